Background: an optimization exercise with open tools, aiming at small area. Do not read the settings as production practice.
RTL that was checked went through simulation tests only; none was proved equivalent to the original.
The runs stand in the order in which they began. Some may have run side by side, so a run need not build on the results above it, and the first need not be the original design.
Some runs may be left out. An edit can pass the tests and still lose a function that they never use.
Only the layout flow was run in runs 3 to 5, 13, 14, 16, 18 and 22; the RTL was not checked for function there.
Power and IR drop assume default switching activity.

--- flow/design.v ---
`timescale 1ns / 1ps
module apb_bus(
	input i_clk,
	input i_rst_n,
	input i_psel,
	input i_pwrite,
	input i_penable,
	input [31:0] i_paddr,
	input [31:0] i_pwdata,
	output[31:0] o_prdata,
	output o_pready, 
	output o_pslverr,
	input i_error,
	input [31:0] i_rdata,
	output [11:0] o_addr,
	output o_wr_en, 
	output o_rd_en,
	output [31:0] o_wdata
);
assign o_wr_en = i_psel & i_pwrite & i_penable & o_pready & (i_paddr[31:12] == 20'h40002);
assign o_addr =  (i_paddr[31:12] == 20'h40002)?i_paddr[11:0]:0;
assign o_wdata = i_pwdata;
assign o_rd_en = i_psel & !i_pwrite & i_penable & o_pready & (i_paddr[31:12] == 20'h40002);
assign o_prdata = o_pready? i_rdata: 32'b0;
assign o_pready = 1'b1;
	assign o_pslverr = o_pready & (i_error | (i_psel & i_penable & (i_paddr[31:0] >= 32'h40002018 & i_paddr[31:0] <= 32'h40002FFF )));  
endmodule
`timescale 1ns / 1ps
module fifo (
    input              i_clk,
    input              i_rst_n,
    input              i_wr_en,
    input              i_rd_en,
    input  [15:0]      i_data_in,
    output [15:0]      o_data_out,
    output             o_fifo_full,
    output             o_fifo_empty
);    
    reg  [4:0]  r_wptr, r_rptr;         
    reg  [15:0] r_mem[15:0];            
    wire w_fifo_wr, w_fifo_rd, w_fbit_comp, w_pointer_equal;
    assign w_fifo_wr = (~o_fifo_full)  & i_wr_en;
    assign w_fifo_rd = (~o_fifo_empty) & i_rd_en;
    assign w_fbit_comp     = r_wptr[4] ^ r_rptr[4];
    assign w_pointer_equal = (r_wptr[3:0] == r_rptr[3:0]);
    assign o_fifo_full  = w_fbit_comp    & w_pointer_equal;
    assign o_fifo_empty = (~w_fbit_comp) & w_pointer_equal;
    always @(posedge i_clk or negedge i_rst_n) begin
        if(!i_rst_n)
            r_wptr <= 5'b00000;
        else if(w_fifo_wr)
            r_wptr <= r_wptr + 1'b1;
        else 
            r_wptr <= r_wptr;
    end
    always @(posedge i_clk or negedge i_rst_n) begin
        if(!i_rst_n)
            r_rptr <= 5'b00000;
        else if(w_fifo_rd)
            r_rptr <= r_rptr + 1'b1;
        else 
            r_rptr <= r_rptr;
    end
    always @(posedge i_clk) begin
        if(w_fifo_wr) 
            r_mem[r_wptr[3:0]] <= i_data_in;
    end
    assign o_data_out = r_mem[r_rptr[3:0]];
endmodule
`timescale 1ns / 1ps
module interrupt(
	output o_int,
	input tx_empty,
	input tx_full,
	input rx_empty,
	input rx_full,
	input en_tx_empty,
	input en_tx_full,
	input en_rx_empty,
	input en_rx_full
    );
    wire int_tx_empty;    
    wire int_tx_full;     
    wire int_rx_empty;    
    wire int_rx_full;     
    assign int_tx_empty = tx_empty & en_tx_empty;
    assign int_tx_full = tx_full & en_tx_full;
    assign int_rx_empty = rx_empty & en_rx_empty;
    assign int_rx_full = rx_full & en_rx_full;
    assign o_int = int_tx_empty | int_tx_full | int_rx_empty | int_rx_full;
endmodule
`timescale 1ns / 1ps
module register(
    input i_clk,
    input i_rst_n,
    input i_rd_en,
    input i_wr_en,
    input [11:0] i_addr,
    input [31:0] i_wdata,
    output o_error,
    output reg [31:0] o_rdata,
    input i_busy,
    output [7:0] o_div_val,
    output o_cpol,
    output o_cpha,
    output o_wls,
    output o_cdte,
    output [1:0] o_ss,
    input i_tx_empty,
    input i_tx_full,
    output reg o_tx_wr_en,
    output [15:0] o_tx_data,
    input i_rx_empty,
    input i_rx_full,
    input [15:0] i_rx_data,
    output reg o_rx_rd_en,
    output o_en_tx_empty,
    output o_en_tx_full,
    output o_en_rx_empty,
    output o_en_rx_full
    );
    parameter DEFAULT_LCR   = 32'h0000_0000;
    parameter DEFAULT_DLR   = 32'h0000_0000;
    parameter DEFAULT_IER   = 32'h0000_0000;
    parameter DEFAULT_FSR   = 32'h0000_000A;
    parameter DEFAULT_TBR   = 32'h0000_0000;
    parameter DEFAULT_RBR   = 32'h0000_0000;
    reg [31:0] r_LCR;
    reg [31:0] r_DLR;
    reg [31:0] r_IER;
    reg [31:0] r_FSR;
    reg [31:0] r_TBR;
    reg [31:0] r_RBR;
    reg [6:0] r_sel;
    reg r_LCR_change, r_div_val_change, r_div_val_limit;
    always@(i_addr) begin
        case(i_addr)
            12'h000: r_sel = 6'b00_0001;      
            12'h004: r_sel = 6'b00_0010;      
            12'h008: r_sel = 6'b00_0100;      
            12'h00C: r_sel = 6'b00_1000;      
            12'h010: r_sel = 6'b01_0000;      
            12'h014: r_sel = 6'b10_0000;      
            default: r_sel = 6'b00_0000;
        endcase
     end
     always@(*) begin
        if(!i_rst_n) begin
            r_LCR_change = 0;
            r_div_val_change = 0;
            r_div_val_limit = 0;
        end
        else if (i_wr_en) begin
            r_div_val_change = r_sel[1] && i_busy && i_wdata[7:0]!=r_DLR[7:0];
            r_LCR_change = r_sel[0] && i_busy && i_wdata[5:0]!=r_LCR[5:0];
            r_div_val_limit = r_sel[1] && (i_wdata[7:0] == 8'd0);
        end
        else begin
            r_LCR_change = 0;
            r_div_val_change = 0;
            r_div_val_limit = 0;
        end 
     end 
     assign o_error = r_LCR_change | r_div_val_change;
     always@(posedge i_clk, negedge i_rst_n) begin
        if (!i_rst_n)
            r_LCR <= DEFAULT_LCR;
        else if(i_wr_en && r_sel[0] && !i_rd_en && ~o_error)
            r_LCR[5:0] <= i_wdata[5:0];
        else
            r_LCR <= r_LCR;
     end
     assign o_wls    	= r_LCR[0];
     assign o_cpol    	= r_LCR[1];
     assign o_cpha    	= r_LCR[2];
     assign o_cdte    	= r_LCR[3];
     assign o_ss      	= r_LCR[5:4];
     always@(posedge i_clk, negedge i_rst_n) begin
        if (!i_rst_n)
            r_DLR <= DEFAULT_DLR;
        else if (i_wr_en && r_sel[1] && !i_rd_en && ~o_error)
            r_DLR <= i_wdata[7:0];
        else
            r_DLR <= r_DLR;
     end
     assign o_div_val = r_DLR[7:0];
     always@(posedge i_clk, negedge i_rst_n) begin
        if (!i_rst_n)  
            r_IER <= DEFAULT_IER;
        else if (i_wr_en && r_sel[2] && !i_rd_en && ~o_error)
            r_IER <= i_wdata[3:0];
        else
            r_IER <= r_IER;
     end
     assign o_en_tx_empty = r_IER[0];
     assign o_en_tx_full = r_IER[1]; 
     assign o_en_rx_empty = r_IER[2];
     assign o_en_rx_full = r_IER[3];
     always@(posedge i_clk, negedge i_rst_n) begin
     	if (!i_rst_n)
     		r_FSR <= DEFAULT_FSR;
     	else
     		r_FSR <= r_FSR;
     end
     always@(posedge i_clk, negedge i_rst_n) begin
     	if (!i_rst_n)
     		r_TBR <= DEFAULT_TBR;
     	else if (i_wr_en && r_sel[4] && !i_rd_en && ~o_error)
     		r_TBR <= i_wdata[15:0];
     	else
     		r_TBR <= r_TBR;
     end
     assign o_tx_data = r_TBR;
     always@(posedge i_clk, negedge i_rst_n) begin
     	if(!i_rst_n)
     		r_RBR <= DEFAULT_RBR;
     	else
     		r_RBR <= r_RBR;
     end
     always@(*) begin
     	if (i_rd_en)
     		case(r_sel) 
     			6'b00_0001: o_rdata = r_LCR;												 
     			6'b00_0010: o_rdata = r_DLR;												 
     			6'b00_0100: o_rdata = r_IER;												 
     			6'b00_1000: o_rdata = {28'h0, i_rx_full, i_rx_empty, i_tx_full, i_tx_empty}; 
     			6'b01_0000: o_rdata = 32'h0000_0000;										 
     			6'b10_0000: o_rdata = {16'h0000, i_rx_data};											 
     			default:	o_rdata = 32'hFFFF_FFFF;										 
     		endcase
     	else
     		o_rdata = 0;
     end
     always@(posedge i_clk or negedge i_rst_n) begin
     	if(!i_rst_n) 
     		o_tx_wr_en <= 1'b0;
     	else if (~i_tx_full & i_wr_en & r_sel[4])
     		o_tx_wr_en <= 1'b1;
     	else
     		o_tx_wr_en <= 1'b0;
     end
     always@(posedge i_clk or negedge i_rst_n) begin
     	if (!i_rst_n)
     		o_rx_rd_en <= 1'b0;
     	else if (~i_rx_empty & i_rd_en & r_sel[5])
     		o_rx_rd_en <= 1'b1;
     	else 
     		o_rx_rd_en <= 1'b0;
     end     
endmodule
`timescale 1ns / 1ps
module spi_cs_gen(
    input  wire [1:0] i_ss,
    input  wire [1:0] i_state,
    output wire [3:0] o_SS
);
    wire [3:0] w_sel =
        (i_ss == 2'd0) ? 4'b0001 :
        (i_ss == 2'd1) ? 4'b0010 :
        (i_ss == 2'd2) ? 4'b0100 :
                         4'b1000;
    assign o_SS =
        (i_state == 2'b01 ||  
         i_state == 2'b10 )   
         ? ~w_sel             
         : 4'b1111;
endmodule
`timescale 1ns / 1ps
module spi_fsm_ctrl(
    input  wire       i_clk,
    input  wire       i_rst_n,
    input  wire       i_tx_empty,
    input  wire       i_rx_full,
    input  wire       i_cdte,
    input  wire       i_frame_done,
    output reg        o_tx_load,
    output reg        o_tx_rd,
    output reg        o_frame_init,
    output reg        o_in_transfer,
    output reg        o_shift_en,
    output reg        o_sample_en,
    output reg [1:0]  o_state,
    output wire       o_busy
);
    localparam [1:0]
        ST_IDLE     = 2'b00,
        ST_LOAD     = 2'b01,
        ST_TRANSFER = 2'b10,
        ST_DONE     = 2'b11;
    reg [1:0] next_state;
    reg [2:0] gap_cnt;
    assign o_busy = (o_state != ST_IDLE);
    always @(*) begin
        next_state     = o_state;
        o_tx_load      = 1'b0;
        o_tx_rd        = 1'b0;
        o_frame_init   = 1'b0;
        o_in_transfer  = 1'b0;
        o_shift_en     = 1'b0;
        o_sample_en    = 1'b0;
        case (o_state)
            ST_IDLE: begin
                if (!i_tx_empty && !i_rx_full)
                    next_state = ST_LOAD;
            end
            ST_LOAD: begin
                o_tx_rd      = 1'b1;
                o_tx_load    = 1'b1;
                o_frame_init = 1'b1;
                next_state   = ST_TRANSFER;
            end
            ST_TRANSFER: begin
                o_in_transfer = 1'b1;
                o_shift_en    = 1'b1;
                o_sample_en   = 1'b1;
                if (i_frame_done) begin
                    if (!i_cdte)
                        next_state = ST_DONE;
                    else begin
                        if (!i_tx_empty && !i_rx_full)
                            next_state = ST_LOAD;
                        else
                            next_state = ST_IDLE;
                    end
                end
            end
            ST_DONE: begin
                if (gap_cnt == 3)
                    next_state = ST_IDLE;
            end
        endcase
    end
    always @(posedge i_clk or negedge i_rst_n) begin
        if (!i_rst_n) begin
            o_state <= ST_IDLE;
            gap_cnt <= 3'd0;
        end else begin
            o_state <= next_state;
            if (o_state == ST_DONE) begin
                if (gap_cnt != 3'd3)
                    gap_cnt <= gap_cnt + 1'b1;
            end else begin
                gap_cnt <= 3'd0;
            end
        end
    end
endmodule
`timescale 1ns / 1ps
module spi_shift_datapath(
    input  wire        i_clk,
    input  wire        i_rst_n,
    input  wire        i_cpha,
    input  wire        i_wls,
    input  wire [15:0] i_tx_data,
    input  wire [4:0]  i_bit_cnt,
    input  wire        i_tx_load,
    input  wire        i_shift_en,
    input  wire        i_sample_en,
    input  wire        i_frame_done,
    input  wire        i_frame_active,
    input  wire        i_leading_edge,
    input  wire        i_trailing_edge,
    input  wire        i_MISO,
    output reg         o_MOSI,
    output reg         o_rx_wr,
    output reg [15:0]  o_rx_data
);
    reg [15:0] tx_shift;
    reg [15:0] rx_shift;
    reg [4:0]  tx_idx;
    reg [3:0]  rx_idx;
    wire w_shift_edge  = i_cpha ? i_leading_edge  : i_trailing_edge;
    wire w_sample_edge = i_cpha ? i_trailing_edge : i_leading_edge;
    always @(posedge i_clk or negedge i_rst_n) begin
        if (!i_rst_n) begin
            tx_shift <= 16'h0000;
            rx_shift <= 16'h0000;
            tx_idx   <= 0;
            rx_idx   <= 0;
            o_MOSI   <= 1'b0;
            o_rx_wr  <= 1'b0;
            o_rx_data<= 16'h0000;
        end else begin
            o_rx_wr <= 1'b0;
            if (i_tx_load) begin
                tx_shift <= i_wls ? i_tx_data
                                  : {8'h00, i_tx_data[7:0]};
                rx_shift <= 16'h0000;
                rx_idx   <= 0;
                if (!i_cpha) begin
                    tx_idx  <= i_bit_cnt - 1;
                    o_MOSI  <= i_tx_data[i_bit_cnt-1];
                end
                else begin
                    tx_idx <= i_bit_cnt;
                end
            end
            if (i_shift_en && w_shift_edge && i_frame_active) begin
                if (tx_idx != 0) begin
                    tx_idx <= tx_idx - 1;
                    o_MOSI <= tx_shift[tx_idx-1];
                end
            end
            if (i_sample_en && w_sample_edge && i_frame_active) begin
                rx_shift <= {rx_shift[14:0], i_MISO};
                if (rx_idx != (i_bit_cnt - 1))
                    rx_idx <= rx_idx + 1'b1;
            end
            if (i_frame_done) begin
                o_rx_data <= i_wls ? rx_shift
                                   : {8'h00, rx_shift[7:0]};
                o_rx_wr   <= 1'b1;
            end
        end
    end
endmodule
`timescale 1ns / 1ps
module spi_sclk_gen(
    input  wire       i_clk,
    input  wire       i_rst_n,
    input  wire       i_cpol,
    input  wire [7:0] i_div_val,
    input  wire [5:0] i_edge_total,
    input  wire       i_frame_init,
    input  wire       i_in_transfer,
    output reg        o_sclk,
    output reg        o_frame_done,
    output reg        o_frame_active,
    output wire       o_leading_edge,
    output wire       o_trailing_edge
);
    reg [8:0] div_cnt;
    reg [5:0] edge_rem;
    wire toggle = o_frame_active && (div_cnt == i_div_val);
    assign o_leading_edge  = toggle && (o_sclk == i_cpol);
    assign o_trailing_edge = toggle && (o_sclk != i_cpol);
    always @(posedge i_clk or negedge i_rst_n) begin
        if (!i_rst_n) begin
            o_sclk       <= 1'b0;
            div_cnt      <= 9'd0;
            edge_rem     <= 6'd0;
            o_frame_active <= 1'b0;
            o_frame_done <= 1'b0;
        end else begin
            o_frame_done <= 1'b0;
            if (i_frame_init) begin
                o_sclk       <= i_cpol;
                div_cnt      <= 9'd0;
                edge_rem     <= i_edge_total;
                o_frame_active <= 1'b1;
            end
            else if (!i_in_transfer) begin
                o_sclk       <= i_cpol;
                div_cnt      <= 9'd0;
                edge_rem     <= 6'd0;
                o_frame_active <= 1'b0;
            end
            else if (o_frame_active) begin
                if (toggle) begin
                    div_cnt <= 0;
                    o_sclk  <= ~o_sclk;
                    if (edge_rem != 0) begin
                        edge_rem <= edge_rem - 1'b1;
                        if (edge_rem == 6'd1) begin
                            o_frame_active <= 1'b0;
                            o_frame_done <= 1'b1;
                            o_sclk       <= i_cpol;
                        end
                    end
                end
                else begin
                    div_cnt <= div_cnt + 1'b1;
                end
            end
        end
    end
endmodule
`timescale 1ns / 1ps
module spi_master(
    input  wire        i_clk,
    input  wire        i_rst_n,
    input  wire [7:0]  i_div_val,
    input  wire        i_cpol,
    input  wire        i_cpha,
    input  wire        i_wls,
    input  wire        i_cdte,
    input  wire [1:0]  i_ss,
    output wire        o_busy,
    input  wire [15:0] i_tx_data,
    input  wire        i_tx_empty,
    input  wire        i_tx_full,
    output wire [15:0] o_rx_data,
    input  wire        i_rx_empty,
    input  wire        i_rx_full,
    output wire        o_tx_rd,
    output wire        o_rx_wr,
    input  wire        i_MISO,
    output wire        o_MOSI,
    output wire        o_SCLK,
    output wire [3:0]  o_SS
);
    wire [1:0] w_state;
    wire       w_tx_load, w_tx_rd, w_frame_init, w_in_transfer;
    wire       w_shift_en, w_sample_en;
    wire       w_leading_edge, w_trailing_edge, w_frame_done, w_frame_active;
    wire [4:0] bit_cnt  = i_wls ? 5'd16 : 5'd8;
    wire [5:0] edge_cnt = {bit_cnt,1'b0};
    spi_fsm_ctrl FSM(
        .i_clk(i_clk),
        .i_rst_n(i_rst_n),
        .i_tx_empty(i_tx_empty),
        .i_rx_full(i_rx_full),
        .i_cdte(i_cdte),
        .i_frame_done(w_frame_done),
        .o_tx_load(w_tx_load),
        .o_tx_rd(o_tx_rd),
        .o_frame_init(w_frame_init),
        .o_in_transfer(w_in_transfer),
        .o_shift_en(w_shift_en),
        .o_sample_en(w_sample_en),
        .o_state(w_state),
        .o_busy(o_busy)
    );
    spi_sclk_gen SCLK_GEN(
        .i_clk(i_clk),
        .i_rst_n(i_rst_n),
        .i_cpol(i_cpol),
        .i_div_val(i_div_val),
        .i_edge_total(edge_cnt),
        .i_frame_init(w_frame_init),
        .i_in_transfer(w_in_transfer),
        .o_sclk(o_SCLK),
        .o_frame_done(w_frame_done),
        .o_frame_active(w_frame_active),
        .o_leading_edge(w_leading_edge),
        .o_trailing_edge(w_trailing_edge)
    );
    spi_shift_datapath SHIFT(
        .i_clk(i_clk),
        .i_rst_n(i_rst_n),
        .i_cpha(i_cpha),
        .i_wls(i_wls),
        .i_tx_data(i_tx_data),
        .i_bit_cnt(bit_cnt),
        .i_tx_load(w_tx_load),
        .i_shift_en(w_shift_en),
        .i_sample_en(w_sample_en),
        .i_frame_done(w_frame_done),
        .i_frame_active(w_frame_active),
        .i_leading_edge(w_leading_edge),
        .i_trailing_edge(w_trailing_edge),
        .i_MISO(i_MISO),
        .o_MOSI(o_MOSI),
        .o_rx_wr(o_rx_wr),
        .o_rx_data(o_rx_data)
    );
    spi_cs_gen CS(
        .i_ss(i_ss),
        .i_state(w_state),
        .o_SS(o_SS)
    );
endmodule
`timescale 1ns / 1ps
module apb_spi_top(
    input  wire        i_clk,
    input  wire        i_rst_n,
    input  wire        i_psel,
    input  wire        i_pwrite,
    input  wire        i_penable,
    input  wire [31:0] i_paddr,
    input  wire [31:0] i_pwdata,
    output wire [31:0] o_prdata,
    output wire        o_pready,
    output wire        o_pslverr,
    input  wire        i_MISO,
    output wire        o_MOSI,
    output wire        o_SCLK,
    output wire        o_SS0,
    output wire        o_SS1,
    output wire        o_SS2,
    output wire        o_SS3,
    output wire        o_int
);
    wire [11:0] w_addr;
    wire        w_wr_en;
    wire        w_rd_en;
    wire [31:0] w_wdata;
    wire        w_error;
    wire [31:0] w_rdata;
    wire [7:0]  w_div_val;
    wire        w_cpol;
    wire        w_cpha;
    wire        w_wls;
    wire        w_cdte;
    wire [1:0]  w_ss;           
    wire        w_busy;
    wire        w_tx_empty;
    wire        w_tx_full;
    wire        w_tx_wr_en;
    wire [15:0] w_tx_data;
    wire        w_rx_empty;
    wire        w_rx_full;
    wire        w_rx_rd_en;
    wire [15:0] w_rx_fifo_dout;
    wire        w_tx_rd;
    wire        w_rx_wr;
    wire [15:0] w_tx_fifo_dout;
    wire [15:0] w_rx_spi_data;
    wire        w_en_tx_empty;
    wire        w_en_tx_full;
    wire        w_en_rx_empty;
    wire        w_en_rx_full;
    wire [3:0] w_SS_bus;
    apb_bus u_apb_bus (
        .i_clk     (i_clk),
        .i_rst_n   (i_rst_n),
        .i_psel    (i_psel),
        .i_pwrite  (i_pwrite),
        .i_penable (i_penable),
        .i_paddr   (i_paddr),
        .i_pwdata  (i_pwdata),
        .o_prdata  (o_prdata),
        .o_pready  (o_pready),
        .o_pslverr (o_pslverr),
        .i_error   (w_error),
        .i_rdata   (w_rdata),
        .o_addr    (w_addr),
        .o_wr_en   (w_wr_en),
        .o_rd_en   (w_rd_en),
        .o_wdata   (w_wdata)
    );
    register u_register (
        .i_clk      (i_clk),
        .i_rst_n    (i_rst_n),
        .i_rd_en    (w_rd_en),
        .i_wr_en    (w_wr_en),
        .i_addr     (w_addr),
        .i_wdata    (w_wdata),
        .o_error    (w_error),
        .o_rdata    (w_rdata),
        .i_busy     (w_busy),
        .o_div_val  (w_div_val),
        .o_cpol     (w_cpol),
        .o_cpha     (w_cpha),
        .o_wls      (w_wls),
        .o_cdte     (w_cdte),
        .o_ss       (w_ss),
        .i_tx_empty (w_tx_empty),
        .i_tx_full  (w_tx_full),
        .o_tx_wr_en (w_tx_wr_en),
        .o_tx_data  (w_tx_data),
        .i_rx_empty (w_rx_empty),
        .i_rx_full  (w_rx_full),
        .i_rx_data  (w_rx_fifo_dout),
        .o_rx_rd_en (w_rx_rd_en),
        .o_en_tx_empty (w_en_tx_empty),
        .o_en_tx_full  (w_en_tx_full),
        .o_en_rx_empty (w_en_rx_empty),
        .o_en_rx_full  (w_en_rx_full)
    );
    fifo u_tx_fifo (
        .i_clk       (i_clk),
        .i_rst_n     (i_rst_n),
        .i_wr_en     (w_tx_wr_en),
        .i_rd_en     (w_tx_rd),
        .i_data_in   (w_tx_data),
        .o_data_out  (w_tx_fifo_dout),
        .o_fifo_full (w_tx_full),
        .o_fifo_empty(w_tx_empty)
    );
    fifo u_rx_fifo (
        .i_clk       (i_clk),
        .i_rst_n     (i_rst_n),
        .i_wr_en     (w_rx_wr),
        .i_rd_en     (w_rx_rd_en),
        .i_data_in   (w_rx_spi_data),
        .o_data_out  (w_rx_fifo_dout),
        .o_fifo_full (w_rx_full),
        .o_fifo_empty(w_rx_empty)
    );
    spi_master u_spi_master (
        .i_clk      (i_clk),
        .i_rst_n    (i_rst_n),
        .i_div_val  (w_div_val),
        .i_cpol     (w_cpol),
        .i_cpha     (w_cpha),
        .i_wls      (w_wls),
        .i_cdte     (w_cdte),
        .i_ss       (w_ss),
        .o_busy     (w_busy),
        .i_tx_data  (w_tx_fifo_dout),
        .i_tx_empty (w_tx_empty),
        .i_tx_full  (w_tx_full),
        .o_rx_data  (w_rx_spi_data),
        .i_rx_empty (w_rx_empty),
        .i_rx_full  (w_rx_full),
        .o_tx_rd    (w_tx_rd),
        .o_rx_wr    (w_rx_wr),
        .i_MISO     (i_MISO),
        .o_MOSI     (o_MOSI),
        .o_SCLK     (o_SCLK),
        .o_SS       (w_SS_bus)       
    );
    assign o_SS0 = w_SS_bus[0];
    assign o_SS1 = w_SS_bus[1];
    assign o_SS2 = w_SS_bus[2];
    assign o_SS3 = w_SS_bus[3];
    interrupt u_interrupt (
        .o_int        (o_int),
        .tx_empty     (w_tx_empty),
        .tx_full      (w_tx_full),
        .rx_empty     (w_rx_empty),
        .rx_full      (w_rx_full),
        .en_tx_empty  (w_en_tx_empty),
        .en_tx_full   (w_en_tx_full),
        .en_rx_empty  (w_en_rx_empty),
        .en_rx_full   (w_en_rx_full)
    );
endmodule
--- flow/config.mk ---
export PLATFORM = sky130hd
export DESIGN_NAME = apb_spi_top
export DESIGN_NICKNAME = apb_spi_top
export VERILOG_FILES = /design/flow/design.v
export SDC_FILE = /design/flow/constraint.sdc
export NUM_CORES = 4
export LEC_CHECK = 0
export CAP_MARGIN = 20
export CORE_MARGIN = 2
export CORE_UTILIZATION = 40
export PLACE_DENSITY = 0.6
export SLEW_MARGIN = 20
--- flow/constraint.sdc ---
create_clock -name core_clock -period 10.0 [get_ports {i_clk}]
set_input_delay 2.0000 -clock core_clock [delete_from_list [all_inputs] [get_ports {i_clk}]]
set_output_delay 2.0000 -clock core_clock [all_outputs]
set_load 0.01 [all_outputs]
--- flow/run.sh ---
#!/bin/bash
# synth_recipe.tcl (not shown) runs the flow's synth.tcl, then flattens the netlist and writes it again
# the make line also repeats each setting of config.mk as NAME=value (left out here)
make -C /OpenROAD-flow-scripts/flow DESIGN_CONFIG=/design/flow/config.mk WORK_HOME=/design/flow/orfs CLKGATE_MAP_FILE= SYNTH_SCRIPT=/design/flow/synth_recipe.tcl finish
==> notes.md, run 1 <==
- TritonCTS clock tree: built
- Area contributors post-synth: edfxtp_1 (57%), dfrtp_1 (13%), mux4_2 (12%)
- GR peak layer: met2
- Cts bufs inserted: 70
- Latest clock arrival within the worst-skew pair: about 0.6 ns
- Synth Warn #: 5
- DRT Pass-1 Iters: 5
- Flip-flop and latch count after synthesis: between 600 and 700
- Layout cells sized above 1: a little under a quarter
- Yosys top cell area share: a little under three fifths
- Detail-routed net length per standard cell: 23.3 um
- Starting Density: between 40% and 50%
- Fin. max-slew vios: 0
- Max Cap Viol: 0
- Vias per cell: 5.43
- Status: complete, no violations
- First-pass GRT wire length: about 90000 um
- Post-synth top flop: edfxtp_1
- DIE HEIGHT: 263 um
- Syn_area_per_cell: 17.6 sq um
- Row Count: between 90 and 100
- Gr usage total: 17.4%
- Met2 Track Usage GR: between 30 and 40%
- CP Class: input port to primary output
- Core box area: between 60000 and 70000 sq um
- Met1 GRT Util: around 22%
- Sequential element share of the synthesized area: between 70% and 80%
- Worst-margin pin slew: ~1.1 ns
- Htree depth: 3
- Post-layout min period: approximately 7 ns
- Final Hold Viols: 0
- Syn Nets: around 1600
- Final WL: about 60000 um
- Initial antenna violation count: 2
- Max clock buf depth: 3
- Max FO, Critical Path: 13
- Largest net degree at the start of global routing: between 60 and 70
- Critical path data required time: 8.00 ns
- # Post-CTS Setup Buffers: 0
- Total grt overflow: 0
- Cell Area, Synth: about 27000 sq um
- Slew HR: roughly 28%
- Signal arrival time at the worst endpoint: 5.18 ns
- Post-DRT Antenna Nets: 0
- Root Buffer: clkbuf_16
- 1st-iter DRT viols: around 1100
- Synth cell types: 66
- Post-synth EDFFs: 512
- Nets: roughly 1700
- Routed vias: approximately 14000
- Post-CTS Resized: 0
- Post-DP HPWL: between 30000 and 40000 um
- Met3 Use GR: 3.10%
- Cells after Synth: approximately 1500
- Final setup fails: 0
- Ports: about 110
- Die area: a little under 70000 sq um
- RSZ-0062 raised after global routing: false
- Synth area leader: edfxtp_1
- Clk slew on worst S/H paths: about 0.060 ns
- # port buffers: 93
- Inserted Diodes: 0
- Layout overhead on the synthesized area: 15.9%
- Setup TNS: 0 ns
- Drc violations: 0
- Fin crit share: 71.8%
- Fill cells: between 5000 and 6000
- Fmax: 0.139 GHz
- Hold Path Class: flip-flop to flip-flop
- Sink Count: roughly 650
- Hold buffer count at CTS: 0
- CP endpoint kind: primary output
- Crit start category: input port
- Die Wd: ~260 um
- GP Congestion: between 0.7 and 0.8
- Number of global-route vias before repair: 14321
- Worst Skew: between 0.02 and 0.03 ns
- Post-synth ARST share: 20.7%
-- routing by layer --
metal  wire, um  part of all wire (%)  vias to the layer above
met3       3080                   5.2                       97
met1      24700                    41                     7253
met4       1480                   2.5                        0
met2      30300                    51                      333
met5          0                     0                        -
li1           -                     -                     6168
-- cell families after synthesis --
kind of cell	Yosys count	share of synthesized area, %
mux	243	16.1
flops	646	70.0
xor+xnor	65	2.13
buf+inv	125	2.17
fa+ha+maj	23	1.08
other cells	1	0.0140
compound gates	117	2.73
simple gates	300	5.73
-- layout make-up --
| cell class | instances | area, sq um | share of cell area (%) |
|---|---|---|---|
| multi-input cells | 749 | 7510 | 24.2 |
| inverters | 35 | 131 | 0.424 |
| clock inverters | 36 | 345 | 1.11 |
| repair buffers | 127 | 1200 | 3.87 |
| clock buffers | 94 | 2000 | 6.44 |
| well taps | 864 | 1080 | 3.49 |
| flip-flops and latches | 646 | 18700 | 60.4 |
-- flip-flops by register name (all words and copies together) (netlist names), 4 cells and up --
register / cells
u_register.r_DLR: 8
u_register.r_IER: 4
u_register.r_LCR: 6
u_register.r_TBR: 16
u_rx_fifo.r_mem: 256
u_rx_fifo.r_rptr: 5
u_rx_fifo.r_wptr: 5
u_spi_master.SCLK_GEN.div_cnt: 9
u_spi_master.SCLK_GEN.edge_rem: 6
u_spi_master.SHIFT.o_rx_data: 16
u_spi_master.SHIFT.rx_shift: 16
u_spi_master.SHIFT.tx_idx: 5
u_spi_master.SHIFT.tx_shift: 16
u_tx_fifo.r_mem: 256
u_tx_fifo.r_rptr: 5
u_tx_fifo.r_wptr: 5
-- per-stage QoR --
stage | util, % | setup WS [ns] | std cells | instance area [sq um] | hold slack [ns]
4_1_cts | 47.0 | 2.82 | 2550 | 31000 | 0.479
2_1_floorplan | - | 4.29 | 1520 | 26700 | 0.352
6_report | 47.0 | 2.82 | 2551 | 31000 | 0.474
5_1_grt | 47.0 | 2.65 | 2551 | 31000 | 0.511
3_3_place_gp | 43.4 | 2.88 | 2420 | 28600 | 0.466
3_5_place_dp | 43.4 | 2.82 | 2420 | 28600 | 0.466
-- critical path, stage by stage --
cell	delay, ns
clkdlybuf4s50_1	0.45
nor4b_2	0.31
nand4_2	0.22
nor2_4	0.22
nand3_2	0.13
or4_1	0.79
o22ai_1	0.41
clkdlybuf4s50_1	0.63
-- synthesized netlist by cell type, types with 12 or more instances --
master    number
nand4_1       23
xor2_1        15
edfxtp_1     512
ha_1          23
mux2i_1       34
clkbuf_1      43
buf_2         21
xnor2_1       50
inv_1         35
nand2_1       75
a21oi_1       35
buf_4         16
nor2_1        76
dfrtp_1      134
mux2_2        59
nor3_1        12
nand3_1       44
mux4_2       141
o21ai_0       35
-- path summary, 6_finish.rpt --
path | from | endpoint | slack, ns | depth (start not counted)
setup reg to reg | u_tx_fifo.r_rptr[0] | u_tx_fifo.r_mem[1][0] | 6.18 | 7
max in group asynchronous | i_rst_n | u_rx_fifo.r_rptr[0] | 6.77 | 3
setup / recovery | i_paddr[23] | o_prdata[4] | 2.82 | 8
hold / removal | u_spi_master.SHIFT.tx_shift[7] | u_spi_master.SHIFT.tx_shift[7] | 0.47 | 1
hold reg to reg | u_spi_master.SHIFT.tx_shift[7] | u_spi_master.SHIFT.tx_shift[7] | 0.47 | 1
min in group asynchronous | i_rst_n | u_register.r_TBR[6] | 1.26 | 1
-- cells in the final DEF, fill, tap and decap left out, types with 11 or more instances in the layout --
cell type and instances:
a21oi_1 35, clkbuf_16 74, dfrtp_1 128, buf_4 33
nand4_1 23, mux2i_1 34, o21ai_0 35, nand3_1 44
clkinv_1 11, ha_1 23, nor2b_1 11, mux4_2 141
nand2_1 75, clkdlybuf4s50_1 92, nor2_2 12, inv_1 34
nor2_1 65, edfxtp_1 512, clkbuf_1 13, xor2_1 15
mux2_2 59, clkinv_2 13, xnor2_1 50
Power of run 1 is not shown: the default activity estimate is doubtful for this run.
==> run 2, diff against run 1 <==
==> flow/design.v (replaced) <==
`timescale 1ns / 1ps
module apb_spi_top(
    input  wire        i_clk,
    input  wire        i_rst_n,
    input  wire        i_psel,
    input  wire        i_pwrite,
    input  wire        i_penable,
    input  wire [31:0] i_paddr,
    input  wire [31:0] i_pwdata,
    output wire [31:0] o_prdata,
    output wire        o_pready,
    output wire        o_pslverr,
    input  wire        i_MISO,
    output reg         o_MOSI,
    output reg         o_SCLK,
    output wire        o_SS0,
    output wire        o_SS1,
    output wire        o_SS2,
    output wire        o_SS3,
    output wire        o_int
);
    localparam [1:0] ST_IDLE = 2'd0, ST_LOAD = 2'd1, ST_XFER = 2'd2, ST_DONE = 2'd3;
    wire        page = (i_paddr[31:12] == 20'h40002);
    wire [11:0] off  = i_paddr[11:0];
    wire        acc  = i_psel & i_penable & page;
    wire        wr   = acc & i_pwrite;
    wire        rd   = acc & ~i_pwrite;
    wire s_lcr = (off == 12'h000);
    wire s_dlr = (off == 12'h004);
    wire s_ier = (off == 12'h008);
    wire s_tbr = (off == 12'h010);
    wire s_rbr = (off == 12'h014);
    reg  [1:0] state;
    reg  [1:0] gap;
    wire busy = (state != ST_IDLE);
    wire st_load = (state == ST_LOAD);
    wire st_xfer = (state == ST_XFER);
    reg  [5:0] lcr;
    reg  [7:0] dlr;
    reg  [3:0] ier;
    wire wls  = lcr[0];
    wire cpol = lcr[1];
    wire cpha = lcr[2];
    wire cdte = lcr[3];
    reg  [15:0] tmem [0:15];
    reg  [15:0] rmem [0:15];
    reg  [4:0]  twp, trp, rwp, rrp;
    wire t_eq    = (twp[3:0] == trp[3:0]);
    wire t_empty = t_eq & (twp[4] == trp[4]);
    wire t_full  = t_eq & (twp[4] != trp[4]);
    wire r_eq    = (rwp[3:0] == rrp[3:0]);
    wire r_empty = r_eq & (rwp[4] == rrp[4]);
    wire r_full  = r_eq & (rwp[4] != rrp[4]);
    wire [15:0] thead = tmem[trp[3:0]];
    wire [15:0] rhead = rmem[rrp[3:0]];
    wire tbr_w = wr & s_tbr & ~t_full;
    reg  tx_push, rx_pop, rx_wr;
    reg  [15:0] rx_sh;
    wire rx_w = rx_wr & ~r_full;
    always @(posedge i_clk) begin
        if (tbr_w) tmem[twp[3:0]] <= i_pwdata[15:0];
        if (rx_w)  rmem[rwp[3:0]] <= rx_sh;
    end
    always @(posedge i_clk or negedge i_rst_n) begin
        if (!i_rst_n) begin
            twp <= 5'd0; trp <= 5'd0; rwp <= 5'd0; rrp <= 5'd0;
            tx_push <= 1'b0; rx_pop <= 1'b0;
        end else begin
            tx_push <= tbr_w;
            rx_pop  <= rd & s_rbr & ~r_empty;
            if (tx_push) twp <= twp + 1'b1;
            if (st_load) trp <= trp + 1'b1;
            if (rx_w)    rwp <= rwp + 1'b1;
            if (rx_pop)  rrp <= rrp + 1'b1;
        end
    end
    always @(posedge i_clk or negedge i_rst_n) begin
        if (!i_rst_n) begin
            lcr <= 6'd0; dlr <= 8'd0; ier <= 4'd0;
        end else begin
            if (wr & s_lcr & ~busy) lcr <= i_pwdata[5:0];
            if (wr & s_dlr & ~busy) dlr <= i_pwdata[7:0];
            if (wr & s_ier)         ier <= i_pwdata[3:0];
        end
    end
    assign o_pready  = 1'b1;
    assign o_pslverr = (wr & busy & ((s_lcr & (i_pwdata[5:0] != lcr)) |
                                     (s_dlr & (i_pwdata[7:0] != dlr))))
                     | (acc & (off >= 12'h018));
    reg [31:0] rdata;
    always @(*) begin
        case (off)
            12'h000: rdata = {26'd0, lcr};
            12'h004: rdata = {24'd0, dlr};
            12'h008: rdata = {28'd0, ier};
            12'h00C: rdata = {28'd0, r_full, r_empty, t_full, t_empty};
            12'h010: rdata = 32'd0;
            12'h014: rdata = {16'd0, rhead};
            default: rdata = 32'hFFFF_FFFF;
        endcase
    end
    assign o_prdata = page ? rdata : 32'd0;
    assign o_int = (t_empty & ier[0]) | (t_full & ier[1]) | (r_empty & ier[2]) | (r_full & ier[3]);
    reg  [7:0] cnt;       
    reg  [5:0] m;         
    reg        done;
    reg [15:0] tx_sh;
    wire z      = (cnt == 8'd0);
    wire toggle = st_xfer & ~done & z;
    wire shedge = m[0] ^ cpha;
    wire can_go = ~t_empty & ~r_full;
    always @(posedge i_clk or negedge i_rst_n) begin
        if (!i_rst_n) begin
            state <= ST_IDLE;
            gap   <= 2'd0;
        end else begin
            if (state == ST_DONE) gap <= gap + 1'b1;
            case (state)
                ST_IDLE: if (can_go) state <= ST_LOAD;
                ST_LOAD: state <= ST_XFER;
                ST_XFER: if (done) state <= ~cdte ? ST_DONE : (can_go ? ST_LOAD : ST_IDLE);
                ST_DONE: if (gap == 2'd3) state <= ST_IDLE;
            endcase
        end
    end
    always @(posedge i_clk) begin
        cnt <= (z | st_load) ? dlr : cnt - 1'b1;
        if (st_load)     m <= wls ? 6'd30 : 6'd14;
        else if (toggle) m <= m - 1'b1;
        if (st_load) tx_sh <= thead;
        if (toggle & ~shedge)
            rx_sh <= {rx_sh[14:8], rx_sh[7] & wls, rx_sh[6:0], i_MISO};
    end
    always @(posedge i_clk or negedge i_rst_n) begin
        if (!i_rst_n) begin
            o_SCLK <= 1'b0;
            o_MOSI <= 1'b0;
            done   <= 1'b0;
            rx_wr  <= 1'b0;
        end else begin
            done  <= toggle & m[5];
            rx_wr <= done;
            if (!st_xfer)    o_SCLK <= cpol;
            else if (toggle) o_SCLK <= ~o_SCLK;
            if (st_load & ~cpha)                o_MOSI <= wls ? thead[15] : thead[7];
            else if (toggle & shedge & ~m[5])   o_MOSI <= tx_sh[m[4:1]];
        end
    end
    wire ss_act = st_load | st_xfer;
    assign o_SS0 = ~(ss_act & (lcr[5:4] == 2'd0));
    assign o_SS1 = ~(ss_act & (lcr[5:4] == 2'd1));
    assign o_SS2 = ~(ss_act & (lcr[5:4] == 2'd2));
    assign o_SS3 = ~(ss_act & (lcr[5:4] == 2'd3));
endmodule
==> run 2 against run 1 <==
Synthesized area is 8.5% lower. Die area shrank 8.4%. Cell area fell by 8.1%. Still clean on timing, DRC and antenna. Highest routed layer unchanged.
==> notes.md, run 2 <==
- Status: complete, no violations
- Layout cells sized above 1: 25.0% (+1.9 points)
- Inst Count DP: 2041 (-16%)
- Syn Nets: 1276 (-21%)
- Largest net degree at the start of global routing: 69 (+11%)
- Sequential element share of the synthesized area: 73.1% (+3.1 points)
- Vias per cell: 5.39 (-0.72%)
- Clk slew on worst S/H paths: 0.06 ns (about the same)
- Fin crit share: 72.6% (+0.76 points)
- Synth area leader: edfxtp_1
- Internal: 0.00434 W
- Cells after Synth: 1188 (-22%)
- Yosys top cell area share: 67.5% (+10 points)
- Hold Path Class: flip-flop to flip-flop
- Sw Share: 21.2%
- Setup TNS: 0 ns (unchanged)
- Peak VDD IR: between 0.15 and 0.2 mV
- # Post-CTS Setup Buffers: 0 (unchanged)
- Syn_area_per_cell: 20.6 sq um (+17%)
- Die area: 63100 sq um (-8.4%)
- Hold buffer count at CTS: 0 (unchanged)
- DIE HEIGHT: 251 um (-4.3%)
- Commonest cells after routing, fill and taps aside: edfxtp_1 (550), mux4_2 (158), clkdlybuf4s50_1 (92), clkbuf_16 (67), buf_4 (45)
- Total power divided by cell area: slightly below 200 nW/um^2
- Initial antenna violation count: 0 (-2)
- Post-synth ARST share: 7.92% (-13 points)
- Post-DP HPWL: 31000 um (-15%)
- CP endpoint kind: primary output
- First-pass GRT wire length: 78800 um (-12%)
- Fin. max-slew vios: 0 (unchanged)
- Post-CTS Resized: 0 (unchanged)
- Layout overhead on the synthesized area: 16.5%
- RSZ-0062 raised after global routing: false
- Commonest cells post-synth: edfxtp_1 (550), mux4_2 (158), dfrtp_1 (48), inv_1 (42), xnor2_1 (34)
- Clock power share: 42.8%
- 1st-iter DRT viols: 1130 (+3.9%)
- Htree depth: 3 (unchanged)
- Max FO, Critical Path: 13 (unchanged)
- Gr usage total: 17.2% (-0.27 points)
- Crit start category: input port
- Fin cells: 2156 (-15%)
- Drc violations: 0 (unchanged)
- Slew HR: 23.5% (-4.5 points)
- Final Hold Viols: 0 (unchanged)
- Post-layout min period: 7.26 ns (+0.0756 ns)
- DRT Pass-1 Iters: 5 (unchanged)
- Ports: 111 (unchanged)
- Final setup fails: 0 (unchanged)
- Pleak: about 9.1 nW
- Synth cell types: 66 (unchanged)
- Die Wd: 251 um (-4.3%)
- TritonCTS clock tree: built
- # port buffers: 93 (unchanged)
- Post-synth top flop: edfxtp_1
- WHS Path Cells: 0 (-1)
- Post-DRT Antenna Nets: 0 (unchanged)
- Gate power share: around 6%
- Max clock buf depth: 3 (unchanged)
- Most common cell in the netlist: edfxtp_1
- Root Buffer: clkbuf_16
- Reg2Reg Depth: 6 (-1)
- Most common cell after layout, fill and taps aside: edfxtp_1
- Sequential share of power: roughly half
- Sw power: between 0.001 and 0.0015 W
- Critical path data required time: 8.00 ns (about the same)
- Synth Warn #: 1 (-4)
- Hold slack: 0.448 ns (-0.0258 ns)
- Signal arrival time at the worst endpoint: 5.26 ns (+0.08 ns)
- Inserted Diodes: 0 (unchanged)
- Row Count: 90 (-4.3%)
- Flip-flop and latch count after synthesis: 606 (-6.2%)
- Final Util: 47.2% (+0.21 points)
- Final WL: 53600 um (-9.9%)
- Cts bufs inserted: 66 (-5.7%)
- Routed vias: 11622 (-16%)
- Starting Density: 40.5% (about the same)
- Cell Area, Synth: 24500 sq um (-8.5%)
- CP Class: input port to primary output
- Max Cap Viol: 0 (unchanged)
- Worst-margin pin slew: 1.15 ns (+0.0669 ns)
- Latest clock arrival within the worst-skew pair: 0.60 ns (about the same)
- Area contributors post-synth: edfxtp_1 (68%), mux4_2 (15%), dfrtp_1 (4.9%)
- Fmax: 0.138 GHz (-1.0%)
- Total grt overflow: 0 (unchanged)
- Detail-routed net length per standard cell: 24.9 um (+6.6%)
- Nets: 1415 (-18%)
- Core box area: 60400 sq um (-8.5%)
- Setup ws final: 2.74 ns (-0.0756 ns)
- Worst Skew: 0.0188 ns (-0.00802 ns)
- Post-synth EDFFs: 550 (+7.4%)
- Sink Count: 606 (-6.2%)
- GP Congestion: 0.750 (-4.9%)
- Post-place setup slack: 2.72 ns (-0.0973 ns)
- Number of global-route vias before repair: 12127 (-15%)
## run 2: final cells by class
| type | count | area, sq um |
|---|---|---|
| timing repair buffer | 139 | 1270 |
| clock buffer | 80 | 1730 |
| clock inverter | 35 | 380 |
| tap | 782 | 978 |
| inverter | 43 | 161 |
| sequential | 606 | 17900 |
| fill | 4987 | 31900 |
| multi-input combinational | 471 | 6080 |
## run 2: kinds of logic after synthesis
kind of cell    Yosys count  share of synthesized area (%)
flops                   606                           73.1
mux                     194                           16.5
simple gates            146                           3.75
buf+inv                 111                           2.14
compound gates           57                           1.64
other cells               1                         0.0153
fa+ha+maj                18                          0.921
xor+xnor                 55                           1.97
## run 2: per-layer routing
| layer | vias to the layer above | share of wire (%) | track usage (%) |
|---|---|---|---|
| met4 | 0 | 2.9 | 5.99 |
| met2 | 279 | 51 | 29.0 |
| met5 | - | 0 | 0 |
| met1 | 6122 | 42 | 22.6 |
| li1 | 5119 | - | - |
| met3 | 102 | 4.3 | 2.90 |
## run 2: worst paths after layout
kind | startpoint | end | slack (ns)
worst max-delay path | i_paddr[7] | o_prdata[7] | 2.74
worst min-delay path | done | rx_wr | 0.45
worst max register to register | rrp[1] | rmem[10][11] | 6.51
worst min register to register | done | rx_wr | 0.45
max in group asynchronous | i_rst_n | rrp[0] | 8.01
min in group asynchronous | i_rst_n | o_SCLK | 1.49
## run 2: worst max-delay path, cell delays in order
cell and delay (ns):
clkdlybuf4s50_1 0.43, or4_4 0.57, nor4_2 0.32, or4b_1 0.70
or2_4 0.41, o221ai_1 0.22, clkdlybuf4s50_1 0.60
## run 2: metrics by stage
| stage | power, W | instance area (sq um) |
|---|---|---|
| 3_5_place_dp | 0.00321 | 26400 |
| 4_1_cts | 0.00557 | 28500 |
| 6_report | 0.00551 | 28500 |
| 2_1_floorplan | 0.00310 | 24500 |
| 3_3_place_gp | 0.00320 | 26400 |
| 5_1_grt | 0.00569 | 28500 |
## run 2: power groups by stage
stage               sequential (W)  clock (W)  combinational [W]
floorplan                  0.00283          0           0.000274
global placement           0.00287          0           0.000330
detailed placement         0.00287          0           0.000336
CTS                        0.00282    0.00241           0.000339
global route               0.00282    0.00251           0.000358
finish                     0.00282    0.00236           0.000333
==> run 3, diff against run 2 <==
--- a/flow/design.v
+++ b/flow/design.v
@@ -51,8 +51,14 @@
     wire r_eq    = (rwp[3:0] == rrp[3:0]);
     wire r_empty = r_eq & (rwp[4] == rrp[4]);
     wire r_full  = r_eq & (rwp[4] != rrp[4]);
-    wire [15:0] thead = tmem[trp[3:0]];
-    wire [15:0] rhead = rmem[rrp[3:0]];
+    wire [15:0] tsel, rsel;
+    wire [15:0] thead, rhead;
+    spi_dec16 u_tdec (.i_a(trp[3:0]), .o_y(tsel));
+    spi_dec16 u_rdec (.i_a(rrp[3:0]), .o_y(rsel));
+    spi_ohmux16 u_tmux (.i_sel(tsel), .i_d({tmem[15], tmem[14], tmem[13], tmem[12], tmem[11], tmem[10], tmem[9], tmem[8],
+                                             tmem[7], tmem[6], tmem[5], tmem[4], tmem[3], tmem[2], tmem[1], tmem[0]}), .o_q(thead));
+    spi_ohmux16 u_rmux (.i_sel(rsel), .i_d({rmem[15], rmem[14], rmem[13], rmem[12], rmem[11], rmem[10], rmem[9], rmem[8],
+                                             rmem[7], rmem[6], rmem[5], rmem[4], rmem[3], rmem[2], rmem[1], rmem[0]}), .o_q(rhead));
     wire tbr_w = wr & s_tbr & ~t_full;
     reg  tx_push, rx_pop, rx_wr;
     reg  [15:0] rx_sh;
@@ -152,3 +158,25 @@
     assign o_SS2 = ~(ss_act & (lcr[5:4] == 2'd2));
     assign o_SS3 = ~(ss_act & (lcr[5:4] == 2'd3));
 endmodule
+module spi_dec16(input wire [3:0] i_a, output wire [15:0] o_y);
+    assign o_y = 16'd1 << i_a;
+endmodule
+module spi_ohmux16(input wire [15:0] i_sel, input wire [255:0] i_d, output wire [15:0] o_q);
+    genvar b;
+    generate for (b = 0; b < 16; b = b + 1) begin : g_bit
+        wire [5:0] g;
+        spi_aoi222 u_g0 (.i_a({i_d[16*2+b],  i_d[16*1+b],  i_d[16*0+b]}),  .i_s(i_sel[2:0]),   .o_y(g[0]));
+        spi_aoi222 u_g1 (.i_a({i_d[16*5+b],  i_d[16*4+b],  i_d[16*3+b]}),  .i_s(i_sel[5:3]),   .o_y(g[1]));
+        spi_aoi222 u_g2 (.i_a({i_d[16*8+b],  i_d[16*7+b],  i_d[16*6+b]}),  .i_s(i_sel[8:6]),   .o_y(g[2]));
+        spi_aoi222 u_g3 (.i_a({i_d[16*11+b], i_d[16*10+b], i_d[16*9+b]}),  .i_s(i_sel[11:9]),  .o_y(g[3]));
+        spi_aoi222 u_g4 (.i_a({i_d[16*14+b], i_d[16*13+b], i_d[16*12+b]}), .i_s(i_sel[14:12]), .o_y(g[4]));
+        assign g[5] = ~(i_d[16*15+b] & i_sel[15]);
+        spi_nand6 u_n (.i_a(g), .o_y(o_q[b]));
+    end endgenerate
+endmodule
+module spi_aoi222(input wire [2:0] i_a, input wire [2:0] i_s, output wire o_y);
+    assign o_y = ~((i_a[0] & i_s[0]) | (i_a[1] & i_s[1]) | (i_a[2] & i_s[2]));
+endmodule
+module spi_nand6(input wire [5:0] i_a, output wire o_y);
+    assign o_y = ~&i_a;
+endmodule
==> flow/config.mk (replaced) <==
export PLATFORM = sky130hd
export DESIGN_NAME = apb_spi_top
export DESIGN_NICKNAME = apb_spi_top
export VERILOG_FILES = /design/flow/design.v
export SDC_FILE = /design/flow/constraint.sdc
export NUM_CORES = 4
export LEC_CHECK = 0
export CAP_MARGIN = 0
export CORE_MARGIN = 2
export CORE_UTILIZATION = 70
export CTS_BUF_LIST = sky130_fd_sc_hd__clkbuf_8
export CTS_CLUSTER_DIAMETER = 50
export CTS_CLUSTER_SIZE = 20
export PLACE_DENSITY = 0.85
export SLEW_MARGIN = 0
export SYNTH_HIERARCHICAL = 1
export SYNTH_MINIMUM_KEEP_SIZE = 0
==> run 3 against run 2 <==
Still clean. Setup slack worse by 0.047 ns. Clock power shrank about 40%. Global-route usage rose by 13 points. Wire length grew 0.23%. Synthesized area fell by 4.9%. Cell area is 9.9% lower. First-iteration DRC count up 140%. Critical endpoint is now o_prdata[11].
==> notes.md, run 3 <==
- Critical R2R Capture: rmem[1][8]
- Die area: 34700 sq um (-45%)
- Syn Nets: 1377 (+7.9%)
- Final Util: 78.7% (+32 points)
- CP peak stage delay: 0.84 ns (+0.14 ns)
- Reg2reg start: rrp[2]
- Total Power: 0.00446 W (-19%)
- CP Class: input port to primary output
- DIE HEIGHT: 186 um (-26%)
- Hold EP: gap[0]
- Post-synth ARST share: 7.92% (unchanged)
- Syn_area_per_cell: 18.1 sq um (-12%)
- Initial antenna violation count: 3 (+3)
- Layout overhead on the synthesized area: 10.3%
- Most common cell in the netlist: edfxtp_1
- CP endpoint kind: primary output
- Total power divided by cell area: 174 nW/um^2 (-10%)
- Sequential element share of the synthesized area: 76.8% (+3.7 points)
- Fill cells: 1681 (-66%)
- WHS Path Cells: 1 (+1)
- Pleak: 8.35 nW (-8.3%)
- Synth Warn #: 7 (+6)
- Worst path cell trace: clkdlybuf4s50_1 > or4_1 > or4_1 > nor4_2 > a21o_1 > clkdlybuf4s50_1
- Worst Skew: 0.0522 ns (+0.0334 ns)
- RSZ-0062 raised after global routing: false
- Cts bufs inserted: 44 (-33%)
- Clk slew on worst S/H paths: 0.09 ns (+0.03 ns)
- Yosys top cell area share: 71.0% (+3.4 points)
- Hold slack: 0.497 ns (+0.0497 ns)
- Max Cap Viol: 0 (unchanged)
- Hold buffer count at CTS: 0 (unchanged)
- Ports: 111 (unchanged)
- Post-synth EDFFs: 550 (unchanged)
- Top delay family on crit path: simple AND/OR/NAND/NOR gates
- Flip-flop and latch count after synthesis: 606 (unchanged)
- Critical path data required time: 8.00 ns (about the same)
- Worst-margin pin slew: 1.11 ns (-0.0367 ns)
- Final WL: 53800 um (+0.23%)
- Starting Density: 71.3% (+31 points)
- Max FO, Critical Path: 10 (-3)
- Slew HR: 25.7% (+2.2 points)
- Crit start category: input port
- Total grt overflow: 0 (unchanged)
- Setup ws final: 2.70 ns (-0.0471 ns)
- Cell Area, Synth: 23300 sq um (-4.9%)
- Htree depth: 2 (-1)
- Die Wd: 186 um (-26%)
- Sink Count: 606 (unchanged)
- Hold Path Class: flip-flop to flip-flop
- Post-synth top flop: edfxtp_1
- Synth cell types: 65 (-1.5%)
- # port buffers: 93 (unchanged)
- Post-CTS Resized: 0 (unchanged)
- Root Buffer: clkbuf_8
- Cells after Synth: 1289 (+8.5%)
- Largest net degree at the start of global routing: 49 (-29%)
- Latest clock arrival within the worst-skew pair: 0.62 ns (+0.02 ns)
- Commonest cells post-synth: edfxtp_1 (550), a222oi_1 (160), nand2_1 (52), dfrtp_1 (48), nand3_1 (42)
- Signal arrival time at the worst endpoint: 5.30 ns (+0.04 ns)
- Setup TNS: 0 ns (unchanged)
- Fmax: 0.137 GHz (-0.65%)
- TritonCTS clock tree: built
- Fin. max-slew vios: 0 (unchanged)
- Post-place setup slack: 2.76 ns (+0.0333 ns)
- Synth area leader: edfxtp_1
- Final Hold Viols: 0 (unchanged)
- Post-DRT Antenna Nets: 0 (unchanged)
- Post-DP HPWL: 31300 um (+0.94%)
- Hold Crit Start: gap[0]
- Gr usage total: 30.7% (+13 points)
- Vias per cell: 7.22 (+34%)
- Row Count: 66 (-27%)
- DRT Pass-1 Iters: 8 (+3)
- Slowest CP cell: nor4_2
- Layout cells sized above 1: 11.5% (-13 points)
- Final setup fails: 0 (unchanged)
- Multi-input logic area: 5030 sq um (-17%)
- Peak VDD IR: 0.149 mV (-22%)
- Buffers plus inverters on the worst setup path: 2 (unchanged)
- Fin crit share: 73.0% (+0.47 points)
- Area contributors post-synth: edfxtp_1 (71%), a222oi_1 (6.9%), dfrtp_1 (5.2%)
- Detail-routed net length per standard cell: 28.6 um (+15%)
- Routed vias: 13578 (+17%)
- Commonest cells after routing, fill and taps aside: edfxtp_1 (550), a222oi_1 (160), clkdlybuf4s50_1 (92), nand2_1 (52), dfrtp_1 (48)
- # Post-CTS Setup Buffers: 0 (unchanged)
- Number of global-route vias before repair: 13383 (+10%)
- GP Congestion: 0.843 (+12%)
- Drc violations: 0 (unchanged)
- Nets: 1498 (+5.9%)
- Most common cell after layout, fill and taps aside: edfxtp_1
- Post-layout min period: 7.30 ns (+0.0471 ns)
- Reg2Reg Depth: 6 (unchanged)
- Register Area: 17900 sq um (about the same)
- R2r setup slk: 6.68 ns (+0.17 ns)
- 1st-iter DRT viols: 2670 (+140%)
- Status: complete, no violations
- First-pass GRT wire length: 80400 um (+2.0%)
- Inserted Diodes: 0 (unchanged)
- Core box area: 32600 sq um (-46%)
- Max clock buf depth: 3 (unchanged)
## run 3: worst max-delay path by stage
stage | from | end | slack [ns] | depth (start not counted)
floorplan | i_paddr[18] | o_prdata[17] | 3.77 | 6
global placement | i_paddr[9] | o_prdata[11] | 2.82 | 6
detailed placement | i_paddr[9] | o_prdata[15] | 2.76 | 6
CTS | i_paddr[9] | o_prdata[11] | 2.69 | 6
global route | i_paddr[9] | o_prdata[11] | 2.60 | 6
finish | i_paddr[9] | o_prdata[11] | 2.70 | 6
## run 3: cell families (layout without fill, tap and decap cells)
kind of cell	count (synthesis)	count (layout)	synth area share (%)
buffers and inverters	63	213	1.65
AO/OA/AOI/OAI	222	222	8.72
adder cells (fa/ha/maj)	18	18	0.968
AND/OR/NAND/NOR	288	288	7.97
other	1	1	0.0161
flip-flops	606	606	76.8
XOR/XNOR	54	54	2.03
multiplexers	37	37	1.83
## run 3: final cells by class
cell class | instances | share of cell area [%]
Timing Repair Buffer | 123 | 4.48
Inverter | 15 | 0.219
Clock buffer | 44 | 2.36
Sequential cell | 606 | 69.6
Multi-Input combinational cell | 620 | 19.6
Clock inverter | 31 | 1.56
Tap cell | 442 | 2.15
## run 3: metal layers
| metal | global-route usage [%] | up-vias | wire [um] |
|---|---|---|---|
| li1 | - | 5700 | - |
| met1 | 44.6 | 6696 | 19800 |
| met2 | 47.9 | 1054 | 25400 |
| met3 | 6.53 | 122 | 7370 |
| met4 | 9.02 | 6 | 1180 |
| met5 | 0 | - | 40 |
## run 3: where the power goes
group | leakage, nW | total, W | switching (W) | internal (W)
Combinational | 2.20 | 0.000227 | 0.000123 | 0.000104
Sequential | 5.67 | 0.00281 | 0.0000349 | 0.00278
Clock | 0.482 | 0.00142 | 0.000819 | 0.000602
## run 3: stage by stage
stage	std cells	area (sq um)
after floorplan	1289	23300
after global placement	1806	24700
after CTS	1881	25700
final	1881	25700
after global routing	1881	25700
after detailed placement	1806	24700
## run 3: per-module statistics from Yosys, one instance, submodules excluded
module / flops+latches / area, sq um
spi_aoi222: 0 / 10.0
spi_ohmux16: 0 / 98.8
spi_dec16: 0 / 226
spi_nand6: 0 / 13.8
apb_spi_top: 606 / 20600
## run 3: worst register-to-register path, stage by stage, from the launching register on
cell and delay (ns):
dfrtp_1 0.83, xor2_1 0.21, nor4_1 0.12, a21boi_1 0.59, nand2_1 0.37, nor3_2 0.58, buf_4 0.33
==> run 4, diff against run 3 <==
--- a/flow/config.mk
+++ b/flow/config.mk
@@ -8,9 +8,9 @@
 export CAP_MARGIN = 0
 export CORE_MARGIN = 2
 export CORE_UTILIZATION = 70
-export CTS_BUF_LIST = sky130_fd_sc_hd__clkbuf_8
-export CTS_CLUSTER_DIAMETER = 50
-export CTS_CLUSTER_SIZE = 20
+export CTS_BUF_LIST = sky130_fd_sc_hd__clkbuf_4
+export CTS_CLUSTER_DIAMETER = 40
+export CTS_CLUSTER_SIZE = 10
 export PLACE_DENSITY = 0.85
 export SLEW_MARGIN = 0
 export SYNTH_HIERARCHICAL = 1
==> run 4 against run 3 <==
Global-route usage down 0.34 points. Critical endpoint unchanged. Still clean on timing, DRC and antenna. Non-clock buffer count is the same. Die area is the same. Combinational power is 2% lower. Clock power is 13% lower.
==> notes.md, run 4 <==
- Status: complete, no violations
- Gr usage total: 30.3% (-0.34 points)
- Post-place instance area: 24700 sq um (unchanged)
- Max Cap Viol: 0 (unchanged)
- Reg2reg start: trp[0]
- Max FO, Critical Path: 10 (unchanged)
- Pleak: 8.33 nW (-0.22%)
- Post-CTS Resized: 0 (unchanged)
- Number of global-route vias before repair: 13530 (+1.1%)
- Post-synth ARST share: 7.92% (unchanged)
- Crit start category: input port
- Commonest cells after routing, fill and taps aside: edfxtp_1 (550), a222oi_1 (160), clkdlybuf4s50_1 (92), clkbuf_4 (86), nand2_1 (52)
- Cell Area, Synth: 23300 sq um (unchanged)
- Hold EP: gap[0]
- Multi-input logic area: 5030 sq um (unchanged)
- Row Count: 66 (unchanged)
- Die area: 34700 sq um (unchanged)
- Register Area: 17900 sq um (unchanged)
- Most common cell after layout, fill and taps aside: edfxtp_1
- Post-synth EDFFs: 550 (unchanged)
- TritonCTS clock tree: built
- Synth area leader: edfxtp_1
- # port buffers: 93 (unchanged)
- Post-layout min period: 7.27 ns (-0.0303 ns)
- Die Wd: 186 um (unchanged)
- Sink Count: 606 (unchanged)
- Drc violations: 0 (unchanged)
- # Post-CTS Setup Buffers: 0 (unchanged)
- CP endpoint kind: primary output
- Signal arrival time at the worst endpoint: 5.27 ns (-0.03 ns)
- Final Hold Viols: 0 (unchanged)
- GP Congestion: 0.843 (unchanged)
- Post-synth top flop: edfxtp_1
- Cts bufs inserted: 73 (+66%)
- Synth cell types: 65 (unchanged)
- Fmax: 0.137 GHz (+0.42%)
- Fin crit share: 72.7% (-0.30 points)
- Hold Path Class: flip-flop to flip-flop
- WHS Path Cells: 1 (unchanged)
- Detail-routed net length per standard cell: 27.6 um (-3.6%)
- Initial antenna violation count: 2 (-1)
- Synth Warn #: 7 (unchanged)
- Fin cells: 1904 (+1.2%)
- DIE HEIGHT: 186 um (unchanged)
- Layout overhead on the synthesized area: 9.37%
- Post-DP HPWL: 31300 um (unchanged)
- Htree depth: 3 (+1)
- Fill cells: 1735 (+3.2%)
- Critical R2R Capture: o_MOSI
- Largest net degree at the start of global routing: 49 (unchanged)
- Layout cells sized above 1: 13.1% (+1.5 points)
- Hold Crit Start: gap[0]
- Total power divided by cell area: 168 nW/um^2 (-3.5%)
- Post-route cell area: 25500 sq um (-0.88%)
- Worst Skew: 0.0423 ns (-0.00989 ns)
- CP Class: input port to primary output
- Cells after Synth: 1289 (unchanged)
- Critical path data required time: 8.00 ns (about the same)
- Final setup fails: 0 (unchanged)
- Nets: 1527 (+1.9%)
- Commonest cells post-synth: edfxtp_1 (550), a222oi_1 (160), nand2_1 (52), dfrtp_1 (48), nand3_1 (42)
- First-pass GRT wire length: 79300 um (-1.3%)
- Max clock buf depth: 3 (unchanged)
- Setup TNS: 0 ns (unchanged)
- Clk slew on worst S/H paths: 0.10 ns (about the same)
- 1st-iter DRT viols: 2661 (-0.34%)
- Worst-margin pin slew: 1.12 ns (+0.00887 ns)
- DRT Pass-1 Iters: 12 (+4)
- Starting Density: 71.3% (unchanged)
- Fin. max-slew vios: 0 (unchanged)
- Inst Count DP: 1806 (unchanged)
- Final Util: 78.0% (-0.69 points)
- Post-DRT Antenna Nets: 0 (unchanged)
- RSZ-0062 raised after global routing: false
- Yosys top cell area share: 71.0% (unchanged)
- Total grt overflow: 0 (unchanged)
- Most common cell in the netlist: edfxtp_1
- Reg2Reg Depth: 9 (+3)
- Vias per cell: 7.14 (-1.1%)
- Root Buffer: clkbuf_4
- Slew HR: 25.1% (-0.59 points)
- Latest clock arrival within the worst-skew pair: 0.75 ns (+0.13 ns)
- Routed vias: 13588 (+0.074%)
- Ports: 111 (unchanged)
- Core box area: 32600 sq um (unchanged)
- Sequential element share of the synthesized area: 76.8% (unchanged)
- Final WL: 52500 um (-2.4%)
- Area contributors post-synth: edfxtp_1 (71%), a222oi_1 (6.9%), dfrtp_1 (5.2%)
- R2r setup slk: 6.76 ns (+0.08 ns)
- Flip-flop and latch count after synthesis: 606 (unchanged)
- Hold buffer count at CTS: 0 (unchanged)
- Syn_area_per_cell: 18.1 sq um (unchanged)
- Peak VDD IR: 0.124 mV (-17%)
- Syn Nets: 1377 (unchanged)
## run 4: cell counts after synthesis
Identical to the previous run, type by type.
## run 4: layout make-up
cell class	instances	area share, %
clock buffer	86	2.54
tap	442	2.17
multi-input combinational	620	19.8
clock inverter	11	0.521
inverter	15	0.221
antenna	1	0.00983
timing repair buffer	123	4.52
sequential	606	70.2
## run 4: critical path: stages
cell             delay, ns
clkdlybuf4s50_1       0.39
or4_1                 0.54
or4_1                 0.73
nor4_2                0.82
a21o_1                0.23
clkdlybuf4s50_1       0.56
## run 4: report_power, final
part	leakage [nW]	internal [W]	switching [W]
clock network	0.463	0.000480	0.000751
logic	2.20	0.000104	0.000119
registers	5.67	0.00278	0.0000349
total	8.33	0.00336	0.000905
## run 4: stage by stage
step	power (W)	hold WS, ns	setup WS [ns]
floorplan	0.00299	0.367	3.77
global placement	0.00308	0.463	2.82
detailed placement	0.00309	0.477	2.76
CTS	0.00428	0.497	2.75
global route	0.00440	0.507	2.62
finish	0.00427	0.496	2.73
## run 4: kinds of logic after synthesis
| group | share of synthesized area, % |
|---|---|
| XOR/XNOR | 2.03 |
| AO/OA/AOI/OAI | 8.72 |
| adder cells (fa/ha/maj) | 0.968 |
| other | 0.0161 |
| AND/OR/NAND/NOR | 7.97 |
| multiplexers | 1.83 |
| flip-flops | 76.8 |
| buffers and inverters | 1.65 |
## run 4: worst max-delay path by stage
stage                           start      endpoint  cells past startpoint  slack, ns
after detailed placement   i_paddr[9]  o_prdata[15]                      6       2.76
after CTS                  i_paddr[9]  o_prdata[15]                      6       2.75
after global routing       i_paddr[9]  o_prdata[15]                      6       2.62
after global placement     i_paddr[9]  o_prdata[11]                      6       2.82
final                      i_paddr[9]  o_prdata[11]                      6       2.73
after floorplan           i_paddr[18]  o_prdata[17]                      6       3.77
## run 4: modules after synthesis, one instance, submodules excluded
module | copies in the design | area (sq um) | cells
apb_spi_top | 1 | 20600 | 989
spi_ohmux16 | 2 | 98.8 | 18
spi_dec16 | 2 | 226 | 20
spi_nand6 | 32 | 13.8 | 2
spi_aoi222 | 160 | 10.0 | 1
## run 4: layer usage
| layer | up-vias | GRT usage, % | part of all wire (%) |
|---|---|---|---|
| met5 | - | 0 | 0.025 |
| li1 | 5802 | - | - |
| met1 | 6645 | 43.7 | 37 |
| met4 | 2 | 9.85 | 2.2 |
| met3 | 121 | 7.56 | 14 |
| met2 | 1018 | 46.5 | 47 |
==> run 5, diff against run 4 <==
--- a/flow/design.v
+++ b/flow/design.v
@@ -44,40 +44,45 @@
     wire cdte = lcr[3];
     reg  [15:0] tmem [0:15];
     reg  [15:0] rmem [0:15];
-    reg  [4:0]  twp, trp, rwp, rrp;
-    wire t_eq    = (twp[3:0] == trp[3:0]);
-    wire t_empty = t_eq & (twp[4] == trp[4]);
-    wire t_full  = t_eq & (twp[4] != trp[4]);
-    wire r_eq    = (rwp[3:0] == rrp[3:0]);
-    wire r_empty = r_eq & (rwp[4] == rrp[4]);
-    wire r_full  = r_eq & (rwp[4] != rrp[4]);
+    reg  [4:0]  th, rh;
+    reg  tx_push, rx_pop, rx_wr;
+    reg  [15:0] rx_sh;
+    wire t_empty = tx_push ? (th == 5'd0) : (th == 5'd31);
+    wire t_full  = ~tx_push & (th == 5'd15);
+    wire r_empty = (rh == 5'd31);
+    wire r_full  = (rh == 5'd15);
+    wire tbr_w   = wr & s_tbr & ~t_full;
+    wire rx_w    = rx_wr & ~r_full;
     wire [15:0] tsel, rsel;
     wire [15:0] thead, rhead;
-    spi_dec16 u_tdec (.i_a(trp[3:0]), .o_y(tsel));
-    spi_dec16 u_rdec (.i_a(rrp[3:0]), .o_y(rsel));
+    spi_dec16 u_tdec (.i_a(th[3:0]), .o_y(tsel));
+    spi_dec16 u_rdec (.i_a(rh[3:0]), .o_y(rsel));
     spi_ohmux16 u_tmux (.i_sel(tsel), .i_d({tmem[15], tmem[14], tmem[13], tmem[12], tmem[11], tmem[10], tmem[9], tmem[8],
                                              tmem[7], tmem[6], tmem[5], tmem[4], tmem[3], tmem[2], tmem[1], tmem[0]}), .o_q(thead));
     spi_ohmux16 u_rmux (.i_sel(rsel), .i_d({rmem[15], rmem[14], rmem[13], rmem[12], rmem[11], rmem[10], rmem[9], rmem[8],
                                              rmem[7], rmem[6], rmem[5], rmem[4], rmem[3], rmem[2], rmem[1], rmem[0]}), .o_q(rhead));
-    wire tbr_w = wr & s_tbr & ~t_full;
-    reg  tx_push, rx_pop, rx_wr;
-    reg  [15:0] rx_sh;
-    wire rx_w = rx_wr & ~r_full;
+    integer k;
     always @(posedge i_clk) begin
-        if (tbr_w) tmem[twp[3:0]] <= i_pwdata[15:0];
-        if (rx_w)  rmem[rwp[3:0]] <= rx_sh;
+        if (tbr_w) begin
+            tmem[0] <= i_pwdata[15:0];
+            for (k = 1; k < 16; k = k + 1) tmem[k] <= tmem[k-1];
+        end
+        if (rx_w) begin
+            rmem[0] <= rx_sh;
+            for (k = 1; k < 16; k = k + 1) rmem[k] <= rmem[k-1];
+        end
     end
     always @(posedge i_clk or negedge i_rst_n) begin
         if (!i_rst_n) begin
-            twp <= 5'd0; trp <= 5'd0; rwp <= 5'd0; rrp <= 5'd0;
+            th <= 5'd31; rh <= 5'd31;
             tx_push <= 1'b0; rx_pop <= 1'b0;
         end else begin
             tx_push <= tbr_w;
             rx_pop  <= rd & s_rbr & ~r_empty;
-            if (tx_push) twp <= twp + 1'b1;
-            if (st_load) trp <= trp + 1'b1;
-            if (rx_w)    rwp <= rwp + 1'b1;
-            if (rx_pop)  rrp <= rrp + 1'b1;
+            if (tbr_w & ~st_load)      th <= th + 1'b1;
+            else if (~tbr_w & st_load) th <= th - 1'b1;
+            if (rx_w & ~rx_pop)        rh <= rh + 1'b1;
+            else if (~rx_w & rx_pop)   rh <= rh - 1'b1;
         end
     end
     always @(posedge i_clk or negedge i_rst_n) begin
==> run 5 against run 4 <==
Still clean on timing, DRC and antenna. First-iteration DRC count down 8.5%. Maximum frequency up 5.3%. Flip-flop and latch count down 10. Synthesized cell count down 3.5%. Critical endpoint is now o_prdata[0]. Largest cell class unchanged.
==> notes.md, run 5 <==
- Largest net degree at the start of global routing: 209 (+330%)
- Layout overhead on the synthesized area: 9.85%
- Latest clock arrival within the worst-skew pair: 0.78 ns (+0.03 ns)
- Pleak: 8.33 nW (about the same)
- Setup ws final: 3.09 ns (+0.364 ns)
- Ports: 111 (unchanged)
- Fin crit share: 69.1% (-3.6 points)
- Max FO, Critical Path: 15 (+5)
- # port buffers: 93 (unchanged)
- Fin. max-slew vios: 0 (unchanged)
- Vias per cell: 7.15 (+0.25%)
- Crit start category: input port
- Starting Density: 70.7% (-0.60 points)
- Most common cell in the netlist: edfxtp_1
- Cts bufs inserted: 76 (+4.1%)
- Hold slack: 0.418 ns (-0.0772 ns)
- Post-CTS Resized: 0 (unchanged)
- Post-synth ARST share: 6.38% (-1.5 points)
- Post-DP HPWL: 29000 um (-7.3%)
- Sink Count: 596 (-1.7%)
- Die Wd: 185 um (-0.66%)
- Post-DRT Antenna Nets: 0 (unchanged)
- Syn Nets: 1332 (-3.3%)
- CP Class: input port to primary output
- Post-place instance area: 24200 sq um (-1.8%)
- Signal arrival time at the worst endpoint: 4.91 ns (-0.36 ns)
- Routed vias: 13293 (-2.2%)
- GP Congestion: 0.901 (+7.0%)
- Final WL: 46700 um (-11%)
- 1st-iter DRT viols: 2436 (-8.5%)
- Synth area leader: edfxtp_1
- Status: complete, no violations
- CP endpoint kind: primary output
- Reg2Reg Depth: 12 (+3)
- Area contributors post-synth: edfxtp_1 (72%), a222oi_1 (7.0%), dfrtp_1 (3.1%)
- Number of global-route vias before repair: 12776 (-5.6%)
- Root Buffer: clkbuf_4
- First-pass GRT wire length: 71800 um (-9.4%)
- Yosys top cell area share: 71.9% (+0.97 points)
- Slew HR: 27.8% (+2.7 points)
- DRT Pass-1 Iters: 11 (-1)
- WHS Path Cells: 0 (-1)
- Final Hold Viols: 0 (unchanged)
- Sequential element share of the synthesized area: 76.8% (about the same)
- Total power divided by cell area: 179 nW/um^2 (+6.8%)
- Critical path data required time: 8.00 ns (about the same)
- Synth cell types: 67 (+3.1%)
- Post-synth top flop: edfxtp_1
- Post-route cell area: 25200 sq um (-0.91%)
- DIE HEIGHT: 185 um (-0.66%)
- Clk slew on worst S/H paths: 0.10 ns (about the same)
- # Post-CTS Setup Buffers: 0 (unchanged)
- Post-synth EDFFs: 550 (unchanged)
- Max Cap Viol: 0 (unchanged)
- Max clock buf depth: 3 (unchanged)
- Fmax: 0.145 GHz (+5.3%)
- Core box area: 32500 sq um (-0.51%)
- Total grt overflow: 0 (unchanged)
- Gr usage total: 27.8% (-2.5 points)
- Post-place setup slack: 3.13 ns (+0.379 ns)
- RSZ-0062 raised after global routing: false
- Worst-margin pin slew: 1.08 ns (-0.0426 ns)
- Flip-flop and latch count after synthesis: 596 (-1.7%)
- Hold Path Class: flip-flop to flip-flop
- Final Util: 77.7% (-0.32 points)
- TritonCTS clock tree: built
- Final setup fails: 0 (unchanged)
- Cells after Synth: 1244 (-3.5%)
- Most common cell after layout, fill and taps aside: edfxtp_1
- Commonest cells post-synth: edfxtp_1 (550), a222oi_1 (160), nand2_1 (52), nand3_1 (40), nor2_1 (38)
- Row Count: 66 (unchanged)
- Syn_area_per_cell: 18.5 sq um (+2.2%)
- Commonest cells after routing, fill and taps aside: edfxtp_1 (550), a222oi_1 (160), clkbuf_4 (92), clkdlybuf4s50_1 (92), nand2_1 (52)
- Layout cells sized above 1: 13.7% (+0.64 points)
- Htree depth: 3 (unchanged)
- Nets: 1469 (-3.8%)
- Initial antenna violation count: 2 (unchanged)
- Synth Warn #: 9 (+2)
- Worst Skew: 0.0545 ns (+0.0123 ns)
- Drc violations: 0 (unchanged)
- Detail-routed net length per standard cell: 25.2 um (-8.7%)
- Peak VDD IR: 0.127 mV (+2.9%)
- Post-layout min period: 6.91 ns (-0.364 ns)
- Die area: 34300 sq um (-1.3%)
- Cell Area, Synth: 23000 sq um (-1.3%)
- Hold buffer count at CTS: 0 (unchanged)
-- run 5: cell types whose count changed after synthesis, sizes merged, moves of 5 or more --
cell,change
clkbuf,-7
and3,-16
nor2,+5
xor2,-17
dfstp,+10
dfrtp,-20
nor2b,-7
a21oi,+19
a21o,-6
-- run 5: path summary, 6_finish.rpt --
path	start	end	slack, ns
setup / recovery	i_paddr[9]	o_prdata[0]	3.09
hold / removal	rmem[13][7]	rmem[14][7]	0.42
setup reg to reg	th[0]	th[4]	6.14
hold reg to reg	rmem[13][7]	rmem[14][7]	0.42
max in group asynchronous	i_rst_n	o_MOSI	8.09
min in group asynchronous	i_rst_n	lcr[1]	1.35
-- run 5: cells by family after synthesis --
group                    Yosys count  synth area share, %
AO/OA/AOI/OAI                    225                 8.74
AND/OR/NAND/NOR                  277                 8.49
other                              1               0.0163
flip-flops                       596                 76.8
multiplexers                      35                 1.86
adder cells (fa/ha/maj)           18                 1.05
buffers and inverters             57                 1.68
XOR/XNOR                          35                 1.34
-- run 5: final cells by class --
| cell class | count | area, sq um |
|---|---|---|
| Sequential cell | 596 | 17600 |
| Fill cell | 1679 | 7230 |
| Multi-Input combinational cell | 591 | 4980 |
| Timing Repair Buffer | 100 | 1000 |
| Clock buffer | 92 | 691 |
| Tap cell | 442 | 553 |
| Clock inverter | 20 | 289 |
| Inverter | 16 | 60.1 |
| Antenna cell | 1 | 2.50 |
-- run 5: power by group --
group | internal [W] | leakage, nW | switching, W
Combinational | 0.000137 | 1.97 | 0.000228
Clock | 0.000620 | 0.565 | 0.000783
Sequential | 0.00271 | 5.79 | 0.0000379
Total | 0.00347 | 8.33 | 0.00105
-- run 5: worst max-delay path: stages --
cell,delay (ns)
clkdlybuf4s50_1,0.46
or4_1,0.63
nor4_4,0.81
nand2_1,0.16
a31oi_1,0.26
clkdlybuf4s50_1,0.59
-- run 5: modules after synthesis (local to each module, per instance) --
module	cells inside	times used
spi_dec16	20	2
spi_nand6	2	32
apb_spi_top	944	1
spi_ohmux16	18	2
spi_aoi222	1	160
-- run 5: stage by stage --
step | TNS (ns) | power [W] | cells
after global routing | 0 | 0.00466 | 1858
after global placement | 0 | 0.00314 | 1745
final | 0 | 0.00451 | 1858
after floorplan | -375.85 | 0.00303 | 1244
after CTS | 0 | 0.00454 | 1857
after detailed placement | 0 | 0.00316 | 1745
-- run 5: per-layer routing --
metal / GRT usage [%] / share of wire, %
met1: 40.9 / 40
met5: 0 / 0
met2: 43.0 / 48
met3: 5.86 / 11
met4: 8.57 / 2.1
==> run 6, diff against run 5 <==
--- a/flow/design.v
+++ b/flow/design.v
@@ -42,47 +42,56 @@
     wire cpol = lcr[1];
     wire cpha = lcr[2];
     wire cdte = lcr[3];
-    reg  [15:0] tmem [0:15];
-    reg  [15:0] rmem [0:15];
-    reg  [4:0]  th, rh;
-    reg  tx_push, rx_pop, rx_wr;
+    reg  [15:0] tring [0:15];
+    reg  [15:0] rring [0:15];
+    reg  [3:0]  xh, rh;
+    reg  [4:0]  xc, rc;
+    reg  [15:0] tbr;
     reg  [15:0] rx_sh;
-    wire t_empty = tx_push ? (th == 5'd0) : (th == 5'd31);
-    wire t_full  = ~tx_push & (th == 5'd15);
-    wire r_empty = (rh == 5'd31);
-    wire r_full  = (rh == 5'd15);
+    reg         tx_push, tx_pend, rx_pop, rx_wr, done;
+    wire t_empty = (xc == 5'd0);
+    wire t_full  = xc[4];
+    wire r_empty = (rc == 5'd0);
+    wire r_full  = rc[4];
     wire tbr_w   = wr & s_tbr & ~t_full;
-    wire rx_w    = rx_wr & ~r_full;
+    wire [3:0] xtail = xh + xc[3:0];
+    wire [3:0] rtail = rh + rc[3:0];
+    wire t_ins = (tx_push & ~xtail[0]) | tx_pend;
+    wire r_ins = ((done & (~r_full | rx_pop)) | (rx_wr & ~r_full)) & ~rtail[0];
     wire [15:0] tsel, rsel;
     wire [15:0] thead, rhead;
-    spi_dec16 u_tdec (.i_a(th[3:0]), .o_y(tsel));
-    spi_dec16 u_rdec (.i_a(rh[3:0]), .o_y(rsel));
-    spi_ohmux16 u_tmux (.i_sel(tsel), .i_d({tmem[15], tmem[14], tmem[13], tmem[12], tmem[11], tmem[10], tmem[9], tmem[8],
-                                             tmem[7], tmem[6], tmem[5], tmem[4], tmem[3], tmem[2], tmem[1], tmem[0]}), .o_q(thead));
-    spi_ohmux16 u_rmux (.i_sel(rsel), .i_d({rmem[15], rmem[14], rmem[13], rmem[12], rmem[11], rmem[10], rmem[9], rmem[8],
-                                             rmem[7], rmem[6], rmem[5], rmem[4], rmem[3], rmem[2], rmem[1], rmem[0]}), .o_q(rhead));
+    spi_dec16 u_tdec (.i_a(xh), .o_y(tsel));
+    spi_dec16 u_rdec (.i_a(rh), .o_y(rsel));
+    spi_ohmux16 u_tmux (.i_sel(tsel), .i_d({tring[15], tring[14], tring[13], tring[12], tring[11], tring[10], tring[9], tring[8],
+                                             tring[7], tring[6], tring[5], tring[4], tring[3], tring[2], tring[1], tring[0]}), .o_q(thead));
+    spi_ohmux16 u_rmux (.i_sel(rsel), .i_d({rring[15], rring[14], rring[13], rring[12], rring[11], rring[10], rring[9], rring[8],
+                                             rring[7], rring[6], rring[5], rring[4], rring[3], rring[2], rring[1], rring[0]}), .o_q(rhead));
     integer k;
     always @(posedge i_clk) begin
-        if (tbr_w) begin
-            tmem[0] <= i_pwdata[15:0];
-            for (k = 1; k < 16; k = k + 1) tmem[k] <= tmem[k-1];
-        end
-        if (rx_w) begin
-            rmem[0] <= rx_sh;
-            for (k = 1; k < 16; k = k + 1) rmem[k] <= rmem[k-1];
+        if (tbr_w) tbr <= i_pwdata[15:0];
+        tring[0] <= tring[15];
+        rring[0] <= rring[15];
+        for (k = 1; k < 16; k = k + 1) begin
+            if ((k & 1) && t_ins && (xtail[3:1] == (k >> 1))) tring[k] <= tbr;
+            else                                          tring[k] <= tring[k-1];
+            if ((k & 1) && r_ins && (rtail[3:1] == (k >> 1))) rring[k] <= rx_sh;
+            else                                              rring[k] <= rring[k-1];
         end
     end
     always @(posedge i_clk or negedge i_rst_n) begin
         if (!i_rst_n) begin
-            th <= 5'd31; rh <= 5'd31;
-            tx_push <= 1'b0; rx_pop <= 1'b0;
+            xh <= 4'd0; rh <= 4'd0; xc <= 5'd0; rc <= 5'd0;
+            tx_push <= 1'b0; tx_pend <= 1'b0; rx_pop <= 1'b0;
         end else begin
             tx_push <= tbr_w;
+            tx_pend <= tx_push & xtail[0];
             rx_pop  <= rd & s_rbr & ~r_empty;
-            if (tbr_w & ~st_load)      th <= th + 1'b1;
-            else if (~tbr_w & st_load) th <= th - 1'b1;
-            if (rx_w & ~rx_pop)        rh <= rh + 1'b1;
-            else if (~rx_w & rx_pop)   rh <= rh - 1'b1;
+            xh <= xh + 1'b1 + st_load;
+            rh <= rh + 1'b1 + rx_pop;
+            if (tx_push & ~st_load)      xc <= xc + 1'b1;
+            else if (~tx_push & st_load) xc <= xc - 1'b1;
+            if (rx_wr & ~r_full & ~rx_pop)    rc <= rc + 1'b1;
+            else if (~(rx_wr & ~r_full) & rx_pop) rc <= rc - 1'b1;
         end
     end
     always @(posedge i_clk or negedge i_rst_n) begin
@@ -114,7 +123,6 @@
     assign o_int = (t_empty & ier[0]) | (t_full & ier[1]) | (r_empty & ier[2]) | (r_full & ier[3]);
     reg  [7:0] cnt;       
     reg  [5:0] m;         
-    reg        done;
     reg [15:0] tx_sh;
     wire z      = (cnt == 8'd0);
     wire toggle = st_xfer & ~done & z;
==> run 6 against run 5 <==
Setup slack got worse by 0.23 ns. Synthesized cell count grew 28%. Core utilization grew 0.67 points. Critical path depth down 1. Global-route usage is 3.9 points higher. Clock power barely moved. Sequential share of layout area shrank 15 points. Wire length rose by 13%. Clock-buffer cell count rose by 20. Flip-flop and latch count grew 25. Critical endpoint is now o_prdata[23]. Clock skew hardly changed. Total power decreased by 7.6%.
==> notes.md, run 6 <==
- Status: complete, no violations
- DIE HEIGHT: 180 um (-2.6%)
- Largest net degree at the start of global routing: 48 (-77%)
- Latest clock arrival within the worst-skew pair: 0.76 ns (-0.02 ns)
- 1st-iter DRT viols: 2087 (-14%)
- Drc violations: 0 (unchanged)
- Gr usage total: 31.8% (+3.9 points)
- Synth cell types: 60 (-10%)
- Vias per cell: 6.67 (-6.8%)
- Slowest CP cell: nor2b_1
- Slew HR: 15.6% (-12 points)
- Clk slew on worst S/H paths: 0.11 ns (about the same)
- Sequential share of power: 61.0% (+0.2 points)
- Post-CTS Resized: 0 (unchanged)
- Nets: 1821 (+24%)
- Cell Area, Synth: 21800 sq um (-5.3%)
- Total grt overflow: 0 (unchanged)
- Total power divided by cell area: 174 nW/um^2 (-2.8%)
- Pleak: 9.65 nW (+16%)
- Synth area leader: dfxtp_1
- Starting Density: 71.1% (+0.37 points)
- Post-route cell area: 24000 sq um (-4.9%)
- CP endpoint kind: primary output
- Fmax: 0.140 GHz (-3.2%)
- Max Cap Viol: 0 (unchanged)
- Most common cell after layout, fill and taps aside: dfxtp_1
- Max clock buf depth: 3 (unchanged)
- CP peak stage delay: 0.77 ns (-0.04 ns)
- Hold slack: 0.306 ns (-0.112 ns)
- RSZ-0062 raised after global routing: false
- Initial antenna violation count: 1 (-1)
- Final Hold Viols: 0 (unchanged)
- Post-layout min period: 7.14 ns (+0.229 ns)
- Fin crit share: 71.4% (+2.3 points)
- Synth Warn #: 9 (unchanged)
- Hold Path Class: flip-flop to flip-flop
- Final setup fails: 0 (unchanged)
- Cell mode on critical path: clkdlybuf4s50_1
- Commonest cells after routing, fill and taps aside: dfxtp_1 (520), mux2_2 (277), a222oi_1 (162), clkbuf_4 (112), clkdlybuf4s50_1 (92)
- Hold buffer count at CTS: 0 (unchanged)
- Core box area: 30600 sq um (-5.7%)
- Internal: 0.00320 W (-7.7%)
- Commonest cells post-synth: dfxtp_1 (520), mux2_2 (277), a222oi_1 (162), nand2_1 (71), edfxtp_1 (54)
- Worst path cell trace: clkdlybuf4s50_1 > or4b_4 > or3_2 > nor2b_1 > clkdlybuf4s50_1
- Most common cell in the netlist: dfxtp_1
- Cells after Synth: 1592 (+28%)
- Die area: 32500 sq um (-5.1%)
- Worst Skew: 0.0544 ns (-0.000108 ns)
- Max FO, Critical Path: 17 (+2)
- # port buffers: 93 (unchanged)
- Post-DRT Antenna Nets: 0 (unchanged)
- Crit start category: input port
- Sink Count: 621 (+4.2%)
- Post-DP HPWL: 31700 um (+9.2%)
- Cts bufs inserted: 76 (unchanged)
- Syn Nets: 1692 (+27%)
- Post-synth ARST share: 7.57% (+1.2 points)
- # Post-CTS Setup Buffers: 0 (unchanged)
- Final WL: 52700 um (+13%)
- Gate power share: 4.7% (-3.4 points)
- Peak VDD IR: 0.119 mV (-6.3%)
- Buffers plus inverters on the worst setup path: 2 (unchanged)
- Area contributors post-synth: dfxtp_1 (48%), mux2_2 (14%), a222oi_1 (7.5%)
- CP Class: input port to primary output
- Syn_area_per_cell: 13.7 sq um (-26%)
- Sw power: 0.000975 W (-7.1%)
- Die Wd: 180 um (-2.6%)
- TritonCTS clock tree: built
- Row Count: 64 (-3.0%)
- Detail-routed net length per standard cell: 24.3 um (-3.5%)
- Number of global-route vias before repair: 14491 (+13%)
- Fin. max-slew vios: 0 (unchanged)
- Sequential element share of the synthesized area: 60.7% (-16 points)
- Yosys top cell area share: 47.9% (-24 points)
- First-pass GRT wire length: 81100 um (+13%)
- Post-place instance area: 22900 sq um (-5.3%)
- Layout cells sized above 1: 26.4% (+13 points)
- Post-synth EDFFs: 54 (-90%)
- DRT Pass-1 Iters: 10 (-1)
- GP Congestion: 0.895 (-0.71%)
- Htree depth: 3 (unchanged)
- Total Power: 0.00417 W (-7.6%)
- Critical path data required time: 8.00 ns (about the same)
- Top delay family on crit path: simple AND/OR/NAND/NOR gates
- Sw Share: 23.4% (+0.12 points)
- Routed vias: 14467 (+8.8%)
- Signal arrival time at the worst endpoint: 5.14 ns (+0.23 ns)
- Setup TNS: 0 ns (unchanged)
- Clock power share: 34.3% (+3.2 points)
- Root Buffer: clkbuf_4
- Post-synth top flop: dfxtp_1
- Ports: 111 (unchanged)
- Layout overhead on the synthesized area: 10.2%
- Worst-margin pin slew: 1.26 ns (+0.187 ns)
- Flip-flop and latch count after synthesis: 621 (+4.2%)
## run 6: cells by family (layout without fill, tap and decap cells)
logic type,count (synthesis),count (layout),share of synthesized area [%]
mux,287,287,15.1
flops,621,621,60.7
buf+inv,85,265,2.32
simple gates,288,288,8.59
xor+xnor,50,50,2.05
compound gates,230,230,9.32
other cells,1,3,0.0172
fa+ha+maj,30,30,1.86
## run 6: layer usage
metal  up-vias  part of all wire, %  global-route usage [%]
met5         -                    0                       0
met1      7124                   41                    43.6
li1       6447                    -                       -
met2       778                   47                    50.3
met3       118                  9.7                    6.53
met4         0                  2.8                    11.8
## run 6: power by group through the flow
stage	clock network (W)	logic, W	registers, W
detailed placement	0	0.000192	0.00260
CTS	0.00145	0.000193	0.00254
floorplan	0	0.000127	0.00258
global route	0.00156	0.000214	0.00255
global placement	0	0.000186	0.00260
finish	0.00143	0.000196	0.00254
## run 6: worst paths after layout
check / cells past startpoint / slack [ns] / end / start
setup reg to reg: 6 / 6.57 / tring[7][10] / xh[1]
hold / removal: 0 / 0.31 / tring[8][7] / tring[7][7]
min in group asynchronous: 1 / 1.42 / gap[0] / i_rst_n
setup / recovery: 5 / 2.86 / o_prdata[23] / i_paddr[12]
hold reg to reg: 0 / 0.31 / tring[8][7] / tring[7][7]
max in group asynchronous: 1 / 7.88 / ier[0] / i_rst_n
## run 6: layout make-up
type | instances | area (sq um)
Fill cell | 1864 | 6610
Tap cell | 396 | 495
Inverter | 21 | 78.8
Clock inverter | 17 | 185
Multi-Input combinational cell | 886 | 8070
Clock buffer | 112 | 841
Timing Repair Buffer | 115 | 1090
Antenna cell | 2 | 5.00
Sequential cell | 621 | 13200
## run 6: through the flow
stage,setup WS (ns),util (%),std cells
2_1_floorplan,3.96,-,1592
3_3_place_gp,2.94,75.0,2039
3_5_place_dp,2.82,75.0,2039
4_1_cts,2.82,78.4,2168
5_1_grt,2.69,78.4,2169
6_report,2.86,78.4,2170
## run 6: worst reg2reg max path, cell delays in order, from the launching register on
cell and delay, ns:
dfrtp_1 0.86, ha_1 0.35, a21o_1 0.18, a21oi_1 0.23
xnor2_2 0.24, nor2b_2 1.02, mux2_2 0.43
## run 6: modules after synthesis, one instance, submodules excluded
module,cells,copies in the design,flops+latches
spi_ohmux16,18,2,0
spi_nand6,2,32,0
apb_spi_top,1292,1,621
spi_dec16,20,2,0
spi_aoi222,1,160,0
==> run 7, diff against run 6 <==
==> flow/flow/run.sh (new file) <==
#!/bin/bash
# Standard ORFS layout (standard.sh) with two changes:
#  - port buffers use the smallest buffer cell instead of the resizer's pick
#  - clock tree synthesis without dummy loads
set -euo pipefail
export BUFFER_PORTS_ARGS="-buffer_cell sky130_fd_sc_hd__buf_1"
export CTS_ARGS="-sink_clustering_enable -repair_clock_nets -dont_use_dummy_load -buf_list sky130_fd_sc_hd__clkbuf_4 -sink_clustering_size 10 -sink_clustering_max_diameter 40"
bash standard.sh > standard.log 2>&1
==> flow/standard.sh (new file) <==
#!/bin/bash
# synth_recipe.tcl (not shown) runs the flow's synth.tcl, then flattens the netlist and writes it again
# the make line also repeats each setting of config.mk as NAME=value (left out here)
make -C /OpenROAD-flow-scripts/flow DESIGN_CONFIG=/design/flow/config.mk WORK_HOME=/design/flow/orfs CLKGATE_MAP_FILE= SYNTH_SCRIPT=/design/flow/synth_recipe.tcl "${@:-finish}"
removed: flow/run.sh
==> run 7 against run 6 <==
Still clean on timing, DRC and antenna. Setup slack improved by 0.90 ns. Synthesized area did not move. Die area did not move. Highest routed layer unchanged.
==> notes.md, run 7 <==
- CP peak stage delay: 0.71 ns (-0.06 ns)
- Commonest cells after routing, fill and taps aside: dfxtp_1 (520), mux2_2 (277), a222oi_1 (162), buf_1 (92), clkbuf_4 (76)
- First-pass GRT wire length: 79700 um (-1.7%)
- Synth Warn #: 9 (unchanged)
- Post-DP HPWL: 31300 um (-1.3%)
- Sink Count: 621 (unchanged)
- DIE HEIGHT: 180 um (unchanged)
- Core box area: 30600 sq um (unchanged)
- Die Wd: 180 um (unchanged)
- Gate power share: 4.8% (about the same)
- Clock power share: 28.7% (-5.6 points)
- Hold Path Class: flip-flop to flip-flop
- Htree depth: 3 (unchanged)
- Cell Area, Synth: 21800 sq um (unchanged)
- Worst path cell trace: buf_1 > or4b_4 > or3_2 > nor2b_1 > buf_1
- Commonest cells post-synth: dfxtp_1 (520), mux2_2 (277), a222oi_1 (162), nand2_1 (71), edfxtp_1 (54)
- Cell mode on critical path: buf_1
- Peak VDD IR: 0.140 mV (+18%)
- Cells after Synth: 1592 (unchanged)
- Initial antenna violation count: 1 (unchanged)
- Post-layout min period: 6.24 ns (-0.896 ns)
- DRT Pass-1 Iters: 10 (unchanged)
- Number of global-route vias before repair: 14627 (+0.94%)
- Largest net degree at the start of global routing: 48 (unchanged)
- Syn Nets: 1692 (unchanged)
- Sequential share of power: 66.5% (+5.5 points)
- Hold buffer count at CTS: 0 (unchanged)
- Internal: 0.00294 W (-8.2%)
- 1st-iter DRT viols: 2068 (-0.91%)
- Signal arrival time at the worst endpoint: 4.24 ns (-0.90 ns)
- Worst-margin pin slew: 1.26 ns (-0.00110 ns)
- Total Power: 0.00383 W (-8.3%)
- Synth area leader: dfxtp_1
- Fill cells: 1965 (+5.4%)
- CP endpoint kind: primary output
- # port buffers: 93 (unchanged)
- Fin crit share: 62.4% (-9.0 points)
- Slowest CP cell: nor2b_1
- Flip-flop and latch count after synthesis: 621 (unchanged)
- Detail-routed net length per standard cell: 24.4 um (+0.68%)
- Pleak: 9.17 nW (-5.0%)
- Gr usage total: 31.3% (-0.50 points)
- Fmax: 0.160 GHz (+14%)
- Syn_area_per_cell: 13.7 sq um (unchanged)
- Fin. max-slew vios: 0 (unchanged)
- Post-DRT Antenna Nets: 0 (unchanged)
- Crit start category: input port
- Final WL: 51700 um (-1.8%)
- Synth cell types: 60 (unchanged)
- Post-route cell area: 22900 sq um (-4.3%)
- Max FO, Critical Path: 17 (unchanged)
- Area contributors post-synth: dfxtp_1 (48%), mux2_2 (14%), a222oi_1 (7.5%)
- Slew HR: 15.7% (+0.073 points)
- Ports: 111 (unchanged)
- Latest clock arrival within the worst-skew pair: 0.75 ns (about the same)
- Post-CTS Resized: 0 (unchanged)
- Die area: 32500 sq um (unchanged)
- Post-synth EDFFs: 54 (unchanged)
- Setup TNS: 0 ns (unchanged)
- Post-place setup slack: 3.72 ns (+0.898 ns)
- RSZ-0062 raised after global routing: false
- Setup ws final: 3.76 ns (+0.896 ns)
- Root Buffer: clkbuf_4
- Most common cell in the netlist: dfxtp_1
- TritonCTS clock tree: built
- Sw power: 0.000891 W (-8.6%)
- Starting Density: 71.1% (unchanged)
- # Post-CTS Setup Buffers: 0 (unchanged)
- Vias per cell: 6.81 (+2.1%)
- Worst Skew: 0.0804 ns (+0.0259 ns)
- Total grt overflow: 0 (unchanged)
- Yosys top cell area share: 47.9% (unchanged)
- Cts bufs inserted: 76 (unchanged)
- Max Cap Viol: 0 (unchanged)
- Critical path data required time: 8.00 ns (about the same)
- Routed vias: 14409 (-0.40%)
- Layout overhead on the synthesized area: 5.48%
- Layout cells sized above 1: 24.3% (-2.1 points)
- Post-place instance area: 22400 sq um (-2.5%)
- Status: complete, no violations
- Post-synth top flop: dfxtp_1
- Max clock buf depth: 3 (unchanged)
- Sequential element share of the synthesized area: 60.7% (unchanged)
- CP Class: input port to primary output
- GP Congestion: 0.918 (+2.6%)
- Post-synth ARST share: 7.57% (unchanged)
- Row Count: 64 (unchanged)
- Nets: 1821 (unchanged)
- Sw Share: 23.3% (-0.074 points)
- Top delay family on crit path: simple AND/OR/NAND/NOR gates
- Final setup fails: 0 (unchanged)
- Clk slew on worst S/H paths: 0.10 ns (about the same)
- Most common cell after layout, fill and taps aside: dfxtp_1
- Buffers plus inverters on the worst setup path: 2 (unchanged)
- Total power divided by cell area: 167 nW/um^2 (-4.2%)
- Final Hold Viols: 0 (unchanged)
- Drc violations: 0 (unchanged)
[run 7: final timing paths]
| kind | from | to | slack [ns] | depth (start not counted) |
|---|---|---|---|---|
| setup / recovery | i_paddr[12] | o_prdata[23] | 3.76 | 5 |
| hold / removal | tring[13][5] | tring[14][5] | 0.31 | 0 |
| setup reg to reg | state[1] | xc[4] | 6.55 | 11 |
| hold reg to reg | tring[13][5] | tring[14][5] | 0.31 | 0 |
| max in group asynchronous | i_rst_n | lcr[5] | 8.18 | 2 |
| min in group asynchronous | i_rst_n | rh[1] | 1.36 | 2 |
[run 7: cell families after synthesis]
family / count (synthesis) / share of synthesized area, %
flops: 621 / 60.7
simple gates: 288 / 8.59
mux: 287 / 15.1
compound gates: 230 / 9.32
buf+inv: 85 / 2.32
xor+xnor: 50 / 2.05
fa+ha+maj: 30 / 1.86
other cells: 1 / 0.0172
[run 7: layout make-up]
cell class              instances  area [sq um]  share of cell area (%)
diodes                          2          5.00                  0.0218
inverters                      21          78.8                   0.344
flip-flops and latches        621         13200                    57.6
repair buffers                115           515                    2.25
clock buffers                  76           571                    2.49
multi-input cells             886          8070                    35.2
well taps                     396           495                    2.16
[run 7: stage by stage]
| stage | hold slack (ns) | utilization [%] | instances |
|---|---|---|---|
| after floorplan | 0.330 | - | 1592 |
| after global placement | 0.332 | 73.1 | 2039 |
| after detailed placement | 0.334 | 73.1 | 2039 |
| after CTS | 0.306 | 75.0 | 2115 |
| after global routing | 0.308 | 75.0 | 2117 |
| final | 0.305 | 75.0 | 2117 |
[run 7: layer usage]
metal	vias up	part of all wire (%)	track usage, %
met2	826	46	49.3
met5	-	0	0
met4	0	3.4	14.0
met3	144	11	7.07
li1	6390	-	-
met1	7049	40	41.7
[run 7: worst reg2reg max path: cells and delay by family (launching register included)]
family                   cells  cell delay [ns]
adder cells (fa/ha/maj)      3             1.49
buffers and inverters        3             0.64
flip-flops                   1             0.43
AO/OA/AOI/OAI                2             0.37
XOR/XNOR                     2             0.30
AND/OR/NAND/NOR              1             0.07
[run 7: per-module statistics from Yosys (local to each module, per instance)]
module / flip-flops and latches / times used
spi_ohmux16: 0 / 2
spi_nand6: 0 / 32
spi_dec16: 0 / 2
spi_aoi222: 0 / 160
apb_spi_top: 621 / 1
[run 7: power groups by stage]
stage                     sequential (W)  combinational, W  clock [W]
after floorplan                  0.00258          0.000127          0
after global placement           0.00260          0.000171          0
after detailed placement         0.00260          0.000180          0
after CTS                        0.00254          0.000181    0.00111
after global routing             0.00255          0.000198    0.00121
final                            0.00254          0.000184    0.00110
==> run 8, diff against run 7 <==
--- a/flow/design.v
+++ b/flow/design.v
@@ -58,17 +58,20 @@
     wire [3:0] rtail = rh + rc[3:0];
     wire t_ins = (tx_push & ~xtail[0]) | tx_pend;
     wire r_ins = ((done & (~r_full | rx_pop)) | (rx_wr & ~r_full)) & ~rtail[0];
-    wire [15:0] tsel, rsel;
-    wire [15:0] thead, rhead;
-    spi_dec16 u_tdec (.i_a(xh), .o_y(tsel));
+    reg  [15:0] thead;
+    reg         thv;
+    wire th_tbr  = tx_push & (xc == {4'd0, st_load});
+    wire th_ring = ~thv & (xh == 4'd0) & ~t_empty;
+    wire [15:0] rsel;
+    wire [15:0] rhead;
     spi_dec16 u_rdec (.i_a(rh), .o_y(rsel));
-    spi_ohmux16 u_tmux (.i_sel(tsel), .i_d({tring[15], tring[14], tring[13], tring[12], tring[11], tring[10], tring[9], tring[8],
-                                             tring[7], tring[6], tring[5], tring[4], tring[3], tring[2], tring[1], tring[0]}), .o_q(thead));
     spi_ohmux16 u_rmux (.i_sel(rsel), .i_d({rring[15], rring[14], rring[13], rring[12], rring[11], rring[10], rring[9], rring[8],
                                              rring[7], rring[6], rring[5], rring[4], rring[3], rring[2], rring[1], rring[0]}), .o_q(rhead));
     integer k;
     always @(posedge i_clk) begin
         if (tbr_w) tbr <= i_pwdata[15:0];
+        if (th_tbr)       thead <= tbr;
+        else if (th_ring) thead <= tring[0];
         tring[0] <= tring[15];
         rring[0] <= rring[15];
         for (k = 1; k < 16; k = k + 1) begin
@@ -82,7 +85,10 @@
         if (!i_rst_n) begin
             xh <= 4'd0; rh <= 4'd0; xc <= 5'd0; rc <= 5'd0;
             tx_push <= 1'b0; tx_pend <= 1'b0; rx_pop <= 1'b0;
-        end else begin
+            thv <= 1'b0;
+        end else begin
+            if (th_tbr | th_ring) thv <= 1'b1;
+            else if (st_load)     thv <= 1'b0;
             tx_push <= tbr_w;
             tx_pend <= tx_push & xtail[0];
             rx_pop  <= rd & s_rbr & ~r_empty;
==> run 8 against run 7 <==
Still clean on timing, DRC and antenna. Combinational power down 33%. Cell count down 5.6%. Non-clock buffer count decreased by 9. Cell area shrank 2.7%. Critical endpoint is now o_prdata[6].
==> notes.md, run 8 <==
- Post-DRT Antenna Nets: 0 (unchanged)
- Synth Warn #: 9 (unchanged)
- Peak VDD IR: 0.132 mV (-6.1%)
- Final WL: 43500 um (-16%)
- Cells after Synth: 1487 (-6.6%)
- Post-synth top flop: dfxtp_1
- Fill cells: 1894 (-3.6%)
- 1st-iter DRT viols: 1200 (-42%)
- Hold buffer count at CTS: 0 (unchanged)
- Drc violations: 0 (unchanged)
- Syn Nets: 1587 (-6.2%)
- Detail-routed net length per standard cell: 21.8 um (-11%)
- Cell Area, Synth: 21200 sq um (-2.6%)
- Met2 Track Usage GR: 47.0% (-2.3 points)
- Final setup fails: 0 (unchanged)
- Initial antenna violation count: 3 (+2)
- CP Class: input port to primary output
- Hold Crit Start: rring[11][0]
- Reg2Reg Depth: 11 (unchanged)
- DRT Pass-1 Iters: 10 (unchanged)
- Routed vias: 12340 (-14%)
- Post-route cell area: 22300 sq um (-2.7%)
- Post-CTS Resized: 0 (unchanged)
- Root Buffer: clkbuf_4
- Crit start category: input port
- Fin. max-slew vios: 0 (unchanged)
- Critical path data required time: 8.00 ns (about the same)
- Gr usage total: 28.0% (-3.3 points)
- Post-DP HPWL: 26400 um (-15%)
- Multi-input logic area: 7020 sq um (-13%)
- Status: complete, no violations
- Syn_area_per_cell: 14.2 sq um (+4.3%)
- Clk slew on worst S/H paths: 0.11 ns (about the same)
- Hold Path Class: flip-flop to flip-flop
- Sink Count: 638 (+2.7%)
- R2r setup slk: 6.35 ns (-0.20 ns)
- # port buffers: 93 (unchanged)
- GR peak layer: met2
- Row Count: 63 (-1.6%)
- Cts bufs inserted: 76 (unchanged)
- Total power divided by cell area: 171 nW/um^2 (+2.8%)
- Worst-margin pin slew: 1.13 ns (-0.139 ns)
- Max Cap Viol: 0 (unchanged)
- Yosys top cell area share: 49.1% (+1.3 points)
- Post-layout min period: 6.59 ns (+0.352 ns)
- Worst Skew: 0.0963 ns (+0.0159 ns)
- Vias per cell: 6.17 (-9.3%)
- Number of global-route vias before repair: 12584 (-14%)
- Nets: 1709 (-6.2%)
- Hold slack: 0.289 ns (-0.0163 ns)
- Die Wd: 178 um (-1.3%)
- Layout overhead on the synthesized area: 5.33%
- Max clock buf depth: 3 (unchanged)
- Die area: 31700 sq um (-2.6%)
- Area contributors post-synth: dfxtp_1 (49%), mux2_2 (15%), edfxtp_1 (9.9%)
- Setup TNS: 0 ns (unchanged)
- Total grt overflow: 0 (unchanged)
- Pleak: 9.18 nW (about the same)
- Critical R2R Capture: xc[4]
- Met3 Use GR: 5.12% (-2.0 points)
- Htree depth: 3 (unchanged)
- Reg2reg start: state[1]
- Largest net degree at the start of global routing: 49 (+2.1%)
- Synth cell types: 65 (+8.3%)
- Slew HR: 24.7% (+9.0 points)
- Hold EP: rring[12][0]
- Layout cells sized above 1: 25.3% (+1.0 points)
- GP Congestion: 0.841 (-8.4%)
- WHS Path Cells: 0 (unchanged)
- Ports: 111 (unchanged)
- Worst setup path start: i_paddr[9]
- RSZ-0062 raised after global routing: false
- Final Hold Viols: 0 (unchanged)
- DIE HEIGHT: 178 um (-1.3%)
- Post-synth ARST share: 7.52% (-0.045 points)
- Total Power: 0.00383 W (about the same)
- CP endpoint kind: primary output
- Commonest cells after routing, fill and taps aside: dfxtp_1 (520), mux2_2 (285), buf_1 (92), a222oi_1 (81), clkbuf_4 (76)
- Flip-flop and latch count after synthesis: 638 (+2.7%)
- Most common cell in the netlist: dfxtp_1
- Fmax: 0.152 GHz (-5.3%)
- Max FO, Critical Path: 17 (unchanged)
- Post-place instance area: 21700 sq um (-2.8%)
- Sequential element share of the synthesized area: 64.7% (+4.0 points)
- First-pass GRT wire length: 67600 um (-15%)
- Register Area: 13700 sq um (+3.8%)
- Post-synth EDFFs: 70 (+30%)
- Signal arrival time at the worst endpoint: 4.59 ns (+0.35 ns)
- TritonCTS clock tree: built
- # Post-CTS Setup Buffers: 0 (unchanged)
- Starting Density: 71.3% (+0.18 points)
- Core box area: 29700 sq um (-2.9%)
- Synth area leader: dfxtp_1
- Most common cell after layout, fill and taps aside: dfxtp_1
- Commonest cells post-synth: dfxtp_1 (520), mux2_2 (285), a222oi_1 (81), edfxtp_1 (70), nand2_1 (52)
- Latest clock arrival within the worst-skew pair: 0.75 ns (about the same)
- Met1 GRT Util: 35.9% (-5.8 points)
- Fin crit share: 65.9% (+3.5 points)
## run 8: cell count changes in the layout (fill, tap and decap cells not counted), sizes merged, moves of 9 or more
cell / change
mux2: +18
xnor2: -10
a222oi: -81
edfxtp: +16
and4: -17
xor2: +11
nand2: -18
buf: -9
nand3: -22
## run 8: worst max-delay path by stage
stage / endpoint / slack, ns / cells after the start
detailed placement: o_prdata[6] / 3.47 / 7
CTS: o_prdata[6] / 3.46 / 7
global route: o_prdata[6] / 3.37 / 7
floorplan: o_prdata[17] / 4.24 / 6
global placement: o_prdata[6] / 3.49 / 7
finish: o_prdata[6] / 3.41 / 7
## run 8: through the flow
step           setup WS [ns]  utilization [%]  std cells
2_1_floorplan           4.24                -       1487
3_3_place_gp            3.49             73.2       1921
3_5_place_dp            3.47             73.2       1921
4_1_cts                 3.46             75.1       1997
5_1_grt                 3.37             75.1       1999
6_report                3.41             75.1       1999
## run 8: where the power goes
part | internal, W | switching, W
clock network | 0.000351 | 0.000746
registers | 0.00259 | 0.0000138
logic | 0.0000537 | 0.0000703
total | 0.00300 | 0.000831
## run 8: layer usage
metal,part of all wire (%),up-vias,wire [um]
met5,0,-,0
met1,41,6114,18000
li1,-,5715,-
met2,49,403,21200
met4,3.1,0,1360
met3,6.7,108,2920
## run 8: kinds of logic after synthesis
kind of cell               count (synthesis)  synth area share, %
AOI/OAI and AO/OA                        151                 5.93
xor gates and xnor gates                  51                 2.14
adders and majority gates                 30                 1.91
buffers and inverters                     80                 2.18
DFF                                      638                 64.7
muxes                                    307                 16.3
other                                      1               0.0177
and+or+nand+nor                          229                 6.82
## run 8: worst max-delay path: stages
cell and delay (ns):
buf_1 0.07, or4_1 0.70, nor4_2 0.28, and4b_1 0.86, a221oi_1 0.23, nor2_1 0.25
buf_1 0.19
## run 8: layout make-up
cell class / instances / area share (%)
multi-input cells: 769 / 31.5
well taps: 390 / 2.19
inverters: 18 / 0.303
diodes: 2 / 0.0224
flip-flops and latches: 638 / 61.5
repair buffers: 106 / 2.01
clock buffers: 76 / 2.56
## run 8: modules after synthesis, one instance, submodules excluded
module       cell area [sq um]  flip-flops and latches  cells inside  copies in the design
apb_spi_top              19800                     638          1337                     1
spi_dec16                  277                       0            20                     1
spi_ohmux16               98.8                       0            18                     1
spi_nand6                 13.8                       0             2                    16
spi_aoi222                10.0                       0             1                    80
==> run 9, diff against run 8 <==
==> flow/flow/run.sh (replaced) <==
#!/bin/bash
# Standard ORFS layout (standard.sh) with two changes:
#  - port buffers use the smallest buffer cell instead of the resizer's pick
#  - clock tree synthesis without dummy loads
set -euo pipefail
export BUFFER_PORTS_ARGS="-buffer_cell sky130_fd_sc_hd__buf_1"
export CTS_ARGS="-sink_clustering_enable -repair_clock_nets -dont_use_dummy_load -buf_list sky130_fd_sc_hd__clkbuf_16 -sink_clustering_size 32 -sink_clustering_max_diameter 50"
bash standard.sh > standard.log 2>&1
==> run 9 against run 8 <==
Still clean. Combinational power about the same. Sequential share of layout area decreased by 1.1 points. Wire length grew 1.7%. Clock power grew 32%. Flip-flop and latch count stayed put. Via count hardly changed. Synthesized cell count did not move. Cell count is 2.0% lower. Clock skew shrank 0.021 ns. Cell area up 1.8%. Setup slack got worse by 0.043 ns. Largest power group unchanged.
==> notes.md, run 9 <==
- Status: complete, no violations
- Latest clock arrival within the worst-skew pair: 0.56 ns (-0.19 ns)
- Register Area: 13700 sq um (unchanged)
- Root Buffer: clkbuf_16
- Signal arrival time at the worst endpoint: 4.64 ns (+0.05 ns)
- Final setup fails: 0 (unchanged)
- Multi-input logic area: 7020 sq um (unchanged)
- Flip-flop and latch count after synthesis: 638 (unchanged)
- Htree depth: 2 (-1)
- Slowest CP cell: and4b_1
- Synth area leader: dfxtp_1
- Setup TNS: 0 ns (unchanged)
- Syn Nets: 1587 (unchanged)
- Reg2Reg Depth: 11 (unchanged)
- Top delay family on crit path: simple AND/OR/NAND/NOR gates
- Crit. path cell count: 7 (unchanged)
- Peak VDD IR: 0.164 mV (+24%)
- Slew HR: 24.5% (-0.14 points)
- Worst-margin pin slew: 1.13 ns (+0.00714 ns)
- Worst Skew: 0.0754 ns (-0.0209 ns)
- CP endpoint kind: primary output
- Vias per cell: 6.29 (+1.9%)
- TritonCTS clock tree: built
- Total grt overflow: 0 (unchanged)
- Largest net degree at the start of global routing: 49 (unchanged)
- Area contributors post-synth: dfxtp_1 (49%), mux2_2 (15%), edfxtp_1 (9.9%)
- Total power divided by cell area: 184 nW/um^2 (+7.4%)
- Buffers plus inverters on the worst setup path: 2 (unchanged)
- Post-DP HPWL: 26400 um (unchanged)
- Row Count: 63 (unchanged)
- Post-synth ARST share: 7.52% (unchanged)
- Post-DRT Antenna Nets: 0 (unchanged)
- Critical path data required time: 8.00 ns (about the same)
- Syn_area_per_cell: 14.2 sq um (unchanged)
- First-pass GRT wire length: 68200 um (+0.91%)
- Final Hold Viols: 0 (unchanged)
- Fill cells: 1807 (-4.6%)
- Most common cell in the netlist: dfxtp_1
- Core box area: 29700 sq um (unchanged)
- Commonest cells post-synth: dfxtp_1 (520), mux2_2 (285), a222oi_1 (81), edfxtp_1 (70), nand2_1 (52)
- 1st-iter DRT viols: 1097 (-8.6%)
- DIE HEIGHT: 178 um (unchanged)
- WHS Path Cells: 0 (unchanged)
- Sequential element share of the synthesized area: 64.7% (unchanged)
- Post-layout min period: 6.64 ns (+0.0426 ns)
- Post-place instance area: 21700 sq um (unchanged)
- Detail-routed net length per standard cell: 22.5 um (+3.7%)
- Max FO, Critical Path: 17 (unchanged)
- Crit start category: input port
- Number of global-route vias before repair: 12481 (-0.82%)
- Fin cells: 1960 (-2.0%)
- Hold slack: 0.292 ns (+0.00299 ns)
- Most common cell after layout, fill and taps aside: dfxtp_1
- Hold Path Class: flip-flop to flip-flop
- Clk slew on worst S/H paths: 0.10 ns (about the same)
- Fin. max-slew vios: 0 (unchanged)
- Worst path cell trace: buf_1 > or4_1 > nor4_2 > and4b_1 > a221oi_1 > nor2_1 > buf_1
- DRT Pass-1 Iters: 9 (-1)
- Max Cap Viol: 0 (unchanged)
- Die area: 31700 sq um (unchanged)
- Cells after Synth: 1487 (unchanged)
- Ports: 111 (unchanged)
- Cell mode on critical path: buf_1
- Routed vias: 12335 (-0.041%)
- RSZ-0062 raised after global routing: false
- GP Congestion: 0.841 (unchanged)
- Final WL: 44200 um (+1.7%)
- Starting Density: 71.3% (unchanged)
- Commonest cells after routing, fill and taps aside: dfxtp_1 (520), mux2_2 (285), buf_1 (92), a222oi_1 (81), edfxtp_1 (70)
- Sink Count: 638 (unchanged)
- Yosys top cell area share: 49.1% (unchanged)
- Post-route cell area: 22700 sq um (+1.8%)
- Post-synth EDFFs: 70 (unchanged)
- Cell Area, Synth: 21200 sq um (unchanged)
- Cts bufs inserted: 39 (-49%)
- CP Class: input port to primary output
- CP peak stage delay: 0.87 ns (about the same)
- Layout cells sized above 1: 23.6% (-1.8 points)
- Inst Count DP: 1921 (unchanged)
- Gr usage total: 28.1% (+0.098 points)
- Post-CTS Resized: 0 (unchanged)
- Synth cell types: 65 (unchanged)
- Die Wd: 178 um (unchanged)
- Fmax: 0.151 GHz (-0.64%)
- Layout overhead on the synthesized area: 7.22%
- Nets: 1672 (-2.2%)
- Pleak: 9.31 nW (+1.4%)
- Post-synth top flop: dfxtp_1
- Synth Warn #: 9 (unchanged)
- Initial antenna violation count: 0 (-3)
- Hold buffer count at CTS: 0 (unchanged)
- Drc violations: 0 (unchanged)
- # Post-CTS Setup Buffers: 0 (unchanged)
- Max clock buf depth: 3 (unchanged)
- Final Util: 76.4% (+1.3 points)
- Inserted Diodes: 0 (-2)
- # port buffers: 93 (unchanged)
- Fin crit share: 66.4% (+0.43 points)
[run 9: layer usage]
layer	part of all wire (%)	vias up	global-route usage (%)
li1	-	5600	-
met1	41	6148	36.2
met3	6.7	110	4.11
met2	49	477	48.4
met5	0	-	0
met4	3.1	0	9.87
[run 9: final cells by class]
cell class	instances	area share, %
timing repair buffer	106	1.97
inverter	18	0.297
clock buffer	39	4.30
tap	390	2.15
multi-input combinational	769	30.9
sequential	638	60.4
[run 9: final timing paths]
path / startpoint / end / slack (ns)
max in group asynchronous: i_rst_n / xc[2] / 7.96
worst min-delay path: tring[3][0] / tring[4][0] / 0.29
min in group asynchronous: i_rst_n / xh[3] / 1.58
worst max-delay path: i_paddr[9] / o_prdata[6] / 3.36
worst max register to register: state[1] / xc[4] / 6.34
worst min register to register: tring[3][0] / tring[4][0] / 0.29
[run 9: kinds of logic after synthesis]
kind of cell | share of synthesized area [%]
fa+ha+maj | 1.91
buf+inv | 2.18
compound gates | 5.93
simple gates | 6.82
flops | 64.7
other cells | 0.0177
mux | 16.3
xor+xnor | 2.14
[run 9: per-stage QoR]
stage,setup slack (ns),total power (W)
floorplan,4.24,0.00275
global placement,3.49,0.00278
detailed placement,3.47,0.00279
CTS,3.46,0.00420
global route,3.37,0.00430
finish,3.36,0.00418
[run 9: where the power goes]
| group | internal [W] | switching, W |
|---|---|---|
| Clock | 0.000693 | 0.000760 |
| Combinational | 0.0000537 | 0.0000710 |
| Sequential | 0.00259 | 0.0000138 |
| Total | 0.00334 | 0.000845 |
[run 9: modules after synthesis, one instance, submodules excluded]
| module | cells | times used |
|---|---|---|
| apb_spi_top | 1337 | 1 |
| spi_nand6 | 2 | 16 |
| spi_aoi222 | 1 | 80 |
| spi_ohmux16 | 18 | 1 |
| spi_dec16 | 20 | 1 |
==> run 10, diff against run 9 <==
==> flow/flow/run.sh (replaced) <==
#!/bin/bash
# Standard ORFS layout (standard.sh) with two changes:
#  - port buffers use the smallest buffer cell instead of the resizer's pick
#  - clock tree synthesis without dummy loads
set -euo pipefail
export BUFFER_PORTS_ARGS="-buffer_cell sky130_fd_sc_hd__buf_1"
export CTS_ARGS="-sink_clustering_enable -repair_clock_nets -dont_use_dummy_load -buf_list sky130_fd_sc_hd__clkbuf_4 -sink_clustering_size 12 -sink_clustering_max_diameter 30"
bash standard.sh > standard.log 2>&1
==> run 10 against run 9 <==
Register-to-register slack barely moved. Still clean on timing, DRC and antenna. Non-clock buffer count did not move. Via count grew 1.3%. Largest cell class unchanged. Critical endpoint unchanged. Sequential power about the same. Critical path type unchanged. Largest power group unchanged.
==> notes.md, run 10 <==
- Hold Path Class: flip-flop to flip-flop
- Reg2Reg Depth: 11 (unchanged)
- Post-Synth Simple-Gate Area: 6.82% (unchanged)
- WHS Path Cells: 0 (unchanged)
- Post-synth ARST share: 7.52% (unchanged)
- Critical path data required time: 8.00 ns (about the same)
- Total grt overflow: 0 (unchanged)
- Cell Area, Synth: 21200 sq um (unchanged)
- Sink Count: 638 (unchanged)
- Latest clock arrival within the worst-skew pair: 0.79 ns (+0.23 ns)
- Setup TNS: 0 ns (unchanged)
- Gr usage total: 28.0% (-0.028 points)
- Post-DP HPWL: 26400 um (unchanged)
- Reg2reg start: state[1]
- First-pass GRT wire length: 68000 um (-0.38%)
- Max Cap Viol: 0 (unchanged)
- R2r setup slk: 6.34 ns (about the same)
- Critical R2R Capture: xc[4]
- Row Count: 63 (unchanged)
- Worst-margin pin slew: 1.13 ns (-0.00345 ns)
- Syn Nets: 1587 (unchanged)
- Total power divided by cell area: 176 nW/um^2 (-4.7%)
- Cell mode on critical path: buf_1
- Most common cell after layout, fill and taps aside: dfxtp_1
- Commonest cells post-synth: dfxtp_1 (520), mux2_2 (285), a222oi_1 (81), edfxtp_1 (70), nand2_1 (52)
- Root Buffer: clkbuf_4
- Hold slack: 0.271 ns (-0.0214 ns)
- Multiplexer share of the synthesized area: 16.3% (unchanged)
- Drc violations: 0 (unchanged)
- Post-place setup slack: 3.47 ns (unchanged)
- Hold buffer count at CTS: 0 (unchanged)
- Slew HR: 24.4% (-0.11 points)
- Ports: 111 (unchanged)
- Post-synth top flop: dfxtp_1
- Htree depth: 3 (+1)
- CP peak stage delay: 0.86 ns (about the same)
- Fill cells: 1869 (+3.4%)
- Die Wd: 178 um (unchanged)
- Cts bufs inserted: 99 (+150%)
- Peak VDD IR: 0.148 mV (-9.7%)
- Post-CTS Resized: 0 (unchanged)
- Post-layout min period: 6.57 ns (-0.0625 ns)
- Setup ws final: 3.43 ns (+0.0625 ns)
- Fmax: 0.152 GHz (+0.95%)
- Synth Area in Compound Gates: 5.93% (unchanged)
- Largest family of logic cells by synthesized area: multiplexers
- Hold EP: tring[6][7]
- XOR/XNOR share of the synthesized area: 2.14% (unchanged)
- Clk slew on worst S/H paths: 0.11 ns (about the same)
- Initial antenna violation count: 1 (+1)
- Syn_area_per_cell: 14.2 sq um (unchanged)
- CP Class: input port to primary output
- Synth Warn #: 9 (unchanged)
- Max clock buf depth: 3 (unchanged)
- Cells after Synth: 1487 (unchanged)
- Crit start category: input port
- Nets: 1732 (+3.6%)
- 1st-iter DRT viols: 1198 (+9.2%)
- GP Congestion: 0.841 (unchanged)
- Post-DRT Antenna Nets: 0 (unchanged)
- Fin. max-slew vios: 0 (unchanged)
- Largest net degree at the start of global routing: 49 (unchanged)
- RSZ-0062 raised after global routing: false
- Die area: 31700 sq um (unchanged)
- # port buffers: 93 (unchanged)
- Hold Crit Start: tring[5][7]
- Vias per cell: 6.19 (-1.7%)
- Most common cell in the netlist: dfxtp_1
- Final WL: 43500 um (-1.5%)
- Top delay family on crit path: simple AND/OR/NAND/NOR gates
- Layout cells sized above 1: 26.4% (+2.8 points)
- Number of global-route vias before repair: 12841 (+2.9%)
- Post-synth EDFFs: 70 (unchanged)
- DIE HEIGHT: 178 um (unchanged)
- CP endpoint kind: primary output
- Pleak: 9.28 nW (-0.27%)
- Buffers plus inverters on the worst setup path: 2 (unchanged)
- Fin crit share: 65.7% (-0.62 points)
- Status: complete, no violations
- Sequential element share of the synthesized area: 64.7% (unchanged)
- Area contributors post-synth: dfxtp_1 (49%), mux2_2 (15%), edfxtp_1 (9.9%)
- Worst path cell trace: buf_1 > or4_1 > nor4_2 > and4b_1 > a221oi_1 > nor2_1 > buf_1
- Final setup fails: 0 (unchanged)
- Commonest cells after routing, fill and taps aside: dfxtp_1 (520), mux2_2 (285), clkbuf_4 (99), buf_1 (92), a222oi_1 (81)
- DRT Pass-1 Iters: 6 (-3)
- Flip-flop and latch count after synthesis: 638 (unchanged)
- Max FO, Critical Path: 17 (unchanged)
- Starting Density: 71.3% (unchanged)
- TritonCTS clock tree: built
- Adder-cell share of the synthesized area: 1.91% (unchanged)
- Fin cells: 2021 (+3.1%)
- Slowest CP cell: and4b_1
- Final Util: 75.7% (-0.77 points)
- Inst Count DP: 1921 (unchanged)
- Yosys top cell area share: 49.1% (unchanged)
- # Post-CTS Setup Buffers: 0 (unchanged)
- Layout overhead on the synthesized area: 6.14%
- Final Hold Viols: 0 (unchanged)
- Core box area: 29700 sq um (unchanged)
- Worst Skew: 0.104 ns (+0.0282 ns)
- Signal arrival time at the worst endpoint: 4.57 ns (-0.07 ns)
- Detail-routed net length per standard cell: 21.5 um (-4.5%)
- Synth cell types: 65 (unchanged)
- Synth area leader: dfxtp_1
- Routed vias: 12501 (+1.3%)
==> run 10: cell counts after synthesis <==
No cell type changed its count.
==> run 10: how the worst max path moves through the flow <==
| stage | from | end | slack (ns) | cells past startpoint |
|---|---|---|---|---|
| detailed placement | i_paddr[9] | o_prdata[6] | 3.47 | 7 |
| global placement | i_paddr[9] | o_prdata[6] | 3.49 | 7 |
| CTS | i_paddr[9] | o_prdata[6] | 3.45 | 7 |
| finish | i_paddr[9] | o_prdata[6] | 3.43 | 7 |
| floorplan | i_paddr[5] | o_prdata[17] | 4.24 | 6 |
| global route | i_paddr[9] | o_prdata[6] | 3.36 | 7 |
==> run 10: layer usage <==
layer  global-route usage, %  up-vias  part of all wire [%]
li1                        -     5756                     -
met1                    35.6     6149                    41
met2                    47.5      479                    49
met3                    5.29      117                   6.8
met4                    11.1        0                   2.9
met5                       0        -                     0
==> run 10: cell type report <==
cell class              instances  area [sq um]  share of cell area (%)
diodes                          1          2.50                  0.0111
clock buffers                  99           743                    3.31
inverters                      18          67.6                   0.300
multi-input cells             769          7020                    31.2
flip-flops and latches        638         13700                    61.0
well taps                     390           488                    2.17
repair buffers                106           448                    1.99
==> run 10: modules after synthesis (local to each module, per instance) <==
module | cell area [sq um] | cells | flops+latches
apb_spi_top | 19800 | 1337 | 638
spi_dec16 | 277 | 20 | 0
spi_ohmux16 | 98.8 | 18 | 0
spi_nand6 | 13.8 | 2 | 0
spi_aoi222 | 10.0 | 1 | 0
==> run 10: cells by family (layout without fill, tap and decap cells) <==
kind of cell | Yosys count | in the layout
AOI/OAI and AO/OA | 151 | 151
xor gates and xnor gates | 51 | 51
adders and majority gates | 30 | 30
buffers and inverters | 80 | 223
DFF | 638 | 638
muxes | 307 | 307
other | 1 | 2
and+or+nand+nor | 229 | 229
==> run 10: metrics by stage <==
step,instance area [sq um],total power (W)
floorplan,21200,0.00275
global placement,21700,0.00278
detailed placement,21700,0.00279
CTS,22500,0.00398
global route,22500,0.00410
finish,22500,0.00395
==> run 10: power breakdown <==
| part | leakage, nW | internal (W) | switching (W) |
|---|---|---|---|
| sequential | 5.50 | 0.00259 | 0.0000138 |
| clock | 0.455 | 0.000453 | 0.000765 |
| combinational | 3.33 | 0.0000536 | 0.0000702 |
| total | 9.28 | 0.00310 | 0.000849 |
==> run 11, diff against run 10 <==
--- a/flow/design.v
+++ b/flow/design.v
@@ -70,20 +70,23 @@
     integer k;
     always @(posedge i_clk) begin
         if (tbr_w) tbr <= i_pwdata[15:0];
+        xh <= xh + 1'b1 + st_load;
+        rh <= rh + 1'b1 + rx_pop;
         if (th_tbr)       thead <= tbr;
         else if (th_ring) thead <= tring[0];
         tring[0] <= tring[15];
         rring[0] <= rring[15];
         for (k = 1; k < 16; k = k + 1) begin
-            if ((k & 1) && t_ins && (xtail[3:1] == (k >> 1))) tring[k] <= tbr;
-            else                                          tring[k] <= tring[k-1];
+            if (k & 1) tring[k] <= ~((t_ins && (xtail[3:1] == (k >> 1))) ? (((k >> 1) & 1) ? ~tbr : tbr)
+                                                                           : tring[k-1]);
+            else       tring[k] <= tring[k-1];
             if ((k & 1) && r_ins && (rtail[3:1] == (k >> 1))) rring[k] <= rx_sh;
             else                                              rring[k] <= rring[k-1];
         end
     end
     always @(posedge i_clk or negedge i_rst_n) begin
         if (!i_rst_n) begin
-            xh <= 4'd0; rh <= 4'd0; xc <= 5'd0; rc <= 5'd0;
+            xc <= 5'd0; rc <= 5'd0;
             tx_push <= 1'b0; tx_pend <= 1'b0; rx_pop <= 1'b0;
             thv <= 1'b0;
         end else begin
@@ -92,8 +95,6 @@
             tx_push <= tbr_w;
             tx_pend <= tx_push & xtail[0];
             rx_pop  <= rd & s_rbr & ~r_empty;
-            xh <= xh + 1'b1 + st_load;
-            rh <= rh + 1'b1 + rx_pop;
             if (tx_push & ~st_load)      xc <= xc + 1'b1;
             else if (~tx_push & st_load) xc <= xc - 1'b1;
             if (rx_wr & ~r_full & ~rx_pop)    rc <= rc + 1'b1;
@@ -178,7 +179,19 @@
     assign o_SS3 = ~(ss_act & (lcr[5:4] == 2'd3));
 endmodule
 module spi_dec16(input wire [3:0] i_a, output wire [15:0] o_y);
-    assign o_y = 16'd1 << i_a;
+    wire [3:0] lo, hi;
+    spi_dec4 u_lo (.i_a(i_a[1:0]), .o_y(lo));
+    spi_dec4 u_hi (.i_a(i_a[3:2]), .o_y(hi));
+    spi_and4x4 u_and (.i_lo(lo), .i_hi(hi), .o_y(o_y));
+endmodule
+module spi_dec4(input wire [1:0] i_a, output wire [3:0] o_y);
+    assign o_y = 4'd1 << i_a;
+endmodule
+module spi_and4x4(input wire [3:0] i_lo, input wire [3:0] i_hi, output wire [15:0] o_y);
+    genvar i;
+    generate for (i = 0; i < 16; i = i + 1) begin : g_and
+        assign o_y[i] = i_lo[i % 4] & i_hi[i / 4];
+    end endgenerate
 endmodule
 module spi_ohmux16(input wire [15:0] i_sel, input wire [255:0] i_d, output wire [15:0] o_q);
     genvar b;
==> flow/flow/run.sh (replaced) <==
#!/bin/bash
# Standard ORFS layout (standard.sh) with two changes:
#  - port buffers use the smallest buffer cell instead of the resizer's pick
#  - clock tree synthesis without dummy loads
set -euo pipefail
export BUFFER_PORTS_ARGS="-buffer_cell sky130_fd_sc_hd__buf_1"
export RECOVER_POWER=100
export CTS_ARGS="-sink_clustering_enable -repair_clock_nets -dont_use_dummy_load -buf_list sky130_fd_sc_hd__clkbuf_4 -sink_clustering_size 10 -sink_clustering_max_diameter 40"
bash standard.sh > standard.log 2>&1
==> run 11 against run 10 <==
Now fails the layout checks on max-capacitance violations, max-slew violations. Clock-buffer cell count is 23 lower. Cell area shrank 2.6%. Sequential power hardly changed. Critical path depth is 1 lower. Cell count increased by 0.59%. Total power shrank 2.4%. Largest power group unchanged.
==> notes.md, run 11 <==
- Status: failed layout checks
- Violated checks: max-capacitance violations, max-slew violations
- Fmax: 0.153 GHz (+0.31%)
- Largest family of logic cells by synthesized area: multiplexers
- First-pass GRT wire length: 68200 um (+0.34%)
- Die Wd: 177 um (-0.70%)
- Total power divided by cell area: 176 nW/um^2 (+0.19%)
- Initial antenna violation count: 2 (+1)
- CP endpoint: o_prdata[23]
- Critical path data required time: 8.00 ns (about the same)
- Final WL: 43700 um (+0.46%)
- Detail-routed net length per standard cell: 21.5 um (-0.13%)
- Syn_area_per_cell: 13.8 sq um (-3.4%)
- Fin cells: 2033 (+0.59%)
- Crit. path cell count: 6 (-1)
- 1st-iter DRT viols: 1254 (+4.7%)
- Gr usage total: 28.5% (+0.48 points)
- Post-DRT Antenna Nets: 0 (unchanged)
- Setup TNS: 0 ns (unchanged)
- Hold Path Class: flip-flop to flip-flop
- Post-Synth Simple-Gate Area: 6.69% (-0.12 points)
- Flip-flop and latch count after synthesis: 638 (unchanged)
- Sequential element share of the synthesized area: 65.5% (+0.74 points)
- DIE HEIGHT: 177 um (-0.70%)
- Cells after Synth: 1518 (+2.1%)
- Fin. max-slew vios: 163 (+163)
- Critical R2R Capture: thead[3]
- Hold buffer count at CTS: 0 (unchanged)
- Top delay family on crit path: simple AND/OR/NAND/NOR gates
- R2r setup slk: 5.47 ns (-0.87 ns)
- Multiplexer share of the synthesized area: 15.0% (-1.3 points)
- Adder-cell share of the synthesized area: 1.94% (+0.028 points)
- Max FO, Critical Path: 17 (unchanged)
- Layout overhead on the synthesized area: 4.89%
- Commonest cells after routing, fill and taps aside: dfxtp_1 (528), mux2_2 (152), mux2i_1 (132), buf_1 (85), a222oi_1 (81)
- Post-synth top flop: dfxtp_1
- Ports: 111 (unchanged)
- Worst setup path start: i_paddr[18]
- XOR/XNOR share of the synthesized area: 2.17% (+0.031 points)
- Synth cell types: 58 (-11%)
- Worst path cell trace: buf_1 > nor4b_1 > nand3_1 > nand2b_1 > nor2_1 > buf_1
- Fill cells: 1945 (+4.1%)
- Row Count: 63 (unchanged)
- Register Area: 13700 sq um (-0.29%)
- Final Hold Viols: 0 (unchanged)
- Commonest cells post-synth: dfxtp_1 (528), mux2_2 (153), mux2i_1 (132), a222oi_1 (81), edfxtp_1 (70)
- CP peak stage delay: 0.99 ns (+0.13 ns)
- Multi-input logic area: 6640 sq um (-5.4%)
- Buffers plus inverters on the worst setup path: 2 (unchanged)
- # port buffers: 93 (unchanged)
- Die area: 31200 sq um (-1.4%)
- Synth Area in Compound Gates: 6.24% (+0.31 points)
- Routed vias: 12438 (-0.50%)
- Slowest CP cell: nor2_1
- Crit start category: input port
- Total grt overflow: 0 (unchanged)
- # Post-CTS Setup Buffers: 0 (unchanged)
- Number of global-route vias before repair: 12651 (-1.5%)
- Post-DP HPWL: 27100 um (+2.5%)
- Setup ws final: 3.45 ns (+0.0206 ns)
- Cell Area, Synth: 20900 sq um (-1.4%)
- Area contributors post-synth: dfxtp_1 (51%), edfxtp_1 (10%), mux2_2 (8.2%)
- Post-place setup slack: 3.45 ns (-0.0182 ns)
- TritonCTS clock tree: built
- Worst-margin pin slew: 2.21 ns (+1.08 ns)
- Max clock buf depth: 3 (unchanged)
- Reg2Reg Depth: 8 (-3)
- Worst Skew: 0.0848 ns (-0.0188 ns)
- Core box area: 29500 sq um (-0.80%)
- Layout cells sized above 1: 14.9% (-12 points)
- Signal arrival time at the worst endpoint: 4.55 ns (-0.02 ns)
- GP Congestion: 0.841 (about the same)
- Sink Count: 638 (unchanged)
- Synth Warn #: 9 (unchanged)
- Peak VDD IR: 0.151 mV (+1.8%)
- Post-route cell area: 21900 sq um (-2.6%)
- Post-synth ARST share: 6.27% (-1.3 points)
- Nets: 1743 (+0.64%)
- Root Buffer: clkbuf_4
- Post-CTS Resized: 0 (unchanged)
- Synth area leader: dfxtp_1
- Starting Density: 70.8% (-0.45 points)
- DRT Pass-1 Iters: 10 (+4)
- Slew HR: -47.5% (-72 points)
- Pleak: 8.66 nW (-6.7%)
- Fin crit share: 65.5% (-0.21 points)
- Max Cap Viol: 8 (+8)
- Post-layout min period: 6.55 ns (-0.0206 ns)
- Htree depth: 3 (unchanged)
- Total Power: 0.00385 W (-2.4%)
- Most common cell in the netlist: dfxtp_1
- Latest clock arrival within the worst-skew pair: 0.73 ns (-0.06 ns)
- CP Class: input port to primary output
- Vias per cell: 6.12 (-1.1%)
- Post-synth EDFFs: 70 (unchanged)
- Cell mode on critical path: buf_1
- Syn Nets: 1618 (+2.0%)
- Largest net degree at the start of global routing: 41 (-16%)
- CP endpoint kind: primary output
- Drc violations: 0 (unchanged)
- Inst Count DP: 1955 (+1.8%)
- Reg2reg start: state[1]
- Cts bufs inserted: 76 (-23%)
- Clk slew on worst S/H paths: 0.09 ns (-0.02 ns)
- WHS Path Cells: 0 (unchanged)
- Final setup fails: 0 (unchanged)
- Most common cell after layout, fill and taps aside: dfxtp_1
- Post-place instance area: 21400 sq um (-1.4%)
- Yosys top cell area share: 50.6% (+1.5 points)
- RSZ-0062 raised after global routing: false
-- run 11: worst min-delay path by stage --
stage | endpoint | startpoint | slack (ns)
floorplan | tring[0][0] | tring[15][0] | 0.31
global placement | tring[10][11] | tring[9][11] | 0.31
detailed placement | tring[12][4] | tring[11][4] | 0.31
CTS | tring[12][6] | tring[11][6] | 0.27
global route | tring[10][3] | tring[9][3] | 0.28
finish | tring[10][3] | tring[9][3] | 0.28
-- run 11: power by group --
group,switching (W),internal (W)
Sequential,0.0000203,0.00260
Combinational,0.0000829,0.0000600
Clock,0.000739,0.000351
-- run 11: layout make-up --
class                      instances  share of cell area (%)
sequential                       638                    62.4
inverter                          37                   0.634
antenna                            2                  0.0228
multi-input combinational        787                    30.3
tap                              390                    2.23
timing repair buffer             103                    1.77
clock buffer                      76                    2.60
-- run 11: modules after synthesis (local to each module, per instance), a selection --
module,area [sq um],flip-flops and latches,times used,cells inside
apb_spi_top,19600,638,1,1364
spi_dec4,26.3,0,2,4
spi_and4x4,100,0,1,16
spi_nand6,13.8,0,16,2
spi_ohmux16,98.8,0,1,18
spi_aoi222,10.0,0,80,1
-- run 11: metal layers --
metal | GRT usage, % | vias to the layer above | wire (um)
met4 | 13.3 | 0 | 1540
li1 | - | 5744 | -
met2 | 48.2 | 443 | 21600
met1 | 35.7 | 6129 | 17800
met3 | 5.28 | 122 | 2730
met5 | 0 | - | 0
-- run 11: logic make-up (layout without fill, tap and decap cells) --
group,Yosys count,after routing
flip-flops,638,638
AND/OR/NAND/NOR,249,249
other,1,3
multiplexers,289,289
adder cells (fa/ha/maj),30,30
XOR/XNOR,51,51
buffers and inverters,93,216
AO/OA/AOI/OAI,167,167
-- run 11: stage by stage --
stage	hold WS (ns)	utilization, %
floorplan	0.310	-
global placement	0.310	72.7
detailed placement	0.312	72.7
CTS	0.274	74.6
global route	0.277	74.3
finish	0.277	74.3
==> run 12, diff against run 11 <==
==> flow/design.v: back to that of run 8 <==
==> flow/flow/run.sh (replaced) <==
#!/bin/bash
# Standard ORFS layout (standard.sh) with two changes:
#  - port buffers use the smallest buffer cell instead of the resizer's pick
#  - clock tree synthesis without dummy loads
set -euo pipefail
export BUFFER_PORTS_ARGS="-buffer_cell sky130_fd_sc_hd__buf_1"
export CTS_ARGS="-sink_clustering_enable -repair_clock_nets -dont_use_dummy_load -buf_list sky130_fd_sc_hd__clkbuf_8 -sink_clustering_size 20 -sink_clustering_max_diameter 40"
bash standard.sh > standard.log 2>&1
==> run 12 against run 11 <==
Now clean on timing, DRC and antenna. Cell count fell by 2.9%. Clock skew rose by 0.0078 ns. Critical path depth rose by 1. Synthesized area rose by 1.4%. Combinational power fell by 13%. Worst hold slack improved by 0.014 ns. Clock power rose by 12%. Sequential share of layout area fell by 1.4 points. Core utilization rose by 1.4 points. Setup slack got worse by 0.048 ns.
==> notes.md, run 12 <==
- Status: complete, no violations
- TritonCTS clock tree: built
- Yosys top cell area share: 49.1% (-1.5 points)
- DIE HEIGHT: 178 um (+0.70%)
- Cell Area, Synth: 21200 sq um (+1.4%)
- Most common cell in the netlist: dfxtp_1
- Cts bufs inserted: 54 (-29%)
- Crit start category: input port
- Post-synth top flop: dfxtp_1
- Worst Skew: 0.0925 ns (+0.00777 ns)
- Final Util: 75.7% (+1.4 points)
- Detail-routed net length per standard cell: 22.2 um (+3.1%)
- Fin crit share: 66.0% (+0.48 points)
- Row Count: 63 (unchanged)
- Syn_area_per_cell: 14.2 sq um (+3.6%)
- GP Congestion: 0.841 (about the same)
- Pleak: 9.22 nW (+6.4%)
- Post-DRT Antenna Nets: 0 (unchanged)
- Setup ws final: 3.40 ns (-0.0483 ns)
- Max Cap Viol: 0 (-8)
- Starting Density: 71.3% (+0.45 points)
- Total grt overflow: 0 (unchanged)
- Setup TNS: 0 ns (unchanged)
- Layout cells sized above 1: 24.3% (+9.4 points)
- Area contributors post-synth: dfxtp_1 (49%), mux2_2 (15%), edfxtp_1 (9.9%)
- Core box area: 29700 sq um (+0.80%)
- Cells after Synth: 1487 (-2.0%)
- Die Wd: 178 um (+0.70%)
- Cell mode on critical path: buf_1
- Commonest cells post-synth: dfxtp_1 (520), mux2_2 (285), a222oi_1 (81), edfxtp_1 (70), nand2_1 (52)
- Layout overhead on the synthesized area: 6.12%
- Max FO, Critical Path: 17 (unchanged)
- Ports: 111 (unchanged)
- Adder-cell share of the synthesized area: 1.91% (-0.028 points)
- Commonest cells after routing, fill and taps aside: dfxtp_1 (520), mux2_2 (285), buf_1 (92), a222oi_1 (81), edfxtp_1 (70)
- CP peak stage delay: 0.87 ns (-0.12 ns)
- Gr usage total: 28.0% (-0.54 points)
- Htree depth: 2 (-1)
- Latest clock arrival within the worst-skew pair: 0.62 ns (-0.11 ns)
- Clk slew on worst S/H paths: 0.11 ns (+0.02 ns)
- Synth Area in Compound Gates: 5.93% (-0.31 points)
- # Post-CTS Setup Buffers: 0 (unchanged)
- Slowest CP cell: and4b_1
- Fill cells: 1864 (-4.2%)
- Post-place setup slack: 3.47 ns (+0.0182 ns)
- Synth Warn #: 9 (unchanged)
- DRT Pass-1 Iters: 10 (unchanged)
- Worst-margin pin slew: 1.14 ns (-1.08 ns)
- Multiplexer share of the synthesized area: 16.3% (+1.3 points)
- Critical path data required time: 8.00 ns (about the same)
- Die area: 31700 sq um (+1.4%)
- Total Power: 0.00395 W (+2.6%)
- Vias per cell: 6.21 (+1.4%)
- Peak VDD IR: 0.168 mV (+12%)
- RSZ-0062 raised after global routing: false
- CP Class: input port to primary output
- Largest family of logic cells by synthesized area: multiplexers
- CP endpoint kind: primary output
- Total power divided by cell area: 176 nW/um^2 (about the same)
- Hold Path Class: flip-flop to flip-flop
- Inserted Diodes: 0 (-2)
- Post-CTS Resized: 0 (unchanged)
- Largest net degree at the start of global routing: 49 (+20%)
- Max clock buf depth: 3 (unchanged)
- Multi-input logic area: 7020 sq um (+5.7%)
- Slew HR: 24.0% (+71 points)
- Fin. max-slew vios: 0 (-100%)
- Post-DP HPWL: 26400 um (-2.5%)
- Nets: 1687 (-3.2%)
- Fmax: 0.151 GHz (-0.73%)
- Root Buffer: clkbuf_8
- Post-layout min period: 6.60 ns (+0.0483 ns)
- Post-synth ARST share: 7.52% (+1.3 points)
- Worst path cell trace: buf_1 > or4_1 > nor4_2 > and4b_1 > a221oi_1 > nor2_1 > buf_1
- Synth cell types: 65 (+12%)
- Register Area: 13700 sq um (+0.29%)
- Post-synth EDFFs: 70 (unchanged)
- Initial antenna violation count: 0 (-2)
- Final WL: 43800 um (+0.16%)
- Drc violations: 0 (unchanged)
- Final Hold Viols: 0 (unchanged)
- Sink Count: 638 (unchanged)
- Syn Nets: 1587 (-1.9%)
- # port buffers: 93 (unchanged)
- Hold buffer count at CTS: 0 (unchanged)
- Flip-flop and latch count after synthesis: 638 (unchanged)
- Number of global-route vias before repair: 12503 (-1.2%)
- Synth area leader: dfxtp_1
- Signal arrival time at the worst endpoint: 4.60 ns (+0.05 ns)
- Post-Synth Simple-Gate Area: 6.82% (+0.12 points)
- Final setup fails: 0 (unchanged)
- First-pass GRT wire length: 68100 um (about the same)
- Sequential element share of the synthesized area: 64.7% (-0.74 points)
- Most common cell after layout, fill and taps aside: dfxtp_1
- XOR/XNOR share of the synthesized area: 2.14% (-0.031 points)
- 1st-iter DRT viols: 1076 (-14%)
- Routed vias: 12257 (-1.5%)
## run 12: cell families (layout without fill, tap and decap cells)
family                   count (synthesis)  count (layout)
AO/OA/AOI/OAI                          151             151
other                                    1               1
adder cells (fa/ha/maj)                 30              30
flip-flops                             638             638
AND/OR/NAND/NOR                        229             229
XOR/XNOR                                51              51
buffers and inverters                   80             178
multiplexers                           307             307
## run 12: worst max-delay path: cells and delay by family
| family | cells | cell delay (ns) |
|---|---|---|
| buffers and inverters | 2 | 0.26 |
| AND/OR/NAND/NOR | 4 | 2.09 |
| AO/OA/AOI/OAI | 1 | 0.24 |
## run 12: worst paths after layout
kind,start,endpoint,slack [ns],cells after the start
max,i_paddr[9],o_prdata[6],3.40,7
min,tring[7][7],tring[8][7],0.29,0
max reg2reg,state[1],xc[4],6.39,11
min reg2reg,tring[7][7],tring[8][7],0.29,0
max in group asynchronous,i_rst_n,o_SCLK,8.01,2
min in group asynchronous,i_rst_n,rc[2],1.49,2
## run 12: routing by layer
layer / global-route usage, % / share of wire, %
met4: 9.08 / 2.5
met1: 36.5 / 41
met2: 48.0 / 49
met3: 4.37 / 7.0
met5: 0 / 0
## run 12: modules after synthesis (local to each module, per instance)
module,area [sq um],flops+latches
spi_nand6,13.8,0
spi_aoi222,10.0,0
spi_dec16,277,0
spi_ohmux16,98.8,0
apb_spi_top,19800,638
## run 12: final cells by class
cell class / instances / area share (%)
clock buffers: 54 / 3.31
inverters: 18 / 0.301
multi-input cells: 769 / 31.2
flip-flops and latches: 638 / 61.0
well taps: 390 / 2.17
repair buffers: 106 / 1.99
## run 12: report_power, final
part	internal, W	switching, W
combinational	0.0000537	0.0000711
sequential	0.00259	0.0000139
clock	0.000480	0.000742
## run 12: per-stage QoR
| step | instance area (sq um) | hold slack (ns) | cells |
|---|---|---|---|
| 3_5_place_dp | 21700 | 0.312 | 1921 |
| 2_1_floorplan | 21200 | 0.310 | 1487 |
| 6_report | 22500 | 0.290 | 1975 |
| 5_1_grt | 22500 | 0.281 | 1975 |
| 3_3_place_gp | 21700 | 0.310 | 1921 |
| 4_1_cts | 22500 | 0.286 | 1975 |
==> run 13, diff against run 12 <==
--- a/flow/design.v
+++ b/flow/design.v
@@ -64,26 +64,30 @@
     wire th_ring = ~thv & (xh == 4'd0) & ~t_empty;
     wire [15:0] rsel;
     wire [15:0] rhead;
-    spi_dec16 u_rdec (.i_a(rh), .o_y(rsel));
-    spi_ohmux16 u_rmux (.i_sel(rsel), .i_d({rring[15], rring[14], rring[13], rring[12], rring[11], rring[10], rring[9], rring[8],
+    spi_dec16p u_rdec (.i_a(rh), .o_y(rsel));
+    spi_ohmux16p u_rmux (.i_sel(rsel), .i_d({rring[15], rring[14], rring[13], rring[12], rring[11], rring[10], rring[9], rring[8],
                                              rring[7], rring[6], rring[5], rring[4], rring[3], rring[2], rring[1], rring[0]}), .o_q(rhead));
     integer k;
     always @(posedge i_clk) begin
         if (tbr_w) tbr <= i_pwdata[15:0];
+        xh <= xh + 1'b1 + st_load;
+        rh <= rh + 1'b1 + rx_pop;
         if (th_tbr)       thead <= tbr;
         else if (th_ring) thead <= tring[0];
         tring[0] <= tring[15];
         rring[0] <= rring[15];
         for (k = 1; k < 16; k = k + 1) begin
-            if ((k & 1) && t_ins && (xtail[3:1] == (k >> 1))) tring[k] <= tbr;
-            else                                          tring[k] <= tring[k-1];
-            if ((k & 1) && r_ins && (rtail[3:1] == (k >> 1))) rring[k] <= rx_sh;
-            else                                              rring[k] <= rring[k-1];
-        end
-    end
-    always @(posedge i_clk or negedge i_rst_n) begin
-        if (!i_rst_n) begin
-            xh <= 4'd0; rh <= 4'd0; xc <= 5'd0; rc <= 5'd0;
+            if (k & 1) tring[k] <= ~((t_ins && (xtail[3:1] == (k >> 1))) ? (((k >> 1) & 1) ? ~tbr : tbr)
+                                                                           : tring[k-1]);
+            else       tring[k] <= tring[k-1];
+            if (k & 1) rring[k] <= ~((r_ins && (rtail[3:1] == (k >> 1))) ? (((k >> 1) & 1) ? ~rx_sh : rx_sh)
+                                                                           : rring[k-1]);
+            else       rring[k] <= rring[k-1];
+        end
+    end
+    always @(posedge i_clk or negedge i_rst_n) begin
+        if (!i_rst_n) begin
+            xc <= 5'd0; rc <= 5'd0;
             tx_push <= 1'b0; tx_pend <= 1'b0; rx_pop <= 1'b0;
             thv <= 1'b0;
         end else begin
@@ -92,8 +96,6 @@
             tx_push <= tbr_w;
             tx_pend <= tx_push & xtail[0];
             rx_pop  <= rd & s_rbr & ~r_empty;
-            xh <= xh + 1'b1 + st_load;
-            rh <= rh + 1'b1 + rx_pop;
             if (tx_push & ~st_load)      xc <= xc + 1'b1;
             else if (~tx_push & st_load) xc <= xc - 1'b1;
             if (rx_wr & ~r_full & ~rx_pop)    rc <= rc + 1'b1;
@@ -177,25 +179,49 @@
     assign o_SS2 = ~(ss_act & (lcr[5:4] == 2'd2));
     assign o_SS3 = ~(ss_act & (lcr[5:4] == 2'd3));
 endmodule
-module spi_dec16(input wire [3:0] i_a, output wire [15:0] o_y);
-    assign o_y = 16'd1 << i_a;
-endmodule
-module spi_ohmux16(input wire [15:0] i_sel, input wire [255:0] i_d, output wire [15:0] o_q);
+module spi_dec16p(input wire [3:0] i_a, output wire [15:0] o_y);
+    wire [3:0] lo, hi;
+    spi_dec4 u_lo (.i_a(i_a[1:0]), .o_y(lo));
+    spi_dec4 u_hi (.i_a(i_a[3:2]), .o_y(hi));
+    spi_and4x4p u_and (.i_lo(lo), .i_hi(hi), .o_y(o_y));
+endmodule
+module spi_dec4(input wire [1:0] i_a, output wire [3:0] o_y);
+    assign o_y = 4'd1 << i_a;
+endmodule
+module spi_and4x4p(input wire [3:0] i_lo, input wire [3:0] i_hi, output wire [15:0] o_y);
+    genvar i;
+    generate for (i = 0; i < 16; i = i + 1) begin : g_and
+        if (((i + 1) >> 1) & 1) begin : g_n
+            assign o_y[i] = ~(i_lo[i % 4] & i_hi[i / 4]);
+        end else begin : g_p
+            assign o_y[i] = i_lo[i % 4] & i_hi[i / 4];
+        end
+    end endgenerate
+endmodule
+module spi_ohmux16p(input wire [15:0] i_sel, input wire [255:0] i_d, output wire [15:0] o_q);
     genvar b;
     generate for (b = 0; b < 16; b = b + 1) begin : g_bit
-        wire [5:0] g;
-        spi_aoi222 u_g0 (.i_a({i_d[16*2+b],  i_d[16*1+b],  i_d[16*0+b]}),  .i_s(i_sel[2:0]),   .o_y(g[0]));
-        spi_aoi222 u_g1 (.i_a({i_d[16*5+b],  i_d[16*4+b],  i_d[16*3+b]}),  .i_s(i_sel[5:3]),   .o_y(g[1]));
-        spi_aoi222 u_g2 (.i_a({i_d[16*8+b],  i_d[16*7+b],  i_d[16*6+b]}),  .i_s(i_sel[8:6]),   .o_y(g[2]));
-        spi_aoi222 u_g3 (.i_a({i_d[16*11+b], i_d[16*10+b], i_d[16*9+b]}),  .i_s(i_sel[11:9]),  .o_y(g[3]));
-        spi_aoi222 u_g4 (.i_a({i_d[16*14+b], i_d[16*13+b], i_d[16*12+b]}), .i_s(i_sel[14:12]), .o_y(g[4]));
-        assign g[5] = ~(i_d[16*15+b] & i_sel[15]);
-        spi_nand6 u_n (.i_a(g), .o_y(o_q[b]));
+        wire [2:0] g;
+        wire [3:0] h;
+        spi_aoi222 u_g0 (.i_a({i_d[16*4+b],  i_d[16*3+b],  i_d[16*0+b]}),  .i_s({i_sel[4],  i_sel[3],  i_sel[0]}),  .o_y(g[0]));
+        spi_aoi222 u_g1 (.i_a({i_d[16*11+b], i_d[16*8+b],  i_d[16*7+b]}),  .i_s({i_sel[11], i_sel[8],  i_sel[7]}),  .o_y(g[1]));
+        spi_aoi22  u_g2 (.i_a({i_d[16*15+b], i_d[16*12+b]}),               .i_s({i_sel[15], i_sel[12]}),            .o_y(g[2]));
+        spi_oai22  u_h0 (.i_a({i_d[16*2+b],  i_d[16*1+b]}),  .i_s({i_sel[2],  i_sel[1]}),  .o_y(h[0]));
+        spi_oai22  u_h1 (.i_a({i_d[16*6+b],  i_d[16*5+b]}),  .i_s({i_sel[6],  i_sel[5]}),  .o_y(h[1]));
+        spi_oai22  u_h2 (.i_a({i_d[16*10+b], i_d[16*9+b]}),  .i_s({i_sel[10], i_sel[9]}),  .o_y(h[2]));
+        spi_oai22  u_h3 (.i_a({i_d[16*14+b], i_d[16*13+b]}), .i_s({i_sel[14], i_sel[13]}), .o_y(h[3]));
+        spi_or_mix u_o (.i_g(g), .i_h(h), .o_y(o_q[b]));
     end endgenerate
 endmodule
 module spi_aoi222(input wire [2:0] i_a, input wire [2:0] i_s, output wire o_y);
     assign o_y = ~((i_a[0] & i_s[0]) | (i_a[1] & i_s[1]) | (i_a[2] & i_s[2]));
 endmodule
-module spi_nand6(input wire [5:0] i_a, output wire o_y);
-    assign o_y = ~&i_a;
-endmodule
+module spi_aoi22(input wire [1:0] i_a, input wire [1:0] i_s, output wire o_y);
+    assign o_y = ~((i_a[0] & i_s[0]) | (i_a[1] & i_s[1]));
+endmodule
+module spi_oai22(input wire [1:0] i_a, input wire [1:0] i_s, output wire o_y);
+    assign o_y = ~((i_a[0] | i_s[0]) & (i_a[1] | i_s[1]));
+endmodule
+module spi_or_mix(input wire [2:0] i_g, input wire [3:0] i_h, output wire o_y);
+    assign o_y = ~&i_g | (|i_h);
+endmodule
==> flow/flow/run.sh (replaced) <==
#!/bin/bash
# Standard ORFS layout (standard.sh) with three changes:
#  - port buffers use the smallest buffer cell instead of the resizer's pick
#  - after global placement, gates with timing slack are downsized
#    (flow/pre_resize.tcl) before the usual repair_design
#  - clock tree synthesis without dummy loads
set -euo pipefail
export BUFFER_PORTS_ARGS="-buffer_cell sky130_fd_sc_hd__buf_1"
export PRE_RESIZE_TCL="$PWD/flow/pre_resize.tcl"
export CTS_ARGS="-sink_clustering_enable -repair_clock_nets -dont_use_dummy_load -buf_list sky130_fd_sc_hd__clkbuf_4 -sink_clustering_size 10 -sink_clustering_max_diameter 40"
bash standard.sh > standard.log 2>&1
==> flow/flow/pre_resize.tcl (new file) <==
# Downsize gates off the critical paths before repair_design runs (resize.tcl
# calls repair_design right after this hook, fixing any slew or cap left over).
estimate_parasitics -placement
set_dont_use $::env(DONT_USE_CELLS)
repair_timing -recover_power 100 -verbose
==> run 13 against run 12 <==
Still clean. Flip-flop and latch count unchanged. Worst hold slack better by 0.014 ns. Combinational power rose by 18%. First-iteration DRC count is 1.1% lower. Via count grew 3.1%. Die area fell by 0.91%. Cell area shrank 1.4%. Core utilization decreased by 0.63 points. Synthesized cell count increased by 4.3%. Maximum frequency shrank 4.5%. Critical path type unchanged. Critical endpoint is now o_prdata[7]. Largest power group unchanged. Highest routed layer unchanged.
==> notes.md, run 13 <==
- Max clock buf depth: 3 (unchanged)
- Status: complete, no violations
- Total power divided by cell area: 175 nW/um^2 (-0.33%)
- Drc violations: 0 (unchanged)
- Final WL: 45400 um (+3.7%)
- Layout overhead on the synthesized area: 5.68%
- 1st-iter DRT viols: 1064 (-1.1%)
- Final setup fails: 0 (unchanged)
- Htree depth: 3 (+1)
- Fill cells: 1856 (-0.43%)
- Largest net degree at the start of global routing: 35 (-29%)
- Cell mode on critical path: buf_1
- CP peak stage delay: 0.91 ns (+0.04 ns)
- Critical path data required time: 8.00 ns (about the same)
- Clk slew on worst S/H paths: 0.10 ns (about the same)
- DIE HEIGHT: 177 um (-0.46%)
- Final Hold Viols: 0 (unchanged)
- Peak VDD IR: 0.154 mV (-8.0%)
- Post-DP HPWL: 28600 um (+8.3%)
- Worst-margin pin slew: 1.41 ns (+0.279 ns)
- Multi-input logic area: 6710 sq um (-4.5%)
- Max Cap Viol: 0 (unchanged)
- Multiplexer share of the synthesized area: 14.1% (-2.2 points)
- # Post-CTS Setup Buffers: 0 (unchanged)
- Post-DRT Antenna Nets: 0 (unchanged)
- Post-synth ARST share: 6.27% (-1.3 points)
- Vias per cell: 6.07 (-2.2%)
- Syn_area_per_cell: 13.5 sq um (-5.0%)
- Starting Density: 71.0% (-0.29 points)
- Nets: 1792 (+6.2%)
- Max FO, Critical Path: 10 (-7)
- Synth Warn #: 9 (unchanged)
- # port buffers: 93 (unchanged)
- Slowest CP cell: nor4_1
- Gr usage total: 29.6% (+1.7 points)
- Root Buffer: clkbuf_4
- Slew HR: 5.45% (-19 points)
- Synth area leader: dfxtp_1
- Routed vias: 12637 (+3.1%)
- Post-Synth Simple-Gate Area: 7.11% (+0.29 points)
- Signal arrival time at the worst endpoint: 4.91 ns (+0.31 ns)
- Latest clock arrival within the worst-skew pair: 0.77 ns (+0.15 ns)
- GP Congestion: 0.899 (+6.9%)
- Die area: 31400 sq um (-0.91%)
- Syn Nets: 1651 (+4.0%)
- Top delay family on crit path: simple AND/OR/NAND/NOR gates
- Cells after Synth: 1551 (+4.3%)
- Synth cell types: 61 (-6.2%)
- Worst path cell trace: buf_1 > nor4_1 > nand4_1 > a221oi_1 > nor2_1 > buf_1
- Hold buffer count at CTS: 0 (unchanged)
- Yosys top cell area share: 50.4% (+1.2 points)
- TritonCTS clock tree: built
- Die Wd: 177 um (-0.46%)
- Commonest cells post-synth: dfxtp_1 (528), mux2i_1 (261), edfxtp_1 (70), o22ai_1 (64), inv_1 (57)
- Fin. max-slew vios: 0 (unchanged)
- Synth Area in Compound Gates: 6.98% (+1.1 points)
- Post-synth top flop: dfxtp_1
- Fmax: 0.145 GHz (-4.5%)
- Row Count: 63 (unchanged)
- Cts bufs inserted: 79 (+46%)
- Setup TNS: 0 ns (unchanged)
- Most common cell after layout, fill and taps aside: dfxtp_1
- Detail-routed net length per standard cell: 21.8 um (-1.6%)
- Total grt overflow: 0 (unchanged)
- Most common cell in the netlist: dfxtp_1
- First-pass GRT wire length: 71100 um (+4.3%)
- Crit start category: input port
- CP endpoint kind: primary output
- Number of global-route vias before repair: 13100 (+4.8%)
- Fin crit share: 69.1% (+3.1 points)
- Post-synth EDFFs: 70 (unchanged)
- CP Class: input port to primary output
- XOR/XNOR share of the synthesized area: 2.17% (+0.026 points)
- RSZ-0062 raised after global routing: false
- Flip-flop and latch count after synthesis: 638 (unchanged)
- Commonest cells after routing, fill and taps aside: dfxtp_1 (528), mux2i_1 (261), buf_1 (85), clkbuf_4 (79), edfxtp_1 (70)
- Adder-cell share of the synthesized area: 1.93% (+0.018 points)
- Cell Area, Synth: 21000 sq um (-0.94%)
- Worst Skew: 0.111 ns (+0.0187 ns)
- Hold Path Class: flip-flop to flip-flop
- Sink Count: 638 (unchanged)
- Post-CTS Resized: 0 (unchanged)
- Area contributors post-synth: dfxtp_1 (50%), mux2i_1 (12%), edfxtp_1 (10%)
- Ports: 111 (unchanged)
- Pleak: 9.46 nW (+2.7%)
- Register Area: 13700 sq um (-0.29%)
- Layout cells sized above 1: 10.1% (-14 points)
- Total Power: 0.00389 W (-1.7%)
- Core box area: 29600 sq um (-0.53%)
- Buffers plus inverters on the worst setup path: 2 (unchanged)
- Sequential element share of the synthesized area: 65.2% (+0.42 points)
- Largest family of logic cells by synthesized area: multiplexers
- Initial antenna violation count: 1 (+1)
- DRT Pass-1 Iters: 9 (-1)
- Post-layout min period: 6.91 ns (+0.314 ns)
[run 13: path summary, 6_finish.rpt]
kind	slack, ns	endpoint	from	cells after the start
worst max register to register	6.26	tring[7][7]	xc[1]	7
max in group asynchronous	8.36	rx_wr	i_rst_n	2
min in group asynchronous	1.17	xc[2]	i_rst_n	1
worst min register to register	0.30	tring[4][7]	tring[3][7]	0
worst max-delay path	3.09	o_prdata[7]	i_paddr[9]	6
worst min-delay path	0.30	tring[4][7]	tring[3][7]	0
[run 13: layer usage]
layer  vias to the layer above  wire, um  track usage, %
met3                       127      3070            5.97
met1                      6157     18400            36.9
li1                       5860         -               -
met4                         0      1460            12.5
met5                         -         0               0
met2                       493     22500            50.4
[run 13: per-module statistics from Yosys, one instance, submodules excluded, excerpt]
module / times used / area (sq um)
apb_spi_top: 1 / 19600
spi_and4x4p: 1 / 80.1
spi_dec4: 2 / 26.3
spi_or_mix: 16 / 23.8
spi_aoi22: 16 / 12.5
spi_aoi222: 32 / 10.0
spi_oai22: 64 / 6.26
[run 13: where the power goes]
group	internal [W]	switching, W
registers	0.00260	0.0000190
logic	0.0000618	0.0000851
clock network	0.000364	0.000758
total	0.00302	0.000862
[run 13: cell families after synthesis]
kind of cell / count (synthesis)
other cells: 1
xor+xnor: 49
flops: 638
compound gates: 204
mux: 289
fa+ha+maj: 30
simple gates: 231
buf+inv: 109
[run 13: through the flow]
step | cell area, sq um | worst slack, ns | instances | hold WS (ns) | utilization [%]
finish | 22200 | 3.09 | 2082 | 0.305 | 75.0
global route | 22200 | 2.87 | 2081 | 0.301 | 75.0
CTS | 22200 | 3.19 | 2080 | 0.291 | 75.0
detailed placement | 21600 | 3.16 | 2001 | 0.312 | 73.0
global placement | 21600 | 3.81 | 1998 | 0.310 | 73.2
floorplan | 21000 | 4.33 | 1551 | 0.310 | -
[run 13: area by class of cell]
type,instances,area share (%)
diodes,2,0.0226
clock buffers,79,2.67
inverters,57,0.965
multi-input cells,804,30.3
flip-flops and latches,638,61.7
well taps,390,2.20
repair buffers,112,2.23
==> run 14, diff against run 13 <==
--- a/flow/design.v
+++ b/flow/design.v
@@ -31,7 +31,7 @@
     wire s_tbr = (off == 12'h010);
     wire s_rbr = (off == 12'h014);
     reg  [1:0] state;
-    reg  [1:0] gap;
+    reg  [5:0] m;         
     wire busy = (state != ST_IDLE);
     wire st_load = (state == ST_LOAD);
     wire st_xfer = (state == ST_XFER);
@@ -48,7 +48,8 @@
     reg  [4:0]  xc, rc;
     reg  [15:0] tbr;
     reg  [15:0] rx_sh;
-    reg         tx_push, tx_pend, rx_pop, rx_wr, done;
+    reg         tx_push, tx_pend, rx_pop, rx_wr;
+    wire        done = st_xfer & m[5] & ~m[0];
     wire t_empty = (xc == 5'd0);
     wire t_full  = xc[4];
     wire r_empty = (rc == 5'd0);
@@ -64,8 +65,8 @@
     wire th_ring = ~thv & (xh == 4'd0) & ~t_empty;
     wire [15:0] rsel;
     wire [15:0] rhead;
-    spi_dec16p u_rdec (.i_a(rh), .o_y(rsel));
-    spi_ohmux16p u_rmux (.i_sel(rsel), .i_d({rring[15], rring[14], rring[13], rring[12], rring[11], rring[10], rring[9], rring[8],
+    spi_dec16 u_rdec (.i_a(rh), .o_y(rsel));
+    spi_ohmux16 u_rmux (.i_sel(rsel), .i_d({rring[15], rring[14], rring[13], rring[12], rring[11], rring[10], rring[9], rring[8],
                                              rring[7], rring[6], rring[5], rring[4], rring[3], rring[2], rring[1], rring[0]}), .o_q(rhead));
     integer k;
     always @(posedge i_clk) begin
@@ -80,9 +81,8 @@
             if (k & 1) tring[k] <= ~((t_ins && (xtail[3:1] == (k >> 1))) ? (((k >> 1) & 1) ? ~tbr : tbr)
                                                                            : tring[k-1]);
             else       tring[k] <= tring[k-1];
-            if (k & 1) rring[k] <= ~((r_ins && (rtail[3:1] == (k >> 1))) ? (((k >> 1) & 1) ? ~rx_sh : rx_sh)
-                                                                           : rring[k-1]);
-            else       rring[k] <= rring[k-1];
+            if ((k & 1) && r_ins && (rtail[3:1] == (k >> 1))) rring[k] <= rx_sh;
+            else                                              rring[k] <= rring[k-1];
         end
     end
     always @(posedge i_clk or negedge i_rst_n) begin
@@ -130,7 +130,6 @@
     assign o_prdata = page ? rdata : 32'd0;
     assign o_int = (t_empty & ier[0]) | (t_full & ier[1]) | (r_empty & ier[2]) | (r_full & ier[3]);
     reg  [7:0] cnt;       
-    reg  [5:0] m;         
     reg [15:0] tx_sh;
     wire z      = (cnt == 8'd0);
     wire toggle = st_xfer & ~done & z;
@@ -139,21 +138,19 @@
     always @(posedge i_clk or negedge i_rst_n) begin
         if (!i_rst_n) begin
             state <= ST_IDLE;
-            gap   <= 2'd0;
-        end else begin
-            if (state == ST_DONE) gap <= gap + 1'b1;
+        end else begin
             case (state)
                 ST_IDLE: if (can_go) state <= ST_LOAD;
                 ST_LOAD: state <= ST_XFER;
                 ST_XFER: if (done) state <= ~cdte ? ST_DONE : (can_go ? ST_LOAD : ST_IDLE);
-                ST_DONE: if (gap == 2'd3) state <= ST_IDLE;
+                ST_DONE: if (m == 6'd59) state <= ST_IDLE;
             endcase
         end
     end
     always @(posedge i_clk) begin
         cnt <= (z | st_load) ? dlr : cnt - 1'b1;
         if (st_load)     m <= wls ? 6'd30 : 6'd14;
-        else if (toggle) m <= m - 1'b1;
+        else if (toggle | (state == ST_DONE)) m <= m - 1'b1;
         if (st_load) tx_sh <= thead;
         if (toggle & ~shedge)
             rx_sh <= {rx_sh[14:8], rx_sh[7] & wls, rx_sh[6:0], i_MISO};
@@ -162,10 +159,8 @@
         if (!i_rst_n) begin
             o_SCLK <= 1'b0;
             o_MOSI <= 1'b0;
-            done   <= 1'b0;
             rx_wr  <= 1'b0;
         end else begin
-            done  <= toggle & m[5];
             rx_wr <= done;
             if (!st_xfer)    o_SCLK <= cpol;
             else if (toggle) o_SCLK <= ~o_SCLK;
@@ -179,49 +174,37 @@
     assign o_SS2 = ~(ss_act & (lcr[5:4] == 2'd2));
     assign o_SS3 = ~(ss_act & (lcr[5:4] == 2'd3));
 endmodule
-module spi_dec16p(input wire [3:0] i_a, output wire [15:0] o_y);
+module spi_dec16(input wire [3:0] i_a, output wire [15:0] o_y);
     wire [3:0] lo, hi;
     spi_dec4 u_lo (.i_a(i_a[1:0]), .o_y(lo));
     spi_dec4 u_hi (.i_a(i_a[3:2]), .o_y(hi));
-    spi_and4x4p u_and (.i_lo(lo), .i_hi(hi), .o_y(o_y));
+    spi_and4x4 u_and (.i_lo(lo), .i_hi(hi), .o_y(o_y));
 endmodule
 module spi_dec4(input wire [1:0] i_a, output wire [3:0] o_y);
     assign o_y = 4'd1 << i_a;
 endmodule
-module spi_and4x4p(input wire [3:0] i_lo, input wire [3:0] i_hi, output wire [15:0] o_y);
+module spi_and4x4(input wire [3:0] i_lo, input wire [3:0] i_hi, output wire [15:0] o_y);
     genvar i;
     generate for (i = 0; i < 16; i = i + 1) begin : g_and
-        if (((i + 1) >> 1) & 1) begin : g_n
-            assign o_y[i] = ~(i_lo[i % 4] & i_hi[i / 4]);
-        end else begin : g_p
-            assign o_y[i] = i_lo[i % 4] & i_hi[i / 4];
-        end
+        assign o_y[i] = i_lo[i % 4] & i_hi[i / 4];
     end endgenerate
 endmodule
-module spi_ohmux16p(input wire [15:0] i_sel, input wire [255:0] i_d, output wire [15:0] o_q);
+module spi_ohmux16(input wire [15:0] i_sel, input wire [255:0] i_d, output wire [15:0] o_q);
     genvar b;
     generate for (b = 0; b < 16; b = b + 1) begin : g_bit
-        wire [2:0] g;
-        wire [3:0] h;
-        spi_aoi222 u_g0 (.i_a({i_d[16*4+b],  i_d[16*3+b],  i_d[16*0+b]}),  .i_s({i_sel[4],  i_sel[3],  i_sel[0]}),  .o_y(g[0]));
-        spi_aoi222 u_g1 (.i_a({i_d[16*11+b], i_d[16*8+b],  i_d[16*7+b]}),  .i_s({i_sel[11], i_sel[8],  i_sel[7]}),  .o_y(g[1]));
-        spi_aoi22  u_g2 (.i_a({i_d[16*15+b], i_d[16*12+b]}),               .i_s({i_sel[15], i_sel[12]}),            .o_y(g[2]));
-        spi_oai22  u_h0 (.i_a({i_d[16*2+b],  i_d[16*1+b]}),  .i_s({i_sel[2],  i_sel[1]}),  .o_y(h[0]));
-        spi_oai22  u_h1 (.i_a({i_d[16*6+b],  i_d[16*5+b]}),  .i_s({i_sel[6],  i_sel[5]}),  .o_y(h[1]));
-        spi_oai22  u_h2 (.i_a({i_d[16*10+b], i_d[16*9+b]}),  .i_s({i_sel[10], i_sel[9]}),  .o_y(h[2]));
-        spi_oai22  u_h3 (.i_a({i_d[16*14+b], i_d[16*13+b]}), .i_s({i_sel[14], i_sel[13]}), .o_y(h[3]));
-        spi_or_mix u_o (.i_g(g), .i_h(h), .o_y(o_q[b]));
+        wire [5:0] g;
+        spi_aoi222 u_g0 (.i_a({i_d[16*2+b],  i_d[16*1+b],  i_d[16*0+b]}),  .i_s(i_sel[2:0]),   .o_y(g[0]));
+        spi_aoi222 u_g1 (.i_a({i_d[16*5+b],  i_d[16*4+b],  i_d[16*3+b]}),  .i_s(i_sel[5:3]),   .o_y(g[1]));
+        spi_aoi222 u_g2 (.i_a({i_d[16*8+b],  i_d[16*7+b],  i_d[16*6+b]}),  .i_s(i_sel[8:6]),   .o_y(g[2]));
+        spi_aoi222 u_g3 (.i_a({i_d[16*11+b], i_d[16*10+b], i_d[16*9+b]}),  .i_s(i_sel[11:9]),  .o_y(g[3]));
+        spi_aoi222 u_g4 (.i_a({i_d[16*14+b], i_d[16*13+b], i_d[16*12+b]}), .i_s(i_sel[14:12]), .o_y(g[4]));
+        assign g[5] = ~(i_d[16*15+b] & i_sel[15]);
+        spi_nand6 u_n (.i_a(g), .o_y(o_q[b]));
     end endgenerate
 endmodule
 module spi_aoi222(input wire [2:0] i_a, input wire [2:0] i_s, output wire o_y);
     assign o_y = ~((i_a[0] & i_s[0]) | (i_a[1] & i_s[1]) | (i_a[2] & i_s[2]));
 endmodule
-module spi_aoi22(input wire [1:0] i_a, input wire [1:0] i_s, output wire o_y);
-    assign o_y = ~((i_a[0] & i_s[0]) | (i_a[1] & i_s[1]));
-endmodule
-module spi_oai22(input wire [1:0] i_a, input wire [1:0] i_s, output wire o_y);
-    assign o_y = ~((i_a[0] | i_s[0]) & (i_a[1] | i_s[1]));
-endmodule
-module spi_or_mix(input wire [2:0] i_g, input wire [3:0] i_h, output wire o_y);
-    assign o_y = ~&i_g | (|i_h);
-endmodule
+module spi_nand6(input wire [5:0] i_a, output wire o_y);
+    assign o_y = ~&i_a;
+endmodule
==> run 14 against run 13 <==
Total power grew 0.23%. Maximum frequency grew 0.51%. Die area shrank 1.5%. Global-route usage shrank 0.51 points. Cell count shrank 3.5%. Non-clock buffer count grew 4. Critical path type unchanged. Critical endpoint is now o_prdata[4]. Largest cell class unchanged. Highest routed layer unchanged.
==> notes.md, run 14 <==
- Syn_area_per_cell: 13.9 sq um (+2.5%)
- Post-synth EDFFs: 70 (unchanged)
- Die area: 30900 sq um (-1.5%)
- Fill cells: 1848 (-0.43%)
- Post-DP HPWL: 28100 um (-1.8%)
- Fin crit share: 68.8% (-0.35 points)
- R2r setup slk: 6.10 ns (-0.16 ns)
- Peak VDD IR: 0.121 mV (-21%)
- Syn Nets: 1590 (-3.7%)
- GP Congestion: 0.843 (-6.3%)
- Drc violations: 0 (unchanged)
- Layout cells sized above 1: 15.9% (+5.8 points)
- Starting Density: 71.6% (+0.62 points)
- Latest clock arrival within the worst-skew pair: 0.74 ns (-0.03 ns)
- Hold buffer count at CTS: 0 (unchanged)
- CP endpoint kind: primary output
- Most common cell after layout, fill and taps aside: dfxtp_1
- Sequential share of power: 67.2% (about the same)
- Htree depth: 3 (unchanged)
- Total power divided by cell area: 178 nW/um^2 (+1.4%)
- Crit start category: input port
- Ports: 111 (unchanged)
- Cells after Synth: 1490 (-3.9%)
- First-pass GRT wire length: 69500 um (-2.3%)
- Worst path cell trace: buf_1 > or4_1 > or4_1 > nor3_2 > clkbuf_1 > a22oi_1 > a31oi_1 > buf_1
- Synth cell types: 66 (+8.2%)
- Internal: 0.00302 W (-0.18%)
- CP peak stage delay: 0.83 ns (-0.08 ns)
- Synth Warn #: 9 (unchanged)
- DIE HEIGHT: 176 um (-0.75%)
- # port buffers: 93 (unchanged)
- Worst-margin pin slew: 1.42 ns (+0.00532 ns)
- Largest net degree at the start of global routing: 35 (unchanged)
- Post-place setup slack: 3.20 ns (+0.0385 ns)
- Gate power share: 5.0% (+1.2 points)
- Post-DRT Antenna Nets: 0 (unchanged)
- Sink Count: 635 (-0.47%)
- Max clock buf depth: 3 (unchanged)
- CP Class: input port to primary output
- Hold Path Class: flip-flop to flip-flop
- Final setup fails: 0 (unchanged)
- Post-synth top flop: dfxtp_1
- Post-layout min period: 6.88 ns (-0.0352 ns)
- Pleak: 8.66 nW (-8.5%)
- Number of global-route vias before repair: 12797 (-2.3%)
- Nets: 1725 (-3.7%)
- Critical path data required time: 8.00 ns (about the same)
- Max Cap Viol: 0 (unchanged)
- Core box area: 28900 sq um (-2.4%)
- Slowest CP cell: clkbuf_1
- Post-CTS Resized: 0 (unchanged)
- Setup TNS: 0 ns (unchanged)
- Cts bufs inserted: 75 (-5.1%)
- Total grt overflow: 0 (unchanged)
- Post-synth ARST share: 5.83% (-0.44 points)
- TritonCTS clock tree: built
- Commonest cells after routing, fill and taps aside: dfxtp_1 (528), mux2_2 (146), mux2i_1 (133), buf_1 (85), a222oi_1 (82)
- Area contributors post-synth: dfxtp_1 (51%), edfxtp_1 (10%), mux2_2 (8.0%)
- Total Power: 0.00390 W (+0.23%)
- Slew HR: 5.36% (-0.090 points)
- Setup ws final: 3.12 ns (+0.0352 ns)
- Layout overhead on the synthesized area: 6.04%
- Clk slew on worst S/H paths: 0.10 ns (about the same)
- Fmax: 0.145 GHz (+0.51%)
- Sw power: 0.000876 W (+1.7%)
- Clock power share: 27.8% (-1.1 points)
- Fin. max-slew vios: 0 (unchanged)
- Max FO, Critical Path: 17 (+7)
- Commonest cells post-synth: dfxtp_1 (528), mux2_2 (146), mux2i_1 (133), a222oi_1 (82), edfxtp_1 (70)
- Yosys top cell area share: 51.1% (+0.78 points)
- Routed vias: 12361 (-2.2%)
- RSZ-0062 raised after global routing: false
- Worst Skew: 0.104 ns (-0.00775 ns)
- Vias per cell: 6.15 (+1.3%)
- Synth area leader: dfxtp_1
- Cell Area, Synth: 20700 sq um (-1.5%)
- Final WL: 44700 um (-1.5%)
- DRT Pass-1 Iters: 9 (unchanged)
- 1st-iter DRT viols: 1221 (+15%)
- Signal arrival time at the worst endpoint: 4.88 ns (-0.03 ns)
- Detail-routed net length per standard cell: 22.3 um (+2.0%)
- Die Wd: 176 um (-0.75%)
- # Post-CTS Setup Buffers: 0 (unchanged)
- Status: complete, no violations
- Gr usage total: 29.1% (-0.51 points)
- Most common cell in the netlist: dfxtp_1
- Final Hold Viols: 0 (unchanged)
- Row Count: 62 (-1.6%)
- Initial antenna violation count: 1 (unchanged)
- Sw Share: 22.5% (+0.32 points)
- Flip-flop and latch count after synthesis: 635 (-0.47%)
- Root Buffer: clkbuf_4
- Sequential element share of the synthesized area: 65.8% (+0.65 points)
- Final Util: 75.9% (+0.91 points)
==> run 14: layout make-up <==
class,count,area [sq um],area share (%)
Sequential cell,635,13600,62.1
Multi-Input combinational cell,763,6620,30.2
Clock buffer,75,563,2.57
Timing Repair Buffer,116,520,2.38
Tap cell,384,480,2.19
Inverter,34,128,0.582
Antenna cell,3,7.51,0.0343
==> run 14: cells by family (layout without fill, tap and decap cells) <==
logic type,after synthesis,count (layout),share of synthesized area [%]
AOI/OAI and AO/OA,171,171,6.57
xor gates and xnor gates,49,49,2.08
adders and majority gates,30,30,1.96
buffers and inverters,92,225,2.16
DFF,635,635,65.8
muxes,287,287,15.1
other,1,4,0.0181
and+or+nand+nor,225,225,6.30
==> run 14: path summary, 6_finish.rpt <==
check | start | cells after the start | end
min in group asynchronous | i_rst_n | 1 | rc[1]
hold / removal | tring[9][1] | 0 | tring[10][1]
max in group asynchronous | i_rst_n | 2 | lcr[1]
hold reg to reg | tring[9][1] | 0 | tring[10][1]
setup reg to reg | xc[0] | 7 | tring[3][5]
setup / recovery | i_paddr[9] | 8 | o_prdata[4]
==> run 14: layer usage <==
metal | share of wire (%) | vias up | GRT usage, %
li1 | - | 5679 | -
met4 | 3.4 | 0 | 11.6
met3 | 6.0 | 120 | 4.29
met5 | 0 | - | 0
met1 | 40 | 6121 | 36.9
met2 | 50 | 441 | 50.6
==> run 14: per-stage QoR <==
step                hold slack, ns  instances  cell area [sq um]
CTS                          0.254       2005              21900
global placement             0.310       1927              21400
floorplan                    0.310       1490              20700
global route                 0.259       2010              21900
finish                       0.281       2010              21900
detailed placement           0.312       1930              21300
==> run 14: per-module statistics from Yosys, one instance, submodules excluded, excerpt <==
module       copies in the design  flip-flops and latches  cell area [sq um]
spi_nand6                      16                       0               13.8
spi_dec4                        2                       0               26.3
apb_spi_top                     1                     635              19400
spi_and4x4                      1                       0                100
spi_ohmux16                     1                       0               98.8
spi_aoi222                     80                       0               10.0
==> run 14: critical path: cells and delay by family <==
| family | cells | cell delay, ns |
|---|---|---|
| AO/OA/AOI/OAI | 2 | 0.51 |
| buffers and inverters | 3 | 1.09 |
| AND/OR/NAND/NOR | 3 | 1.28 |
==> run 14: power by group through the flow <==
stage	clock, W	combinational [W]	sequential (W)
6_report	0.00108	0.000194	0.00262
5_1_grt	0.00121	0.000221	0.00262
4_1_cts	0.00110	0.000196	0.00262
3_5_place_dp	0	0.000194	0.00268
3_3_place_gp	0	0.000185	0.00267
2_1_floorplan	0	0.000137	0.00267
==> run 15, diff against run 14 <==
--- a/flow/design.v
+++ b/flow/design.v
@@ -31,7 +31,7 @@
     wire s_tbr = (off == 12'h010);
     wire s_rbr = (off == 12'h014);
     reg  [1:0] state;
-    reg  [5:0] m;         
+    reg  [1:0] gap;
     wire busy = (state != ST_IDLE);
     wire st_load = (state == ST_LOAD);
     wire st_xfer = (state == ST_XFER);
@@ -48,8 +48,7 @@
     reg  [4:0]  xc, rc;
     reg  [15:0] tbr;
     reg  [15:0] rx_sh;
-    reg         tx_push, tx_pend, rx_pop, rx_wr;
-    wire        done = st_xfer & m[5] & ~m[0];
+    reg         tx_push, tx_pend, rx_pop, rx_wr, done;
     wire t_empty = (xc == 5'd0);
     wire t_full  = xc[4];
     wire r_empty = (rc == 5'd0);
@@ -130,6 +129,7 @@
     assign o_prdata = page ? rdata : 32'd0;
     assign o_int = (t_empty & ier[0]) | (t_full & ier[1]) | (r_empty & ier[2]) | (r_full & ier[3]);
     reg  [7:0] cnt;       
+    reg  [5:0] m;         
     reg [15:0] tx_sh;
     wire z      = (cnt == 8'd0);
     wire toggle = st_xfer & ~done & z;
@@ -138,19 +138,21 @@
     always @(posedge i_clk or negedge i_rst_n) begin
         if (!i_rst_n) begin
             state <= ST_IDLE;
-        end else begin
+            gap   <= 2'd0;
+        end else begin
+            if (state == ST_DONE) gap <= gap + 1'b1;
             case (state)
                 ST_IDLE: if (can_go) state <= ST_LOAD;
                 ST_LOAD: state <= ST_XFER;
                 ST_XFER: if (done) state <= ~cdte ? ST_DONE : (can_go ? ST_LOAD : ST_IDLE);
-                ST_DONE: if (m == 6'd59) state <= ST_IDLE;
+                ST_DONE: if (gap == 2'd3) state <= ST_IDLE;
             endcase
         end
     end
     always @(posedge i_clk) begin
         cnt <= (z | st_load) ? dlr : cnt - 1'b1;
         if (st_load)     m <= wls ? 6'd30 : 6'd14;
-        else if (toggle | (state == ST_DONE)) m <= m - 1'b1;
+        else if (toggle) m <= m - 1'b1;
         if (st_load) tx_sh <= thead;
         if (toggle & ~shedge)
             rx_sh <= {rx_sh[14:8], rx_sh[7] & wls, rx_sh[6:0], i_MISO};
@@ -159,8 +161,10 @@
         if (!i_rst_n) begin
             o_SCLK <= 1'b0;
             o_MOSI <= 1'b0;
+            done   <= 1'b0;
             rx_wr  <= 1'b0;
         end else begin
+            done  <= toggle & m[5];
             rx_wr <= done;
             if (!st_xfer)    o_SCLK <= cpol;
             else if (toggle) o_SCLK <= ~o_SCLK;
==> run 15 against run 14 <==
Synthesized area is 1.1% higher. Synthesized cell count is 1.9% higher. Sequential share of layout area is 0.21 points higher. Cell count is 1.2% higher. Combinational power is 26% lower. Total power is 0.80% lower. Cell area is 0.22% higher. Clock power hardly changed. Clock skew is 0.0033 ns lower. Core utilization is 1.4 points lower. Clock-buffer cell count is 1 higher. Worst hold slack better by 0.0013 ns.
==> notes.md, run 15 <==
- Sw Share: 22.1% (-0.42 points)
- Syn Nets: 1618 (+1.8%)
- # Post-CTS Setup Buffers: 0 (unchanged)
- Die area: 31200 sq um (+1.0%)
- 1st-iter DRT viols: 1305 (+6.9%)
- RSZ-0062 raised after global routing: false
- Most common cell in the netlist: dfxtp_1
- Clock power share: 28.5% (+0.7 points)
- Sink Count: 638 (+0.47%)
- CP Class: input port to primary output
- Hold Path Class: flip-flop to flip-flop
- Peak VDD IR: 0.145 mV (+20%)
- Setup ws final: 3.43 ns (+0.310 ns)
- Internal: 0.00301 W (-0.26%)
- Layout overhead on the synthesized area: 5.16%
- Final setup fails: 0 (unchanged)
- Final Hold Viols: 0 (unchanged)
- Die Wd: 177 um (+0.51%)
- Latest clock arrival within the worst-skew pair: 0.73 ns (about the same)
- Nets: 1745 (+1.2%)
- Inst Count DP: 1957 (+1.4%)
- Most common cell after layout, fill and taps aside: dfxtp_1
- CP endpoint kind: primary output
- Starting Density: 70.8% (-0.78 points)
- Synth Warn #: 9 (unchanged)
- Worst Skew: 0.100 ns (-0.00332 ns)
- Drc violations: 0 (unchanged)
- Initial antenna violation count: 2 (+1)
- Fin crit share: 65.7% (-3.1 points)
- Post-layout min period: 6.57 ns (-0.310 ns)
- Crit start category: input port
- Sequential share of power: 67.8% (+0.6 points)
- Commonest cells after routing, fill and taps aside: dfxtp_1 (528), mux2_2 (153), mux2i_1 (132), buf_1 (85), a222oi_1 (81)
- Layout cells sized above 1: 15.7% (-0.19 points)
- Register Area: 13700 sq um (+0.55%)
- Vias per cell: 6.09 (-0.97%)
- Commonest cells post-synth: dfxtp_1 (528), mux2_2 (153), mux2i_1 (132), a222oi_1 (81), edfxtp_1 (70)
- Fin cells: 2035 (+1.2%)
- Ports: 111 (unchanged)
- Post-synth ARST share: 6.27% (+0.44 points)
- Number of global-route vias before repair: 12775 (-0.17%)
- Flip-flop and latch count after synthesis: 638 (+0.47%)
- First-pass GRT wire length: 68900 um (-0.78%)
- Post-route cell area: 22000 sq um (+0.22%)
- Area contributors post-synth: dfxtp_1 (51%), edfxtp_1 (10%), mux2_2 (8.2%)
- Routed vias: 12393 (+0.26%)
- DRT Pass-1 Iters: 9 (unchanged)
- Signal arrival time at the worst endpoint: 4.57 ns (-0.31 ns)
- Post-synth EDFFs: 70 (unchanged)
- Status: complete, no violations
- Total grt overflow: 0 (unchanged)
- Gate power share: 3.7% (-1.3 points)
- Post-DP HPWL: 27200 um (-3.1%)
- Multi-input logic area: 6660 sq um (+0.59%)
- Post-place setup slack: 3.48 ns (+0.276 ns)
- Post-DRT Antenna Nets: 0 (unchanged)
- Pleak: 8.70 nW (+0.44%)
- Sequential element share of the synthesized area: 65.5% (-0.33 points)
- Max FO, Critical Path: 17 (unchanged)
- Syn_area_per_cell: 13.8 sq um (-0.81%)
- Post-place instance area: 21400 sq um (+0.40%)
- Core box area: 29500 sq um (+2.2%)
- Total Power: 0.00386 W (-0.80%)
- GP Congestion: 0.841 (-0.27%)
- Gr usage total: 28.7% (-0.42 points)
- DIE HEIGHT: 177 um (+0.51%)
- Fmax: 0.152 GHz (+4.7%)
- Yosys top cell area share: 50.6% (-0.53 points)
- TritonCTS clock tree: built
- Post-CTS Resized: 0 (unchanged)
- Row Count: 63 (+1.6%)
- Cts bufs inserted: 76 (+1.3%)
- Max Cap Viol: 0 (unchanged)
- Detail-routed net length per standard cell: 21.6 um (-2.8%)
- Fill cells: 1924 (+4.1%)
- Largest net degree at the start of global routing: 35 (unchanged)
- Post-synth top flop: dfxtp_1
- Root Buffer: clkbuf_4
- # port buffers: 93 (unchanged)
- Cell Area, Synth: 20900 sq um (+1.1%)
- Cells after Synth: 1518 (+1.9%)
- Max clock buf depth: 3 (unchanged)
- Critical path data required time: 8.00 ns (about the same)
- Slew HR: 4.84% (-0.52 points)
- Sw power: 0.000853 W (-2.6%)
- Clk slew on worst S/H paths: 0.09 ns (about the same)
- Setup TNS: 0 ns (unchanged)
- Synth cell types: 58 (-12%)
- Total power divided by cell area: 176 nW/um^2 (-1.0%)
- Fin. max-slew vios: 0 (unchanged)
- Worst-margin pin slew: 1.43 ns (+0.00776 ns)
- Htree depth: 3 (unchanged)
- Hold buffer count at CTS: 0 (unchanged)
- Synth area leader: dfxtp_1
- Final WL: 44000 um (-1.6%)
-- run 15: critical path: stages --
cell,delay (ns)
buf_1,0.08
nor4b_1,0.45
nand3_1,0.17
nand2b_1,0.61
nor2_1,1.00
buf_1,0.23
-- run 15: final timing paths --
check	endpoint	startpoint	depth (start not counted)	slack (ns)
worst max-delay path	o_prdata[23]	i_paddr[21]	6	3.43
min in group asynchronous	tx_pend	i_rst_n	1	1.11
worst min-delay path	tring[10][3]	tring[9][3]	0	0.28
worst max register to register	xc[4]	state[1]	12	6.22
max in group asynchronous	rc[3]	i_rst_n	2	8.32
worst min register to register	tring[10][3]	tring[9][3]	0	0.28
-- run 15: modules after synthesis, one instance, submodules excluded, a selection --
module | cells | flip-flops and latches | cell area (sq um) | times used
spi_aoi222 | 1 | 0 | 10.0 | 80
spi_dec4 | 4 | 0 | 26.3 | 2
apb_spi_top | 1364 | 638 | 19600 | 1
spi_nand6 | 2 | 0 | 13.8 | 16
spi_ohmux16 | 18 | 0 | 98.8 | 1
spi_and4x4 | 16 | 0 | 100 | 1
-- run 15: layer usage --
| layer | share of wire [%] | up-vias | global-route usage [%] | routed length [um] |
|---|---|---|---|---|
| met5 | 0 | - | 0 | 0 |
| met4 | 3.1 | 0 | 11.9 | 1350 |
| met3 | 6.8 | 118 | 5.69 | 2990 |
| met2 | 50 | 484 | 49.2 | 21900 |
| met1 | 40 | 6053 | 35.7 | 17800 |
| li1 | - | 5738 | - | - |
-- run 15: power groups by stage --
stage | clock network [W] | logic (W) | registers [W]
final | 0.00110 | 0.000144 | 0.00262
after global routing | 0.00122 | 0.000164 | 0.00262
after CTS | 0.00112 | 0.000144 | 0.00262
after detailed placement | 0 | 0.000143 | 0.00268
after global placement | 0 | 0.000137 | 0.00268
after floorplan | 0 | 0.000110 | 0.00267
-- run 15: logic make-up (layout without fill, tap and decap cells) --
| group | after synthesis | count (layout) | share of synthesized area, % |
|---|---|---|---|
| AND/OR/NAND/NOR | 249 | 249 | 6.69 |
| other | 1 | 3 | 0.0180 |
| buffers and inverters | 93 | 218 | 2.46 |
| AO/OA/AOI/OAI | 167 | 167 | 6.24 |
| flip-flops | 638 | 638 | 65.5 |
| multiplexers | 289 | 289 | 15.0 |
| XOR/XNOR | 51 | 51 | 2.17 |
| adder cells (fa/ha/maj) | 30 | 30 | 1.94 |
-- run 15: through the flow --
stage	utilization, %	hold slack, ns
2_1_floorplan	-	0.310
3_3_place_gp	72.7	0.310
3_5_place_dp	72.5	0.312
4_1_cts	74.5	0.287
5_1_grt	74.5	0.277
6_report	74.5	0.282
-- run 15: cell type report --
cell class                 instances  share of cell area (%)
sequential                       638                    62.3
antenna                            2                  0.0228
multi-input combinational        787                    30.3
clock buffer                      76                    2.60
inverter                          37                   0.632
tap                              390                    2.22
timing repair buffer             105                    1.96
==> run 16, diff against run 15 <==
--- a/flow/design.v
+++ b/flow/design.v
@@ -31,7 +31,7 @@
     wire s_tbr = (off == 12'h010);
     wire s_rbr = (off == 12'h014);
     reg  [1:0] state;
-    reg  [1:0] gap;
+    reg  [5:0] m;         
     wire busy = (state != ST_IDLE);
     wire st_load = (state == ST_LOAD);
     wire st_xfer = (state == ST_XFER);
@@ -48,7 +48,8 @@
     reg  [4:0]  xc, rc;
     reg  [15:0] tbr;
     reg  [15:0] rx_sh;
-    reg         tx_push, tx_pend, rx_pop, rx_wr, done;
+    reg         tx_push, tx_pend, rx_pop, rx_wr;
+    wire        done = st_xfer & m[5] & ~m[0];
     wire t_empty = (xc == 5'd0);
     wire t_full  = xc[4];
     wire r_empty = (rc == 5'd0);
@@ -56,12 +57,13 @@
     wire tbr_w   = wr & s_tbr & ~t_full;
     wire [3:0] xtail = xh + xc[3:0];
     wire [3:0] rtail = rh + rc[3:0];
-    wire t_ins = (tx_push & ~xtail[0]) | tx_pend;
+    wire t0    = (xc == {4'd0, st_load});
+    wire t_ins = (tx_push & ~t0 & ~xtail[0]) | tx_pend;
+    wire t_now = tx_push & t0;
     wire r_ins = ((done & (~r_full | rx_pop)) | (rx_wr & ~r_full)) & ~rtail[0];
     reg  [15:0] thead;
     reg         thv;
-    wire th_tbr  = tx_push & (xc == {4'd0, st_load});
-    wire th_ring = ~thv & (xh == 4'd0) & ~t_empty;
+    wire th_ring = ~thv & (xh == 4'd15) & ~t_empty;
     wire [15:0] rsel;
     wire [15:0] rhead;
     spi_dec16 u_rdec (.i_a(rh), .o_y(rsel));
@@ -70,14 +72,13 @@
     integer k;
     always @(posedge i_clk) begin
         if (tbr_w) tbr <= i_pwdata[15:0];
-        xh <= xh + 1'b1 + st_load;
+        xh <= t_now ? 4'd15 : xh + 1'b1 + st_load;
         rh <= rh + 1'b1 + rx_pop;
-        if (th_tbr)       thead <= tbr;
-        else if (th_ring) thead <= tring[0];
+        if (th_ring) thead <= tring[15];
         tring[0] <= tring[15];
         rring[0] <= rring[15];
         for (k = 1; k < 16; k = k + 1) begin
-            if (k & 1) tring[k] <= ~((t_ins && (xtail[3:1] == (k >> 1))) ? (((k >> 1) & 1) ? ~tbr : tbr)
+            if (k & 1) tring[k] <= ~(((t_ins && (xtail[3:1] == (k >> 1))) || (t_now && k == 15)) ? (((k >> 1) & 1) ? ~tbr : tbr)
                                                                            : tring[k-1]);
             else       tring[k] <= tring[k-1];
             if ((k & 1) && r_ins && (rtail[3:1] == (k >> 1))) rring[k] <= rx_sh;
@@ -90,10 +91,10 @@
             tx_push <= 1'b0; tx_pend <= 1'b0; rx_pop <= 1'b0;
             thv <= 1'b0;
         end else begin
-            if (th_tbr | th_ring) thv <= 1'b1;
+            if (th_ring)          thv <= 1'b1;
             else if (st_load)     thv <= 1'b0;
             tx_push <= tbr_w;
-            tx_pend <= tx_push & xtail[0];
+            tx_pend <= tx_push & ~t0 & xtail[0];
             rx_pop  <= rd & s_rbr & ~r_empty;
             if (tx_push & ~st_load)      xc <= xc + 1'b1;
             else if (~tx_push & st_load) xc <= xc - 1'b1;
@@ -129,7 +130,6 @@
     assign o_prdata = page ? rdata : 32'd0;
     assign o_int = (t_empty & ier[0]) | (t_full & ier[1]) | (r_empty & ier[2]) | (r_full & ier[3]);
     reg  [7:0] cnt;       
-    reg  [5:0] m;         
     reg [15:0] tx_sh;
     wire z      = (cnt == 8'd0);
     wire toggle = st_xfer & ~done & z;
@@ -138,21 +138,19 @@
     always @(posedge i_clk or negedge i_rst_n) begin
         if (!i_rst_n) begin
             state <= ST_IDLE;
-            gap   <= 2'd0;
-        end else begin
-            if (state == ST_DONE) gap <= gap + 1'b1;
+        end else begin
             case (state)
                 ST_IDLE: if (can_go) state <= ST_LOAD;
                 ST_LOAD: state <= ST_XFER;
                 ST_XFER: if (done) state <= ~cdte ? ST_DONE : (can_go ? ST_LOAD : ST_IDLE);
-                ST_DONE: if (gap == 2'd3) state <= ST_IDLE;
+                ST_DONE: if (m == 6'd59) state <= ST_IDLE;
             endcase
         end
     end
     always @(posedge i_clk) begin
         cnt <= (z | st_load) ? dlr : cnt - 1'b1;
         if (st_load)     m <= wls ? 6'd30 : 6'd14;
-        else if (toggle) m <= m - 1'b1;
+        else if (toggle | (state == ST_DONE)) m <= m - 1'b1;
         if (st_load) tx_sh <= thead;
         if (toggle & ~shedge)
             rx_sh <= {rx_sh[14:8], rx_sh[7] & wls, rx_sh[6:0], i_MISO};
@@ -161,10 +159,8 @@
         if (!i_rst_n) begin
             o_SCLK <= 1'b0;
             o_MOSI <= 1'b0;
-            done   <= 1'b0;
             rx_wr  <= 1'b0;
         end else begin
-            done  <= toggle & m[5];
             rx_wr <= done;
             if (!st_xfer)    o_SCLK <= cpol;
             else if (toggle) o_SCLK <= ~o_SCLK;
==> run 16 against run 15 <==
Critical endpoint is now o_prdata[31]. Non-clock buffer count increased by 9. Critical path type unchanged. Highest routed layer unchanged. Wire length decreased by 0.19%. Synthesized area decreased by 0.34%. Cell count decreased by 1.3%.
==> notes.md, run 16 <==
- Post-layout min period: 6.56 ns (-0.00575 ns)
- Worst setup path start: i_paddr[12]
- Sink Count: 635 (-0.47%)
- CP Class: input port to primary output
- WHS Path Cells: 0 (unchanged)
- Detail-routed net length per standard cell: 21.9 um (+1.1%)
- Latest clock arrival within the worst-skew pair: 0.75 ns (+0.02 ns)
- Layout overhead on the synthesized area: 5.25% (about the same)
- 1st-iter DRT viols: 1410 (+8.0%)
- Number of global-route vias before repair: 12448 (-2.6%)
- Status: complete, no violations
- GP Congestion: 0.806 (-4.1%)
- Fin. max-slew vios: 0 (unchanged)
- Cells after Synth: 1486 (-2.1%)
- Syn Nets: 1586 (-2.0%)
- Clk slew on worst S/H paths: 0.11 ns (+0.02 ns)
- Setup ws final: 3.44 ns (+0.00575 ns)
- Post-CTS Resized: 0 (unchanged)
- Max clock buf depth: 3 (unchanged)
- Reg2reg start: state[1]
- Hold Path Class: flip-flop to flip-flop
- Multi-input logic area: 6640 sq um (-0.23%)
- Cell Area, Synth: 20800 sq um (-0.34%)
- Crit start category: input port
- Die area: 31100 sq um (-0.33%)
- Final Hold Viols: 0 (unchanged)
- Signal arrival time at the worst endpoint: 4.56 ns (about the same)
- Post-synth EDFFs: 70 (unchanged)
- # Post-CTS Setup Buffers: 0 (unchanged)
- Vias per cell: 6.12 (+0.51%)
- Pleak: 8.36 nW (-3.9%)
- Routed vias: 12297 (-0.77%)
- Yosys top cell area share: 50.8% (+0.17 points)
- Starting Density: 70.6% (-0.24 points)
- First-pass GRT wire length: 67900 um (-1.5%)
- Fin crit share: 65.6% (about the same)
- Hold Crit Start: rring[11][13]
- Root Buffer: clkbuf_4
- Syn_area_per_cell: 14.0 sq um (+1.8%)
- Final WL: 44000 um (-0.19%)
- Post-place setup slack: 3.49 ns (+0.0157 ns)
- Max FO, Critical Path: 19 (+2)
- Post-DRT Antenna Nets: 0 (unchanged)
- # port buffers: 93 (unchanged)
- Largest net degree at the start of global routing: 36 (+2.9%)
- Total power divided by cell area: 176 nW/um^2 (+0.24%)
- Most common cell after layout, fill and taps aside: dfxtp_1
- Cts bufs inserted: 77 (+1.3%)
- Initial antenna violation count: 1 (-1)
- Flip-flop and latch count after synthesis: 635 (-0.47%)
- Row Count: 63 (unchanged)
- Critical R2R Capture: tring[1][3]
- Hold slack: 0.248 ns (-0.0339 ns)
- Setup TNS: 0 ns (unchanged)
- Post-synth ARST share: 5.83% (-0.44 points)
- Slew HR: 4.44% (-0.40 points)
- Post-DP HPWL: 27100 um (-0.63%)
- Commonest cells after routing, fill and taps aside: dfxtp_1 (528), mux2_2 (148), mux2i_1 (133), buf_1 (86), a222oi_1 (81)
- Fmax: 0.152 GHz (about the same)
- Core box area: 29500 sq um (unchanged)
- CP endpoint kind: primary output
- Hold buffer count at CTS: 0 (unchanged)
- Most common cell in the netlist: dfxtp_1
- Peak VDD IR: 0.179 mV (+23%)
- Ports: 111 (unchanged)
- Htree depth: 3 (unchanged)
- Register Area: 13600 sq um (-0.55%)
- Critical path data required time: 8.00 ns (about the same)
- Final setup fails: 0 (unchanged)
- Worst-margin pin slew: 1.43 ns (+0.00600 ns)
- Post-synth top flop: dfxtp_1
- Hold EP: rring[12][13]
- Sequential element share of the synthesized area: 65.3% (-0.14 points)
- Die Wd: 176 um (-0.17%)
- Total grt overflow: 0 (unchanged)
- DIE HEIGHT: 176 um (-0.17%)
- Max Cap Viol: 0 (unchanged)
- Reg2Reg Depth: 8 (-4)
- Area contributors post-synth: dfxtp_1 (51%), edfxtp_1 (10%), mux2_2 (8.0%)
- TritonCTS clock tree: built
- Fill cells: 1871 (-2.8%)
- Commonest cells post-synth: dfxtp_1 (528), mux2_2 (148), mux2i_1 (133), a222oi_1 (81), edfxtp_1 (70)
- Nets: 1720 (-1.4%)
- Synth Warn #: 9 (unchanged)
- Drc violations: 0 (unchanged)
- Synth area leader: dfxtp_1
- Layout cells sized above 1: 16.4% (+0.68 points)
- Worst Skew: 0.113 ns (+0.0124 ns)
- Synth cell types: 71 (+22%)
- R2r setup slk: 6.42 ns (+0.20 ns)
- RSZ-0062 raised after global routing: false
- DRT Pass-1 Iters: 6 (-3)
- Gr usage total: 28.4% (-0.34 points)
-- run 16: cell families (layout without fill, tap and decap cells) --
logic type               Yosys count  in the layout  share of synthesized area (%)
flip-flops                       635            635                           65.3
multiplexers                     291            291                           15.3
AND/OR/NAND/NOR                  232            232                           6.69
AO/OA/AOI/OAI                    154            154                           6.18
buffers and inverters             93            225                           2.45
XOR/XNOR                          50             50                           2.10
adder cells (fa/ha/maj)           30             30                           1.95
other                              1              2                         0.0180
-- run 16: how the worst max path moves through the flow --
stage,end,slack [ns]
detailed placement,o_prdata[31],3.49
finish,o_prdata[31],3.44
CTS,o_prdata[31],3.49
global placement,o_prdata[31],3.88
global route,o_prdata[17],3.12
floorplan,o_prdata[17],4.27
-- run 16: final cells by class --
type                       instances  share of cell area [%]
tap                              390                    2.23
timing repair buffer             114                    2.15
antenna                            1                  0.0114
clock buffer                      77                    2.64
inverter                          34                   0.583
sequential                       635                    62.1
multi-input combinational        758                    30.3
-- run 16: worst max-delay path, stage by stage --
cell and delay (ns):
buf_1 0.09, nor4b_1 0.37, and3_1 0.20, nand3_1 0.61
a21oi_1 1.07, buf_1 0.22
-- run 16: per-module statistics from Yosys, one instance, submodules excluded, a selection --
module,times used,cell area [sq um]
spi_and4x4,1,100
spi_nand6,16,13.8
spi_ohmux16,1,98.8
spi_aoi222,80,10.0
spi_dec4,2,26.3
apb_spi_top,1,19500
-- run 16: where the power goes --
part	switching, W	internal (W)
Sequential	0.0000134	0.00258
Combinational	0.000108	0.0000641
Clock	0.000744	0.000356
Total	0.000865	0.00300
-- run 16: stage by stage --
step	utilization [%]	total power [W]	std cells	cell area, sq um
6_report	74.3	0.00386	2009	21900
5_1_grt	74.3	0.00400	2009	21900
4_1_cts	74.3	0.00388	2008	21900
3_5_place_dp	72.3	0.00282	1931	21300
3_3_place_gp	72.7	0.00282	1929	21400
2_1_floorplan	-	0.00278	1486	20800
-- run 16: routing by layer --
layer	track usage [%]	wire length, um	vias up
met2	48.2	21400	511
met5	0	0	-
met3	4.67	3020	117
met4	10.3	1390	0
li1	-	-	5646
met1	37.0	18100	6023
==> run 17, diff against run 16 <==
--- a/flow/design.v
+++ b/flow/design.v
@@ -47,7 +47,7 @@
     reg  [3:0]  xh, rh;
     reg  [4:0]  xc, rc;
     reg  [15:0] tbr;
-    reg  [15:0] rx_sh;
+    reg  [15:0] rx_sh;    
     reg         tx_push, tx_pend, rx_pop, rx_wr;
     wire        done = st_xfer & m[5] & ~m[0];
     wire t_empty = (xc == 5'd0);
@@ -130,7 +130,6 @@
     assign o_prdata = page ? rdata : 32'd0;
     assign o_int = (t_empty & ier[0]) | (t_full & ier[1]) | (r_empty & ier[2]) | (r_full & ier[3]);
     reg  [7:0] cnt;       
-    reg [15:0] tx_sh;
     wire z      = (cnt == 8'd0);
     wire toggle = st_xfer & ~done & z;
     wire shedge = m[0] ^ cpha;
@@ -151,8 +150,8 @@
         cnt <= (z | st_load) ? dlr : cnt - 1'b1;
         if (st_load)     m <= wls ? 6'd30 : 6'd14;
         else if (toggle | (state == ST_DONE)) m <= m - 1'b1;
-        if (st_load) tx_sh <= thead;
-        if (toggle & ~shedge)
+        if (st_load) rx_sh <= thead;
+        else if (toggle & ~shedge)
             rx_sh <= {rx_sh[14:8], rx_sh[7] & wls, rx_sh[6:0], i_MISO};
     end
     always @(posedge i_clk or negedge i_rst_n) begin
@@ -165,7 +164,7 @@
             if (!st_xfer)    o_SCLK <= cpol;
             else if (toggle) o_SCLK <= ~o_SCLK;
             if (st_load & ~cpha)                o_MOSI <= wls ? thead[15] : thead[7];
-            else if (toggle & shedge & ~m[5])   o_MOSI <= tx_sh[m[4:1]];
+            else if (toggle & shedge & ~m[5])   o_MOSI <= wls ? rx_sh[15] : rx_sh[7];
         end
     end
     wire ss_act = st_load | st_xfer;
==> run 17 against run 16 <==
Via count rose by 1.4%. Setup slack got worse by 0.20 ns. Combinational power fell by 12%. Cell area fell by 2.8%. Clock power barely moved. Critical endpoint is now o_prdata[30]. Largest cell class unchanged. Largest power group unchanged.
==> notes.md, run 17 <==
- Status: complete, no violations
- Signal arrival time at the worst endpoint: 4.76 ns (+0.20 ns)
- Max FO, Critical Path: 19 (unchanged)
- Flip-flop and latch count after synthesis: 619 (-2.5%)
- Ports: 111 (unchanged)
- Cells after Synth: 1499 (+0.87%)
- Slowest CP cell: a21oi_1
- Slew HR: 13.7% (+9.3 points)
- Synth Area in Compound Gates: 6.60% (+0.42 points)
- Final Hold Viols: 0 (unchanged)
- Sw Share: 22.4% (+0.035 points)
- Worst path cell trace: buf_1 > or4_2 > nand3b_1 > or3b_1 > a21oi_1 > buf_1
- First-pass GRT wire length: 68900 um (+1.4%)
- Die Wd: 174 um (-1.5%)
- Fin. max-slew vios: 0 (unchanged)
- Gate power share: 4.1% (-0.4 points)
- Post-synth top flop: dfxtp_1
- Post-DP HPWL: 28000 um (+3.6%)
- Most common cell in the netlist: dfxtp_1
- Starting Density: 70.7% (+0.14 points)
- Sink Count: 619 (-2.5%)
- Hold Path Class: flip-flop to flip-flop
- Fmax: 0.148 GHz (-3.0%)
- Post-layout min period: 6.76 ns (+0.200 ns)
- Largest net degree at the start of global routing: 35 (-2.8%)
- Fin cells: 1999 (-0.50%)
- # port buffers: 93 (unchanged)
- Adder-cell share of the synthesized area: 2.01% (+0.060 points)
- Post-Synth Simple-Gate Area: 6.72% (+0.026 points)
- Synth cell types: 60 (-15%)
- Commonest cells post-synth: dfxtp_1 (528), mux2_2 (163), mux2i_1 (112), a222oi_1 (82)
- GP Congestion: 0.857 (+6.3%)
- Detail-routed net length per standard cell: 22.2 um (+1.5%)
- Syn Nets: 1599 (+0.82%)
- Clock power share: 28.6% (about the same)
- Pleak: 8.95 nW (+7.1%)
- Worst Skew: 0.0972 ns (-0.0154 ns)
- Crit start category: input port
- Most common cell after layout, fill and taps aside: dfxtp_1
- Sequential share of power: 67.4% (+0.3 points)
- Final WL: 44400 um (+1.0%)
- # Post-CTS Setup Buffers: 0 (unchanged)
- Sequential element share of the synthesized area: 65.0% (-0.38 points)
- Total power divided by cell area: 176 nW/um^2 (-0.42%)
- Commonest cells after routing, fill and taps aside: dfxtp_1 (528), mux2_2 (163), mux2i_1 (112), buf_1 (86), a222oi_1 (82)
- Cell mode on critical path: buf_1
- Root Buffer: clkbuf_4
- Fin crit share: 67.6% (+2.0 points)
- Die area: 30200 sq um (-2.9%)
- Peak VDD IR: 0.177 mV (-1.3%)
- Top delay family on crit path: simple AND/OR/NAND/NOR gates
- Nets: 1716 (-0.23%)
- Inst Count DP: 1925 (-0.31%)
- TritonCTS clock tree: built
- DIE HEIGHT: 174 um (-1.5%)
- CP Class: input port to primary output
- Largest family of logic cells by synthesized area: multiplexers
- Total grt overflow: 0 (unchanged)
- Post-synth EDFFs: 54 (-23%)
- Core box area: 28500 sq um (-3.2%)
- Drc violations: 0 (unchanged)
- Hold buffer count at CTS: 0 (unchanged)
- Post-CTS Resized: 0 (unchanged)
- 1st-iter DRT viols: 1290 (-8.5%)
- Gr usage total: 29.4% (+1.0 points)
- RSZ-0062 raised after global routing: false
- Post-DRT Antenna Nets: 0 (unchanged)
- Synth Warn #: 9 (unchanged)
- Cts bufs inserted: 73 (-5.2%)
- Yosys top cell area share: 52.3% (+1.6 points)
- Post-synth ARST share: 5.98% (+0.15 points)
- Worst-margin pin slew: 1.29 ns (-0.139 ns)
- Final setup fails: 0 (unchanged)
- Max clock buf depth: 3 (unchanged)
- Internal: 0.00290 W (-3.2%)
- Initial antenna violation count: 1 (unchanged)
- Number of global-route vias before repair: 12594 (+1.2%)
- Sw power: 0.000839 W (-3.0%)
- Latest clock arrival within the worst-skew pair: 0.74 ns (about the same)
- XOR/XNOR share of the synthesized area: 2.21% (+0.11 points)
- DRT Pass-1 Iters: 7 (+1)
- Vias per cell: 6.24 (+1.9%)
- Syn_area_per_cell: 13.5 sq um (-3.8%)
- Setup TNS: 0 ns (unchanged)
- Buffers plus inverters on the worst setup path: 2 (unchanged)
- Synth area leader: dfxtp_1
- CP endpoint kind: primary output
- Routed vias: 12468 (+1.4%)
- Area contributors post-synth: dfxtp_1 (52%), mux2_2 (9.1%), edfxtp_1 (8.0%)
- Multiplexer share of the synthesized area: 15.1% (-0.22 points)
- Htree depth: 3 (unchanged)
- Layout cells sized above 1: 16.1% (-0.27 points)
- Layout overhead on the synthesized area: 5.46%
- Row Count: 62 (-1.6%)
- CP peak stage delay: 0.85 ns (-0.22 ns)
- Cell Area, Synth: 20200 sq um (-3.0%)
- Max Cap Viol: 0 (unchanged)
- Critical path data required time: 8.00 ns (about the same)
- Clk slew on worst S/H paths: 0.10 ns (about the same)
[run 17: metal layers]
metal | track usage, % | part of all wire (%) | wire (um)
met1 | 37.6 | 40 | 17900
met2 | 50.4 | 49 | 22000
met3 | 4.80 | 7.3 | 3250
met4 | 11.2 | 3.0 | 1340
met5 | 0 | 0 | 0
[run 17: worst reg2reg max path, delay by kind of cell, from the launching register on]
| family | cells | cell delay [ns] |
|---|---|---|
| AND/OR/NAND/NOR | 1 | 1.06 |
| adder cells (fa/ha/maj) | 1 | 0.83 |
| AO/OA/AOI/OAI | 3 | 0.71 |
| buffers and inverters | 2 | 0.93 |
| XOR/XNOR | 1 | 0.19 |
| flip-flops | 1 | 0.45 |
[run 17: layout make-up]
type                       instances  area, sq um
clock buffer                      73          548
tap                              384          480
inverter                          34          128
multi-input combinational        781         6590
fill                            1856         7250
timing repair buffer             107          429
antenna                            1         2.50
sequential                       619        13100
[run 17: path summary, 6_finish.rpt]
path                                    from      endpoint  slack, ns  cells past startpoint
worst max-delay path             i_paddr[22]  o_prdata[30]       3.24                      6
worst min-delay path            tring[11][0]  tring[12][0]       0.27                      0
worst max register to register      state[1]   tring[7][7]       5.68                      8
worst min register to register  tring[11][0]  tring[12][0]       0.27                      0
max in group asynchronous            i_rst_n        lcr[0]       8.42                      2
min in group asynchronous            i_rst_n         rc[1]       1.14                      1
[run 17: kinds of logic (layout without fill, tap and decap cells)]
| family | Yosys count | after routing |
|---|---|---|
| adder cells (fa/ha/maj) | 30 | 30 |
| buffers and inverters | 99 | 214 |
| other | 1 | 2 |
| XOR/XNOR | 51 | 51 |
| AND/OR/NAND/NOR | 251 | 251 |
| flip-flops | 619 | 619 |
| AO/OA/AOI/OAI | 168 | 168 |
| multiplexers | 280 | 280 |
[run 17: power groups by stage]
stage / clock network [W] / logic [W] / registers (W)
finish: 0.00107 / 0.000152 / 0.00252
floorplan: 0 / 0.000102 / 0.00257
global placement: 0 / 0.000141 / 0.00257
CTS: 0.00109 / 0.000151 / 0.00252
global route: 0.00118 / 0.000171 / 0.00252
detailed placement: 0 / 0.000150 / 0.00258
[run 17: per-stage QoR]
step | utilization (%) | worst slack (ns) | cell area (sq um) | total power [W] | hold WS (ns)
2_1_floorplan | - | 3.82 | 20200 | 0.00267 | 0.310
3_5_place_dp | 72.7 | 3.28 | 20700 | 0.00273 | 0.312
3_3_place_gp | 72.8 | 3.57 | 20800 | 0.00272 | 0.310
6_report | 74.6 | 3.24 | 21300 | 0.00374 | 0.274
4_1_cts | 74.6 | 3.28 | 21300 | 0.00376 | 0.253
5_1_grt | 74.6 | 3.08 | 21300 | 0.00387 | 0.267
[run 17: per-module statistics from Yosys, one instance, submodules excluded, a selection]
module	times used	flip-flops and latches	cells	cell area (sq um)
apb_spi_top	1	619	1345	18900
spi_and4x4	1	0	16	100
spi_aoi222	80	0	1	10.0
spi_dec4	2	0	4	26.3
spi_nand6	16	0	2	13.8
spi_ohmux16	1	0	18	98.8
==> run 18, diff against run 17 <==
--- a/flow/design.v
+++ b/flow/design.v
@@ -48,8 +48,12 @@
     reg  [4:0]  xc, rc;
     reg  [15:0] tbr;
     reg  [15:0] rx_sh;    
-    reg         tx_push, tx_pend, rx_pop, rx_wr;
+    reg         tx_push, tx_pend, rx_pop, rx_wr, rx_p2;
     wire        done = st_xfer & m[5] & ~m[0];
+    reg  [7:0] cnt;       
+    wire z      = (cnt == 8'd0);
+    wire toggle = st_xfer & ~done & z;
+    wire shedge = m[0] ^ cpha;
     wire t_empty = (xc == 5'd0);
     wire t_full  = xc[4];
     wire r_empty = (rc == 5'd0);
@@ -60,42 +64,68 @@
     wire t0    = (xc == {4'd0, st_load});
     wire t_ins = (tx_push & ~t0 & ~xtail[0]) | tx_pend;
     wire t_now = tx_push & t0;
-    wire r_ins = ((done & (~r_full | rx_pop)) | (rx_wr & ~r_full)) & ~rtail[0];
+    wire [3:0] rt1  = rtail + 1'b1;
+    wire p_t    = (rtail == 4'd0) | (rtail == 4'd3) | (rtail == 4'd6) | (rtail == 4'd9) | (rtail == 4'd12) | (rtail == 4'd15);
+    wire p_t1   = (rt1 == 4'd0) | (rt1 == 4'd3) | (rt1 == 4'd6) | (rt1 == 4'd9) | (rt1 == 4'd12) | (rt1 == 4'd15);
+    wire r_acc1 = rx_wr & ~r_full & ~p_t;         
+    wire r_k0   = (rc == {4'd0, rx_pop});
+    wire r_reph = r_acc1 & ~p_t1 & r_k0;
+    wire r_ins  = (((done & (~r_full | rx_pop)) | r_acc1) & p_t1) | rx_p2;
+    wire [3:0] r_tg = rx_p2 ? rtail : rt1;
     reg  [15:0] thead;
     reg         thv;
-    wire th_ring = ~thv & (xh == 4'd15) & ~t_empty;
+    reg         sl;       
+    wire fs      = toggle & ~shedge & ~sl;
+    wire th_ring = (~thv | fs) & (xh == 4'd15) & ~t_empty;
     wire [15:0] rsel;
     wire [15:0] rhead;
     spi_dec16 u_rdec (.i_a(rh), .o_y(rsel));
     spi_ohmux16 u_rmux (.i_sel(rsel), .i_d({rring[15], rring[14], rring[13], rring[12], rring[11], rring[10], rring[9], rring[8],
                                              rring[7], rring[6], rring[5], rring[4], rring[3], rring[2], rring[1], rring[0]}), .o_q(rhead));
+    wire [15:0] t_sel, r_sel;             
+    wire [15:0] tnext [0:15];
+    wire [15:0] rnext [0:15];
+    wire [15:0] tbr_n = ~tbr;
+    genvar gk;
+    generate for (gk = 0; gk < 16; gk = gk + 1) begin : g_slot
+        if (gk & 1) begin : g_t
+            assign t_sel[gk] = (t_ins && (xtail[3:1] == (gk >> 1))) || (t_now && gk == 15);
+            spi_mux2i_w u_tm (.i_s(t_sel[gk]), .i_a1(((gk >> 1) & 1) ? tbr_n : tbr), .i_a0(tring[gk-1]), .o_y(tnext[gk]));
+        end else begin : g_tc
+            assign t_sel[gk] = 1'b0;
+            assign tnext[gk] = tring[(gk + 15) % 16];
+        end
+        if (gk % 3 == 0) begin : g_r
+            assign r_sel[gk] = (r_ins && r_tg == gk) || (r_reph && gk == 15);
+            spi_mux2_w u_rm (.i_s(r_sel[gk]), .i_a1(rx_sh), .i_a0(rring[(gk + 15) % 16]), .o_y(rnext[gk]));
+        end else begin : g_rc
+            assign r_sel[gk] = 1'b0;
+            assign rnext[gk] = rring[(gk + 15) % 16];
+        end
+    end endgenerate
     integer k;
     always @(posedge i_clk) begin
         if (tbr_w) tbr <= i_pwdata[15:0];
         xh <= t_now ? 4'd15 : xh + 1'b1 + st_load;
-        rh <= rh + 1'b1 + rx_pop;
+        rh <= r_reph ? 4'd15 : rh + 1'b1 + rx_pop;
         if (th_ring) thead <= tring[15];
-        tring[0] <= tring[15];
-        rring[0] <= rring[15];
-        for (k = 1; k < 16; k = k + 1) begin
-            if (k & 1) tring[k] <= ~(((t_ins && (xtail[3:1] == (k >> 1))) || (t_now && k == 15)) ? (((k >> 1) & 1) ? ~tbr : tbr)
-                                                                           : tring[k-1]);
-            else       tring[k] <= tring[k-1];
-            if ((k & 1) && r_ins && (rtail[3:1] == (k >> 1))) rring[k] <= rx_sh;
-            else                                              rring[k] <= rring[k-1];
+        for (k = 0; k < 16; k = k + 1) begin
+            tring[k] <= tnext[k];
+            rring[k] <= rnext[k];
         end
     end
     always @(posedge i_clk or negedge i_rst_n) begin
         if (!i_rst_n) begin
             xc <= 5'd0; rc <= 5'd0;
-            tx_push <= 1'b0; tx_pend <= 1'b0; rx_pop <= 1'b0;
+            tx_push <= 1'b0; tx_pend <= 1'b0; rx_pop <= 1'b0; rx_p2 <= 1'b0;
             thv <= 1'b0;
         end else begin
             if (th_ring)          thv <= 1'b1;
-            else if (st_load)     thv <= 1'b0;
+            else if (fs)          thv <= 1'b0;
             tx_push <= tbr_w;
             tx_pend <= tx_push & ~t0 & xtail[0];
             rx_pop  <= rd & s_rbr & ~r_empty;
+            rx_p2   <= r_acc1 & ~p_t1 & ~r_k0;
             if (tx_push & ~st_load)      xc <= xc + 1'b1;
             else if (~tx_push & st_load) xc <= xc - 1'b1;
             if (rx_wr & ~r_full & ~rx_pop)    rc <= rc + 1'b1;
@@ -129,10 +159,6 @@
     end
     assign o_prdata = page ? rdata : 32'd0;
     assign o_int = (t_empty & ier[0]) | (t_full & ier[1]) | (r_empty & ier[2]) | (r_full & ier[3]);
-    reg  [7:0] cnt;       
-    wire z      = (cnt == 8'd0);
-    wire toggle = st_xfer & ~done & z;
-    wire shedge = m[0] ^ cpha;
     wire can_go = ~t_empty & ~r_full;
     always @(posedge i_clk or negedge i_rst_n) begin
         if (!i_rst_n) begin
@@ -150,9 +176,11 @@
         cnt <= (z | st_load) ? dlr : cnt - 1'b1;
         if (st_load)     m <= wls ? 6'd30 : 6'd14;
         else if (toggle | (state == ST_DONE)) m <= m - 1'b1;
-        if (st_load) rx_sh <= thead;
-        else if (toggle & ~shedge)
-            rx_sh <= {rx_sh[14:8], rx_sh[7] & wls, rx_sh[6:0], i_MISO};
+        if (st_load) sl <= 1'b0;
+        else if (toggle & ~shedge) sl <= 1'b1;
+        if (toggle & ~shedge)
+            rx_sh <= sl ? {rx_sh[14:8], rx_sh[7] & wls, rx_sh[6:0], i_MISO}
+                        : {thead[14:8], thead[7] & wls, thead[6:0], i_MISO};
     end
     always @(posedge i_clk or negedge i_rst_n) begin
         if (!i_rst_n) begin
@@ -164,7 +192,7 @@
             if (!st_xfer)    o_SCLK <= cpol;
             else if (toggle) o_SCLK <= ~o_SCLK;
             if (st_load & ~cpha)                o_MOSI <= wls ? thead[15] : thead[7];
-            else if (toggle & shedge & ~m[5])   o_MOSI <= wls ? rx_sh[15] : rx_sh[7];
+            else if (toggle & shedge & ~m[5])   o_MOSI <= sl ? (wls ? rx_sh[15] : rx_sh[7]) : (wls ? thead[15] : thead[7]);
         end
     end
     wire ss_act = st_load | st_xfer;
@@ -207,3 +235,21 @@
 module spi_nand6(input wire [5:0] i_a, output wire o_y);
     assign o_y = ~&i_a;
 endmodule
+module spi_mux2i_w(input wire i_s, input wire [15:0] i_a1, input wire [15:0] i_a0, output wire [15:0] o_y);
+    genvar b;
+    generate for (b = 0; b < 16; b = b + 1) begin : g_b
+        spi_mux2i u_m (.i_s(i_s), .i_a1(i_a1[b]), .i_a0(i_a0[b]), .o_y(o_y[b]));
+    end endgenerate
+endmodule
+module spi_mux2i(input wire i_s, input wire i_a1, input wire i_a0, output wire o_y);
+    assign o_y = ~(i_s ? i_a1 : i_a0);
+endmodule
+module spi_mux2_w(input wire i_s, input wire [15:0] i_a1, input wire [15:0] i_a0, output wire [15:0] o_y);
+    genvar b;
+    generate for (b = 0; b < 16; b = b + 1) begin : g_b
+        spi_mux2 u_m (.i_s(i_s), .i_a1(i_a1[b]), .i_a0(i_a0[b]), .o_y(o_y[b]));
+    end endgenerate
+endmodule
+module spi_mux2(input wire i_s, input wire i_a1, input wire i_a0, output wire o_y);
+    assign o_y = i_s ? i_a1 : i_a0;
+endmodule
--- a/flow/flow/run.sh
+++ b/flow/flow/run.sh
@@ -7,5 +7,5 @@
 set -euo pipefail
 export BUFFER_PORTS_ARGS="-buffer_cell sky130_fd_sc_hd__buf_1"
 export PRE_RESIZE_TCL="$PWD/flow/pre_resize.tcl"
-export CTS_ARGS="-sink_clustering_enable -repair_clock_nets -dont_use_dummy_load -buf_list sky130_fd_sc_hd__clkbuf_4 -sink_clustering_size 10 -sink_clustering_max_diameter 40"
+export CTS_ARGS="-sink_clustering_enable -repair_clock_nets -dont_use_dummy_load -buf_list sky130_fd_sc_hd__clkbuf_4 -sink_clustering_size 11 -sink_clustering_max_diameter 35"
 bash standard.sh > standard.log 2>&1
==> run 18 against run 17 <==
Setup slack better by 0.33 ns. Sequential power hardly changed. First-iteration DRC count is 13% lower. Die area is 0.94% higher.
==> notes.md, run 18 <==
- Status: complete, no violations
- Worst Skew: 0.101 ns (+0.00418 ns)
- Final setup fails: 0 (unchanged)
- Pleak: 8.31 nW (-7.2%)
- Cell Area, Synth: 20400 sq um (+0.96%)
- Sequential element share of the synthesized area: 64.6% (-0.40 points)
- Yosys top cell area share: 51.9% (-0.40 points)
- Post-layout min period: 6.43 ns (-0.333 ns)
- Hold buffer count at CTS: 0 (unchanged)
- Slew HR: 4.49% (-9.3 points)
- Routed vias: 11995 (-3.8%)
- Commonest cells after routing, fill and taps aside: dfxtp_1 (529), mux2i_1 (135), mux2_2 (90), buf_1 (85), a222oi_1 (81)
- Fin crit share: 64.3% (-3.3 points)
- Flip-flop and latch count after synthesis: 621 (+0.32%)
- CP Class: input port to primary output
- Core box area: 28700 sq um (+0.54%)
- Post-CTS Resized: 0 (unchanged)
- Most common cell after layout, fill and taps aside: dfxtp_1
- Number of global-route vias before repair: 12245 (-2.8%)
- Syn Nets: 1556 (-2.7%)
- Max Cap Viol: 0 (unchanged)
- Total Power: 0.00376 W (+0.57%)
- Cell mode on critical path: buf_1
- Fin cells: 1995 (-0.20%)
- DRT Pass-1 Iters: 8 (+1)
- Synth area leader: dfxtp_1
- Final Hold Viols: 0 (unchanged)
- Peak VDD IR: 0.149 mV (-16%)
- Worst path cell trace: buf_1 > nor4b_1 > and3_1 > nand3_1 > or2_2 > nor2_1 > a21o_1 > buf_1
- Post-DRT Antenna Nets: 0 (unchanged)
- Post-synth EDFFs: 54 (unchanged)
- Ports: 111 (unchanged)
- Detail-routed net length per standard cell: 21.3 um (-4.2%)
- CP endpoint kind: primary output
- Sink Count: 621 (+0.32%)
- # Post-CTS Setup Buffers: 0 (unchanged)
- TritonCTS clock tree: built
- Cts bufs inserted: 73 (unchanged)
- Max clock buf depth: 3 (unchanged)
- Most common cell in the netlist: dfxtp_1
- # port buffers: 93 (unchanged)
- Final Util: 74.6% (about the same)
- Commonest cells post-synth: dfxtp_1 (529), mux2i_1 (135), mux2_4 (104), a222oi_1 (81), edfxtp_1 (54)
- Post-DP HPWL: 26900 um (-4.1%)
- Final WL: 42500 um (-4.4%)
- Total power divided by cell area: 176 nW/um^2 (about the same)
- Critical path data required time: 8.00 ns (about the same)
- Die area: 30500 sq um (+0.94%)
- Total grt overflow: 0 (unchanged)
- Layout cells sized above 1: 13.2% (-2.9 points)
- First-pass GRT wire length: 65800 um (-4.4%)
- Max FO, Critical Path: 11 (-8)
- Fin. max-slew vios: 0 (unchanged)
- Hold Path Class: flip-flop to flip-flop
- Htree depth: 3 (unchanged)
- Area contributors post-synth: dfxtp_1 (52%), edfxtp_1 (8.0%), mux2_4 (7.7%)
- Post-synth top flop: dfxtp_1
- Drc violations: 0 (unchanged)
- Synth Warn #: 11 (+2)
- Cells after Synth: 1452 (-3.1%)
- Die Wd: 175 um (+0.47%)
- Slowest CP cell: nor2_1
- Starting Density: 71.0% (+0.29 points)
- Crit start category: input port
- Largest net degree at the start of global routing: 25 (-29%)
- Top delay family on crit path: simple AND/OR/NAND/NOR gates
- Root Buffer: clkbuf_4
- CP peak stage delay: 0.76 ns (-0.09 ns)
- Gr usage total: 27.9% (-1.5 points)
- Signal arrival time at the worst endpoint: 4.43 ns (-0.33 ns)
- Initial antenna violation count: 3 (+2)
- 1st-iter DRT viols: 1123 (-13%)
- Nets: 1716 (unchanged)
- Vias per cell: 6.01 (-3.6%)
- Layout overhead on the synthesized area: 5.01%
- RSZ-0062 raised after global routing: false
- Synth cell types: 60 (unchanged)
- Syn_area_per_cell: 14.0 sq um (+4.2%)
- Setup TNS: 0 ns (unchanged)
- Row Count: 62 (unchanged)
- Clk slew on worst S/H paths: 0.10 ns (about the same)
- Buffers plus inverters on the worst setup path: 2 (unchanged)
- Worst-margin pin slew: 1.43 ns (+0.139 ns)
- DIE HEIGHT: 175 um (+0.47%)
- Fmax: 0.156 GHz (+5.2%)
- GP Congestion: 0.883 (+3.1%)
- Fill cells: 1877 (+1.1%)
- Latest clock arrival within the worst-skew pair: 0.75 ns (about the same)
- Inst Count DP: 1921 (-0.21%)
- Post-synth ARST share: 6.12% (+0.14 points)
[run 18: through the flow]
stage / hold WS (ns) / instance area (sq um) / setup slack [ns]
final: 0.256 / 21400 / 3.57
after global routing: 0.234 / 21400 / 3.44
after CTS: 0.227 / 21400 / 3.65
after detailed placement: 0.312 / 20900 / 3.65
after global placement: 0.311 / 21200 / 3.69
after floorplan: 0.310 / 20400 / 4.37
[run 18: metal layers]
metal | track usage (%) | part of all wire (%)
met2 | 47.5 | 49
met1 | 35.4 | 41
met5 | 0 | 0
met4 | 10.3 | 2.6
met3 | 5.50 | 6.4
[run 18: area by class of cell]
class / count / area [sq um] / area share (%)
Antenna cell: 1 / 2.50 / 0.0117
Clock buffer: 73 / 548 / 2.56
Inverter: 40 / 150 / 0.701
Multi-Input combinational cell: 757 / 6530 / 30.5
Sequential cell: 621 / 13200 / 61.5
Tap cell: 384 / 480 / 2.24
Timing Repair Buffer: 119 / 539 / 2.52
[run 18: cell families after synthesis]
family,after synthesis,synth area share [%]
flops,621,64.6
mux,271,16.1
simple gates,237,6.40
compound gates,160,6.44
buf+inv,74,1.81
xor+xnor,54,2.42
fa+ha+maj,34,2.23
other cells,1,0.0184
[run 18: final timing paths]
path	slack [ns]	from	end	cells past startpoint
max in group asynchronous	8.19	i_rst_n	lcr[3]	2
min in group asynchronous	1.20	i_rst_n	dlr[1]	1
hold / removal	0.26	tring[1][7]	tring[2][7]	0
setup / recovery	3.57	i_paddr[18]	o_prdata[13]	8
hold reg to reg	0.26	tring[1][7]	tring[2][7]	0
setup reg to reg	5.30	rc[0]	rring[15][14]	10
[run 18: Yosys stat by module (local to each module, per instance), a selection]
module | copies in the design | area (sq um)
spi_mux2 | 96 | 15.0
spi_mux2i | 128 | 10.0
spi_nand6 | 16 | 13.8
spi_and4x4 | 1 | 100
spi_ohmux16 | 1 | 98.8
spi_aoi222 | 80 | 10.0
spi_dec4 | 2 | 26.3
apb_spi_top | 1 | 16400
[run 18: power by group]
part / internal (W) / switching (W) / leakage [nW] / total, W
Combinational: 0.0000706 / 0.000102 / 2.54 / 0.000173
Clock: 0.000338 / 0.000714 / 0.336 / 0.00105
Sequential: 0.00252 / 0.0000187 / 5.43 / 0.00254
Total: 0.00293 / 0.000835 / 8.31 / 0.00376
==> run 19, diff against run 18 <==
--- a/flow/design.v
+++ b/flow/design.v
@@ -82,36 +82,21 @@
     spi_dec16 u_rdec (.i_a(rh), .o_y(rsel));
     spi_ohmux16 u_rmux (.i_sel(rsel), .i_d({rring[15], rring[14], rring[13], rring[12], rring[11], rring[10], rring[9], rring[8],
                                              rring[7], rring[6], rring[5], rring[4], rring[3], rring[2], rring[1], rring[0]}), .o_q(rhead));
-    wire [15:0] t_sel, r_sel;             
-    wire [15:0] tnext [0:15];
-    wire [15:0] rnext [0:15];
-    wire [15:0] tbr_n = ~tbr;
-    genvar gk;
-    generate for (gk = 0; gk < 16; gk = gk + 1) begin : g_slot
-        if (gk & 1) begin : g_t
-            assign t_sel[gk] = (t_ins && (xtail[3:1] == (gk >> 1))) || (t_now && gk == 15);
-            spi_mux2i_w u_tm (.i_s(t_sel[gk]), .i_a1(((gk >> 1) & 1) ? tbr_n : tbr), .i_a0(tring[gk-1]), .o_y(tnext[gk]));
-        end else begin : g_tc
-            assign t_sel[gk] = 1'b0;
-            assign tnext[gk] = tring[(gk + 15) % 16];
-        end
-        if (gk % 3 == 0) begin : g_r
-            assign r_sel[gk] = (r_ins && r_tg == gk) || (r_reph && gk == 15);
-            spi_mux2_w u_rm (.i_s(r_sel[gk]), .i_a1(rx_sh), .i_a0(rring[(gk + 15) % 16]), .o_y(rnext[gk]));
-        end else begin : g_rc
-            assign r_sel[gk] = 1'b0;
-            assign rnext[gk] = rring[(gk + 15) % 16];
-        end
-    end endgenerate
     integer k;
     always @(posedge i_clk) begin
         if (tbr_w) tbr <= i_pwdata[15:0];
         xh <= t_now ? 4'd15 : xh + 1'b1 + st_load;
         rh <= r_reph ? 4'd15 : rh + 1'b1 + rx_pop;
         if (th_ring) thead <= tring[15];
-        for (k = 0; k < 16; k = k + 1) begin
-            tring[k] <= tnext[k];
-            rring[k] <= rnext[k];
+        tring[0] <= tring[15];
+        if (r_ins && r_tg == 4'd0) rring[0] <= rx_sh;
+        else                       rring[0] <= rring[15];
+        for (k = 1; k < 16; k = k + 1) begin
+            if (k & 1) tring[k] <= ~(((t_ins && (xtail[3:1] == (k >> 1))) || (t_now && k == 15)) ? (((k >> 1) & 1) ? ~tbr : tbr)
+                                                                           : tring[k-1]);
+            else       tring[k] <= tring[k-1];
+            if ((k % 3 == 0) && ((r_ins && r_tg == k) || (r_reph && k == 15))) rring[k] <= rx_sh;
+            else                                                               rring[k] <= rring[k-1];
         end
     end
     always @(posedge i_clk or negedge i_rst_n) begin
@@ -235,21 +220,3 @@
 module spi_nand6(input wire [5:0] i_a, output wire o_y);
     assign o_y = ~&i_a;
 endmodule
-module spi_mux2i_w(input wire i_s, input wire [15:0] i_a1, input wire [15:0] i_a0, output wire [15:0] o_y);
-    genvar b;
-    generate for (b = 0; b < 16; b = b + 1) begin : g_b
-        spi_mux2i u_m (.i_s(i_s), .i_a1(i_a1[b]), .i_a0(i_a0[b]), .o_y(o_y[b]));
-    end endgenerate
-endmodule
-module spi_mux2i(input wire i_s, input wire i_a1, input wire i_a0, output wire o_y);
-    assign o_y = ~(i_s ? i_a1 : i_a0);
-endmodule
-module spi_mux2_w(input wire i_s, input wire [15:0] i_a1, input wire [15:0] i_a0, output wire [15:0] o_y);
-    genvar b;
-    generate for (b = 0; b < 16; b = b + 1) begin : g_b
-        spi_mux2 u_m (.i_s(i_s), .i_a1(i_a1[b]), .i_a0(i_a0[b]), .o_y(o_y[b]));
-    end endgenerate
-endmodule
-module spi_mux2(input wire i_s, input wire i_a1, input wire i_a0, output wire o_y);
-    assign o_y = i_s ? i_a1 : i_a0;
-endmodule
--- a/flow/flow/run.sh
+++ b/flow/flow/run.sh
@@ -7,5 +7,5 @@
 set -euo pipefail
 export BUFFER_PORTS_ARGS="-buffer_cell sky130_fd_sc_hd__buf_1"
 export PRE_RESIZE_TCL="$PWD/flow/pre_resize.tcl"
-export CTS_ARGS="-sink_clustering_enable -repair_clock_nets -dont_use_dummy_load -buf_list sky130_fd_sc_hd__clkbuf_4 -sink_clustering_size 11 -sink_clustering_max_diameter 35"
+export CTS_ARGS="-sink_clustering_enable -repair_clock_nets -dont_use_dummy_load -buf_list sky130_fd_sc_hd__clkbuf_4 -sink_clustering_size 10 -sink_clustering_max_diameter 40"
 bash standard.sh > standard.log 2>&1
==> run 19 against run 18 <==
Critical path type unchanged. Clock power barely moved. Via count is 3.6% higher. Synthesized area is 0.83% lower. Setup slack got worse by 0.091 ns. Sequential power about the same. Clock skew decreased by 0.013 ns. Total power rose by 1.2%. Largest power group unchanged. Still clean on timing, DRC and antenna. Maximum frequency shrank 1.4%. Cell area is 0.61% lower. Die area decreased by 0.82%. Critical endpoint is now o_pslverr.
==> notes.md, run 19 <==
- Hold buffer count at CTS: 0 (unchanged)
- Commonest cells after routing, fill and taps aside: dfxtp_1 (529), mux2_2 (124), nand2_1 (88), buf_1 (84), a222oi_1 (82)
- Most common cell in the netlist: dfxtp_1
- Flip-flop and latch count after synthesis: 621 (unchanged)
- Post-CTS Resized: 0 (unchanged)
- Sequential element share of the synthesized area: 65.1% (+0.54 points)
- Final setup fails: 0 (unchanged)
- Signal arrival time at the worst endpoint: 4.52 ns (+0.09 ns)
- Final WL: 42000 um (-1.1%)
- Routed vias: 12426 (+3.6%)
- CP endpoint kind: primary output
- Fin. max-slew vios: 0 (unchanged)
- Peak VDD IR: 0.131 mV (-12%)
- Synth area leader: dfxtp_1
- GP Congestion: 0.923 (+4.4%)
- Drc violations: 0 (unchanged)
- Htree depth: 3 (unchanged)
- Post-synth ARST share: 6.12% (unchanged)
- Clk slew on worst S/H paths: 0.10 ns (about the same)
- Hold slack: 0.255 ns (-0.000516 ns)
- Die Wd: 174 um (-0.41%)
- Largest net degree at the start of global routing: 33 (+32%)
- Latest clock arrival within the worst-skew pair: 0.75 ns (about the same)
- Vias per cell: 6.03 (+0.32%)
- Total Power: 0.00381 W (+1.2%)
- Hold EP: tring[4][6]
- Cell mode on critical path: buf_1
- First-pass GRT wire length: 66600 um (+1.1%)
- Synth Area in Compound Gates: 8.67% (+2.2 points)
- Total power divided by cell area: 179 nW/um^2 (+1.9%)
- Fin cells: 2060 (+3.3%)
- CP peak stage delay: 0.46 ns (-0.30 ns)
- Synth Warn #: 9 (-2)
- Slew HR: 4.13% (-0.36 points)
- Adder-cell share of the synthesized area: 2.25% (+0.019 points)
- Multiplexer share of the synthesized area: 11.2% (-4.9 points)
- Cells after Synth: 1557 (+7.2%)
- Starting Density: 70.8% (-0.21 points)
- Most common cell after layout, fill and taps aside: dfxtp_1
- Worst path cell trace: buf_1 > nor4_1 > nand2_1 > nor3_1 > clkbuf_1 > and3_1 > a22oi_1 > or3b_2 > a41oi_1 > buf_1
- Max clock buf depth: 3 (unchanged)
- Post-DRT Antenna Nets: 0 (unchanged)
- CP Class: input port to primary output
- Number of global-route vias before repair: 12532 (+2.3%)
- Buffers plus inverters on the worst setup path: 3 (+1)
- Critical R2R Capture: rring[0][7]
- Detail-routed net length per standard cell: 20.4 um (-4.2%)
- DRT Pass-1 Iters: 8 (unchanged)
- Hold Crit Start: tring[3][6]
- Layout cells sized above 1: 14.3% (+1.1 points)
- Nets: 1781 (+3.8%)
- Cts bufs inserted: 74 (+1.4%)
- Fmax: 0.153 GHz (-1.4%)
- Root Buffer: clkbuf_4
- Total grt overflow: 0 (unchanged)
- Reg2Reg Depth: 10 (unchanged)
- Max FO, Critical Path: 14 (+3)
- R2r setup slk: 4.97 ns (-0.33 ns)
- Largest family of logic cells by synthesized area: multiplexers
- Inst Count DP: 1985 (+3.3%)
- Yosys top cell area share: 52.4% (+0.44 points)
- Critical path data required time: 8.00 ns (about the same)
- XOR/XNOR share of the synthesized area: 2.32% (-0.10 points)
- Syn_area_per_cell: 13.0 sq um (-7.5%)
- 1st-iter DRT viols: 1366 (+22%)
- Layout overhead on the synthesized area: 5.25%
- Row Count: 62 (unchanged)
- Final Hold Viols: 0 (unchanged)
- Final Util: 74.5% (about the same)
- Status: complete, no violations
- Worst Skew: 0.0879 ns (-0.0134 ns)
- Synth cell types: 71 (+18%)
- Cell Area, Synth: 20200 sq um (-0.83%)
- Gr usage total: 27.9% (+0.059 points)
- Max Cap Viol: 0 (unchanged)
- Post-synth top flop: dfxtp_1
- Commonest cells post-synth: dfxtp_1 (529), mux2_2 (123), nand2_1 (88), nor2_1 (83), a222oi_1 (82)
- Area contributors post-synth: dfxtp_1 (52%), edfxtp_1 (8.0%), mux2_2 (6.9%)
- Syn Nets: 1661 (+6.7%)
- Core box area: 28500 sq um (-0.54%)
- Initial antenna violation count: 1 (-2)
- RSZ-0062 raised after global routing: false
- Hold Path Class: flip-flop to flip-flop
- Ports: 111 (unchanged)
- Post-layout min period: 6.52 ns (+0.0907 ns)
- Post-synth EDFFs: 54 (unchanged)
- Setup TNS: 0 ns (unchanged)
- # Post-CTS Setup Buffers: 0 (unchanged)
- Reg2reg start: rc[0]
- Die area: 30300 sq um (-0.82%)
- Worst-margin pin slew: 1.44 ns (+0.00538 ns)
- TritonCTS clock tree: built
- Crit start category: input port
- Top delay family on crit path: simple AND/OR/NAND/NOR gates
- WHS Path Cells: 0 (unchanged)
- Fin crit share: 65.2% (+0.91 points)
- Post-DP HPWL: 26200 um (-2.5%)
- Slowest CP cell: clkbuf_1
- Post-Synth Simple-Gate Area: 7.60% (+1.2 points)
- Pleak: 8.29 nW (-0.17%)
- # port buffers: 93 (unchanged)
- DIE HEIGHT: 174 um (-0.41%)
- Sink Count: 621 (unchanged)
==> run 19: changes by cell type after synthesis, moves of 14 or more <==
cell      before  now
nand2_1       52   88
mux2_4       104   10
o21ai_0       21   35
mux2_2        31  123
inv_1         40   26
mux2i_1      135   71
a21oi_1       21   68
clkbuf_1      15   30
nor2_1        41   83
buf_4         16   34
==> run 19: cell type report <==
| class | count | area, sq um |
|---|---|---|
| flip-flops and latches | 621 | 13200 |
| fillers | 1889 | 7270 |
| multi-input cells | 832 | 6440 |
| clock buffers | 74 | 556 |
| repair buffers | 122 | 537 |
| well taps | 384 | 480 |
| inverters | 26 | 97.6 |
| diodes | 1 | 2.50 |
==> run 19: stage by stage <==
| stage | setup slack (ns) | cell area [sq um] |
|---|---|---|
| after detailed placement | 3.53 | 20700 |
| after CTS | 3.53 | 21300 |
| after floorplan | 3.97 | 20200 |
| after global routing | 3.29 | 21300 |
| final | 3.48 | 21300 |
| after global placement | 3.83 | 20800 |
==> run 19: Yosys stat by module, one instance, submodules excluded, a selection <==
module,cells,copies in the design
spi_nand6,2,16
spi_aoi222,1,80
spi_dec4,4,2
apb_spi_top,1403,1
spi_and4x4,16,1
spi_ohmux16,18,1
==> run 19: worst max path at each step <==
stage	start	endpoint	slack, ns	cells after the start
final	i_paddr[9]	o_pslverr	3.48	10
after global routing	i_paddr[9]	o_pslverr	3.29	10
after CTS	i_paddr[9]	o_pslverr	3.53	10
after detailed placement	i_paddr[9]	o_pslverr	3.53	10
after global placement	i_paddr[9]	o_prdata[8]	3.83	9
after floorplan	i_paddr[18]	o_prdata[17]	3.97	6
==> run 19: cell families after synthesis <==
family	after synthesis
AND/OR/NAND/NOR	306
flip-flops	621
multiplexers	205
buffers and inverters	104
other	1
adder cells (fa/ha/maj)	34
XOR/XNOR	51
AO/OA/AOI/OAI	235
==> run 19: report_power, final <==
| part | internal (W) | switching, W | leakage [nW] |
|---|---|---|---|
| Sequential | 0.00252 | 0.0000262 | 5.34 |
| Clock | 0.000342 | 0.000724 | 0.340 |
| Combinational | 0.0000785 | 0.000113 | 2.61 |
==> run 19: routing by layer <==
layer / up-vias / GRT usage, % / wire length (um)
met4: 0 / 11.2 / 1340
li1: 5820 / - / -
met5: - / 0 / 0
met1: 5976 / 36.9 / 17500
met2: 522 / 45.8 / 19900
met3: 108 / 5.40 / 3290
==> run 20, diff against run 19 <==
--- a/flow/design.v
+++ b/flow/design.v
@@ -85,8 +85,6 @@
     integer k;
     always @(posedge i_clk) begin
         if (tbr_w) tbr <= i_pwdata[15:0];
-        xh <= t_now ? 4'd15 : xh + 1'b1 + st_load;
-        rh <= r_reph ? 4'd15 : rh + 1'b1 + rx_pop;
         if (th_ring) thead <= tring[15];
         tring[0] <= tring[15];
         if (r_ins && r_tg == 4'd0) rring[0] <= rx_sh;
@@ -102,9 +100,12 @@
     always @(posedge i_clk or negedge i_rst_n) begin
         if (!i_rst_n) begin
             xc <= 5'd0; rc <= 5'd0;
+            xh <= 4'd0; rh <= 4'd0;
             tx_push <= 1'b0; tx_pend <= 1'b0; rx_pop <= 1'b0; rx_p2 <= 1'b0;
             thv <= 1'b0;
         end else begin
+            xh <= t_now ? 4'd15 : xh + 1'b1 + st_load;
+            rh <= r_reph ? 4'd15 : rh + 1'b1 + rx_pop;
             if (th_ring)          thv <= 1'b1;
             else if (fs)          thv <= 1'b0;
             tx_push <= tbr_w;
==> run 20 against run 19 <==
Still clean on timing, DRC and antenna. Via count decreased by 1.7%. Sequential power about the same. Non-clock buffer count decreased by 10. First-iteration DRC count decreased by 17%. Combinational power decreased by 13%. Synthesized cell count decreased by 0.83%. Worst hold slack improved by 0.026 ns. Register-to-register slack improved by 0.04 ns. Sequential share of layout area increased by 0.28 points. Cell area decreased by 0.15%. Maximum frequency decreased by 4.3%. Setup slack got worse by 0.29 ns. Highest routed layer unchanged.
==> notes.md, run 20 <==
- Synth Area in Compound Gates: 8.30% (-0.37 points)
- Vias per cell: 5.98 (-0.80%)
- Layout overhead on the synthesized area: 4.92%
- Routed vias: 12213 (-1.7%)
- Layout cells sized above 1: 14.1% (-0.20 points)
- Fmax: 0.147 GHz (-4.3%)
- Core box area: 28600 sq um (+0.27%)
- Worst setup path start: i_paddr[9]
- Cell mode on critical path: buf_1
- Final Hold Viols: 0 (unchanged)
- Pleak: 8.42 nW (+1.5%)
- Row Count: 62 (unchanged)
- Nets: 1762 (-1.1%)
- GP Congestion: 0.874 (-5.3%)
- Most common cell after layout, fill and taps aside: dfxtp_1
- Hold slack: 0.281 ns (+0.0257 ns)
- Cells after Synth: 1544 (-0.83%)
- Peak VDD IR: 0.137 mV (+4.1%)
- DIE HEIGHT: 174 um (about the same)
- Status: complete, no violations
- Multiplexer share of the synthesized area: 11.2% (-0.043 points)
- TritonCTS clock tree: built
- Post-DRT Antenna Nets: 0 (unchanged)
- CP endpoint kind: primary output
- Gr usage total: 27.3% (-0.65 points)
- Worst path cell trace: buf_1 > nor4_1 > nand2_1 > nor3_1 > nand2b_1 > nor2_1 > a21o_1 > buf_1
- Gate power share: 4.5% (-0.5 points)
- Yosys top cell area share: 51.5% (-0.88 points)
- Max Cap Viol: 0 (unchanged)
- Signal arrival time at the worst endpoint: 4.81 ns (+0.29 ns)
- Setup TNS: 0 ns (unchanged)
- First-pass GRT wire length: 65600 um (-1.5%)
- Worst-margin pin slew: 1.38 ns (-0.0546 ns)
- Synth area leader: dfxtp_1
- Sequential share of power: 67.6% (+0.6 points)
- Latest clock arrival within the worst-skew pair: 0.73 ns (-0.02 ns)
- Critical R2R Capture: rring[6][0]
- Die Wd: 174 um (about the same)
- Max FO, Critical Path: 11 (-3)
- Commonest cells post-synth: dfxtp_1 (521), mux2_2 (123), nand2_1 (84), a222oi_1 (82), nor2_1 (75)
- DRT Pass-1 Iters: 7 (-1)
- Post-DP HPWL: 26000 um (-1.1%)
- Syn_area_per_cell: 13.1 sq um (+1.0%)
- Area contributors post-synth: dfxtp_1 (52%), edfxtp_1 (8.0%), mux2_2 (6.8%)
- Internal: 0.00293 W (-0.52%)
- R2r setup slk: 5.01 ns (+0.04 ns)
- Synth Warn #: 9 (unchanged)
- Hold Path Class: flip-flop to flip-flop
- Post-CTS Resized: 0 (unchanged)
- Sequential element share of the synthesized area: 65.2% (+0.093 points)
- Fin cells: 2041 (-0.92%)
- Synth cell types: 71 (unchanged)
- Drc violations: 0 (unchanged)
- Critical path data required time: 8.00 ns (about the same)
- Fin. max-slew vios: 0 (unchanged)
- Total power divided by cell area: 177 nW/um^2 (-1.1%)
- Post-synth top flop: dfxtp_1
- CP peak stage delay: 0.85 ns (+0.39 ns)
- Clock power share: 27.9% (about the same)
- Worst Skew: 0.135 ns (+0.0474 ns)
- RSZ-0062 raised after global routing: false
- Post-Synth Simple-Gate Area: 8.06% (+0.46 points)
- Syn Nets: 1648 (-0.78%)
- Htree depth: 3 (unchanged)
- Hold buffer count at CTS: 0 (unchanged)
- CP Class: input port to primary output
- Sw Share: 22.1% (-0.57 points)
- Largest net degree at the start of global routing: 34 (+3.0%)
- Most common cell in the netlist: dfxtp_1
- Cts bufs inserted: 73 (-1.4%)
- Ports: 111 (unchanged)
- Root Buffer: clkbuf_4
- Fin crit share: 68.1% (+2.9 points)
- Commonest cells after routing, fill and taps aside: dfxtp_1 (521), mux2_2 (127), nand2_1 (84), buf_1 (84), a222oi_1 (82)
- # Post-CTS Setup Buffers: 0 (unchanged)
- Sink Count: 621 (unchanged)
- Detail-routed net length per standard cell: 20.0 um (-1.8%)
- CP endpoint: o_prdata[12]
- Post-synth ARST share: 7.41% (+1.3 points)
- 1st-iter DRT viols: 1129 (-17%)
- Post-route cell area: 21200 sq um (-0.15%)
- Die area: 30300 sq um (+0.16%)
- Post-layout min period: 6.81 ns (+0.290 ns)
- Final WL: 40900 um (-2.7%)
- Reg2reg start: rc[0]
- Number of global-route vias before repair: 12482 (-0.40%)
- Starting Density: 70.7% (-0.078 points)
- Total grt overflow: 0 (unchanged)
- Post-place instance area: 20700 sq um (-0.10%)
- Initial antenna violation count: 1 (unchanged)
- Clk slew on worst S/H paths: 0.10 ns (about the same)
- Crit start category: input port
- Sw power: 0.000831 W (-3.8%)
- Max clock buf depth: 3 (unchanged)
- Post-synth EDFFs: 54 (unchanged)
- XOR/XNOR share of the synthesized area: 2.32% (-0.0037 points)
- Largest family of logic cells by synthesized area: multiplexers
- Reg2Reg Depth: 12 (+2)
- Final setup fails: 0 (unchanged)
- Adder-cell share of the synthesized area: 2.25% (-0.0036 points)
- Flip-flop and latch count after synthesis: 621 (unchanged)
- Inst Count DP: 1967 (-0.91%)
- Slowest CP cell: nor3_1
- Slew HR: 7.77% (+3.6 points)
- Cell Area, Synth: 20200 sq um (+0.16%)
- # port buffers: 93 (unchanged)
-- run 20: cell families (layout without fill, tap and decap cells) --
| family | count (synthesis) | after routing |
|---|---|---|
| buffers and inverters | 97 | 209 |
| DFF | 621 | 621 |
| AOI/OAI and AO/OA | 227 | 227 |
| adders and majority gates | 34 | 34 |
| xor gates and xnor gates | 51 | 51 |
| muxes | 204 | 204 |
| and+or+nand+nor | 309 | 309 |
| other | 1 | 2 |
-- run 20: power by group through the flow --
stage / combinational, W / sequential [W] / clock [W]
6_report: 0.000167 / 0.00254 / 0.00105
5_1_grt: 0.000187 / 0.00255 / 0.00117
4_1_cts: 0.000166 / 0.00254 / 0.00108
3_5_place_dp: 0.000165 / 0.00260 / 0
3_3_place_gp: 0.000155 / 0.00260 / 0
2_1_floorplan: 0.000120 / 0.00259 / 0
-- run 20: metrics by stage --
step           utilization (%)  worst slack, ns  power [W]
2_1_floorplan                -             4.00    0.00271
3_3_place_gp              72.6             3.19    0.00275
3_5_place_dp              72.3             3.20    0.00276
4_1_cts                   74.2             3.17    0.00378
5_1_grt                   74.2             2.91    0.00391
6_report                  74.2             3.19    0.00376
-- run 20: final cells by class --
| cell class | instances | area (sq um) |
|---|---|---|
| Antenna cell | 1 | 2.50 |
| Clock buffer | 73 | 548 |
| Fill cell | 1902 | 7380 |
| Inverter | 24 | 90.1 |
| Multi-Input combinational cell | 826 | 6460 |
| Sequential cell | 621 | 13200 |
| Tap cell | 384 | 480 |
| Timing Repair Buffer | 112 | 459 |
-- run 20: worst min-delay path by stage --
stage	from	depth (start not counted)	to
3_5_place_dp	tring[9][12]	0	tring[10][12]
3_3_place_gp	tring[11][15]	0	tring[12][15]
5_1_grt	tring[3][4]	0	tring[4][4]
4_1_cts	tring[11][4]	0	tring[12][4]
2_1_floorplan	tring[9][0]	0	tring[10][0]
6_report	tring[11][4]	0	tring[12][4]
-- run 20: Yosys stat by module, one instance, submodules excluded, a selection --
module	cell area (sq um)	copies in the design	cells inside
spi_dec4	26.3	2	4
spi_ohmux16	98.8	1	18
apb_spi_top	19000	1	1390
spi_nand6	13.8	16	2
spi_and4x4	100	1	16
spi_aoi222	10.0	80	1
-- run 20: worst max-delay path: cells and delay by family --
kind / cells / cell delay [ns]
buf+inv: 2 / 0.22
compound gates: 1 / 0.24
simple gates: 5 / 2.33
-- run 20: routing by layer --
| layer | GRT usage [%] | wire, um | part of all wire (%) |
|---|---|---|---|
| met1 | 35.9 | 17500 | 43 |
| met2 | 45.9 | 19900 | 49 |
| met3 | 4.18 | 2300 | 5.6 |
| met4 | 10.4 | 1230 | 3.0 |
| met5 | 0 | 0 | 0 |
==> run 21, diff against run 20 <==
--- a/flow/design.v
+++ b/flow/design.v
@@ -84,6 +84,11 @@
                                              rring[7], rring[6], rring[5], rring[4], rring[3], rring[2], rring[1], rring[0]}), .o_q(rhead));
     integer k;
     always @(posedge i_clk) begin
+        tx_push <= tbr_w;
+        tx_pend <= tx_push & ~t0 & xtail[0];
+        rx_pop  <= rd & s_rbr & ~r_empty;
+        rx_p2   <= r_acc1 & ~p_t1 & ~r_k0;
+        rx_wr   <= done;
         if (tbr_w) tbr <= i_pwdata[15:0];
         if (th_ring) thead <= tring[15];
         tring[0] <= tring[15];
@@ -101,17 +106,12 @@
         if (!i_rst_n) begin
             xc <= 5'd0; rc <= 5'd0;
             xh <= 4'd0; rh <= 4'd0;
-            tx_push <= 1'b0; tx_pend <= 1'b0; rx_pop <= 1'b0; rx_p2 <= 1'b0;
             thv <= 1'b0;
         end else begin
             xh <= t_now ? 4'd15 : xh + 1'b1 + st_load;
             rh <= r_reph ? 4'd15 : rh + 1'b1 + rx_pop;
             if (th_ring)          thv <= 1'b1;
             else if (fs)          thv <= 1'b0;
-            tx_push <= tbr_w;
-            tx_pend <= tx_push & ~t0 & xtail[0];
-            rx_pop  <= rd & s_rbr & ~r_empty;
-            rx_p2   <= r_acc1 & ~p_t1 & ~r_k0;
             if (tx_push & ~st_load)      xc <= xc + 1'b1;
             else if (~tx_push & st_load) xc <= xc - 1'b1;
             if (rx_wr & ~r_full & ~rx_pop)    rc <= rc + 1'b1;
@@ -172,9 +172,7 @@
         if (!i_rst_n) begin
             o_SCLK <= 1'b0;
             o_MOSI <= 1'b0;
-            rx_wr  <= 1'b0;
-        end else begin
-            rx_wr <= done;
+        end else begin
             if (!st_xfer)    o_SCLK <= cpol;
             else if (toggle) o_SCLK <= ~o_SCLK;
             if (st_load & ~cpha)                o_MOSI <= wls ? thead[15] : thead[7];
==> run 21 against run 20 <==
Still clean. Core utilization about the same. Clock skew shrank 0.054 ns. Cell count down 0.34%. Die area fell by 0.68%. Non-clock buffer count is 8 lower. Clock power about the same. Wire length grew 0.45%. Synthesized area is 0.70% lower. Setup slack better by 0.24 ns. Synthesized cell count shrank 0.39%. Critical endpoint is now o_pslverr.
==> notes.md, run 21 <==
- Post-DRT Antenna Nets: 0 (unchanged)
- CP Class: input port to primary output
- Sink Count: 621 (unchanged)
- Cell Area, Synth: 20100 sq um (-0.70%)
- Status: complete, no violations
- First-pass GRT wire length: 65600 um (about the same)
- Final WL: 41000 um (+0.45%)
- Fin crit share: 65.7% (-2.4 points)
- Routed vias: 12136 (-0.63%)
- Synth area leader: dfxtp_1
- Die area: 30100 sq um (-0.68%)
- Number of global-route vias before repair: 12285 (-1.6%)
- Commonest cells after routing, fill and taps aside: dfxtp_1 (526), mux2_2 (129), buf_1 (86), a222oi_1 (82), nor2_1 (80)
- Clk slew on worst S/H paths: 0.09 ns (about the same)
- Post-place setup slack: 3.46 ns (+0.261 ns)
- Fill cells: 1885 (-0.89%)
- Signal arrival time at the worst endpoint: 4.57 ns (-0.24 ns)
- Critical path data required time: 8.00 ns (about the same)
- Die Wd: 173 um (-0.34%)
- Max clock buf depth: 3 (unchanged)
- Met2 Track Usage GR: 46.1% (+0.20 points)
- GP Congestion: 0.875 (+0.14%)
- Crit start category: input port
- Met3 Use GR: 5.00% (+0.82 points)
- Hold Crit Start: tring[5][6]
- Multi-input logic area: 6360 sq um (-1.6%)
- Flip-flop and latch count after synthesis: 621 (unchanged)
- Post-CTS Resized: 0 (unchanged)
- Total grt overflow: 0 (unchanged)
- Yosys top cell area share: 52.4% (+0.86 points)
- Sw power: 0.000831 W (about the same)
- Most common cell after layout, fill and taps aside: dfxtp_1
- Starting Density: 70.6% (-0.11 points)
- Cells after Synth: 1538 (-0.39%)
- Register Area: 13200 sq um (-0.19%)
- Hold buffer count at CTS: 0 (unchanged)
- R2r setup slk: 5.31 ns (+0.30 ns)
- Vias per cell: 5.97 (-0.29%)
- Critical R2R Capture: rring[6][10]
- Row Count: 62 (unchanged)
- Reg2Reg Depth: 11 (-1)
- Layout overhead on the synthesized area: 5.11%
- Post-route cell area: 21100 sq um (-0.52%)
- Multiplexer share of the synthesized area: 11.1% (-0.058 points)
- Peak VDD IR: 0.137 mV (about the same)
- Commonest cells post-synth: dfxtp_1 (526), mux2_2 (128), a222oi_1 (82), nor2_1 (82), nand2_1 (77)
- Total Power: 0.00376 W (about the same)
- # port buffers: 93 (unchanged)
- Internal: 0.00293 W (about the same)
- Largest family of logic cells by synthesized area: multiplexers
- Hold EP: tring[6][6]
- Gr usage total: 27.5% (+0.26 points)
- Fmax: 0.152 GHz (+3.6%)
- Setup TNS: 0 ns (unchanged)
- Layout cells sized above 1: 14.1% (about the same)
- Hold Path Class: flip-flop to flip-flop
- Adder-cell share of the synthesized area: 2.26% (+0.016 points)
- Reg2reg start: rh[0]
- Setup ws final: 3.43 ns (+0.239 ns)
- Detail-routed net length per standard cell: 20.2 um (+0.79%)
- Pleak: 8.44 nW (+0.34%)
- Sw Share: 22.1% (+0.023 points)
- Max FO, Critical Path: 9 (-2)
- Total power divided by cell area: 178 nW/um^2 (+0.48%)
- Largest net degree at the start of global routing: 34 (unchanged)
- Max Cap Viol: 0 (unchanged)
- Sequential share of power: 67.6% (about the same)
- Most common cell in the netlist: dfxtp_1
- CP endpoint kind: primary output
- Drc violations: 0 (unchanged)
- Initial antenna violation count: 1 (unchanged)
- Final setup fails: 0 (unchanged)
- Root Buffer: clkbuf_4
- Synth Warn #: 9 (unchanged)
- Post-Synth Simple-Gate Area: 8.00% (-0.055 points)
- Post-place instance area: 20600 sq um (-0.62%)
- Post-synth top flop: dfxtp_1
- Ports: 111 (unchanged)
- Met1 GRT Util: 36.2% (+0.26 points)
- Syn Nets: 1642 (-0.36%)
- # Post-CTS Setup Buffers: 0 (unchanged)
- WHS Path Cells: 0 (unchanged)
- Post-synth EDFFs: 54 (unchanged)
- TritonCTS clock tree: built
- Synth Area in Compound Gates: 8.24% (-0.060 points)
- Slew HR: 8.53% (+0.76 points)
- RSZ-0062 raised after global routing: false
- Worst-margin pin slew: 1.37 ns (-0.0114 ns)
- Post-synth ARST share: 6.60% (-0.81 points)
- Clock power share: 28.7% (+0.8 points)
- Post-layout min period: 6.57 ns (-0.239 ns)
- Post-DP HPWL: 25600 um (-1.5%)
- Worst Skew: 0.0810 ns (-0.0544 ns)
- Cts bufs inserted: 75 (+2.7%)
- 1st-iter DRT viols: 1427 (+26%)
- DRT Pass-1 Iters: 8 (+1)
- Gate power share: 3.7% (-0.8 points)
- Htree depth: 3 (unchanged)
- Synth cell types: 69 (-2.8%)
- Area contributors post-synth: dfxtp_1 (52%), edfxtp_1 (8.1%), mux2_2 (7.2%)
- Final Hold Viols: 0 (unchanged)
- XOR/XNOR share of the synthesized area: 2.36% (+0.047 points)
- DIE HEIGHT: 173 um (-0.34%)
- Nets: 1754 (-0.45%)
- Sequential element share of the synthesized area: 65.5% (+0.33 points)
- GR peak layer: met2
- Core box area: 28500 sq um (-0.54%)
- Latest clock arrival within the worst-skew pair: 0.70 ns (-0.03 ns)
- Fin. max-slew vios: 0 (unchanged)
- Syn_area_per_cell: 13.1 sq um (-0.31%)
-- run 21: cell types whose count changed in the layout (fill, tap and decap cells not counted), sizes merged, moves of 6 or more --
cell / change
clkbuf: -10
nor2: +7
xnor2: -7
xor2: +7
a221oi: +6
-- run 21: cell families after synthesis --
group           after synthesis
compound gates              223
mux                         205
buf+inv                      96
xor+xnor                     51
fa+ha+maj                    34
flops                       621
other cells                   1
simple gates                307
-- run 21: how the worst max path moves through the flow --
stage,startpoint,endpoint,slack [ns],cells after the start
after CTS,i_paddr[9],o_pslverr,3.46,9
after global placement,i_paddr[9],o_prdata[12],3.64,8
after floorplan,i_paddr[18],o_prdata[17],4.12,6
after detailed placement,i_paddr[9],o_pslverr,3.46,9
after global routing,i_paddr[9],o_pslverr,3.13,9
final,i_paddr[9],o_pslverr,3.43,9
-- run 21: worst max-delay path: stages --
cell     delay (ns)
buf_1          0.07
nor4_1         0.36
nand2_1        0.17
or4_1          0.48
nor3b_1        0.77
a22oi_1        0.18
o31a_1         0.28
nor2_1         0.10
buf_1          0.16
-- run 21: power groups by stage --
stage | sequential (W) | combinational (W) | clock (W)
after floorplan | 0.00259 | 0.0000980 | 0
after global placement | 0.00260 | 0.000130 | 0
after detailed placement | 0.00260 | 0.000138 | 0
after CTS | 0.00254 | 0.000139 | 0.00110
after global routing | 0.00254 | 0.000158 | 0.00120
final | 0.00254 | 0.000138 | 0.00108
-- run 21: per-stage QoR --
stage               hold WS, ns  std cells  util [%]
CTS                       0.280       2032      74.2
global placement          0.310       1952      72.4
detailed placement        0.312       1957      72.2
global route              0.289       2034      74.2
floorplan                 0.310       1538         -
finish                    0.290       2034      74.2
-- run 21: per-module statistics from Yosys, one instance, submodules excluded, a selection --
module       cells inside  times used
apb_spi_top          1384           1
spi_and4x4             16           1
spi_aoi222              1          80
spi_dec4                4           2
spi_nand6               2          16
spi_ohmux16            18           1
-- run 21: layout make-up --
type	count	area share (%)
well taps	384	2.27
repair buffers	104	2.13
inverters	27	0.479
flip-flops and latches	621	62.3
clock buffers	75	2.66
diodes	2	0.0237
multi-input cells	821	30.1
-- run 21: metal layers --
metal | share of wire (%) | vias up
li1 | - | 5736
met1 | 43 | 5900
met2 | 49 | 417
met3 | 5.7 | 83
met4 | 2.6 | 0
met5 | 0 | -
==> run 22, diff against run 21 <==
--- a/flow/design.v
+++ b/flow/design.v
@@ -62,8 +62,15 @@
     wire [3:0] xtail = xh + xc[3:0];
     wire [3:0] rtail = rh + rc[3:0];
     wire t0    = (xc == {4'd0, st_load});
-    wire t_ins = (tx_push & ~t0 & ~xtail[0]) | tx_pend;
     wire t_now = tx_push & t0;
+    wire [3:0] xt1 = xtail + 1'b1;
+    wire p_x   = (xtail == 4'd1) | (xtail == 4'd4) | (xtail == 4'd7) | (xtail == 4'd10) | (xtail == 4'd13) | (xtail == 4'd15);
+    wire p_x1  = (xt1 == 4'd1) | (xt1 == 4'd4) | (xt1 == 4'd7) | (xt1 == 4'd10) | (xt1 == 4'd13) | (xt1 == 4'd15);
+    wire t_ina = tbr_w & p_x1;                    
+    wire t_acc1 = tx_push & ~t0 & ~p_x;           
+    wire t_ins = t_ina | (t_acc1 & p_x1) | tx_pend;
+    wire [3:0] t_tg = tx_pend ? xtail : xt1;
+    wire [15:0] t_src = t_ina ? i_pwdata[15:0] : tbr;
     wire [3:0] rt1  = rtail + 1'b1;
     wire p_t    = (rtail == 4'd0) | (rtail == 4'd3) | (rtail == 4'd6) | (rtail == 4'd9) | (rtail == 4'd12) | (rtail == 4'd15);
     wire p_t1   = (rt1 == 4'd0) | (rt1 == 4'd3) | (rt1 == 4'd6) | (rt1 == 4'd9) | (rt1 == 4'd12) | (rt1 == 4'd15);
@@ -85,19 +92,29 @@
     integer k;
     always @(posedge i_clk) begin
         tx_push <= tbr_w;
-        tx_pend <= tx_push & ~t0 & xtail[0];
+        tx_pend <= t_acc1 & ~p_x1;
         rx_pop  <= rd & s_rbr & ~r_empty;
         rx_p2   <= r_acc1 & ~p_t1 & ~r_k0;
         rx_wr   <= done;
         if (tbr_w) tbr <= i_pwdata[15:0];
         if (th_ring) thead <= tring[15];
         tring[0] <= tring[15];
+        tring[2] <= tring[1];
+        tring[3] <= tring[2];
+        tring[5] <= tring[4];
+        tring[6] <= tring[5];
+        tring[8] <= tring[7];
+        tring[9] <= tring[8];
+        tring[11] <= tring[10];
+        tring[12] <= tring[11];
+        tring[14] <= tring[13];
         if (r_ins && r_tg == 4'd0) rring[0] <= rx_sh;
         else                       rring[0] <= rring[15];
         for (k = 1; k < 16; k = k + 1) begin
-            if (k & 1) tring[k] <= ~(((t_ins && (xtail[3:1] == (k >> 1))) || (t_now && k == 15)) ? (((k >> 1) & 1) ? ~tbr : tbr)
-                                                                           : tring[k-1]);
-            else       tring[k] <= tring[k-1];
+            if (k == 1 || k == 7 || k == 13)
+                tring[k] <= ~((t_ins && t_tg == k) ? t_src : tring[k-1]);
+            if (k == 4 || k == 10 || k == 15)
+                tring[k] <= ~(((t_ins && t_tg == k) || (t_now && k == 15)) ? ~t_src : tring[k-1]);
             if ((k % 3 == 0) && ((r_ins && r_tg == k) || (r_reph && k == 15))) rring[k] <= rx_sh;
             else                                                               rring[k] <= rring[k-1];
         end
==> run 22 against run 21 <==
Total power grew 6.2%. Synthesized cell count fell by 2.0%. Setup slack got worse by 0.38 ns. Die area increased by 2.9%. Largest cell class unchanged. Critical path type unchanged. Largest power group unchanged. Still clean on timing, DRC and antenna. Synthesized area grew 3.0%.
==> notes.md, run 22 <==
- Slew HR: 2.73% (-5.8 points)
- Root Buffer: clkbuf_4
- Peak VDD IR: 0.152 mV (+11%)
- Ports: 111 (unchanged)
- Fin. max-slew vios: 0 (unchanged)
- DIE HEIGHT: 176 um (+1.4%)
- Top delay family on crit path: simple AND/OR/NAND/NOR gates
- TritonCTS clock tree: built
- Nets: 1745 (-0.51%)
- Status: complete, no violations
- Clk slew on worst S/H paths: 0.10 ns (about the same)
- Flip-flop and latch count after synthesis: 621 (unchanged)
- CP endpoint kind: primary output
- Cell Area, Synth: 20700 sq um (+3.0%)
- Post-synth top flop: dfxtp_1
- Gr usage total: 27.9% (+0.32 points)
- Post-synth EDFFs: 54 (unchanged)
- DRT Pass-1 Iters: 6 (-2)
- Reg2Reg Depth: 12 (+1)
- Cells after Synth: 1507 (-2.0%)
- GP Congestion: 0.887 (+1.4%)
- Hold Path Class: flip-flop to flip-flop
- Worst Skew: 0.113 ns (+0.0322 ns)
- Sink Count: 621 (unchanged)
- Fin crit share: 69.6% (+3.8 points)
- Post-place instance area: 21200 sq um (+3.3%)
- Reg2reg start: rh[0]
- Worst path cell trace: buf_1 > nor4_1 > nand2_1 > or3_1 > nor3b_1 > clkbuf_1 > nand2_1 > nor2_1 > a21o_1 > buf_1
- Post-layout min period: 6.96 ns (+0.385 ns)
- CP peak stage delay: 0.89 ns (+0.12 ns)
- Worst-margin pin slew: 1.46 ns (+0.0870 ns)
- Post-route cell area: 21800 sq um (+3.3%)
- Final WL: 42600 um (+3.8%)
- Syn Nets: 1616 (-1.6%)
- Final setup fails: 0 (unchanged)
- Max clock buf depth: 3 (unchanged)
- Cts bufs inserted: 76 (+1.3%)
- Commonest cells after routing, fill and taps aside: dfxtp_1 (526), mux2_2 (144), mux2i_1 (121), buf_1 (83), a222oi_1 (82)
- Syn_area_per_cell: 13.7 sq um (+5.1%)
- Largest net degree at the start of global routing: 33 (-2.9%)
- Hold buffer count at CTS: 0 (unchanged)
- Die Wd: 176 um (+1.4%)
- Commonest cells post-synth: dfxtp_1 (526), mux2_2 (145), mux2i_1 (121), a222oi_1 (82), nand2_1 (57)
- Most common cell in the netlist: dfxtp_1
- Total grt overflow: 0 (unchanged)
- Post-DP HPWL: 27200 um (+6.6%)
- Detail-routed net length per standard cell: 21.1 um (+4.5%)
- Slowest CP cell: nor2_1
- Buffers plus inverters on the worst setup path: 3 (+1)
- Sequential element share of the synthesized area: 63.6% (-1.9 points)
- Synth area leader: dfxtp_1
- Crit start category: input port
- First-pass GRT wire length: 67600 um (+3.1%)
- # port buffers: 93 (unchanged)
- CP endpoint: o_prdata[8]
- Area contributors post-synth: dfxtp_1 (51%), mux2_2 (7.9%), edfxtp_1 (7.8%)
- Post-synth ARST share: 6.60% (unchanged)
- Post-CTS Resized: 0 (unchanged)
- Die area: 31000 sq um (+2.9%)
- Total power divided by cell area: 183 nW/um^2 (+2.8%)
- 1st-iter DRT viols: 1084 (-24%)
- Critical R2R Capture: rring[0][7]
- Max FO, Critical Path: 11 (+2)
- CP Class: input port to primary output
- # Post-CTS Setup Buffers: 0 (unchanged)
- Row Count: 62 (unchanged)
- Drc violations: 0 (unchanged)
- Layout overhead on the synthesized area: 5.40%
- Yosys top cell area share: 50.8% (-1.5 points)
- RSZ-0062 raised after global routing: false
- Post-DRT Antenna Nets: 0 (unchanged)
- Layout cells sized above 1: 16.6% (+2.5 points)
- Core box area: 28900 sq um (+1.6%)
- Initial antenna violation count: 3 (+2)
- Latest clock arrival within the worst-skew pair: 0.73 ns (+0.03 ns)
- Signal arrival time at the worst endpoint: 4.96 ns (+0.39 ns)
- Worst setup path start: i_paddr[9]
- Number of global-route vias before repair: 12668 (+3.1%)
- Fmax: 0.144 GHz (-5.5%)
- Critical path data required time: 8.00 ns (about the same)
- Vias per cell: 6.09 (+2.0%)
- R2r setup slk: 5.31 ns (about the same)
- Htree depth: 3 (unchanged)
- Synth cell types: 72 (+4.3%)
- Synth Warn #: 9 (unchanged)
- Starting Density: 71.6% (+0.94 points)
- Crit. path cell count: 10 (+1)
- Max Cap Viol: 0 (unchanged)
- Routed vias: 12296 (+1.3%)
- Most common cell after layout, fill and taps aside: dfxtp_1
- Pleak: 8.98 nW (+6.3%)
- Final Hold Viols: 0 (unchanged)
- Setup TNS: 0 ns (unchanged)
==> run 22: cell count changes in the layout (fill, tap and decap cells not counted), sizes merged, moves of 5 or more <==
cell	delta
mux2	+28
clkbuf	+11
buf	-6
o21ai	-23
a21oi	-37
mux2i	+49
nor2	-39
nand2	-22
nor3	-6
ha	+5
==> run 22: per-layer routing <==
layer  GRT usage [%]  vias to the layer above  part of all wire, %
met2            46.4                      440                   48
met1            36.6                     6002                   44
met3            4.82                      106                  5.9
met4            11.1                        2                  2.9
met5               0                        -                0.033
li1                -                     5746                    -
==> run 22: per-stage QoR <==
| step | instances | power [W] | setup WS [ns] | hold WS, ns | utilization (%) |
|---|---|---|---|---|---|
| after floorplan | 1507 | 0.00289 | 4.06 | 0.310 | - |
| after global placement | 1940 | 0.00295 | 3.25 | 0.310 | 73.5 |
| after detailed placement | 1942 | 0.00297 | 3.02 | 0.312 | 73.4 |
| after CTS | 2018 | 0.00401 | 3.02 | 0.268 | 75.4 |
| after global routing | 2019 | 0.00416 | 2.83 | 0.274 | 75.4 |
| final | 2020 | 0.00399 | 3.04 | 0.283 | 75.4 |
==> run 22: cell type report <==
class / instances / area (sq um)
Tap cell: 384 / 480
Antenna cell: 2 / 5.00
Timing Repair Buffer: 108 / 455
Multi-Input combinational cell: 801 / 7030
Sequential cell: 621 / 13200
Clock buffer: 76 / 571
Inverter: 28 / 105
Fill cell: 1840 / 7110
==> run 22: modules after synthesis (local to each module, per instance), a selection <==
module / flops+latches / area, sq um / times used
spi_dec4: 0 / 26.3 / 2
spi_aoi222: 0 / 10.0 / 80
spi_and4x4: 0 / 100 / 1
apb_spi_top: 621 / 19400 / 1
spi_ohmux16: 0 / 98.8 / 1
spi_nand6: 0 / 13.8 / 16
==> run 22: worst register-to-register path: cells and delay by family (launching register included) <==
kind                     cells  cell delay [ns]
buffers and inverters        2             1.20
adder cells (fa/ha/maj)      3             1.10
AO/OA/AOI/OAI                3             0.76
AND/OR/NAND/NOR              3             0.59
flip-flops                   1             0.44
multiplexers                 1             0.44
==> run 22: kinds of logic (layout without fill, tap and decap cells) <==
| family | count (synthesis) | in the layout | synth area share, % |
|---|---|---|---|
| flops | 621 | 621 | 63.6 |
| mux | 283 | 283 | 15.0 |
| simple gates | 243 | 243 | 6.36 |
| compound gates | 179 | 179 | 7.47 |
| buf+inv | 85 | 212 | 2.34 |
| xor+xnor | 56 | 56 | 2.65 |
| fa+ha+maj | 39 | 39 | 2.50 |
| other cells | 1 | 3 | 0.0181 |
==> run 22: how the worst min path moves through the flow <==
stage / depth (start not counted) / to / from / slack, ns
final: 0 / tring[8][1] / tring[7][1] / 0.28
after CTS: 0 / tring[8][1] / tring[7][1] / 0.27
after detailed placement: 0 / tring[11][7] / tring[10][7] / 0.31
after floorplan: 0 / tring[11][0] / tring[10][0] / 0.31
after global routing: 0 / tring[8][1] / tring[7][1] / 0.27
after global placement: 0 / tring[8][8] / tring[7][8] / 0.31
==> run 22: power breakdown <==
group,internal [W],switching [W]
Combinational,0.000121,0.000167
Sequential,0.00259,0.0000433
Clock,0.000351,0.000721
==> run 23, diff against run 22 <==
==> flow/design.v: back to that of run 21 <==
--- a/flow/config.mk
+++ b/flow/config.mk
@@ -11,7 +11,7 @@
 export CTS_BUF_LIST = sky130_fd_sc_hd__clkbuf_4
 export CTS_CLUSTER_DIAMETER = 40
 export CTS_CLUSTER_SIZE = 10
-export PLACE_DENSITY = 0.85
+export PLACE_DENSITY = 0.75
 export SLEW_MARGIN = 0
 export SYNTH_HIERARCHICAL = 1
 export SYNTH_MINIMUM_KEEP_SIZE = 0
==> run 23 against run 22 <==
Still clean. Cell count rose by 0.79%. Synthesized cell count grew 2.1%. Total power is 5.9% lower. Sequential power shrank 3%. Clock-buffer cell count down 1. Sequential share of layout area increased by 1.9 points. Die area is 2.8% lower. Largest cell class unchanged. Highest routed layer is now met4.
==> notes.md, run 23 <==
- Status: complete, no violations
- Peak VDD IR: 0.125 mV (-18%)
- Routed vias: 12229 (-0.54%)
- Hold buffer count at CTS: 0 (unchanged)
- Post-synth top flop: dfxtp_1
- Latest clock arrival within the worst-skew pair: 0.73 ns (about the same)
- Flip-flop and latch count after synthesis: 621 (unchanged)
- Htree depth: 3 (unchanged)
- Final WL: 41200 um (-3.4%)
- Worst setup path start: i_paddr[9]
- Sw Share: 22.0% (-1.3 points)
- Initial antenna violation count: 1 (-2)
- Drc violations: 0 (unchanged)
- Sequential element share of the synthesized area: 65.5% (+1.9 points)
- Total grt overflow: 0 (unchanged)
- Die area: 30100 sq um (-2.8%)
- Total power divided by cell area: 177 nW/um^2 (-2.9%)
- Worst Skew: 0.138 ns (+0.0252 ns)
- Post-DP HPWL: 25100 um (-7.7%)
- Crit start category: input port
- Reg2reg start: rc[0]
- Final Util: 74.3% (-1.2 points)
- RSZ-0062 raised after global routing: false
- Root Buffer: clkbuf_4
- Post-DRT Antenna Nets: 0 (unchanged)
- Core box area: 28500 sq um (-1.6%)
- Fin. max-slew vios: 0 (unchanged)
- TritonCTS clock tree: built
- Yosys top cell area share: 52.4% (+1.5 points)
- Gate power share: 3.7% (-3.5 points)
- Detail-routed net length per standard cell: 20.2 um (-4.1%)
- Signal arrival time at the worst endpoint: 4.62 ns (-0.34 ns)
- GP Congestion: 0.882 (-0.66%)
- Met1 GRT Util: 37.5% (+0.90 points)
- Fin cells: 2036 (+0.79%)
- # port buffers: 93 (unchanged)
- Post-synth EDFFs: 54 (unchanged)
- Die Wd: 173 um (-1.4%)
- Max FO, Critical Path: 9 (-2)
- CP Class: input port to primary output
- # Post-CTS Setup Buffers: 0 (unchanged)
- Final Hold Viols: 0 (unchanged)
- Max clock buf depth: 3 (unchanged)
- Number of global-route vias before repair: 12037 (-5.0%)
- Synth Warn #: 9 (unchanged)
- GR peak layer: met2
- Clock power share: 28.6% (+1.7 points)
- Cts bufs inserted: 75 (-1.3%)
- Area contributors post-synth: dfxtp_1 (52%), edfxtp_1 (8.1%), mux2_2 (7.2%)
- Ports: 111 (unchanged)
- Setup TNS: 0 ns (unchanged)
- Syn Nets: 1642 (+1.6%)
- Met3 Use GR: 4.47% (-0.35 points)
- Synth area leader: dfxtp_1
- Layout cells sized above 1: 14.4% (-2.2 points)
- Synth cell types: 69 (-4.2%)
- Starting Density: 70.6% (-0.94 points)
- First-pass GRT wire length: 65300 um (-3.4%)
- DIE HEIGHT: 173 um (-1.4%)
- Cells after Synth: 1538 (+2.1%)
- Fmax: 0.151 GHz (+5.1%)
- Sw power: 0.000827 W (-11%)
- Post-CTS Resized: 0 (unchanged)
- Pleak: 8.46 nW (-5.8%)
- Clk slew on worst S/H paths: 0.09 ns (about the same)
- Fin crit share: 66.2% (-3.4 points)
- Hold Path Class: flip-flop to flip-flop
- Hold Crit Start: tring[9][13]
- Post-synth ARST share: 6.60% (unchanged)
- Internal: 0.00293 W (-4.3%)
- Max Cap Viol: 0 (unchanged)
- Commonest cells post-synth: dfxtp_1 (526), mux2_2 (128), a222oi_1 (82), nor2_1 (82), nand2_1 (77)
- Vias per cell: 6.01 (-1.3%)
- DRT Pass-1 Iters: 7 (+1)
- Inst Count DP: 1960 (+0.93%)
- Worst-margin pin slew: 1.35 ns (-0.110 ns)
- Slew HR: 9.76% (+7.0 points)
- Sink Count: 621 (unchanged)
- 1st-iter DRT viols: 1226 (+13%)
- Gr usage total: 27.6% (-0.27 points)
- Final setup fails: 0 (unchanged)
- Nets: 1757 (+0.69%)
- Commonest cells after routing, fill and taps aside: dfxtp_1 (526), mux2_2 (128), buf_1 (85), a222oi_1 (82)
- Most common cell in the netlist: dfxtp_1
- Syn_area_per_cell: 13.1 sq um (-4.9%)
- Met2 Track Usage GR: 44.8% (-1.5 points)
- Largest net degree at the start of global routing: 36 (+9.1%)
- Most common cell after layout, fill and taps aside: dfxtp_1
- Row Count: 62 (unchanged)
- Layout overhead on the synthesized area: 5.17%
- CP endpoint kind: primary output
- Post-layout min period: 6.62 ns (-0.340 ns)
- Critical path data required time: 8.00 ns (about the same)
- Sequential share of power: 67.7% (+1.8 points)
- Cell Area, Synth: 20100 sq um (-2.9%)
[run 23: worst max-delay path, cell delays in order]
cell     delay, ns
buf_1         0.07
nor4_1        0.37
nand2_1       0.16
or4_1         0.47
nor3b_1       0.77
a22oi_1       0.23
o31a_1        0.29
nor2_1        0.08
buf_1         0.17
[run 23: metrics by stage]
step	total power, W	setup slack [ns]	hold WS (ns)	instance area [sq um]
final	0.00375	3.38	0.306	21100
after detailed placement	0.00273	3.46	0.312	20600
after floorplan	0.00269	4.12	0.310	20100
after CTS	0.00378	3.45	0.297	21100
after global placement	0.00273	3.66	0.310	20700
after global routing	0.00390	3.11	0.307	21100
[run 23: cells by family after synthesis]
logic type	count (synthesis)	synth area share [%]
flops	621	65.5
buf+inv	96	2.46
fa+ha+maj	34	2.26
compound gates	223	8.24
mux	205	11.1
other cells	1	0.0186
xor+xnor	51	2.36
simple gates	307	8.00
[run 23: final cells by class]
class | count | area (sq um)
sequential | 621 | 13200
timing repair buffer | 107 | 454
tap | 384 | 480
inverter | 27 | 101
fill | 2035 | 7320
clock buffer | 75 | 563
antenna | 1 | 2.50
multi-input combinational | 821 | 6370
[run 23: modules after synthesis (local to each module, per instance), excerpt]
module,cells inside,area (sq um),flip-flops and latches,copies in the design
apb_spi_top,1384,18800,621,1
spi_and4x4,16,100,0,1
spi_aoi222,1,10.0,0,80
spi_dec4,4,26.3,0,2
spi_nand6,2,13.8,0,16
spi_ohmux16,18,98.8,0,1
[run 23: path summary, 6_finish.rpt]
path / end / slack [ns] / cells after the start
hold / removal: tring[10][13] / 0.31 / 0
min in group asynchronous: xc[3] / 1.23 / 2
hold reg to reg: tring[10][13] / 0.31 / 0
max in group asynchronous: rc[2] / 8.23 / 3
setup / recovery: o_pslverr / 3.38 / 9
setup reg to reg: rring[6][2] / 5.32 / 11
[run 23: power by group through the flow]
| stage | Clock, W | Sequential (W) | Combinational (W) |
|---|---|---|---|
| after floorplan | 0 | 0.00259 | 0.0000980 |
| after global placement | 0 | 0.00260 | 0.000131 |
| after detailed placement | 0 | 0.00260 | 0.000137 |
| after CTS | 0.00110 | 0.00254 | 0.000138 |
| after global routing | 0.00120 | 0.00254 | 0.000157 |
| final | 0.00107 | 0.00254 | 0.000138 |
[run 23: metal layers]
layer,vias to the layer above,share of wire (%)
met3,108,6.2
met2,391,46
li1,5752,-
met4,0,3.4
met1,5978,44
met5,-,0
==> run 24, diff against run 23 <==
--- a/flow/config.mk
+++ b/flow/config.mk
@@ -11,7 +11,8 @@
 export CTS_BUF_LIST = sky130_fd_sc_hd__clkbuf_4
 export CTS_CLUSTER_DIAMETER = 40
 export CTS_CLUSTER_SIZE = 10
-export PLACE_DENSITY = 0.75
+export GPL_TIMING_DRIVEN = 0
+export PLACE_DENSITY = 0.85
 export SLEW_MARGIN = 0
 export SYNTH_HIERARCHICAL = 1
 export SYNTH_MINIMUM_KEEP_SIZE = 0
==> run 24 against run 23 <==
Still clean. Clock power about the same. First-iteration DRC count increased by 2.8%. Total power decreased by 0.40%. Combinational power about the same. Maximum frequency decreased by 2.0%. Register-to-register slack got worse by 0.12 ns. Critical path depth unchanged. Sequential share of layout area decreased by 0.81 points. Non-clock buffer count increased by 58. Setup slack got worse by 0.14 ns. Clock skew decreased by 0.047 ns.
==> notes.md, run 24 <==
- Status: complete, no violations
- Post-synth top flop: dfxtp_1
- Gate power share: 3.7% (about the same)
- Final Hold Viols: 0 (unchanged)
- Setup TNS: 0 ns (unchanged)
- Initial antenna violation count: 1 (unchanged)
- Most common cell after layout, fill and taps aside: dfxtp_1
- Die Wd: 173 um (unchanged)
- Hold buffer count at CTS: 0 (unchanged)
- Starting Density: 70.6% (unchanged)
- Total grt overflow: 0 (unchanged)
- Crit start category: input port
- Core box area: 28500 sq um (unchanged)
- Flip-flop and latch count after synthesis: 621 (unchanged)
- # port buffers: 92 (-1.1%)
- Worst Skew: 0.0915 ns (-0.0468 ns)
- Number of global-route vias before repair: 12738 (+5.8%)
- Final WL: 41100 um (-0.19%)
- Layout cells sized above 1: 15.1% (+0.69 points)
- Area contributors post-synth: dfxtp_1 (52%), edfxtp_1 (8.1%), mux2_2 (7.2%)
- Sequential element share of the synthesized area: 65.5% (unchanged)
- Detail-routed net length per standard cell: 19.6 um (-2.9%)
- Nets: 1814 (+3.2%)
- Ports: 111 (unchanged)
- Most common cell in the netlist: dfxtp_1
- RSZ-0062 raised after global routing: false
- Clock power share: 28.3% (-0.3 points)
- Critical path data required time: 8.00 ns (about the same)
- Total power divided by cell area: 174 nW/um^2 (-1.7%)
- CP endpoint kind: primary output
- Yosys top cell area share: 52.4% (unchanged)
- Latest clock arrival within the worst-skew pair: 0.70 ns (-0.03 ns)
- Post-place setup slack: 3.31 ns (-0.146 ns)
- Largest net degree at the start of global routing: 35 (-2.8%)
- Htree depth: 3 (unchanged)
- Root Buffer: clkbuf_4
- Post-DP HPWL: 27300 um (+8.8%)
- Pleak: 8.62 nW (+1.9%)
- Post-CTS Resized: 0 (unchanged)
- Sw power: 0.000815 W (-1.4%)
- Vias per cell: 5.92 (-1.5%)
- TritonCTS clock tree: built
- Fmax: 0.148 GHz (-2.0%)
- Sequential share of power: 68.0% (+0.3 points)
- # Post-CTS Setup Buffers: 0 (unchanged)
- Commonest cells after routing, fill and taps aside: dfxtp_1 (526), mux2_2 (129), buf_1 (89), a222oi_1 (82), nor2_1 (81)
- Hold Crit Start: tring[1][7]
- Sw Share: 21.8% (-0.22 points)
- Internal: 0.00292 W (-0.12%)
- Peak VDD IR: 0.134 mV (+7.8%)
- First-pass GRT wire length: 66500 um (+1.9%)
- CP Class: input port to primary output
- Cells after Synth: 1538 (unchanged)
- Drc violations: 0 (unchanged)
- Fin. max-slew vios: 0 (unchanged)
- Worst setup path start: i_paddr[9]
- Reg2reg start: rc[0]
- Cts bufs inserted: 74 (-1.3%)
- Synth cell types: 69 (unchanged)
- Post-synth ARST share: 6.60% (unchanged)
- Cell Area, Synth: 20100 sq um (unchanged)
- GP Congestion: 0.868 (-1.5%)
- Synth Warn #: 9 (unchanged)
- Max clock buf depth: 3 (unchanged)
- Worst-margin pin slew: 1.36 ns (+0.0111 ns)
- DRT Pass-1 Iters: 8 (+1)
- Synth area leader: dfxtp_1
- Slew HR: 9.10% (-0.66 points)
- Sink Count: 621 (unchanged)
- Syn_area_per_cell: 13.1 sq um (unchanged)
- Final setup fails: 0 (unchanged)
- Clk slew on worst S/H paths: 0.10 ns (about the same)
- Commonest cells post-synth: dfxtp_1 (526), mux2_2 (128), a222oi_1 (82), nor2_1 (82), nand2_1 (77)
- Hold Path Class: flip-flop to flip-flop
- Post-synth EDFFs: 54 (unchanged)
- DIE HEIGHT: 173 um (unchanged)
- Syn Nets: 1642 (unchanged)
- Fin crit share: 67.5% (+1.4 points)
- Row Count: 62 (unchanged)
- Gr usage total: 27.8% (+0.26 points)
- Signal arrival time at the worst endpoint: 4.75 ns (+0.13 ns)
- Fill cells: 1873 (-8.0%)
- Post-DRT Antenna Nets: 0 (unchanged)
- Die area: 30100 sq um (unchanged)
- Post-layout min period: 6.75 ns (+0.137 ns)
- Routed vias: 12385 (+1.3%)
- 1st-iter DRT viols: 1260 (+2.8%)
- Max Cap Viol: 0 (unchanged)
- Layout overhead on the synthesized area: 6.55%
- Setup ws final: 3.25 ns (-0.137 ns)
- Max FO, Critical Path: 9 (unchanged)
[run 24: cell counts after synthesis]
No cell type changed its count.
[run 24: final cells by class]
class	instances	area, sq um	area share (%)
multi-input cells	821	6340	29.6
flip-flops and latches	621	13200	61.5
well taps	384	480	2.24
inverters	27	101	0.473
clock buffers	74	556	2.59
diodes	1	2.50	0.0117
plain buffers	69	360	1.68
repair buffers	96	408	1.90
[run 24: layer usage]
layer  vias to the layer above  track usage (%)  share of wire [%]
li1                       5858                -                  -
met1                      6023             36.3                 43
met2                       411             46.7                 49
met3                        93             4.61                5.8
met4                         0             11.2                2.9
met5                         -            0.481                  0
[run 24: through the flow]
step / utilization [%] / hold WS [ns] / power (W) / instances / cell area, sq um
after CTS: 75.2 / 0.301 / 0.00377 / 2092 / 21400
final: 75.3 / 0.316 / 0.00374 / 2093 / 21400
after global routing: 75.3 / 0.319 / 0.00388 / 2093 / 21400
after global placement: 73.5 / 0.310 / 0.00272 / 2014 / 20900
after detailed placement: 73.3 / 0.312 / 0.00274 / 2018 / 20900
after floorplan: - / 0.310 / 0.00269 / 1538 / 20100
[run 24: path summary, 6_finish.rpt]
check / end / slack [ns] / cells after the start
worst max-delay path: o_pslverr / 3.25 / 9
worst min-delay path: tring[2][7] / 0.32 / 0
worst max register to register: rring[15][6] / 5.20 / 12
worst min register to register: tring[2][7] / 0.32 / 0
max in group asynchronous: ier[0] / 8.29 / 2
min in group asynchronous: xh[2] / 1.12 / 1
[run 24: critical path: stages]
cell     delay [ns]
buf_1          0.07
nor4_1         0.37
nand2_1        0.19
or4_1          0.49
nor3b_1        0.82
a22oi_1        0.23
o31a_1         0.29
nor2_1         0.12
buf_1          0.17
[run 24: power groups by stage]
stage	clock, W	sequential [W]	combinational (W)
2_1_floorplan	0	0.00259	0.0000980
3_3_place_gp	0	0.00260	0.000128
3_5_place_dp	0	0.00260	0.000138
4_1_cts	0.00109	0.00254	0.000139
5_1_grt	0.00118	0.00254	0.000160
6_report	0.00106	0.00254	0.000139
[run 24: per-module statistics from Yosys, one instance, submodules excluded, excerpt]
| module | cells inside | area (sq um) | times used |
|---|---|---|---|
| spi_nand6 | 2 | 13.8 | 16 |
| spi_and4x4 | 16 | 100 | 1 |
| spi_ohmux16 | 18 | 98.8 | 1 |
| spi_dec4 | 4 | 26.3 | 2 |
| spi_aoi222 | 1 | 10.0 | 80 |
| apb_spi_top | 1384 | 18800 | 1 |
[run 24: logic make-up after synthesis]
| logic type | count (synthesis) | synth area share, % |
|---|---|---|
| other | 1 | 0.0186 |
| adders and majority gates | 34 | 2.26 |
| AOI/OAI and AO/OA | 223 | 8.24 |
| DFF | 621 | 65.5 |
| and+or+nand+nor | 307 | 8.00 |
| buffers and inverters | 96 | 2.46 |
| xor gates and xnor gates | 51 | 2.36 |
| muxes | 205 | 11.1 |

-- static timing again, ports no longer ideal --
The flow's constraints put no driver on any port. The routed layouts listed below were extracted and timed again, unchanged, in two steps. Step 1, drivers: a clkbuf_16 drives i_clk and a buf_2 each remaining input, both assumed. Step 2 times the ports against the registers' clock, not the clock port: input delays grow and output delays shrink by t, the midpoint of the rising clock arrivals with the driver on. Three values: ideal ports, drivers, drivers and shift; two values: the first two.
run	shift t [ns]	setup WS [ns]	worst hold slack (ns)	latest minus earliest clock arrival (ns)
run 1	0.659	2.820 / 2.791 / 2.791	0.474 / 0.474 / 0.474	0.033 / 0.033
run 2	0.653	2.744 / 2.723 / 2.723	0.448 / 0.448 / 0.448	0.023 / 0.023
run 3	0.642	2.697 / 2.668 / 2.668	0.497 / 0.497 / 0.497	0.054 / 0.054
run 4	0.772	2.727 / 2.698 / 2.698	0.496 / 0.496 / 0.496	0.046 / 0.045
run 5	0.802	3.091 / 3.070 / 3.070	0.418 / 0.418 / 0.418	0.066 / 0.066
run 6	0.786	2.863 / 2.841 / 2.841	0.306 / 0.306 / 0.306	0.073 / 0.073
run 7	0.764	3.758 / 3.738 / 3.738	0.305 / 0.305 / 0.305	0.081 / 0.081
run 8	0.761	3.407 / 3.376 / 3.376	0.289 / 0.289 / 0.289	0.116 / 0.116
run 9	0.575	3.364 / 3.334 / 3.334	0.292 / 0.292 / 0.292	0.075 / 0.075
run 10	0.774	3.427 / 3.395 / 3.395	0.271 / 0.271 / 0.271	0.117 / 0.117
run 11	0.740	3.447 / 3.415 / 3.415	0.277 / 0.277 / 0.277	0.106 / 0.106
run 12	0.629	3.399 / 3.368 / 3.368	0.290 / 0.290 / 0.290	0.093 / 0.093
run 13	0.758	3.085 / 3.062 / 3.062	0.305 / 0.305 / 0.305	0.112 / 0.112
run 14	0.726	3.120 / 3.099 / 3.099	0.281 / 0.281 / 0.281	0.132 / 0.132
run 15	0.741	3.430 / 3.398 / 3.398	0.282 / 0.282 / 0.282	0.120 / 0.120
run 16	0.713	3.436 / 3.412 / 3.412	0.248 / 0.248 / 0.248	0.164 / 0.163
run 17	0.738	3.236 / 3.213 / 3.213	0.274 / 0.274 / 0.274	0.106 / 0.106
run 18	0.733	3.569 / 3.539 / 3.539	0.256 / 0.256 / 0.256	0.133 / 0.133
run 19	0.732	3.479 / 3.455 / 3.455	0.255 / 0.255 / 0.255	0.117 / 0.117
run 20	0.709	3.189 / 3.166 / 3.166	0.281 / 0.281 / 0.281	0.136 / 0.135
run 21	0.721	3.428 / 3.406 / 3.406	0.290 / 0.290 / 0.290	0.115 / 0.115
run 22	0.726	3.043 / 3.020 / 3.020	0.283 / 0.283 / 0.283	0.113 / 0.113
run 23	0.700	3.383 / 3.361 / 3.361	0.306 / 0.306 / 0.306	0.138 / 0.139
run 24	0.715	3.246 / 3.225 / 3.225	0.316 / 0.316 / 0.316	0.113 / 0.112
